From an optimization exercise on the open Yosys and OpenROAD flow, aimed at small area; shortcuts taken in it are not production practice. Function was checked by simulation only, so behaviour that the tests miss may differ from the original. Runs are listed by start time; runs that overlapped did not see each other's results, and the first one shown may already differ from the original design. Some runs may be left out. An edit can pass the tests and still lose a function that they never use. The clock cells of runs 17 to 25 come from the design's own scripts or RTL, not from TritonCTS. The clock input has no modelled driver; a real chip could not lean on it and would need a root buffer or a full tree. Power is estimated from default activity; no workload was simulated.

$ cat design/flow/design.v
module matrix_calculator(
    input wire op,
    input wire [31:0] A, B,
    output reg [31:0]C );
always @(*) begin
    if(~op) begin
        C[31:24] <= A[31:24] * B[31:24] + A[23:16] * B[15:8];
        C[23:16] <= A[31:24] * B[23:16] + A[23:16] * B[7:0];
        C[15:8] <= A[15:8] * B[31:24] + A[7:0] * B[15:8];
        C[7:0] <= A[15:8] * B[23:16] + A[7:0] * B[7:0];
    end
    else begin
        C[31:24] <= A[31:24] + B[31:24] ;
        C[23:16] <= A[23:16] + B[23:16] ;
        C[15:8] <= A[15:8] + B[15:8];
        C[7:0] <= A[7:0] + B[7:0];
    end
end
endmodule
module matrix_alu_top (
    input  wire        clk,
    input  wire        op,
    input  wire [31:0] A,
    input  wire [31:0] B,
    output reg  [31:0] C
);
reg        op_r;
reg [31:0] a_r, b_r;
wire [31:0] c_w;
always @(posedge clk) begin
    op_r <= op;
    a_r  <= A;
    b_r  <= B;
    C    <= c_w;
end
matrix_calculator alu (
    .op(op_r),
    .A(a_r),
    .B(b_r),
    .C(c_w)
);
endmodule
$ cat design/flow/run.sh
#!/bin/bash
# synth_recipe.tcl (not shown) runs the flow's synth.tcl, then flattens the netlist and writes it again
# the make line also repeats each setting of config.mk as NAME=value (left out here)
make -C /OpenROAD-flow-scripts/flow DESIGN_CONFIG=/design/flow/config.mk WORK_HOME=/design/flow/orfs CLKGATE_MAP_FILE= SYNTH_SCRIPT=/design/flow/synth_recipe.tcl finish
$ cat design/flow/config.mk
export PLATFORM = sky130hd
export DESIGN_NAME = matrix_alu_top
export DESIGN_NICKNAME = matrix_alu_top
export VERILOG_FILES = /design/flow/design.v
export SDC_FILE = /design/flow/constraint.sdc
export NUM_CORES = 4
export LEC_CHECK = 0
export CAP_MARGIN = 20
export CORE_MARGIN = 2
export CORE_UTILIZATION = 40
export SLEW_MARGIN = 20
$ cat design/flow/constraint.sdc
create_clock -name core_clock -period 5.2 [get_ports {clk}]
set_input_delay 1.0400 -clock core_clock [delete_from_list [all_inputs] [get_ports {clk}]]
set_output_delay 1.0400 -clock core_clock [all_outputs]
set_load 0.01 [all_outputs]
==> impl_metrics.csv, run 1 <==
group,metric,value,unit
clock_tree,cts_tree,"built",
clock_tree,root_buffer,"clkbuf_16",
sta,relSlewSlack,52.0,%
final_layout,insertedDiodeCount,0,
clock_tree,h-tree-depth,3,
synth,ys_warn_count,2,
floorplan,num_rows,60,
routing,vias_per_cell,4.71,
routing,wl_per_cell,17.0,microns
worst_setup_path,crit_fanout,8,
global_route,grt_max_degree,43,
place,gp_congestion,0.891,
worst_hold_path,hp-class,"reg2reg",
final_layout,layout_commonest_cell,"inv_1",
pwr,internal-power,2.94,mW
worst_hold_path,whs_path_depth,3,
pwr,ir_worst_vdd,0.169,mV
sta,final-hold-violation-count,0,
clock_tree,hold_buffers,0,
flow_run,max_cap_viol_count,0,
pwr,p_switching,1.98,mW
floorplan,ios,98,
pwr,p_seq_share,20.0,%
floorplan,die_height,171,microns
routing,num_vias,7989,
final_layout,final_cell_mix,"203 x inv_1, 168 x ha_1, 139 x and2_1",
routing,dr.pass1.iters,5,
worst_setup_path,setup.worst_path.class,"reg2reg",
global_route,antenna_found_initial,2,
synth,netlist_instances,1195,
pwr,combinationalPowerShare,65.4,%
floorplan,fp.dieArea,29100,sq um
synth,avgSynthCellArea,9.28,sq um
sta,rsz0062_at_grt,"false",
clock_tree,clock_latency,0.36,ns
final_layout,finalInstanceArea,13100,sq um
worst_setup_path,ff2ff_path_depth,18,
final_layout,drive_above_1_share,6.34,%
final_layout,final.fill_count,2628,
place,placed_area,12800,sq um
synth,syn-cell-area,11100,sq um
routing,drtIter0Drc,408,
floorplan,start_util,40.9,%
place,dp_hpwl,24200,microns
routing,ant_nets,0,
sta,timing.fmax,0.202,GHz
pwr,swShare,40.3,%
sta,clock_skew,0.0123,ns
pwr,fin_total_pwr,4.92,mW
final_layout,syn_to_final_growth,18.0,%
sta,min_period,4.94,ns
global_route,grt_use_total,20.8,%
sta,tightestPinTransition,0.719,ns
synth,synth_cell_types,25,
sta,finalSetupViolCount,0,
routing,drt-total-wl,28900,microns
pwr,p_leak,6.26,nW
global_route,overflow,0,
clock_tree,clkTransAtPathRegs,0.07,ns
clock_tree,cts_made_buffers,9,
clock_tree,clk_path_buf_depth,2,
outcome,outcome,"timing/DRC/antenna clean",
global_route,grt_pass1_vias,8366,
worst_setup_path,endpoint_kind,"flop",
synth,synth_nets,1557,
sta,finalMaxSlewViolations,0,
worst_setup_path,cp.arrival,5.17,ns
sta,post-route-period-util,95.0,%
synth,yosys_register_bits,97,
pwr,power_density,376,nW/um^2
clock_tree,clkSinkCount,97,
place,portBuffers,97,
worst_setup_path,cp-start-kind,"flop",
routing,drc,0,
synth,ys_seq_area_share,17.5,%
pwr,clockPowerShare,14.5,%
sta,tns,0,ns
floorplan,core_area,27100,sq um
floorplan,die-width,171,microns
global_route,grt_pass1_wl,45600,microns
final_layout,finalNetCount,1682,
worst_setup_path,crit_required,5.43,ns
cells by family (layout without fill, tap and decap cells):
kind of cell | count (synthesis) | in the layout | synth area share, %
and+or+nand+nor | 320 | 320 | 14.2
adders and majority gates | 296 | 296 | 42.0
buffers and inverters | 239 | 369 | 8.18
xor gates and xnor gates | 160 | 160 | 12.6
DFF | 97 | 97 | 17.5
AOI/OAI and AO/OA | 61 | 61 | 3.34
muxes | 22 | 22 | 2.13
Yosys cell counts:
library cell | n | area, sq um
a2111oi_0 | 1 | 8.76
a21o_1 | 12 | 90.1
a21oi_1 | 33 | 165
and2_1 | 139 | 870
buf_1 | 1 | 3.75
buf_2 | 8 | 40.0
clkbuf_1 | 27 | 101
dfxtp_1 | 97 | 1940
fa_1 | 128 | 2560
ha_1 | 168 | 2100
inv_1 | 203 | 762
mux2_2 | 13 | 146
mux2i_1 | 9 | 90.1
nand2_1 | 135 | 507
nand2b_1 | 2 | 12.5
nor2_1 | 34 | 128
nor2b_1 | 5 | 31.3
nor3_1 | 5 | 25.0
o21a_1 | 3 | 22.5
o21ai_0 | 3 | 15.0
o21ai_1 | 1 | 5.00
o21bai_1 | 5 | 37.5
o41ai_1 | 3 | 26.3
xnor2_1 | 123 | 1080
xor2_1 | 37 | 324
layout make-up:
cell class	count	area [sq um]	area share [%]
clock buffers	12	246	1.88
clock inverters	4	52.6	0.402
inverters	203	762	5.82
multi-input cells	859	8250	63.0
flip-flops and latches	97	1950	14.9
well taps	372	465	3.56
repair buffers	150	1370	10.5
routing by layer:
| metal | up-vias | global-route usage [%] | wire (microns) |
|---|---|---|---|
| met5 | - | 0 | 0 |
| met3 | 28 | 2.78 | 1470 |
| met1 | 3879 | 28.9 | 13500 |
| met2 | 204 | 34.5 | 13500 |
| li1 | 3878 | - | - |
| met4 | 0 | 4.76 | 415 |
metrics by stage:
stage	util [%]	hold WS, ns	cells	worst slack (ns)
global placement	47.2	0.739	1681	0.285
global route	48.3	0.836	1697	0.0143
detailed placement	47.2	0.752	1681	0.237
floorplan	-	0.642	1195	0.312
finish	48.3	0.759	1697	0.260
CTS	48.3	0.766	1697	0.209
what timing repair did:
action / in CTS / in global routing
endpoints found under the setup margin: 0 / 3
gates resized for setup: 0 / 3
setup buffers: 0 / 0
final timing paths:
kind                start    end  slack [ns]
setup / recovery  b_r[17]  C[23]        0.26
hold / removal    b_r[23]  C[23]        0.76
setup reg to reg  b_r[17]  C[23]        0.26
hold reg to reg   b_r[23]  C[23]        0.76
flip-flops by register name (all words and copies together), names as in the netlist:
| signal | flops |
|---|---|
| C | 32 |
| a_r | 32 |
| b_r | 32 |
| op_r | 1 |
power groups by stage:
stage	clock network, mW	logic [mW]	registers, mW
finish	0.715	3.22	0.985
floorplan	0	2.39	1.01
detailed placement	0	3.25	1.00
global route	0.749	3.66	0.999
CTS	0.727	3.26	0.986
global placement	0	3.17	1.00
worst max-delay path: stages, from the launching register on:
cell and delay, ns:
dfxtp_1 0.49, buf_4 0.23, nand2_1 0.08, fa_1 0.55, inv_1 0.05, ha_1 0.26
inv_1 0.05, fa_1 0.52, inv_1 0.06, fa_1 0.56, fa_1 0.44, fa_1 0.45
ha_1 0.31, inv_1 0.08, o21bai_1 0.07, a21oi_1 0.22, xnor2_1 0.16, xnor2_1 0.14
mux2i_1 0.08
==> run 2: changes to the inputs <==
==> design/flow/design.v (replaced) <==
module matrix_calculator(
    input  wire        op,
    input  wire [31:0] A, B,
    output wire [31:0] C
);
    wire [7:0] a11 = A[31:24], a12 = A[23:16], a21 = A[15:8], a22 = A[7:0];
    wire [7:0] b11 = B[31:24], b12 = B[23:16], b21 = B[15:8], b22 = B[7:0];
    wire [7:0] g11 = {b11[7:1] & {7{~op}}, b11[0] | op};    
    wire [7:0] g22 = {b22[7:1] & {7{~op}}, b22[0] | op};    
    wire [7:0] g21 = b21 & {8{~op}};                        
    wire [7:0] g12 = b12 & {8{~op}};                        
    wire p1 = a11[0] & g11[0];
    wire p2 = a11[0] & g11[1];
    wire p3 = a11[0] & g11[2];
    wire p4 = a11[0] & g11[3];
    wire p5 = a11[0] & g11[4];
    wire p6 = a11[0] & g11[5];
    wire p7 = a11[0] & g11[6];
    wire p8 = a11[0] & g11[7];
    wire p9 = a11[1] & g11[0];
    wire p10 = a11[1] & g11[1];
    wire p11 = a11[1] & g11[2];
    wire p12 = a11[1] & g11[3];
    wire p13 = a11[1] & g11[4];
    wire p14 = a11[1] & g11[5];
    wire p15 = a11[1] & g11[6];
    wire p16 = a11[2] & g11[0];
    wire p17 = a11[2] & g11[1];
    wire p18 = a11[2] & g11[2];
    wire p19 = a11[2] & g11[3];
    wire p20 = a11[2] & g11[4];
    wire p21 = a11[2] & g11[5];
    wire p22 = a11[3] & g11[0];
    wire p23 = a11[3] & g11[1];
    wire p24 = a11[3] & g11[2];
    wire p25 = a11[3] & g11[3];
    wire p26 = a11[3] & g11[4];
    wire p27 = a11[4] & g11[0];
    wire p28 = a11[4] & g11[1];
    wire p29 = a11[4] & g11[2];
    wire p30 = a11[4] & g11[3];
    wire p31 = a11[5] & g11[0];
    wire p32 = a11[5] & g11[1];
    wire p33 = a11[5] & g11[2];
    wire p34 = a11[6] & g11[0];
    wire p35 = a11[6] & g11[1];
    wire p36 = a11[7] & g11[0];
    wire p37 = (a12[0] & g21[0]) | (op & b11[0]);
    wire p38 = a12[0] & g21[1];
    wire p39 = a12[0] & g21[2];
    wire p40 = a12[0] & g21[3];
    wire p41 = a12[0] & g21[4];
    wire p42 = a12[0] & g21[5];
    wire p43 = a12[0] & g21[6];
    wire p44 = a12[0] & g21[7];
    wire p45 = (a12[1] & g21[0]) | (op & b11[1]);
    wire p46 = a12[1] & g21[1];
    wire p47 = a12[1] & g21[2];
    wire p48 = a12[1] & g21[3];
    wire p49 = a12[1] & g21[4];
    wire p50 = a12[1] & g21[5];
    wire p51 = a12[1] & g21[6];
    wire p52 = (a12[2] & g21[0]) | (op & b11[2]);
    wire p53 = a12[2] & g21[1];
    wire p54 = a12[2] & g21[2];
    wire p55 = a12[2] & g21[3];
    wire p56 = a12[2] & g21[4];
    wire p57 = a12[2] & g21[5];
    wire p58 = (a12[3] & g21[0]) | (op & b11[3]);
    wire p59 = a12[3] & g21[1];
    wire p60 = a12[3] & g21[2];
    wire p61 = a12[3] & g21[3];
    wire p62 = a12[3] & g21[4];
    wire p63 = (a12[4] & g21[0]) | (op & b11[4]);
    wire p64 = a12[4] & g21[1];
    wire p65 = a12[4] & g21[2];
    wire p66 = a12[4] & g21[3];
    wire p67 = (a12[5] & g21[0]) | (op & b11[5]);
    wire p68 = a12[5] & g21[1];
    wire p69 = a12[5] & g21[2];
    wire p70 = (a12[6] & g21[0]) | (op & b11[6]);
    wire p71 = a12[6] & g21[1];
    wire p72 = (a12[7] & g21[0]) | (op & b11[7]);
    wire s73 = p1 ^ p37;
    wire c74 = p1 & p37;
    wire s75 = p2 ^ p38 ^ p45;
    wire c76 = (p2 & p38) | (p2 & p45) | (p38 & p45);
    wire s77 = p9 ^ c74 ^ s75;
    wire c78 = (p9 & c74) | (p9 & s75) | (c74 & s75);
    wire s79 = p10 ^ p16 ^ p3;
    wire c80 = (p10 & p16) | (p10 & p3) | (p16 & p3);
    wire s81 = p39 ^ p46 ^ p52;
    wire c82 = (p39 & p46) | (p39 & p52) | (p46 & p52);
    wire s83 = c76 ^ s79 ^ s81;
    wire c84 = (c76 & s79) | (c76 & s81) | (s79 & s81);
    wire s85 = c78 ^ s83;
    wire c86 = c78 & s83;
    wire s87 = p11 ^ p17 ^ p22;
    wire c88 = (p11 & p17) | (p11 & p22) | (p17 & p22);
    wire s89 = p4 ^ p40 ^ p47;
    wire c90 = (p4 & p40) | (p4 & p47) | (p40 & p47);
    wire s91 = p53 ^ p58 ^ c80;
    wire c92 = (p53 & p58) | (p53 & c80) | (p58 & c80);
    wire s93 = c82 ^ s87 ^ s89;
    wire c94 = (c82 & s87) | (c82 & s89) | (s87 & s89);
    wire s95 = c84 ^ s91 ^ s93;
    wire c96 = (c84 & s91) | (c84 & s93) | (s91 & s93);
    wire s97 = c86 ^ s95;
    wire c98 = c86 & s95;
    wire s99 = p12 ^ p18 ^ p23;
    wire c100 = (p12 & p18) | (p12 & p23) | (p18 & p23);
    wire s101 = p27 ^ p41 ^ p48;
    wire c102 = (p27 & p41) | (p27 & p48) | (p41 & p48);
    wire s103 = p5 ^ p54 ^ p59;
    wire c104 = (p5 & p54) | (p5 & p59) | (p54 & p59);
    wire s105 = p63 ^ c88 ^ c90;
    wire c106 = (p63 & c88) | (p63 & c90) | (c88 & c90);
    wire s107 = s101 ^ s103 ^ s99;
    wire c108 = (s101 & s103) | (s101 & s99) | (s103 & s99);
    wire s109 = c92 ^ c94 ^ s105;
    wire c110 = (c92 & c94) | (c92 & s105) | (c94 & s105);
    wire s111 = s107 ^ c96 ^ s109;
    wire c112 = (s107 & c96) | (s107 & s109) | (c96 & s109);
    wire s113 = c98 ^ s111;
    wire c114 = c98 & s111;
    wire s115 = p13 ^ p19 ^ p24;
    wire c116 = (p13 & p19) | (p13 & p24) | (p19 & p24);
    wire s117 = p28 ^ p31 ^ p42;
    wire c118 = (p28 & p31) | (p28 & p42) | (p31 & p42);
    wire s119 = p49 ^ p55 ^ p6;
    wire c120 = (p49 & p55) | (p49 & p6) | (p55 & p6);
    wire s121 = p60 ^ p64 ^ p67;
    wire c122 = (p60 & p64) | (p60 & p67) | (p64 & p67);
    wire s123 = c100 ^ c102 ^ c104;
    wire c124 = (c100 & c102) | (c100 & c104) | (c102 & c104);
    wire s125 = s115 ^ s117 ^ s119;
    wire c126 = (s115 & s117) | (s115 & s119) | (s117 & s119);
    wire s127 = s121 ^ c106 ^ c108;
    wire c128 = (s121 & c106) | (s121 & c108) | (c106 & c108);
    wire s129 = s123 ^ s125 ^ c110;
    wire c130 = (s123 & s125) | (s123 & c110) | (s125 & c110);
    wire s131 = s127 ^ c112 ^ s129;
    wire c132 = (s127 & c112) | (s127 & s129) | (c112 & s129);
    wire s133 = c114 ^ s131;
    wire c134 = c114 & s131;
    wire s135 = p14 ^ p20 ^ p25;
    wire c136 = (p14 & p20) | (p14 & p25) | (p20 & p25);
    wire s137 = p29 ^ p32 ^ p34;
    wire c138 = (p29 & p32) | (p29 & p34) | (p32 & p34);
    wire s139 = p43 ^ p50 ^ p56;
    wire c140 = (p43 & p50) | (p43 & p56) | (p50 & p56);
    wire s141 = p61 ^ p65 ^ p68;
    wire c142 = (p61 & p65) | (p61 & p68) | (p65 & p68);
    wire s143 = p7 ^ p70 ^ c116;
    wire c144 = (p7 & p70) | (p7 & c116) | (p70 & c116);
    wire s145 = c118 ^ c120 ^ c122;
    wire c146 = (c118 & c120) | (c118 & c122) | (c120 & c122);
    wire s147 = s135 ^ s137 ^ s139;
    wire c148 = (s135 & s137) | (s135 & s139) | (s137 & s139);
    wire s149 = s141 ^ c124 ^ c126;
    wire c150 = (s141 & c124) | (s141 & c126) | (c124 & c126);
    wire s151 = s143 ^ s145 ^ s147;
    wire c152 = (s143 & s145) | (s143 & s147) | (s145 & s147);
    wire s153 = c128 ^ s149 ^ s151;
    wire c154 = (c128 & s149) | (c128 & s151) | (s149 & s151);
    wire s155 = c130 ^ s153 ^ c132;
    wire c156 = (c130 & s153) | (c130 & c132) | (s153 & c132);
    wire s157 = c134 ^ s155;
    wire c158 = c134 & s155;
    assign C[31:24] = {p15 ^ p21 ^ p26 ^ p30 ^ p33 ^ p35 ^ p36 ^ p44 ^ p51 ^ p57 ^ p62 ^ p66 ^ p69 ^ p71 ^ p72 ^ p8 ^ c136 ^ c138 ^ c140 ^ c142 ^ c144 ^ c146 ^ c148 ^ c150 ^ c152 ^ c154 ^ c156 ^ c158, s157, s133, s113, s97, s85, s77, s73};
    wire p159 = a12[0] & g22[0];
    wire p160 = a12[0] & g22[1];
    wire p161 = a12[0] & g22[2];
    wire p162 = a12[0] & g22[3];
    wire p163 = a12[0] & g22[4];
    wire p164 = a12[0] & g22[5];
    wire p165 = a12[0] & g22[6];
    wire p166 = a12[0] & g22[7];
    wire p167 = a12[1] & g22[0];
    wire p168 = a12[1] & g22[1];
    wire p169 = a12[1] & g22[2];
    wire p170 = a12[1] & g22[3];
    wire p171 = a12[1] & g22[4];
    wire p172 = a12[1] & g22[5];
    wire p173 = a12[1] & g22[6];
    wire p174 = a12[2] & g22[0];
    wire p175 = a12[2] & g22[1];
    wire p176 = a12[2] & g22[2];
    wire p177 = a12[2] & g22[3];
    wire p178 = a12[2] & g22[4];
    wire p179 = a12[2] & g22[5];
    wire p180 = a12[3] & g22[0];
    wire p181 = a12[3] & g22[1];
    wire p182 = a12[3] & g22[2];
    wire p183 = a12[3] & g22[3];
    wire p184 = a12[3] & g22[4];
    wire p185 = a12[4] & g22[0];
    wire p186 = a12[4] & g22[1];
    wire p187 = a12[4] & g22[2];
    wire p188 = a12[4] & g22[3];
    wire p189 = a12[5] & g22[0];
    wire p190 = a12[5] & g22[1];
    wire p191 = a12[5] & g22[2];
    wire p192 = a12[6] & g22[0];
    wire p193 = a12[6] & g22[1];
    wire p194 = a12[7] & g22[0];
    wire p195 = (a11[0] & g12[0]) | (op & b12[0]);
    wire p196 = a11[0] & g12[1];
    wire p197 = a11[0] & g12[2];
    wire p198 = a11[0] & g12[3];
    wire p199 = a11[0] & g12[4];
    wire p200 = a11[0] & g12[5];
    wire p201 = a11[0] & g12[6];
    wire p202 = a11[0] & g12[7];
    wire p203 = (a11[1] & g12[0]) | (op & b12[1]);
    wire p204 = a11[1] & g12[1];
    wire p205 = a11[1] & g12[2];
    wire p206 = a11[1] & g12[3];
    wire p207 = a11[1] & g12[4];
    wire p208 = a11[1] & g12[5];
    wire p209 = a11[1] & g12[6];
    wire p210 = (a11[2] & g12[0]) | (op & b12[2]);
    wire p211 = a11[2] & g12[1];
    wire p212 = a11[2] & g12[2];
    wire p213 = a11[2] & g12[3];
    wire p214 = a11[2] & g12[4];
    wire p215 = a11[2] & g12[5];
    wire p216 = (a11[3] & g12[0]) | (op & b12[3]);
    wire p217 = a11[3] & g12[1];
    wire p218 = a11[3] & g12[2];
    wire p219 = a11[3] & g12[3];
    wire p220 = a11[3] & g12[4];
    wire p221 = (a11[4] & g12[0]) | (op & b12[4]);
    wire p222 = a11[4] & g12[1];
    wire p223 = a11[4] & g12[2];
    wire p224 = a11[4] & g12[3];
    wire p225 = (a11[5] & g12[0]) | (op & b12[5]);
    wire p226 = a11[5] & g12[1];
    wire p227 = a11[5] & g12[2];
    wire p228 = (a11[6] & g12[0]) | (op & b12[6]);
    wire p229 = a11[6] & g12[1];
    wire p230 = (a11[7] & g12[0]) | (op & b12[7]);
    wire s231 = p159 ^ p195;
    wire c232 = p159 & p195;
    wire s233 = p160 ^ p167 ^ p196;
    wire c234 = (p160 & p167) | (p160 & p196) | (p167 & p196);
    wire s235 = p203 ^ c232 ^ s233;
    wire c236 = (p203 & c232) | (p203 & s233) | (c232 & s233);
    wire s237 = p161 ^ p168 ^ p174;
    wire c238 = (p161 & p168) | (p161 & p174) | (p168 & p174);
    wire s239 = p197 ^ p204 ^ p210;
    wire c240 = (p197 & p204) | (p197 & p210) | (p204 & p210);
    wire s241 = c234 ^ s237 ^ s239;
    wire c242 = (c234 & s237) | (c234 & s239) | (s237 & s239);
    wire s243 = c236 ^ s241;
    wire c244 = c236 & s241;
    wire s245 = p162 ^ p169 ^ p175;
    wire c246 = (p162 & p169) | (p162 & p175) | (p169 & p175);
    wire s247 = p180 ^ p198 ^ p205;
    wire c248 = (p180 & p198) | (p180 & p205) | (p198 & p205);
    wire s249 = p211 ^ p216 ^ c238;
    wire c250 = (p211 & p216) | (p211 & c238) | (p216 & c238);
    wire s251 = c240 ^ s245 ^ s247;
    wire c252 = (c240 & s245) | (c240 & s247) | (s245 & s247);
    wire s253 = c242 ^ s249 ^ s251;
    wire c254 = (c242 & s249) | (c242 & s251) | (s249 & s251);
    wire s255 = c244 ^ s253;
    wire c256 = c244 & s253;
    wire s257 = p163 ^ p170 ^ p176;
    wire c258 = (p163 & p170) | (p163 & p176) | (p170 & p176);
    wire s259 = p181 ^ p185 ^ p199;
    wire c260 = (p181 & p185) | (p181 & p199) | (p185 & p199);
    wire s261 = p206 ^ p212 ^ p217;
    wire c262 = (p206 & p212) | (p206 & p217) | (p212 & p217);
    wire s263 = p221 ^ c246 ^ c248;
    wire c264 = (p221 & c246) | (p221 & c248) | (c246 & c248);
    wire s265 = s257 ^ s259 ^ s261;
    wire c266 = (s257 & s259) | (s257 & s261) | (s259 & s261);
    wire s267 = c250 ^ c252 ^ s263;
    wire c268 = (c250 & c252) | (c250 & s263) | (c252 & s263);
    wire s269 = s265 ^ c254 ^ s267;
    wire c270 = (s265 & c254) | (s265 & s267) | (c254 & s267);
    wire s271 = c256 ^ s269;
    wire c272 = c256 & s269;
    wire s273 = p164 ^ p171 ^ p177;
    wire c274 = (p164 & p171) | (p164 & p177) | (p171 & p177);
    wire s275 = p182 ^ p186 ^ p189;
    wire c276 = (p182 & p186) | (p182 & p189) | (p186 & p189);
    wire s277 = p200 ^ p207 ^ p213;
    wire c278 = (p200 & p207) | (p200 & p213) | (p207 & p213);
    wire s279 = p218 ^ p222 ^ p225;
    wire c280 = (p218 & p222) | (p218 & p225) | (p222 & p225);
    wire s281 = c258 ^ c260 ^ c262;
    wire c282 = (c258 & c260) | (c258 & c262) | (c260 & c262);
    wire s283 = s273 ^ s275 ^ s277;
    wire c284 = (s273 & s275) | (s273 & s277) | (s275 & s277);
    wire s285 = s279 ^ c264 ^ c266;
    wire c286 = (s279 & c264) | (s279 & c266) | (c264 & c266);
    wire s287 = s281 ^ s283 ^ c268;
    wire c288 = (s281 & s283) | (s281 & c268) | (s283 & c268);
    wire s289 = s285 ^ c270 ^ s287;
    wire c290 = (s285 & c270) | (s285 & s287) | (c270 & s287);
    wire s291 = c272 ^ s289;
    wire c292 = c272 & s289;
    wire s293 = p165 ^ p172 ^ p178;
    wire c294 = (p165 & p172) | (p165 & p178) | (p172 & p178);
    wire s295 = p183 ^ p187 ^ p190;
    wire c296 = (p183 & p187) | (p183 & p190) | (p187 & p190);
    wire s297 = p192 ^ p201 ^ p208;
    wire c298 = (p192 & p201) | (p192 & p208) | (p201 & p208);
    wire s299 = p214 ^ p219 ^ p223;
    wire c300 = (p214 & p219) | (p214 & p223) | (p219 & p223);
    wire s301 = p226 ^ p228 ^ c274;
    wire c302 = (p226 & p228) | (p226 & c274) | (p228 & c274);
    wire s303 = c276 ^ c278 ^ c280;
    wire c304 = (c276 & c278) | (c276 & c280) | (c278 & c280);
    wire s305 = s293 ^ s295 ^ s297;
    wire c306 = (s293 & s295) | (s293 & s297) | (s295 & s297);
    wire s307 = s299 ^ c282 ^ c284;
    wire c308 = (s299 & c282) | (s299 & c284) | (c282 & c284);
    wire s309 = s301 ^ s303 ^ s305;
    wire c310 = (s301 & s303) | (s301 & s305) | (s303 & s305);
    wire s311 = c286 ^ s307 ^ s309;
    wire c312 = (c286 & s307) | (c286 & s309) | (s307 & s309);
    wire s313 = c288 ^ s311 ^ c290;
    wire c314 = (c288 & s311) | (c288 & c290) | (s311 & c290);
    wire s315 = c292 ^ s313;
    wire c316 = c292 & s313;
    assign C[23:16] = {p166 ^ p173 ^ p179 ^ p184 ^ p188 ^ p191 ^ p193 ^ p194 ^ p202 ^ p209 ^ p215 ^ p220 ^ p224 ^ p227 ^ p229 ^ p230 ^ c294 ^ c296 ^ c298 ^ c300 ^ c302 ^ c304 ^ c306 ^ c308 ^ c310 ^ c312 ^ c314 ^ c316, s315, s291, s271, s255, s243, s235, s231};
    wire p317 = a21[0] & g11[0];
    wire p318 = a21[0] & g11[1];
    wire p319 = a21[0] & g11[2];
    wire p320 = a21[0] & g11[3];
    wire p321 = a21[0] & g11[4];
    wire p322 = a21[0] & g11[5];
    wire p323 = a21[0] & g11[6];
    wire p324 = a21[0] & g11[7];
    wire p325 = a21[1] & g11[0];
    wire p326 = a21[1] & g11[1];
    wire p327 = a21[1] & g11[2];
    wire p328 = a21[1] & g11[3];
    wire p329 = a21[1] & g11[4];
    wire p330 = a21[1] & g11[5];
    wire p331 = a21[1] & g11[6];
    wire p332 = a21[2] & g11[0];
    wire p333 = a21[2] & g11[1];
    wire p334 = a21[2] & g11[2];
    wire p335 = a21[2] & g11[3];
    wire p336 = a21[2] & g11[4];
    wire p337 = a21[2] & g11[5];
    wire p338 = a21[3] & g11[0];
    wire p339 = a21[3] & g11[1];
    wire p340 = a21[3] & g11[2];
    wire p341 = a21[3] & g11[3];
    wire p342 = a21[3] & g11[4];
    wire p343 = a21[4] & g11[0];
    wire p344 = a21[4] & g11[1];
    wire p345 = a21[4] & g11[2];
    wire p346 = a21[4] & g11[3];
    wire p347 = a21[5] & g11[0];
    wire p348 = a21[5] & g11[1];
    wire p349 = a21[5] & g11[2];
    wire p350 = a21[6] & g11[0];
    wire p351 = a21[6] & g11[1];
    wire p352 = a21[7] & g11[0];
    wire p353 = (a22[0] & g21[0]) | (op & b21[0]);
    wire p354 = a22[0] & g21[1];
    wire p355 = a22[0] & g21[2];
    wire p356 = a22[0] & g21[3];
    wire p357 = a22[0] & g21[4];
    wire p358 = a22[0] & g21[5];
    wire p359 = a22[0] & g21[6];
    wire p360 = a22[0] & g21[7];
    wire p361 = (a22[1] & g21[0]) | (op & b21[1]);
    wire p362 = a22[1] & g21[1];
    wire p363 = a22[1] & g21[2];
    wire p364 = a22[1] & g21[3];
    wire p365 = a22[1] & g21[4];
    wire p366 = a22[1] & g21[5];
    wire p367 = a22[1] & g21[6];
    wire p368 = (a22[2] & g21[0]) | (op & b21[2]);
    wire p369 = a22[2] & g21[1];
    wire p370 = a22[2] & g21[2];
    wire p371 = a22[2] & g21[3];
    wire p372 = a22[2] & g21[4];
    wire p373 = a22[2] & g21[5];
    wire p374 = (a22[3] & g21[0]) | (op & b21[3]);
    wire p375 = a22[3] & g21[1];
    wire p376 = a22[3] & g21[2];
    wire p377 = a22[3] & g21[3];
    wire p378 = a22[3] & g21[4];
    wire p379 = (a22[4] & g21[0]) | (op & b21[4]);
    wire p380 = a22[4] & g21[1];
    wire p381 = a22[4] & g21[2];
    wire p382 = a22[4] & g21[3];
    wire p383 = (a22[5] & g21[0]) | (op & b21[5]);
    wire p384 = a22[5] & g21[1];
    wire p385 = a22[5] & g21[2];
    wire p386 = (a22[6] & g21[0]) | (op & b21[6]);
    wire p387 = a22[6] & g21[1];
    wire p388 = (a22[7] & g21[0]) | (op & b21[7]);
    wire s389 = p317 ^ p353;
    wire c390 = p317 & p353;
    wire s391 = p318 ^ p325 ^ p354;
    wire c392 = (p318 & p325) | (p318 & p354) | (p325 & p354);
    wire s393 = p361 ^ c390 ^ s391;
    wire c394 = (p361 & c390) | (p361 & s391) | (c390 & s391);
    wire s395 = p319 ^ p326 ^ p332;
    wire c396 = (p319 & p326) | (p319 & p332) | (p326 & p332);
    wire s397 = p355 ^ p362 ^ p368;
    wire c398 = (p355 & p362) | (p355 & p368) | (p362 & p368);
    wire s399 = c392 ^ s395 ^ s397;
    wire c400 = (c392 & s395) | (c392 & s397) | (s395 & s397);
    wire s401 = c394 ^ s399;
    wire c402 = c394 & s399;
    wire s403 = p320 ^ p327 ^ p333;
    wire c404 = (p320 & p327) | (p320 & p333) | (p327 & p333);
    wire s405 = p338 ^ p356 ^ p363;
    wire c406 = (p338 & p356) | (p338 & p363) | (p356 & p363);
    wire s407 = p369 ^ p374 ^ c396;
    wire c408 = (p369 & p374) | (p369 & c396) | (p374 & c396);
    wire s409 = c398 ^ s403 ^ s405;
    wire c410 = (c398 & s403) | (c398 & s405) | (s403 & s405);
    wire s411 = c400 ^ s407 ^ s409;
    wire c412 = (c400 & s407) | (c400 & s409) | (s407 & s409);
    wire s413 = c402 ^ s411;
    wire c414 = c402 & s411;
    wire s415 = p321 ^ p328 ^ p334;
    wire c416 = (p321 & p328) | (p321 & p334) | (p328 & p334);
    wire s417 = p339 ^ p343 ^ p357;
    wire c418 = (p339 & p343) | (p339 & p357) | (p343 & p357);
    wire s419 = p364 ^ p370 ^ p375;
    wire c420 = (p364 & p370) | (p364 & p375) | (p370 & p375);
    wire s421 = p379 ^ c404 ^ c406;
    wire c422 = (p379 & c404) | (p379 & c406) | (c404 & c406);
    wire s423 = s415 ^ s417 ^ s419;
    wire c424 = (s415 & s417) | (s415 & s419) | (s417 & s419);
    wire s425 = c408 ^ c410 ^ s421;
    wire c426 = (c408 & c410) | (c408 & s421) | (c410 & s421);
    wire s427 = s423 ^ c412 ^ s425;
    wire c428 = (s423 & c412) | (s423 & s425) | (c412 & s425);
    wire s429 = c414 ^ s427;
    wire c430 = c414 & s427;
    wire s431 = p322 ^ p329 ^ p335;
    wire c432 = (p322 & p329) | (p322 & p335) | (p329 & p335);
    wire s433 = p340 ^ p344 ^ p347;
    wire c434 = (p340 & p344) | (p340 & p347) | (p344 & p347);
    wire s435 = p358 ^ p365 ^ p371;
    wire c436 = (p358 & p365) | (p358 & p371) | (p365 & p371);
    wire s437 = p376 ^ p380 ^ p383;
    wire c438 = (p376 & p380) | (p376 & p383) | (p380 & p383);
    wire s439 = c416 ^ c418 ^ c420;
    wire c440 = (c416 & c418) | (c416 & c420) | (c418 & c420);
    wire s441 = s431 ^ s433 ^ s435;
    wire c442 = (s431 & s433) | (s431 & s435) | (s433 & s435);
    wire s443 = s437 ^ c422 ^ c424;
    wire c444 = (s437 & c422) | (s437 & c424) | (c422 & c424);
    wire s445 = s439 ^ s441 ^ c426;
    wire c446 = (s439 & s441) | (s439 & c426) | (s441 & c426);
    wire s447 = s443 ^ c428 ^ s445;
    wire c448 = (s443 & c428) | (s443 & s445) | (c428 & s445);
    wire s449 = c430 ^ s447;
    wire c450 = c430 & s447;
    wire s451 = p323 ^ p330 ^ p336;
    wire c452 = (p323 & p330) | (p323 & p336) | (p330 & p336);
    wire s453 = p341 ^ p345 ^ p348;
    wire c454 = (p341 & p345) | (p341 & p348) | (p345 & p348);
    wire s455 = p350 ^ p359 ^ p366;
    wire c456 = (p350 & p359) | (p350 & p366) | (p359 & p366);
    wire s457 = p372 ^ p377 ^ p381;
    wire c458 = (p372 & p377) | (p372 & p381) | (p377 & p381);
    wire s459 = p384 ^ p386 ^ c432;
    wire c460 = (p384 & p386) | (p384 & c432) | (p386 & c432);
    wire s461 = c434 ^ c436 ^ c438;
    wire c462 = (c434 & c436) | (c434 & c438) | (c436 & c438);
    wire s463 = s451 ^ s453 ^ s455;
    wire c464 = (s451 & s453) | (s451 & s455) | (s453 & s455);
    wire s465 = s457 ^ c440 ^ c442;
    wire c466 = (s457 & c440) | (s457 & c442) | (c440 & c442);
    wire s467 = s459 ^ s461 ^ s463;
    wire c468 = (s459 & s461) | (s459 & s463) | (s461 & s463);
    wire s469 = c444 ^ s465 ^ s467;
    wire c470 = (c444 & s465) | (c444 & s467) | (s465 & s467);
    wire s471 = c446 ^ s469 ^ c448;
    wire c472 = (c446 & s469) | (c446 & c448) | (s469 & c448);
    wire s473 = c450 ^ s471;
    wire c474 = c450 & s471;
    assign C[15:8] = {p324 ^ p331 ^ p337 ^ p342 ^ p346 ^ p349 ^ p351 ^ p352 ^ p360 ^ p367 ^ p373 ^ p378 ^ p382 ^ p385 ^ p387 ^ p388 ^ c452 ^ c454 ^ c456 ^ c458 ^ c460 ^ c462 ^ c464 ^ c466 ^ c468 ^ c470 ^ c472 ^ c474, s473, s449, s429, s413, s401, s393, s389};
    wire p475 = a22[0] & g22[0];
    wire p476 = a22[0] & g22[1];
    wire p477 = a22[0] & g22[2];
    wire p478 = a22[0] & g22[3];
    wire p479 = a22[0] & g22[4];
    wire p480 = a22[0] & g22[5];
    wire p481 = a22[0] & g22[6];
    wire p482 = a22[0] & g22[7];
    wire p483 = a22[1] & g22[0];
    wire p484 = a22[1] & g22[1];
    wire p485 = a22[1] & g22[2];
    wire p486 = a22[1] & g22[3];
    wire p487 = a22[1] & g22[4];
    wire p488 = a22[1] & g22[5];
    wire p489 = a22[1] & g22[6];
    wire p490 = a22[2] & g22[0];
    wire p491 = a22[2] & g22[1];
    wire p492 = a22[2] & g22[2];
    wire p493 = a22[2] & g22[3];
    wire p494 = a22[2] & g22[4];
    wire p495 = a22[2] & g22[5];
    wire p496 = a22[3] & g22[0];
    wire p497 = a22[3] & g22[1];
    wire p498 = a22[3] & g22[2];
    wire p499 = a22[3] & g22[3];
    wire p500 = a22[3] & g22[4];
    wire p501 = a22[4] & g22[0];
    wire p502 = a22[4] & g22[1];
    wire p503 = a22[4] & g22[2];
    wire p504 = a22[4] & g22[3];
    wire p505 = a22[5] & g22[0];
    wire p506 = a22[5] & g22[1];
    wire p507 = a22[5] & g22[2];
    wire p508 = a22[6] & g22[0];
    wire p509 = a22[6] & g22[1];
    wire p510 = a22[7] & g22[0];
    wire p511 = (a21[0] & g12[0]) | (op & b22[0]);
    wire p512 = a21[0] & g12[1];
    wire p513 = a21[0] & g12[2];
    wire p514 = a21[0] & g12[3];
    wire p515 = a21[0] & g12[4];
    wire p516 = a21[0] & g12[5];
    wire p517 = a21[0] & g12[6];
    wire p518 = a21[0] & g12[7];
    wire p519 = (a21[1] & g12[0]) | (op & b22[1]);
    wire p520 = a21[1] & g12[1];
    wire p521 = a21[1] & g12[2];
    wire p522 = a21[1] & g12[3];
    wire p523 = a21[1] & g12[4];
    wire p524 = a21[1] & g12[5];
    wire p525 = a21[1] & g12[6];
    wire p526 = (a21[2] & g12[0]) | (op & b22[2]);
    wire p527 = a21[2] & g12[1];
    wire p528 = a21[2] & g12[2];
    wire p529 = a21[2] & g12[3];
    wire p530 = a21[2] & g12[4];
    wire p531 = a21[2] & g12[5];
    wire p532 = (a21[3] & g12[0]) | (op & b22[3]);
    wire p533 = a21[3] & g12[1];
    wire p534 = a21[3] & g12[2];
    wire p535 = a21[3] & g12[3];
    wire p536 = a21[3] & g12[4];
    wire p537 = (a21[4] & g12[0]) | (op & b22[4]);
    wire p538 = a21[4] & g12[1];
    wire p539 = a21[4] & g12[2];
    wire p540 = a21[4] & g12[3];
    wire p541 = (a21[5] & g12[0]) | (op & b22[5]);
    wire p542 = a21[5] & g12[1];
    wire p543 = a21[5] & g12[2];
    wire p544 = (a21[6] & g12[0]) | (op & b22[6]);
    wire p545 = a21[6] & g12[1];
    wire p546 = (a21[7] & g12[0]) | (op & b22[7]);
    wire s547 = p475 ^ p511;
    wire c548 = p475 & p511;
    wire s549 = p476 ^ p483 ^ p512;
    wire c550 = (p476 & p483) | (p476 & p512) | (p483 & p512);
    wire s551 = p519 ^ c548 ^ s549;
    wire c552 = (p519 & c548) | (p519 & s549) | (c548 & s549);
    wire s553 = p477 ^ p484 ^ p490;
    wire c554 = (p477 & p484) | (p477 & p490) | (p484 & p490);
    wire s555 = p513 ^ p520 ^ p526;
    wire c556 = (p513 & p520) | (p513 & p526) | (p520 & p526);
    wire s557 = c550 ^ s553 ^ s555;
    wire c558 = (c550 & s553) | (c550 & s555) | (s553 & s555);
    wire s559 = c552 ^ s557;
    wire c560 = c552 & s557;
    wire s561 = p478 ^ p485 ^ p491;
    wire c562 = (p478 & p485) | (p478 & p491) | (p485 & p491);
    wire s563 = p496 ^ p514 ^ p521;
    wire c564 = (p496 & p514) | (p496 & p521) | (p514 & p521);
    wire s565 = p527 ^ p532 ^ c554;
    wire c566 = (p527 & p532) | (p527 & c554) | (p532 & c554);
    wire s567 = c556 ^ s561 ^ s563;
    wire c568 = (c556 & s561) | (c556 & s563) | (s561 & s563);
    wire s569 = c558 ^ s565 ^ s567;
    wire c570 = (c558 & s565) | (c558 & s567) | (s565 & s567);
    wire s571 = c560 ^ s569;
    wire c572 = c560 & s569;
    wire s573 = p479 ^ p486 ^ p492;
    wire c574 = (p479 & p486) | (p479 & p492) | (p486 & p492);
    wire s575 = p497 ^ p501 ^ p515;
    wire c576 = (p497 & p501) | (p497 & p515) | (p501 & p515);
    wire s577 = p522 ^ p528 ^ p533;
    wire c578 = (p522 & p528) | (p522 & p533) | (p528 & p533);
    wire s579 = p537 ^ c562 ^ c564;
    wire c580 = (p537 & c562) | (p537 & c564) | (c562 & c564);
    wire s581 = s573 ^ s575 ^ s577;
    wire c582 = (s573 & s575) | (s573 & s577) | (s575 & s577);
    wire s583 = c566 ^ c568 ^ s579;
    wire c584 = (c566 & c568) | (c566 & s579) | (c568 & s579);
    wire s585 = s581 ^ c570 ^ s583;
    wire c586 = (s581 & c570) | (s581 & s583) | (c570 & s583);
    wire s587 = c572 ^ s585;
    wire c588 = c572 & s585;
    wire s589 = p480 ^ p487 ^ p493;
    wire c590 = (p480 & p487) | (p480 & p493) | (p487 & p493);
    wire s591 = p498 ^ p502 ^ p505;
    wire c592 = (p498 & p502) | (p498 & p505) | (p502 & p505);
    wire s593 = p516 ^ p523 ^ p529;
    wire c594 = (p516 & p523) | (p516 & p529) | (p523 & p529);
    wire s595 = p534 ^ p538 ^ p541;
    wire c596 = (p534 & p538) | (p534 & p541) | (p538 & p541);
    wire s597 = c574 ^ c576 ^ c578;
    wire c598 = (c574 & c576) | (c574 & c578) | (c576 & c578);
    wire s599 = s589 ^ s591 ^ s593;
    wire c600 = (s589 & s591) | (s589 & s593) | (s591 & s593);
    wire s601 = s595 ^ c580 ^ c582;
    wire c602 = (s595 & c580) | (s595 & c582) | (c580 & c582);
    wire s603 = s597 ^ s599 ^ c584;
    wire c604 = (s597 & s599) | (s597 & c584) | (s599 & c584);
    wire s605 = s601 ^ c586 ^ s603;
    wire c606 = (s601 & c586) | (s601 & s603) | (c586 & s603);
    wire s607 = c588 ^ s605;
    wire c608 = c588 & s605;
    wire s609 = p481 ^ p488 ^ p494;
    wire c610 = (p481 & p488) | (p481 & p494) | (p488 & p494);
    wire s611 = p499 ^ p503 ^ p506;
    wire c612 = (p499 & p503) | (p499 & p506) | (p503 & p506);
    wire s613 = p508 ^ p517 ^ p524;
    wire c614 = (p508 & p517) | (p508 & p524) | (p517 & p524);
    wire s615 = p530 ^ p535 ^ p539;
    wire c616 = (p530 & p535) | (p530 & p539) | (p535 & p539);
    wire s617 = p542 ^ p544 ^ c590;
    wire c618 = (p542 & p544) | (p542 & c590) | (p544 & c590);
    wire s619 = c592 ^ c594 ^ c596;
    wire c620 = (c592 & c594) | (c592 & c596) | (c594 & c596);
    wire s621 = s609 ^ s611 ^ s613;
    wire c622 = (s609 & s611) | (s609 & s613) | (s611 & s613);
    wire s623 = s615 ^ c598 ^ c600;
    wire c624 = (s615 & c598) | (s615 & c600) | (c598 & c600);
    wire s625 = s617 ^ s619 ^ s621;
    wire c626 = (s617 & s619) | (s617 & s621) | (s619 & s621);
    wire s627 = c602 ^ s623 ^ s625;
    wire c628 = (c602 & s623) | (c602 & s625) | (s623 & s625);
    wire s629 = c604 ^ s627 ^ c606;
    wire c630 = (c604 & s627) | (c604 & c606) | (s627 & c606);
    wire s631 = c608 ^ s629;
    wire c632 = c608 & s629;
    assign C[7:0] = {p482 ^ p489 ^ p495 ^ p500 ^ p504 ^ p507 ^ p509 ^ p510 ^ p518 ^ p525 ^ p531 ^ p536 ^ p540 ^ p543 ^ p545 ^ p546 ^ c610 ^ c612 ^ c614 ^ c616 ^ c618 ^ c620 ^ c622 ^ c624 ^ c626 ^ c628 ^ c630 ^ c632, s631, s607, s587, s571, s559, s551, s547};
endmodule
module matrix_alu_top (
    input  wire        clk,
    input  wire        op,
    input  wire [31:0] A,
    input  wire [31:0] B,
    output reg  [31:0] C
);
wire [31:0] c_w;
reg  [31:0] c_r;
always @(posedge clk) begin
    c_r <= c_w;
    C   <= c_r;
end
matrix_calculator alu (
    .op(op),
    .A(A),
    .B(B),
    .C(c_w)
);
endmodule
==> impl_metrics.csv, run 2 <==
group,metric,value,unit
outcome,outcome,"failed layout checks",
outcome,failed_checks,"negative setup slack",
clock_tree,h-tree-depth,3,
final_layout,fin_cells,1376,
synth,synth_edf_count,0,
sta,finalMaxSlewViolations,0,
global_route,grt_pass1_wl,38300,microns
floorplan,fp.dieArea,21500,sq um
synth,yosysTopAreaCell,"fa_1",
synth,synth_cell_types,30,
worst_setup_path,ff2ff_path_depth,0,
worst_setup_path,endpoint_kind,"flop",
routing,dr.pass1.iters,6,
clock_tree,clock_latency,0.35,ns
worst_setup_path,crit_top_cell,"fa_2",
global_route,antenna_found_initial,0,
sta,relSlewSlack,73.0,%
final_layout,insertedDiodeCount,0,
worst_setup_path,cp.arrival,5.67,ns
worst_setup_path,r2r_slack,4.79,ns
synth,yosys_register_bits,64,
routing,drtIter0Drc,389,
place,gp_congestion,0.899,
global_route,grt_max_degree,14,
clock_tree,hold_buffers,0,
worst_hold_path,hp-class,"reg2reg",
synth,syn-cell-area,8150,sq um
floorplan,die_height,147,microns
worst_setup_path,crit_required,5.43,ns
floorplan,num_rows,52,
floorplan,die-width,147,microns
place,placed_area,10600,sq um
synth,ys.flop_type,"dfxtp_1",
sta,rsz0062_at_grt,"true",
worst_hold_path,whs_path_depth,0,
sta,clock_skew,0.0105,ns
clock_tree,clkSinkCount,64,
worst_hold_path,hp-start,"c_r[19]",
routing,drt-total-wl,24000,microns
place,dp_hpwl,20500,microns
global_route,grt_use_total,23.8,%
final_layout,syn_to_final_growth,36.6,%
clock_tree,root_buffer,"clkbuf_16",
final_layout,drive_above_1_share,24.2,%
routing,drc,0,
synth,synth_nets,1109,
sta,min_period,5.44,ns
clock_tree,clk_path_buf_depth,2,
pwr,p_leak,5.09,nW
routing,num_vias,6415,
pwr,power_density,299,nW/um^2
clock_tree,cts_made_buffers,9,
synth,avgSynthCellArea,9.35,sq um
sta,final-hold-violation-count,0,
final_layout,finalInstanceArea,11100,sq um
final_layout,top_regs,"C x32, c_r x32",
global_route,overflow,0,
worst_setup_path,r2r-start,"c_r[23]",
floorplan,ios,98,
floorplan,core_area,20100,sq um
floorplan,start_util,40.5,%
synth,netlist_instances,871,
flow_run,max_cap_viol_count,0,
sta,tightestPinTransition,0.401,ns
worst_setup_path,cp_slowest_stage_delay,0.50,ns
final_layout,post-route-util,55.3,%
worst_setup_path,crit_fanout,8,
place,place_inst,1347,
final_layout,layout_commonest_cell,"buf_4",
clock_tree,clkTransAtPathRegs,0.05,ns
synth,ys_warn_count,1,
sta,worst_slack,-0.243,ns
routing,wl_per_cell,17.5,microns
clock_tree,cts_tree,"built",
sta,finalSetupViolCount,4,
routing,ant_nets,0,
worst_setup_path,setup.worst_path.class,"in2reg",
synth,synth_most_common_cell,"fa_1",
final_layout,finalNetCount,1341,
synth,synthTopCellsByArea,"fa_1 36%, dfxtp_1 16%, and2_1 11%",
global_route,grt_pass1_vias,6931,
worst_setup_path,crit_family,"adder cells",
place,portBuffers,97,
pwr,fin_total_pwr,3.33,mW
worst_setup_path,reg2reg_to,"C[23]",
worst_setup_path,cp_cell_sequence,"buf_8 > buf_12 > buf_4 > buf_4 > nor2b_4 > and2_4 > fa_1 > inv_2 > fa_2 > fa_2 > fa_2 > fa_2 > fa_1 > inv_1 > ha_2 > xor2_1 > xnor2_1 > buf_4 > xnor2_2 > xnor2_2 > xnor2_2 > xnor2_1",
synth,synth-async-reset-ratio,0,%
synth,ys_top_cells_by_count,"148 x fa_1, 145 x inv_1, 138 x and2_1",
worst_setup_path,cp_slowest_cell,"fa_1",
sta,timing.fmax,0.184,GHz
synth,ys_seq_area_share,15.7,%
worst_hold_path,whs_endpoint,"C[19]",
final_layout,final_cell_mix,"152 x buf_4, 139 x inv_1, 126 x and2_1",
routing,vias_per_cell,4.66,
worst_setup_path,cp-start-kind,"input pin",
synth,synth_top_area_share,36.4,%
pwr,ir_worst_vdd,0.169,mV
worst_setup_path,path_buf_inv,7,
sta,post-route-period-util,105,%
run 2: cell count changes after synthesis, sizes merged, moves of 33 or more:
cell   change
dfxtp     -33
ha       -144
nand2     -34
xnor2     -40
nor2b     +47
inv       -58
run 2: routing by layer:
metal / wire (microns) / GRT usage, %
met1: 10500 / 31.9
met3: 1380 / 3.66
met5: 0 / 0
met4: 621 / 8.45
met2: 11500 / 39.2
run 2: worst max-delay path by stage:
| stage | start | end | slack [ns] | cells past startpoint |
|---|---|---|---|---|
| global route | op | c_r[31] | -0.44 | 21 |
| finish | op | c_r[7] | -0.24 | 22 |
| detailed placement | B[26] | c_r[31] | -1.05 | 19 |
| global placement | B[26] | c_r[31] | -0.88 | 19 |
| floorplan | op | c_r[31] | -0.45 | 21 |
| CTS | op | c_r[31] | -0.31 | 21 |
run 2: cell type report:
cell class                 count  area (sq um)
multi-input combinational    624          6460
inverter                     145           544
tap                          270           338
clock buffer                  14           274
timing repair buffer         259          2230
fill                        1832          8980
sequential                    64          1280
run 2: metrics by stage:
step | hold WS (ns) | TNS [ns] | setup WS (ns)
floorplan | 0.310 | -0.714 | -0.452
global placement | 0.310 | -2.88 | -0.881
detailed placement | 0.312 | -3.27 | -1.05
CTS | 0.324 | -0.910 | -0.305
global route | 0.328 | -1.60 | -0.442
finish | 0.323 | -0.819 | -0.243
run 2: power breakdown:
part | internal (mW) | switching (mW) | total (mW) | leakage [nW]
Clock | 0.357 | 0.226 | 0.583 | 0.135
Combinational | 1.06 | 0.913 | 1.97 | 4.42
Sequential | 0.730 | 0.0459 | 0.776 | 0.540
Total | 2.14 | 1.18 | 3.33 | 5.09
run 2: kinds of logic after synthesis:
logic type      share of synthesized area (%)
buf+inv                                  8.63
fa+ha+maj                                40.1
flops                                    15.7
compound gates                           3.35
xor+xnor                                 11.3
mux                                     0.369
simple gates                             20.6
run 2: timing repair:
item                                    CTS  global route
pin swaps                                34            23
resized for setup                        69            32
setup buffers                            11             4
endpoints found under the setup margin    4             4
==> run 3: changes to the inputs <==
--- a/design/flow/design.v
+++ b/design/flow/design.v
@@ -653,16 +653,19 @@
     input  wire [31:0] B,
     output reg  [31:0] C
 );
+reg        op_r;
+reg [31:0] a_r, b_r;
 wire [31:0] c_w;
-reg  [31:0] c_r;
 always @(posedge clk) begin
-    c_r <= c_w;
-    C   <= c_r;
+    op_r <= op;
+    a_r  <= A;
+    b_r  <= B;
+    C    <= c_w;
 end
 matrix_calculator alu (
-    .op(op),
-    .A(A),
-    .B(B),
+    .op(op_r),
+    .A(a_r),
+    .B(b_r),
     .C(c_w)
 );
 endmodule
==> impl_metrics.csv, run 3 <==
group,metric,value,unit
synth,synthTopCellsByArea,"fa_1 34%, dfxtp_1 22%, and2_1 10%",
global_route,grt_pass1_wl,40000,microns
pwr,fin_total_pwr,3.54,mW
final_layout,final.fill_count,2013,
final_layout,final_cell_mix,"147 x fa_1, 145 x inv_1, 143 x and2_1",
routing,vias_per_cell,4.84,
synth,netlist_instances,898,
clock_tree,h-tree-depth,3,
worst_hold_path,hp-class,"reg2reg",
sta,whs,0.611,ns
worst_setup_path,cp-start-kind,"flop",
sta,final-hold-violation-count,0,
pwr,swShare,37.1,%
routing,ant_nets,0,
final_layout,drive_above_1_share,12.3,%
synth,synth_most_common_cell,"fa_1",
routing,wl_per_cell,19.4,microns
flow_run,max_cap_viol_count,0,
synth,yosysTopAreaCell,"fa_1",
pwr,p_leak,4.91,nW
synth,synth-async-reset-ratio,0,%
worst_setup_path,endpoint_kind,"flop",
final_layout,layout_commonest_cell,"fa_1",
floorplan,die_height,152,microns
worst_setup_path,crit_fanout,16,
final_layout,finalNetCount,1292,
global_route,grt_use_total,23.1,%
pwr,clockPowerShare,20.0,%
place,gp_congestion,0.984,
clock_tree,clkSinkCount,97,
worst_setup_path,path_buf_inv,3,
worst_setup_path,crit_family,"adder cells",
pwr,ir_worst_vdd,0.168,mV
clock_tree,root_buffer,"clkbuf_16",
worst_setup_path,cp_cell_sequence,"buf_12 > nor2b_1 > buf_4 > a22oi_1 > fa_1 > fa_1 > fa_1 > fa_1 > fa_1 > fa_1 > inv_1 > ha_1 > xor2_1 > xnor2_2 > xnor2_1 > xnor2_1 > xnor2_1",
clock_tree,cts_made_buffers,9,
clock_tree,hold_buffers,0,
worst_setup_path,cp_slowest_cell,"fa_1",
sta,post-route-period-util,96.7,%
synth,synth_top_area_share,33.8,%
routing,num_vias,6475,
routing,drtIter0Drc,508,
worst_setup_path,setup.worst_path.class,"reg2reg",
worst_setup_path,crit_required,5.46,ns
sta,relSlewSlack,59.1,%
synth,ys_top_cells_by_count,"148 x fa_1, 145 x inv_1, 143 x and2_1",
global_route,antenna_found_initial,0,
synth,ys.flop_type,"dfxtp_1",
pwr,internal-power,2.22,mW
global_route,grt_max_degree,20,
clock_tree,clkTransAtPathRegs,0.08,ns
sta,finalSetupViolCount,0,
sta,clock_skew,0.0158,ns
pwr,p_seq_share,27.8,%
synth,avgSynthCellArea,9.77,sq um
floorplan,die-width,152,microns
routing,drt-total-wl,26000,microns
synth,ys_seq_area_share,22.1,%
floorplan,ios,98,
sta,tns,0,ns
sta,min_period,5.03,ns
synth,synth_cell_types,28,
sta,timing.fmax,0.199,GHz
worst_setup_path,cp.arrival,5.29,ns
floorplan,core_area,21700,sq um
final_layout,top_regs,"C x32, a_r x32, b_r x32",
final_layout,insertedDiodeCount,0,
floorplan,start_util,40.4,%
synth,syn-cell-area,8770,sq um
pwr,p_switching,1.31,mW
worst_setup_path,cp_slowest_stage_delay,0.49,ns
synth,synth_edf_count,0,
routing,drc,0,
sta,tightestPinTransition,0.612,ns
clock_tree,cts_tree,"built",
outcome,outcome,"timing/DRC/antenna clean",
global_route,grt_pass1_vias,6717,
place,dp_hpwl,21000,microns
clock_tree,clk_path_buf_depth,2,
floorplan,num_rows,54,
routing,dr.pass1.iters,5,
final_layout,syn_to_final_growth,25.8,%
pwr,combinationalPowerShare,52.3,%
pwr,power_density,321,nW/um^2
worst_setup_path,crit_top_cell,"fa_1",
synth,yosys_register_bits,97,
global_route,overflow,0,
clock_tree,clock_latency,0.36,ns
floorplan,fp.dieArea,23100,sq um
synth,synth_nets,1136,
sta,finalMaxSlewViolations,0,
place,portBuffers,97,
synth,ys_warn_count,1,
==> run 3: cell types whose count changed in the layout (fill, tap and decap cells not counted), moves of 12 or more <==
| cell | before | now |
|---|---|---|
| and2_1 | 126 | 143 |
| dlygate4sd2_1 | 23 | 0 |
| dfxtp_1 | 64 | 96 |
| and2_4 | 12 | 0 |
| buf_4 | 152 | 79 |
| fa_2 | 32 | 1 |
| fa_1 | 116 | 147 |
| clkdlybuf4s50_1 | 64 | 97 |
==> run 3: layer usage <==
layer / track usage (%) / vias up / wire, microns
li1: - / 2933 / -
met1: 34.0 / 3165 / 11800
met2: 34.1 / 338 / 11100
met3: 4.42 / 39 / 2390
met4: 7.65 / 0 / 727
met5: 0 / - / 0
==> run 3: cell type report <==
type                    instances  area [sq um]  share of cell area (%)
multi-input cells             620          6270                    56.8
flip-flops and latches         97          1950                    17.6
repair buffers                181          1630                    14.8
inverters                     145           544                    4.93
well taps                     280           350                    3.17
clock buffers                  10           239                    2.17
clock inverters                 6          57.6                   0.522
==> run 3: cells by family (layout without fill, tap and decap cells) <==
group           count (synthesis)  after routing  synth area share (%)
flops                          97             97                  22.1
compound gates                 39             39                  3.08
mux                             3              3                 0.342
simple gates                  306            306                  18.9
buf+inv                       181            342                  7.86
xor+xnor                      100            100                  10.5
fa+ha+maj                     172            172                  37.2
==> run 3: final timing paths <==
check                           slack, ns    end   start  depth (start not counted)
worst max-delay path                 0.17  C[31]    op_r                         17
worst min-delay path                 0.61   C[7]  b_r[7]                          2
worst max register to register       0.17  C[31]    op_r                         17
worst min register to register       0.61   C[7]  b_r[7]                          2
==> run 3: power groups by stage <==
stage	registers, mW	logic [mW]	clock network (mW)
2_1_floorplan	1.02	1.11	0
3_3_place_gp	1.00	1.76	0
3_5_place_dp	1.00	1.77	0
4_1_cts	0.982	1.79	0.723
5_1_grt	0.996	2.10	0.747
6_report	0.983	1.85	0.706
==> run 3: per-stage QoR <==
stage | worst slack (ns) | instance area [sq um] | utilization, % | std cells
after global routing | -0.0239 | 11000 | 50.9 | 1339
after CTS | 0.0388 | 10900 | 50.1 | 1335
after global placement | 0.0579 | 10600 | 48.7 | 1319
after floorplan | 0.0202 | 8780 | - | 898
final | 0.172 | 11000 | 50.9 | 1339
after detailed placement | -0.0670 | 10600 | 48.7 | 1319
==> run 3: worst min-delay path, stage by stage, from the launching register on <==
cell and delay, ns:
dfxtp_1 0.33, mux2i_1 0.17, xnor2_1 0.08
==> run 3: what timing repair did <==
| item | in CTS | in global routing |
|---|---|---|
| pin swaps | 1 | 4 |
| resized for setup | 3 | 33 |
| setup buffers | 0 | 4 |
| endpoints found under the setup margin | 2 | 4 |
==> run 4: changes to the inputs <==
==> design/flow/flow/run.sh (new file) <==
#!/bin/bash
# Standard synthesis, then re-choose full-adder / gate output polarities to
# drop inverters (flow/fapol.py), then the standard layout with the
# smallest buffer on the ports.
set -euo pipefail
NET=orfs/results/sky130hd/matrix_alu_top/base/1_2_yosys.v
bash standard.sh synth > synth.log 2>&1
cp $NET synth_orig.v
python3 flow/fapol.py synth_orig.v $NET > fapol.log 2>&1
touch $NET
bash standard.sh synth > synth_odb.log 2>&1
export BUFFER_PORTS_ARGS="-buffer_cell sky130_fd_sc_hd__buf_1"
bash standard.sh finish > finish.log 2>&1
==> design/flow/flow/fapol.py (new file) <==
#!/usr/bin/env python3
"""Re-choose the polarity of full-adder cells (and of gates with a
complementary twin) in a mapped sky130hd netlist so that fewer inverters are
needed. A full adder is self-dual: fa(~a,~b,~c) = (~cout, ~sum).
usage: fapol.py IN.v OUT.v"""
import re, sys, random

PFX = 'sky130_fd_sc_hd__'
OUTPINS = {'X', 'Y', 'Q', 'Q_N', 'SUM', 'COUT', 'HI', 'LO'}
# complementary twins: (type, outpin) <-> (type, outpin), same inputs
TWINS = {}
AREA = {'inv_1': 3.7536, 'nand2_1': 3.7536, 'and2_1': 6.256, 'nor2_1': 3.7536,
        'or2_1': 6.256, 'xor2_1': 8.7584, 'xnor2_1': 8.7584, 'a21oi_1': 5.0048,
        'a21o_1': 7.5072, 'o21ai_0': 5.0048, 'o21a_1': 7.5072, 'a22oi_1': 7.5072,
        'a22o_1': 8.7584, 'nor2b_1': 6.256, 'or2b_1': 7.5072, 'nand2b_1': 6.256,
        'and2b_1': 7.5072, 'nand3_1': 5.0048, 'and3_1': 6.256, 'nor3_1': 5.0048,
        'or3_1': 6.256, 'o22ai_1': 6.256, 'o22a_1': 8.7584, 'xnor3_1': 22.5216,
        'xor3_1': 23.7728}
for a, b in [('and2_1', 'nand2_1'), ('or2_1', 'nor2_1'), ('xor2_1', 'xnor2_1'),
             ('a21o_1', 'a21oi_1'), ('o21a_1', 'o21ai_0'), ('a22o_1', 'a22oi_1'),
             ('or2b_1', 'nor2b_1'), ('and2b_1', 'nand2b_1'), ('and3_1', 'nand3_1'),
             ('or3_1', 'nor3_1'), ('o22a_1', 'o22ai_1'), ('xor3_1', 'xnor3_1')]:
    TWINS[a] = b
    TWINS[b] = a
INV = AREA['inv_1']
YOUT = {'nand2_1', 'nor2_1', 'xnor2_1', 'a21oi_1', 'o21ai_0', 'a22oi_1', 'nor2b_1',
        'nand2b_1', 'nand3_1', 'nor3_1', 'o22ai_1', 'inv_1'}

src = open(sys.argv[1]).read()
cell_re = re.compile(r'^  (' + PFX + r'\w+)\s+(\S+)\s*\((.*?)\n  \);\n', re.S | re.M)
pin_re = re.compile(r'\.(\w+)\(([^()]*)\)')

cells = []
for m in cell_re.finditer(src):
    t, n, body = m.group(1), m.group(2), m.group(3)
    pins = [(p, v.strip()) for p, v in pin_re.findall(body)]
    cells.append({'t': t[len(PFX):], 'n': n, 'pins': pins, 'span': m.span()})

def outpin(t, p):
    return p in OUTPINS

drv = {}
for i, c in enumerate(cells):
    for p, v in c['pins']:
        if v and outpin(c['t'], p):
            drv[v] = (i, p)

def is_inv(c):
    return c['t'].startswith('inv_') or c['t'].startswith('clkinv')

ports = set()
for m in re.finditer(r'^\s*(input|output)\s*(\[[^\]]*\])?\s*([^;]+);', src, re.M):
    for nm in m.group(3).split(','):
        ports.add(nm.strip())
def is_port_net(v):
    return v.split('[')[0].strip() in ports

def root(v):
    pol = 0
    seen = 0
    while v in drv and is_inv(cells[drv[v][0]]):
        c = cells[drv[v][0]]
        v = dict(c['pins'])['A']
        pol ^= 1
        seen += 1
        assert seen < 100
    return v, pol

flip_ok = [c['t'].startswith('fa_') or c['t'] in TWINS for c in cells]
loads = {}   # base signal -> list of (cell idx, pin, pol)
for i, c in enumerate(cells):
    if is_inv(c):
        continue
    for p, v in c['pins']:
        if not v or outpin(c['t'], p):
            continue
        s, pol = root(v)
        loads.setdefault(s, []).append((i, p, pol))
# inverters driving ports: keep them as they are
keep_inv = set()
for i, c in enumerate(cells):
    if is_inv(c) and is_port_net(dict(c['pins'])['Y']):
        keep_inv.add(i)
        s, pol = root(dict(c['pins'])['Y'])
        loads.setdefault(s, []).append((i, 'PORT', pol))

f = [0] * len(cells)

def provided(s):
    if s in drv:
        i, p = drv[s]
        if flip_ok[i]:
            return f[i]
    return 0

XORT = {'xor2_1', 'xnor2_1', 'xor3_1', 'xnor3_1'}
def wants(s):
    """set of polarities (relative to the logical signal s) the loads need"""
    w = set()
    for i, p, pol in loads.get(s, []):
        if cells[i]['t'] in XORT and p != 'PORT':
            continue   # an xor absorbs an inverted input by becoming an xnor
        if cells[i]['t'].startswith('fa_') and p != 'PORT':
            w.add(pol ^ f[i])
        else:
            w.add(pol)
    return w

def sig_cost(s):
    return INV if (provided(s) ^ 1) in wants(s) else 0.0

def cell_sigs(i):
    c = cells[i]
    out = set()
    for p, v in c['pins']:
        if not v:
            continue
        if outpin(c['t'], p):
            out.add(v)
        elif c['t'].startswith('fa_'):
            out.add(root(v)[0])
    return out

def cell_area(i):
    t = cells[i]['t']
    if t in TWINS and f[i]:
        return AREA[TWINS[t]]
    return AREA.get(t, 0.0)

sigs_of = [cell_sigs(i) if flip_ok[i] else set() for i in range(len(cells))]
def delta(i):
    ss = sigs_of[i]
    before = sum(sig_cost(s) for s in ss) + cell_area(i)
    f[i] ^= 1
    after = sum(sig_cost(s) for s in ss) + cell_area(i)
    f[i] ^= 1
    return after - before

allsigs = set(loads) | set(drv)
def total():
    return sum(sig_cost(s) for s in allsigs if not (s in drv and is_inv(cells[drv[s][0]]))) + \
        sum(cell_area(i) for i in range(len(cells)) if flip_ok[i])

flippable = [i for i in range(len(cells)) if flip_ok[i]]
start = total()
rnd = random.Random(1)
import math
cur = start
best = start; bestf = f[:]
T = 4.0
steps = 200000
for k in range(steps):
    T = 4.0 * (1 - k / steps) + 0.01
    i = flippable[rnd.randrange(len(flippable))]
    d = delta(i)
    if d <= 0 or rnd.random() < math.exp(-d / T):
        f[i] ^= 1
        cur += d
        if cur < best - 1e-9:
            best, bestf = cur, f[:]
f = bestf
print(f'fapol: cost {start:.1f} -> {best:.1f}, flipped {sum(f)} cells', file=sys.stderr)

# ---- rewrite ----
newinv = {}     # signal -> inverted net name
def inv_net(phys):
    if phys not in newinv:
        base = phys.strip()
        nm = '\\' + (base[1:] if base.startswith('\\') else base) + '_fpinv '
        newinv[phys] = nm
    return newinv[phys]

def net_for(s, want):
    """net carrying logical (s ^ want)"""
    if want == provided(s):
        return s
    return inv_net(s)

out_cells = []
for i, c in enumerate(cells):
    if is_inv(c) and i not in keep_inv:
        continue
    t = c['t']
    par = f[i] if flip_ok[i] and t in TWINS else 0
    if t in XORT:
        for p, v in c['pins']:
            if v and not outpin(t, p):
                s_, pol = root(v)
                par ^= pol ^ provided(s_)
    nt = TWINS[t] if par else t
    pins = []
    for p, v in c['pins']:
        np_ = p
        if t in TWINS and nt != t:
            # output pin names differ between X / Y twins
            if p in ('X', 'Y'):
                np_ = 'Y' if p == 'X' else 'X'
        if not v or outpin(t, p) or i in keep_inv:
            if i in keep_inv and p == 'A':
                s, pol = root(v)
                v = net_for(s, pol)
            pins.append((np_, v))
            continue
        s, pol = root(v)
        if t in XORT:
            pins.append((np_, s))
            continue
        w = pol ^ (f[i] if t.startswith('fa_') else 0)
        pins.append((np_, net_for(s, w)))
    out_cells.append((nt, c['n'], pins))

# fix output-pin name for twins: X-cells use X, Y-cells use Y
def fix_out(nt, pins):
    res = []
    for p, v in pins:
        if p in ('X', 'Y'):
            p = 'Y' if nt in YOUT else 'X'
        res.append((p, v))
    return res

def esc(v):
    v = v.strip()
    return v + ' ' if v.startswith('\\') else v

lines = []
for k, (s, nm) in enumerate(sorted(newinv.items())):
    lines.append(f'  wire {nm};')
body = []
for nt, n, pins in out_cells:
    if nt in TWINS:
        pins = fix_out(nt, pins)
    body.append(f'  {PFX}{nt} {n} (\n' + ',\n'.join(f'    .{p}({esc(v)})' for p, v in pins) + '\n  );\n')
for k, (s, nm) in enumerate(sorted(newinv.items())):
    body.append(f'  {PFX}inv_1 fpinv_{k} (\n    .A({esc(s)}),\n    .Y({esc(nm)})\n  );\n')

first = cells[0]['span'][0]
last = cells[-1]['span'][1]
head = src[:first]
tail = src[last:]
# drop nothing from head; add new wires before the first cell
out = head + '\n'.join(lines) + '\n' + ''.join(body) + tail
open(sys.argv[2], 'w').write(out)
==> design/flow/standard.sh (new file) <==
#!/bin/bash
# synth_recipe.tcl (not shown) runs the flow's synth.tcl, then flattens the netlist and writes it again
# the make line also repeats each setting of config.mk as NAME=value (left out here)
make -C /OpenROAD-flow-scripts/flow DESIGN_CONFIG=/design/flow/config.mk WORK_HOME=/design/flow/orfs CLKGATE_MAP_FILE= SYNTH_SCRIPT=/design/flow/synth_recipe.tcl "${@:-finish}"
removed: design/flow/run.sh
==> impl_metrics.csv, run 4 <==
group,metric,value,unit
sta,final-hold-violation-count,0,
place,dp_hpwl,18000,microns
sta,finalSetupViolCount,0,
final_layout,syn_to_final_growth,20.6,%
pwr,fin_total_pwr,3.13,mW
sta,relSlewSlack,69.8,%
pwr,p_seq_share,31.2,%
worst_setup_path,crit_family,"adder cells",
worst_hold_path,hp-class,"reg2reg",
worst_setup_path,cp.arrival,5.24,ns
floorplan,start_util,41.0,%
sta,timing.fmax,0.200,GHz
final_layout,layout_commonest_cell,"nand2_1",
synth,netlist_instances,778,
pwr,ir_worst_vdd,0.158,mV
worst_setup_path,cp_slowest_stage_delay,0.59,ns
sta,worst_slack,0.209,ns
worst_setup_path,r2r-start,"op_r",
synth,avgSynthCellArea,10.3,sq um
synth,synth_nets,1016,
pwr,p_switching,1.18,mW
clock_tree,clkTransAtPathRegs,0.08,ns
worst_setup_path,path_buf_inv,3,
global_route,grt_use_total,22.0,%
pwr,clockPowerShare,20.9,%
routing,drtIter0Drc,567,
worst_setup_path,endpoint_kind,"flop",
final_layout,post-route-util,49.4,%
worst_setup_path,crit_fanout,12,
routing,ant_nets,0,
clock_tree,cts_tree,"built",
pwr,p_leak,3.58,nW
synth,syn-cell-area,8000,sq um
sta,clock_skew,0.0136,ns
floorplan,core_area,19500,sq um
outcome,outcome,"timing/DRC/antenna clean",
floorplan,die-width,145,microns
floorplan,ios,98,
final_layout,final_cell_mix,"240 x nand2_1, 133 x fa_1, 97 x buf_1",
worst_setup_path,crit_required,5.45,ns
clock_tree,h-tree-depth,3,
global_route,grt_max_degree,29,
global_route,grt_pass1_vias,6344,
worst_setup_path,setup.worst_path.class,"reg2reg",
floorplan,die_height,145,microns
place,place_inst,1174,
worst_setup_path,cp_slowest_cell,"fa_1",
sta,tns,0,ns
clock_tree,clock_latency,0.37,ns
sta,min_period,4.99,ns
final_layout,fin_cells,1200,
final_layout,drive_above_1_share,14.5,%
global_route,overflow,0,
routing,vias_per_cell,4.93,
routing,drt-total-wl,22300,microns
sta,finalMaxSlewViolations,0,
floorplan,num_rows,51,
worst_setup_path,cp_cell_sequence,"buf_4 > nor2b_2 > buf_4 > nand2_1 > fa_1 > fa_1 > fa_1 > fa_1 > fa_1 > fa_1 > inv_1 > ha_1 > xnor2_1 > xor2_1 > xnor2_1 > xnor2_1 > xor2_1",
place,portBuffers,97,
worst_hold_path,hp-start,"b_r[15]",
pwr,internal-power,1.95,mW
clock_tree,clk_path_buf_depth,2,
global_route,grt_pass1_wl,35500,microns
routing,wl_per_cell,18.6,microns
flow_run,max_cap_viol_count,0,
final_layout,top_regs,"C x32, a_r x32, b_r x32",
routing,num_vias,5919,
worst_setup_path,r2r_slack,0.21,ns
worst_setup_path,worstSetupStartpoint,"op_r",
floorplan,fp.dieArea,21200,sq um
worst_setup_path,cp-start-kind,"flop",
routing,drc,0,
clock_tree,clkSinkCount,97,
sta,rsz0062_at_grt,"true",
place,gp_congestion,0.909,
pwr,swShare,37.8,%
clock_tree,root_buffer,"clkbuf_16",
sta,post-route-period-util,96.0,%
global_route,antenna_found_initial,0,
clock_tree,cts_made_buffers,9,
pwr,power_density,324,nW/um^2
final_layout,finalNetCount,1168,
synth,ys_warn_count,1,
final_layout,insertedDiodeCount,0,
routing,dr.pass1.iters,5,
place,dp_slack,-0.0559,ns
worst_setup_path,crit_top_cell,"fa_1",
clock_tree,hold_buffers,0,
sta,tightestPinTransition,0.452,ns
pwr,combinationalPowerShare,47.9,%
==> run 4: worst paths after layout <==
kind	endpoint	cells after the start
worst max register to register	C[31]	17
worst min-delay path	C[15]	2
worst min register to register	C[15]	2
worst max-delay path	C[31]	17
==> run 4: what timing repair did <==
item | in CTS | in global routing
gates cloned | 0 | 1
setup buffers | 0 | 9
setup endpoints to repair | 1 | 4
pin swaps | 2 | 15
resized for setup | 6 | 43
==> run 4: metal layers <==
layer	track usage, %	vias to the layer above	part of all wire (%)
li1	-	2693	-
met1	31.2	2907	44
met2	34.7	280	47
met3	3.92	39	7.6
met4	6.52	0	1.7
met5	0	-	0
==> run 4: area by class of cell <==
type,count,area (sq um)
inverters,25,93.8
multi-input cells,620,5950
well taps,265,332
flip-flops and latches,97,1950
clock inverters,5,38.8
repair buffers,177,1050
fillers,1861,9870
clock buffers,11,243
==> run 4: power groups by stage <==
stage	Clock [mW]	Combinational [mW]	Sequential [mW]
after floorplan	0	1.04	1.02
after global placement	0	1.45	0.998
after detailed placement	0	1.48	0.993
after CTS	0.672	1.50	0.976
after global routing	0.706	1.75	0.987
final	0.654	1.50	0.975
==> run 4: metrics by stage <==
stage                     hold WS, ns  instance area [sq um]
after floorplan                 0.540                   8010
after global placement          0.688                   9130
after detailed placement        0.664                   9130
after CTS                       0.694                   9430
after global routing            0.736                   9650
final                           0.685                   9650
==> run 4: tightest hold or removal path, stage by stage (launching register included) <==
cell	delay, ns
dfxtp_1	0.35
mux2i_1	0.20
xor2_1	0.09
==> run 5: changes to the inputs <==
--- a/design/flow/design.v
+++ b/design/flow/design.v
@@ -653,19 +653,16 @@
     input  wire [31:0] B,
     output reg  [31:0] C
 );
-reg        op_r;
-reg [31:0] a_r, b_r;
 wire [31:0] c_w;
+reg  [31:0] c_r;
 always @(posedge clk) begin
-    op_r <= op;
-    a_r  <= A;
-    b_r  <= B;
-    C    <= c_w;
+    c_r <= c_w;
+    C   <= c_r;
 end
 matrix_calculator alu (
-    .op(op_r),
-    .A(a_r),
-    .B(b_r),
+    .op(op),
+    .A(A),
+    .B(B),
     .C(c_w)
 );
 endmodule
==> impl_metrics.csv, run 5 <==
group,metric,value,unit
outcome,outcome,"failed layout checks",
outcome,failed_checks,"negative setup slack",
sta,clock_skew,0.00260,ns
global_route,grt.busiest_layer,"met2",
final_layout,syn_to_final_growth,31.0,%
routing,num_vias,6055,
clock_tree,clkTransAtPathRegs,0.05,ns
sta,finalMaxSlewViolations,0,
sta,rsz0062_at_grt,"true",
routing,drc,0,
floorplan,die-width,140,microns
sta,tns,-0.354,ns
worst_setup_path,critical_path.endpoint,"c_r[31]",
worst_setup_path,setup.worst_path.class,"in2reg",
worst_setup_path,r2r_slack,4.77,ns
worst_setup_path,cp.arrival,5.63,ns
clock_tree,hold_buffers,0,
routing,wl_per_cell,18.3,microns
synth,netlist_instances,755,
final_layout,final.fill_count,1641,
floorplan,die_height,140,microns
clock_tree,clk_path_buf_depth,2,
sta,min_period,5.35,ns
worst_setup_path,crit_fanout,2,
place,gp_congestion,0.933,
final_layout,finalNetCount,1215,
flow_run,max_cap_viol_count,0,
global_route,grt_max_degree,19,
worst_setup_path,crit_top_cell,"fa_2",
final_layout,layout_commonest_cell,"nand2_1",
global_route,antenna_found_initial,0,
routing,drt-total-wl,22200,microns
floorplan,fp.dieArea,19600,sq um
final_layout,post-route-util,53.6,%
final_layout,multiInputGateArea,6130,sq um
routing,drtIter0Drc,398,
worst_setup_path,r2r-start,"c_r[23]",
global_route,grt_use_met3,3.76,%
worst_setup_path,cp_slowest_stage_delay,0.55,ns
sta,timing.fmax,0.187,GHz
pwr,p_leak,3.77,nW
sta,worst_slack,-0.153,ns
routing,dr.pass1.iters,23,
final_layout,register_area,1280,sq um
floorplan,start_util,40.9,%
clock_tree,clock_latency,0.35,ns
final_layout,drive_above_1_share,26.3,%
synth,synth_nets,993,
worst_hold_path,hp-class,"reg2reg",
pwr,ir_worst_vdd,0.150,mV
global_route,use_met2,40.2,%
sta,whs,0.322,ns
sta,relSlewSlack,74.0,%
clock_tree,clkSinkCount,64,
worst_setup_path,worstSetupStartpoint,"B[11]",
synth,ys_warn_count,1,
pwr,power_density,312,nW/um^2
floorplan,core_area,18100,sq um
global_route,grt_util_met1,31.5,%
floorplan,num_rows,49,
global_route,grt_pass1_wl,35500,microns
final_layout,insertedDiodeCount,0,
clock_tree,h-tree-depth,3,
sta,final-hold-violation-count,0,
final_layout,top_regs,"C x32, c_r x32",
global_route,grt_pass1_vias,6602,
routing,vias_per_cell,5.00,
worst_setup_path,crit_required,5.48,ns
place,dp_hpwl,18700,microns
clock_tree,cts_tree,"built",
worst_setup_path,endpoint_kind,"flop",
worst_setup_path,cp-start-kind,"input pin",
synth,syn-cell-area,7400,sq um
worst_hold_path,whs_path_depth,0,
global_route,grt_use_total,24.1,%
sta,post-route-period-util,103,%
clock_tree,cts_made_buffers,9,
floorplan,ios,98,
sta,tightestPinTransition,0.389,ns
final_layout,final_cell_mix,"231 x nand2_1, 144 x buf_4, 114 x fa_1",
clock_tree,root_buffer,"clkbuf_16",
routing,ant_nets,0,
worst_setup_path,cp_cell_sequence,"buf_1 > nor2b_4 > nand2_2 > fa_2 > fa_1 > fa_2 > fa_2 > fa_2 > fa_1 > inv_1 > ha_2 > xor2_2 > xnor2_1 > xnor2_1 > xor3_1 > xnor2_2 > xor2_1 > xor2_1",
place,portBuffers,97,
global_route,overflow,0,
synth,avgSynthCellArea,9.80,sq um
worst_setup_path,reg2reg_to,"C[23]",
sta,finalSetupViolCount,4,
worst_setup_path,cp_slowest_cell,"fa_1",
worst_setup_path,ff2ff_path_depth,0,
[run 5: final cells by class]
cell class / count / share of cell area (%)
Clock inverter: 3 / 0.155
Multi-Input combinational cell: 624 / 63.3
Sequential cell: 64 / 13.2
Inverter: 29 / 1.12
Timing Repair Buffer: 249 / 16.5
Clock buffer: 13 / 2.79
Tap cell: 229 / 2.96
[run 5: report_power, final]
group / total (mW) / internal, mW / switching [mW]
Sequential: 0.774 / 0.730 / 0.0437
Clock: 0.571 / 0.358 / 0.213
Combinational: 1.68 / 0.800 / 0.878
Total: 3.02 / 1.89 / 1.13
[run 5: worst max-delay path, delay by kind of cell]
| family | cells | cell delay (ns) |
|---|---|---|
| buf+inv | 2 | 0.23 |
| xor+xnor | 7 | 1.28 |
| simple gates | 2 | 0.30 |
| fa+ha+maj | 7 | 2.75 |
[run 5: how the worst min path moves through the flow]
stage | from | endpoint | slack [ns]
2_1_floorplan | c_r[0] | C[0] | 0.31
3_3_place_gp | c_r[4] | C[4] | 0.31
3_5_place_dp | c_r[0] | C[0] | 0.31
4_1_cts | c_r[10] | C[10] | 0.32
5_1_grt | c_r[12] | C[12] | 0.32
6_report | c_r[10] | C[10] | 0.32
[run 5: routing by layer]
| layer | vias up | routed length (microns) |
|---|---|---|
| li1 | 2752 | - |
| met1 | 3005 | 9240 |
| met2 | 253 | 10700 |
| met3 | 45 | 1520 |
| met4 | 0 | 713 |
| met5 | - | 0 |
[run 5: per-stage QoR]
stage          cell area [sq um]  total power [mW]  cells  setup slack [ns]
2_1_floorplan               7650              1.95    755            -0.626
3_3_place_gp                9050              2.37   1181            -0.789
3_5_place_dp                9050              2.42   1181            -0.875
4_1_cts                     9580              3.07   1205            -0.162
5_1_grt                     9690              3.32   1211            -0.377
6_report                    9690              3.02   1211            -0.153
[run 5: what timing repair did]
item	CTS	global route
buffers inserted	7	6
pin swaps	22	21
gates cloned	1	0
endpoints found under the setup margin	4	4
gates resized for setup	48	18
==> run 6: changes to the inputs <==
--- a/design/flow/design.v
+++ b/design/flow/design.v
@@ -653,16 +653,19 @@
     input  wire [31:0] B,
     output reg  [31:0] C
 );
+reg        op_r;
+reg [31:0] a_r, b_r;
 wire [31:0] c_w;
-reg  [31:0] c_r;
 always @(posedge clk) begin
-    c_r <= c_w;
-    C   <= c_r;
+    op_r <= op;
+    a_r  <= A;
+    b_r  <= B;
+    C    <= c_w;
 end
 matrix_calculator alu (
-    .op(op),
-    .A(A),
-    .B(B),
+    .op(op_r),
+    .A(a_r),
+    .B(b_r),
     .C(c_w)
 );
 endmodule
--- a/design/flow/flow/run.sh
+++ b/design/flow/flow/run.sh
@@ -10,4 +10,5 @@
 touch $NET
 bash standard.sh synth > synth_odb.log 2>&1
 export BUFFER_PORTS_ARGS="-buffer_cell sky130_fd_sc_hd__buf_1"
+export CTS_ARGS="-sink_clustering_enable -repair_clock_nets -dont_use_dummy_load -buf_list {sky130_fd_sc_hd__clkbuf_4 sky130_fd_sc_hd__clkbuf_8}"
 bash standard.sh finish > finish.log 2>&1
--- a/design/flow/config.mk
+++ b/design/flow/config.mk
@@ -5,7 +5,8 @@
 export SDC_FILE = /design/flow/constraint.sdc
 export NUM_CORES = 4
 export LEC_CHECK = 0
-export CAP_MARGIN = 20
+export CAP_MARGIN = 10
 export CORE_MARGIN = 2
 export CORE_UTILIZATION = 40
-export SLEW_MARGIN = 20
+export GPL_TIMING_DRIVEN = 0
+export SLEW_MARGIN = 10
==> impl_metrics.csv, run 6 <==
group,metric,value,unit
global_route,overflow,0,
floorplan,core_area,19500,sq um
final_layout,layout_commonest_cell,"nand2_1",
place,dp_slack,-0.794,ns
clock_tree,clkSinkCount,97,
place,dp_hpwl,17100,microns
floorplan,die-width,145,microns
sta,timing.fmax,0.192,GHz
worst_setup_path,path_buf_inv,5,
synth,syn-cell-area,8000,sq um
routing,ant_nets,0,
flow_run,max_cap_viol_count,0,
synth,avgSynthCellArea,10.3,sq um
clock_tree,h-tree-depth,3,
clock_tree,clkTransAtPathRegs,0.12,ns
worst_setup_path,crit_cells,19,
floorplan,die_height,145,microns
worst_setup_path,cp_slowest_stage_delay,0.57,ns
pwr,power_density,315,nW/um^2
clock_tree,cts_tree,"built",
sta,whs,0.710,ns
outcome,outcome,"failed layout checks",
outcome,failed_checks,"negative setup slack",
sta,worst_slack,-0.00135,ns
worst_setup_path,crit_fanout,9,
global_route,grt_pass1_vias,6334,
sta,finalMaxSlewViolations,0,
sta,rsz0062_at_grt,"true",
worst_hold_path,hp-class,"in2reg",
clock_tree,cts_made_buffers,9,
pwr,ir_worst_vdd,0.180,mV
routing,drtIter0Drc,525,
clock_tree,root_buffer,"clkbuf_8",
worst_setup_path,endpoint_kind,"flop",
worst_setup_path,crit_top_cell,"fa_1",
worst_setup_path,crit_family,"adder cells",
sta,post-route-period-util,100,%
worst_setup_path,cp_slowest_cell,"fa_1",
final_layout,finalNetCount,1142,
sta,tightestPinTransition,0.669,ns
worst_hold_path,whs_path_depth,1,
clock_tree,clock_latency,0.41,ns
floorplan,num_rows,51,
routing,drc,0,
global_route,grt_use_total,21.8,%
worst_setup_path,crit_required,5.50,ns
worst_setup_path,ff2ff_path_depth,19,
sta,tns,-0.00135,ns
worst_setup_path,cp.arrival,5.50,ns
place,gp_congestion,0.901,
routing,num_vias,5875,
sta,clock_skew,0.0476,ns
sta,final-hold-violation-count,0,
global_route,grt_max_degree,21,
synth,synth_nets,1016,
floorplan,fp.dieArea,21200,sq um
floorplan,ios,98,
clock_tree,clk_path_buf_depth,2,
floorplan,start_util,41.0,%
final_layout,top_regs,"C x32, a_r x32, b_r x32",
synth,ys_warn_count,1,
worst_setup_path,cp_cell_sequence,"clkbuf_16 > clkbuf_16 > buf_12 > nor2b_4 > buf_6 > nand2_2 > fa_1 > fa_1 > fa_1 > fa_1 > fa_1 > inv_2 > ha_4 > xor2_4 > xor2_2 > xor2_1 > xor2_1 > xor2_1 > xor2_1",
routing,drt-total-wl,22100,microns
worst_setup_path,cp-start-kind,"flop",
routing,dr.pass1.iters,5,
routing,wl_per_cell,19.0,microns
final_layout,syn_to_final_growth,19.0,%
synth,netlist_instances,778,
place,portBuffers,97,
sta,relSlewSlack,55.4,%
routing,vias_per_cell,5.03,
sta,min_period,5.20,ns
global_route,antenna_found_initial,1,
final_layout,final_cell_mix,"236 x nand2_1, 106 x fa_1, 97 x buf_1",
final_layout,drive_above_1_share,16.5,%
clock_tree,hold_buffers,0,
worst_setup_path,setup.worst_path.class,"reg2reg",
sta,finalSetupViolCount,1,
global_route,grt_pass1_wl,35000,microns
pwr,p_leak,3.42,nW
-- run 6: worst paths after layout --
path / from / endpoint / slack (ns)
setup reg to reg: op_r / C[7] / -0.001
hold / removal: A[16] / a_r[16] / 0.71
setup / recovery: op_r / C[7] / -0.001
hold reg to reg: b_r[7] / C[7] / 0.72
-- run 6: timing repair --
item	in CTS	in global routing
endpoints found under the setup margin	4	4
pin swaps	35	49
setup buffers	25	3
resized for setup	99	64
-- run 6: layout make-up --
cell class | instances | area, sq um
Sequential cell | 97 | 1950
Buffer | 26 | 250
Multi-Input combinational cell | 620 | 6170
Fill cell | 1856 | 10000
Tap cell | 265 | 332
Clock buffer | 9 | 124
Timing Repair Buffer | 125 | 597
Antenna cell | 1 | 2.50
Inverter | 25 | 97.6
-- run 6: routing by layer --
layer | track usage (%) | part of all wire (%) | up-vias
met2 | 34.7 | 47 | 298
li1 | - | - | 2628
met3 | 5.42 | 8.7 | 37
met5 | 0 | 0 | -
met1 | 29.6 | 42 | 2912
met4 | 6.47 | 2.2 | 0
-- run 6: worst reg2reg max path: stages (launching register included) --
cell       delay, ns
dfxtp_4         0.38
clkbuf_16       0.16
clkbuf_16       0.16
buf_12          0.15
nor2b_4         0.20
buf_6           0.14
nand2_2         0.05
fa_1            0.47
fa_1            0.57
fa_1            0.45
fa_1            0.50
fa_1            0.53
inv_2           0.05
ha_4            0.17
xor2_4          0.15
xor2_2          0.23
xor2_1          0.19
xor2_1          0.18
xor2_1          0.18
xor2_1          0.22
-- run 6: power by group --
| group | internal [mW] | total, mW | leakage (nW) | switching [mW] |
|---|---|---|---|---|
| Combinational | 0.758 | 1.60 | 2.53 | 0.846 |
| Sequential | 0.899 | 0.989 | 0.819 | 0.0896 |
| Clock | 0.156 | 0.408 | 0.0647 | 0.252 |
| Total | 1.81 | 3.00 | 3.42 | 1.19 |
-- run 6: stage by stage --
step / std cells / cell area, sq um / utilization (%) / power [mW]
floorplan: 778 / 8010 / - / 2.07
global placement: 1140 / 8710 / 44.6 / 2.42
detailed placement: 1140 / 8710 / 44.6 / 2.45
CTS: 1167 / 9300 / 47.6 / 2.93
global route: 1167 / 9520 / 48.7 / 3.30
finish: 1168 / 9520 / 48.8 / 3.00
==> run 7: changes to the inputs <==
==> design/flow/design.v (replaced) <==
module matrix_calc_s1(
    input  wire        op,
    input  wire [31:0] A, B,
    output wire [39:0] S
);
    wire [7:0] a11 = A[31:24], a12 = A[23:16], a21 = A[15:8], a22 = A[7:0];
    wire [7:0] b11 = B[31:24], b12 = B[23:16], b21 = B[15:8], b22 = B[7:0];
    wire [7:0] g11 = {b11[7:1] & {7{~op}}, b11[0] | op};
    wire [7:0] g22 = {b22[7:1] & {7{~op}}, b22[0] | op};
    wire [7:0] g21 = b21 & {8{~op}};
    wire [7:0] g12 = b12 & {8{~op}};
    wire p1 = a11[0] & g11[0];
    wire p2 = a11[0] & g11[1];
    wire p3 = a11[0] & g11[2];
    wire p4 = a11[0] & g11[3];
    wire p5 = a11[0] & g11[4];
    wire p6 = a11[0] & g11[5];
    wire p7 = a11[0] & g11[6];
    wire p8 = a11[0] & g11[7];
    wire p9 = a11[1] & g11[0];
    wire p10 = a11[1] & g11[1];
    wire p11 = a11[1] & g11[2];
    wire p12 = a11[1] & g11[3];
    wire p13 = a11[1] & g11[4];
    wire p14 = a11[1] & g11[5];
    wire p15 = a11[1] & g11[6];
    wire p16 = a11[2] & g11[0];
    wire p17 = a11[2] & g11[1];
    wire p18 = a11[2] & g11[2];
    wire p19 = a11[2] & g11[3];
    wire p20 = a11[2] & g11[4];
    wire p21 = a11[2] & g11[5];
    wire p22 = a11[3] & g11[0];
    wire p23 = a11[3] & g11[1];
    wire p24 = a11[3] & g11[2];
    wire p25 = a11[3] & g11[3];
    wire p26 = a11[3] & g11[4];
    wire p27 = a11[4] & g11[0];
    wire p28 = a11[4] & g11[1];
    wire p29 = a11[4] & g11[2];
    wire p30 = a11[4] & g11[3];
    wire p31 = a11[5] & g11[0];
    wire p32 = a11[5] & g11[1];
    wire p33 = a11[5] & g11[2];
    wire p34 = a11[6] & g11[0];
    wire p35 = a11[6] & g11[1];
    wire p36 = a11[7] & g11[0];
    wire p37 = (a12[0] & g21[0]) | (op & b11[0]);
    wire p38 = a12[0] & g21[1];
    wire p39 = a12[0] & g21[2];
    wire p40 = a12[0] & g21[3];
    wire p41 = a12[0] & g21[4];
    wire p42 = a12[0] & g21[5];
    wire p43 = a12[0] & g21[6];
    wire p44 = a12[0] & g21[7];
    wire p45 = (a12[1] & g21[0]) | (op & b11[1]);
    wire p46 = a12[1] & g21[1];
    wire p47 = a12[1] & g21[2];
    wire p48 = a12[1] & g21[3];
    wire p49 = a12[1] & g21[4];
    wire p50 = a12[1] & g21[5];
    wire p51 = a12[1] & g21[6];
    wire p52 = (a12[2] & g21[0]) | (op & b11[2]);
    wire p53 = a12[2] & g21[1];
    wire p54 = a12[2] & g21[2];
    wire p55 = a12[2] & g21[3];
    wire p56 = a12[2] & g21[4];
    wire p57 = a12[2] & g21[5];
    wire p58 = (a12[3] & g21[0]) | (op & b11[3]);
    wire p59 = a12[3] & g21[1];
    wire p60 = a12[3] & g21[2];
    wire p61 = a12[3] & g21[3];
    wire p62 = a12[3] & g21[4];
    wire p63 = (a12[4] & g21[0]) | (op & b11[4]);
    wire p64 = a12[4] & g21[1];
    wire p65 = a12[4] & g21[2];
    wire p66 = a12[4] & g21[3];
    wire p67 = (a12[5] & g21[0]) | (op & b11[5]);
    wire p68 = a12[5] & g21[1];
    wire p69 = a12[5] & g21[2];
    wire p70 = (a12[6] & g21[0]) | (op & b11[6]);
    wire p71 = a12[6] & g21[1];
    wire p72 = (a12[7] & g21[0]) | (op & b11[7]);
    wire s73 = p1 ^ p37;
    wire c74 = p1 & p37;
    wire s75 = p2 ^ p38 ^ p45;
    wire c76 = (p2 & p38) | (p2 & p45) | (p38 & p45);
    wire s77 = p9 ^ c74 ^ s75;
    wire c78 = (p9 & c74) | (p9 & s75) | (c74 & s75);
    wire s79 = p10 ^ p16 ^ p3;
    wire c80 = (p10 & p16) | (p10 & p3) | (p16 & p3);
    wire s81 = p39 ^ p46 ^ p52;
    wire c82 = (p39 & p46) | (p39 & p52) | (p46 & p52);
    wire s83 = c76 ^ s79 ^ s81;
    wire c84 = (c76 & s79) | (c76 & s81) | (s79 & s81);
    wire s85 = c78 ^ s83;
    wire c86 = c78 & s83;
    wire s87 = p11 ^ p17 ^ p22;
    wire c88 = (p11 & p17) | (p11 & p22) | (p17 & p22);
    wire s89 = p4 ^ p40 ^ p47;
    wire c90 = (p4 & p40) | (p4 & p47) | (p40 & p47);
    wire s91 = p53 ^ p58 ^ c80;
    wire c92 = (p53 & p58) | (p53 & c80) | (p58 & c80);
    wire s93 = c82 ^ s87 ^ s89;
    wire c94 = (c82 & s87) | (c82 & s89) | (s87 & s89);
    wire s95 = c84 ^ s91 ^ s93;
    wire c96 = (c84 & s91) | (c84 & s93) | (s91 & s93);
    wire s97 = c86 ^ s95;
    wire c98 = c86 & s95;
    wire s99 = p12 ^ p18 ^ p23;
    wire c100 = (p12 & p18) | (p12 & p23) | (p18 & p23);
    wire s101 = p27 ^ p41 ^ p48;
    wire c102 = (p27 & p41) | (p27 & p48) | (p41 & p48);
    wire s103 = p5 ^ p54 ^ p59;
    wire c104 = (p5 & p54) | (p5 & p59) | (p54 & p59);
    wire s105 = p63 ^ c88 ^ c90;
    wire c106 = (p63 & c88) | (p63 & c90) | (c88 & c90);
    wire s107 = s101 ^ s103 ^ s99;
    wire c108 = (s101 & s103) | (s101 & s99) | (s103 & s99);
    wire s109 = c92 ^ c94 ^ s105;
    wire c110 = (c92 & c94) | (c92 & s105) | (c94 & s105);
    wire s111 = s107 ^ c96 ^ s109;
    wire c112 = (s107 & c96) | (s107 & s109) | (c96 & s109);
    wire s113 = c98 ^ s111;
    wire c114 = c98 & s111;
    wire s115 = p13 ^ p19 ^ p24;
    wire c116 = (p13 & p19) | (p13 & p24) | (p19 & p24);
    wire s117 = p28 ^ p31 ^ p42;
    wire c118 = (p28 & p31) | (p28 & p42) | (p31 & p42);
    wire s119 = p49 ^ p55 ^ p6;
    wire c120 = (p49 & p55) | (p49 & p6) | (p55 & p6);
    wire s121 = p60 ^ p64 ^ p67;
    wire c122 = (p60 & p64) | (p60 & p67) | (p64 & p67);
    wire s123 = c100 ^ c102 ^ c104;
    wire c124 = (c100 & c102) | (c100 & c104) | (c102 & c104);
    wire s125 = s115 ^ s117 ^ s119;
    wire c126 = (s115 & s117) | (s115 & s119) | (s117 & s119);
    wire s127 = s121 ^ c106 ^ c108;
    wire c128 = (s121 & c106) | (s121 & c108) | (c106 & c108);
    wire s129 = s123 ^ s125 ^ c110;
    wire c130 = (s123 & s125) | (s123 & c110) | (s125 & c110);
    wire s131 = s127 ^ c112 ^ s129;
    wire c132 = (s127 & c112) | (s127 & s129) | (c112 & s129);
    wire s133 = c114 ^ s131;
    wire c134 = c114 & s131;
    wire s135 = p14 ^ p20 ^ p25;
    wire c136 = (p14 & p20) | (p14 & p25) | (p20 & p25);
    wire s137 = p29 ^ p32 ^ p34;
    wire c138 = (p29 & p32) | (p29 & p34) | (p32 & p34);
    wire s139 = p43 ^ p50 ^ p56;
    wire c140 = (p43 & p50) | (p43 & p56) | (p50 & p56);
    wire s141 = p61 ^ p65 ^ p68;
    wire c142 = (p61 & p65) | (p61 & p68) | (p65 & p68);
    wire s143 = p7 ^ p70 ^ c116;
    wire c144 = (p7 & p70) | (p7 & c116) | (p70 & c116);
    wire s145 = c118 ^ c120 ^ c122;
    wire c146 = (c118 & c120) | (c118 & c122) | (c120 & c122);
    wire s147 = s135 ^ s137 ^ s139;
    wire c148 = (s135 & s137) | (s135 & s139) | (s137 & s139);
    wire s149 = s141 ^ c124 ^ c126;
    wire c150 = (s141 & c124) | (s141 & c126) | (c124 & c126);
    wire s151 = s143 ^ s145 ^ s147;
    wire c152 = (s143 & s145) | (s143 & s147) | (s145 & s147);
    wire s153 = c128 ^ s149 ^ s151;
    wire c154 = (c128 & s149) | (c128 & s151) | (s149 & s151);
    wire s155 = c130 ^ s153 ^ c132;
    wire c156 = (c130 & s153) | (c130 & c132) | (s153 & c132);
    wire x159 = p15 ^ p21;
    wire x160 = p26 ^ p30;
    wire x161 = p33 ^ p35;
    wire x162 = p36 ^ p44;
    wire x163 = p51 ^ p57;
    wire x164 = p62 ^ p66;
    wire x165 = p69 ^ p71;
    wire x166 = p72 ^ p8;
    wire x167 = x159 ^ x160;
    wire x168 = x161 ^ x162;
    wire x169 = x163 ^ x164;
    wire x170 = x165 ^ x166;
    wire x171 = x167 ^ x168;
    wire x172 = x169 ^ x170;
    wire x173 = c136 ^ c138;
    wire x174 = c140 ^ c142;
    wire x175 = x171 ^ x172;
    wire x176 = x173 ^ x174;
    wire x177 = x175 ^ x176;
    wire x178 = c144 ^ c146;
    wire x179 = c148 ^ x177;
    wire x180 = x178 ^ x179;
    wire x181 = c150 ^ c152;
    wire x182 = x180 ^ x181;
    wire x183 = x182 ^ c154;
    wire p186 = a12[0] & g22[0];
    wire p187 = a12[0] & g22[1];
    wire p188 = a12[0] & g22[2];
    wire p189 = a12[0] & g22[3];
    wire p190 = a12[0] & g22[4];
    wire p191 = a12[0] & g22[5];
    wire p192 = a12[0] & g22[6];
    wire p193 = a12[0] & g22[7];
    wire p194 = a12[1] & g22[0];
    wire p195 = a12[1] & g22[1];
    wire p196 = a12[1] & g22[2];
    wire p197 = a12[1] & g22[3];
    wire p198 = a12[1] & g22[4];
    wire p199 = a12[1] & g22[5];
    wire p200 = a12[1] & g22[6];
    wire p201 = a12[2] & g22[0];
    wire p202 = a12[2] & g22[1];
    wire p203 = a12[2] & g22[2];
    wire p204 = a12[2] & g22[3];
    wire p205 = a12[2] & g22[4];
    wire p206 = a12[2] & g22[5];
    wire p207 = a12[3] & g22[0];
    wire p208 = a12[3] & g22[1];
    wire p209 = a12[3] & g22[2];
    wire p210 = a12[3] & g22[3];
    wire p211 = a12[3] & g22[4];
    wire p212 = a12[4] & g22[0];
    wire p213 = a12[4] & g22[1];
    wire p214 = a12[4] & g22[2];
    wire p215 = a12[4] & g22[3];
    wire p216 = a12[5] & g22[0];
    wire p217 = a12[5] & g22[1];
    wire p218 = a12[5] & g22[2];
    wire p219 = a12[6] & g22[0];
    wire p220 = a12[6] & g22[1];
    wire p221 = a12[7] & g22[0];
    wire p222 = (a11[0] & g12[0]) | (op & b12[0]);
    wire p223 = a11[0] & g12[1];
    wire p224 = a11[0] & g12[2];
    wire p225 = a11[0] & g12[3];
    wire p226 = a11[0] & g12[4];
    wire p227 = a11[0] & g12[5];
    wire p228 = a11[0] & g12[6];
    wire p229 = a11[0] & g12[7];
    wire p230 = (a11[1] & g12[0]) | (op & b12[1]);
    wire p231 = a11[1] & g12[1];
    wire p232 = a11[1] & g12[2];
    wire p233 = a11[1] & g12[3];
    wire p234 = a11[1] & g12[4];
    wire p235 = a11[1] & g12[5];
    wire p236 = a11[1] & g12[6];
    wire p237 = (a11[2] & g12[0]) | (op & b12[2]);
    wire p238 = a11[2] & g12[1];
    wire p239 = a11[2] & g12[2];
    wire p240 = a11[2] & g12[3];
    wire p241 = a11[2] & g12[4];
    wire p242 = a11[2] & g12[5];
    wire p243 = (a11[3] & g12[0]) | (op & b12[3]);
    wire p244 = a11[3] & g12[1];
    wire p245 = a11[3] & g12[2];
    wire p246 = a11[3] & g12[3];
    wire p247 = a11[3] & g12[4];
    wire p248 = (a11[4] & g12[0]) | (op & b12[4]);
    wire p249 = a11[4] & g12[1];
    wire p250 = a11[4] & g12[2];
    wire p251 = a11[4] & g12[3];
    wire p252 = (a11[5] & g12[0]) | (op & b12[5]);
    wire p253 = a11[5] & g12[1];
    wire p254 = a11[5] & g12[2];
    wire p255 = (a11[6] & g12[0]) | (op & b12[6]);
    wire p256 = a11[6] & g12[1];
    wire p257 = (a11[7] & g12[0]) | (op & b12[7]);
    wire s258 = p186 ^ p222;
    wire c259 = p186 & p222;
    wire s260 = p187 ^ p194 ^ p223;
    wire c261 = (p187 & p194) | (p187 & p223) | (p194 & p223);
    wire s262 = p230 ^ c259 ^ s260;
    wire c263 = (p230 & c259) | (p230 & s260) | (c259 & s260);
    wire s264 = p188 ^ p195 ^ p201;
    wire c265 = (p188 & p195) | (p188 & p201) | (p195 & p201);
    wire s266 = p224 ^ p231 ^ p237;
    wire c267 = (p224 & p231) | (p224 & p237) | (p231 & p237);
    wire s268 = c261 ^ s264 ^ s266;
    wire c269 = (c261 & s264) | (c261 & s266) | (s264 & s266);
    wire s270 = c263 ^ s268;
    wire c271 = c263 & s268;
    wire s272 = p189 ^ p196 ^ p202;
    wire c273 = (p189 & p196) | (p189 & p202) | (p196 & p202);
    wire s274 = p207 ^ p225 ^ p232;
    wire c275 = (p207 & p225) | (p207 & p232) | (p225 & p232);
    wire s276 = p238 ^ p243 ^ c265;
    wire c277 = (p238 & p243) | (p238 & c265) | (p243 & c265);
    wire s278 = c267 ^ s272 ^ s274;
    wire c279 = (c267 & s272) | (c267 & s274) | (s272 & s274);
    wire s280 = c269 ^ s276 ^ s278;
    wire c281 = (c269 & s276) | (c269 & s278) | (s276 & s278);
    wire s282 = c271 ^ s280;
    wire c283 = c271 & s280;
    wire s284 = p190 ^ p197 ^ p203;
    wire c285 = (p190 & p197) | (p190 & p203) | (p197 & p203);
    wire s286 = p208 ^ p212 ^ p226;
    wire c287 = (p208 & p212) | (p208 & p226) | (p212 & p226);
    wire s288 = p233 ^ p239 ^ p244;
    wire c289 = (p233 & p239) | (p233 & p244) | (p239 & p244);
    wire s290 = p248 ^ c273 ^ c275;
    wire c291 = (p248 & c273) | (p248 & c275) | (c273 & c275);
    wire s292 = s284 ^ s286 ^ s288;
    wire c293 = (s284 & s286) | (s284 & s288) | (s286 & s288);
    wire s294 = c277 ^ c279 ^ s290;
    wire c295 = (c277 & c279) | (c277 & s290) | (c279 & s290);
    wire s296 = s292 ^ c281 ^ s294;
    wire c297 = (s292 & c281) | (s292 & s294) | (c281 & s294);
    wire s298 = c283 ^ s296;
    wire c299 = c283 & s296;
    wire s300 = p191 ^ p198 ^ p204;
    wire c301 = (p191 & p198) | (p191 & p204) | (p198 & p204);
    wire s302 = p209 ^ p213 ^ p216;
    wire c303 = (p209 & p213) | (p209 & p216) | (p213 & p216);
    wire s304 = p227 ^ p234 ^ p240;
    wire c305 = (p227 & p234) | (p227 & p240) | (p234 & p240);
    wire s306 = p245 ^ p249 ^ p252;
    wire c307 = (p245 & p249) | (p245 & p252) | (p249 & p252);
    wire s308 = c285 ^ c287 ^ c289;
    wire c309 = (c285 & c287) | (c285 & c289) | (c287 & c289);
    wire s310 = s300 ^ s302 ^ s304;
    wire c311 = (s300 & s302) | (s300 & s304) | (s302 & s304);
    wire s312 = s306 ^ c291 ^ c293;
    wire c313 = (s306 & c291) | (s306 & c293) | (c291 & c293);
    wire s314 = s308 ^ s310 ^ c295;
    wire c315 = (s308 & s310) | (s308 & c295) | (s310 & c295);
    wire s316 = s312 ^ c297 ^ s314;
    wire c317 = (s312 & c297) | (s312 & s314) | (c297 & s314);
    wire s318 = c299 ^ s316;
    wire c319 = c299 & s316;
    wire s320 = p192 ^ p199 ^ p205;
    wire c321 = (p192 & p199) | (p192 & p205) | (p199 & p205);
    wire s322 = p210 ^ p214 ^ p217;
    wire c323 = (p210 & p214) | (p210 & p217) | (p214 & p217);
    wire s324 = p219 ^ p228 ^ p235;
    wire c325 = (p219 & p228) | (p219 & p235) | (p228 & p235);
    wire s326 = p241 ^ p246 ^ p250;
    wire c327 = (p241 & p246) | (p241 & p250) | (p246 & p250);
    wire s328 = p253 ^ p255 ^ c301;
    wire c329 = (p253 & p255) | (p253 & c301) | (p255 & c301);
    wire s330 = c303 ^ c305 ^ c307;
    wire c331 = (c303 & c305) | (c303 & c307) | (c305 & c307);
    wire s332 = s320 ^ s322 ^ s324;
    wire c333 = (s320 & s322) | (s320 & s324) | (s322 & s324);
    wire s334 = s326 ^ c309 ^ c311;
    wire c335 = (s326 & c309) | (s326 & c311) | (c309 & c311);
    wire s336 = s328 ^ s330 ^ s332;
    wire c337 = (s328 & s330) | (s328 & s332) | (s330 & s332);
    wire s338 = c313 ^ s334 ^ s336;
    wire c339 = (c313 & s334) | (c313 & s336) | (s334 & s336);
    wire s340 = c315 ^ s338 ^ c317;
    wire c341 = (c315 & s338) | (c315 & c317) | (s338 & c317);
    wire x344 = p193 ^ p200;
    wire x345 = p206 ^ p211;
    wire x346 = p215 ^ p218;
    wire x347 = p220 ^ p221;
    wire x348 = p229 ^ p236;
    wire x349 = p242 ^ p247;
    wire x350 = p251 ^ p254;
    wire x351 = p256 ^ p257;
    wire x352 = x344 ^ x345;
    wire x353 = x346 ^ x347;
    wire x354 = x348 ^ x349;
    wire x355 = x350 ^ x351;
    wire x356 = x352 ^ x353;
    wire x357 = x354 ^ x355;
    wire x358 = c321 ^ c323;
    wire x359 = c325 ^ c327;
    wire x360 = x356 ^ x357;
    wire x361 = x358 ^ x359;
    wire x362 = x360 ^ x361;
    wire x363 = c329 ^ c331;
    wire x364 = c333 ^ x362;
    wire x365 = x363 ^ x364;
    wire x366 = c335 ^ c337;
    wire x367 = x365 ^ x366;
    wire x368 = x367 ^ c339;
    wire p371 = a21[0] & g11[0];
    wire p372 = a21[0] & g11[1];
    wire p373 = a21[0] & g11[2];
    wire p374 = a21[0] & g11[3];
    wire p375 = a21[0] & g11[4];
    wire p376 = a21[0] & g11[5];
    wire p377 = a21[0] & g11[6];
    wire p378 = a21[0] & g11[7];
    wire p379 = a21[1] & g11[0];
    wire p380 = a21[1] & g11[1];
    wire p381 = a21[1] & g11[2];
    wire p382 = a21[1] & g11[3];
    wire p383 = a21[1] & g11[4];
    wire p384 = a21[1] & g11[5];
    wire p385 = a21[1] & g11[6];
    wire p386 = a21[2] & g11[0];
    wire p387 = a21[2] & g11[1];
    wire p388 = a21[2] & g11[2];
    wire p389 = a21[2] & g11[3];
    wire p390 = a21[2] & g11[4];
    wire p391 = a21[2] & g11[5];
    wire p392 = a21[3] & g11[0];
    wire p393 = a21[3] & g11[1];
    wire p394 = a21[3] & g11[2];
    wire p395 = a21[3] & g11[3];
    wire p396 = a21[3] & g11[4];
    wire p397 = a21[4] & g11[0];
    wire p398 = a21[4] & g11[1];
    wire p399 = a21[4] & g11[2];
    wire p400 = a21[4] & g11[3];
    wire p401 = a21[5] & g11[0];
    wire p402 = a21[5] & g11[1];
    wire p403 = a21[5] & g11[2];
    wire p404 = a21[6] & g11[0];
    wire p405 = a21[6] & g11[1];
    wire p406 = a21[7] & g11[0];
    wire p407 = (a22[0] & g21[0]) | (op & b21[0]);
    wire p408 = a22[0] & g21[1];
    wire p409 = a22[0] & g21[2];
    wire p410 = a22[0] & g21[3];
    wire p411 = a22[0] & g21[4];
    wire p412 = a22[0] & g21[5];
    wire p413 = a22[0] & g21[6];
    wire p414 = a22[0] & g21[7];
    wire p415 = (a22[1] & g21[0]) | (op & b21[1]);
    wire p416 = a22[1] & g21[1];
    wire p417 = a22[1] & g21[2];
    wire p418 = a22[1] & g21[3];
    wire p419 = a22[1] & g21[4];
    wire p420 = a22[1] & g21[5];
    wire p421 = a22[1] & g21[6];
    wire p422 = (a22[2] & g21[0]) | (op & b21[2]);
    wire p423 = a22[2] & g21[1];
    wire p424 = a22[2] & g21[2];
    wire p425 = a22[2] & g21[3];
    wire p426 = a22[2] & g21[4];
    wire p427 = a22[2] & g21[5];
    wire p428 = (a22[3] & g21[0]) | (op & b21[3]);
    wire p429 = a22[3] & g21[1];
    wire p430 = a22[3] & g21[2];
    wire p431 = a22[3] & g21[3];
    wire p432 = a22[3] & g21[4];
    wire p433 = (a22[4] & g21[0]) | (op & b21[4]);
    wire p434 = a22[4] & g21[1];
    wire p435 = a22[4] & g21[2];
    wire p436 = a22[4] & g21[3];
    wire p437 = (a22[5] & g21[0]) | (op & b21[5]);
    wire p438 = a22[5] & g21[1];
    wire p439 = a22[5] & g21[2];
    wire p440 = (a22[6] & g21[0]) | (op & b21[6]);
    wire p441 = a22[6] & g21[1];
    wire p442 = (a22[7] & g21[0]) | (op & b21[7]);
    wire s443 = p371 ^ p407;
    wire c444 = p371 & p407;
    wire s445 = p372 ^ p379 ^ p408;
    wire c446 = (p372 & p379) | (p372 & p408) | (p379 & p408);
    wire s447 = p415 ^ c444 ^ s445;
    wire c448 = (p415 & c444) | (p415 & s445) | (c444 & s445);
    wire s449 = p373 ^ p380 ^ p386;
    wire c450 = (p373 & p380) | (p373 & p386) | (p380 & p386);
    wire s451 = p409 ^ p416 ^ p422;
    wire c452 = (p409 & p416) | (p409 & p422) | (p416 & p422);
    wire s453 = c446 ^ s449 ^ s451;
    wire c454 = (c446 & s449) | (c446 & s451) | (s449 & s451);
    wire s455 = c448 ^ s453;
    wire c456 = c448 & s453;
    wire s457 = p374 ^ p381 ^ p387;
    wire c458 = (p374 & p381) | (p374 & p387) | (p381 & p387);
    wire s459 = p392 ^ p410 ^ p417;
    wire c460 = (p392 & p410) | (p392 & p417) | (p410 & p417);
    wire s461 = p423 ^ p428 ^ c450;
    wire c462 = (p423 & p428) | (p423 & c450) | (p428 & c450);
    wire s463 = c452 ^ s457 ^ s459;
    wire c464 = (c452 & s457) | (c452 & s459) | (s457 & s459);
    wire s465 = c454 ^ s461 ^ s463;
    wire c466 = (c454 & s461) | (c454 & s463) | (s461 & s463);
    wire s467 = c456 ^ s465;
    wire c468 = c456 & s465;
    wire s469 = p375 ^ p382 ^ p388;
    wire c470 = (p375 & p382) | (p375 & p388) | (p382 & p388);
    wire s471 = p393 ^ p397 ^ p411;
    wire c472 = (p393 & p397) | (p393 & p411) | (p397 & p411);
    wire s473 = p418 ^ p424 ^ p429;
    wire c474 = (p418 & p424) | (p418 & p429) | (p424 & p429);
    wire s475 = p433 ^ c458 ^ c460;
    wire c476 = (p433 & c458) | (p433 & c460) | (c458 & c460);
    wire s477 = s469 ^ s471 ^ s473;
    wire c478 = (s469 & s471) | (s469 & s473) | (s471 & s473);
    wire s479 = c462 ^ c464 ^ s475;
    wire c480 = (c462 & c464) | (c462 & s475) | (c464 & s475);
    wire s481 = s477 ^ c466 ^ s479;
    wire c482 = (s477 & c466) | (s477 & s479) | (c466 & s479);
    wire s483 = c468 ^ s481;
    wire c484 = c468 & s481;
    wire s485 = p376 ^ p383 ^ p389;
    wire c486 = (p376 & p383) | (p376 & p389) | (p383 & p389);
    wire s487 = p394 ^ p398 ^ p401;
    wire c488 = (p394 & p398) | (p394 & p401) | (p398 & p401);
    wire s489 = p412 ^ p419 ^ p425;
    wire c490 = (p412 & p419) | (p412 & p425) | (p419 & p425);
    wire s491 = p430 ^ p434 ^ p437;
    wire c492 = (p430 & p434) | (p430 & p437) | (p434 & p437);
    wire s493 = c470 ^ c472 ^ c474;
    wire c494 = (c470 & c472) | (c470 & c474) | (c472 & c474);
    wire s495 = s485 ^ s487 ^ s489;
    wire c496 = (s485 & s487) | (s485 & s489) | (s487 & s489);
    wire s497 = s491 ^ c476 ^ c478;
    wire c498 = (s491 & c476) | (s491 & c478) | (c476 & c478);
    wire s499 = s493 ^ s495 ^ c480;
    wire c500 = (s493 & s495) | (s493 & c480) | (s495 & c480);
    wire s501 = s497 ^ c482 ^ s499;
    wire c502 = (s497 & c482) | (s497 & s499) | (c482 & s499);
    wire s503 = c484 ^ s501;
    wire c504 = c484 & s501;
    wire s505 = p377 ^ p384 ^ p390;
    wire c506 = (p377 & p384) | (p377 & p390) | (p384 & p390);
    wire s507 = p395 ^ p399 ^ p402;
    wire c508 = (p395 & p399) | (p395 & p402) | (p399 & p402);
    wire s509 = p404 ^ p413 ^ p420;
    wire c510 = (p404 & p413) | (p404 & p420) | (p413 & p420);
    wire s511 = p426 ^ p431 ^ p435;
    wire c512 = (p426 & p431) | (p426 & p435) | (p431 & p435);
    wire s513 = p438 ^ p440 ^ c486;
    wire c514 = (p438 & p440) | (p438 & c486) | (p440 & c486);
    wire s515 = c488 ^ c490 ^ c492;
    wire c516 = (c488 & c490) | (c488 & c492) | (c490 & c492);
    wire s517 = s505 ^ s507 ^ s509;
    wire c518 = (s505 & s507) | (s505 & s509) | (s507 & s509);
    wire s519 = s511 ^ c494 ^ c496;
    wire c520 = (s511 & c494) | (s511 & c496) | (c494 & c496);
    wire s521 = s513 ^ s515 ^ s517;
    wire c522 = (s513 & s515) | (s513 & s517) | (s515 & s517);
    wire s523 = c498 ^ s519 ^ s521;
    wire c524 = (c498 & s519) | (c498 & s521) | (s519 & s521);
    wire s525 = c500 ^ s523 ^ c502;
    wire c526 = (c500 & s523) | (c500 & c502) | (s523 & c502);
    wire x529 = p378 ^ p385;
    wire x530 = p391 ^ p396;
    wire x531 = p400 ^ p403;
    wire x532 = p405 ^ p406;
    wire x533 = p414 ^ p421;
    wire x534 = p427 ^ p432;
    wire x535 = p436 ^ p439;
    wire x536 = p441 ^ p442;
    wire x537 = x529 ^ x530;
    wire x538 = x531 ^ x532;
    wire x539 = x533 ^ x534;
    wire x540 = x535 ^ x536;
    wire x541 = x537 ^ x538;
    wire x542 = x539 ^ x540;
    wire x543 = c506 ^ c508;
    wire x544 = c510 ^ c512;
    wire x545 = x541 ^ x542;
    wire x546 = x543 ^ x544;
    wire x547 = x545 ^ x546;
    wire x548 = c514 ^ c516;
    wire x549 = c518 ^ x547;
    wire x550 = x548 ^ x549;
    wire x551 = c520 ^ c522;
    wire x552 = x550 ^ x551;
    wire x553 = x552 ^ c524;
    wire p556 = a22[0] & g22[0];
    wire p557 = a22[0] & g22[1];
    wire p558 = a22[0] & g22[2];
    wire p559 = a22[0] & g22[3];
    wire p560 = a22[0] & g22[4];
    wire p561 = a22[0] & g22[5];
    wire p562 = a22[0] & g22[6];
    wire p563 = a22[0] & g22[7];
    wire p564 = a22[1] & g22[0];
    wire p565 = a22[1] & g22[1];
    wire p566 = a22[1] & g22[2];
    wire p567 = a22[1] & g22[3];
    wire p568 = a22[1] & g22[4];
    wire p569 = a22[1] & g22[5];
    wire p570 = a22[1] & g22[6];
    wire p571 = a22[2] & g22[0];
    wire p572 = a22[2] & g22[1];
    wire p573 = a22[2] & g22[2];
    wire p574 = a22[2] & g22[3];
    wire p575 = a22[2] & g22[4];
    wire p576 = a22[2] & g22[5];
    wire p577 = a22[3] & g22[0];
    wire p578 = a22[3] & g22[1];
    wire p579 = a22[3] & g22[2];
    wire p580 = a22[3] & g22[3];
    wire p581 = a22[3] & g22[4];
    wire p582 = a22[4] & g22[0];
    wire p583 = a22[4] & g22[1];
    wire p584 = a22[4] & g22[2];
    wire p585 = a22[4] & g22[3];
    wire p586 = a22[5] & g22[0];
    wire p587 = a22[5] & g22[1];
    wire p588 = a22[5] & g22[2];
    wire p589 = a22[6] & g22[0];
    wire p590 = a22[6] & g22[1];
    wire p591 = a22[7] & g22[0];
    wire p592 = (a21[0] & g12[0]) | (op & b22[0]);
    wire p593 = a21[0] & g12[1];
    wire p594 = a21[0] & g12[2];
    wire p595 = a21[0] & g12[3];
    wire p596 = a21[0] & g12[4];
    wire p597 = a21[0] & g12[5];
    wire p598 = a21[0] & g12[6];
    wire p599 = a21[0] & g12[7];
    wire p600 = (a21[1] & g12[0]) | (op & b22[1]);
    wire p601 = a21[1] & g12[1];
    wire p602 = a21[1] & g12[2];
    wire p603 = a21[1] & g12[3];
    wire p604 = a21[1] & g12[4];
    wire p605 = a21[1] & g12[5];
    wire p606 = a21[1] & g12[6];
    wire p607 = (a21[2] & g12[0]) | (op & b22[2]);
    wire p608 = a21[2] & g12[1];
    wire p609 = a21[2] & g12[2];
    wire p610 = a21[2] & g12[3];
    wire p611 = a21[2] & g12[4];
    wire p612 = a21[2] & g12[5];
    wire p613 = (a21[3] & g12[0]) | (op & b22[3]);
    wire p614 = a21[3] & g12[1];
    wire p615 = a21[3] & g12[2];
    wire p616 = a21[3] & g12[3];
    wire p617 = a21[3] & g12[4];
    wire p618 = (a21[4] & g12[0]) | (op & b22[4]);
    wire p619 = a21[4] & g12[1];
    wire p620 = a21[4] & g12[2];
    wire p621 = a21[4] & g12[3];
    wire p622 = (a21[5] & g12[0]) | (op & b22[5]);
    wire p623 = a21[5] & g12[1];
    wire p624 = a21[5] & g12[2];
    wire p625 = (a21[6] & g12[0]) | (op & b22[6]);
    wire p626 = a21[6] & g12[1];
    wire p627 = (a21[7] & g12[0]) | (op & b22[7]);
    wire s628 = p556 ^ p592;
    wire c629 = p556 & p592;
    wire s630 = p557 ^ p564 ^ p593;
    wire c631 = (p557 & p564) | (p557 & p593) | (p564 & p593);
    wire s632 = p600 ^ c629 ^ s630;
    wire c633 = (p600 & c629) | (p600 & s630) | (c629 & s630);
    wire s634 = p558 ^ p565 ^ p571;
    wire c635 = (p558 & p565) | (p558 & p571) | (p565 & p571);
    wire s636 = p594 ^ p601 ^ p607;
    wire c637 = (p594 & p601) | (p594 & p607) | (p601 & p607);
    wire s638 = c631 ^ s634 ^ s636;
    wire c639 = (c631 & s634) | (c631 & s636) | (s634 & s636);
    wire s640 = c633 ^ s638;
    wire c641 = c633 & s638;
    wire s642 = p559 ^ p566 ^ p572;
    wire c643 = (p559 & p566) | (p559 & p572) | (p566 & p572);
    wire s644 = p577 ^ p595 ^ p602;
    wire c645 = (p577 & p595) | (p577 & p602) | (p595 & p602);
    wire s646 = p608 ^ p613 ^ c635;
    wire c647 = (p608 & p613) | (p608 & c635) | (p613 & c635);
    wire s648 = c637 ^ s642 ^ s644;
    wire c649 = (c637 & s642) | (c637 & s644) | (s642 & s644);
    wire s650 = c639 ^ s646 ^ s648;
    wire c651 = (c639 & s646) | (c639 & s648) | (s646 & s648);
    wire s652 = c641 ^ s650;
    wire c653 = c641 & s650;
    wire s654 = p560 ^ p567 ^ p573;
    wire c655 = (p560 & p567) | (p560 & p573) | (p567 & p573);
    wire s656 = p578 ^ p582 ^ p596;
    wire c657 = (p578 & p582) | (p578 & p596) | (p582 & p596);
    wire s658 = p603 ^ p609 ^ p614;
    wire c659 = (p603 & p609) | (p603 & p614) | (p609 & p614);
    wire s660 = p618 ^ c643 ^ c645;
    wire c661 = (p618 & c643) | (p618 & c645) | (c643 & c645);
    wire s662 = s654 ^ s656 ^ s658;
    wire c663 = (s654 & s656) | (s654 & s658) | (s656 & s658);
    wire s664 = c647 ^ c649 ^ s660;
    wire c665 = (c647 & c649) | (c647 & s660) | (c649 & s660);
    wire s666 = s662 ^ c651 ^ s664;
    wire c667 = (s662 & c651) | (s662 & s664) | (c651 & s664);
    wire s668 = c653 ^ s666;
    wire c669 = c653 & s666;
    wire s670 = p561 ^ p568 ^ p574;
    wire c671 = (p561 & p568) | (p561 & p574) | (p568 & p574);
    wire s672 = p579 ^ p583 ^ p586;
    wire c673 = (p579 & p583) | (p579 & p586) | (p583 & p586);
    wire s674 = p597 ^ p604 ^ p610;
    wire c675 = (p597 & p604) | (p597 & p610) | (p604 & p610);
    wire s676 = p615 ^ p619 ^ p622;
    wire c677 = (p615 & p619) | (p615 & p622) | (p619 & p622);
    wire s678 = c655 ^ c657 ^ c659;
    wire c679 = (c655 & c657) | (c655 & c659) | (c657 & c659);
    wire s680 = s670 ^ s672 ^ s674;
    wire c681 = (s670 & s672) | (s670 & s674) | (s672 & s674);
    wire s682 = s676 ^ c661 ^ c663;
    wire c683 = (s676 & c661) | (s676 & c663) | (c661 & c663);
    wire s684 = s678 ^ s680 ^ c665;
    wire c685 = (s678 & s680) | (s678 & c665) | (s680 & c665);
    wire s686 = s682 ^ c667 ^ s684;
    wire c687 = (s682 & c667) | (s682 & s684) | (c667 & s684);
    wire s688 = c669 ^ s686;
    wire c689 = c669 & s686;
    wire s690 = p562 ^ p569 ^ p575;
    wire c691 = (p562 & p569) | (p562 & p575) | (p569 & p575);
    wire s692 = p580 ^ p584 ^ p587;
    wire c693 = (p580 & p584) | (p580 & p587) | (p584 & p587);
    wire s694 = p589 ^ p598 ^ p605;
    wire c695 = (p589 & p598) | (p589 & p605) | (p598 & p605);
    wire s696 = p611 ^ p616 ^ p620;
    wire c697 = (p611 & p616) | (p611 & p620) | (p616 & p620);
    wire s698 = p623 ^ p625 ^ c671;
    wire c699 = (p623 & p625) | (p623 & c671) | (p625 & c671);
    wire s700 = c673 ^ c675 ^ c677;
    wire c701 = (c673 & c675) | (c673 & c677) | (c675 & c677);
    wire s702 = s690 ^ s692 ^ s694;
    wire c703 = (s690 & s692) | (s690 & s694) | (s692 & s694);
    wire s704 = s696 ^ c679 ^ c681;
    wire c705 = (s696 & c679) | (s696 & c681) | (c679 & c681);
    wire s706 = s698 ^ s700 ^ s702;
    wire c707 = (s698 & s700) | (s698 & s702) | (s700 & s702);
    wire s708 = c683 ^ s704 ^ s706;
    wire c709 = (c683 & s704) | (c683 & s706) | (s704 & s706);
    wire s710 = c685 ^ s708 ^ c687;
    wire c711 = (c685 & s708) | (c685 & c687) | (s708 & c687);
    wire x714 = p563 ^ p570;
    wire x715 = p576 ^ p581;
    wire x716 = p585 ^ p588;
    wire x717 = p590 ^ p591;
    wire x718 = p599 ^ p606;
    wire x719 = p612 ^ p617;
    wire x720 = p621 ^ p624;
    wire x721 = p626 ^ p627;
    wire x722 = x714 ^ x715;
    wire x723 = x716 ^ x717;
    wire x724 = x718 ^ x719;
    wire x725 = x720 ^ x721;
    wire x726 = x722 ^ x723;
    wire x727 = x724 ^ x725;
    wire x728 = c691 ^ c693;
    wire x729 = c695 ^ c697;
    wire x730 = x726 ^ x727;
    wire x731 = x728 ^ x729;
    wire x732 = x730 ^ x731;
    wire x733 = c699 ^ c701;
    wire x734 = c703 ^ x732;
    wire x735 = x733 ^ x734;
    wire x736 = c705 ^ c707;
    wire x737 = x735 ^ x736;
    wire x738 = x737 ^ c709;
    assign S = {c711, x738, s710, c689, c526, x553, s525, c504, c341, x368, s340, c319, c156, x183, s155, c134, s628, s632, s640, s652, s668, s688, s443, s447, s455, s467, s483, s503, s258, s262, s270, s282, s298, s318, s73, s77, s85, s97, s113, s133};
endmodule
module matrix_calc_s2(
    input  wire [39:0] S,
    output wire [31:0] C
);
    wire s133, s113, s97, s85, s77, s73, s318, s298, s282, s270, s262, s258, s503, s483, s467, s455, s447, s443, s688, s668, s652, s640, s632, s628, c134, s155, x183, c156, c319, s340, x368, c341, c504, s525, x553, c526, c689, s710, x738, c711;
    assign {c711, x738, s710, c689, c526, x553, s525, c504, c341, x368, s340, c319, c156, x183, s155, c134, s628, s632, s640, s652, s668, s688, s443, s447, s455, s467, s483, s503, s258, s262, s270, s282, s298, s318, s73, s77, s85, s97, s113, s133} = S;
    wire s157 = c134 ^ s155;
    wire c158 = c134 & s155;
    wire x184 = x183 ^ c156;
    wire x185 = x184 ^ c158;
    wire s342 = c319 ^ s340;
    wire c343 = c319 & s340;
    wire x369 = x368 ^ c341;
    wire x370 = x369 ^ c343;
    wire s527 = c504 ^ s525;
    wire c528 = c504 & s525;
    wire x554 = x553 ^ c526;
    wire x555 = x554 ^ c528;
    wire s712 = c689 ^ s710;
    wire c713 = c689 & s710;
    wire x739 = x738 ^ c711;
    wire x740 = x739 ^ c713;
    assign C = {x185, s157, s133, s113, s97, s85, s77, s73, x370, s342, s318, s298, s282, s270, s262, s258, x555, s527, s503, s483, s467, s455, s447, s443, x740, s712, s688, s668, s652, s640, s632, s628};
endmodule
module matrix_alu_top (
    input  wire        clk,
    input  wire        op,
    input  wire [31:0] A,
    input  wire [31:0] B,
    output reg  [31:0] C
);
wire [39:0] s_w;
reg  [39:0] s_r;
wire [31:0] c_w;
always @(posedge clk) begin
    s_r <= s_w;
    C   <= c_w;
end
matrix_calc_s1 st1 (.op(op), .A(A), .B(B), .S(s_w));
matrix_calc_s2 st2 (.S(s_r), .C(c_w));
endmodule
--- a/design/flow/flow/run.sh
+++ b/design/flow/flow/run.sh
@@ -10,5 +10,4 @@
 touch $NET
 bash standard.sh synth > synth_odb.log 2>&1
 export BUFFER_PORTS_ARGS="-buffer_cell sky130_fd_sc_hd__buf_1"
-export CTS_ARGS="-sink_clustering_enable -repair_clock_nets -dont_use_dummy_load -buf_list {sky130_fd_sc_hd__clkbuf_4 sky130_fd_sc_hd__clkbuf_8}"
 bash standard.sh finish > finish.log 2>&1
==> design/flow/config.mk (replaced) <==
export PLATFORM = sky130hd
export DESIGN_NAME = matrix_alu_top
export DESIGN_NICKNAME = matrix_alu_top
export VERILOG_FILES = /design/flow/design.v
export SDC_FILE = /design/flow/constraint.sdc
export NUM_CORES = 4
export LEC_CHECK = 0
export CAP_MARGIN = 20
export CORE_MARGIN = 2
export CORE_UTILIZATION = 40
export SLEW_MARGIN = 20
==> impl_metrics.csv, run 7 <==
group,metric,value,unit
worst_setup_path,endpoint_kind,"flop",
sta,final-hold-violation-count,0,
place,placed_area,8510,sq um
routing,dr.pass1.iters,5,
final_layout,drive_above_1_share,8.74,%
clock_tree,root_buffer,"clkbuf_16",
worst_setup_path,cp_cell_sequence,"buf_2 > buf_4 > nor2b_1 > nand2_1 > fa_1 > fa_1 > fa_1 > fa_1 > xnor2_1 > xnor2_1 > xnor2_1 > xor2_1 > xnor2_1 > xnor2_1",
global_route,grt_use_total,22.6,%
final_layout,finalInstanceArea,8790,sq um
worst_hold_path,whs_endpoint,"C[20]",
global_route,antenna_found_initial,0,
global_route,overflow,0,
final_layout,layout_commonest_cell,"nand2_1",
worst_setup_path,setup.worst_path.class,"in2reg",
clock_tree,clk_path_buf_depth,2,
routing,num_vias,5847,
synth,netlist_instances,797,
global_route,grt_pass1_wl,33900,microns
sta,post-route-period-util,89.2,%
clock_tree,cts_made_buffers,9,
worst_setup_path,path_buf_inv,2,
synth,avgSynthCellArea,9.52,sq um
worst_setup_path,cp.arrival,4.87,ns
pwr,fin_total_pwr,2.84,mW
worst_setup_path,cp_slowest_cell,"fa_1",
floorplan,core_area,18600,sq um
routing,drc,0,
floorplan,num_rows,50,
clock_tree,clkTransAtPathRegs,0.06,ns
worst_setup_path,crit_required,5.44,ns
pwr,ir_worst_vdd,0.174,mV
pwr,power_density,322,nW/um^2
clock_tree,clkSinkCount,72,
synth,syn-cell-area,7590,sq um
clock_tree,ctsResizeCount,0,
final_layout,fin_cells,1161,
worst_setup_path,cp-start-kind,"input pin",
worst_hold_path,whs_path_depth,0,
sta,min_period,4.64,ns
final_layout,post-route-util,47.2,%
sta,worst_slack,0.560,ns
worst_setup_path,crit_family,"adder cells",
sta,finalSetupViolCount,0,
outcome,outcome,"timing/DRC/antenna clean",
synth,ys_warn_count,1,
worst_setup_path,crit_fanout,22,
worst_setup_path,r2r-start,"s_r[24]",
routing,ant_nets,0,
final_layout,top_regs,"s_r x40, C x32",
pwr,p_leak,3.23,nW
place,dp_hpwl,17600,microns
place,dp_slack,0.240,ns
clock_tree,cts_setup_buffers,0,
clock_tree,cts_tree,"built",
worst_hold_path,hp-class,"reg2reg",
global_route,grt_pass1_vias,6262,
final_layout,largest_register,"s_r",
floorplan,die_height,142,microns
routing,vias_per_cell,5.04,
final_layout,finalNetCount,1163,
final_layout,syn_to_final_growth,15.9,%
worst_setup_path,crit_top_cell,"xnor2_1",
sta,relSlewSlack,52.6,%
worst_setup_path,reg2reg_to,"C[31]",
floorplan,fp.dieArea,20100,sq um
worst_setup_path,r2r_slack,4.28,ns
worst_setup_path,cp_slowest_stage_delay,0.57,ns
clock_tree,h-tree-depth,3,
floorplan,die-width,142,microns
sta,clock_skew,0.00912,ns
sta,rsz0062_at_grt,"false",
sta,finalMaxSlewViolations,0,
final_layout,largest_reg_flops,40,
floorplan,start_util,40.7,%
clock_tree,clock_latency,0.34,ns
floorplan,ios,98,
sta,tightestPinTransition,0.711,ns
clock_tree,hold_buffers,0,
synth,synth_nets,1035,
sta,tns,0,ns
final_layout,final_cell_mix,"267 x nand2_1, 148 x fa_1, 96 x buf_1",
worst_setup_path,ff2ff_path_depth,3,
sta,timing.fmax,0.216,GHz
routing,wl_per_cell,18.4,microns
routing,drtIter0Drc,484,
routing,drt-total-wl,21300,microns
place,portBuffers,97,
global_route,grt_max_degree,23,
worst_hold_path,hp-start,"s_r[7]",
final_layout,insertedDiodeCount,0,
place,place_inst,1148,
place,gp_congestion,0.917,
flow_run,max_cap_viol_count,0,
sta,whs,0.323,ns
run 7: power by group:
part           internal [mW]  total (mW)  switching [mW]
Combinational          0.626        1.38           0.750
Clock                  0.367       0.592           0.225
Sequential             0.808       0.867          0.0588
Total                   1.80        2.84            1.03
run 7: routing by layer:
| layer | up-vias | routed length, microns | GRT usage [%] |
|---|---|---|---|
| li1 | 2659 | - | - |
| met1 | 2898 | 8920 | 29.3 |
| met2 | 249 | 10200 | 37.7 |
| met3 | 41 | 1640 | 4.93 |
| met4 | 0 | 545 | 7.42 |
| met5 | - | 0 | 0 |
run 7: how the worst max path moves through the flow:
stage	from	to	slack, ns	cells past startpoint
after detailed placement	op	s_r[34]	0.24	14
after global routing	op	s_r[38]	0.33	14
after floorplan	op	s_r[38]	0.20	16
final	op	s_r[34]	0.56	14
after global placement	op	s_r[34]	0.30	14
after CTS	op	s_r[34]	0.57	14
run 7: worst register-to-register path: stages, from the launching register on:
cell and delay (ns):
dfxtp_1 0.31, ha_1 0.20, xor2_1 0.15, xor2_1 0.14
run 7: final cells by class:
cell class | count | area (sq um)
clock buffers | 13 | 280
well taps | 234 | 293
flip-flops and latches | 72 | 1440
repair buffers | 158 | 823
multi-input cells | 646 | 5810
inverters | 38 | 143
fillers | 1806 | 9850
==> run 8: changes to the inputs <==
--- a/design/flow/design.v
+++ b/design/flow/design.v
@@ -1,7 +1,7 @@
 module matrix_calc_s1(
     input  wire        op,
     input  wire [31:0] A, B,
-    output wire [39:0] S
+    output wire [35:0] S
 );
     wire [7:0] a11 = A[31:24], a12 = A[23:16], a21 = A[15:8], a22 = A[7:0];
     wire [7:0] b11 = B[31:24], b12 = B[23:16], b21 = B[15:8], b22 = B[7:0];
@@ -190,6 +190,7 @@
     wire x181 = c150 ^ c152;
     wire x182 = x180 ^ x181;
     wire x183 = x182 ^ c154;
+    wire x184 = x183 ^ c156;
     wire p186 = a12[0] & g22[0];
     wire p187 = a12[0] & g22[1];
     wire p188 = a12[0] & g22[2];
@@ -371,6 +372,7 @@
     wire x366 = c335 ^ c337;
     wire x367 = x365 ^ x366;
     wire x368 = x367 ^ c339;
+    wire x369 = x368 ^ c341;
     wire p371 = a21[0] & g11[0];
     wire p372 = a21[0] & g11[1];
     wire p373 = a21[0] & g11[2];
@@ -552,6 +554,7 @@
     wire x551 = c520 ^ c522;
     wire x552 = x550 ^ x551;
     wire x553 = x552 ^ c524;
+    wire x554 = x553 ^ c526;
     wire p556 = a22[0] & g22[0];
     wire p557 = a22[0] & g22[1];
     wire p558 = a22[0] & g22[2];
@@ -733,29 +736,26 @@
     wire x736 = c705 ^ c707;
     wire x737 = x735 ^ x736;
     wire x738 = x737 ^ c709;
-    assign S = {c711, x738, s710, c689, c526, x553, s525, c504, c341, x368, s340, c319, c156, x183, s155, c134, s628, s632, s640, s652, s668, s688, s443, s447, s455, s467, s483, s503, s258, s262, s270, s282, s298, s318, s73, s77, s85, s97, s113, s133};
+    wire x739 = x738 ^ c711;
+    assign S = {x739, s710, c689, x554, s525, c504, x369, s340, c319, x184, s155, c134, s628, s632, s640, s652, s668, s688, s443, s447, s455, s467, s483, s503, s258, s262, s270, s282, s298, s318, s73, s77, s85, s97, s113, s133};
 endmodule
 module matrix_calc_s2(
-    input  wire [39:0] S,
+    input  wire [35:0] S,
     output wire [31:0] C
 );
-    wire s133, s113, s97, s85, s77, s73, s318, s298, s282, s270, s262, s258, s503, s483, s467, s455, s447, s443, s688, s668, s652, s640, s632, s628, c134, s155, x183, c156, c319, s340, x368, c341, c504, s525, x553, c526, c689, s710, x738, c711;
-    assign {c711, x738, s710, c689, c526, x553, s525, c504, c341, x368, s340, c319, c156, x183, s155, c134, s628, s632, s640, s652, s668, s688, s443, s447, s455, s467, s483, s503, s258, s262, s270, s282, s298, s318, s73, s77, s85, s97, s113, s133} = S;
+    wire s133, s113, s97, s85, s77, s73, s318, s298, s282, s270, s262, s258, s503, s483, s467, s455, s447, s443, s688, s668, s652, s640, s632, s628, c134, s155, x184, c319, s340, x369, c504, s525, x554, c689, s710, x739;
+    assign {x739, s710, c689, x554, s525, c504, x369, s340, c319, x184, s155, c134, s628, s632, s640, s652, s668, s688, s443, s447, s455, s467, s483, s503, s258, s262, s270, s282, s298, s318, s73, s77, s85, s97, s113, s133} = S;
     wire s157 = c134 ^ s155;
     wire c158 = c134 & s155;
-    wire x184 = x183 ^ c156;
     wire x185 = x184 ^ c158;
     wire s342 = c319 ^ s340;
     wire c343 = c319 & s340;
-    wire x369 = x368 ^ c341;
     wire x370 = x369 ^ c343;
     wire s527 = c504 ^ s525;
     wire c528 = c504 & s525;
-    wire x554 = x553 ^ c526;
     wire x555 = x554 ^ c528;
     wire s712 = c689 ^ s710;
     wire c713 = c689 & s710;
-    wire x739 = x738 ^ c711;
     wire x740 = x739 ^ c713;
     assign C = {x185, s157, s133, s113, s97, s85, s77, s73, x370, s342, s318, s298, s282, s270, s262, s258, x555, s527, s503, s483, s467, s455, s447, s443, x740, s712, s688, s668, s652, s640, s632, s628};
 endmodule
@@ -766,8 +766,8 @@
     input  wire [31:0] B,
     output reg  [31:0] C
 );
-wire [39:0] s_w;
-reg  [39:0] s_r;
+wire [35:0] s_w;
+reg  [35:0] s_r;
 wire [31:0] c_w;
 always @(posedge clk) begin
     s_r <= s_w;
==> design/flow/flow/run.sh (replaced) <==
#!/bin/bash
# Standard synthesis, then re-choose full-adder / gate output polarities to
# drop inverters (flow/fapol2.py), then the standard layout with the
# smallest buffer on the ports.
set -euo pipefail
NET=orfs/results/sky130hd/matrix_alu_top/base/1_2_yosys.v
bash standard.sh synth > synth.log 2>&1
cp $NET synth_orig.v
python3 flow/fapol2.py synth_orig.v $NET > fapol.log 2>&1
touch $NET
bash standard.sh synth > synth_odb.log 2>&1
export BUFFER_PORTS_ARGS="-buffer_cell sky130_fd_sc_hd__buf_1"
bash standard.sh finish > finish.log 2>&1
==> design/flow/flow/fapol2.py (new file) <==
#!/usr/bin/env python3
"""Re-choose signal polarities in a mapped sky130hd netlist to need fewer
inverters and smaller gates.

A full adder is self-dual, fa(~a,~b,~c) = (~cout, ~sum), so each one may run
on inverted signals. Two-input AND-type gates absorb inversions on any pin
(and2/nand2/nor2/or2/nor2b/nand2b), xor gates absorb input inversions, and a
few gates have a complementary twin. Half adders are split into an xor and an
AND-type gate (same area as ha_1). Inverters are then placed only where a
signal is still needed in the other polarity. The choice is made by
simulated annealing on area.
usage: fapol2.py IN.v OUT.v"""
import re, sys, random, math

PFX = 'sky130_fd_sc_hd__'
OUTPINS = {'X', 'Y', 'Q', 'Q_N', 'SUM', 'COUT', 'HI', 'LO'}
AREA = {'inv_1': 3.7536, 'nand2_1': 3.7536, 'and2_1': 6.256, 'nor2_1': 3.7536,
        'or2_1': 6.256, 'xor2_1': 8.7584, 'xnor2_1': 8.7584, 'a21oi_1': 5.0048,
        'a21o_1': 7.5072, 'o21ai_0': 5.0048, 'o21a_1': 7.5072, 'a22oi_1': 7.5072,
        'a22o_1': 8.7584, 'nor2b_1': 6.256, 'or2b_1': 7.5072, 'nand2b_1': 6.256,
        'and2b_1': 7.5072, 'nand3_1': 5.0048, 'and3_1': 6.256, 'nor3_1': 5.0048,
        'or3_1': 6.256, 'o22ai_1': 6.256, 'o22a_1': 8.7584, 'xnor3_1': 22.5216,
        'xor3_1': 23.7728}
INV = AREA['inv_1']
TWINS = {}
for a, b in [('a21o_1', 'a21oi_1'), ('o21a_1', 'o21ai_0'), ('a22o_1', 'a22oi_1'),
             ('and3_1', 'nand3_1'), ('or3_1', 'nor3_1'), ('o22a_1', 'o22ai_1')]:
    TWINS[a] = b
    TWINS[b] = a
YOUT = {'nand2_1', 'nor2_1', 'xnor2_1', 'a21oi_1', 'o21ai_0', 'a22oi_1', 'nor2b_1',
        'nand2b_1', 'nand3_1', 'nor3_1', 'o22ai_1', 'inv_1'}
# AND-type gates: type -> (pin a, pin b, la, lb, lo, out pin):
# out = lo ^ ((a ^ la) & (b ^ lb))
ANDT = {'and2_1': ('A', 'B', 0, 0, 0), 'nand2_1': ('A', 'B', 0, 0, 1),
        'nor2_1': ('A', 'B', 1, 1, 0), 'or2_1': ('A', 'B', 1, 1, 1),
        'nor2b_1': ('A', 'B_N', 1, 0, 0), 'or2b_1': ('A', 'B_N', 1, 0, 1),
        'and2b_1': ('A_N', 'B', 1, 0, 0), 'nand2b_1': ('A_N', 'B', 1, 0, 1)}
# realisation of (la, lb, lo): (type, pin for a, pin for b)
REAL = {(0, 0, 0): ('and2_1', 'A', 'B'), (0, 0, 1): ('nand2_1', 'A', 'B'),
        (1, 1, 0): ('nor2_1', 'A', 'B'), (1, 1, 1): ('or2_1', 'A', 'B'),
        (1, 0, 0): ('nor2b_1', 'A', 'B_N'), (1, 0, 1): ('nand2b_1', 'A_N', 'B'),
        (0, 1, 0): ('nor2b_1', 'B_N', 'A'), (0, 1, 1): ('nand2b_1', 'B', 'A_N')}
XORT = {'xor2_1': 0, 'xnor2_1': 1, 'xor3_1': 0, 'xnor3_1': 1}

src = open(sys.argv[1]).read()
cell_re = re.compile(r'^  (' + PFX + r'\w+)\s+(\S+)\s*\((.*?)\n  \);\n', re.S | re.M)
pin_re = re.compile(r'\.(\w+)\(([^()]*)\)')

cells = []
spans = []
for m in cell_re.finditer(src):
    t, n, body = m.group(1)[len(PFX):], m.group(2), m.group(3)
    pins = [(p, v.strip()) for p, v in pin_re.findall(body)]
    spans.append(m.span())
    if t.startswith('ha_'):
        d = dict(pins)
        cells.append({'t': 'xor2_1', 'n': n + '_hx', 'pins': [('A', d['A']), ('B', d['B']), ('X', d.get('SUM', ''))]})
        cells.append({'t': 'and2_1', 'n': n + '_ha', 'pins': [('A', d['A']), ('B', d['B']), ('X', d.get('COUT', ''))]})
    else:
        cells.append({'t': t, 'n': n, 'pins': pins})

drv = {}
for i, c in enumerate(cells):
    for p, v in c['pins']:
        if v and p in OUTPINS:
            drv[v] = (i, p)

def is_inv(c):
    return c['t'].startswith('inv_') or c['t'].startswith('clkinv')

ports = set()
for m in re.finditer(r'^\s*(input|output)\s*(\[[^\]]*\])?\s*([^;]+);', src, re.M):
    for nm in m.group(3).split(','):
        ports.add(nm.strip())
def is_port_net(v):
    return v.split('[')[0].strip() in ports

def root(v):
    pol = 0
    while v in drv and is_inv(cells[drv[v][0]]):
        v = dict(cells[drv[v][0]]['pins'])['A']
        pol ^= 1
    return v, pol

def kind(c):
    t = c['t']
    if t.startswith('fa_'):
        return 'fa'
    if t in ANDT:
        return 'and'
    if t in XORT:
        return 'xor'
    if t in TWINS:
        return 'twin'
    return 'fixed'

K = [kind(c) for c in cells]
flippable = [i for i, c in enumerate(cells) if not is_inv(c) and K[i] != 'fixed'
             and any(p in OUTPINS and v for p, v in c['pins'])]
flipset = set(flippable)

# loads: base signal -> list of (cell, pin, pol)
loads = {}
inpins = {}   # cell -> list of (pin, base, pol)
keep_inv = set()
for i, c in enumerate(cells):
    if is_inv(c):
        if is_port_net(dict(c['pins'])['Y']):
            keep_inv.add(i)
            s, pol = root(dict(c['pins'])['Y'])
            loads.setdefault(s, []).append((i, 'PORT', pol))
        continue
    inpins[i] = []
    for p, v in c['pins']:
        if not v or p in OUTPINS:
            continue
        s, pol = root(v)
        loads.setdefault(s, []).append((i, p, pol))
        inpins[i].append((p, s, pol))

f = [0] * len(cells)

def provided(s):
    if s in drv:
        i = drv[s][0]
        if i in flipset:
            return f[i]
    return 0

def sig_cost(s):
    prov = provided(s)
    for i, p, pol in loads.get(s, []):
        if p == 'PORT':
            w = pol
        elif K[i] in ('and', 'xor'):
            continue
        elif K[i] == 'fa':
            w = pol ^ f[i]
        else:
            w = pol
        if w != prov:
            return INV
    return 0.0

def and_flags(i):
    c = cells[i]
    pa, pb, la, lb, lo = ANDT[c['t']]
    d = {p: (s, pol) for p, s, pol in inpins[i]}
    sa, pola = d[pa]
    sb, polb = d[pb]
    return (la ^ pola ^ provided(sa), lb ^ polb ^ provided(sb), lo ^ f[i])

def cell_area(i):
    k = K[i]
    t = cells[i]['t']
    if k == 'and':
        return AREA[REAL[and_flags(i)][0]]
    if k == 'twin':
        return AREA[TWINS[t]] if f[i] else AREA[t]
    return 0.0

# neighbourhoods
outsig = {i: [v for p, v in cells[i]['pins'] if p in OUTPINS and v] for i in range(len(cells))}
aff_sigs, aff_cells = {}, {}
for i in flippable:
    ss = set(outsig[i])
    if K[i] == 'fa':
        ss |= {s for p, s, pol in inpins[i]}
    aff_sigs[i] = list(ss)
    cs = {i}
    for s in outsig[i]:
        for j, p, pol in loads.get(s, []):
            if p != 'PORT' and K[j] == 'and':
                cs.add(j)
    aff_cells[i] = list(cs)

def local(i):
    return sum(sig_cost(s) for s in aff_sigs[i]) + sum(cell_area(j) for j in aff_cells[i])

def delta(i):
    b = local(i)
    f[i] ^= 1
    a = local(i)
    f[i] ^= 1
    return a - b

allsig = set(loads)
def total():
    return sum(sig_cost(s) for s in allsig) + sum(cell_area(i) for i in range(len(cells)))

start = total()
rnd = random.Random(1)
cur = start
best, bestf = start, f[:]
steps = 400000
for k in range(steps):
    T = 4.0 * (1 - k / steps) + 0.01
    i = flippable[rnd.randrange(len(flippable))]
    d = delta(i)
    if d <= 0 or rnd.random() < math.exp(-d / T):
        f[i] ^= 1
        cur += d
        if cur < best - 1e-9:
            best, bestf = cur, f[:]
f = bestf
print(f'fapol2: cost {start:.1f} -> {total():.1f}, flipped {sum(f)} of {len(flippable)}', file=sys.stderr)

# ---- rewrite ----
def esc(v):
    v = v.strip()
    return v + ' ' if v.startswith('\\') else v

newinv = {}
def inv_net(s):
    if s not in newinv:
        base = s[1:] if s.startswith('\\') else s
        newinv[s] = '\\' + base + '_fpinv'
    return newinv[s]

def net_for(s, want):
    return s if want == provided(s) else inv_net(s)

body = []
def emit(t, n, pins):
    body.append(f'  {PFX}{t} {n} (\n' + ',\n'.join(f'    .{p}({esc(v)})' for p, v in pins) + '\n  );\n')

for i, c in enumerate(cells):
    t = c['t']
    if is_inv(c):
        if i in keep_inv:
            d = dict(c['pins'])
            s, pol = root(d['A'])
            emit(t, c['n'], [('A', net_for(s, pol)), ('Y', d['Y'])])
        continue
    k = K[i]
    if k == 'and':
        la, lb, lo = and_flags(i)
        nt, qa, qb = REAL[(la, lb, lo)]
        pa, pb = ANDT[t][0], ANDT[t][1]
        d = {p: s for p, s, pol in inpins[i]}
        out = outsig[i][0] if outsig[i] else ''
        emit(nt, c['n'], [(qa, d[pa]), (qb, d[pb]), ('Y' if nt in YOUT else 'X', out)])
        continue
    if k == 'xor':
        par = XORT[t] ^ f[i]
        for p, s, pol in inpins[i]:
            par ^= pol ^ provided(s)
        three = t.startswith('x') and t[-3] == '3' or '3_' in t
        nt = ('xnor3_1' if par else 'xor3_1') if '3' in t.split('_')[0] else ('xnor2_1' if par else 'xor2_1')
        pins = []
        for p, v in c['pins']:
            if p in OUTPINS:
                pins.append(('Y' if nt in YOUT else 'X', v))
            else:
                pins.append((p, root(v)[0]))
        emit(nt, c['n'], pins)
        continue
    nt = TWINS[t] if (k == 'twin' and f[i]) else t
    pins = []
    for p, v in c['pins']:
        if p in OUTPINS or not v:
            if k == 'twin' and f[i] and p in ('X', 'Y'):
                p = 'Y' if nt in YOUT else 'X'
            pins.append((p, v))
            continue
        s, pol = root(v)
        w = pol ^ (f[i] if k == 'fa' else 0)
        pins.append((p, net_for(s, w)))
    emit(nt, c['n'], pins)

for k_, (s, nm) in enumerate(sorted(newinv.items())):
    emit('inv_1', f'fpinv_{k_}', [('A', s), ('Y', nm)])

wires = ''.join(f'  wire {esc(nm)};\n' for s, nm in sorted(newinv.items()))
head = src[:spans[0][0]]
tail = src[spans[-1][1]:]
open(sys.argv[2], 'w').write(head + wires + ''.join(body) + tail)
removed: design/flow/flow/fapol.py
==> impl_metrics.csv, run 8 <==
group,metric,value,unit
outcome,outcome,"timing/DRC/antenna clean",
final_layout,largest_register,"s_r",
worst_setup_path,endpoint_kind,"flop",
sta,finalMaxSlewViolations,0,
pwr,fin_total_pwr,2.93,mW
floorplan,fp.dieArea,19700,sq um
clock_tree,clkTransAtPathRegs,0.05,ns
sta,timing.fmax,0.201,GHz
global_route,grt_use_total,22.4,%
worst_setup_path,cp-start-kind,"input pin",
place,gp_congestion,0.917,
sta,relSlewSlack,64.8,%
synth,avgSynthCellArea,9.45,sq um
place,dp_slack,-0.190,ns
global_route,overflow,0,
clock_tree,hold_buffers,0,
synth,ys_warn_count,1,
routing,drc,0,
final_layout,largest_reg_flops,36,
worst_hold_path,hp-class,"reg2reg",
synth,netlist_instances,785,
clock_tree,cts_tree,"built",
floorplan,num_rows,49,
global_route,grt_max_degree,23,
final_layout,fin_cells,1197,
sta,min_period,4.99,ns
synth,syn-cell-area,7420,sq um
worst_setup_path,ff2ff_path_depth,2,
final_layout,post-route-util,50.3,%
routing,num_vias,5960,
worst_setup_path,r2r_slack,4.55,ns
clock_tree,h-tree-depth,3,
place,place_inst,1182,
synth,synth_nets,999,
place,portBuffers,97,
place,dp_hpwl,17700,microns
sta,whs,0.321,ns
sta,tightestPinTransition,0.527,ns
final_layout,finalNetCount,1179,
clock_tree,cts_made_buffers,9,
worst_setup_path,cp.arrival,5.20,ns
routing,vias_per_cell,4.98,
sta,finalSetupViolCount,0,
pwr,power_density,323,nW/um^2
clock_tree,clk_path_buf_depth,2,
final_layout,top_regs,"s_r x36, C x32",
floorplan,die-width,140,microns
sta,clock_skew,0.00265,ns
worst_setup_path,crit_fanout,22,
pwr,p_leak,3.22,nW
flow_run,max_cap_viol_count,0,
global_route,grt_pass1_vias,6256,
pwr,ir_worst_vdd,0.167,mV
floorplan,ios,98,
final_layout,finalInstanceArea,9090,sq um
final_layout,final.fill_count,1758,
routing,dr.pass1.iters,5,
sta,rsz0062_at_grt,"false",
routing,ant_nets,0,
routing,wl_per_cell,17.4,microns
routing,drtIter0Drc,533,
worst_setup_path,crit_required,5.41,ns
place,placed_area,8820,sq um
worst_hold_path,whs_path_depth,0,
floorplan,core_area,18100,sq um
worst_setup_path,setup.worst_path.class,"in2reg",
final_layout,insertedDiodeCount,0,
global_route,antenna_found_initial,0,
sta,tns,0,ns
sta,final-hold-violation-count,0,
final_layout,drive_above_1_share,15.5,%
sta,post-route-period-util,95.9,%
clock_tree,clock_latency,0.33,ns
clock_tree,clkSinkCount,68,
final_layout,final_cell_mix,"280 x nand2_1, 138 x fa_1, 112 x buf_4",
sta,worst_slack,0.215,ns
clock_tree,root_buffer,"clkbuf_16",
global_route,grt_pass1_wl,33300,microns
floorplan,die_height,140,microns
final_layout,syn_to_final_growth,22.5,%
final_layout,layout_commonest_cell,"nand2_1",
floorplan,start_util,41.0,%
routing,drt-total-wl,20800,microns
-- run 8: repair_timing --
item,4_1_cts,5_1_grt
setup buffers,0,1
setup endpoints to repair,0,3
resized for setup,0,3
-- run 8: layout make-up --
cell class | count | area (sq um) | share of cell area [%]
clock inverter | 3 | 15.0 | 0.165
inverter | 8 | 30.0 | 0.330
clock buffer | 11 | 243 | 2.67
multi-input combinational | 667 | 5910 | 65.0
tap | 229 | 287 | 3.15
sequential | 68 | 1360 | 15.0
timing repair buffer | 211 | 1250 | 13.7
-- run 8: worst max-delay path, stage by stage --
cell	delay, ns
buf_2	0.14
buf_4	0.23
nor2b_4	0.18
buf_4	0.16
nand2_2	0.07
fa_2	0.59
fa_2	0.44
fa_2	0.36
fa_2	0.37
fa_2	0.37
fa_2	0.34
xor2_1	0.15
xnor2_1	0.19
xnor2_1	0.15
xnor2_1	0.15
xnor2_1	0.10
xor2_1	0.16
-- run 8: final timing paths --
path              startpoint  endpoint
setup / recovery          op   s_r[35]
hold / removal        s_r[8]     C[19]
setup reg to reg     s_r[33]      C[7]
hold reg to reg       s_r[8]     C[19]
-- run 8: report_power, final --
| group | internal (mW) | switching [mW] |
|---|---|---|
| clock network | 0.327 | 0.205 |
| logic | 0.776 | 0.807 |
| registers | 0.765 | 0.0539 |
| total | 1.87 | 1.07 |
-- run 8: per-layer routing --
layer	global-route usage, %	share of wire (%)	vias up
met5	0	0	-
met4	6.06	1.8	0
met3	3.45	6.6	23
met2	36.3	48	244
met1	31.4	44	2945
li1	-	-	2748
==> run 9: changes to the inputs <==
--- a/design/flow/flow/run.sh
+++ b/design/flow/flow/run.sh
@@ -10,4 +10,5 @@
 touch $NET
 bash standard.sh synth > synth_odb.log 2>&1
 export BUFFER_PORTS_ARGS="-buffer_cell sky130_fd_sc_hd__buf_1"
+export CTS_ARGS="-sink_clustering_enable -repair_clock_nets -dont_use_dummy_load -sink_clustering_size 24 -sink_clustering_max_diameter 80 -buf_list {sky130_fd_sc_hd__clkbuf_8}"
 bash standard.sh finish > finish.log 2>&1
==> impl_metrics.csv, run 9 <==
group,metric,value,unit
synth,ys_warn_count,1,
global_route,overflow,0,
routing,ant_nets,0,
routing,drc,0,
sta,clock_skew,0.0131,ns
place,gp_congestion,0.917,
worst_setup_path,r2r_slack,4.55,ns
floorplan,fp.dieArea,19700,sq um
pwr,p_seq_share,30.0,%
floorplan,die-width,140,microns
routing,drtIter0Drc,544,
sta,tightestPinTransition,0.541,ns
final_layout,drive_above_1_share,15.1,%
floorplan,num_rows,49,
clock_tree,cts_made_buffers,9,
worst_setup_path,cp_slowest_stage_delay,0.55,ns
worst_setup_path,crit_fanout,22,
routing,dr.pass1.iters,5,
final_layout,insertedDiodeCount,0,
pwr,p_switching,1.03,mW
flow_run,max_cap_viol_count,0,
sta,whs,0.312,ns
pwr,power_density,304,nW/um^2
final_layout,layout_commonest_cell,"nand2_1",
sta,final-hold-violation-count,0,
routing,num_vias,5901,
worst_setup_path,cp.arrival,5.20,ns
sta,tns,0,ns
clock_tree,clkTransAtPathRegs,0.08,ns
pwr,internal-power,1.69,mW
final_layout,multiInputGateArea,5910,sq um
sta,timing.fmax,0.202,GHz
synth,netlist_instances,785,
place,portBuffers,97,
sta,finalMaxSlewViolations,0,
sta,finalSetupViolCount,0,
final_layout,fin_cells,1192,
pwr,p_leak,3.15,nW
sta,relSlewSlack,63.9,%
global_route,grt_max_degree,23,
clock_tree,clock_latency,0.36,ns
worst_setup_path,endpoint_kind,"flop",
place,place_inst,1182,
worst_hold_path,hp-class,"reg2reg",
outcome,outcome,"timing/DRC/antenna clean",
final_layout,largest_reg_flops,36,
pwr,ir_worst_vdd,0.153,mV
global_route,grt_use_total,22.3,%
final_layout,register_area,1360,sq um
floorplan,start_util,41.0,%
clock_tree,root_buffer,"clkbuf_8",
pwr,swShare,37.8,%
synth,avgSynthCellArea,9.45,sq um
place,dp_hpwl,17700,microns
pwr,clockPowerShare,12.0,%
worst_setup_path,ff2ff_path_depth,2,
worst_setup_path,cp_cell_sequence,"buf_2 > buf_4 > o21ai_0 > buf_4 > fa_1 > fa_1 > fa_1 > fa_1 > fa_1 > fa_1 > xnor2_1 > xnor2_1 > xnor2_1 > xor2_1 > xnor2_1",
clock_tree,clkSinkCount,68,
worst_hold_path,hp-start,"s_r[20]",
routing,vias_per_cell,4.95,
synth,synth_nets,999,
clock_tree,clk_path_buf_depth,2,
worst_setup_path,cp_slowest_cell,"fa_1",
worst_setup_path,crit_top_cell,"fa_1",
pwr,combinationalPowerShare,58.0,%
worst_setup_path,reg2reg_to,"C[7]",
final_layout,final_cell_mix,"280 x nand2_1, 139 x fa_1, 112 x buf_4",
final_layout,final.fill_count,1775,
synth,syn-cell-area,7420,sq um
sta,rsz0062_at_grt,"false",
sta,post-route-period-util,95.4,%
sta,min_period,4.96,ns
final_layout,top_regs,"s_r x36, C x32",
worst_hold_path,whs_endpoint,"C[3]",
worst_setup_path,setup.worst_path.class,"in2reg",
routing,wl_per_cell,17.4,microns
routing,drt-total-wl,20700,microns
global_route,grt_pass1_wl,33200,microns
floorplan,ios,98,
worst_setup_path,r2r-start,"s_r[33]",
worst_setup_path,cp-start-kind,"input pin",
floorplan,die_height,140,microns
final_layout,finalInstanceArea,8960,sq um
clock_tree,h-tree-depth,3,
floorplan,core_area,18100,sq um
final_layout,syn_to_final_growth,20.7,%
final_layout,finalNetCount,1179,
global_route,antenna_found_initial,0,
worst_hold_path,whs_path_depth,0,
place,placed_area,8820,sq um
final_layout,largest_register,"s_r",
worst_setup_path,crit_required,5.44,ns
global_route,grt_pass1_vias,6256,
clock_tree,cts_tree,"built",
run 9: power by group through the flow:
stage	registers [mW]	logic, mW	clock network [mW]
3_5_place_dp	0.833	1.60	0
3_3_place_gp	0.829	1.57	0
2_1_floorplan	0.887	1.15	0
5_1_grt	0.839	1.79	0.359
6_report	0.817	1.58	0.325
4_1_cts	0.821	1.61	0.342
run 9: metrics by stage:
step / util [%] / power, mW / worst slack [ns]
after floorplan: - / 2.03 / 0.00697
after global placement: 48.8 / 2.40 / -0.0823
after detailed placement: 48.8 / 2.44 / -0.190
after CTS: 49.5 / 2.77 / 0.192
after global routing: 49.5 / 2.99 / 0.00325
final: 49.5 / 2.72 / 0.238
run 9: area by class of cell:
type	count	area share, %
clock buffer	9	1.38
inverter	8	0.335
multi-input combinational	667	66.0
sequential	68	15.2
tap	229	3.20
timing repair buffer	211	13.9
run 9: timing repair:
| action | 4_1_cts | 5_1_grt |
|---|---|---|
| hold buffers | 0 | 0 |
| buffers inserted | 0 | 1 |
| gates resized for setup | 0 | 2 |
| setup endpoints to repair | 0 | 3 |
run 9: how the worst max path moves through the flow:
stage / start / end / slack (ns) / cells after the start
2_1_floorplan: op / s_r[32] / 0.007 / 16
3_3_place_gp: op / s_r[26] / -0.08 / 15
3_5_place_dp: op / s_r[32] / -0.19 / 15
4_1_cts: op / s_r[26] / 0.19 / 15
5_1_grt: op / s_r[26] / 0.003 / 16
6_report: op / s_r[32] / 0.24 / 15
run 9: worst max-delay path: cells and delay by family:
kind / cells / cell delay [ns]
XOR/XNOR: 5 / 0.76
adder cells (fa/ha/maj): 6 / 2.61
AO/OA/AOI/OAI: 1 / 0.17
buffers and inverters: 3 / 0.61
run 9: routing by layer:
metal  global-route usage (%)  wire, microns  vias to the layer above
li1                         -              -                     2738
met1                     31.3           9190                     2904
met2                     36.3           9880                      234
met3                     2.32           1260                       25
met4                     7.34            419                        0
met5                        0              0                        -
==> run 10: changes to the inputs <==
==> design/flow/design.v: back to that of run 7 <==
--- a/design/flow/config.mk
+++ b/design/flow/config.mk
@@ -8,4 +8,5 @@
 export CAP_MARGIN = 20
 export CORE_MARGIN = 2
 export CORE_UTILIZATION = 40
+export GPL_TIMING_DRIVEN = 0
 export SLEW_MARGIN = 20
==> impl_metrics.csv, run 10 <==
group,metric,value,unit
pwr,fin_total_pwr,2.65,mW
worst_setup_path,endpoint_kind,"flop",
sta,whs,0.317,ns
sta,clock_skew,0.0106,ns
place,place_inst,1126,
final_layout,post-route-util,45.3,%
final_layout,syn_to_final_growth,11.8,%
flow_run,max_cap_viol_count,0,
synth,syn-cell-area,7530,sq um
final_layout,insertedDiodeCount,0,
outcome,outcome,"timing/DRC/antenna clean",
final_layout,finalNetCount,1118,
routing,drtIter0Drc,614,
final_layout,fin_cells,1136,
worst_hold_path,hp-start,"s_r[0]",
place,dp_hpwl,17200,microns
clock_tree,cts_tree,"built",
global_route,grt_pass1_wl,33500,microns
worst_setup_path,crit_required,5.47,ns
clock_tree,clk_path_buf_depth,2,
final_layout,top_regs,"s_r x40, C x32",
sta,tightestPinTransition,0.628,ns
place,placed_area,8150,sq um
floorplan,fp.dieArea,19900,sq um
synth,netlist_instances,805,
sta,timing.fmax,0.202,GHz
worst_setup_path,setup.worst_path.class,"in2reg",
floorplan,core_area,18600,sq um
floorplan,die_height,141,microns
routing,dr.pass1.iters,7,
floorplan,num_rows,50,
worst_setup_path,r2r_slack,4.37,ns
routing,ant_nets,0,
routing,wl_per_cell,18.7,microns
place,gp_congestion,0.892,
final_layout,largest_reg_flops,40,
final_layout,final.fill_count,1831,
clock_tree,hold_buffers,0,
synth,synth_nets,1019,
place,dp_slack,-0.925,ns
sta,worst_slack,0.248,ns
sta,relSlewSlack,58.2,%
sta,rsz0062_at_grt,"false",
place,portBuffers,87,
global_route,antenna_found_initial,0,
global_route,grt_use_total,22.6,%
routing,drt-total-wl,21300,microns
routing,drc,0,
synth,ys_warn_count,1,
pwr,ir_worst_vdd,0.101,mV
sta,finalMaxSlewViolations,0,
synth,avgSynthCellArea,9.35,sq um
floorplan,start_util,40.5,%
routing,vias_per_cell,5.25,
final_layout,finalInstanceArea,8420,sq um
final_layout,final_cell_mix,"273 x nand2_1, 146 x fa_1, 86 x buf_1",
worst_setup_path,cp-start-kind,"input pin",
pwr,power_density,315,nW/um^2
global_route,grt_max_degree,11,
floorplan,die-width,141,microns
floorplan,ios,98,
global_route,grt_pass1_vias,6185,
sta,min_period,4.95,ns
worst_setup_path,crit_fanout,10,
pwr,p_leak,2.86,nW
sta,finalSetupViolCount,0,
worst_setup_path,worstSetupStartpoint,"A[17]",
clock_tree,root_buffer,"clkbuf_8",
sta,final-hold-violation-count,0,
clock_tree,clock_latency,0.37,ns
sta,tns,0,ns
worst_setup_path,cp.arrival,5.22,ns
global_route,overflow,0,
clock_tree,clkSinkCount,72,
routing,num_vias,5960,
final_layout,layout_commonest_cell,"nand2_1",
final_layout,drive_above_1_share,6.87,%
worst_hold_path,hp-class,"reg2reg",
worst_setup_path,r2r-start,"s_r[28]",
final_layout,largest_register,"s_r",
clock_tree,clkTransAtPathRegs,0.08,ns
clock_tree,h-tree-depth,3,
sta,post-route-period-util,95.2,%
clock_tree,cts_made_buffers,9,
==> run 10: critical path, stage by stage <==
cell      delay, ns
buf_1          0.18
clkbuf_1       0.50
nor2b_2        0.32
nand2_1        0.10
fa_1           0.51
fa_1           0.57
fa_1           0.44
fa_2           0.35
xnor2_1        0.14
xor2_1         0.17
xnor2_1        0.29
xor2_1         0.21
xnor2_1        0.15
xor2_1         0.25
==> run 10: area by class of cell <==
type	instances	area, sq um	share of cell area (%)
tap	234	293	3.48
timing repair buffer	90	363	4.31
sequential	72	1440	17.1
buffer	39	235	2.79
clock buffer	9	124	1.47
inverter	22	82.6	0.981
multi-input combinational	670	5880	69.8
==> run 10: metal layers <==
metal,GRT usage [%],part of all wire (%),up-vias
met3,3.40,9.7,44
met1,31.0,41,3000
li1,-,-,2622
met2,35.7,46,294
met4,9.74,3.3,0
met5,0,0,-
==> run 10: worst paths after layout <==
check,to,cells past startpoint
min reg2reg,C[29],0
max reg2reg,C[23],3
max,s_r[30],14
min,C[29],0
==> run 10: where the power goes <==
part | internal (mW) | leakage (nW) | switching, mW | total (mW)
logic | 0.651 | 2.19 | 0.796 | 1.45
registers | 0.807 | 0.606 | 0.0580 | 0.865
clock network | 0.154 | 0.0647 | 0.186 | 0.341
total | 1.61 | 2.86 | 1.04 | 2.65
==> run 10: timing repair <==
item	in CTS	in global routing
resized for setup	21	32
setup buffers	0	3
setup endpoints to repair	13	5
pin swaps	0	7
==> run 11: changes to the inputs <==
==> design/flow/design.v: back to that of run 8 <==
==> impl_metrics.csv, run 11 <==
group,metric,value,unit
floorplan,core_area,18100,sq um
clock_tree,clkTransAtPathRegs,0.07,ns
final_layout,final.fill_count,1730,
worst_setup_path,setup.worst_path.class,"in2reg",
final_layout,finalNetCount,1125,
synth,netlist_instances,785,
pwr,p_leak,3.03,nW
pwr,ir_worst_vdd,0.141,mV
worst_setup_path,cp.arrival,5.37,ns
synth,ys_warn_count,1,
worst_setup_path,crit_fanout,11,
floorplan,ios,98,
final_layout,post-route-util,48.5,%
final_layout,finalInstanceArea,8760,sq um
final_layout,layout_commonest_cell,"nand2_1",
final_layout,largest_register,"s_r",
place,gp_congestion,0.890,
floorplan,num_rows,49,
clock_tree,clock_latency,0.36,ns
routing,drc,0,
sta,clock_skew,0.0124,ns
final_layout,register_area,1360,sq um
final_layout,drive_above_1_share,14.9,%
clock_tree,clk_path_buf_depth,2,
worst_hold_path,hp-class,"reg2reg",
synth,synth_nets,999,
routing,vias_per_cell,5.22,
final_layout,final_cell_mix,"280 x nand2_1, 131 x fa_1, 77 x buf_1",
worst_setup_path,crit_family,"adder cells",
routing,dr.pass1.iters,5,
final_layout,fin_cells,1138,
clock_tree,hold_buffers,0,
sta,post-route-period-util,98.1,%
place,portBuffers,83,
final_layout,insertedDiodeCount,0,
outcome,outcome,"timing/DRC/antenna clean",
routing,num_vias,5941,
routing,ant_nets,0,
worst_setup_path,cp_slowest_cell,"fa_1",
routing,drt-total-wl,21800,microns
worst_setup_path,endpoint_kind,"flop",
sta,finalMaxSlewViolations,0,
sta,relSlewSlack,58.0,%
clock_tree,clkSinkCount,68,
clock_tree,root_buffer,"clkbuf_8",
pwr,power_density,322,nW/um^2
sta,tns,0,ns
global_route,grt_pass1_vias,6395,
worst_setup_path,path_buf_inv,4,
global_route,grt_pass1_wl,34000,microns
place,placed_area,8130,sq um
clock_tree,cts_tree,"built",
final_layout,largest_reg_flops,36,
place,dp_slack,-0.814,ns
clock_tree,cts_made_buffers,9,
sta,whs,0.316,ns
global_route,antenna_found_initial,0,
final_layout,multiInputGateArea,6050,sq um
worst_setup_path,cp_slowest_stage_delay,0.53,ns
routing,drtIter0Drc,553,
global_route,overflow,0,
clock_tree,h-tree-depth,3,
sta,worst_slack,0.0963,ns
floorplan,start_util,41.0,%
synth,avgSynthCellArea,9.45,sq um
flow_run,max_cap_viol_count,0,
worst_setup_path,crit_top_cell,"fa_1",
worst_setup_path,crit_required,5.47,ns
global_route,grt_max_degree,15,
floorplan,die_height,140,microns
synth,syn-cell-area,7420,sq um
final_layout,syn_to_final_growth,18.1,%
sta,timing.fmax,0.196,GHz
sta,min_period,5.10,ns
sta,tightestPinTransition,0.631,ns
routing,wl_per_cell,19.1,microns
worst_setup_path,cp_cell_sequence,"buf_6 > clkbuf_16 > buf_8 > nor2b_4 > buf_4 > nand2_1 > fa_1 > fa_1 > fa_1 > fa_1 > fa_1 > fa_2 > xnor2_2 > xnor2_2 > xnor2_1 > xnor2_1 > xor2_1",
pwr,fin_total_pwr,2.82,mW
floorplan,die-width,140,microns
place,place_inst,1097,
sta,finalSetupViolCount,0,
sta,final-hold-violation-count,0,
final_layout,top_regs,"s_r x36, C x32",
floorplan,fp.dieArea,19700,sq um
worst_setup_path,cp-start-kind,"input pin",
global_route,grt_use_total,23.1,%
place,dp_hpwl,17100,microns
## run 11: metal layers
metal | global-route usage, % | share of wire (%)
met2 | 37.6 | 48
met1 | 31.0 | 41
met5 | 0 | 0
met3 | 4.58 | 8.8
met4 | 7.97 | 2.2
## run 11: what timing repair did
action	4_1_cts	5_1_grt
hold endpoints to repair	0	0
endpoints found under the setup margin	4	4
gates cloned	0	1
pin swaps	2	12
buffers inserted	11	21
resized for setup	48	57
## run 11: worst register-to-register path, cell delays in order, from the launching register on
cell     delay, ns
dfxtp_1       0.35
nand2_1       0.07
xnor2_1       0.12
## run 11: area by class of cell
cell class	count	share of cell area (%)
multi-input combinational	667	69.1
sequential	68	15.5
timing repair buffer	116	6.51
buffer	41	3.85
tap	229	3.27
clock buffer	9	1.41
inverter	8	0.343
## run 11: power by group
part | total, mW | internal, mW | switching (mW) | leakage (nW)
clock | 0.327 | 0.154 | 0.174 | 0.0647
sequential | 0.819 | 0.764 | 0.0549 | 0.572
combinational | 1.68 | 0.798 | 0.879 | 2.40
## run 11: final timing paths
check / start / endpoint / slack, ns / cells after the start
worst min-delay path: s_r[18] / C[5] / 0.32 / 0
worst max register to register: s_r[33] / C[7] / 4.55 / 2
worst min register to register: s_r[18] / C[5] / 0.32 / 0
worst max-delay path: op / s_r[29] / 0.1 / 17
==> run 12: changes to the inputs <==
==> design/flow/design.v: back to that of run 7 <==
--- a/design/flow/config.mk
+++ b/design/flow/config.mk
@@ -7,6 +7,6 @@
 export LEC_CHECK = 0
 export CAP_MARGIN = 20
 export CORE_MARGIN = 2
-export CORE_UTILIZATION = 40
+export CORE_UTILIZATION = 60
 export GPL_TIMING_DRIVEN = 0
 export SLEW_MARGIN = 20
==> impl_metrics.csv, run 12 <==
group,metric,value,unit
global_route,grt_pass1_vias,6491,
global_route,grt_pass1_wl,33400,microns
sta,finalSetupViolCount,0,
sta,clock_skew,0.0192,ns
global_route,antenna_found_initial,0,
final_layout,syn_to_final_growth,9.86,%
worst_setup_path,crit_fanout,10,
routing,drc,0,
floorplan,die-width,116,microns
worst_setup_path,reg2reg_to,"C[15]",
clock_tree,clkTransAtPathRegs,0.07,ns
sta,min_period,5.00,ns
final_layout,largest_register,"s_r",
floorplan,num_rows,40,
worst_setup_path,endpoint_kind,"flop",
flow_run,max_cap_viol_count,0,
routing,drt-total-wl,20700,microns
pwr,power_density,319,nW/um^2
synth,syn-cell-area,7530,sq um
clock_tree,cts_made_buffers,9,
sta,tightestPinTransition,0.678,ns
routing,ant_nets,0,
final_layout,largest_reg_flops,40,
worst_setup_path,r2r-start,"s_r[33]",
sta,relSlewSlack,54.8,%
final_layout,final_cell_mix,"274 x nand2_1, 148 x fa_1, 86 x buf_1",
worst_setup_path,cp_slowest_stage_delay,0.58,ns
global_route,grt_util_met1,44.0,%
routing,wl_per_cell,19.4,microns
final_layout,finalInstanceArea,8270,sq um
final_layout,finalNetCount,1117,
routing,vias_per_cell,5.62,
final_layout,final.fill_count,1012,
floorplan,die_height,116,microns
clock_tree,clk_path_buf_depth,2,
synth,ys_warn_count,1,
sta,timing.fmax,0.200,GHz
global_route,use_met2,55.3,%
routing,num_vias,6010,
clock_tree,hold_buffers,0,
floorplan,ios,98,
final_layout,layout_commonest_cell,"nand2_1",
worst_setup_path,worstSetupStartpoint,"A[17]",
synth,avgSynthCellArea,9.35,sq um
routing,drtIter0Drc,563,
global_route,grt_use_total,33.9,%
global_route,grt_max_degree,12,
place,dp_hpwl,16600,microns
worst_setup_path,crit_top_cell,"fa_1",
worst_setup_path,crit_required,5.48,ns
place,portBuffers,87,
worst_setup_path,cp.arrival,5.28,ns
worst_setup_path,critical_path.endpoint,"s_r[30]",
worst_setup_path,setup.worst_path.class,"in2reg",
global_route,grt.busiest_layer,"met2",
worst_setup_path,ff2ff_path_depth,3,
final_layout,drive_above_1_share,6.10,%
floorplan,fp.dieArea,13500,sq um
clock_tree,clock_latency,0.37,ns
clock_tree,root_buffer,"clkbuf_8",
outcome,outcome,"timing/DRC/antenna clean",
place,gp_congestion,0.940,
final_layout,top_regs,"s_r x40, C x32",
global_route,grt_use_met3,8.79,%
sta,post-route-period-util,96.2,%
place,placed_area,8060,sq um
clock_tree,cts_tree,"built",
final_layout,post-route-util,68.3,%
floorplan,start_util,62.1,%
worst_hold_path,hp-class,"reg2reg",
worst_setup_path,cp_cell_sequence,"buf_1 > clkbuf_1 > nor2b_2 > nand2_1 > fa_1 > fa_1 > fa_1 > fa_1 > xnor2_1 > xor2_1 > xnor2_1 > xor2_1 > xnor2_1 > xor2_1",
clock_tree,clkSinkCount,72,
sta,final-hold-violation-count,0,
floorplan,core_area,12100,sq um
synth,synth_nets,1019,
sta,finalMaxSlewViolations,0,
pwr,fin_total_pwr,2.64,mW
clock_tree,h-tree-depth,3,
pwr,p_leak,2.82,nW
pwr,ir_worst_vdd,0.298,mV
synth,netlist_instances,805,
worst_setup_path,cp_slowest_cell,"fa_1",
global_route,overflow,0,
worst_setup_path,cp-start-kind,"input pin",
worst_setup_path,r2r_slack,4.38,ns
final_layout,insertedDiodeCount,0,
routing,dr.pass1.iters,8,
sta,rsz0062_at_grt,"false",
run 12: repair_timing:
| item | in CTS | in global routing |
|---|---|---|
| buffers inserted | 0 | 2 |
| pin swaps | 0 | 2 |
| resized for setup | 18 | 18 |
| cloned | 0 | 0 |
| setup endpoints to repair | 10 | 4 |
run 12: cell type report:
| class | instances | area, sq um | area share (%) |
|---|---|---|---|
| clock buffer | 9 | 124 | 1.50 |
| timing repair buffer | 89 | 343 | 4.15 |
| buffer | 39 | 214 | 2.59 |
| tap | 168 | 210 | 2.54 |
| sequential | 72 | 1440 | 17.4 |
| inverter | 22 | 82.6 | 0.999 |
| multi-input combinational | 670 | 5850 | 70.8 |
run 12: where the power goes:
group	total, mW	switching (mW)	leakage [nW]	internal (mW)
Combinational	1.43	0.792	2.15	0.641
Sequential	0.871	0.0633	0.606	0.808
Clock	0.336	0.182	0.0647	0.154
run 12: worst min-delay path by stage:
stage	slack, ns	end	cells after the start	startpoint
final	0.31	C[9]	0	s_r[16]
after global routing	0.31	C[9]	0	s_r[16]
after CTS	0.31	C[9]	0	s_r[16]
after detailed placement	0.31	C[25]	0	s_r[4]
after global placement	0.31	C[12]	0	s_r[13]
after floorplan	0.31	C[0]	0	s_r[23]
run 12: worst max-delay path: cells and delay by family:
family / cells / cell delay, ns
xor gates and xnor gates: 6 / 1.20
buffers and inverters: 2 / 0.62
and+or+nand+nor: 2 / 0.47
adders and majority gates: 4 / 1.95
run 12: per-stage QoR:
| step | setup TNS [ns] | instances | worst slack [ns] | hold slack, ns |
|---|---|---|---|---|
| after floorplan | 0 | 805 | 0.203 | 0.310 |
| after global placement | -7.88 | 1060 | -0.785 | 0.310 |
| after detailed placement | -8.45 | 1060 | -0.837 | 0.312 |
| after CTS | 0 | 1069 | 0.000919 | 0.310 |
| after global routing | 0 | 1069 | 0.0382 | 0.309 |
| final | 0 | 1069 | 0.196 | 0.310 |
run 12: metal layers:
| layer | vias up | share of wire (%) |
|---|---|---|
| met4 | 0 | 3.0 |
| li1 | 2620 | - |
| met1 | 2986 | 38 |
| met5 | - | 0 |
| met2 | 345 | 49 |
| met3 | 59 | 10 |
==> run 13: changes to the inputs <==
--- a/design/flow/design.v
+++ b/design/flow/design.v
@@ -1,7 +1,7 @@
 module matrix_calc_s1(
     input  wire        op,
     input  wire [31:0] A, B,
-    output wire [39:0] S
+    output wire [43:0] S
 );
     wire [7:0] a11 = A[31:24], a12 = A[23:16], a21 = A[15:8], a22 = A[7:0];
     wire [7:0] b11 = B[31:24], b12 = B[23:16], b21 = B[15:8], b22 = B[7:0];
@@ -141,8 +141,6 @@
     wire c130 = (s123 & s125) | (s123 & c110) | (s125 & c110);
     wire s131 = s127 ^ c112 ^ s129;
     wire c132 = (s127 & c112) | (s127 & s129) | (c112 & s129);
-    wire s133 = c114 ^ s131;
-    wire c134 = c114 & s131;
     wire s135 = p14 ^ p20 ^ p25;
     wire c136 = (p14 & p20) | (p14 & p25) | (p20 & p25);
     wire s137 = p29 ^ p32 ^ p34;
@@ -163,8 +161,6 @@
     wire c152 = (s143 & s145) | (s143 & s147) | (s145 & s147);
     wire s153 = c128 ^ s149 ^ s151;
     wire c154 = (c128 & s149) | (c128 & s151) | (s149 & s151);
-    wire s155 = c130 ^ s153 ^ c132;
-    wire c156 = (c130 & s153) | (c130 & c132) | (s153 & c132);
     wire x159 = p15 ^ p21;
     wire x160 = p26 ^ p30;
     wire x161 = p33 ^ p35;
@@ -322,8 +318,6 @@
     wire c315 = (s308 & s310) | (s308 & c295) | (s310 & c295);
     wire s316 = s312 ^ c297 ^ s314;
     wire c317 = (s312 & c297) | (s312 & s314) | (c297 & s314);
-    wire s318 = c299 ^ s316;
-    wire c319 = c299 & s316;
     wire s320 = p192 ^ p199 ^ p205;
     wire c321 = (p192 & p199) | (p192 & p205) | (p199 & p205);
     wire s322 = p210 ^ p214 ^ p217;
@@ -344,8 +338,6 @@
     wire c337 = (s328 & s330) | (s328 & s332) | (s330 & s332);
     wire s338 = c313 ^ s334 ^ s336;
     wire c339 = (c313 & s334) | (c313 & s336) | (s334 & s336);
-    wire s340 = c315 ^ s338 ^ c317;
-    wire c341 = (c315 & s338) | (c315 & c317) | (s338 & c317);
     wire x344 = p193 ^ p200;
     wire x345 = p206 ^ p211;
     wire x346 = p215 ^ p218;
@@ -503,8 +495,6 @@
     wire c500 = (s493 & s495) | (s493 & c480) | (s495 & c480);
     wire s501 = s497 ^ c482 ^ s499;
     wire c502 = (s497 & c482) | (s497 & s499) | (c482 & s499);
-    wire s503 = c484 ^ s501;
-    wire c504 = c484 & s501;
     wire s505 = p377 ^ p384 ^ p390;
     wire c506 = (p377 & p384) | (p377 & p390) | (p384 & p390);
     wire s507 = p395 ^ p399 ^ p402;
@@ -525,8 +515,6 @@
     wire c522 = (s513 & s515) | (s513 & s517) | (s515 & s517);
     wire s523 = c498 ^ s519 ^ s521;
     wire c524 = (c498 & s519) | (c498 & s521) | (s519 & s521);
-    wire s525 = c500 ^ s523 ^ c502;
-    wire c526 = (c500 & s523) | (c500 & c502) | (s523 & c502);
     wire x529 = p378 ^ p385;
     wire x530 = p391 ^ p396;
     wire x531 = p400 ^ p403;
@@ -684,8 +672,6 @@
     wire c685 = (s678 & s680) | (s678 & c665) | (s680 & c665);
     wire s686 = s682 ^ c667 ^ s684;
     wire c687 = (s682 & c667) | (s682 & s684) | (c667 & s684);
-    wire s688 = c669 ^ s686;
-    wire c689 = c669 & s686;
     wire s690 = p562 ^ p569 ^ p575;
     wire c691 = (p562 & p569) | (p562 & p575) | (p569 & p575);
     wire s692 = p580 ^ p584 ^ p587;
@@ -706,8 +692,6 @@
     wire c707 = (s698 & s700) | (s698 & s702) | (s700 & s702);
     wire s708 = c683 ^ s704 ^ s706;
     wire c709 = (c683 & s704) | (c683 & s706) | (s704 & s706);
-    wire s710 = c685 ^ s708 ^ c687;
-    wire c711 = (c685 & s708) | (c685 & c687) | (s708 & c687);
     wire x714 = p563 ^ p570;
     wire x715 = p576 ^ p581;
     wire x716 = p585 ^ p588;
@@ -733,26 +717,42 @@
     wire x736 = c705 ^ c707;
     wire x737 = x735 ^ x736;
     wire x738 = x737 ^ c709;
-    assign S = {c711, x738, s710, c689, c526, x553, s525, c504, c341, x368, s340, c319, c156, x183, s155, c134, s628, s632, s640, s652, s668, s688, s443, s447, s455, s467, s483, s503, s258, s262, s270, s282, s298, s318, s73, s77, s85, s97, s113, s133};
+    assign S = {x738, c687, s708, c685, s686, c669, x553, c502, s523, c500, s501, c484, x368, c317, s338, c315, s316, c299, x183, c132, s153, c130, s131, c114, s628, s632, s640, s652, s668, s443, s447, s455, s467, s483, s258, s262, s270, s282, s298, s73, s77, s85, s97, s113};
 endmodule
 module matrix_calc_s2(
-    input  wire [39:0] S,
+    input  wire [43:0] S,
     output wire [31:0] C
 );
-    wire s133, s113, s97, s85, s77, s73, s318, s298, s282, s270, s262, s258, s503, s483, s467, s455, s447, s443, s688, s668, s652, s640, s632, s628, c134, s155, x183, c156, c319, s340, x368, c341, c504, s525, x553, c526, c689, s710, x738, c711;
-    assign {c711, x738, s710, c689, c526, x553, s525, c504, c341, x368, s340, c319, c156, x183, s155, c134, s628, s632, s640, s652, s668, s688, s443, s447, s455, s467, s483, s503, s258, s262, s270, s282, s298, s318, s73, s77, s85, s97, s113, s133} = S;
+    wire s113, s97, s85, s77, s73, s298, s282, s270, s262, s258, s483, s467, s455, s447, s443, s668, s652, s640, s632, s628, c114, s131, c130, s153, c132, x183, c299, s316, c315, s338, c317, x368, c484, s501, c500, s523, c502, x553, c669, s686, c685, s708, c687, x738;
+    assign {x738, c687, s708, c685, s686, c669, x553, c502, s523, c500, s501, c484, x368, c317, s338, c315, s316, c299, x183, c132, s153, c130, s131, c114, s628, s632, s640, s652, s668, s443, s447, s455, s467, s483, s258, s262, s270, s282, s298, s73, s77, s85, s97, s113} = S;
+    wire s133 = c114 ^ s131;
+    wire c134 = c114 & s131;
+    wire s155 = c130 ^ s153 ^ c132;
+    wire c156 = (c130 & s153) | (c130 & c132) | (s153 & c132);
     wire s157 = c134 ^ s155;
     wire c158 = c134 & s155;
     wire x184 = x183 ^ c156;
     wire x185 = x184 ^ c158;
+    wire s318 = c299 ^ s316;
+    wire c319 = c299 & s316;
+    wire s340 = c315 ^ s338 ^ c317;
+    wire c341 = (c315 & s338) | (c315 & c317) | (s338 & c317);
     wire s342 = c319 ^ s340;
     wire c343 = c319 & s340;
     wire x369 = x368 ^ c341;
     wire x370 = x369 ^ c343;
+    wire s503 = c484 ^ s501;
+    wire c504 = c484 & s501;
+    wire s525 = c500 ^ s523 ^ c502;
+    wire c526 = (c500 & s523) | (c500 & c502) | (s523 & c502);
     wire s527 = c504 ^ s525;
     wire c528 = c504 & s525;
     wire x554 = x553 ^ c526;
     wire x555 = x554 ^ c528;
+    wire s688 = c669 ^ s686;
+    wire c689 = c669 & s686;
+    wire s710 = c685 ^ s708 ^ c687;
+    wire c711 = (c685 & s708) | (c685 & c687) | (s708 & c687);
     wire s712 = c689 ^ s710;
     wire c713 = c689 & s710;
     wire x739 = x738 ^ c711;
@@ -766,8 +766,8 @@
     input  wire [31:0] B,
     output reg  [31:0] C
 );
-wire [39:0] s_w;
-reg  [39:0] s_r;
+wire [43:0] s_w;
+reg  [43:0] s_r;
 wire [31:0] c_w;
 always @(posedge clk) begin
     s_r <= s_w;
--- a/design/flow/config.mk
+++ b/design/flow/config.mk
@@ -7,6 +7,6 @@
 export LEC_CHECK = 0
 export CAP_MARGIN = 20
 export CORE_MARGIN = 2
-export CORE_UTILIZATION = 60
+export CORE_UTILIZATION = 40
 export GPL_TIMING_DRIVEN = 0
 export SLEW_MARGIN = 20
==> impl_metrics.csv, run 13 <==
group,metric,value,unit
floorplan,start_util,40.8,%
routing,drtIter0Drc,555,
pwr,combinationalPowerShare,52.9,%
sta,finalMaxSlewViolations,0,
clock_tree,root_buffer,"clkbuf_8",
clock_tree,hold_buffers,0,
sta,min_period,5.07,ns
clock_tree,clock_latency,0.37,ns
place,dp_hpwl,17200,microns
pwr,internal-power,1.66,mW
worst_setup_path,r2r_slack,3.84,ns
place,portBuffers,81,
worst_setup_path,cp-start-kind,"input pin",
final_layout,final_cell_mix,"279 x nand2_1, 148 x fa_1, 82 x buf_1",
clock_tree,clkTransAtPathRegs,0.08,ns
sta,rsz0062_at_grt,"true",
routing,dr.pass1.iters,6,
pwr,swShare,37.9,%
floorplan,core_area,18700,sq um
worst_setup_path,endpoint_kind,"flop",
synth,synth_nets,1014,
clock_tree,cts_tree,"built",
clock_tree,h-tree-depth,3,
sta,post-route-period-util,97.5,%
worst_hold_path,hp-class,"reg2reg",
worst_setup_path,crit_family,"adder cells",
clock_tree,cts_made_buffers,9,
worst_setup_path,crit_fanout,10,
global_route,antenna_found_initial,0,
routing,wl_per_cell,19.0,microns
final_layout,largest_register,"s_r",
final_layout,syn_to_final_growth,11.5,%
pwr,p_leak,2.99,nW
global_route,grt_pass1_vias,5997,
floorplan,num_rows,50,
clock_tree,clk_path_buf_depth,2,
final_layout,final.fill_count,1872,
sta,tns,0,ns
worst_setup_path,cp_slowest_stage_delay,0.59,ns
routing,num_vias,5865,
sta,whs,0.315,ns
sta,relSlewSlack,53.0,%
sta,clock_skew,0.0125,ns
pwr,clockPowerShare,12.8,%
pwr,p_seq_share,34.4,%
global_route,overflow,0,
routing,drt-total-wl,21500,microns
pwr,p_switching,1.01,mW
final_layout,insertedDiodeCount,0,
global_route,grt_use_total,22.5,%
clock_tree,clkSinkCount,76,
sta,tightestPinTransition,0.704,ns
synth,avgSynthCellArea,9.54,sq um
sta,finalSetupViolCount,0,
worst_setup_path,setup.worst_path.class,"in2reg",
floorplan,fp.dieArea,20200,sq um
sta,final-hold-violation-count,0,
synth,syn-cell-area,7630,sq um
floorplan,die-width,142,microns
routing,vias_per_cell,5.20,
floorplan,die_height,142,microns
pwr,ir_worst_vdd,0.110,mV
final_layout,finalNetCount,1110,
synth,ys_warn_count,1,
final_layout,largest_reg_flops,44,
pwr,power_density,314,nW/um^2
global_route,grt_pass1_wl,33400,microns
worst_setup_path,crit_required,5.46,ns
final_layout,drive_above_1_share,8.05,%
floorplan,ios,98,
final_layout,multiInputGateArea,5920,sq um
worst_setup_path,cp_slowest_cell,"fa_1",
outcome,outcome,"timing/DRC/antenna clean",
final_layout,top_regs,"s_r x44, C x32",
routing,drc,0,
worst_setup_path,cp_cell_sequence,"buf_1 > clkbuf_1 > nor2b_4 > nand2_1 > fa_1 > fa_1 > fa_1 > fa_1 > xnor2_2 > xnor2_1 > xor2_1 > xor2_1 > xor2_1 > xor2_1",
flow_run,max_cap_viol_count,0,
worst_setup_path,path_buf_inv,2,
global_route,grt_max_degree,15,
final_layout,register_area,1520,sq um
routing,ant_nets,0,
synth,netlist_instances,800,
sta,timing.fmax,0.197,GHz
worst_setup_path,cp.arrival,5.33,ns
place,gp_congestion,0.898,
final_layout,layout_commonest_cell,"nand2_1",
run 13: power by group through the flow:
stage / logic (mW) / registers, mW / clock network (mW)
detailed placement: 1.41 / 0.937 / 0
global route: 1.61 / 0.947 / 0.380
finish: 1.41 / 0.920 / 0.341
CTS: 1.42 / 0.924 / 0.360
floorplan: 1.00 / 0.986 / 0
global placement: 1.39 / 0.931 / 0
run 13: stage by stage:
| step | instances | cell area (sq um) | setup slack, ns | utilization (%) | total power [mW] |
|---|---|---|---|---|---|
| 3_5_place_dp | 1115 | 8230 | -0.758 | 44.0 | 2.35 |
| 6_report | 1128 | 8510 | 0.130 | 45.5 | 2.67 |
| 2_1_floorplan | 800 | 7630 | 0.137 | - | 1.99 |
| 4_1_cts | 1123 | 8410 | 0.0134 | 44.9 | 2.70 |
| 5_1_grt | 1128 | 8510 | -0.0450 | 45.5 | 2.94 |
| 3_3_place_gp | 1115 | 8230 | -0.736 | 44.0 | 2.32 |
run 13: final timing paths:
check	startpoint	end	cells after the start
min reg2reg	s_r[7]	C[18]	0
max reg2reg	s_r[22]	C[31]	4
max	A[25]	s_r[25]	14
min	s_r[7]	C[18]	0
run 13: worst register-to-register path: stages (launching register included):
cell      delay, ns
dfxtp_1        0.32
fa_1           0.57
nand2b_1       0.08
xnor2_1        0.18
xor2_1         0.15
run 13: area by class of cell:
cell class	count	area share, %
sequential	76	17.9
timing repair buffer	86	4.01
clock buffer	9	1.46
multi-input combinational	660	69.5
buffer	42	2.79
tap	234	3.44
inverter	21	0.926
run 13: per-layer routing:
layer / vias to the layer above / wire length [microns] / GRT usage [%]
li1: 2606 / - / -
met1: 2908 / 8620 / 30.2
met2: 307 / 10100 / 35.6
met3: 44 / 2020 / 4.31
met4: 0 / 717 / 9.79
met5: - / 0 / 0
run 13: what timing repair did:
action,4_1_cts,5_1_grt
pin swaps,0,4
endpoints found under the setup margin,4,4
setup buffers,0,5
resized for setup,22,40
==> run 14: changes to the inputs <==
--- a/design/flow/design.v
+++ b/design/flow/design.v
@@ -1,7 +1,7 @@
 module matrix_calc_s1(
     input  wire        op,
     input  wire [31:0] A, B,
-    output wire [43:0] S
+    output wire [31:0] S
 );
     wire [7:0] a11 = A[31:24], a12 = A[23:16], a21 = A[15:8], a22 = A[7:0];
     wire [7:0] b11 = B[31:24], b12 = B[23:16], b21 = B[15:8], b22 = B[7:0];
@@ -141,6 +141,8 @@
     wire c130 = (s123 & s125) | (s123 & c110) | (s125 & c110);
     wire s131 = s127 ^ c112 ^ s129;
     wire c132 = (s127 & c112) | (s127 & s129) | (c112 & s129);
+    wire s133 = c114 ^ s131;
+    wire c134 = c114 & s131;
     wire s135 = p14 ^ p20 ^ p25;
     wire c136 = (p14 & p20) | (p14 & p25) | (p20 & p25);
     wire s137 = p29 ^ p32 ^ p34;
@@ -161,6 +163,10 @@
     wire c152 = (s143 & s145) | (s143 & s147) | (s145 & s147);
     wire s153 = c128 ^ s149 ^ s151;
     wire c154 = (c128 & s149) | (c128 & s151) | (s149 & s151);
+    wire s155 = c130 ^ s153 ^ c132;
+    wire c156 = (c130 & s153) | (c130 & c132) | (s153 & c132);
+    wire s157 = c134 ^ s155;
+    wire c158 = c134 & s155;
     wire x159 = p15 ^ p21;
     wire x160 = p26 ^ p30;
     wire x161 = p33 ^ p35;
@@ -186,6 +192,8 @@
     wire x181 = c150 ^ c152;
     wire x182 = x180 ^ x181;
     wire x183 = x182 ^ c154;
+    wire x184 = x183 ^ c156;
+    wire x185 = x184 ^ c158;
     wire p186 = a12[0] & g22[0];
     wire p187 = a12[0] & g22[1];
     wire p188 = a12[0] & g22[2];
@@ -318,6 +326,8 @@
     wire c315 = (s308 & s310) | (s308 & c295) | (s310 & c295);
     wire s316 = s312 ^ c297 ^ s314;
     wire c317 = (s312 & c297) | (s312 & s314) | (c297 & s314);
+    wire s318 = c299 ^ s316;
+    wire c319 = c299 & s316;
     wire s320 = p192 ^ p199 ^ p205;
     wire c321 = (p192 & p199) | (p192 & p205) | (p199 & p205);
     wire s322 = p210 ^ p214 ^ p217;
@@ -338,6 +348,10 @@
     wire c337 = (s328 & s330) | (s328 & s332) | (s330 & s332);
     wire s338 = c313 ^ s334 ^ s336;
     wire c339 = (c313 & s334) | (c313 & s336) | (s334 & s336);
+    wire s340 = c315 ^ s338 ^ c317;
+    wire c341 = (c315 & s338) | (c315 & c317) | (s338 & c317);
+    wire s342 = c319 ^ s340;
+    wire c343 = c319 & s340;
     wire x344 = p193 ^ p200;
     wire x345 = p206 ^ p211;
     wire x346 = p215 ^ p218;
@@ -363,6 +377,8 @@
     wire x366 = c335 ^ c337;
     wire x367 = x365 ^ x366;
     wire x368 = x367 ^ c339;
+    wire x369 = x368 ^ c341;
+    wire x370 = x369 ^ c343;
     wire p371 = a21[0] & g11[0];
     wire p372 = a21[0] & g11[1];
     wire p373 = a21[0] & g11[2];
@@ -495,6 +511,8 @@
     wire c500 = (s493 & s495) | (s493 & c480) | (s495 & c480);
     wire s501 = s497 ^ c482 ^ s499;
     wire c502 = (s497 & c482) | (s497 & s499) | (c482 & s499);
+    wire s503 = c484 ^ s501;
+    wire c504 = c484 & s501;
     wire s505 = p377 ^ p384 ^ p390;
     wire c506 = (p377 & p384) | (p377 & p390) | (p384 & p390);
     wire s507 = p395 ^ p399 ^ p402;
@@ -515,6 +533,10 @@
     wire c522 = (s513 & s515) | (s513 & s517) | (s515 & s517);
     wire s523 = c498 ^ s519 ^ s521;
     wire c524 = (c498 & s519) | (c498 & s521) | (s519 & s521);
+    wire s525 = c500 ^ s523 ^ c502;
+    wire c526 = (c500 & s523) | (c500 & c502) | (s523 & c502);
+    wire s527 = c504 ^ s525;
+    wire c528 = c504 & s525;
     wire x529 = p378 ^ p385;
     wire x530 = p391 ^ p396;
     wire x531 = p400 ^ p403;
@@ -540,6 +562,8 @@
     wire x551 = c520 ^ c522;
     wire x552 = x550 ^ x551;
     wire x553 = x552 ^ c524;
+    wire x554 = x553 ^ c526;
+    wire x555 = x554 ^ c528;
     wire p556 = a22[0] & g22[0];
     wire p557 = a22[0] & g22[1];
     wire p558 = a22[0] & g22[2];
@@ -672,6 +696,8 @@
     wire c685 = (s678 & s680) | (s678 & c665) | (s680 & c665);
     wire s686 = s682 ^ c667 ^ s684;
     wire c687 = (s682 & c667) | (s682 & s684) | (c667 & s684);
+    wire s688 = c669 ^ s686;
+    wire c689 = c669 & s686;
     wire s690 = p562 ^ p569 ^ p575;
     wire c691 = (p562 & p569) | (p562 & p575) | (p569 & p575);
     wire s692 = p580 ^ p584 ^ p587;
@@ -692,6 +718,10 @@
     wire c707 = (s698 & s700) | (s698 & s702) | (s700 & s702);
     wire s708 = c683 ^ s704 ^ s706;
     wire c709 = (c683 & s704) | (c683 & s706) | (s704 & s706);
+    wire s710 = c685 ^ s708 ^ c687;
+    wire c711 = (c685 & s708) | (c685 & c687) | (s708 & c687);
+    wire s712 = c689 ^ s710;
+    wire c713 = c689 & s710;
     wire x714 = p563 ^ p570;
     wire x715 = p576 ^ p581;
     wire x716 = p585 ^ p588;
@@ -717,46 +747,16 @@
     wire x736 = c705 ^ c707;
     wire x737 = x735 ^ x736;
     wire x738 = x737 ^ c709;
-    assign S = {x738, c687, s708, c685, s686, c669, x553, c502, s523, c500, s501, c484, x368, c317, s338, c315, s316, c299, x183, c132, s153, c130, s131, c114, s628, s632, s640, s652, s668, s443, s447, s455, s467, s483, s258, s262, s270, s282, s298, s73, s77, s85, s97, s113};
+    wire x739 = x738 ^ c711;
+    wire x740 = x739 ^ c713;
+    assign S = {s628, s632, s640, s652, s668, s688, s712, x740, s443, s447, s455, s467, s483, s503, s527, x555, s258, s262, s270, s282, s298, s318, s342, x370, s73, s77, s85, s97, s113, s133, s157, x185};
 endmodule
 module matrix_calc_s2(
-    input  wire [43:0] S,
+    input  wire [31:0] S,
     output wire [31:0] C
 );
-    wire s113, s97, s85, s77, s73, s298, s282, s270, s262, s258, s483, s467, s455, s447, s443, s668, s652, s640, s632, s628, c114, s131, c130, s153, c132, x183, c299, s316, c315, s338, c317, x368, c484, s501, c500, s523, c502, x553, c669, s686, c685, s708, c687, x738;
-    assign {x738, c687, s708, c685, s686, c669, x553, c502, s523, c500, s501, c484, x368, c317, s338, c315, s316, c299, x183, c132, s153, c130, s131, c114, s628, s632, s640, s652, s668, s443, s447, s455, s467, s483, s258, s262, s270, s282, s298, s73, s77, s85, s97, s113} = S;
-    wire s133 = c114 ^ s131;
-    wire c134 = c114 & s131;
-    wire s155 = c130 ^ s153 ^ c132;
-    wire c156 = (c130 & s153) | (c130 & c132) | (s153 & c132);
-    wire s157 = c134 ^ s155;
-    wire c158 = c134 & s155;
-    wire x184 = x183 ^ c156;
-    wire x185 = x184 ^ c158;
-    wire s318 = c299 ^ s316;
-    wire c319 = c299 & s316;
-    wire s340 = c315 ^ s338 ^ c317;
-    wire c341 = (c315 & s338) | (c315 & c317) | (s338 & c317);
-    wire s342 = c319 ^ s340;
-    wire c343 = c319 & s340;
-    wire x369 = x368 ^ c341;
-    wire x370 = x369 ^ c343;
-    wire s503 = c484 ^ s501;
-    wire c504 = c484 & s501;
-    wire s525 = c500 ^ s523 ^ c502;
-    wire c526 = (c500 & s523) | (c500 & c502) | (s523 & c502);
-    wire s527 = c504 ^ s525;
-    wire c528 = c504 & s525;
-    wire x554 = x553 ^ c526;
-    wire x555 = x554 ^ c528;
-    wire s688 = c669 ^ s686;
-    wire c689 = c669 & s686;
-    wire s710 = c685 ^ s708 ^ c687;
-    wire c711 = (c685 & s708) | (c685 & c687) | (s708 & c687);
-    wire s712 = c689 ^ s710;
-    wire c713 = c689 & s710;
-    wire x739 = x738 ^ c711;
-    wire x740 = x739 ^ c713;
+    wire x185, s157, s133, s113, s97, s85, s77, s73, x370, s342, s318, s298, s282, s270, s262, s258, x555, s527, s503, s483, s467, s455, s447, s443, x740, s712, s688, s668, s652, s640, s632, s628;
+    assign {s628, s632, s640, s652, s668, s688, s712, x740, s443, s447, s455, s467, s483, s503, s527, x555, s258, s262, s270, s282, s298, s318, s342, x370, s73, s77, s85, s97, s113, s133, s157, x185} = S;
     assign C = {x185, s157, s133, s113, s97, s85, s77, s73, x370, s342, s318, s298, s282, s270, s262, s258, x555, s527, s503, s483, s467, s455, s447, s443, x740, s712, s688, s668, s652, s640, s632, s628};
 endmodule
 module matrix_alu_top (
@@ -766,8 +766,8 @@
     input  wire [31:0] B,
     output reg  [31:0] C
 );
-wire [43:0] s_w;
-reg  [43:0] s_r;
+wire [31:0] s_w;
+reg  [31:0] s_r;
 wire [31:0] c_w;
 always @(posedge clk) begin
     s_r <= s_w;
==> design/flow/flow/run.sh (replaced) <==
#!/bin/bash
# Standard synthesis, then re-choose full-adder / gate output polarities to
# drop inverters (flow/fapol2.py), rebalance xor trees by estimated
# arrival (flow/xorbal.py), then the standard layout with the
# smallest buffer on the ports.
set -euo pipefail
NET=orfs/results/sky130hd/matrix_alu_top/base/1_2_yosys.v
bash standard.sh synth > synth.log 2>&1
cp $NET synth_orig.v
python3 flow/fapol2.py synth_orig.v synth_fapol.v > fapol.log 2>&1
python3 flow/xorbal.py synth_fapol.v $NET > xorbal.log 2>&1
touch $NET
bash standard.sh synth > synth_odb.log 2>&1
export BUFFER_PORTS_ARGS="-buffer_cell sky130_fd_sc_hd__buf_1"
export CTS_ARGS="-sink_clustering_enable -repair_clock_nets -dont_use_dummy_load -sink_clustering_size 24 -sink_clustering_max_diameter 80 -buf_list {sky130_fd_sc_hd__clkbuf_8}"
bash standard.sh finish > finish.log 2>&1
==> design/flow/flow/xorbal.py (new file) <==
#!/usr/bin/env python3
"""Rebuild chains/trees of 2-input xor gates in a mapped sky130hd netlist so
that late-arriving inputs pass through fewer gates (Huffman order on a rough
arrival-time estimate). Same function, same number of gates.
usage: xorbal.py IN.v OUT.v"""
import re, sys, heapq

PFX = 'sky130_fd_sc_hd__'
OUTPINS = {'X', 'Y', 'Q', 'Q_N', 'SUM', 'COUT', 'HI', 'LO'}
DEL = {'fa': {'SUM': 0.48, 'COUT': 0.40}, 'ha': {'SUM': 0.25, 'COUT': 0.2},
       'xor2': 0.20, 'xnor2': 0.20, 'nand2': 0.10, 'nor2': 0.12, 'inv': 0.06,
       'buf': 0.15, 'clkbuf': 0.3}
DX = 0.20

src = open(sys.argv[1]).read()
cell_re = re.compile(r'^  (' + PFX + r'\w+)\s+(\S+)\s*\((.*?)\n  \);\n', re.S | re.M)
pin_re = re.compile(r'\.(\w+)\(([^()]*)\)')
cells, spans = [], []
for m in cell_re.finditer(src):
    t, n, body = m.group(1)[len(PFX):], m.group(2), m.group(3)
    cells.append({'t': t, 'n': n, 'pins': [(p, v.strip()) for p, v in pin_re.findall(body)]})
    spans.append(m.span())

drv, loads = {}, {}
for i, c in enumerate(cells):
    for p, v in c['pins']:
        if not v:
            continue
        if p in OUTPINS:
            drv[v] = (i, p)
        else:
            loads.setdefault(v, []).append((i, p))

def fam(t):
    return t.rsplit('_', 1)[0]

def is_x2(i):
    return fam(cells[i]['t']) in ('xor2', 'xnor2')

# arrival estimate (seq outputs / ports at 0)
arr = {}
def arrival(v, depth=0):
    if v in arr:
        return arr[v]
    if v not in drv or depth > 500:
        arr[v] = 0.0
        return 0.0
    i, p = drv[v]
    c = cells[i]
    f = fam(c['t'])
    if f.startswith('df'):
        a = 0.35
    else:
        ins = [arrival(w, depth + 1) for q, w in c['pins'] if q not in OUTPINS and w]
        d = DEL.get(f, 0.2)
        if isinstance(d, dict):
            d = d.get(p, 0.4)
        a = (max(ins) if ins else 0.0) + d
    arr[v] = a
    return a

sys.setrecursionlimit(10000)
for v in list(drv):
    arrival(v)

def outnet(i):
    return [v for p, v in cells[i]['pins'] if p in OUTPINS][0]

# a tree root: an xor2 whose output is not consumed solely by one xor2
internal = set()
for i, c in enumerate(cells):
    if not is_x2(i):
        continue
    o = outnet(i)
    ls = loads.get(o, [])
    if len(ls) == 1 and is_x2(ls[0][0]) and not re.match(r'^(C|A|B)\[', o):
        internal.add(i)

removed = set()
newcells = {}
cnt = 0
changed = 0
for r, c in enumerate(cells):
    if not is_x2(r) or r in internal:
        continue
    # collect leaves
    nodes, leaves, par = [], [], 0
    stack = [r]
    while stack:
        i = stack.pop()
        nodes.append(i)
        if fam(cells[i]['t']) == 'xnor2':
            par ^= 1
        for p, v in cells[i]['pins']:
            if p in OUTPINS:
                continue
            if v in drv and drv[v][0] in internal and drv[v][0] not in nodes:
                stack.append(drv[v][0])
            else:
                leaves.append(v)
    if len(nodes) < 3:
        continue
    old_depth = arr[outnet(r)]
    h = [(arrival(v), k, v) for k, v in enumerate(leaves)]
    heapq.heapify(h)
    names = [cells[i]['n'] for i in nodes if i != r]
    build = []
    k = len(leaves)
    while len(h) > 2:
        a1, _, v1 = heapq.heappop(h)
        a2, _, v2 = heapq.heappop(h)
        cnt += 1
        nn = f'\\xb_{cnt}'
        build.append(('xor2_1', names.pop(), [('A', v1), ('B', v2), ('X', nn)]))
        k += 1
        heapq.heappush(h, (max(a1, a2) + DX, k, nn))
    a1, _, v1 = heapq.heappop(h)
    a2, _, v2 = heapq.heappop(h)
    new_depth = max(a1, a2) + DX
    build.append(('xnor2_1' if par else 'xor2_1', cells[r]['n'],
                  [('A', v1), ('B', v2), ('Y' if par else 'X', outnet(r))]))
    for i in nodes:
        removed.add(i)
    newcells[r] = build
    if new_depth < old_depth - 1e-6:
        changed += 1

print(f'xorbal: rebuilt {len(newcells)} xor trees, {changed} faster', file=sys.stderr)

def esc(v):
    return v + ' ' if v.startswith('\\') else v

body, wires = [], []
for i, c in enumerate(cells):
    if i in newcells:
        for t, n, pins in newcells[i]:
            body.append(f'  {PFX}{t} {n} (\n' + ',\n'.join(f'    .{p}({esc(v)})' for p, v in pins) + '\n  );\n')
            for p, v in pins:
                if v.startswith('\\xb_'):
                    wires.append(f'  wire {esc(v)};\n')
        continue
    if i in removed:
        continue
    body.append(f'  {PFX}{c["t"]} {c["n"]} (\n' + ',\n'.join(f'    .{p}({esc(v)})' for p, v in c['pins']) + '\n  );\n')
wires = sorted(set(wires))
open(sys.argv[2], 'w').write(src[:spans[0][0]] + ''.join(wires) + ''.join(body) + src[spans[-1][1]:])
==> impl_metrics.csv, run 14 <==
group,metric,value,unit
flow_run,max_cap_viol_count,0,
worst_hold_path,whs_path_depth,0,
floorplan,num_rows,49,
final_layout,final_cell_mix,"260 x nand2_1, 148 x fa_1, 101 x xor2_1",
final_layout,top_regs,"C x32, s_r x32",
floorplan,start_util,40.8,%
sta,timing.fmax,0.197,GHz
clock_tree,clock_latency,0.36,ns
worst_hold_path,whs_endpoint,"C[18]",
worst_setup_path,setup.worst_path.class,"in2reg",
place,gp_congestion,0.941,
global_route,grt_pass1_vias,5840,
clock_tree,clk_path_buf_depth,2,
global_route,grt_pass1_wl,32200,microns
sta,rsz0062_at_grt,"false",
synth,ys_warn_count,1,
routing,num_vias,5625,
final_layout,layout_commonest_cell,"nand2_1",
clock_tree,h-tree-depth,3,
routing,drc,0,
clock_tree,clkTransAtPathRegs,0.06,ns
worst_setup_path,crit_required,5.45,ns
final_layout,drive_above_1_share,5.80,%
final_layout,fin_cells,1092,
sta,post-route-period-util,97.7,%
worst_setup_path,crit_top_cell,"fa_1",
place,place_inst,1082,
worst_setup_path,cp-start-kind,"input pin",
routing,dr.pass1.iters,6,
final_layout,syn_to_final_growth,10.9,%
floorplan,ios,98,
worst_setup_path,reg2reg_to,"C[5]",
worst_setup_path,cp_slowest_cell,"fa_1",
pwr,p_leak,2.70,nW
sta,final-hold-violation-count,0,
sta,finalMaxSlewViolations,0,
sta,finalSetupViolCount,0,
pwr,combinationalPowerShare,58.0,%
synth,netlist_instances,771,
worst_hold_path,hp-start,"s_r[13]",
worst_setup_path,cp.arrival,5.33,ns
outcome,outcome,"timing/DRC/antenna clean",
clock_tree,cts_made_buffers,9,
worst_setup_path,crit_fanout,10,
synth,synth_nets,985,
clock_tree,clkSinkCount,64,
place,portBuffers,82,
worst_setup_path,cp_slowest_stage_delay,0.47,ns
worst_setup_path,crit_cells,14,
pwr,p_switching,1.02,mW
pwr,swShare,39.3,%
floorplan,die-width,139,microns
routing,wl_per_cell,19.1,microns
clock_tree,cts_tree,"built",
final_layout,finalNetCount,1078,
clock_tree,root_buffer,"clkbuf_8",
routing,drtIter0Drc,541,
worst_setup_path,r2r_slack,4.79,ns
pwr,clockPowerShare,12.5,%
floorplan,core_area,18000,sq um
pwr,p_seq_share,29.5,%
worst_hold_path,hp-class,"reg2reg",
sta,min_period,5.08,ns
worst_setup_path,endpoint_kind,"flop",
synth,syn-cell-area,7330,sq um
pwr,fin_total_pwr,2.61,mW
global_route,antenna_found_initial,1,
global_route,grt_use_total,22.1,%
worst_setup_path,path_buf_inv,5,
pwr,internal-power,1.58,mW
sta,relSlewSlack,49.3,%
sta,clock_skew,0.00717,ns
worst_setup_path,ff2ff_path_depth,0,
routing,vias_per_cell,5.15,
worst_setup_path,cp_cell_sequence,"buf_2 > clkbuf_4 > clkbuf_4 > buf_4 > buf_4 > a22oi_1 > fa_1 > fa_1 > fa_1 > fa_1 > fa_1 > fa_1 > nand2b_1 > xor2_1",
worst_setup_path,crit_family,"adder cells",
place,dp_hpwl,16600,microns
global_route,grt_max_degree,11,
floorplan,fp.dieArea,19400,sq um
pwr,ir_worst_vdd,0.212,mV
routing,ant_nets,0,
synth,avgSynthCellArea,9.50,sq um
final_layout,final.fill_count,1791,
floorplan,die_height,139,microns
pwr,power_density,321,nW/um^2
worst_setup_path,r2r-start,"s_r[26]",
sta,tightestPinTransition,0.758,ns
global_route,overflow,0,
routing,drt-total-wl,20900,microns
==> run 14: cell types whose count changed in the layout (fill, tap and decap cells not counted), moves of 11 or more <==
cell,delta
nor2b_1,+12
inv_1,-11
xor2_1,+38
xnor2_1,-29
dfxtp_1,-12
nand2_1,-19
clkbuf_1,+11
==> run 14: per-layer routing <==
layer / vias to the layer above / GRT usage, % / routed length (microns) / share of wire (%)
met5: - / 0 / 0 / 0
met4: 0 / 8.83 / 564 / 2.7
met3: 39 / 3.30 / 1580 / 7.6
met2: 256 / 35.8 / 9960 / 48
met1: 2797 / 29.9 / 8740 / 42
li1: 2533 / - / - / -
==> run 14: area by class of cell <==
class                           instances  area (sq um)  area share [%]
Inverter                               10          37.5           0.462
Timing Repair Buffer                   83           317            3.90
Antenna cell                            1          2.50          0.0308
Tap cell                              229           287            3.53
Buffer                                 41           203            2.49
Clock buffer                            9           124            1.52
Sequential cell                        64          1280            15.8
Multi-Input combinational cell        655          5870            72.3
==> run 14: worst max path at each step <==
stage,endpoint,startpoint,slack [ns]
2_1_floorplan,s_r[0],op,0.06
3_3_place_gp,s_r[0],op,-1.09
3_5_place_dp,s_r[0],op,-1.21
4_1_cts,s_r[8],op,0.04
5_1_grt,s_r[24],op,0.005
6_report,s_r[0],op,0.12
==> run 14: what timing repair did <==
item	CTS	global route
gates resized for setup	17	19
buffers inserted	0	1
setup endpoints to repair	12	6
hold buffers	0	0
==> run 14: power groups by stage <==
stage	clock [mW]	sequential, mW	combinational, mW
6_report	0.326	0.769	1.51
5_1_grt	0.352	0.789	1.70
4_1_cts	0.335	0.772	1.53
3_5_place_dp	0	0.783	1.53
3_3_place_gp	0	0.779	1.50
2_1_floorplan	0	0.839	1.13
==> run 14: per-stage QoR <==
step	setup slack [ns]	TNS, ns	area, sq um	hold WS, ns	utilization [%]
floorplan	0.0637	0	7330	0.310	-
global placement	-1.09	-9.23	7920	0.310	44.1
detailed placement	-1.21	-10.93	7920	0.312	44.1
CTS	0.0364	0	8080	0.322	45.0
global route	0.00459	0	8120	0.329	45.2
finish	0.120	0	8120	0.324	45.2
==> run 15: changes to the inputs <==
--- a/design/flow/design.v
+++ b/design/flow/design.v
@@ -1,7 +1,7 @@
 module matrix_calc_s1(
     input  wire        op,
     input  wire [31:0] A, B,
-    output wire [31:0] S
+    output wire [35:0] S
 );
     wire [7:0] a11 = A[31:24], a12 = A[23:16], a21 = A[15:8], a22 = A[7:0];
     wire [7:0] b11 = B[31:24], b12 = B[23:16], b21 = B[15:8], b22 = B[7:0];
@@ -193,7 +193,6 @@
     wire x182 = x180 ^ x181;
     wire x183 = x182 ^ c154;
     wire x184 = x183 ^ c156;
-    wire x185 = x184 ^ c158;
     wire p186 = a12[0] & g22[0];
     wire p187 = a12[0] & g22[1];
     wire p188 = a12[0] & g22[2];
@@ -378,7 +377,6 @@
     wire x367 = x365 ^ x366;
     wire x368 = x367 ^ c339;
     wire x369 = x368 ^ c341;
-    wire x370 = x369 ^ c343;
     wire p371 = a21[0] & g11[0];
     wire p372 = a21[0] & g11[1];
     wire p373 = a21[0] & g11[2];
@@ -563,7 +561,6 @@
     wire x552 = x550 ^ x551;
     wire x553 = x552 ^ c524;
     wire x554 = x553 ^ c526;
-    wire x555 = x554 ^ c528;
     wire p556 = a22[0] & g22[0];
     wire p557 = a22[0] & g22[1];
     wire p558 = a22[0] & g22[2];
@@ -748,15 +745,18 @@
     wire x737 = x735 ^ x736;
     wire x738 = x737 ^ c709;
     wire x739 = x738 ^ c711;
-    wire x740 = x739 ^ c713;
-    assign S = {s628, s632, s640, s652, s668, s688, s712, x740, s443, s447, s455, s467, s483, s503, s527, x555, s258, s262, s270, s282, s298, s318, s342, x370, s73, s77, s85, s97, s113, s133, s157, x185};
+    assign S = {c713, x739, c528, x554, c343, x369, c158, x184, s628, s632, s640, s652, s668, s688, s712, s443, s447, s455, s467, s483, s503, s527, s258, s262, s270, s282, s298, s318, s342, s73, s77, s85, s97, s113, s133, s157};
 endmodule
 module matrix_calc_s2(
-    input  wire [31:0] S,
+    input  wire [35:0] S,
     output wire [31:0] C
 );
-    wire x185, s157, s133, s113, s97, s85, s77, s73, x370, s342, s318, s298, s282, s270, s262, s258, x555, s527, s503, s483, s467, s455, s447, s443, x740, s712, s688, s668, s652, s640, s632, s628;
-    assign {s628, s632, s640, s652, s668, s688, s712, x740, s443, s447, s455, s467, s483, s503, s527, x555, s258, s262, s270, s282, s298, s318, s342, x370, s73, s77, s85, s97, s113, s133, s157, x185} = S;
+    wire s157, s133, s113, s97, s85, s77, s73, s342, s318, s298, s282, s270, s262, s258, s527, s503, s483, s467, s455, s447, s443, s712, s688, s668, s652, s640, s632, s628, x184, c158, x369, c343, x554, c528, x739, c713;
+    assign {c713, x739, c528, x554, c343, x369, c158, x184, s628, s632, s640, s652, s668, s688, s712, s443, s447, s455, s467, s483, s503, s527, s258, s262, s270, s282, s298, s318, s342, s73, s77, s85, s97, s113, s133, s157} = S;
+    wire x185 = x184 ^ c158;
+    wire x370 = x369 ^ c343;
+    wire x555 = x554 ^ c528;
+    wire x740 = x739 ^ c713;
     assign C = {x185, s157, s133, s113, s97, s85, s77, s73, x370, s342, s318, s298, s282, s270, s262, s258, x555, s527, s503, s483, s467, s455, s447, s443, x740, s712, s688, s668, s652, s640, s632, s628};
 endmodule
 module matrix_alu_top (
@@ -766,8 +766,8 @@
     input  wire [31:0] B,
     output reg  [31:0] C
 );
-wire [31:0] s_w;
-reg  [31:0] s_r;
+wire [35:0] s_w;
+reg  [35:0] s_r;
 wire [31:0] c_w;
 always @(posedge clk) begin
     s_r <= s_w;
--- a/design/flow/config.mk
+++ b/design/flow/config.mk
@@ -7,6 +7,6 @@
 export LEC_CHECK = 0
 export CAP_MARGIN = 20
 export CORE_MARGIN = 2
-export CORE_UTILIZATION = 40
+export CORE_UTILIZATION = 60
 export GPL_TIMING_DRIVEN = 0
 export SLEW_MARGIN = 20
==> impl_metrics.csv, run 15 <==
group,metric,value,unit
outcome,outcome,"timing/DRC/antenna clean",
floorplan,core_area,12100,sq um
worst_setup_path,path_buf_inv,3,
final_layout,largest_register,"s_r",
worst_setup_path,cp_slowest_stage_delay,0.49,ns
final_layout,drive_above_1_share,4.40,%
worst_setup_path,crit_family,"adder cells",
routing,drc,0,
worst_hold_path,hp-class,"reg2reg",
final_layout,fin_cells,1054,
sta,timing.fmax,0.203,GHz
worst_setup_path,crit_required,5.45,ns
synth,netlist_instances,788,
sta,tightestPinTransition,0.719,ns
floorplan,die-width,115,microns
global_route,antenna_found_initial,0,
sta,min_period,4.93,ns
global_route,grt_use_total,34.1,%
worst_hold_path,hp-start,"s_r[25]",
pwr,power_density,322,nW/um^2
sta,post-route-period-util,94.7,%
worst_setup_path,crit_fanout,10,
clock_tree,clk_path_buf_depth,2,
final_layout,final.fill_count,1011,
worst_setup_path,cp_cell_sequence,"clkbuf_2 > clkbuf_4 > nor2b_1 > clkbuf_1 > nand2_1 > fa_1 > fa_1 > fa_1 > fa_1 > fa_1 > fa_1 > xor2_1",
final_layout,multiInputGateArea,5890,sq um
floorplan,fp.dieArea,13300,sq um
final_layout,top_regs,"s_r x36, C x32",
pwr,ir_worst_vdd,0.323,mV
sta,clock_skew,0.0108,ns
synth,synth_nets,1002,
sta,finalSetupViolCount,0,
worst_hold_path,whs_endpoint,"C[2]",
floorplan,die_height,115,microns
clock_tree,root_buffer,"clkbuf_8",
global_route,grt_pass1_wl,33300,microns
routing,vias_per_cell,5.59,
clock_tree,clkSinkCount,68,
routing,dr.pass1.iters,5,
global_route,overflow,0,
synth,ys_warn_count,1,
final_layout,syn_to_final_growth,9.52,%
synth,syn-cell-area,7440,sq um
clock_tree,hold_buffers,0,
worst_setup_path,setup.worst_path.class,"in2reg",
global_route,grt_pass1_vias,6364,
worst_setup_path,r2r-start,"s_r[31]",
place,dp_hpwl,16500,microns
final_layout,post-route-util,67.6,%
worst_setup_path,reg2reg_to,"C[23]",
routing,num_vias,5896,
place,placed_area,7990,sq um
worst_setup_path,cp-start-kind,"input pin",
final_layout,layout_commonest_cell,"nand2_1",
final_layout,insertedDiodeCount,0,
clock_tree,cts_tree,"built",
clock_tree,clock_latency,0.37,ns
final_layout,final_cell_mix,"266 x nand2_1, 148 x fa_1, 94 x xor2_1",
worst_setup_path,r2r_slack,4.63,ns
routing,drtIter0Drc,512,
floorplan,start_util,61.7,%
worst_hold_path,whs_path_depth,0,
sta,finalMaxSlewViolations,0,
final_layout,register_area,1360,sq um
worst_setup_path,cp.arrival,5.18,ns
global_route,grt_max_degree,15,
flow_run,max_cap_viol_count,0,
sta,final-hold-violation-count,0,
sta,relSlewSlack,52.0,%
clock_tree,h-tree-depth,3,
worst_setup_path,endpoint_kind,"flop",
synth,avgSynthCellArea,9.44,sq um
routing,wl_per_cell,19.4,microns
place,portBuffers,90,
routing,drt-total-wl,20500,microns
worst_setup_path,cp_slowest_cell,"clkbuf_1",
floorplan,num_rows,40,
place,gp_congestion,0.951,
pwr,p_leak,2.75,nW
routing,ant_nets,0,
worst_setup_path,crit_top_cell,"fa_1",
place,place_inst,1046,
final_layout,largest_reg_flops,36,
sta,rsz0062_at_grt,"false",
worst_setup_path,ff2ff_path_depth,1,
clock_tree,clkTransAtPathRegs,0.07,ns
clock_tree,cts_made_buffers,9,
final_layout,finalInstanceArea,8150,sq um
floorplan,ios,98,
final_layout,finalNetCount,1102,
## run 15: how the worst max path moves through the flow
stage | from | to | slack (ns) | cells past startpoint
2_1_floorplan | op | s_r[14] | 0.02 | 12
3_3_place_gp | op | s_r[14] | -0.79 | 12
3_5_place_dp | op | s_r[14] | -0.83 | 12
4_1_cts | op | s_r[14] | 0.004 | 12
5_1_grt | op | s_r[7] | 0.05 | 12
6_report | op | s_r[14] | 0.27 | 12
## run 15: power by group
part           internal [mW]  switching (mW)  total [mW]
registers              0.763          0.0517       0.815
clock network          0.154           0.175       0.329
logic                  0.679           0.804        1.48
total                   1.60            1.03        2.63
## run 15: timing repair
| action | CTS | global route |
|---|---|---|
| buffers inserted | 0 | 0 |
| gates resized for setup | 10 | 18 |
| setup endpoints to repair | 13 | 12 |
## run 15: stage by stage
step | hold WS, ns | power [mW] | TNS [ns] | setup WS [ns]
finish | 0.321 | 2.63 | 0 | 0.273
global route | 0.327 | 2.88 | 0 | 0.0486
CTS | 0.317 | 2.66 | 0 | 0.00357
detailed placement | 0.312 | 2.32 | -10.05 | -0.825
global placement | 0.310 | 2.26 | -9.02 | -0.792
floorplan | 0.310 | 1.96 | 0 | 0.0158
## run 15: cell type report
| cell class | count | area share, % |
|---|---|---|
| Multi-Input combinational cell | 667 | 72.3 |
| Sequential cell | 68 | 16.7 |
| Timing Repair Buffer | 90 | 4.14 |
| Tap cell | 168 | 2.58 |
| Clock buffer | 9 | 1.52 |
| Inverter | 12 | 0.553 |
| Buffer | 40 | 2.21 |
## run 15: metal layers
layer | track usage [%] | wire, microns
met1 | 43.2 | 7510
met2 | 56.1 | 9910
met3 | 8.43 | 2380
met4 | 14.1 | 674
met5 | 0 | 0
==> run 16: changes to the inputs <==
==> design/flow/design.v: back to that of run 14 <==
--- a/design/flow/flow/run.sh
+++ b/design/flow/flow/run.sh
@@ -1,13 +1,13 @@
 #!/bin/bash
 # Standard synthesis, then re-choose full-adder / gate output polarities to
-# drop inverters (flow/fapol2.py), rebalance xor trees by estimated
+# drop inverters (flow/fapol3.py), rebalance xor trees by estimated
 # arrival (flow/xorbal.py), then the standard layout with the
 # smallest buffer on the ports.
 set -euo pipefail
 NET=orfs/results/sky130hd/matrix_alu_top/base/1_2_yosys.v
 bash standard.sh synth > synth.log 2>&1
 cp $NET synth_orig.v
-python3 flow/fapol2.py synth_orig.v synth_fapol.v > fapol.log 2>&1
+python3 flow/fapol3.py synth_orig.v synth_fapol.v > fapol.log 2>&1
 python3 flow/xorbal.py synth_fapol.v $NET > xorbal.log 2>&1
 touch $NET
 bash standard.sh synth > synth_odb.log 2>&1
==> design/flow/flow/fapol3.py (new file) <==
#!/usr/bin/env python3
"""Re-choose signal polarities in a mapped sky130hd netlist to need fewer
inverters and smaller gates.

A full adder is self-dual, fa(~a,~b,~c) = (~cout, ~sum), so each one may run
on inverted signals. Two-input AND-type gates absorb inversions on any pin
(and2/nand2/nor2/or2/nor2b/nand2b), xor gates absorb input inversions, and a
few gates have a complementary twin. Half adders are split into an xor and an
AND-type gate (same area as ha_1). Inverters are then placed only where a
signal is still needed in the other polarity. Synthesis buffers are dropped
(the layout's repair step re-buffers what needs it). The choice is made by
simulated annealing on area.
usage: fapol2.py IN.v OUT.v"""
import re, sys, random, math

PFX = 'sky130_fd_sc_hd__'
OUTPINS = {'X', 'Y', 'Q', 'Q_N', 'SUM', 'COUT', 'HI', 'LO'}
AREA = {'inv_1': 3.7536, 'nand2_1': 3.7536, 'and2_1': 6.256, 'nor2_1': 3.7536,
        'or2_1': 6.256, 'xor2_1': 8.7584, 'xnor2_1': 8.7584, 'a21oi_1': 5.0048,
        'a21o_1': 7.5072, 'o21ai_0': 5.0048, 'o21a_1': 7.5072, 'a22oi_1': 7.5072,
        'a22o_1': 8.7584, 'nor2b_1': 6.256, 'or2b_1': 7.5072, 'nand2b_1': 6.256,
        'and2b_1': 7.5072, 'nand3_1': 5.0048, 'and3_1': 6.256, 'nor3_1': 5.0048,
        'or3_1': 6.256, 'o22ai_1': 6.256, 'o22a_1': 8.7584, 'xnor3_1': 22.5216,
        'xor3_1': 23.7728}
INV = AREA['inv_1']
TWINS = {}
for a, b in [('a21o_1', 'a21oi_1'), ('o21a_1', 'o21ai_0'), ('a22o_1', 'a22oi_1'),
             ('and3_1', 'nand3_1'), ('or3_1', 'nor3_1'), ('o22a_1', 'o22ai_1')]:
    TWINS[a] = b
    TWINS[b] = a
YOUT = {'nand2_1', 'nor2_1', 'xnor2_1', 'a21oi_1', 'o21ai_0', 'a22oi_1', 'nor2b_1',
        'nand2b_1', 'nand3_1', 'nor3_1', 'o22ai_1', 'inv_1'}
# AND-type gates: type -> (pin a, pin b, la, lb, lo, out pin):
# out = lo ^ ((a ^ la) & (b ^ lb))
ANDT = {'and2_1': ('A', 'B', 0, 0, 0), 'nand2_1': ('A', 'B', 0, 0, 1),
        'nor2_1': ('A', 'B', 1, 1, 0), 'or2_1': ('A', 'B', 1, 1, 1),
        'nor2b_1': ('A', 'B_N', 1, 0, 0), 'or2b_1': ('A', 'B_N', 1, 0, 1),
        'and2b_1': ('A_N', 'B', 1, 0, 0), 'nand2b_1': ('A_N', 'B', 1, 0, 1)}
# realisation of (la, lb, lo): (type, pin for a, pin for b)
REAL = {(0, 0, 0): ('and2_1', 'A', 'B'), (0, 0, 1): ('nand2_1', 'A', 'B'),
        (1, 1, 0): ('nor2_1', 'A', 'B'), (1, 1, 1): ('or2_1', 'A', 'B'),
        (1, 0, 0): ('nor2b_1', 'A', 'B_N'), (1, 0, 1): ('nand2b_1', 'A_N', 'B'),
        (0, 1, 0): ('nor2b_1', 'B_N', 'A'), (0, 1, 1): ('nand2b_1', 'B', 'A_N')}
XORT = {'xor2_1': 0, 'xnor2_1': 1, 'xor3_1': 0, 'xnor3_1': 1}

src = open(sys.argv[1]).read()
cell_re = re.compile(r'^  (' + PFX + r'\w+)\s+(\S+)\s*\((.*?)\n  \);\n', re.S | re.M)
pin_re = re.compile(r'\.(\w+)\(([^()]*)\)')

cells = []
spans = []
for m in cell_re.finditer(src):
    t, n, body = m.group(1)[len(PFX):], m.group(2), m.group(3)
    pins = [(p, v.strip()) for p, v in pin_re.findall(body)]
    spans.append(m.span())
    if t.startswith('ha_'):
        d = dict(pins)
        cells.append({'t': 'xor2_1', 'n': n + '_hx', 'pins': [('A', d['A']), ('B', d['B']), ('X', d.get('SUM', ''))]})
        cells.append({'t': 'and2_1', 'n': n + '_ha', 'pins': [('A', d['A']), ('B', d['B']), ('X', d.get('COUT', ''))]})
    else:
        cells.append({'t': t, 'n': n, 'pins': pins})

drv = {}
for i, c in enumerate(cells):
    for p, v in c['pins']:
        if v and p in OUTPINS:
            drv[v] = (i, p)

def is_inv(c):
    return c['t'].startswith('inv_') or c['t'].startswith('clkinv')

def is_buf(c):
    return c['t'].startswith('buf_') or c['t'].startswith('clkbuf_')

ports = set()
for m in re.finditer(r'^\s*(input|output)\s*(\[[^\]]*\])?\s*([^;]+);', src, re.M):
    for nm in m.group(3).split(','):
        ports.add(nm.strip())
def is_port_net(v):
    return v.split('[')[0].strip() in ports

def root(v):
    pol = 0
    while v in drv and (is_inv(cells[drv[v][0]]) or is_buf(cells[drv[v][0]])):
        c = cells[drv[v][0]]
        v = dict(c['pins'])['A']
        pol ^= 1 if is_inv(c) else 0
    return v, pol

def kind(c):
    t = c['t']
    if t.startswith('fa_'):
        return 'fa'
    if t in ANDT:
        return 'and'
    if t in XORT:
        return 'xor'
    if t in TWINS:
        return 'twin'
    return 'fixed'

K = [kind(c) for c in cells]
flippable = [i for i, c in enumerate(cells) if not is_inv(c) and not is_buf(c) and K[i] != 'fixed'
             and any(p in OUTPINS and v for p, v in c['pins'])]
flipset = set(flippable)

# loads: base signal -> list of (cell, pin, pol)
loads = {}
inpins = {}   # cell -> list of (pin, base, pol)
keep_inv = set()
def outn(c):
    d = dict(c['pins'])
    return d.get('Y', d.get('X'))

for i, c in enumerate(cells):
    if is_inv(c) or is_buf(c):
        if is_port_net(outn(c)):
            keep_inv.add(i)
            s, pol = root(outn(c))
            loads.setdefault(s, []).append((i, 'PORT', pol))
        continue
    inpins[i] = []
    for p, v in c['pins']:
        if not v or p in OUTPINS:
            continue
        s, pol = root(v)
        loads.setdefault(s, []).append((i, p, pol))
        inpins[i].append((p, s, pol))

f = [0] * len(cells)

def provided(s):
    if s in drv:
        i = drv[s][0]
        if i in flipset:
            return f[i]
    return 0

def sig_cost(s):
    prov = provided(s)
    for i, p, pol in loads.get(s, []):
        if p == 'PORT':
            w = pol
        elif K[i] in ('and', 'xor'):
            continue
        elif K[i] == 'fa':
            w = pol ^ f[i]
        else:
            w = pol
        if w != prov:
            return INV
    return 0.0

def and_flags(i):
    c = cells[i]
    pa, pb, la, lb, lo = ANDT[c['t']]
    d = {p: (s, pol) for p, s, pol in inpins[i]}
    sa, pola = d[pa]
    sb, polb = d[pb]
    return (la ^ pola ^ provided(sa), lb ^ polb ^ provided(sb), lo ^ f[i])

def cell_area(i):
    k = K[i]
    t = cells[i]['t']
    if k == 'and':
        return AREA[REAL[and_flags(i)][0]]
    if k == 'twin':
        return AREA[TWINS[t]] if f[i] else AREA[t]
    return 0.0

# neighbourhoods
outsig = {i: [v for p, v in cells[i]['pins'] if p in OUTPINS and v] for i in range(len(cells))}
aff_sigs, aff_cells = {}, {}
for i in flippable:
    ss = set(outsig[i])
    if K[i] == 'fa':
        ss |= {s for p, s, pol in inpins[i]}
    aff_sigs[i] = list(ss)
    cs = {i}
    for s in outsig[i]:
        for j, p, pol in loads.get(s, []):
            if p != 'PORT' and K[j] == 'and':
                cs.add(j)
    aff_cells[i] = list(cs)

def local(i):
    return sum(sig_cost(s) for s in aff_sigs[i]) + sum(cell_area(j) for j in aff_cells[i])

def delta(i):
    b = local(i)
    f[i] ^= 1
    a = local(i)
    f[i] ^= 1
    return a - b

allsig = set(loads)
def total():
    return sum(sig_cost(s) for s in allsig) + sum(cell_area(i) for i in range(len(cells)))

start = total()
rnd = random.Random(1)
cur = start
best, bestf = start, f[:]
steps = 400000
for k in range(steps):
    T = 4.0 * (1 - k / steps) + 0.01
    i = flippable[rnd.randrange(len(flippable))]
    d = delta(i)
    if d <= 0 or rnd.random() < math.exp(-d / T):
        f[i] ^= 1
        cur += d
        if cur < best - 1e-9:
            best, bestf = cur, f[:]
f = bestf
print(f'fapol2: cost {start:.1f} -> {total():.1f}, flipped {sum(f)} of {len(flippable)}', file=sys.stderr)

# ---- rewrite ----
def esc(v):
    v = v.strip()
    return v + ' ' if v.startswith('\\') else v

newinv = {}
def inv_net(s):
    if s not in newinv:
        base = s[1:] if s.startswith('\\') else s
        newinv[s] = '\\' + base + '_fpinv'
    return newinv[s]

def net_for(s, want):
    return s if want == provided(s) else inv_net(s)

body = []
def emit(t, n, pins):
    body.append(f'  {PFX}{t} {n} (\n' + ',\n'.join(f'    .{p}({esc(v)})' for p, v in pins) + '\n  );\n')

for i, c in enumerate(cells):
    t = c['t']
    if is_inv(c) or is_buf(c):
        if i in keep_inv:
            d = dict(c['pins'])
            s, pol = root(d['A'])
            o = 'Y' if is_inv(c) else 'X'
            emit(t, c['n'], [('A', net_for(s, pol)), (o, d[o])])
        continue
    k = K[i]
    if k == 'and':
        la, lb, lo = and_flags(i)
        nt, qa, qb = REAL[(la, lb, lo)]
        pa, pb = ANDT[t][0], ANDT[t][1]
        d = {p: s for p, s, pol in inpins[i]}
        out = outsig[i][0] if outsig[i] else ''
        emit(nt, c['n'], [(qa, d[pa]), (qb, d[pb]), ('Y' if nt in YOUT else 'X', out)])
        continue
    if k == 'xor':
        par = XORT[t] ^ f[i]
        for p, s, pol in inpins[i]:
            par ^= pol ^ provided(s)
        three = t.startswith('x') and t[-3] == '3' or '3_' in t
        nt = ('xnor3_1' if par else 'xor3_1') if '3' in t.split('_')[0] else ('xnor2_1' if par else 'xor2_1')
        pins = []
        for p, v in c['pins']:
            if p in OUTPINS:
                pins.append(('Y' if nt in YOUT else 'X', v))
            else:
                pins.append((p, root(v)[0]))
        emit(nt, c['n'], pins)
        continue
    nt = TWINS[t] if (k == 'twin' and f[i]) else t
    pins = []
    for p, v in c['pins']:
        if p in OUTPINS or not v:
            if k == 'twin' and f[i] and p in ('X', 'Y'):
                p = 'Y' if nt in YOUT else 'X'
            pins.append((p, v))
            continue
        s, pol = root(v)
        w = pol ^ (f[i] if k == 'fa' else 0)
        pins.append((p, net_for(s, w)))
    emit(nt, c['n'], pins)

for k_, (s, nm) in enumerate(sorted(newinv.items())):
    emit('inv_1', f'fpinv_{k_}', [('A', s), ('Y', nm)])

wires = ''.join(f'  wire {esc(nm)};\n' for s, nm in sorted(newinv.items()))
head = src[:spans[0][0]]
tail = src[spans[-1][1]:]
open(sys.argv[2], 'w').write(head + wires + ''.join(body) + tail)
removed: design/flow/flow/fapol2.py
==> impl_metrics.csv, run 16 <==
group,metric,value,unit
final_layout,top_regs,"C x32, s_r x32",
final_layout,layout_commonest_cell,"nand2_1",
synth,ys_warn_count,1,
place,dp_hpwl,14700,microns
routing,ant_nets,0,
synth,synth_nets,943,
floorplan,num_rows,39,
sta,worst_slack,0.222,ns
worst_setup_path,crit_fanout,48,
routing,dr.pass1.iters,21,
floorplan,start_util,61.9,%
routing,drc,0,
clock_tree,clkSinkCount,64,
synth,netlist_instances,729,
final_layout,fin_cells,979,
flow_run,max_cap_viol_count,0,
sta,post-route-period-util,95.7,%
sta,finalSetupViolCount,0,
clock_tree,hold_buffers,0,
final_layout,multiInputGateArea,5830,sq um
global_route,grt_pass1_vias,6002,
sta,finalMaxSlewViolations,0,
worst_setup_path,ff2ff_path_depth,0,
sta,relSlewSlack,39.6,%
global_route,grt_use_total,31.7,%
final_layout,drive_above_1_share,3.35,%
clock_tree,clkTransAtPathRegs,0.06,ns
floorplan,ios,98,
routing,drt-total-wl,18800,microns
routing,num_vias,5742,
worst_setup_path,cp.arrival,5.23,ns
clock_tree,cts_made_buffers,9,
sta,tns,0,ns
floorplan,die_height,113,microns
sta,timing.fmax,0.201,GHz
global_route,overflow,0,
floorplan,core_area,11500,sq um
final_layout,finalInstanceArea,7840,sq um
floorplan,fp.dieArea,12800,sq um
place,dp_slack,-0.671,ns
floorplan,die-width,113,microns
final_layout,insertedDiodeCount,0,
global_route,grt_pass1_wl,30500,microns
pwr,power_density,329,nW/um^2
worst_setup_path,cp-start-kind,"input pin",
sta,tightestPinTransition,0.907,ns
global_route,grt_util_met1,40.7,%
final_layout,final_cell_mix,"270 x nand2_1, 148 x fa_1, 103 x xor2_1",
global_route,grt_use_met3,7.12,%
clock_tree,clk_path_buf_depth,2,
routing,vias_per_cell,5.87,
place,portBuffers,97,
global_route,grt.busiest_layer,"met2",
global_route,antenna_found_initial,0,
sta,final-hold-violation-count,0,
final_layout,post-route-util,68.1,%
clock_tree,h-tree-depth,3,
global_route,grt_max_degree,49,
routing,drtIter0Drc,456,
place,gp_congestion,0.937,
clock_tree,clock_latency,0.36,ns
worst_setup_path,crit_required,5.45,ns
worst_hold_path,whs_path_depth,0,
final_layout,syn_to_final_growth,10.1,%
pwr,p_leak,2.61,nW
clock_tree,cts_tree,"built",
sta,rsz0062_at_grt,"false",
place,placed_area,7690,sq um
clock_tree,root_buffer,"clkbuf_8",
routing,wl_per_cell,19.2,microns
worst_setup_path,setup.worst_path.class,"in2reg",
global_route,use_met2,52.4,%
pwr,ir_worst_vdd,0.388,mV
synth,syn-cell-area,7130,sq um
outcome,outcome,"timing/DRC/antenna clean",
final_layout,finalNetCount,1052,
final_layout,final.fill_count,972,
sta,min_period,4.98,ns
worst_setup_path,endpoint_kind,"flop",
final_layout,register_area,1280,sq um
place,place_inst,970,
synth,avgSynthCellArea,9.78,sq um
sta,clock_skew,0.0130,ns
worst_hold_path,hp-class,"reg2reg",
-- run 16: cell types whose count changed in the layout (fill, tap and decap cells not counted), moves of 5 or more --
cell	change
xnor2_1	-6
buf_1	+6
clkbuf_2	-9
a22oi_1	+5
xor2_1	+9
nor2b_1	-6
a21oi_1	-7
nor2_1	-7
nor2b_2	+6
clkbuf_1	-24
nand2b_1	-8
-- run 16: timing repair --
action / 4_1_cts / 5_1_grt
setup endpoints to repair: 7 / 5
gates cloned: 0 / 0
resized for setup: 6 / 6
buffers inserted: 0 / 0
-- run 16: stage by stage --
step | power [mW] | hold WS [ns]
after global placement | 2.23 | 0.310
after global routing | 2.83 | 0.328
final | 2.58 | 0.317
after detailed placement | 2.29 | 0.313
after CTS | 2.62 | 0.317
after floorplan | 1.92 | 0.310
-- run 16: report_power, final --
| group | internal, mW | total, mW | switching, mW |
|---|---|---|---|
| sequential | 0.730 | 0.778 | 0.0481 |
| clock | 0.153 | 0.315 | 0.162 |
| combinational | 0.684 | 1.49 | 0.803 |
-- run 16: area by class of cell --
cell class              instances  share of cell area, %
multi-input cells             655                   74.3
flip-flops and latches         64                   16.3
clock buffers                   9                   1.58
inverters                      10                  0.479
repair buffers                 98                   4.99
well taps                     143                   2.28
-- run 16: path summary, 6_finish.rpt --
| path | start | to | slack, ns |
|---|---|---|---|
| worst min-delay path | s_r[15] | C[16] | 0.32 |
| worst max-delay path | op | s_r[24] | 0.22 |
| worst min register to register | s_r[15] | C[16] | 0.32 |
| worst max register to register | s_r[20] | C[11] | 4.77 |
-- run 16: metal layers --
layer	up-vias	wire (microns)	share of wire, %
met5	-	0	0
met4	0	776	4.1
met3	79	2180	12
met2	372	9040	48
met1	2818	6760	36
li1	2473	-	-
-- run 16: worst max-delay path, stage by stage --
cell	delay, ns
buf_6	0.18
buf_12	0.22
nor2b_2	0.54
nand2_1	0.17
fa_1	0.52
fa_1	0.43
fa_1	0.45
fa_1	0.42
fa_1	0.41
fa_1	0.48
nand2b_1	0.18
xor2_1	0.14
==> run 17: changes to the inputs <==
==> design/flow/flow/run.sh (replaced) <==
#!/bin/bash
# Standard synthesis, then re-choose full-adder / gate output polarities to
# drop inverters (flow/fapol3.py), rebalance xor trees by estimated
# arrival (flow/xorbal.py), then the standard layout with the
# smallest buffer on the ports and a hand-built clock tree (flow/my_cts.tcl).
set -euo pipefail
NET=orfs/results/sky130hd/matrix_alu_top/base/1_2_yosys.v
bash standard.sh synth > synth.log 2>&1
cp $NET synth_orig.v
python3 flow/fapol3.py synth_orig.v synth_fapol.v > fapol.log 2>&1
python3 flow/xorbal.py synth_fapol.v $NET > xorbal.log 2>&1
touch $NET
bash standard.sh synth > synth_odb.log 2>&1
export BUFFER_PORTS_ARGS="-buffer_cell sky130_fd_sc_hd__buf_1"
export PRE_CTS_TCL=$PWD/flow/my_cts.tcl
bash standard.sh finish > finish.log 2>&1
==> design/flow/flow/my_cts.tcl (new file) <==
# Clock tree built by hand (sourced as PRE_CTS_TCL): the flip-flops are split
# into MCTS_K clusters by position (k-means), each cluster gets one leaf
# clock buffer at its centroid, and one root buffer next to the clock pin
# drives the leaves. TritonCTS is then skipped (it would build an H-tree with
# eight leaves for this small design).
set mcts_k [expr { [info exists ::env(MCTS_K)] ? $::env(MCTS_K) : 4 }]
set mcts_leaf [expr { [info exists ::env(MCTS_LEAF)] ? $::env(MCTS_LEAF) : "sky130_fd_sc_hd__clkbuf_8" }]
set mcts_root [expr { [info exists ::env(MCTS_ROOT)] ? $::env(MCTS_ROOT) : "sky130_fd_sc_hd__clkbuf_8" }]

set db [ord::get_db]
set block [ord::get_db_block]
set clknet [$block findNet clk]
set sinks {}
foreach it [$clknet getITerms] {
  lappend sinks $it
}
set n [llength $sinks]
set xs {}
set ys {}
foreach it $sinks {
  set inst [$it getInst]
  set bb [$inst getBBox]
  lappend xs [expr { ([$bb xMin] + [$bb xMax]) / 2.0 }]
  lappend ys [expr { ([$bb yMin] + [$bb yMax]) / 2.0 }]
}
# k-means, seeded with points spread along x+y
set order [lsort -real -indices [lmap x $xs y $ys { expr { $x + $y } }]]
set cx {}
set cy {}
for { set k 0 } { $k < $mcts_k } { incr k } {
  set i [lindex $order [expr { int(($k + 0.5) * $n / $mcts_k) }]]
  lappend cx [lindex $xs $i]
  lappend cy [lindex $ys $i]
}
set asg [lrepeat $n 0]
for { set iter 0 } { $iter < 50 } { incr iter } {
  for { set i 0 } { $i < $n } { incr i } {
    set best 0
    set bd 1e30
    for { set k 0 } { $k < $mcts_k } { incr k } {
      set d [expr { abs([lindex $xs $i] - [lindex $cx $k]) + abs([lindex $ys $i] - [lindex $cy $k]) }]
      if { $d < $bd } {
        set bd $d
        set best $k
      }
    }
    lset asg $i $best
  }
  for { set k 0 } { $k < $mcts_k } { incr k } {
    set sx 0.0
    set sy 0.0
    set c 0
    for { set i 0 } { $i < $n } { incr i } {
      if { [lindex $asg $i] == $k } {
        set sx [expr { $sx + [lindex $xs $i] }]
        set sy [expr { $sy + [lindex $ys $i] }]
        incr c
      }
    }
    if { $c > 0 } {
      lset cx $k [expr { $sx / $c }]
      lset cy $k [expr { $sy / $c }]
    }
  }
}
# clock pin position
set bt [$block findBTerm clk]
set pbb [$bt getBBox]
set px [expr { ([$pbb xMin] + [$pbb xMax]) / 2 }]
set py [expr { ([$pbb yMin] + [$pbb yMax]) / 2 }]
# root buffer between the pin and the centre of the leaves
set mx 0.0
set my 0.0
foreach x $cx y $cy {
  set mx [expr { $mx + $x / $mcts_k }]
  set my [expr { $my + $y / $mcts_k }]
}
set root [odb::dbInst_create $block [$db findMaster $mcts_root] mcts_root]
$root setLocation [expr { int(($px + $mx) / 2) }] [expr { int(($py + $my) / 2) }]
$root setPlacementStatus PLACED
set rootnet [odb::dbNet_create $block mcts_root_net]
$rootnet setSigType CLOCK
[$root findITerm A] connect $clknet
[$root findITerm X] connect $rootnet
for { set k 0 } { $k < $mcts_k } { incr k } {
  set leaf [odb::dbInst_create $block [$db findMaster $mcts_leaf] mcts_leaf_$k]
  $leaf setLocation [expr { int([lindex $cx $k]) }] [expr { int([lindex $cy $k]) }]
  $leaf setPlacementStatus PLACED
  set lnet [odb::dbNet_create $block mcts_leaf_net_$k]
  $lnet setSigType CLOCK
  [$leaf findITerm A] connect $rootnet
  [$leaf findITerm X] connect $lnet
  set c 0
  for { set i 0 } { $i < $n } { incr i } {
    if { [lindex $asg $i] == $k } {
      set it [lindex $sinks $i]
      $it disconnect
      $it connect $lnet
      incr c
    }
  }
  puts "mcts: leaf $k at ([lindex $cx $k], [lindex $cy $k]) drives $c sinks"
}
set_propagated_clock [all_clocks]
# the tree is built; skip TritonCTS
rename clock_tree_synthesis mcts_unused_clock_tree_synthesis
proc clock_tree_synthesis { args } {
  puts "mcts: clock tree built by hand, clock_tree_synthesis skipped"
}
--- a/design/flow/config.mk
+++ b/design/flow/config.mk
@@ -7,6 +7,6 @@
 export LEC_CHECK = 0
 export CAP_MARGIN = 20
 export CORE_MARGIN = 2
-export CORE_UTILIZATION = 60
+export CORE_UTILIZATION = 40
 export GPL_TIMING_DRIVEN = 0
 export SLEW_MARGIN = 20
==> impl_metrics.csv, run 17 <==
group,metric,value,unit
outcome,outcome,"timing/DRC/antenna clean",
clock_tree,cts_setup_buffers,0,
final_layout,insertedDiodeCount,0,
floorplan,die_height,137,microns
clock_tree,clkTransAtPathRegs,0.09,ns
synth,avgSynthCellArea,9.78,sq um
floorplan,num_rows,48,
worst_setup_path,cp-start-kind,"input pin",
worst_setup_path,setup.worst_path.class,"in2reg",
routing,drtIter0Drc,363,
worst_setup_path,r2r-start,"s_r[28]",
clock_tree,clock_latency,0.35,ns
floorplan,core_area,17400,sq um
final_layout,finalInstanceArea,7940,sq um
final_layout,syn_to_final_growth,11.4,%
worst_setup_path,cp_slowest_stage_delay,0.49,ns
synth,syn-cell-area,7130,sq um
routing,drt-total-wl,18700,microns
final_layout,final.fill_count,1742,
routing,dr.pass1.iters,5,
worst_setup_path,endpoint_kind,"flop",
global_route,overflow,0,
worst_setup_path,cp.arrival,5.17,ns
global_route,grt_pass1_wl,30400,microns
worst_setup_path,crit_top_cell,"fa_1",
place,portBuffers,97,
floorplan,die-width,137,microns
synth,synth_nets,943,
final_layout,layout_commonest_cell,"nand2_1",
worst_hold_path,hp-class,"reg2reg",
pwr,p_seq_share,31.1,%
sta,min_period,4.92,ns
worst_setup_path,cp_cell_sequence,"buf_4 > buf_16 > buf_12 > nor2b_4 > nand2_1 > fa_1 > fa_1 > fa_1 > fa_1 > fa_1 > fa_1 > nand2b_1 > xor2_1",
floorplan,start_util,41.1,%
routing,vias_per_cell,5.14,
sta,final-hold-violation-count,0,
global_route,antenna_found_initial,0,
synth,netlist_instances,729,
pwr,internal-power,1.50,mW
routing,drc,0,
sta,rsz0062_at_grt,"false",
floorplan,fp.dieArea,18900,sq um
place,dp_slack,-0.725,ns
sta,clock_skew,0.000676,ns
global_route,grt_max_degree,37,
pwr,clockPowerShare,9.3,%
final_layout,multiInputGateArea,5850,sq um
pwr,power_density,312,nW/um^2
routing,num_vias,5434,
worst_hold_path,hp-start,"s_r[4]",
global_route,grt_use_total,21.0,%
final_layout,register_area,1280,sq um
pwr,swShare,39.4,%
sta,relSlewSlack,46.8,%
place,dp_hpwl,15000,microns
pwr,ir_worst_vdd,0.185,mV
sta,finalMaxSlewViolations,0,
global_route,grt_pass1_vias,5639,
routing,wl_per_cell,17.7,microns
sta,tightestPinTransition,0.798,ns
final_layout,top_regs,"C x32, s_r x32",
worst_setup_path,worstSetupStartpoint,"op",
pwr,p_switching,0.976,mW
sta,tns,0,ns
sta,worst_slack,0.275,ns
worst_setup_path,crit_required,5.45,ns
final_layout,drive_above_1_share,3.24,%
place,gp_congestion,0.896,
sta,post-route-period-util,94.7,%
worst_setup_path,crit_fanout,36,
routing,ant_nets,0,
clock_tree,hold_buffers,0,
synth,ys_warn_count,1,
final_layout,post-route-util,45.7,%
sta,timing.fmax,0.203,GHz
final_layout,final_cell_mix,"270 x nand2_1, 148 x fa_1, 103 x xor2_1",
sta,finalSetupViolCount,0,
pwr,combinationalPowerShare,59.6,%
pwr,p_leak,2.60,nW
floorplan,ios,98,
flow_run,max_cap_viol_count,0,
place,placed_area,7820,sq um
sta,whs,0.331,ns
worst_setup_path,cp_slowest_cell,"fa_1",
final_layout,finalNetCount,1049,
## run 17: routing by layer
metal	global-route usage, %	wire, microns
met1	30.2	8040
met2	35.2	8980
met3	1.73	1360
met4	3.49	338
met5	0	0
## run 17: final cells by class
type / instances / area share, %
tap: 225 / 3.55
timing repair buffer: 99 / 5.23
inverter: 10 / 0.473
buffer: 5 / 0.867
sequential: 64 / 16.1
multi-input combinational: 655 / 73.7
## run 17: final timing paths
check                                to  slack (ns)  cells after the start
worst min-delay path              C[27]        0.33                      0
worst max-delay path            s_r[24]        0.28                     13
worst min register to register    C[27]        0.33                      0
worst max register to register     C[3]        4.80                      0
## run 17: through the flow
step | total power, mW | instances
after floorplan | 1.92 | 729
after global placement | 2.25 | 1051
after detailed placement | 2.29 | 1053
after CTS | 2.52 | 1058
after global routing | 2.74 | 1058
final | 2.47 | 1058
## run 17: critical path: cells and delay by family
| family | cells | cell delay, ns |
|---|---|---|
| and+or+nand+nor | 3 | 0.66 |
| buffers and inverters | 3 | 0.61 |
| adders and majority gates | 6 | 2.71 |
| xor gates and xnor gates | 1 | 0.14 |
## run 17: timing repair
action | 4_1_cts | 5_1_grt
hold endpoints to repair | 0 | 0
resized for setup | 5 | 11
setup endpoints to repair | 8 | 8
## run 17: power by group through the flow
stage	logic, mW	registers [mW]	clock network (mW)
5_1_grt	1.69	0.796	0.259
6_report	1.48	0.769	0.230
4_1_cts	1.51	0.773	0.245
3_5_place_dp	1.50	0.785	0
2_1_floorplan	1.08	0.839	0
3_3_place_gp	1.47	0.779	0
==> run 18: changes to the inputs <==
--- a/design/flow/config.mk
+++ b/design/flow/config.mk
@@ -7,6 +7,6 @@
 export LEC_CHECK = 0
 export CAP_MARGIN = 20
 export CORE_MARGIN = 2
-export CORE_UTILIZATION = 40
+export CORE_UTILIZATION = 60
 export GPL_TIMING_DRIVEN = 0
 export SLEW_MARGIN = 20
==> impl_metrics.csv, run 18 <==
group,metric,value,unit
worst_setup_path,endpoint_kind,"flop",
sta,rsz0062_at_grt,"false",
final_layout,final.fill_count,988,
floorplan,start_util,61.9,%
routing,vias_per_cell,5.82,
pwr,fin_total_pwr,2.50,mW
routing,drt-total-wl,18700,microns
pwr,p_seq_share,31.0,%
sta,finalMaxSlewViolations,0,
sta,timing.fmax,0.201,GHz
place,place_inst,970,
place,dp_hpwl,14700,microns
pwr,combinationalPowerShare,59.5,%
sta,clock_skew,0.000474,ns
synth,netlist_instances,729,
pwr,power_density,321,nW/um^2
worst_setup_path,crit_fanout,48,
final_layout,final_cell_mix,"270 x nand2_1, 148 x fa_1, 103 x xor2_1",
sta,post-route-period-util,95.5,%
floorplan,fp.dieArea,12800,sq um
worst_setup_path,cp.arrival,5.22,ns
worst_setup_path,cp-start-kind,"input pin",
clock_tree,clkTransAtPathRegs,0.10,ns
floorplan,num_rows,39,
final_layout,top_regs,"C x32, s_r x32",
global_route,grt_pass1_wl,30400,microns
pwr,p_leak,2.58,nW
place,gp_congestion,0.937,
final_layout,layout_commonest_cell,"nand2_1",
synth,avgSynthCellArea,9.78,sq um
sta,finalSetupViolCount,0,
global_route,grt_max_degree,49,
routing,num_vias,5671,
pwr,ir_worst_vdd,0.392,mV
floorplan,ios,98,
pwr,clockPowerShare,9.5,%
final_layout,insertedDiodeCount,0,
worst_setup_path,worstSetupStartpoint,"op",
floorplan,die-width,113,microns
sta,relSlewSlack,39.8,%
synth,ys_warn_count,1,
synth,syn-cell-area,7130,sq um
worst_setup_path,r2r-start,"s_r[18]",
pwr,p_switching,1.00,mW
sta,tightestPinTransition,0.903,ns
sta,final-hold-violation-count,0,
routing,wl_per_cell,19.2,microns
worst_setup_path,ff2ff_path_depth,0,
final_layout,drive_above_1_share,2.88,%
outcome,outcome,"timing/DRC/antenna clean",
global_route,antenna_found_initial,0,
worst_setup_path,r2r_slack,4.77,ns
final_layout,fin_cells,975,
sta,tns,0,ns
global_route,grt_pass1_vias,5950,
routing,dr.pass1.iters,21,
worst_hold_path,hp-class,"reg2reg",
place,portBuffers,97,
sta,min_period,4.97,ns
floorplan,die_height,113,microns
worst_setup_path,crit_required,5.45,ns
pwr,swShare,40.1,%
floorplan,core_area,11500,sq um
clock_tree,hold_buffers,0,
worst_setup_path,critical_path.endpoint,"s_r[24]",
flow_run,max_cap_viol_count,0,
worst_setup_path,reg2reg_to,"C[13]",
clock_tree,clock_latency,0.35,ns
sta,whs,0.334,ns
global_route,overflow,0,
final_layout,syn_to_final_growth,9.29,%
routing,drtIter0Drc,423,
worst_setup_path,setup.worst_path.class,"in2reg",
final_layout,finalNetCount,1048,
global_route,grt_use_total,30.6,%
routing,ant_nets,0,
pwr,internal-power,1.50,mW
routing,drc,0,
synth,synth_nets,943,
clock_tree,cts_setup_buffers,0,
[run 18: worst min-delay path by stage]
stage	depth (start not counted)	startpoint	endpoint	slack (ns)
after floorplan	0	s_r[31]	C[0]	0.31
after global placement	0	s_r[19]	C[12]	0.31
after detailed placement	0	s_r[1]	C[30]	0.31
after CTS	0	s_r[1]	C[30]	0.34
after global routing	0	s_r[1]	C[30]	0.34
final	0	s_r[2]	C[29]	0.33
[run 18: final cells by class]
cell class	instances	area (sq um)	area share (%)
Timing Repair Buffer	98	392	5.03
Multi-Input combinational cell	655	5830	74.9
Inverter	10	37.5	0.482
Tap cell	143	179	2.30
Sequential cell	64	1280	16.4
Buffer	5	68.8	0.884
[run 18: stage by stage]
| step | worst slack [ns] | area [sq um] | util, % |
|---|---|---|---|
| after floorplan | 0.507 | 7130 | - |
| after global placement | -2.66 | 7670 | 66.6 |
| after detailed placement | -0.671 | 7690 | 66.8 |
| after CTS | 0.106 | 7780 | 67.5 |
| after global routing | 0.0330 | 7790 | 67.6 |
| final | 0.234 | 7790 | 67.6 |
[run 18: critical path, stage by stage]
cell and delay, ns:
buf_6 0.19, buf_12 0.23, nor2b_2 0.53, nand2_1 0.17
fa_1 0.52, fa_1 0.43, fa_1 0.45, fa_1 0.42
fa_1 0.41, fa_1 0.48, nand2b_1 0.18, xor2_1 0.14
[run 18: metal layers]
metal | vias to the layer above | wire, microns | GRT usage, % | share of wire [%]
li1 | 2465 | - | - | -
met1 | 2814 | 6910 | 41.0 | 37
met2 | 343 | 9300 | 52.5 | 50
met3 | 49 | 1880 | 4.12 | 10
met4 | 0 | 590 | 9.51 | 3.2
met5 | - | 0 | 0 | 0
[run 18: what timing repair did]
item / in CTS / in global routing
setup endpoints to repair: 7 / 4
cloned: 0 / 0
endpoints found under the hold margin: 0 / 0
gates resized for setup: 7 / 5
[run 18: power groups by stage]
stage | Clock, mW | Sequential (mW) | Combinational, mW
final | 0.237 | 0.776 | 1.49
after global placement | 0 | 0.778 | 1.45
after detailed placement | 0 | 0.792 | 1.50
after CTS | 0.249 | 0.780 | 1.51
after floorplan | 0 | 0.839 | 1.08
after global routing | 0.265 | 0.794 | 1.69
==> run 19: changes to the inputs <==
--- a/design/flow/flow/run.sh
+++ b/design/flow/flow/run.sh
@@ -1,7 +1,7 @@
 #!/bin/bash
 # Standard synthesis, then re-choose full-adder / gate output polarities to
 # drop inverters (flow/fapol3.py), rebalance xor trees by estimated
-# arrival (flow/xorbal.py), then the standard layout with the
+# arrival and put late full-adder inputs on fast pins (flow/xorbal.py), then the standard layout with the
 # smallest buffer on the ports and a hand-built clock tree (flow/my_cts.tcl).
 set -euo pipefail
 NET=orfs/results/sky130hd/matrix_alu_top/base/1_2_yosys.v
--- a/design/flow/flow/xorbal.py
+++ b/design/flow/flow/xorbal.py
@@ -1,7 +1,9 @@
 #!/usr/bin/env python3
 """Rebuild chains/trees of 2-input xor gates in a mapped sky130hd netlist so
 that late-arriving inputs pass through fewer gates (Huffman order on a rough
-arrival-time estimate). Same function, same number of gates.
+arrival-time estimate), and connect each full adder's latest input to its
+fastest pin (CIN, then B, then A; the three are interchangeable). Same
+function, same gates.
 usage: xorbal.py IN.v OUT.v"""
 import re, sys, heapq
 
@@ -50,6 +52,16 @@
     f = fam(c['t'])
     if f.startswith('df'):
         a = 0.35
+    elif f == 'fa':
+        d = dict(c['pins'])
+        ins = sorted((arrival(d[q], depth + 1), d[q]) for q in ('A', 'B', 'CIN'))
+        # earliest on A (slowest pin), latest on CIN (fastest pin)
+        newpins = [('A', ins[0][1]), ('B', ins[1][1]), ('CIN', ins[2][1])]
+        c['pins'] = newpins + [(q, v) for q, v in c['pins'] if q in OUTPINS]
+        if p == 'SUM':
+            a = max(ins[0][0] + 0.56, ins[1][0] + 0.53, ins[2][0] + 0.51)
+        else:
+            a = max(ins[0][0] + 0.44, ins[1][0] + 0.42, ins[2][0] + 0.39)
     else:
         ins = [arrival(w, depth + 1) for q, w in c['pins'] if q not in OUTPINS and w]
         d = DEL.get(f, 0.2)
--- a/design/flow/config.mk
+++ b/design/flow/config.mk
@@ -7,6 +7,6 @@
 export LEC_CHECK = 0
 export CAP_MARGIN = 20
 export CORE_MARGIN = 2
-export CORE_UTILIZATION = 60
+export CORE_UTILIZATION = 40
 export GPL_TIMING_DRIVEN = 0
 export SLEW_MARGIN = 20
==> impl_metrics.csv, run 19 <==
group,metric,value,unit
place,place_inst,1053,
floorplan,die_height,137,microns
final_layout,multiInputGateArea,5850,sq um
place,dp_hpwl,15000,microns
sta,rsz0062_at_grt,"true",
global_route,grt_util_met1,30.0,%
worst_setup_path,setup.worst_path.class,"in2reg",
sta,clock_skew,0.000954,ns
routing,wl_per_cell,17.6,microns
clock_tree,cts_setup_buffers,0,
worst_setup_path,cp_cell_sequence,"buf_2 > buf_16 > buf_12 > nor2b_4 > nand2_1 > fa_1 > fa_1 > fa_1 > fa_1 > fa_1 > fa_1 > nand2b_1 > xor2_1",
final_layout,register_area,1280,sq um
pwr,ir_worst_vdd,0.216,mV
routing,vias_per_cell,5.21,
place,portBuffers,97,
worst_setup_path,r2r_slack,4.80,ns
synth,avgSynthCellArea,9.78,sq um
global_route,grt_pass1_vias,5506,
floorplan,core_area,17400,sq um
final_layout,final_cell_mix,"270 x nand2_1, 148 x fa_1, 103 x xor2_1",
clock_tree,hold_buffers,0,
global_route,antenna_found_initial,0,
sta,relSlewSlack,35.0,%
global_route,grt_pass1_wl,29500,microns
worst_setup_path,endpoint_kind,"flop",
synth,netlist_instances,729,
routing,dr.pass1.iters,7,
final_layout,insertedDiodeCount,0,
final_layout,drive_above_1_share,2.88,%
worst_hold_path,whs_path_depth,0,
worst_setup_path,crit_required,5.45,ns
pwr,swShare,39.5,%
pwr,combinationalPowerShare,59.6,%
worst_setup_path,crit_family,"adder cells",
floorplan,die-width,137,microns
sta,timing.fmax,0.200,GHz
final_layout,top_regs,"C x32, s_r x32",
clock_tree,clock_latency,0.35,ns
global_route,use_met2,33.4,%
sta,post-route-period-util,96.0,%
worst_setup_path,cp_slowest_stage_delay,0.51,ns
floorplan,fp.dieArea,18900,sq um
floorplan,start_util,41.1,%
routing,drc,0,
floorplan,ios,98,
final_layout,final.fill_count,1706,
sta,final-hold-violation-count,0,
worst_setup_path,cp_slowest_cell,"fa_1",
worst_hold_path,hp-class,"reg2reg",
worst_setup_path,ff2ff_path_depth,0,
global_route,grt.busiest_layer,"met2",
synth,synth_nets,943,
routing,drtIter0Drc,360,
worst_setup_path,crit_cells,13,
sta,tightestPinTransition,0.975,ns
global_route,overflow,0,
worst_setup_path,crit_fanout,37,
routing,num_vias,5507,
pwr,clockPowerShare,9.4,%
routing,drt-total-wl,18700,microns
sta,min_period,4.99,ns
worst_setup_path,cp.arrival,5.24,ns
routing,ant_nets,0,
global_route,grt_use_met3,1.99,%
pwr,power_density,313,nW/um^2
pwr,p_switching,0.979,mW
global_route,grt_use_total,20.5,%
worst_setup_path,crit_top_cell,"fa_1",
worst_setup_path,path_buf_inv,3,
pwr,p_seq_share,30.9,%
final_layout,fin_cells,1058,
global_route,grt_max_degree,38,
floorplan,num_rows,48,
pwr,fin_total_pwr,2.48,mW
sta,finalSetupViolCount,0,
outcome,outcome,"timing/DRC/antenna clean",
flow_run,max_cap_viol_count,0,
place,gp_congestion,0.881,
final_layout,layout_commonest_cell,"nand2_1",
worst_setup_path,cp-start-kind,"input pin",
synth,syn-cell-area,7130,sq um
sta,finalMaxSlewViolations,0,
synth,ys_warn_count,1,
pwr,internal-power,1.50,mW
final_layout,syn_to_final_growth,11.3,%
final_layout,finalNetCount,1049,
pwr,p_leak,2.60,nW
clock_tree,clkTransAtPathRegs,0.09,ns
## run 19: cell type report
| type | instances | share of cell area (%) |
|---|---|---|
| repair buffers | 99 | 5.21 |
| inverters | 10 | 0.473 |
| plain buffers | 5 | 0.868 |
| multi-input cells | 655 | 73.8 |
| well taps | 225 | 3.55 |
| flip-flops and latches | 64 | 16.2 |
## run 19: layer usage
layer	vias up	part of all wire (%)
met4	0	2.0
met1	2771	43
met3	25	8.2
met2	245	47
li1	2466	-
met5	-	0
## run 19: power by group through the flow
stage          logic [mW]  registers, mW  clock network [mW]
2_1_floorplan        1.09          0.839                   0
6_report             1.48          0.767               0.234
5_1_grt              1.70          0.793               0.264
3_3_place_gp         1.48          0.780                   0
3_5_place_dp         1.51          0.782                   0
4_1_cts              1.51          0.770               0.249
## run 19: path summary, 6_finish.rpt
kind | startpoint | to
max | op | s_r[24]
min | s_r[13] | C[18]
max reg2reg | s_r[30] | C[1]
min reg2reg | s_r[13] | C[18]
## run 19: metrics by stage
stage	hold WS, ns	area [sq um]	worst slack (ns)	TNS [ns]	utilization [%]
final	0.332	7930	0.210	0	45.7
after floorplan	0.310	7130	0.538	0	-
after CTS	0.334	7900	0.00150	0	45.5
after detailed placement	0.312	7820	-0.773	-5.92	45.1
after global routing	0.340	7930	-0.00459	-0.00459	45.7
after global placement	0.310	7770	-2.85	-51.59	44.8
## run 19: what timing repair did
| item | CTS | global route |
|---|---|---|
| pin swaps | 0 | 0 |
| cloned | 0 | 0 |
| gates resized for setup | 4 | 9 |
| setup endpoints to repair | 8 | 8 |
| endpoints found under the hold margin | 0 | 0 |
==> run 20: changes to the inputs <==
==> design/flow/flow/run.sh (replaced) <==
#!/bin/bash
# Standard synthesis, then re-choose full-adder / gate output polarities to
# drop inverters (flow/fapol4.py), rebalance xor trees by estimated
# arrival and put late full-adder inputs on fast pins (flow/xorbal.py), then the standard layout with the
# smallest buffer on the ports and a hand-built clock tree (flow/my_cts.tcl).
set -euo pipefail
NET=orfs/results/sky130hd/matrix_alu_top/base/1_2_yosys.v
bash standard.sh synth > synth.log 2>&1
cp $NET synth_orig.v
python3 flow/fapol4.py synth_orig.v synth_fapol.v > fapol.log 2>&1
python3 flow/xorbal.py synth_fapol.v $NET > xorbal.log 2>&1
touch $NET
bash standard.sh synth > synth_odb.log 2>&1
export BUFFER_PORTS_ARGS="-buffer_cell sky130_fd_sc_hd__buf_1"
export PRE_CTS_TCL=$PWD/flow/my_cts.tcl
bash standard.sh finish > finish.log 2>&1
==> design/flow/flow/fapol4.py (new file) <==
#!/usr/bin/env python3
"""Re-choose signal polarities in a mapped sky130hd netlist to need fewer
inverters and smaller gates.

A full adder is self-dual, fa(~a,~b,~c) = (~cout, ~sum), so each one may run
on inverted signals. Two-input AND-type gates absorb inversions on any pin
(and2/nand2/nor2/or2/nor2b/nand2b), xor gates absorb input inversions, and a
few gates have a complementary twin. Half adders are split into an xor and an
AND-type gate (same area as ha_1). Inverters are then placed only where a
signal is still needed in the other polarity. Synthesis buffers are dropped,
xor3 cells are split into two xor2 and every other gate is set to its
smallest drive (the layout's repair step re-buffers and upsizes what needs it). The choice is made by
simulated annealing on area.
usage: fapol2.py IN.v OUT.v"""
import re, sys, random, math

PFX = 'sky130_fd_sc_hd__'
LIBFILE = '/OpenROAD-flow-scripts/flow/platforms/sky130hd/lib/sky130_fd_sc_hd__tt_025C_1v80.lib'
import os
if os.environ.get('FLOW_HOME'):
    LIBFILE = os.environ['FLOW_HOME'] + '/platforms/sky130hd/lib/sky130_fd_sc_hd__tt_025C_1v80.lib'
OUTPINS = {'X', 'Y', 'Q', 'Q_N', 'SUM', 'COUT', 'HI', 'LO'}
AREA = {'inv_1': 3.7536, 'nand2_1': 3.7536, 'and2_1': 6.256, 'nor2_1': 3.7536,
        'or2_1': 6.256, 'xor2_1': 8.7584, 'xnor2_1': 8.7584, 'a21oi_1': 5.0048,
        'a21o_1': 7.5072, 'o21ai_0': 5.0048, 'o21ai_1': 5.0048, 'o21a_1': 7.5072, 'a22oi_1': 7.5072,
        'a22o_1': 8.7584, 'nor2b_1': 6.256, 'or2b_1': 7.5072, 'nand2b_1': 6.256,
        'and2b_1': 7.5072, 'nand3_1': 5.0048, 'and3_1': 6.256, 'nor3_1': 5.0048,
        'or3_1': 6.256, 'o22ai_1': 6.256, 'o22a_1': 8.7584, 'xnor3_1': 22.5216,
        'xor3_1': 23.7728}
INV = AREA['inv_1']
TWINS = {}
TWINS['o21ai_0'] = 'o21a_1'
for a, b in [('a21o_1', 'a21oi_1'), ('o21a_1', 'o21ai_1'), ('a22o_1', 'a22oi_1'),
             ('and3_1', 'nand3_1'), ('or3_1', 'nor3_1'), ('o22a_1', 'o22ai_1')]:
    TWINS[a] = b
    TWINS[b] = a
YOUT = {'nand2_1', 'nor2_1', 'xnor2_1', 'a21oi_1', 'o21ai_0', 'o21ai_1', 'a22oi_1', 'nor2b_1',
        'nand2b_1', 'nand3_1', 'nor3_1', 'o22ai_1', 'inv_1'}
# AND-type gates: type -> (pin a, pin b, la, lb, lo, out pin):
# out = lo ^ ((a ^ la) & (b ^ lb))
ANDT = {'and2_1': ('A', 'B', 0, 0, 0), 'nand2_1': ('A', 'B', 0, 0, 1),
        'nor2_1': ('A', 'B', 1, 1, 0), 'or2_1': ('A', 'B', 1, 1, 1),
        'nor2b_1': ('A', 'B_N', 1, 0, 0), 'or2b_1': ('A', 'B_N', 1, 0, 1),
        'and2b_1': ('A_N', 'B', 1, 0, 0), 'nand2b_1': ('A_N', 'B', 1, 0, 1)}
# realisation of (la, lb, lo): (type, pin for a, pin for b)
REAL = {(0, 0, 0): ('and2_1', 'A', 'B'), (0, 0, 1): ('nand2_1', 'A', 'B'),
        (1, 1, 0): ('nor2_1', 'A', 'B'), (1, 1, 1): ('or2_1', 'A', 'B'),
        (1, 0, 0): ('nor2b_1', 'A', 'B_N'), (1, 0, 1): ('nand2b_1', 'A_N', 'B'),
        (0, 1, 0): ('nor2b_1', 'B_N', 'A'), (0, 1, 1): ('nand2b_1', 'B', 'A_N')}
XORT = {'xor2_1': 0, 'xnor2_1': 1, 'xor3_1': 0, 'xnor3_1': 1}

src = open(sys.argv[1]).read()
cell_re = re.compile(r'^  (' + PFX + r'\w+)\s+(\S+)\s*\((.*?)\n  \);\n', re.S | re.M)
pin_re = re.compile(r'\.(\w+)\(([^()]*)\)')

# smallest drive of each combinational cell (the layout's repair upsizes
# what needs it)
lib = open(LIBFILE).read()
LIBAREA = {}
for m in re.finditer(r'cell\s*\(\s*"?' + PFX + r'(\w+?)"?\s*\)\s*\{.*?area\s*:\s*([\d.]+)', lib, re.S):
    LIBAREA[m.group(1)] = float(m.group(2))
SMALLEST = {}
for c in LIBAREA:
    base = c.rsplit('_', 1)[0]
    key = (LIBAREA[c], not c.endswith('_1'), c)
    if base not in SMALLEST or key < (LIBAREA[SMALLEST[base]], not SMALLEST[base].endswith('_1'), SMALLEST[base]):
        SMALLEST[base] = c
def smallest(t):
    base = t.rsplit('_', 1)[0]
    if base.startswith(('df', 'sdf', 'dl', 'fa', 'ha', 'conb', 'clkbuf', 'buf', 'clkinv', 'tap', 'fill', 'decap')):
        return t
    return SMALLEST.get(base, t)

cells = []
spans = []
x3 = 0
for m in cell_re.finditer(src):
    t, n, body = m.group(1)[len(PFX):], m.group(2), m.group(3)
    pins = [(p, v.strip()) for p, v in pin_re.findall(body)]
    spans.append(m.span())
    t = smallest(t)
    if t in ('xor3_1', 'xnor3_1'):
        # two xor2 are smaller than one xor3
        d = dict(pins)
        x3 += 1
        mid = '\\' + (n[1:] if n.startswith('\\') else n).strip() + '_x3'
        cells.append({'t': 'xor2_1', 'n': n + '_xa', 'pins': [('A', d['A']), ('B', d['B']), ('X', mid)]})
        cells.append({'t': t.replace('3_1', '2_1'), 'n': n + '_xb', 'pins': [('A', mid), ('B', d['C']), ('Y' if t == 'xnor3_1' else 'X', d.get('X', ''))]})
        continue
    if t.startswith('ha_'):
        d = dict(pins)
        cells.append({'t': 'xor2_1', 'n': n + '_hx', 'pins': [('A', d['A']), ('B', d['B']), ('X', d.get('SUM', ''))]})
        cells.append({'t': 'and2_1', 'n': n + '_ha', 'pins': [('A', d['A']), ('B', d['B']), ('X', d.get('COUT', ''))]})
    else:
        cells.append({'t': t, 'n': n, 'pins': pins})

drv = {}
for i, c in enumerate(cells):
    for p, v in c['pins']:
        if v and p in OUTPINS:
            drv[v] = (i, p)

def is_inv(c):
    return c['t'].startswith('inv_') or c['t'].startswith('clkinv')

def is_buf(c):
    return c['t'].startswith('buf_') or c['t'].startswith('clkbuf_')

ports = set()
for m in re.finditer(r'^\s*(input|output)\s*(\[[^\]]*\])?\s*([^;]+);', src, re.M):
    for nm in m.group(3).split(','):
        ports.add(nm.strip())
def is_port_net(v):
    return v.split('[')[0].strip() in ports

def root(v):
    pol = 0
    while v in drv and (is_inv(cells[drv[v][0]]) or is_buf(cells[drv[v][0]])):
        c = cells[drv[v][0]]
        v = dict(c['pins'])['A']
        pol ^= 1 if is_inv(c) else 0
    return v, pol

def kind(c):
    t = c['t']
    if t.startswith('fa_'):
        return 'fa'
    if t in ANDT:
        return 'and'
    if t in XORT:
        return 'xor'
    if t in TWINS:
        return 'twin'
    return 'fixed'

K = [kind(c) for c in cells]
flippable = [i for i, c in enumerate(cells) if not is_inv(c) and not is_buf(c) and K[i] != 'fixed'
             and any(p in OUTPINS and v for p, v in c['pins'])]
flipset = set(flippable)

# loads: base signal -> list of (cell, pin, pol)
loads = {}
inpins = {}   # cell -> list of (pin, base, pol)
keep_inv = set()
def outn(c):
    d = dict(c['pins'])
    return d.get('Y', d.get('X'))

for i, c in enumerate(cells):
    if is_inv(c) or is_buf(c):
        if is_port_net(outn(c)):
            keep_inv.add(i)
            s, pol = root(outn(c))
            loads.setdefault(s, []).append((i, 'PORT', pol))
        continue
    inpins[i] = []
    for p, v in c['pins']:
        if not v or p in OUTPINS:
            continue
        s, pol = root(v)
        loads.setdefault(s, []).append((i, p, pol))
        inpins[i].append((p, s, pol))

f = [0] * len(cells)

def provided(s):
    if s in drv:
        i = drv[s][0]
        if i in flipset:
            return f[i]
    return 0

def sig_cost(s):
    prov = provided(s)
    for i, p, pol in loads.get(s, []):
        if p == 'PORT':
            w = pol
        elif K[i] in ('and', 'xor'):
            continue
        elif K[i] == 'fa':
            w = pol ^ f[i]
        else:
            w = pol
        if w != prov:
            return INV
    return 0.0

def and_flags(i):
    c = cells[i]
    pa, pb, la, lb, lo = ANDT[c['t']]
    d = {p: (s, pol) for p, s, pol in inpins[i]}
    sa, pola = d[pa]
    sb, polb = d[pb]
    return (la ^ pola ^ provided(sa), lb ^ polb ^ provided(sb), lo ^ f[i])

def cell_area(i):
    k = K[i]
    t = cells[i]['t']
    if k == 'and':
        return AREA[REAL[and_flags(i)][0]]
    if k == 'twin':
        return AREA[TWINS[t]] if f[i] else AREA[t]
    return 0.0

# neighbourhoods
outsig = {i: [v for p, v in cells[i]['pins'] if p in OUTPINS and v] for i in range(len(cells))}
aff_sigs, aff_cells = {}, {}
for i in flippable:
    ss = set(outsig[i])
    if K[i] == 'fa':
        ss |= {s for p, s, pol in inpins[i]}
    aff_sigs[i] = list(ss)
    cs = {i}
    for s in outsig[i]:
        for j, p, pol in loads.get(s, []):
            if p != 'PORT' and K[j] == 'and':
                cs.add(j)
    aff_cells[i] = list(cs)

def local(i):
    return sum(sig_cost(s) for s in aff_sigs[i]) + sum(cell_area(j) for j in aff_cells[i])

def delta(i):
    b = local(i)
    f[i] ^= 1
    a = local(i)
    f[i] ^= 1
    return a - b

allsig = set(loads)
def total():
    return sum(sig_cost(s) for s in allsig) + sum(cell_area(i) for i in range(len(cells)))

start = total()
rnd = random.Random(1)
cur = start
best, bestf = start, f[:]
steps = 400000
for k in range(steps):
    T = 4.0 * (1 - k / steps) + 0.01
    i = flippable[rnd.randrange(len(flippable))]
    d = delta(i)
    if d <= 0 or rnd.random() < math.exp(-d / T):
        f[i] ^= 1
        cur += d
        if cur < best - 1e-9:
            best, bestf = cur, f[:]
f = bestf
print(f'fapol2: cost {start:.1f} -> {total():.1f}, flipped {sum(f)} of {len(flippable)}', file=sys.stderr)

# ---- rewrite ----
def esc(v):
    v = v.strip()
    return v + ' ' if v.startswith('\\') else v

newinv = {}
def inv_net(s):
    if s not in newinv:
        base = s[1:] if s.startswith('\\') else s
        newinv[s] = '\\' + base + '_fpinv'
    return newinv[s]

def net_for(s, want):
    return s if want == provided(s) else inv_net(s)

body = []
def emit(t, n, pins):
    body.append(f'  {PFX}{t} {n} (\n' + ',\n'.join(f'    .{p}({esc(v)})' for p, v in pins) + '\n  );\n')

for i, c in enumerate(cells):
    t = c['t']
    if is_inv(c) or is_buf(c):
        if i in keep_inv:
            d = dict(c['pins'])
            s, pol = root(d['A'])
            o = 'Y' if is_inv(c) else 'X'
            emit(t, c['n'], [('A', net_for(s, pol)), (o, d[o])])
        continue
    k = K[i]
    if k == 'and':
        la, lb, lo = and_flags(i)
        nt, qa, qb = REAL[(la, lb, lo)]
        pa, pb = ANDT[t][0], ANDT[t][1]
        d = {p: s for p, s, pol in inpins[i]}
        out = outsig[i][0] if outsig[i] else ''
        emit(nt, c['n'], [(qa, d[pa]), (qb, d[pb]), ('Y' if nt in YOUT else 'X', out)])
        continue
    if k == 'xor':
        par = XORT[t] ^ f[i]
        for p, s, pol in inpins[i]:
            par ^= pol ^ provided(s)
        three = t.startswith('x') and t[-3] == '3' or '3_' in t
        nt = ('xnor3_1' if par else 'xor3_1') if '3' in t.split('_')[0] else ('xnor2_1' if par else 'xor2_1')
        pins = []
        for p, v in c['pins']:
            if p in OUTPINS:
                pins.append(('Y' if nt in YOUT else 'X', v))
            else:
                pins.append((p, root(v)[0]))
        emit(nt, c['n'], pins)
        continue
    nt = TWINS[t] if (k == 'twin' and f[i]) else t
    pins = []
    for p, v in c['pins']:
        if p in OUTPINS or not v:
            if k == 'twin' and f[i] and p in ('X', 'Y'):
                p = 'Y' if nt in YOUT else 'X'
            pins.append((p, v))
            continue
        s, pol = root(v)
        w = pol ^ (f[i] if k == 'fa' else 0)
        pins.append((p, net_for(s, w)))
    emit(nt, c['n'], pins)

for k_, (s, nm) in enumerate(sorted(newinv.items())):
    emit('inv_1', f'fpinv_{k_}', [('A', s), ('Y', nm)])

wires = ''.join(f'  wire {esc(nm)};\n' for s, nm in sorted(newinv.items()))
head = src[:spans[0][0]]
tail = src[spans[-1][1]:]
open(sys.argv[2], 'w').write(head + wires + ''.join(body) + tail)
--- a/design/flow/config.mk
+++ b/design/flow/config.mk
@@ -7,6 +7,6 @@
 export LEC_CHECK = 0
 export CAP_MARGIN = 20
 export CORE_MARGIN = 2
-export CORE_UTILIZATION = 40
+export CORE_UTILIZATION = 60
 export GPL_TIMING_DRIVEN = 0
 export SLEW_MARGIN = 20
removed: design/flow/flow/fapol3.py
==> impl_metrics.csv, run 20 <==
group,metric,value,unit
final_layout,final_cell_mix,"275 x nand2_1, 148 x fa_1, 108 x xor2_1",
floorplan,num_rows,39,
sta,clock_skew,0.0164,ns
synth,netlist_instances,727,
sta,final-hold-violation-count,0,
routing,vias_per_cell,5.74,
sta,finalMaxSlewViolations,0,
sta,timing.fmax,0.201,GHz
final_layout,insertedDiodeCount,0,
final_layout,syn_to_final_growth,9.55,%
floorplan,die-width,113,microns
pwr,ir_worst_vdd,0.475,mV
clock_tree,clock_latency,0.36,ns
global_route,grt_pass1_wl,30200,microns
routing,drt-total-wl,18500,microns
outcome,outcome,"timing/DRC/antenna clean",
floorplan,start_util,61.7,%
place,gp_congestion,0.938,
global_route,grt_use_total,30.4,%
worst_setup_path,crit_fanout,47,
worst_setup_path,endpoint_kind,"flop",
routing,drc,0,
worst_setup_path,cp.arrival,5.23,ns
clock_tree,clkTransAtPathRegs,0.10,ns
worst_setup_path,cp_slowest_cell,"fa_1",
final_layout,top_regs,"C x32, s_r x32",
clock_tree,hold_buffers,0,
sta,tightestPinTransition,0.863,ns
clock_tree,cts_setup_buffers,0,
routing,drtIter0Drc,369,
worst_setup_path,path_buf_inv,2,
final_layout,finalNetCount,1046,
place,dp_hpwl,14600,microns
worst_setup_path,crit_top_cell,"fa_1",
synth,synth_nets,941,
flow_run,max_cap_viol_count,0,
synth,syn-cell-area,7070,sq um
sta,rsz0062_at_grt,"false",
floorplan,core_area,11500,sq um
worst_setup_path,setup.worst_path.class,"in2reg",
routing,ant_nets,0,
pwr,fin_total_pwr,2.52,mW
worst_hold_path,hp-class,"reg2reg",
sta,min_period,4.97,ns
final_layout,drive_above_1_share,2.41,%
floorplan,ios,98,
floorplan,fp.dieArea,12700,sq um
worst_setup_path,cp-start-kind,"input pin",
routing,num_vias,5581,
pwr,power_density,325,nW/um^2
synth,ys_warn_count,1,
final_layout,final.fill_count,973,
pwr,p_leak,2.54,nW
sta,relSlewSlack,42.5,%
global_route,grt_pass1_vias,6024,
routing,dr.pass1.iters,5,
synth,avgSynthCellArea,9.73,sq um
final_layout,layout_commonest_cell,"nand2_1",
global_route,overflow,0,
sta,post-route-period-util,95.6,%
sta,finalSetupViolCount,0,
floorplan,die_height,113,microns
worst_setup_path,cp_slowest_stage_delay,0.59,ns
place,portBuffers,97,
worst_setup_path,cp_cell_sequence,"buf_4 > buf_12 > or2_4 > nand2_1 > fa_1 > fa_1 > fa_1 > fa_1 > fa_1 > fa_1 > nand2b_1 > xnor2_1",
global_route,antenna_found_initial,0,
sta,whs,0.321,ns
final_layout,post-route-util,67.6,%
global_route,grt_max_degree,48,
worst_setup_path,crit_required,5.46,ns
routing,wl_per_cell,19.0,microns
worst_setup_path,crit_family,"adder cells",
==> run 20: timing repair <==
action | in CTS | in global routing
resized for setup | 4 | 12
gates cloned | 0 | 0
setup endpoints to repair | 8 | 7
==> run 20: layout make-up <==
cell class                 instances  area, sq um  share of cell area, %
multi-input combinational        657         5810                   75.0
sequential                        64         1280                   16.5
timing repair buffer              98          388                   5.01
tap                              143          179                   2.31
buffer                             5         68.8                  0.888
inverter                           6         22.5                  0.291
==> run 20: path summary, 6_finish.rpt <==
check / startpoint / to / slack, ns / depth (start not counted)
min: s_r[30] / C[1] / 0.32 / 0
max: op / s_r[8] / 0.23 / 12
min reg2reg: s_r[30] / C[1] / 0.32 / 0
max reg2reg: s_r[0] / C[31] / 4.78 / 0
==> run 20: power breakdown <==
part / internal (mW) / switching (mW) / total, mW
clock: 0.0875 / 0.152 / 0.240
combinational: 0.687 / 0.817 / 1.50
sequential: 0.728 / 0.0459 / 0.774
total: 1.50 / 1.01 / 2.52
==> run 20: metrics by stage <==
step / setup slack, ns / cell area (sq um) / instances / TNS [ns]
after floorplan: 0.538 / 7070 / 727 / 0
after global placement: -2.73 / 7620 / 967 / -49.02
after detailed placement: -0.744 / 7640 / 968 / -5.20
after CTS: 0.0141 / 7720 / 973 / 0
after global routing: 0.0572 / 7750 / 973 / 0
final: 0.227 / 7750 / 973 / 0
==> run 20: routing by layer <==
layer  up-vias  track usage [%]  part of all wire, %
met5         -                0                    0
met4         0             9.59                  3.4
met3        50             4.43                  9.0
met2       276             51.3                   49
met1      2794             41.1                   39
li1       2461                -                    -
==> run 21: changes to the inputs <==
--- a/design/flow/config.mk
+++ b/design/flow/config.mk
@@ -7,6 +7,6 @@
 export LEC_CHECK = 0
 export CAP_MARGIN = 20
 export CORE_MARGIN = 2
-export CORE_UTILIZATION = 60
+export CORE_UTILIZATION = 50
 export GPL_TIMING_DRIVEN = 0
 export SLEW_MARGIN = 20
==> impl_metrics.csv, run 21 <==
group,metric,value,unit
outcome,outcome,"timing/DRC/antenna clean",
floorplan,num_rows,43,
global_route,grt_use_total,26.1,%
sta,min_period,5.02,ns
global_route,overflow,0,
floorplan,die-width,123,microns
routing,drt-total-wl,19000,microns
place,dp_hpwl,15000,microns
sta,post-route-period-util,96.5,%
floorplan,die_height,123,microns
routing,dr.pass1.iters,5,
floorplan,ios,98,
worst_setup_path,endpoint_kind,"flop",
flow_run,max_cap_viol_count,0,
sta,finalSetupViolCount,0,
final_layout,multiInputGateArea,5790,sq um
final_layout,top_regs,"C x32, s_r x32",
final_layout,insertedDiodeCount,0,
floorplan,start_util,51.2,%
worst_setup_path,crit_required,5.44,ns
clock_tree,clkTransAtPathRegs,0.09,ns
final_layout,finalInstanceArea,7800,sq um
worst_setup_path,cp.arrival,5.26,ns
sta,finalMaxSlewViolations,0,
pwr,power_density,318,nW/um^2
final_layout,finalNetCount,1047,
sta,timing.fmax,0.199,GHz
final_layout,final.fill_count,1290,
floorplan,fp.dieArea,15100,sq um
routing,drtIter0Drc,443,
routing,ant_nets,0,
synth,synth_nets,941,
routing,wl_per_cell,18.7,microns
global_route,antenna_found_initial,0,
worst_setup_path,crit_fanout,19,
pwr,fin_total_pwr,2.48,mW
synth,ys_warn_count,1,
place,portBuffers,97,
worst_setup_path,cp-start-kind,"input pin",
sta,final-hold-violation-count,0,
sta,rsz0062_at_grt,"false",
routing,num_vias,5591,
synth,syn-cell-area,7070,sq um
floorplan,core_area,13800,sq um
sta,clock_skew,0.00754,ns
final_layout,drive_above_1_share,2.05,%
worst_hold_path,hp-class,"reg2reg",
final_layout,syn_to_final_growth,10.3,%
routing,vias_per_cell,5.53,
pwr,p_leak,2.54,nW
place,placed_area,7710,sq um
routing,drc,0,
final_layout,layout_commonest_cell,"nand2_1",
worst_setup_path,setup.worst_path.class,"in2reg",
sta,relSlewSlack,35.0,%
sta,tightestPinTransition,0.973,ns
synth,avgSynthCellArea,9.73,sq um
final_layout,final_cell_mix,"275 x nand2_1, 148 x fa_1, 108 x xor2_1",
place,gp_congestion,0.932,
global_route,grt_pass1_wl,30100,microns
synth,netlist_instances,727,
clock_tree,clock_latency,0.34,ns
clock_tree,cts_setup_buffers,0,
final_layout,register_area,1280,sq um
global_route,grt_pass1_vias,5895,
global_route,grt_max_degree,42,
pwr,ir_worst_vdd,0.313,mV
clock_tree,hold_buffers,0,
## run 21: worst max-delay path, cell delays in order
cell and delay [ns]:
buf_2 0.24, nor2b_1 0.80, nand2_1 0.19, fa_1 0.48
fa_1 0.55, fa_1 0.43, fa_1 0.40, fa_1 0.42
fa_1 0.53, nor2_1 0.06, xnor2_1 0.11
## run 21: layer usage
metal	track usage, %	part of all wire [%]	vias to the layer above
met5	0	0	-
li1	-	-	2456
met2	44.9	48	284
met4	6.47	3.0	0
met1	35.1	40	2812
met3	3.27	8.8	39
## run 21: power breakdown
group | switching (mW) | internal (mW)
combinational | 0.795 | 0.684
clock | 0.144 | 0.0873
sequential | 0.0427 | 0.728
## run 21: repair_timing
action | 4_1_cts | 5_1_grt
resized for setup | 3 | 6
hold endpoints to repair | 0 | 0
setup endpoints to repair | 3 | 8
## run 21: per-stage QoR
stage / hold WS (ns) / util, % / std cells / TNS (ns) / setup slack (ns)
2_1_floorplan: 0.310 / - / 727 / 0 / 0.538
3_3_place_gp: 0.310 / 55.4 / 1004 / -50.77 / -2.81
3_5_place_dp: 0.312 / 55.8 / 1006 / -2.97 / -0.505
4_1_cts: 0.333 / 56.3 / 1011 / 0 / 0.0402
5_1_grt: 0.339 / 56.4 / 1011 / 0 / 0.00355
6_report: 0.332 / 56.4 / 1011 / 0 / 0.183
## run 21: final cells by class
| cell class | instances | share of cell area (%) |
|---|---|---|
| buffer | 5 | 0.882 |
| inverter | 6 | 0.289 |
| multi-input combinational | 657 | 74.2 |
| sequential | 64 | 16.4 |
| tap | 180 | 2.89 |
| timing repair buffer | 99 | 5.29 |
## run 21: final timing paths
check	cells after the start	from	endpoint	slack, ns
max	11	op	s_r[0]	0.18
min	0	s_r[17]	C[14]	0.33
max reg2reg	0	s_r[23]	C[8]	4.79
min reg2reg	0	s_r[17]	C[14]	0.33
==> run 22: changes to the inputs <==
--- a/design/flow/config.mk
+++ b/design/flow/config.mk
@@ -7,6 +7,7 @@
 export LEC_CHECK = 0
 export CAP_MARGIN = 20
 export CORE_MARGIN = 2
-export CORE_UTILIZATION = 50
+export CORE_UTILIZATION = 40
 export GPL_TIMING_DRIVEN = 0
+export PLACE_DENSITY = 0.8
 export SLEW_MARGIN = 20
==> impl_metrics.csv, run 22 <==
group,metric,value,unit
global_route,grt_use_total,21.4,%
clock_tree,clkTransAtPathRegs,0.09,ns
clock_tree,cts_setup_buffers,0,
floorplan,die-width,137,microns
synth,ys_warn_count,1,
clock_tree,hold_buffers,0,
routing,wl_per_cell,18.2,microns
synth,synth_nets,941,
sta,finalSetupViolCount,0,
sta,post-route-period-util,97.4,%
worst_setup_path,crit_required,5.45,ns
global_route,overflow,0,
sta,rsz0062_at_grt,"false",
sta,relSlewSlack,42.9,%
sta,timing.fmax,0.197,GHz
place,dp_slack,-0.842,ns
worst_setup_path,crit_fanout,40,
floorplan,num_rows,48,
routing,num_vias,5699,
final_layout,syn_to_final_growth,11.5,%
global_route,grt_pass1_wl,31000,microns
routing,drt-total-wl,19200,microns
worst_setup_path,cp-start-kind,"input pin",
sta,whs,0.331,ns
place,placed_area,7770,sq um
flow_run,max_cap_viol_count,0,
place,gp_congestion,0.920,
floorplan,ios,98,
final_layout,finalNetCount,1047,
final_layout,finalInstanceArea,7890,sq um
final_layout,top_regs,"C x32, s_r x32",
routing,drtIter0Drc,597,
sta,min_period,5.06,ns
routing,vias_per_cell,5.39,
routing,dr.pass1.iters,5,
synth,avgSynthCellArea,9.73,sq um
floorplan,die_height,137,microns
outcome,outcome,"timing/DRC/antenna clean",
global_route,grt_pass1_vias,6076,
final_layout,layout_commonest_cell,"nand2_1",
sta,tightestPinTransition,0.855,ns
global_route,antenna_found_initial,1,
sta,clock_skew,0.0127,ns
worst_setup_path,setup.worst_path.class,"in2reg",
worst_setup_path,cp.arrival,5.31,ns
sta,worst_slack,0.136,ns
final_layout,final_cell_mix,"275 x nand2_1, 148 x fa_1, 108 x xor2_1",
final_layout,post-route-util,45.6,%
routing,drc,0,
place,portBuffers,97,
floorplan,fp.dieArea,18800,sq um
pwr,ir_worst_vdd,0.256,mV
place,dp_hpwl,15300,microns
global_route,grt_max_degree,41,
final_layout,drive_above_1_share,2.41,%
clock_tree,clock_latency,0.35,ns
sta,finalMaxSlewViolations,0,
synth,syn-cell-area,7070,sq um
floorplan,core_area,17300,sq um
worst_setup_path,r2r_slack,4.79,ns
floorplan,start_util,40.9,%
sta,final-hold-violation-count,0,
worst_hold_path,hp-class,"reg2reg",
routing,ant_nets,0,
synth,netlist_instances,727,
worst_setup_path,endpoint_kind,"flop",
pwr,p_leak,2.56,nW
pwr,power_density,318,nW/um^2
pwr,fin_total_pwr,2.51,mW
[run 22: cell count changes in the layout (fill, tap and decap cells not counted)]
cell / delta
nor2b_4: +3
nor2b_1: -2
buf_2: -1
buf_4: +1
diode_2: +1
nor2b_2: -1
or2_1: -1
or2_4: +1
[run 22: area by class of cell]
| class | instances | area [sq um] |
|---|---|---|
| Fill cell | 1690 | 9410 |
| Multi-Input combinational cell | 657 | 5820 |
| Sequential cell | 64 | 1280 |
| Timing Repair Buffer | 99 | 415 |
| Tap cell | 225 | 282 |
| Buffer | 5 | 68.8 |
| Inverter | 6 | 22.5 |
| Antenna cell | 1 | 2.50 |
[run 22: worst max-delay path, cell delays in order]
cell and delay, ns:
buf_4 0.28, buf_16 0.21, buf_12 0.23, or2_4 0.30, nand2_1 0.11, fa_1 0.59
fa_1 0.45, fa_1 0.41, fa_1 0.44, fa_1 0.43, fa_1 0.49, nand2b_1 0.18
xnor2_1 0.12
[run 22: layer usage]
metal  part of all wire, %  GRT usage, %
met5                 0.068             0
met4                   4.6          9.22
met3                    11          4.96
met2                    48          35.7
met1                    36          26.6
[run 22: worst paths after layout]
path            from     end  cells after the start
max reg2reg  s_r[31]    C[0]                      0
min reg2reg  s_r[26]    C[5]                      0
min          s_r[26]    C[5]                      0
max               op  s_r[8]                     13
[run 22: through the flow]
step / TNS [ns] / cells
6_report: 0 / 1057
5_1_grt: 0 / 1056
4_1_cts: 0 / 1056
3_5_place_dp: -5.61 / 1051
3_3_place_gp: -47.48 / 1049
2_1_floorplan: 0 / 727
[run 22: timing repair]
action,4_1_cts,5_1_grt
resized for setup,6,11
pin swaps,0,0
endpoints found under the setup margin,8,4
[run 22: power breakdown]
part / switching [mW] / internal [mW]
Clock: 0.147 / 0.0874
Sequential: 0.0431 / 0.728
Combinational: 0.812 / 0.692
==> run 23: changes to the inputs <==
--- a/design/flow/config.mk
+++ b/design/flow/config.mk
@@ -7,7 +7,7 @@
 export LEC_CHECK = 0
 export CAP_MARGIN = 20
 export CORE_MARGIN = 2
-export CORE_UTILIZATION = 40
+export CORE_UTILIZATION = 60
 export GPL_TIMING_DRIVEN = 0
-export PLACE_DENSITY = 0.8
+export PLACE_DENSITY = 0.7
 export SLEW_MARGIN = 20
==> impl_metrics.csv, run 23 <==
group,metric,value,unit
outcome,outcome,"timing/DRC/antenna clean",
pwr,clockPowerShare,9.5,%
worst_hold_path,hp-class,"reg2reg",
worst_hold_path,whs_endpoint,"C[14]",
routing,vias_per_cell,5.72,
place,portBuffers,97,
final_layout,post-route-util,67.4,%
global_route,antenna_found_initial,0,
place,dp_slack,-0.690,ns
global_route,overflow,0,
synth,netlist_instances,727,
worst_setup_path,reg2reg_to,"C[23]",
worst_setup_path,endpoint_kind,"flop",
worst_setup_path,ff2ff_path_depth,0,
worst_setup_path,crit_family,"adder cells",
clock_tree,clkTransAtPathRegs,0.10,ns
global_route,grt_pass1_vias,6035,
sta,timing.fmax,0.201,GHz
worst_setup_path,crit_top_cell,"fa_1",
worst_setup_path,setup.worst_path.class,"in2reg",
worst_setup_path,cp-start-kind,"input pin",
pwr,p_switching,0.998,mW
final_layout,final_cell_mix,"275 x nand2_1, 148 x fa_1, 108 x xor2_1",
floorplan,num_rows,39,
pwr,internal-power,1.50,mW
synth,ys_warn_count,1,
worst_setup_path,cp_slowest_cell,"fa_1",
sta,worst_slack,0.229,ns
sta,rsz0062_at_grt,"false",
routing,ant_nets,0,
pwr,combinationalPowerShare,59.5,%
worst_hold_path,hp-start,"s_r[17]",
clock_tree,hold_buffers,0,
synth,synth_nets,941,
sta,finalMaxSlewViolations,0,
sta,relSlewSlack,39.2,%
routing,dr.pass1.iters,5,
final_layout,insertedDiodeCount,0,
sta,clock_skew,0.00111,ns
final_layout,syn_to_final_growth,9.32,%
routing,wl_per_cell,19.0,microns
final_layout,finalNetCount,1046,
worst_setup_path,path_buf_inv,2,
floorplan,ios,98,
clock_tree,cts_setup_buffers,0,
sta,min_period,4.97,ns
place,dp_hpwl,14600,microns
sta,post-route-period-util,95.6,%
worst_setup_path,r2r-start,"s_r[8]",
floorplan,fp.dieArea,12700,sq um
synth,syn-cell-area,7070,sq um
global_route,grt_max_degree,47,
pwr,ir_worst_vdd,0.421,mV
worst_setup_path,cp_cell_sequence,"buf_6 > buf_12 > or2_2 > nand2_1 > fa_1 > fa_1 > fa_1 > fa_1 > fa_1 > fa_1 > nand2b_1 > xnor2_1",
final_layout,top_regs,"C x32, s_r x32",
sta,final-hold-violation-count,0,
worst_hold_path,whs_path_depth,0,
synth,avgSynthCellArea,9.73,sq um
floorplan,start_util,61.7,%
flow_run,max_cap_viol_count,0,
final_layout,fin_cells,973,
final_layout,layout_commonest_cell,"nand2_1",
worst_setup_path,r2r_slack,4.78,ns
clock_tree,clock_latency,0.35,ns
routing,drtIter0Drc,361,
worst_setup_path,crit_required,5.45,ns
final_layout,drive_above_1_share,1.93,%
sta,finalSetupViolCount,0,
floorplan,core_area,11500,sq um
floorplan,die-width,113,microns
global_route,grt_pass1_wl,30400,microns
place,gp_congestion,0.920,
worst_setup_path,cp_slowest_stage_delay,0.58,ns
pwr,p_seq_share,31.0,%
pwr,p_leak,2.53,nW
pwr,power_density,323,nW/um^2
worst_setup_path,cp.arrival,5.22,ns
place,place_inst,968,
global_route,grt_use_total,30.3,%
floorplan,die_height,113,microns
routing,drc,0,
pwr,swShare,40.0,%
sta,tightestPinTransition,0.910,ns
worst_setup_path,crit_fanout,46,
routing,drt-total-wl,18500,microns
routing,num_vias,5568,
## run 23: worst max-delay path by stage
stage               startpoint     end  slack (ns)  depth (start not counted)
finish                      op  s_r[8]        0.23                         12
global route             A[16]  s_r[8]        0.06                         10
CTS                         op  s_r[8]        0.08                         12
detailed placement          op  s_r[8]       -0.69                         12
global placement            op  s_r[8]       -2.70                         11
floorplan                B[25]  s_r[0]        0.54                         10
## run 23: final cells by class
type	instances	area, sq um
flip-flops and latches	64	1280
multi-input cells	657	5790
inverters	6	22.5
plain buffers	5	68.8
fillers	962	3730
repair buffers	98	392
well taps	143	179
## run 23: routing by layer
metal | up-vias | track usage (%) | part of all wire [%]
li1 | 2461 | - | -
met1 | 2734 | 41.7 | 38
met2 | 329 | 50.7 | 49
met3 | 44 | 4.32 | 9.9
met4 | 0 | 8.86 | 3.1
met5 | - | 0 | 0
## run 23: power groups by stage
| stage | sequential (mW) | combinational (mW) | clock [mW] |
|---|---|---|---|
| after global routing | 0.792 | 1.69 | 0.262 |
| final | 0.773 | 1.49 | 0.237 |
| after CTS | 0.777 | 1.51 | 0.246 |
| after global placement | 0.779 | 1.45 | 0 |
| after detailed placement | 0.790 | 1.50 | 0 |
| after floorplan | 0.839 | 1.08 | 0 |
## run 23: metrics by stage
step	TNS, ns	area (sq um)	power (mW)	hold slack (ns)
5_1_grt	0	7730	2.74	0.337
3_3_place_gp	-48.45	7620	2.23	0.310
4_1_cts	0	7730	2.53	0.334
2_1_floorplan	0	7070	1.92	0.310
6_report	0	7730	2.50	0.333
3_5_place_dp	-4.91	7640	2.29	0.312
## run 23: what timing repair did
| item | in CTS | in global routing |
|---|---|---|
| cloned | 0 | 0 |
| setup endpoints to repair | 8 | 2 |
| gates resized for setup | 8 | 2 |
==> run 24: changes to the inputs <==
--- a/design/flow/config.mk
+++ b/design/flow/config.mk
@@ -7,7 +7,7 @@
 export LEC_CHECK = 0
 export CAP_MARGIN = 20
 export CORE_MARGIN = 2
-export CORE_UTILIZATION = 60
+export CORE_UTILIZATION = 65
 export GPL_TIMING_DRIVEN = 0
-export PLACE_DENSITY = 0.7
+export PLACE_DENSITY = 0.75
 export SLEW_MARGIN = 20
==> impl_metrics.csv, run 24 <==
group,metric,value,unit
sta,clock_skew,0.0269,ns
routing,ant_nets,0,
floorplan,core_area,10700,sq um
global_route,grt_max_degree,48,
worst_hold_path,whs_path_depth,0,
final_layout,syn_to_final_growth,9.25,%
clock_tree,clkTransAtPathRegs,0.09,ns
worst_setup_path,setup.worst_path.class,"in2reg",
sta,timing.fmax,0.197,GHz
worst_hold_path,whs_endpoint,"C[13]",
synth,ys_warn_count,1,
global_route,grt_use_total,33.7,%
routing,drc,0,
routing,drtIter0Drc,449,
routing,vias_per_cell,5.87,
floorplan,fp.dieArea,11700,sq um
final_layout,finalNetCount,1046,
global_route,grt_pass1_vias,6171,
sta,whs,0.330,ns
pwr,p_leak,2.53,nW
clock_tree,clock_latency,0.35,ns
floorplan,die-width,108,microns
sta,post-route-period-util,97.5,%
place,dp_hpwl,14600,microns
worst_hold_path,hp-class,"reg2reg",
sta,relSlewSlack,38.7,%
floorplan,start_util,65.8,%
worst_setup_path,crit_required,5.44,ns
worst_setup_path,r2r_slack,4.76,ns
final_layout,final_cell_mix,"275 x nand2_1, 148 x fa_1, 108 x xor2_1",
final_layout,final.fill_count,881,
worst_hold_path,hp-start,"s_r[18]",
worst_setup_path,cp.arrival,5.31,ns
floorplan,ios,98,
flow_run,max_cap_viol_count,0,
sta,tightestPinTransition,0.918,ns
final_layout,multiInputGateArea,5790,sq um
final_layout,register_area,1280,sq um
place,gp_congestion,0.941,
worst_setup_path,path_buf_inv,2,
worst_setup_path,crit_top_cell,"fa_1",
sta,rsz0062_at_grt,"false",
worst_setup_path,cp-start-kind,"input pin",
worst_setup_path,r2r-start,"s_r[23]",
worst_setup_path,cp_slowest_cell,"fa_1",
worst_setup_path,cp_cell_sequence,"buf_4 > buf_12 > nor2b_2 > nand2_1 > fa_1 > fa_1 > fa_1 > fa_1 > fa_1 > fa_1 > nand2b_1 > xnor2_1",
synth,avgSynthCellArea,9.73,sq um
worst_setup_path,endpoint_kind,"flop",
worst_setup_path,reg2reg_to,"C[8]",
routing,drt-total-wl,18500,microns
synth,netlist_instances,727,
global_route,overflow,0,
pwr,fin_total_pwr,2.50,mW
sta,final-hold-violation-count,0,
synth,syn-cell-area,7070,sq um
global_route,antenna_found_initial,0,
floorplan,die_height,108,microns
sta,finalSetupViolCount,0,
synth,synth_nets,941,
pwr,power_density,324,nW/um^2
routing,dr.pass1.iters,5,
sta,min_period,5.07,ns
sta,finalMaxSlewViolations,0,
final_layout,top_regs,"C x32, s_r x32",
final_layout,layout_commonest_cell,"nand2_1",
final_layout,drive_above_1_share,1.93,%
floorplan,num_rows,38,
routing,wl_per_cell,19.0,microns
worst_setup_path,ff2ff_path_depth,0,
worst_setup_path,cp_slowest_stage_delay,0.56,ns
worst_setup_path,crit_fanout,47,
outcome,outcome,"timing/DRC/antenna clean",
global_route,grt_pass1_wl,30100,microns
clock_tree,cts_setup_buffers,0,
place,portBuffers,97,
pwr,ir_worst_vdd,0.350,mV
final_layout,insertedDiodeCount,0,
routing,num_vias,5690,
worst_setup_path,crit_family,"adder cells",
run 24: power by group:
part,internal [mW],switching (mW)
sequential,0.728,0.0477
combinational,0.685,0.811
clock,0.0874,0.144
total,1.50,1.00
run 24: worst max-delay path by stage:
stage | from | endpoint | slack [ns] | cells after the start
after floorplan | B[25] | s_r[0] | 0.54 | 10
after global placement | op | s_r[0] | -2.69 | 11
after CTS | op | s_r[8] | 0.03 | 12
after global routing | op | s_r[8] | 0.009 | 12
after detailed placement | op | s_r[8] | -0.69 | 12
final | op | s_r[8] | 0.13 | 12
run 24: final cells by class:
class,count,area share (%)
multi-input cells,657,75.0
flip-flops and latches,64,16.6
repair buffers,98,5.02
well taps,140,2.27
plain buffers,5,0.891
inverters,6,0.291
run 24: what timing repair did:
action,4_1_cts,5_1_grt
hold buffers,0,0
endpoints found under the setup margin,6,6
resized for setup,6,4
hold endpoints to repair,0,0
pin swaps,0,0
run 24: metrics by stage:
step	setup TNS, ns	instances	area [sq um]	utilization, %	setup WS (ns)
global route	0	970	7730	71.9	0.00945
global placement	-48.15	964	7610	70.8	-2.69
detailed placement	-4.26	965	7630	71.0	-0.693
CTS	0	970	7710	71.8	0.0330
finish	0	970	7730	71.9	0.131
floorplan	0	727	7070	-	0.538
run 24: layer usage:
layer,share of wire (%),global-route usage (%),vias up
li1,-,-,2464
met1,36,43.4,2793
met2,49,57.4,353
met3,10,5.91,80
met4,4.3,12.7,0
met5,0,0,-
==> run 25: changes to the inputs <==
--- a/design/flow/config.mk
+++ b/design/flow/config.mk
@@ -7,7 +7,7 @@
 export LEC_CHECK = 0
 export CAP_MARGIN = 20
 export CORE_MARGIN = 2
-export CORE_UTILIZATION = 65
+export CORE_UTILIZATION = 60
 export GPL_TIMING_DRIVEN = 0
-export PLACE_DENSITY = 0.75
+export PLACE_DENSITY = 0.8
 export SLEW_MARGIN = 20
==> impl_metrics.csv, run 25 <==
group,metric,value,unit
outcome,outcome,"timing/DRC/antenna clean",
sta,timing.fmax,0.200,GHz
worst_setup_path,worstSetupStartpoint,"op",
final_layout,layout_commonest_cell,"nand2_1",
worst_setup_path,endpoint_kind,"flop",
sta,rsz0062_at_grt,"false",
synth,ys_warn_count,1,
final_layout,drive_above_1_share,2.41,%
worst_setup_path,setup.worst_path.class,"in2reg",
pwr,p_leak,2.55,nW
routing,drc,0,
sta,clock_skew,0.000475,ns
routing,drtIter0Drc,489,
worst_setup_path,cp.arrival,5.24,ns
global_route,grt_max_degree,43,
global_route,overflow,0,
floorplan,die_height,113,microns
worst_setup_path,cp_cell_sequence,"buf_2 > buf_12 > nor2b_1 > nand2_1 > fa_1 > fa_1 > fa_1 > fa_1 > fa_1 > fa_1 > nor2_1 > xnor2_1",
worst_setup_path,r2r-start,"s_r[2]",
sta,min_period,5.01,ns
routing,maxUsedRoutingLayer,"met4",
clock_tree,clkTransAtPathRegs,0.08,ns
floorplan,ios,98,
routing,ant_nets,0,
routing,wl_per_cell,19.2,microns
worst_setup_path,r2r_slack,4.79,ns
place,dp_hpwl,15000,microns
global_route,grt_pass1_vias,6228,
global_route,antenna_found_initial,0,
place,portBuffers,97,
synth,netlist_instances,727,
final_layout,final_cell_mix,"275 x nand2_1, 148 x fa_1, 108 x xor2_1",
synth,syn-cell-area,7070,sq um
sta,tightestPinTransition,0.967,ns
sta,post-route-period-util,96.3,%
routing,dr.pass1.iters,5,
worst_setup_path,ff2ff_path_depth,0,
worst_setup_path,crit_family,"adder cells",
worst_setup_path,cp_slowest_cell,"nor2b_1",
sta,finalSetupViolCount,0,
final_layout,finalNetCount,1047,
synth,avgSynthCellArea,9.73,sq um
place,placed_area,7660,sq um
worst_hold_path,hp-class,"reg2reg",
worst_setup_path,crit_required,5.43,ns
final_layout,top_regs,"C x32, s_r x32",
synth,synth_nets,941,
routing,wl_met2,9150,microns
final_layout,insertedDiodeCount,0,
pwr,fin_total_pwr,2.51,mW
final_layout,syn_to_final_growth,9.73,%
flow_run,max_cap_viol_count,0,
worst_setup_path,path_buf_inv,2,
sta,finalMaxSlewViolations,0,
floorplan,die-width,113,microns
worst_setup_path,cp_slowest_stage_delay,0.61,ns
floorplan,num_rows,39,
clock_tree,hold_buffers,0,
worst_setup_path,cp-start-kind,"input pin",
worst_setup_path,reg2reg_to,"C[29]",
worst_setup_path,crit_cells,12,
worst_setup_path,critical_path.endpoint,"s_r[24]",
clock_tree,clock_latency,0.35,ns
sta,relSlewSlack,35.4,%
sta,worst_slack,0.190,ns
routing,wl_met1,6560,microns
routing,drt-total-wl,18700,microns
pwr,power_density,324,nW/um^2
place,gp_congestion,0.936,
final_layout,finalInstanceArea,7760,sq um
place,dp_slack,-0.575,ns
floorplan,fp.dieArea,12700,sq um
sta,final-hold-violation-count,0,
worst_setup_path,crit_top_cell,"fa_1",
sta,whs,0.332,ns
global_route,grt_use_total,30.5,%
global_route,grt_pass1_wl,30500,microns
routing,num_vias,5783,
routing,met3WireLength,2070,microns
floorplan,start_util,61.7,%
floorplan,core_area,11500,sq um
routing,vias_per_cell,5.94,
worst_setup_path,crit_fanout,34,
final_layout,post-route-util,67.7,%
pwr,ir_worst_vdd,0.355,mV
==> run 25: where the power goes <==
part | leakage, nW | switching [mW] | internal, mW
sequential | 0.540 | 0.0462 | 0.728
combinational | 1.97 | 0.817 | 0.690
clock | 0.0359 | 0.146 | 0.0873
total | 2.55 | 1.01 | 1.51
==> run 25: stage by stage <==
| stage | TNS (ns) | instances |
|---|---|---|
| after CTS | 0 | 974 |
| after floorplan | 0 | 727 |
| after global placement | -46.28 | 967 |
| after detailed placement | -3.29 | 969 |
| after global routing | 0 | 974 |
| final | 0 | 974 |
==> run 25: worst min path at each step <==
stage | from | endpoint | slack (ns) | cells after the start
6_report | s_r[30] | C[1] | 0.33 | 0
5_1_grt | s_r[1] | C[30] | 0.34 | 0
4_1_cts | s_r[16] | C[15] | 0.34 | 0
3_5_place_dp | s_r[16] | C[15] | 0.31 | 0
3_3_place_gp | s_r[25] | C[6] | 0.31 | 0
2_1_floorplan | s_r[31] | C[0] | 0.31 | 0
==> run 25: per-layer routing <==
metal  vias up  global-route usage (%)
li1       2465                       -
met1      2837                    37.3
met2       385                    52.1
met3        96                    7.45
met4         0                    12.6
met5         -                       0
==> run 25: what timing repair did <==
action / 4_1_cts / 5_1_grt
setup endpoints to repair: 4 / 8
gates resized for setup: 2 / 12
buffers inserted: 0 / 0
==> run 25: layout make-up <==
cell class / instances / area (sq um)
Inverter: 6 / 22.5
Fill cell: 928 / 3710
Multi-Input combinational cell: 657 / 5800
Buffer: 5 / 68.8
Tap cell: 143 / 179
Sequential cell: 64 / 1280
Timing Repair Buffer: 99 / 405

-- static timing again, ports no longer ideal --
In the flow no input, the clock included, has a driving cell. The finished layouts below were timed again as built, in two steps. Step 1 (the two cells are an assumption about what drives the block):
set clk [get_ports {clk}]
set_driving_cell -lib_cell sky130_fd_sc_hd__clkbuf_16 $clk
set_driving_cell -lib_cell sky130_fd_sc_hd__buf_2 [delete_from_list [all_inputs] $clk]
Step 2, shift: input delay + t, output delay - t, t = (earliest + latest rising clock arrival at the registers) / 2. This alone moves slack from input paths to output paths. a / b / c = ideal / step 1 / step 2; a / b = the first two.
run | shift t [ns] | setup WS [ns] | hold WS [ns] | clock arrival spread, ns | worst slew at a driven data input, ns
run 1 | 0.403 | 0.260 / 0.260 / 0.260 | 0.759 / 0.759 / 0.759 | 0.013 / 0.013 | 0.04
run 2 | 0.391 | -0.243 / -0.238 / -0.629 | 0.323 / 0.323 / 0.323 | 0.014 / 0.014 | 0.05
run 3 | 0.402 | 0.172 / 0.172 / 0.172 | 0.611 / 0.611 / 0.611 | 0.016 / 0.017 | 0.04
run 4 | 0.405 | 0.209 / 0.209 / 0.209 | 0.685 / 0.685 / 0.685 | 0.014 / 0.014 | 0.05
run 5 | 0.383 | -0.153 / -0.258 / -0.641 | 0.322 / 0.322 / 0.322 | 0.008 / 0.008 | 0.15
run 6 | 0.425 | -0.001 / -0.001 / -0.001 | 0.710 / 0.692 / 0.724 | 0.048 / 0.048 | 0.05
run 7 | 0.384 | 0.560 / 0.578 / 0.194 | 0.323 / 0.323 / 0.323 | 0.014 / 0.013 | 0.06
run 8 | 0.373 | 0.215 / 0.235 / -0.139 | 0.321 / 0.321 / 0.321 | 0.011 / 0.011 | 0.05
run 9 | 0.386 | 0.238 / 0.250 / -0.135 | 0.312 / 0.312 / 0.312 | 0.023 / 0.023 | 0.05
run 10 | 0.402 | 0.248 / 0.257 / -0.145 | 0.317 / 0.317 / 0.317 | 0.019 / 0.020 | 0.06
run 11 | 0.389 | 0.096 / 0.071 / -0.318 | 0.316 / 0.316 / 0.316 | 0.023 / 0.023 | 0.08
run 12 | 0.397 | 0.196 / 0.197 / -0.200 | 0.310 / 0.310 / 0.310 | 0.021 / 0.021 | 0.04
run 13 | 0.397 | 0.130 / 0.146 / -0.252 | 0.315 / 0.315 / 0.315 | 0.022 / 0.021 | 0.06
run 14 | 0.398 | 0.120 / 0.114 / -0.284 | 0.324 / 0.324 / 0.324 | 0.014 / 0.014 | 0.08
run 15 | 0.400 | 0.273 / 0.262 / -0.138 | 0.321 / 0.321 / 0.321 | 0.011 / 0.012 | 0.06
run 16 | 0.388 | 0.222 / 0.225 / -0.163 | 0.317 / 0.317 / 0.317 | 0.023 / 0.024 | 0.06
run 17 | 0.373 | 0.275 / 0.280 / -0.093 | 0.331 / 0.331 / 0.331 | 0.006 / 0.006 | 0.07
run 18 | 0.372 | 0.234 / 0.227 / -0.145 | 0.334 / 0.334 / 0.334 | 0.011 / 0.010 | 0.07
run 19 | 0.381 | 0.210 / 0.219 / -0.161 | 0.332 / 0.332 / 0.332 | 0.003 / 0.003 | 0.06
run 20 | 0.378 | 0.227 / 0.232 / -0.146 | 0.321 / 0.321 / 0.321 | 0.020 / 0.020 | 0.05
run 21 | 0.368 | 0.183 / 0.189 / -0.179 | 0.332 / 0.332 / 0.332 | 0.009 / 0.010 | 0.05
run 22 | 0.376 | 0.136 / 0.140 / -0.236 | 0.331 / 0.331 / 0.331 | 0.013 / 0.013 | 0.08
run 23 | 0.371 | 0.229 / 0.215 / -0.156 | 0.333 / 0.333 / 0.333 | 0.012 / 0.011 | 0.04
run 24 | 0.358 | 0.131 / 0.131 / -0.227 | 0.330 / 0.330 / 0.330 | 0.027 / 0.027 | 0.04
run 25 | 0.369 | 0.190 / 0.195 / -0.174 | 0.332 / 0.332 / 0.332 | 0.013 / 0.013 | 0.06
With both steps, setup timing fails in 18 of these runs, where it was met with ideal ports. For run 5, which loses most, drivers alone change the setup slack by -0.105 ns; drivers and shift together by -0.488 ns.
